What follows belongs to an exercise in optimizing a design on an open flow for small area and a short achievable clock period; a production flow would make more cautious choices.
At most, simulation tests tie the RTL to the original design; equivalence was not proved.
The runs stand in the order in which they began. Some may have run side by side, so a run need not build on the results above it, and the first need not be the original design.
Some runs may be left out. An edit can pass the tests and still lose a function that they never use.
Function not checked in runs 2 to 8, 13 to 17, 19, 29, 34, 37 and 38: the RTL went through the layout flow alone.
No activity file was given, so power comes from the tool's default toggle rates.

==> design/flow/design.v <==
`timescale 1ns / 1ps
module testAdd(a_1,b_1,sum_1);
	input [63:0] a_1;
	input [63:0] b_1;
	output [63:0] sum_1;
	Add #(.WIDTH(64)) Add_1(a_1,b_1,sum_1);
endmodule
module Add #(parameter WIDTH = 64)(a,b,sum);
input [WIDTH-1:0] a;
input [WIDTH-1:0] b;
output [WIDTH-1:0] sum;
assign{sum} = b + a;
endmodule  
`timescale 1ns / 1ps
module testSub(a_1,b_1,diff_1);
	input [31:0] a_1;
	input [31:0] b_1;
	output [31:0] diff_1;
	Sub #(.WIDTH(32)) Sub_1(a_1,b_1,diff_1);
	endmodule
module Sub #(parameter WIDTH = 32) (a,b,diff);
input [WIDTH - 1: 0] a;
input [WIDTH - 1: 0] b;
output [WIDTH - 1: 0] diff;
	assign{diff} = a - b;
endmodule  
`timescale 1ns / 1ps
module testComp(a_1,b_1,eq_1,lt_1,gt_1);
	input [63:0] a_1;
	input [63:0] b_1;
	output    eq_1;
	output    lt_1;
	output    gt_1;
	Comp #(.WIDTH(64)) Comp_1(a_1,b_1,eq_1,lt_1,gt_1);
endmodule
module Comp #(parameter WIDTH = 64) (a, b, eq, lt, gt);
input [WIDTH - 1:0] a;
input [WIDTH - 1:0] b;
output reg   eq;
output reg   lt;
output reg   gt;
    always @* begin
      if (a<b) begin
        eq = 0;
        lt = 1;
        gt = 0;
      end
      else if (a==b) begin
        eq = 1;
        lt = 0;
        gt = 0;
      end
      else begin
        eq = 0;
        lt = 0;
        gt = 1;
      end
    end
endmodule  
`timescale 1ns / 1ps
module testMux2x1(a_1,b_1,sel_1,d_1);
	input [63:0] a_1;
	input [63:0] b_1;
	input [63:0] sel_1;
	output [63:0] d_1;
	Mux2x1 #(.WIDTH(64)) Mux2x1_1(a_1,b_1,sel_1,d_1);
endmodule
 module Mux2x1 #(parameter WIDTH = 64) (a, b, sel, d);
 input [WIDTH - 1: 0] a; 
 input [WIDTH - 1: 0] b;
 input [WIDTH - 1: 0] sel;
 output [WIDTH - 1: 0] d;
 reg [WIDTH - 1: 0] d;
 always @(a or b or sel)
 if (sel == 1'b0)
 d = a;
 else
 d = b;
 endmodule  
`timescale 1ns / 1ps
module testReg(d_1,Clk,Rst,q_1);
	input Clk;
	input Rst;
	input [31:0] d_1;
	output [31:0] q_1;
	Reg #(.WIDTH(32)) Reg_1(d_1,Clk,Rst,q_1);
endmodule
module Reg #(parameter WIDTH = 32)(d,Clk,Rst,q);
input Clk;
input Rst;
input [WIDTH-1:0] d;
output reg [WIDTH-1:0] q;
 always @(posedge Clk) begin
 if(Rst == 0)begin
 q <= d;
end
end
endmodule  
`timescale 1ns / 1ps
module testSHL(a_1,sh_amt_1,d_1);
	input [1:0] a_1;
	input [1:0] sh_amt_1;
	output [1:0] d_1;
	SHL #(.WIDTH(2)) SHL_1(a_1,sh_amt_1,d_1);
endmodule
module SHL #(parameter WIDTH = 2) (a,sh_amt,d);
input [WIDTH-1 : 0] a;
input [WIDTH-1 : 0] sh_amt;
output [WIDTH-1 : 0] d;
    assign d = {a<<sh_amt};
	endmodule  
`timescale 1ns / 1ps
module testSHR(a_1,sh_amt_1,d_1);
	input [1:0] a_1;
	input [1:0] sh_amt_1;
	output [1:0] d_1;
	SHR #(.WIDTH(2)) SHR_1(a_1,sh_amt_1,d_1);
endmodule
module SHR #(parameter WIDTH = 2) (a,sh_amt,d);
input [WIDTH-1 : 0] a;
input [WIDTH-1 : 0] sh_amt;
output [WIDTH-1 : 0] d;
    assign d = {a>>sh_amt};
	endmodule  
`timescale 1ns / 1ps
module CircuitTest (a,b,c,z,x,clk,rst);
input [63:0] a, b, c;
input clk,rst;
output [31:0] z, x;
wire [63:0] d, e, f, g, h;			
wire dLTe, dEQe, dGTe; 
wire [63:0] xrin, zrin;
wire [63:0] greg, hreg;
Add #(.WIDTH(64)) Add_1(a,b,d);
Add #(.WIDTH(64)) Add_2(a,c,e);
Sub #(.WIDTH(64)) Sub_1(a,b,f);
Comp #(.WIDTH(64)) Comp_1(d,e,dEQe,dLTe,dGTe);
Mux2x1 #(.WIDTH(64)) Mux2x1_1(d,e,dLTe,g);
Mux2x1 #(.WIDTH(64)) Mux2x1_2(g,f,dEQe,h);
Reg #(.WIDTH(64)) Reg_1(g,clk,rst,greg);
Reg #(.WIDTH(64)) Reg_2(h,clk,rst,hreg);
SHL #(.WIDTH(64)) SHL_1(hreg,dLTe,xrin);
SHR #(.WIDTH(64)) SHR_1(greg,dEQe,zrin);
Reg #(.WIDTH(64)) Reg_3(xrin[31:0],clk,rst,x);
Reg #(.WIDTH(64)) Reg_4(zrin[31:0],clk,rst,z);
endmodule
==> design/flow/run.sh <==
#!/bin/bash
# synth_recipe.tcl (not shown) runs the flow's synth.tcl, then flattens the netlist and writes it again
# the make line also repeats each setting of config.mk as NAME=value (left out here)
make -C /OpenROAD-flow-scripts/flow DESIGN_CONFIG=/design/flow/config.mk WORK_HOME=/design/flow/orfs CLKGATE_MAP_FILE= SYNTH_SCRIPT=/design/flow/synth_recipe.tcl finish
==> design/flow/config.mk <==
export PLATFORM = sky130hd
export DESIGN_NAME = CircuitTest
export DESIGN_NICKNAME = CircuitTest
export VERILOG_FILES = /design/flow/design.v
export SDC_FILE = /design/flow/constraint.sdc
export NUM_CORES = 4
export LEC_CHECK = 0
export CAP_MARGIN = 20
export CORE_MARGIN = 2
export CORE_UTILIZATION = 40
export SLEW_MARGIN = 20
==> design/flow/constraint.sdc <==
create_clock -name core_clock -period 7.5 [get_ports {clk}]
set_input_delay 1.5000 -clock core_clock [delete_from_list [all_inputs] [get_ports {clk}]]
set_output_delay 1.5000 -clock core_clock [all_outputs]
set_load 0.01 [all_outputs]
==> results of run 1 <==
[state kept, by name (all words and copies together), names as in the netlist]
| name | cells |
|---|---|
| Reg_3.q | 32 |
| Reg_2.q | 32 |
| Reg_1.q | 33 |
| Reg_4.q | 32 |
[per-stage QoR]
step                total power [mW]  hold WS, ns  cell area [um^2]  setup slack, ns
detailed placement              3.56        0.509             21200           -0.831
global placement                3.51        0.513             21200           -0.731
floorplan                       2.55        0.491             15700            0.443
global route                    4.82        0.542             22300         -0.00394
finish                          4.52        0.503             22300            0.159
CTS                             4.46        0.507             21900          0.00359
[power by group]
group	switching [mW]	internal, mW	leakage, nW
clock	0.285	0.587	0.318
sequential	0.0939	1.12	1.26
combinational	1.23	1.21	8.47
[routing by layer]
metal	vias up	GRT usage [%]
met1	7427	38.2
met5	-	0
met2	478	41.7
met4	8	5.88
met3	73	2.89
li1	7931	-
[cell usage in the layout, fill, tap and decap left out, types with 17 or more instances in the layout]
cell type,instances
buf_4,337
clkdlybuf4s50_1,248
ha_1,219
nand2_1,201
a21oi_1,192
edfxtp_1,129
nor2_1,111
o21ai_0,106
inv_1,99
xnor2_1,94
a21o_1,85
xor2_1,54
mux2_2,48
nand3_1,32
nor2b_1,29
nor3_1,29
clkbuf_16,28
nand4_1,24
nand2b_1,23
o21bai_1,22
o21a_1,20
a31oi_1,18
and3_1,17
[layout make-up]
| type | instances | share of cell area, % |
|---|---|---|
| multi-input combinational | 1556 | 51.3 |
| timing repair buffer | 605 | 23.8 |
| sequential | 129 | 17.3 |
| tap | 518 | 2.90 |
| clock buffer | 26 | 2.82 |
| inverter | 101 | 1.71 |
| clock inverter | 5 | 0.106 |
[repair_timing]
| item | CTS | global route |
|---|---|---|
| hold buffers | 0 | 0 |
| cloned | 0 | 4 |
| setup buffers | 2 | 8 |
| endpoints found under the setup margin | 129 | 129 |
| resized for setup | 17 | 70 |
| pin swaps | 4 | 42 |
[final timing paths]
| check | from | end | slack (ns) | depth (start not counted) |
|---|---|---|---|---|
| setup / recovery | c[0] | Reg_2.q[12] | 0.16 | 28 |
| hold / removal | Reg_1.q[32] | Reg_4.q[31] | 0.50 | 2 |
| setup reg to reg | Reg_2.q[24] | Reg_3.q[24] | 6.55 | 1 |
| hold reg to reg | Reg_1.q[32] | Reg_4.q[31] | 0.50 | 2 |
[logic make-up after synthesis]
logic type               count (synthesis)  synth area share [%]
flip-flops                             129                  24.7
multiplexers                            57                  4.04
buffers and inverters                  172                  4.46
adder cells (fa/ha/maj)                224                  18.0
XOR/XNOR                               148                  8.26
AO/OA/AOI/OAI                          590                  24.3
AND/OR/NAND/NOR                        537                  16.3
[critical path, delay by kind of cell]
kind	cells	cell delay [ns]
and+or+nand+nor	11	2.06
AOI/OAI and AO/OA	7	1.62
buffers and inverters	5	1.03
adders and majority gates	3	0.89
muxes	1	0.33
xor gates and xnor gates	1	0.08
==> qor.yml, run 1 <==
cts_tree: "built"
initial_core_util_pct: 40.6
synthesis.area_um2: 15700
grt_pass1_vias: 15516
skew_ns: 0.0170
synthCells: 1857
htreeDepth: 4
status: "timing/DRC/antenna clean"
ys_seq_elements: 129
crit_type: "in2reg"
dr_wl_met3_mm: 3.26
yosysMostFrequentCell: "ha_1"
yosys.area.top_type: "edfxtp_1"
critPathArrivalTime_ns: 7.53
cts_sinks: 129
num_vias: 15917
drc: 0
cpMaxStageDelayCell: "clkdlybuf4s50_1"
final.period_utilization_pct: 97.9
finalMaxSlewViolations: 0
slew_headroom_pct: 34.4
dieArea_um2: 40800
overflow: 0
wl_met2_mm: 24.3
multiInputGateArea_um2: 11400
dp.cells: 2895
rows: 72
setup_viol: 0
dieWidth_um: 202
wire_per_inst_um: 18.8
yosysWarnings: 11
crit_fanout: 5
hpwlAfterDp_mm: 47.8
clock_latency_ns: 0.45
wl_met1_mm: 26.6
drive_gt1_share_pct: 21.0
drtPass1Iterations: 6
slowest_delay_ns: 0.46
instances_no_fill: 2940
final_util_pct: 57.8
cp-end-kind: "register"
synth_top_area_share_pct: 24.7
synth-edff-count: 129
clkTransAtPathRegs_ns: 0.05
seq_area_frac_synth_pct: 24.7
antenna_left: 0
synthTopCellsByArea: "edfxtp_1 (25%), ha_1 (18%), a21oi_1 (6.2%), xnor2_1 (5.2%), nand2_1 (4.8%)"
io_pins: 258
final.setup.tns_ns: 0
ys_async_sr_fraction_pct: 0
netlist_top_cells_count: "ha_1 (221), nand2_1 (201), a21oi_1 (195), edfxtp_1 (129), nor2_1 (118)"
post-route-min-period_ns: 7.34
io_buffers: 257
gp_congestion: 0.992
cellPowerDensity_nw_per_um2: 202
synth_nets: 2275
core_um2: 38600
antenna_found_initial: 4
die_y_um: 202
nets: 2836
synthDistinctLibCells: 79
root_buffer: "clkbuf_16"
cts_buffers: 25
tightest_slew_ns: 0.984
grt_pass1_wl_mm: 84.5
fmax_mhz: 136
fillCellCount: 3455
cap_viol_max_count: 0
critPathLaunchType: "primary input"
drt_iter0_drc: 1064
syn_avg_cell_area_um2: 8.45
viasPerCell: 5.41
drt-total-wl_mm: 55.4
grt_max_degree: 86
hold_violations: 0
leakage_nw: 10.1
track_usage_pct: 26.3
top_layer: "met5"
ys.flop_type: "edfxtp_1"
required_ns: 7.69
area_growth_pct: 42.4
cts_buffer_depth: 3
final-seq-area_um2: 3870
ir_drop_v: 0.000153
num_antenna_cells: 0
hold_class: "reg2reg"
==> run 2, diff against run 1 <==
--- a/design/flow/design.v
+++ b/design/flow/design.v
@@ -128,19 +128,1162 @@
 input clk,rst;
-output [31:0] z, x;
-wire [63:0] d, e, f, g, h;			
-wire dLTe, dEQe, dGTe; 
-wire [63:0] xrin, zrin;
-wire [63:0] greg, hreg;
-Add #(.WIDTH(64)) Add_1(a,b,d);
-Add #(.WIDTH(64)) Add_2(a,c,e);
-Sub #(.WIDTH(64)) Sub_1(a,b,f);
-Comp #(.WIDTH(64)) Comp_1(d,e,dEQe,dLTe,dGTe);
-Mux2x1 #(.WIDTH(64)) Mux2x1_1(d,e,dLTe,g);
-Mux2x1 #(.WIDTH(64)) Mux2x1_2(g,f,dEQe,h);
-Reg #(.WIDTH(64)) Reg_1(g,clk,rst,greg);
-Reg #(.WIDTH(64)) Reg_2(h,clk,rst,hreg);
-SHL #(.WIDTH(64)) SHL_1(hreg,dLTe,xrin);
-SHR #(.WIDTH(64)) SHR_1(greg,dEQe,zrin);
-Reg #(.WIDTH(64)) Reg_3(xrin[31:0],clk,rst,x);
-Reg #(.WIDTH(64)) Reg_4(zrin[31:0],clk,rst,z);
+output reg [31:0] z, x;
+reg [32:0] greg;
+reg [31:0] hreg;
+wire n1 = a[0] ^ b[0];
+wire n2 = a[1] ^ b[1];
+wire n3 = a[2] ^ b[2];
+wire n4 = a[3] ^ b[3];
+wire n5 = a[4] ^ b[4];
+wire n6 = a[5] ^ b[5];
+wire n7 = a[6] ^ b[6];
+wire n8 = a[7] ^ b[7];
+wire n9 = a[8] ^ b[8];
+wire n10 = a[9] ^ b[9];
+wire n11 = a[10] ^ b[10];
+wire n12 = a[11] ^ b[11];
+wire n13 = a[12] ^ b[12];
+wire n14 = a[13] ^ b[13];
+wire n15 = a[14] ^ b[14];
+wire n16 = a[15] ^ b[15];
+wire n17 = a[16] ^ b[16];
+wire n18 = a[17] ^ b[17];
+wire n19 = a[18] ^ b[18];
+wire n20 = a[19] ^ b[19];
+wire n21 = a[20] ^ b[20];
+wire n22 = a[21] ^ b[21];
+wire n23 = a[22] ^ b[22];
+wire n24 = a[23] ^ b[23];
+wire n25 = a[24] ^ b[24];
+wire n26 = a[25] ^ b[25];
+wire n27 = a[26] ^ b[26];
+wire n28 = a[27] ^ b[27];
+wire n29 = a[28] ^ b[28];
+wire n30 = a[29] ^ b[29];
+wire n31 = a[30] ^ b[30];
+wire n32 = a[31] ^ b[31];
+wire n33 = a[32] ^ b[32];
+wire n34 = a[0] & b[0];
+wire n35 = a[1] & b[1];
+wire n36 = a[2] & b[2];
+wire n37 = a[3] & b[3];
+wire n38 = a[4] & b[4];
+wire n39 = a[5] & b[5];
+wire n40 = a[6] & b[6];
+wire n41 = a[7] & b[7];
+wire n42 = a[8] & b[8];
+wire n43 = a[9] & b[9];
+wire n44 = a[10] & b[10];
+wire n45 = a[11] & b[11];
+wire n46 = a[12] & b[12];
+wire n47 = a[13] & b[13];
+wire n48 = a[14] & b[14];
+wire n49 = a[15] & b[15];
+wire n50 = a[16] & b[16];
+wire n51 = a[17] & b[17];
+wire n52 = a[18] & b[18];
+wire n53 = a[19] & b[19];
+wire n54 = a[20] & b[20];
+wire n55 = a[21] & b[21];
+wire n56 = a[22] & b[22];
+wire n57 = a[23] & b[23];
+wire n58 = a[24] & b[24];
+wire n59 = a[25] & b[25];
+wire n60 = a[26] & b[26];
+wire n61 = a[27] & b[27];
+wire n62 = a[28] & b[28];
+wire n63 = a[29] & b[29];
+wire n64 = a[30] & b[30];
+wire n65 = a[31] & b[31];
+wire n66 = a[32] & b[32];
+wire n67 = n35 | (n2 & n34);
+wire n68 = n2 & n1;
+wire n69 = n37 | (n4 & n36);
+wire n70 = n4 & n3;
+wire n71 = n39 | (n6 & n38);
+wire n72 = n6 & n5;
+wire n73 = n41 | (n8 & n40);
+wire n74 = n8 & n7;
+wire n75 = n43 | (n10 & n42);
+wire n76 = n10 & n9;
+wire n77 = n45 | (n12 & n44);
+wire n78 = n12 & n11;
+wire n79 = n47 | (n14 & n46);
+wire n80 = n14 & n13;
+wire n81 = n49 | (n16 & n48);
+wire n82 = n16 & n15;
+wire n83 = n51 | (n18 & n50);
+wire n84 = n18 & n17;
+wire n85 = n53 | (n20 & n52);
+wire n86 = n20 & n19;
+wire n87 = n55 | (n22 & n54);
+wire n88 = n22 & n21;
+wire n89 = n57 | (n24 & n56);
+wire n90 = n24 & n23;
+wire n91 = n59 | (n26 & n58);
+wire n92 = n26 & n25;
+wire n93 = n61 | (n28 & n60);
+wire n94 = n28 & n27;
+wire n95 = n63 | (n30 & n62);
+wire n96 = n30 & n29;
+wire n97 = n65 | (n32 & n64);
+wire n98 = n32 & n31;
+wire n99 = n69 | (n70 & n67);
+wire n100 = n70 & n68;
+wire n101 = n73 | (n74 & n71);
+wire n102 = n74 & n72;
+wire n103 = n77 | (n78 & n75);
+wire n104 = n78 & n76;
+wire n105 = n81 | (n82 & n79);
+wire n106 = n82 & n80;
+wire n107 = n85 | (n86 & n83);
+wire n108 = n86 & n84;
+wire n109 = n89 | (n90 & n87);
+wire n110 = n90 & n88;
+wire n111 = n93 | (n94 & n91);
+wire n112 = n94 & n92;
+wire n113 = n97 | (n98 & n95);
+wire n114 = n98 & n96;
+wire n115 = n101 | (n102 & n99);
+wire n116 = n102 & n100;
+wire n117 = n105 | (n106 & n103);
+wire n118 = n106 & n104;
+wire n119 = n109 | (n110 & n107);
+wire n120 = n110 & n108;
+wire n121 = n113 | (n114 & n111);
+wire n122 = n114 & n112;
+wire n123 = n117 | (n118 & n115);
+wire n124 = n118 & n116;
+wire n125 = n121 | (n122 & n119);
+wire n126 = n122 & n120;
+wire n127 = n125 | (n126 & n123);
+wire n128 = n126 & n124;
+wire n129 = n119 | (n120 & n123);
+wire n130 = n120 & n124;
+wire n131 = n103 | (n104 & n115);
+wire n132 = n104 & n116;
+wire n133 = n107 | (n108 & n123);
+wire n134 = n108 & n124;
+wire n135 = n111 | (n112 & n129);
+wire n136 = n112 & n130;
+wire n137 = n71 | (n72 & n99);
+wire n138 = n72 & n100;
+wire n139 = n75 | (n76 & n115);
+wire n140 = n76 & n116;
+wire n141 = n79 | (n80 & n131);
+wire n142 = n80 & n132;
+wire n143 = n83 | (n84 & n123);
+wire n144 = n84 & n124;
+wire n145 = n87 | (n88 & n133);
+wire n146 = n88 & n134;
+wire n147 = n91 | (n92 & n129);
+wire n148 = n92 & n130;
+wire n149 = n95 | (n96 & n135);
+wire n150 = n96 & n136;
+wire n151 = n36 | (n3 & n67);
+wire n152 = n3 & n68;
+wire n153 = n38 | (n5 & n99);
+wire n154 = n5 & n100;
+wire n155 = n40 | (n7 & n137);
+wire n156 = n7 & n138;
+wire n157 = n42 | (n9 & n115);
+wire n158 = n9 & n116;
+wire n159 = n44 | (n11 & n139);
+wire n160 = n11 & n140;
+wire n161 = n46 | (n13 & n131);
+wire n162 = n13 & n132;
+wire n163 = n48 | (n15 & n141);
+wire n164 = n15 & n142;
+wire n165 = n50 | (n17 & n123);
+wire n166 = n17 & n124;
+wire n167 = n52 | (n19 & n143);
+wire n168 = n19 & n144;
+wire n169 = n54 | (n21 & n133);
+wire n170 = n21 & n134;
+wire n171 = n56 | (n23 & n145);
+wire n172 = n23 & n146;
+wire n173 = n58 | (n25 & n129);
+wire n174 = n25 & n130;
+wire n175 = n60 | (n27 & n147);
+wire n176 = n27 & n148;
+wire n177 = n62 | (n29 & n135);
+wire n178 = n29 & n136;
+wire n179 = n64 | (n31 & n149);
+wire n180 = n31 & n150;
+wire n181 = n66 | (n33 & n127);
+wire n182 = n33 & n128;
+wire n183 = n2 ^ n34;
+wire n184 = n3 ^ n67;
+wire n185 = n4 ^ n151;
+wire n186 = n5 ^ n99;
+wire n187 = n6 ^ n153;
+wire n188 = n7 ^ n137;
+wire n189 = n8 ^ n155;
+wire n190 = n9 ^ n115;
+wire n191 = n10 ^ n157;
+wire n192 = n11 ^ n139;
+wire n193 = n12 ^ n159;
+wire n194 = n13 ^ n131;
+wire n195 = n14 ^ n161;
+wire n196 = n15 ^ n141;
+wire n197 = n16 ^ n163;
+wire n198 = n17 ^ n123;
+wire n199 = n18 ^ n165;
+wire n200 = n19 ^ n143;
+wire n201 = n20 ^ n167;
+wire n202 = n21 ^ n133;
+wire n203 = n22 ^ n169;
+wire n204 = n23 ^ n145;
+wire n205 = n24 ^ n171;
+wire n206 = n25 ^ n129;
+wire n207 = n26 ^ n173;
+wire n208 = n27 ^ n147;
+wire n209 = n28 ^ n175;
+wire n210 = n29 ^ n135;
+wire n211 = n30 ^ n177;
+wire n212 = n31 ^ n149;
+wire n213 = n32 ^ n179;
+wire n214 = n33 ^ n127;
+wire n215 = a[33] & b[33];
+wire n216 = a[33] | b[33];
+wire n217 = a[34] & b[34];
+wire n218 = a[34] | b[34];
+wire n219 = a[35] & b[35];
+wire n220 = a[35] | b[35];
+wire n221 = a[36] & b[36];
+wire n222 = a[36] | b[36];
+wire n223 = a[37] & b[37];
+wire n224 = a[37] | b[37];
+wire n225 = a[38] & b[38];
+wire n226 = a[38] | b[38];
+wire n227 = a[39] & b[39];
+wire n228 = a[39] | b[39];
+wire n229 = a[40] & b[40];
+wire n230 = a[40] | b[40];
+wire n231 = a[41] & b[41];
+wire n232 = a[41] | b[41];
+wire n233 = a[42] & b[42];
+wire n234 = a[42] | b[42];
+wire n235 = a[43] & b[43];
+wire n236 = a[43] | b[43];
+wire n237 = a[44] & b[44];
+wire n238 = a[44] | b[44];
+wire n239 = a[45] & b[45];
+wire n240 = a[45] | b[45];
+wire n241 = a[46] & b[46];
+wire n242 = a[46] | b[46];
+wire n243 = a[47] & b[47];
+wire n244 = a[47] | b[47];
+wire n245 = a[48] & b[48];
+wire n246 = a[48] | b[48];
+wire n247 = a[49] & b[49];
+wire n248 = a[49] | b[49];
+wire n249 = a[50] & b[50];
+wire n250 = a[50] | b[50];
+wire n251 = a[51] & b[51];
+wire n252 = a[51] | b[51];
+wire n253 = a[52] & b[52];
+wire n254 = a[52] | b[52];
+wire n255 = a[53] & b[53];
+wire n256 = a[53] | b[53];
+wire n257 = a[54] & b[54];
+wire n258 = a[54] | b[54];
+wire n259 = a[55] & b[55];
+wire n260 = a[55] | b[55];
+wire n261 = a[56] & b[56];
+wire n262 = a[56] | b[56];
+wire n263 = a[57] & b[57];
+wire n264 = a[57] | b[57];
+wire n265 = a[58] & b[58];
+wire n266 = a[58] | b[58];
+wire n267 = a[59] & b[59];
+wire n268 = a[59] | b[59];
+wire n269 = a[60] & b[60];
+wire n270 = a[60] | b[60];
+wire n271 = a[61] & b[61];
+wire n272 = a[61] | b[61];
+wire n273 = a[62] & b[62];
+wire n274 = a[62] | b[62];
+wire n275 = a[63] & b[63];
+wire n276 = a[63] | b[63];
+wire n277 = n217 | (n218 & n215);
+wire n278 = n218 & n216;
+wire n279 = n221 | (n222 & n219);
+wire n280 = n222 & n220;
+wire n281 = n225 | (n226 & n223);
+wire n282 = n226 & n224;
+wire n283 = n229 | (n230 & n227);
+wire n284 = n230 & n228;
+wire n285 = n233 | (n234 & n231);
+wire n286 = n234 & n232;
+wire n287 = n237 | (n238 & n235);
+wire n288 = n238 & n236;
+wire n289 = n241 | (n242 & n239);
+wire n290 = n242 & n240;
+wire n291 = n245 | (n246 & n243);
+wire n292 = n246 & n244;
+wire n293 = n249 | (n250 & n247);
+wire n294 = n250 & n248;
+wire n295 = n253 | (n254 & n251);
+wire n296 = n254 & n252;
+wire n297 = n257 | (n258 & n255);
+wire n298 = n258 & n256;
+wire n299 = n261 | (n262 & n259);
+wire n300 = n262 & n260;
+wire n301 = n265 | (n266 & n263);
+wire n302 = n266 & n264;
+wire n303 = n269 | (n270 & n267);
+wire n304 = n270 & n268;
+wire n305 = n273 | (n274 & n271);
+wire n306 = n274 & n272;
+wire n307 = n279 | (n280 & n277);
+wire n308 = n280 & n278;
+wire n309 = n283 | (n284 & n281);
+wire n310 = n284 & n282;
+wire n311 = n287 | (n288 & n285);
+wire n312 = n288 & n286;
+wire n313 = n291 | (n292 & n289);
+wire n314 = n292 & n290;
+wire n315 = n295 | (n296 & n293);
+wire n316 = n296 & n294;
+wire n317 = n299 | (n300 & n297);
+wire n318 = n300 & n298;
+wire n319 = n303 | (n304 & n301);
+wire n320 = n304 & n302;
+wire n321 = n275 | (n276 & n305);
+wire n322 = n276 & n306;
+wire n323 = n309 | (n310 & n307);
+wire n324 = n310 & n308;
+wire n325 = n313 | (n314 & n311);
+wire n326 = n314 & n312;
+wire n327 = n317 | (n318 & n315);
+wire n328 = n318 & n316;
+wire n329 = n321 | (n322 & n319);
+wire n330 = n322 & n320;
+wire n331 = n325 | (n326 & n323);
+wire n332 = n326 & n324;
+wire n333 = n329 | (n330 & n327);
+wire n334 = n330 & n328;
+wire n335 = n333 | (n334 & n331);
+wire n336 = n334 & n332;
+wire n337 = n335 | (n336 & n181);
+wire n338 = a[0] ^ c[0];
+wire n339 = a[1] ^ c[1];
+wire n340 = a[2] ^ c[2];
+wire n341 = a[3] ^ c[3];
+wire n342 = a[4] ^ c[4];
+wire n343 = a[5] ^ c[5];
+wire n344 = a[6] ^ c[6];
+wire n345 = a[7] ^ c[7];
+wire n346 = a[8] ^ c[8];
+wire n347 = a[9] ^ c[9];
+wire n348 = a[10] ^ c[10];
+wire n349 = a[11] ^ c[11];
+wire n350 = a[12] ^ c[12];
+wire n351 = a[13] ^ c[13];
+wire n352 = a[14] ^ c[14];
+wire n353 = a[15] ^ c[15];
+wire n354 = a[16] ^ c[16];
+wire n355 = a[17] ^ c[17];
+wire n356 = a[18] ^ c[18];
+wire n357 = a[19] ^ c[19];
+wire n358 = a[20] ^ c[20];
+wire n359 = a[21] ^ c[21];
+wire n360 = a[22] ^ c[22];
+wire n361 = a[23] ^ c[23];
+wire n362 = a[24] ^ c[24];
+wire n363 = a[25] ^ c[25];
+wire n364 = a[26] ^ c[26];
+wire n365 = a[27] ^ c[27];
+wire n366 = a[28] ^ c[28];
+wire n367 = a[29] ^ c[29];
+wire n368 = a[30] ^ c[30];
+wire n369 = a[31] ^ c[31];
+wire n370 = a[32] ^ c[32];
+wire n371 = a[0] & c[0];
+wire n372 = a[1] & c[1];
+wire n373 = a[2] & c[2];
+wire n374 = a[3] & c[3];
+wire n375 = a[4] & c[4];
+wire n376 = a[5] & c[5];
+wire n377 = a[6] & c[6];
+wire n378 = a[7] & c[7];
+wire n379 = a[8] & c[8];
+wire n380 = a[9] & c[9];
+wire n381 = a[10] & c[10];
+wire n382 = a[11] & c[11];
+wire n383 = a[12] & c[12];
+wire n384 = a[13] & c[13];
+wire n385 = a[14] & c[14];
+wire n386 = a[15] & c[15];
+wire n387 = a[16] & c[16];
+wire n388 = a[17] & c[17];
+wire n389 = a[18] & c[18];
+wire n390 = a[19] & c[19];
+wire n391 = a[20] & c[20];
+wire n392 = a[21] & c[21];
+wire n393 = a[22] & c[22];
+wire n394 = a[23] & c[23];
+wire n395 = a[24] & c[24];
+wire n396 = a[25] & c[25];
+wire n397 = a[26] & c[26];
+wire n398 = a[27] & c[27];
+wire n399 = a[28] & c[28];
+wire n400 = a[29] & c[29];
+wire n401 = a[30] & c[30];
+wire n402 = a[31] & c[31];
+wire n403 = a[32] & c[32];
+wire n404 = n372 | (n339 & n371);
+wire n405 = n339 & n338;
+wire n406 = n374 | (n341 & n373);
+wire n407 = n341 & n340;
+wire n408 = n376 | (n343 & n375);
+wire n409 = n343 & n342;
+wire n410 = n378 | (n345 & n377);
+wire n411 = n345 & n344;
+wire n412 = n380 | (n347 & n379);
+wire n413 = n347 & n346;
+wire n414 = n382 | (n349 & n381);
+wire n415 = n349 & n348;
+wire n416 = n384 | (n351 & n383);
+wire n417 = n351 & n350;
+wire n418 = n386 | (n353 & n385);
+wire n419 = n353 & n352;
+wire n420 = n388 | (n355 & n387);
+wire n421 = n355 & n354;
+wire n422 = n390 | (n357 & n389);
+wire n423 = n357 & n356;
+wire n424 = n392 | (n359 & n391);
+wire n425 = n359 & n358;
+wire n426 = n394 | (n361 & n393);
+wire n427 = n361 & n360;
+wire n428 = n396 | (n363 & n395);
+wire n429 = n363 & n362;
+wire n430 = n398 | (n365 & n397);
+wire n431 = n365 & n364;
+wire n432 = n400 | (n367 & n399);
+wire n433 = n367 & n366;
+wire n434 = n402 | (n369 & n401);
+wire n435 = n369 & n368;
+wire n436 = n406 | (n407 & n404);
+wire n437 = n407 & n405;
+wire n438 = n410 | (n411 & n408);
+wire n439 = n411 & n409;
+wire n440 = n414 | (n415 & n412);
+wire n441 = n415 & n413;
+wire n442 = n418 | (n419 & n416);
+wire n443 = n419 & n417;
+wire n444 = n422 | (n423 & n420);
+wire n445 = n423 & n421;
+wire n446 = n426 | (n427 & n424);
+wire n447 = n427 & n425;
+wire n448 = n430 | (n431 & n428);
+wire n449 = n431 & n429;
+wire n450 = n434 | (n435 & n432);
+wire n451 = n435 & n433;
+wire n452 = n438 | (n439 & n436);
+wire n453 = n439 & n437;
+wire n454 = n442 | (n443 & n440);
+wire n455 = n443 & n441;
+wire n456 = n446 | (n447 & n444);
+wire n457 = n447 & n445;
+wire n458 = n450 | (n451 & n448);
+wire n459 = n451 & n449;
+wire n460 = n454 | (n455 & n452);
+wire n461 = n455 & n453;
+wire n462 = n458 | (n459 & n456);
+wire n463 = n459 & n457;
+wire n464 = n462 | (n463 & n460);
+wire n465 = n463 & n461;
+wire n466 = n456 | (n457 & n460);
+wire n467 = n457 & n461;
+wire n468 = n440 | (n441 & n452);
+wire n469 = n441 & n453;
+wire n470 = n444 | (n445 & n460);
+wire n471 = n445 & n461;
+wire n472 = n448 | (n449 & n466);
+wire n473 = n449 & n467;
+wire n474 = n408 | (n409 & n436);
+wire n475 = n409 & n437;
+wire n476 = n412 | (n413 & n452);
+wire n477 = n413 & n453;
+wire n478 = n416 | (n417 & n468);
+wire n479 = n417 & n469;
+wire n480 = n420 | (n421 & n460);
+wire n481 = n421 & n461;
+wire n482 = n424 | (n425 & n470);
+wire n483 = n425 & n471;
+wire n484 = n428 | (n429 & n466);
+wire n485 = n429 & n467;
+wire n486 = n432 | (n433 & n472);
+wire n487 = n433 & n473;
+wire n488 = n373 | (n340 & n404);
+wire n489 = n340 & n405;
+wire n490 = n375 | (n342 & n436);
+wire n491 = n342 & n437;
+wire n492 = n377 | (n344 & n474);
+wire n493 = n344 & n475;
+wire n494 = n379 | (n346 & n452);
+wire n495 = n346 & n453;
+wire n496 = n381 | (n348 & n476);
+wire n497 = n348 & n477;
+wire n498 = n383 | (n350 & n468);
+wire n499 = n350 & n469;
+wire n500 = n385 | (n352 & n478);
+wire n501 = n352 & n479;
+wire n502 = n387 | (n354 & n460);
+wire n503 = n354 & n461;
+wire n504 = n389 | (n356 & n480);
+wire n505 = n356 & n481;
+wire n506 = n391 | (n358 & n470);
+wire n507 = n358 & n471;
+wire n508 = n393 | (n360 & n482);
+wire n509 = n360 & n483;
+wire n510 = n395 | (n362 & n466);
+wire n511 = n362 & n467;
+wire n512 = n397 | (n364 & n484);
+wire n513 = n364 & n485;
+wire n514 = n399 | (n366 & n472);
+wire n515 = n366 & n473;
+wire n516 = n401 | (n368 & n486);
+wire n517 = n368 & n487;
+wire n518 = n403 | (n370 & n464);
+wire n519 = n370 & n465;
+wire n520 = n339 ^ n371;
+wire n521 = n340 ^ n404;
+wire n522 = n341 ^ n488;
+wire n523 = n342 ^ n436;
+wire n524 = n343 ^ n490;
+wire n525 = n344 ^ n474;
+wire n526 = n345 ^ n492;
+wire n527 = n346 ^ n452;
+wire n528 = n347 ^ n494;
+wire n529 = n348 ^ n476;
+wire n530 = n349 ^ n496;
+wire n531 = n350 ^ n468;
+wire n532 = n351 ^ n498;
+wire n533 = n352 ^ n478;
+wire n534 = n353 ^ n500;
+wire n535 = n354 ^ n460;
+wire n536 = n355 ^ n502;
+wire n537 = n356 ^ n480;
+wire n538 = n357 ^ n504;
+wire n539 = n358 ^ n470;
+wire n540 = n359 ^ n506;
+wire n541 = n360 ^ n482;
+wire n542 = n361 ^ n508;
+wire n543 = n362 ^ n466;
+wire n544 = n363 ^ n510;
+wire n545 = n364 ^ n484;
+wire n546 = n365 ^ n512;
+wire n547 = n366 ^ n472;
+wire n548 = n367 ^ n514;
+wire n549 = n368 ^ n486;
+wire n550 = n369 ^ n516;
+wire n551 = n370 ^ n464;
+wire n552 = a[33] & c[33];
+wire n553 = a[33] | c[33];
+wire n554 = a[34] & c[34];
+wire n555 = a[34] | c[34];
+wire n556 = a[35] & c[35];
+wire n557 = a[35] | c[35];
+wire n558 = a[36] & c[36];
+wire n559 = a[36] | c[36];
+wire n560 = a[37] & c[37];
+wire n561 = a[37] | c[37];
+wire n562 = a[38] & c[38];
+wire n563 = a[38] | c[38];
+wire n564 = a[39] & c[39];
+wire n565 = a[39] | c[39];
+wire n566 = a[40] & c[40];
+wire n567 = a[40] | c[40];
+wire n568 = a[41] & c[41];
+wire n569 = a[41] | c[41];
+wire n570 = a[42] & c[42];
+wire n571 = a[42] | c[42];
+wire n572 = a[43] & c[43];
+wire n573 = a[43] | c[43];
+wire n574 = a[44] & c[44];
+wire n575 = a[44] | c[44];
+wire n576 = a[45] & c[45];
+wire n577 = a[45] | c[45];
+wire n578 = a[46] & c[46];
+wire n579 = a[46] | c[46];
+wire n580 = a[47] & c[47];
+wire n581 = a[47] | c[47];
+wire n582 = a[48] & c[48];
+wire n583 = a[48] | c[48];
+wire n584 = a[49] & c[49];
+wire n585 = a[49] | c[49];
+wire n586 = a[50] & c[50];
+wire n587 = a[50] | c[50];
+wire n588 = a[51] & c[51];
+wire n589 = a[51] | c[51];
+wire n590 = a[52] & c[52];
+wire n591 = a[52] | c[52];
+wire n592 = a[53] & c[53];
+wire n593 = a[53] | c[53];
+wire n594 = a[54] & c[54];
+wire n595 = a[54] | c[54];
+wire n596 = a[55] & c[55];
+wire n597 = a[55] | c[55];
+wire n598 = a[56] & c[56];
+wire n599 = a[56] | c[56];
+wire n600 = a[57] & c[57];
+wire n601 = a[57] | c[57];
+wire n602 = a[58] & c[58];
+wire n603 = a[58] | c[58];
+wire n604 = a[59] & c[59];
+wire n605 = a[59] | c[59];
+wire n606 = a[60] & c[60];
+wire n607 = a[60] | c[60];
+wire n608 = a[61] & c[61];
+wire n609 = a[61] | c[61];
+wire n610 = a[62] & c[62];
+wire n611 = a[62] | c[62];
+wire n612 = a[63] & c[63];
+wire n613 = a[63] | c[63];
+wire n614 = n554 | (n555 & n552);
+wire n615 = n555 & n553;
+wire n616 = n558 | (n559 & n556);
+wire n617 = n559 & n557;
+wire n618 = n562 | (n563 & n560);
+wire n619 = n563 & n561;
+wire n620 = n566 | (n567 & n564);
+wire n621 = n567 & n565;
+wire n622 = n570 | (n571 & n568);
+wire n623 = n571 & n569;
+wire n624 = n574 | (n575 & n572);
+wire n625 = n575 & n573;
+wire n626 = n578 | (n579 & n576);
+wire n627 = n579 & n577;
+wire n628 = n582 | (n583 & n580);
+wire n629 = n583 & n581;
+wire n630 = n586 | (n587 & n584);
+wire n631 = n587 & n585;
+wire n632 = n590 | (n591 & n588);
+wire n633 = n591 & n589;
+wire n634 = n594 | (n595 & n592);
+wire n635 = n595 & n593;
+wire n636 = n598 | (n599 & n596);
+wire n637 = n599 & n597;
+wire n638 = n602 | (n603 & n600);
+wire n639 = n603 & n601;
+wire n640 = n606 | (n607 & n604);
+wire n641 = n607 & n605;
+wire n642 = n610 | (n611 & n608);
+wire n643 = n611 & n609;
+wire n644 = n616 | (n617 & n614);
+wire n645 = n617 & n615;
+wire n646 = n620 | (n621 & n618);
+wire n647 = n621 & n619;
+wire n648 = n624 | (n625 & n622);
+wire n649 = n625 & n623;
+wire n650 = n628 | (n629 & n626);
+wire n651 = n629 & n627;
+wire n652 = n632 | (n633 & n630);
+wire n653 = n633 & n631;
+wire n654 = n636 | (n637 & n634);
+wire n655 = n637 & n635;
+wire n656 = n640 | (n641 & n638);
+wire n657 = n641 & n639;
+wire n658 = n612 | (n613 & n642);
+wire n659 = n613 & n643;
+wire n660 = n646 | (n647 & n644);
+wire n661 = n647 & n645;
+wire n662 = n650 | (n651 & n648);
+wire n663 = n651 & n649;
+wire n664 = n654 | (n655 & n652);
+wire n665 = n655 & n653;
+wire n666 = n658 | (n659 & n656);
+wire n667 = n659 & n657;
+wire n668 = n662 | (n663 & n660);
+wire n669 = n663 & n661;
+wire n670 = n666 | (n667 & n664);
+wire n671 = n667 & n665;
+wire n672 = n670 | (n671 & n668);
+wire n673 = n671 & n669;
+wire n674 = n672 | (n673 & n518);
+wire n675 = ~b[0] & c[0];
+wire n676 = ~(b[0] ^ c[0]);
+wire n677 = ~b[1] & c[1];
+wire n678 = ~(b[1] ^ c[1]);
+wire n679 = ~b[2] & c[2];
+wire n680 = ~(b[2] ^ c[2]);
+wire n681 = ~b[3] & c[3];
+wire n682 = ~(b[3] ^ c[3]);
+wire n683 = ~b[4] & c[4];
+wire n684 = ~(b[4] ^ c[4]);
+wire n685 = ~b[5] & c[5];
+wire n686 = ~(b[5] ^ c[5]);
+wire n687 = ~b[6] & c[6];
+wire n688 = ~(b[6] ^ c[6]);
+wire n689 = ~b[7] & c[7];
+wire n690 = ~(b[7] ^ c[7]);
+wire n691 = ~b[8] & c[8];
+wire n692 = ~(b[8] ^ c[8]);
+wire n693 = ~b[9] & c[9];
+wire n694 = ~(b[9] ^ c[9]);
+wire n695 = ~b[10] & c[10];
+wire n696 = ~(b[10] ^ c[10]);
+wire n697 = ~b[11] & c[11];
+wire n698 = ~(b[11] ^ c[11]);
+wire n699 = ~b[12] & c[12];
+wire n700 = ~(b[12] ^ c[12]);
+wire n701 = ~b[13] & c[13];
+wire n702 = ~(b[13] ^ c[13]);
+wire n703 = ~b[14] & c[14];
+wire n704 = ~(b[14] ^ c[14]);
+wire n705 = ~b[15] & c[15];
+wire n706 = ~(b[15] ^ c[15]);
+wire n707 = ~b[16] & c[16];
+wire n708 = ~(b[16] ^ c[16]);
+wire n709 = ~b[17] & c[17];
+wire n710 = ~(b[17] ^ c[17]);
+wire n711 = ~b[18] & c[18];
+wire n712 = ~(b[18] ^ c[18]);
+wire n713 = ~b[19] & c[19];
+wire n714 = ~(b[19] ^ c[19]);
+wire n715 = ~b[20] & c[20];
+wire n716 = ~(b[20] ^ c[20]);
+wire n717 = ~b[21] & c[21];
+wire n718 = ~(b[21] ^ c[21]);
+wire n719 = ~b[22] & c[22];
+wire n720 = ~(b[22] ^ c[22]);
+wire n721 = ~b[23] & c[23];
+wire n722 = ~(b[23] ^ c[23]);
+wire n723 = ~b[24] & c[24];
+wire n724 = ~(b[24] ^ c[24]);
+wire n725 = ~b[25] & c[25];
+wire n726 = ~(b[25] ^ c[25]);
+wire n727 = ~b[26] & c[26];
+wire n728 = ~(b[26] ^ c[26]);
+wire n729 = ~b[27] & c[27];
+wire n730 = ~(b[27] ^ c[27]);
+wire n731 = ~b[28] & c[28];
+wire n732 = ~(b[28] ^ c[28]);
+wire n733 = ~b[29] & c[29];
+wire n734 = ~(b[29] ^ c[29]);
+wire n735 = ~b[30] & c[30];
+wire n736 = ~(b[30] ^ c[30]);
+wire n737 = ~b[31] & c[31];
+wire n738 = ~(b[31] ^ c[31]);
+wire n739 = ~b[32] & c[32];
+wire n740 = ~(b[32] ^ c[32]);
+wire n741 = ~b[33] & c[33];
+wire n742 = ~(b[33] ^ c[33]);
+wire n743 = ~b[34] & c[34];
+wire n744 = ~(b[34] ^ c[34]);
+wire n745 = ~b[35] & c[35];
+wire n746 = ~(b[35] ^ c[35]);
+wire n747 = ~b[36] & c[36];
+wire n748 = ~(b[36] ^ c[36]);
+wire n749 = ~b[37] & c[37];
+wire n750 = ~(b[37] ^ c[37]);
+wire n751 = ~b[38] & c[38];
+wire n752 = ~(b[38] ^ c[38]);
+wire n753 = ~b[39] & c[39];
+wire n754 = ~(b[39] ^ c[39]);
+wire n755 = ~b[40] & c[40];
+wire n756 = ~(b[40] ^ c[40]);
+wire n757 = ~b[41] & c[41];
+wire n758 = ~(b[41] ^ c[41]);
+wire n759 = ~b[42] & c[42];
+wire n760 = ~(b[42] ^ c[42]);
+wire n761 = ~b[43] & c[43];
+wire n762 = ~(b[43] ^ c[43]);
+wire n763 = ~b[44] & c[44];
+wire n764 = ~(b[44] ^ c[44]);
+wire n765 = ~b[45] & c[45];
+wire n766 = ~(b[45] ^ c[45]);
+wire n767 = ~b[46] & c[46];
+wire n768 = ~(b[46] ^ c[46]);
+wire n769 = ~b[47] & c[47];
+wire n770 = ~(b[47] ^ c[47]);
+wire n771 = ~b[48] & c[48];
+wire n772 = ~(b[48] ^ c[48]);
+wire n773 = ~b[49] & c[49];
+wire n774 = ~(b[49] ^ c[49]);
+wire n775 = ~b[50] & c[50];
+wire n776 = ~(b[50] ^ c[50]);
+wire n777 = ~b[51] & c[51];
+wire n778 = ~(b[51] ^ c[51]);
+wire n779 = ~b[52] & c[52];
+wire n780 = ~(b[52] ^ c[52]);
+wire n781 = ~b[53] & c[53];
+wire n782 = ~(b[53] ^ c[53]);
+wire n783 = ~b[54] & c[54];
+wire n784 = ~(b[54] ^ c[54]);
+wire n785 = ~b[55] & c[55];
+wire n786 = ~(b[55] ^ c[55]);
+wire n787 = ~b[56] & c[56];
+wire n788 = ~(b[56] ^ c[56]);
+wire n789 = ~b[57] & c[57];
+wire n790 = ~(b[57] ^ c[57]);
+wire n791 = ~b[58] & c[58];
+wire n792 = ~(b[58] ^ c[58]);
+wire n793 = ~b[59] & c[59];
+wire n794 = ~(b[59] ^ c[59]);
+wire n795 = ~b[60] & c[60];
+wire n796 = ~(b[60] ^ c[60]);
+wire n797 = ~b[61] & c[61];
+wire n798 = ~(b[61] ^ c[61]);
+wire n799 = ~b[62] & c[62];
+wire n800 = ~(b[62] ^ c[62]);
+wire n801 = ~b[63] & c[63];
+wire n802 = ~(b[63] ^ c[63]);
+wire n803 = n677 | (n678 & n675);
+wire n804 = n678 & n676;
+wire n805 = n681 | (n682 & n679);
+wire n806 = n682 & n680;
+wire n807 = n685 | (n686 & n683);
+wire n808 = n686 & n684;
+wire n809 = n689 | (n690 & n687);
+wire n810 = n690 & n688;
+wire n811 = n693 | (n694 & n691);
+wire n812 = n694 & n692;
+wire n813 = n697 | (n698 & n695);
+wire n814 = n698 & n696;
+wire n815 = n701 | (n702 & n699);
+wire n816 = n702 & n700;
+wire n817 = n705 | (n706 & n703);
+wire n818 = n706 & n704;
+wire n819 = n709 | (n710 & n707);
+wire n820 = n710 & n708;
+wire n821 = n713 | (n714 & n711);
+wire n822 = n714 & n712;
+wire n823 = n717 | (n718 & n715);
+wire n824 = n718 & n716;
+wire n825 = n721 | (n722 & n719);
+wire n826 = n722 & n720;
+wire n827 = n725 | (n726 & n723);
+wire n828 = n726 & n724;
+wire n829 = n729 | (n730 & n727);
+wire n830 = n730 & n728;
+wire n831 = n733 | (n734 & n731);
+wire n832 = n734 & n732;
+wire n833 = n737 | (n738 & n735);
+wire n834 = n738 & n736;
+wire n835 = n741 | (n742 & n739);
+wire n836 = n742 & n740;
+wire n837 = n745 | (n746 & n743);
+wire n838 = n746 & n744;
+wire n839 = n749 | (n750 & n747);
+wire n840 = n750 & n748;
+wire n841 = n753 | (n754 & n751);
+wire n842 = n754 & n752;
+wire n843 = n757 | (n758 & n755);
+wire n844 = n758 & n756;
+wire n845 = n761 | (n762 & n759);
+wire n846 = n762 & n760;
+wire n847 = n765 | (n766 & n763);
+wire n848 = n766 & n764;
+wire n849 = n769 | (n770 & n767);
+wire n850 = n770 & n768;
+wire n851 = n773 | (n774 & n771);
+wire n852 = n774 & n772;
+wire n853 = n777 | (n778 & n775);
+wire n854 = n778 & n776;
+wire n855 = n781 | (n782 & n779);
+wire n856 = n782 & n780;
+wire n857 = n785 | (n786 & n783);
+wire n858 = n786 & n784;
+wire n859 = n789 | (n790 & n787);
+wire n860 = n790 & n788;
+wire n861 = n793 | (n794 & n791);
+wire n862 = n794 & n792;
+wire n863 = n797 | (n798 & n795);
+wire n864 = n798 & n796;
+wire n865 = n801 | (n802 & n799);
+wire n866 = n802 & n800;
+wire n867 = n805 | (n806 & n803);
+wire n868 = n806 & n804;
+wire n869 = n809 | (n810 & n807);
+wire n870 = n810 & n808;
+wire n871 = n813 | (n814 & n811);
+wire n872 = n814 & n812;
+wire n873 = n817 | (n818 & n815);
+wire n874 = n818 & n816;
+wire n875 = n821 | (n822 & n819);
+wire n876 = n822 & n820;
+wire n877 = n825 | (n826 & n823);
+wire n878 = n826 & n824;
+wire n879 = n829 | (n830 & n827);
+wire n880 = n830 & n828;
+wire n881 = n833 | (n834 & n831);
+wire n882 = n834 & n832;
+wire n883 = n837 | (n838 & n835);
+wire n884 = n838 & n836;
+wire n885 = n841 | (n842 & n839);
+wire n886 = n842 & n840;
+wire n887 = n845 | (n846 & n843);
+wire n888 = n846 & n844;
+wire n889 = n849 | (n850 & n847);
+wire n890 = n850 & n848;
+wire n891 = n853 | (n854 & n851);
+wire n892 = n854 & n852;
+wire n893 = n857 | (n858 & n855);
+wire n894 = n858 & n856;
+wire n895 = n861 | (n862 & n859);
+wire n896 = n862 & n860;
+wire n897 = n865 | (n866 & n863);
+wire n898 = n866 & n864;
+wire n899 = n869 | (n870 & n867);
+wire n900 = n870 & n868;
+wire n901 = n873 | (n874 & n871);
+wire n902 = n874 & n872;
+wire n903 = n877 | (n878 & n875);
+wire n904 = n878 & n876;
+wire n905 = n881 | (n882 & n879);
+wire n906 = n882 & n880;
+wire n907 = n885 | (n886 & n883);
+wire n908 = n886 & n884;
+wire n909 = n889 | (n890 & n887);
+wire n910 = n890 & n888;
+wire n911 = n893 | (n894 & n891);
+wire n912 = n894 & n892;
+wire n913 = n897 | (n898 & n895);
+wire n914 = n898 & n896;
+wire n915 = n901 | (n902 & n899);
+wire n916 = n902 & n900;
+wire n917 = n905 | (n906 & n903);
+wire n918 = n906 & n904;
+wire n919 = n909 | (n910 & n907);
+wire n920 = n910 & n908;
+wire n921 = n913 | (n914 & n911);
+wire n922 = n914 & n912;
+wire n923 = n917 | (n918 & n915);
+wire n924 = n918 & n916;
+wire n925 = n921 | (n922 & n919);
+wire n926 = n922 & n920;
+wire n927 = n925 | (n926 & n923);
+wire n928 = n926 & n924;
+wire n929 = a[0] ^ ~b[0];
+wire n930 = a[1] ^ ~b[1];
+wire n931 = a[2] ^ ~b[2];
+wire n932 = a[3] ^ ~b[3];
+wire n933 = a[4] ^ ~b[4];
+wire n934 = a[5] ^ ~b[5];
+wire n935 = a[6] ^ ~b[6];
+wire n936 = a[7] ^ ~b[7];
+wire n937 = a[8] ^ ~b[8];
+wire n938 = a[9] ^ ~b[9];
+wire n939 = a[10] ^ ~b[10];
+wire n940 = a[11] ^ ~b[11];
+wire n941 = a[12] ^ ~b[12];
+wire n942 = a[13] ^ ~b[13];
+wire n943 = a[14] ^ ~b[14];
+wire n944 = a[15] ^ ~b[15];
+wire n945 = a[16] ^ ~b[16];
+wire n946 = a[17] ^ ~b[17];
+wire n947 = a[18] ^ ~b[18];
+wire n948 = a[19] ^ ~b[19];
+wire n949 = a[20] ^ ~b[20];
+wire n950 = a[21] ^ ~b[21];
+wire n951 = a[22] ^ ~b[22];
+wire n952 = a[23] ^ ~b[23];
+wire n953 = a[24] ^ ~b[24];
+wire n954 = a[25] ^ ~b[25];
+wire n955 = a[26] ^ ~b[26];
+wire n956 = a[27] ^ ~b[27];
+wire n957 = a[28] ^ ~b[28];
+wire n958 = a[29] ^ ~b[29];
+wire n959 = a[30] ^ ~b[30];
+wire n960 = a[31] ^ ~b[31];
+wire n961 = a[0] & ~b[0];
+wire n962 = a[1] & ~b[1];
+wire n963 = a[2] & ~b[2];
+wire n964 = a[3] & ~b[3];
+wire n965 = a[4] & ~b[4];
+wire n966 = a[5] & ~b[5];
+wire n967 = a[6] & ~b[6];
+wire n968 = a[7] & ~b[7];
+wire n969 = a[8] & ~b[8];
+wire n970 = a[9] & ~b[9];
+wire n971 = a[10] & ~b[10];
+wire n972 = a[11] & ~b[11];
+wire n973 = a[12] & ~b[12];
+wire n974 = a[13] & ~b[13];
+wire n975 = a[14] & ~b[14];
+wire n976 = a[15] & ~b[15];
+wire n977 = a[16] & ~b[16];
+wire n978 = a[17] & ~b[17];
+wire n979 = a[18] & ~b[18];
+wire n980 = a[19] & ~b[19];
+wire n981 = a[20] & ~b[20];
+wire n982 = a[21] & ~b[21];
+wire n983 = a[22] & ~b[22];
+wire n984 = a[23] & ~b[23];
+wire n985 = a[24] & ~b[24];
+wire n986 = a[25] & ~b[25];
+wire n987 = a[26] & ~b[26];
+wire n988 = a[27] & ~b[27];
+wire n989 = a[28] & ~b[28];
+wire n990 = a[29] & ~b[29];
+wire n991 = a[30] & ~b[30];
+wire n992 = a[31] & ~b[31];
+wire n993 = n961 | n929;
+wire n994 = n962 | (n930 & n993);
+wire n995 = n930 & n929;
+wire n996 = n964 | (n932 & n963);
+wire n997 = n932 & n931;
+wire n998 = n966 | (n934 & n965);
+wire n999 = n934 & n933;
+wire n1000 = n968 | (n936 & n967);
+wire n1001 = n936 & n935;
+wire n1002 = n970 | (n938 & n969);
+wire n1003 = n938 & n937;
+wire n1004 = n972 | (n940 & n971);
+wire n1005 = n940 & n939;
+wire n1006 = n974 | (n942 & n973);
+wire n1007 = n942 & n941;
+wire n1008 = n976 | (n944 & n975);
+wire n1009 = n944 & n943;
+wire n1010 = n978 | (n946 & n977);
+wire n1011 = n946 & n945;
+wire n1012 = n980 | (n948 & n979);
+wire n1013 = n948 & n947;
+wire n1014 = n982 | (n950 & n981);
+wire n1015 = n950 & n949;
+wire n1016 = n984 | (n952 & n983);
+wire n1017 = n952 & n951;
+wire n1018 = n986 | (n954 & n985);
+wire n1019 = n954 & n953;
+wire n1020 = n988 | (n956 & n987);
+wire n1021 = n956 & n955;
+wire n1022 = n990 | (n958 & n989);
+wire n1023 = n958 & n957;
+wire n1024 = n992 | (n960 & n991);
+wire n1025 = n960 & n959;
+wire n1026 = n996 | (n997 & n994);
+wire n1027 = n997 & n995;
+wire n1028 = n1000 | (n1001 & n998);
+wire n1029 = n1001 & n999;
+wire n1030 = n1004 | (n1005 & n1002);
+wire n1031 = n1005 & n1003;
+wire n1032 = n1008 | (n1009 & n1006);
+wire n1033 = n1009 & n1007;
+wire n1034 = n1012 | (n1013 & n1010);
+wire n1035 = n1013 & n1011;
+wire n1036 = n1016 | (n1017 & n1014);
+wire n1037 = n1017 & n1015;
+wire n1038 = n1020 | (n1021 & n1018);
+wire n1039 = n1021 & n1019;
+wire n1040 = n1024 | (n1025 & n1022);
+wire n1041 = n1025 & n1023;
+wire n1042 = n1028 | (n1029 & n1026);
+wire n1043 = n1029 & n1027;
+wire n1044 = n1032 | (n1033 & n1030);
+wire n1045 = n1033 & n1031;
+wire n1046 = n1036 | (n1037 & n1034);
+wire n1047 = n1037 & n1035;
+wire n1048 = n1040 | (n1041 & n1038);
+wire n1049 = n1041 & n1039;
+wire n1050 = n1044 | (n1045 & n1042);
+wire n1051 = n1045 & n1043;
+wire n1052 = n1048 | (n1049 & n1046);
+wire n1053 = n1049 & n1047;
+wire n1054 = n1052 | (n1053 & n1050);
+wire n1055 = n1053 & n1051;
+wire n1056 = n1046 | (n1047 & n1050);
+wire n1057 = n1047 & n1051;
+wire n1058 = n1030 | (n1031 & n1042);
+wire n1059 = n1031 & n1043;
+wire n1060 = n1034 | (n1035 & n1050);
+wire n1061 = n1035 & n1051;
+wire n1062 = n1038 | (n1039 & n1056);
+wire n1063 = n1039 & n1057;
+wire n1064 = n998 | (n999 & n1026);
+wire n1065 = n999 & n1027;
+wire n1066 = n1002 | (n1003 & n1042);
+wire n1067 = n1003 & n1043;
+wire n1068 = n1006 | (n1007 & n1058);
+wire n1069 = n1007 & n1059;
+wire n1070 = n1010 | (n1011 & n1050);
+wire n1071 = n1011 & n1051;
+wire n1072 = n1014 | (n1015 & n1060);
+wire n1073 = n1015 & n1061;
+wire n1074 = n1018 | (n1019 & n1056);
+wire n1075 = n1019 & n1057;
+wire n1076 = n1022 | (n1023 & n1062);
+wire n1077 = n1023 & n1063;
+wire n1078 = n963 | (n931 & n994);
+wire n1079 = n931 & n995;
+wire n1080 = n965 | (n933 & n1026);
+wire n1081 = n933 & n1027;
+wire n1082 = n967 | (n935 & n1064);
+wire n1083 = n935 & n1065;
+wire n1084 = n969 | (n937 & n1042);
+wire n1085 = n937 & n1043;
+wire n1086 = n971 | (n939 & n1066);
+wire n1087 = n939 & n1067;
+wire n1088 = n973 | (n941 & n1058);
+wire n1089 = n941 & n1059;
+wire n1090 = n975 | (n943 & n1068);
+wire n1091 = n943 & n1069;
+wire n1092 = n977 | (n945 & n1050);
+wire n1093 = n945 & n1051;
+wire n1094 = n979 | (n947 & n1070);
+wire n1095 = n947 & n1071;
+wire n1096 = n981 | (n949 & n1060);
+wire n1097 = n949 & n1061;
+wire n1098 = n983 | (n951 & n1072);
+wire n1099 = n951 & n1073;
+wire n1100 = n985 | (n953 & n1056);
+wire n1101 = n953 & n1057;
+wire n1102 = n987 | (n955 & n1074);
+wire n1103 = n955 & n1075;
+wire n1104 = n989 | (n957 & n1062);
+wire n1105 = n957 & n1063;
+wire n1106 = n991 | (n959 & n1076);
+wire n1107 = n959 & n1077;
+wire n1108 = ~n929;
+wire n1109 = n930 ^ n993;
+wire n1110 = n931 ^ n994;
+wire n1111 = n932 ^ n1078;
+wire n1112 = n933 ^ n1026;
+wire n1113 = n934 ^ n1080;
+wire n1114 = n935 ^ n1064;
+wire n1115 = n936 ^ n1082;
+wire n1116 = n937 ^ n1042;
+wire n1117 = n938 ^ n1084;
+wire n1118 = n939 ^ n1066;
+wire n1119 = n940 ^ n1086;
+wire n1120 = n941 ^ n1058;
+wire n1121 = n942 ^ n1088;
+wire n1122 = n943 ^ n1068;
+wire n1123 = n944 ^ n1090;
+wire n1124 = n945 ^ n1050;
+wire n1125 = n946 ^ n1092;
+wire n1126 = n947 ^ n1070;
+wire n1127 = n948 ^ n1094;
+wire n1128 = n949 ^ n1060;
+wire n1129 = n950 ^ n1096;
+wire n1130 = n951 ^ n1072;
+wire n1131 = n952 ^ n1098;
+wire n1132 = n953 ^ n1056;
+wire n1133 = n954 ^ n1100;
+wire n1134 = n955 ^ n1074;
+wire n1135 = n956 ^ n1102;
+wire n1136 = n957 ^ n1062;
+wire n1137 = n958 ^ n1104;
+wire n1138 = n959 ^ n1076;
+wire n1139 = n960 ^ n1106;
+wire [32:0] dlo = {n214,n213,n212,n211,n210,n209,n208,n207,n206,n205,n204,n203,n202,n201,n200,n199,n198,n197,n196,n195,n194,n193,n192,n191,n190,n189,n188,n187,n186,n185,n184,n183,n1};
+wire [32:0] elo = {n551,n550,n549,n548,n547,n546,n545,n544,n543,n542,n541,n540,n539,n538,n537,n536,n535,n534,n533,n532,n531,n530,n529,n528,n527,n526,n525,n524,n523,n522,n521,n520,n338};
+wire cd = n337;
+wire ce = n674;
+wire dEQe = n928;
+wire bLTc = n927;
+wire dLTe = (cd ^ ce) ? cd : bLTc;
+wire [32:0] g = dLTe ? elo : dlo;
+wire [31:0] f = {n1139,n1138,n1137,n1136,n1135,n1134,n1133,n1132,n1131,n1130,n1129,n1128,n1127,n1126,n1125,n1124,n1123,n1122,n1121,n1120,n1119,n1118,n1117,n1116,n1115,n1114,n1113,n1112,n1111,n1110,n1109,n1108};
+wire [31:0] h = dEQe ? f : g[31:0];
+always @(posedge clk) begin
+  if (!rst) begin
+    greg <= g;
+    hreg <= h;
+    x <= dLTe ? {hreg[30:0], 1'b0} : hreg;
+    z <= dEQe ? greg[32:1] : greg[31:0];
+  end
+end
 endmodule
--- a/design/flow/config.mk
+++ b/design/flow/config.mk
@@ -7,2 +7,3 @@
 export LEC_CHECK = 0
+export ABC_AREA = 1
 export CAP_MARGIN = 20
==> run 2 against run 1 <==
Still clean on timing, DRC and antenna. Count of clock-buffer cells in the layout shrank 8. Fmax rose by 21%. Die area is 22% lower. Total power fell by 36%. Non-clock buffer count is 343 lower. Via count fell by 35%. Critical path type unchanged. Largest cell class unchanged. Largest power group is now registers.
==> qor.yml, run 2 <==
yosys.area_share.simple_pct: 20.8  # +4.6 points
setup_viol: 0  # unchanged
overflow: 0  # unchanged
seq_area_frac_synth_pct: 31.9  # +7.2 points
crit_fanout: 28  # +23
synthDistinctLibCells: 44  # -44%
area_growth_pct: 28.9
ys_seq_elements: 129  # unchanged
rows: 63  # -13%
crit_end: "hreg[22]"
hold_class: "reg2reg"
nets: 2134  # -25%
cts_buffer_depth: 2  # -1
post-route-min-period_ns: 6.04  # -1.30 ns
status: "timing/DRC/antenna clean"
antenna_left: 0  # unchanged
r2r-end: "z[0]"
cpMaxStageDelayCell: "clkdlybuf4s50_1"
leakage_nw: 7.44  # -26%
cp-end-kind: "register"
clkTransAtPathRegs_ns: 0.06  # about the same
drtPass1Iterations: 5  # -1
track_usage_pct: 20.8  # -5.4 points
crit_cells: 32  # +14%
netlist_top_cells_count: "nand2_1 (464), inv_1 (206), ha_1 (155), edfxtp_1 (129), nor2_1 (89)"
largest_reg_flops: 33  # unchanged
crit_top_cell: "nand2_1"
yosysMostFrequentCell: "nand2_1"
final_common_cell: "nand2_1"
fin_ws_ns: 1.46  # +1.30 ns
synthTopCellsByArea: "edfxtp_1 (32%), ha_1 (16%), nand2_1 (14%), fa_1 (8.2%), inv_1 (6.4%)"
startpoint: "c[0]"
num_vias: 10367  # -35%
yosys.area.top_type: "edfxtp_1"
num_antenna_cells: 0  # unchanged
ys_async_sr_fraction_pct: 0  # unchanged
final.period_utilization_pct: 80.6  # -17 points
synth_top_family_by_area: "adder cells"
core_um2: 29800  # -23%
critPathArrivalTime_ns: 6.17  # -1.36 ns
root_buffer: "clkbuf_16"
cts_buffers: 17  # -32%
slew_headroom_pct: 34.8  # +0.38 points
gp_congestion: 0.885  # -11%
synth_xor_area_share_pct: 3.25  # -5.0 points
synth_compound_area_share_pct: 11.6  # -13 points
viasPerCell: 4.85  # -10%
initial_core_util_pct: 40.7  # +0.16 points
skew_ns: 0.0105  # -0.00651 ns
cts_tree: "built"
clock_latency_ns: 0.43  # -0.02 ns
final.setup.tns_ns: 0  # unchanged
cellPowerDensity_nw_per_um2: 185  # -8.6%
required_ns: 7.63  # -0.06 ns
cap_viol_max_count: 0  # unchanged
holdBufCountCts: 0  # unchanged
ys.flop_type: "edfxtp_1"
drive_gt1_share_pct: 4.92  # -16 points
grt_pass1_vias: 10589  # -32%
drt-total-wl_mm: 32.0  # -42%
yosysWarnings: 1  # -10
die_y_um: 178  # -12%
synthCells: 1489  # -20%
wire_per_inst_um: 15.0  # -20%
grt_pass1_wl_mm: 51.6  # -39%
reg2reg_slack_ns: 6.63  # +0.08 ns
cts_sinks: 129  # unchanged
dpl_worst_slack_ns: 0.950  # +1.78 ns
tightest_slew_ns: 0.979  # -0.00573 ns
rr_worst_depth: 2  # +1
fmax_mhz: 165  # +21%
final-seq-area_um2: 3870  # unchanged
synth-edff-count: 129  # unchanged
hold_violations: 0  # unchanged
dieWidth_um: 178  # -12%
crit_type: "in2reg"
synth_top_area_share_pct: 31.9  # +7.2 points
antenna_found_initial: 2  # -2
drc: 0  # unchanged
synthAdderAreaFrac_pct: 24.2  # +6.2 points
post_cts_resized: 0  # -17
htreeDepth: 4  # unchanged
final_cell_mix: "nand2_1 (464), clkdlybuf4s50_1 (257), inv_1 (204), ha_1 (155), edfxtp_1 (129)"
path_buf_inv: 3  # -2
r2r_start: "greg[0]"
grt_max_degree: 74  # -14%
synthesis.area_um2: 12100  # -23%
syn_avg_cell_area_um2: 8.15  # -3.5%
top_register: "greg"
hpwlAfterDp_mm: 26.6  # -44%
fillCellCount: 2842  # -18%
critPathLaunchType: "primary input"
muxShareOfSynthArea_pct: 0  # -4.0 points
io_buffers: 257  # unchanged
rsz0062_at_grt: "no"
cts_setup_buffers: 0  # -2
drt_iter0_drc: 526  # -51%
finalMaxSlewViolations: 0  # unchanged
slowest_delay_ns: 0.49  # +0.03 ns
dieArea_um2: 31800  # -22%
synth_nets: 1888  # -17%
io_pins: 258  # unchanged
multiInputGateArea_um2: 7290  # -36%
ir_drop_v: 0.000133  # -13%
cpLargestDelayFamily: "simple AND/OR/NAND/NOR gates"
-- run 2: cell count changes after synthesis, sizes merged, moves of 47 or more --
cell   previous run  this run
a21o             85        17
a21oi           198        78
fa                3        50
ha              221       155
inv             101       209
mux2             50         0
nand2           201       473
xnor2            94        10
-- run 2: final cells by class --
class | count | share of cell area (%)
clock inverters | 14 | 1.06
multi-input cells | 1116 | 46.5
flip-flops and latches | 129 | 24.7
clock buffers | 18 | 2.74
inverters | 209 | 5.04
well taps | 390 | 3.12
repair buffers | 262 | 16.8
-- run 2: logic make-up after synthesis --
group / after synthesis
xor+xnor: 45
buf+inv: 244
flops: 129
simple gates: 632
compound gates: 234
fa+ha+maj: 205
-- run 2: power by group --
group,switching (mW),internal (mW)
clock,0.319,0.521
sequential,0.0572,0.995
combinational,0.549,0.454
total,0.925,1.97
-- run 2: per-layer routing --
metal / GRT usage, % / part of all wire, % / vias to the layer above
met5: 0 / 0.084 / -
met4: 4.30 / 1.0 / 4
met3: 5.39 / 6.4 / 23
met2: 37.5 / 49 / 253
met1: 25.0 / 43 / 4749
li1: - / - / 5338
-- run 2: metrics by stage --
step                std cells  instance area, um^2  hold slack [ns]  total power [mW]  util (%)
finish                   2138                15700            0.538              2.89      52.5
global route             2138                15700            0.566              3.10      52.5
CTS                      2138                15700            0.536              2.93      52.5
detailed placement       2106                15100            0.516              2.08      50.5
global placement         2106                15100            0.511              2.06      50.5
floorplan                1489                12100            0.494              1.68         -
-- run 2: worst min path at each step --
stage / start / endpoint / slack [ns] / depth (start not counted)
3_3_place_gp: greg[32] / z[31] / 0.51 / 2
6_report: greg[32] / z[31] / 0.54 / 2
2_1_floorplan: greg[32] / z[31] / 0.49 / 2
4_1_cts: greg[32] / z[31] / 0.54 / 2
3_5_place_dp: greg[32] / z[31] / 0.52 / 2
5_1_grt: greg[32] / z[31] / 0.57 / 2
-- run 2: worst min-delay path, stage by stage (launching register included) --
cell      delay, ns
edfxtp_1       0.32
nand2_1        0.05
nand2_1        0.05
==> run 3, diff against run 2 <==
==> design/flow/flow/run.sh (new file) <==
#!/bin/bash
# Own layout flow: the standard ORFS flow (standard.sh) with two changes:
#  - no Yosys full/half-adder extraction (ADDER_MAP_FILE empty), so ABC maps the
#    hand-written prefix carry logic itself;
#  - the port buffers that buffer_ports inserts on every input and output are
#    sky130_fd_sc_hd__buf_2 instead of the default delay buffer.
# Make's full output goes to flow_make.log here; each ORFS step keeps its own log
# under orfs/logs/.
set -uo pipefail
bash standard.sh ADDER_MAP_FILE= \
  "BUFFER_PORTS_ARGS=-buffer_cell sky130_fd_sc_hd__buf_2" \
  finish > flow_make.log 2>&1
==> design/flow/standard.sh (new file) <==
#!/bin/bash
# synth_recipe.tcl (not shown) runs the flow's synth.tcl, then flattens the netlist and writes it again
# the make line also repeats each setting of config.mk as NAME=value (left out here)
make -C /OpenROAD-flow-scripts/flow DESIGN_CONFIG=/design/flow/config.mk WORK_HOME=/design/flow/orfs CLKGATE_MAP_FILE= SYNTH_SCRIPT=/design/flow/synth_recipe.tcl "${@:-finish}"
removed: design/flow/run.sh
==> run 3 against run 2 <==
Setup slack gained 1.6 ns. Fmax grew 36%. Sequential power is essentially flat. Via count grew 17%. Synthesized area shrank 3.2%. Clock power shrank 7.0%. Register-to-register slack lost 0.06 ns. Combinational power shrank 15%. Clock skew shrank 0.0034 ns. Largest cell class unchanged.
==> qor.yml, run 3 <==
fmax_mhz: 225  # +36%
ys_seq_elements: 129  # unchanged
die_y_um: 175  # -1.6%
r2r-end: "z[29]"
final_cell_mix: "nand2_1 (739), inv_1 (273), buf_2 (257), nor2_1 (199), edfxtp_1 (129)"
rows: 62  # -1.6%
total_power_mw: 2.65  # -8.3%
dpl_worst_slack_ns: 2.65  # +1.70 ns
slew_headroom_pct: 31.3  # -3.4 points
largest_reg_flops: 33  # unchanged
synthesis.area_um2: 11800  # -3.2%
fillCellCount: 3004  # +5.7%
yosys.area_share.simple_pct: 38.0  # +17 points
critPathArrivalTime_ns: 4.72  # -1.45 ns
synthCells: 1889  # +27%
critPathLaunchType: "primary input"
cap_viol_max_count: 0  # unchanged
cts_sinks: 129  # unchanged
required_ns: 7.77  # +0.14 ns
rsz0062_at_grt: "no"
startpoint: "b[12]"
grt_pass1_wl_mm: 53.2  # +3.1%
crit_type: "in2reg"
cpLargestDelayFamily: "simple AND/OR/NAND/NOR gates"
track_usage_pct: 21.4  # +0.52 points
cpMaxStageDelayCell: "buf_4"
grt_max_degree: 86  # +16%
clock_latency_ns: 0.41  # -0.02 ns
overflow: 0  # unchanged
top_register: "greg"
slowest_delay_ns: 0.55  # +0.06 ns
synth_xor_area_share_pct: 5.36  # +2.1 points
synth_nets: 2083  # +10%
cts_buffers: 17  # unchanged
antenna_found_initial: 15  # +13
antenna_left: 0  # unchanged
synth_compound_area_share_pct: 13.1  # +1.5 points
synth-edff-count: 129  # unchanged
root_buffer: "clkbuf_16"
final.setup.tns_ns: 0  # unchanged
htreeDepth: 4  # unchanged
viasPerCell: 4.75  # -2.1%
drt_iter0_drc: 898  # +71%
crit_top_cell: "nand2_1"
grt_pass1_vias: 10999  # +3.9%
cts_setup_buffers: 0  # unchanged
yosys.area.top_type: "edfxtp_1"
core_um2: 28800  # -3.4%
crit_cells: 23  # -28%
nets: 2337  # +9.5%
tightest_slew_ns: 1.03  # +0.0515 ns
yosysWarnings: 1  # unchanged
finalMaxSlewViolations: 0  # unchanged
gp_congestion: 0.914  # +3.3%
drc: 0  # unchanged
final_common_cell: "nand2_1"
dieWidth_um: 175  # -1.6%
num_vias: 12100  # +17%
status: "timing/DRC/antenna clean"
drive_gt1_share_pct: 16.0  # +11 points
drtPass1Iterations: 5  # unchanged
rr_worst_depth: 2  # unchanged
r2r_start: "greg[30]"
hold_violations: 0  # unchanged
hpwlAfterDp_mm: 27.6  # +3.7%
holdWs_ns: 0.532  # -0.00646 ns
final.period_utilization_pct: 59.2  # -21 points
synthDistinctLibCells: 49  # +11%
io_pins: 258  # unchanged
cts_buffer_depth: 2  # unchanged
seq_area_frac_synth_pct: 33.0  # +1.1 points
netlist_top_cells_count: "nand2_1 (740), inv_1 (274), nor2_1 (199), edfxtp_1 (129), o21ai_0 (120)"
synthAdderAreaFrac_pct: 0.170  # -24 points
yosysMostFrequentCell: "nand2_1"
cellPowerDensity_nw_per_um2: 190  # +2.6%
ys.flop_type: "edfxtp_1"
syn_avg_cell_area_um2: 6.22  # -24%
synth_top_area_share_pct: 33.0  # +1.1 points
setup_viol: 0  # unchanged
leakage_nw: 7.51  # +0.88%
hold_class: "reg2reg"
clkTransAtPathRegs_ns: 0.06  # about the same
cts_tree: "built"
ir_drop_v: 0.000161  # +21%
fin_ws_ns: 3.06  # +1.60 ns
post-route-min-period_ns: 4.44  # -1.60 ns
io_buffers: 257  # unchanged
cp-end-kind: "register"
wire_per_inst_um: 12.9  # -14%
ys_async_sr_fraction_pct: 0  # unchanged
crit_end: "hreg[28]"
reg2reg_slack_ns: 6.57  # -0.06 ns
synth_top_family_by_area: "simple AND/OR/NAND/NOR gates"
holdBufCountCts: 0  # unchanged
muxShareOfSynthArea_pct: 0  # unchanged
crit_chain: "buf_2 -> inv_1 -> nand2_1 -> nand2_1 -> inv_1 -> nor2_1 -> nand2_1 -> nor2_1 -> nand2_1 -> nand2_1 -> nand2_1 -> nand2_1 -> nand2_1 -> nand2_1 -> nand2_1 -> nand2_2 -> nand2_1 -> nand2_2 -> buf_4 -> nand3_1 -> nand2_1 -> nand2_1 -> nand2_1"
initial_core_util_pct: 40.8  # +0.078 points
skew_ns: 0.00713  # -0.00340 ns
post_cts_resized: 0  # unchanged
dieArea_um2: 30800  # -3.2%
synthTopCellsByArea: "edfxtp_1 (33%), nand2_1 (24%), inv_1 (8.8%), nor2_1 (6.4%), o21ai_0 (5.1%)"
crit_fanout: 47  # +68%
drt-total-wl_mm: 32.9  # +2.7%
area_growth_pct: 19.0
path_buf_inv: 4  # +1
-- run 3: worst min path at each step --
| stage | startpoint | to | slack, ns | depth (start not counted) |
|---|---|---|---|---|
| floorplan | hreg[31] | x[31] | 0.49 | 2 |
| global placement | greg[0] | z[0] | 0.52 | 2 |
| detailed placement | greg[0] | z[0] | 0.52 | 2 |
| CTS | greg[0] | z[0] | 0.54 | 2 |
| global route | greg[0] | z[0] | 0.55 | 2 |
| finish | greg[0] | z[0] | 0.53 | 2 |
-- run 3: kinds of logic (layout without fill, tap and decap cells) --
logic type	Yosys count	count (layout)
compound gates	272	272
xor+xnor	71	71
fa+ha+maj	2	2
buf+inv	308	575
flops	129	129
other cells	0	8
simple gates	1107	1107
-- run 3: layout make-up --
cell class	instances	area, um^2	share of cell area (%)
multi-input cells	1452	6660	47.6
clock buffers	17	425	3.04
diodes	8	20.0	0.143
flip-flops and latches	129	3870	27.7
repair buffers	261	1320	9.41
clock inverters	15	148	1.06
well taps	384	480	3.44
inverters	282	1060	7.59
-- run 3: power breakdown --
group	switching [mW]	internal [mW]	total (mW)
combinational	0.554	0.297	0.851
clock	0.316	0.464	0.780
sequential	0.0441	0.979	1.02
total	0.914	1.74	2.65
-- run 3: tightest hold or removal path, delay by kind of cell (launching register included) --
kind / cells / cell delay (ns)
flops: 1 / 0.32
compound gates: 1 / 0.06
simple gates: 1 / 0.04
-- run 3: metal layers --
layer / share of wire (%) / wire (um) / vias up / global-route usage, %
li1: - / - / 6525 / -
met1: 50 / 16500 / 5186 / 30.7
met2: 41 / 13600 / 334 / 32.4
met3: 6.9 / 2260 / 43 / 4.87
met4: 1.6 / 518 / 12 / 5.07
met5: 0.23 / 76 / - / 0
-- run 3: stage by stage --
stage | util [%] | instances | cell area [um^2]
2_1_floorplan | - | 1889 | 11800
4_1_cts | 48.5 | 2540 | 14000
3_5_place_dp | 46.5 | 2508 | 13400
5_1_grt | 48.6 | 2546 | 14000
3_3_place_gp | 46.5 | 2508 | 13400
6_report | 48.6 | 2548 | 14000
==> run 4, diff against run 3 <==
--- a/design/flow/config.mk
+++ b/design/flow/config.mk
@@ -11,2 +11,3 @@
 export CORE_UTILIZATION = 40
+export SETUP_SLACK_MARGIN = 4
 export SLEW_MARGIN = 20
==> run 4 against run 3 <==
Total power increased by 11%. Count of clock-buffer cells in the layout unchanged. Global-route usage increased by 1.0 points. Hold slack got worse by 0.019 ns. Utilization increased by 7.3 points. Non-clock buffer count increased by 71. Final cell count increased by 2.8%. Critical path depth decreased by 3. Critical path type unchanged.
==> qor.yml, run 4 <==
yosysWarnings: 1  # unchanged
synthCells: 1889  # unchanged
cts_buffers: 17  # unchanged
drive_gt1_share_pct: 31.5  # +16 points
skew_ns: 0.00532  # -0.00182 ns
drc: 0  # unchanged
crit_type: "in2reg"
track_usage_pct: 22.4  # +1.0 points
synthesis.area_um2: 11800  # unchanged
instances_no_fill: 2620  # +2.8%
p_sw_mw: 1.04  # +14%
hold_violations: 0  # unchanged
grt_max_degree: 79  # -8.1%
die_y_um: 175  # unchanged
fmax_mhz: 284  # +26%
synthDistinctLibCells: 49  # unchanged
area_growth_pct: 36.8
synth_top_area_share_pct: 33.0  # unchanged
wire_per_inst_um: 13.9  # +7.6%
pwr-share-clk_pct: 26.5  # -2.9 points
rsz0062_at_grt: "yes"
top_register: "greg"
synthTopCellsByArea: "edfxtp_1 (33%), nand2_1 (24%), inv_1 (8.8%), nor2_1 (6.4%), o21ai_0 (5.1%)"
critPathArrivalTime_ns: 3.75  # -0.97 ns
ys_seq_elements: 129  # unchanged
ys_async_sr_fraction_pct: 0  # unchanged
netlist_top_cells_count: "nand2_1 (740), inv_1 (274), nor2_1 (199), edfxtp_1 (129), o21ai_0 (120)"
hpwlAfterDp_mm: 27.5  # -0.31%
drt-total-wl_mm: 36.4  # +11%
slew_headroom_pct: 37.5  # +6.2 points
num_vias: 12722  # +5.1%
seq_area_frac_synth_pct: 33.0  # unchanged
cellPowerDensity_nw_per_um2: 183  # -3.8%
syn_avg_cell_area_um2: 6.22  # unchanged
nets: 2411  # +3.2%
dieWidth_um: 175  # unchanged
status: "timing/DRC/antenna clean"
core_um2: 28800  # unchanged
clkTransAtPathRegs_ns: 0.06  # about the same
rows: 62  # unchanged
cap_viol_max_count: 0  # unchanged
viasPerCell: 4.86  # +2.3%
holdBufCountCts: 0  # unchanged
cp-end-kind: "register"
cts_sinks: 129  # unchanged
htreeDepth: 4  # unchanged
holdWs_ns: 0.512  # -0.0193 ns
grt_pass1_wl_mm: 55.5  # +4.3%
total_power_mw: 2.93  # +11%
post-route-min-period_ns: 3.52  # -0.926 ns
combPwrFrac_pct: 38.6  # +6.5 points
p_int_mw: 1.90  # +9.0%
drt_iter0_drc: 616  # -31%
final_common_cell: "nand2_1"
drtPass1Iterations: 6  # +1
final.period_utilization_pct: 46.9  # -12 points
power_frac_seq_pct: 34.9  # -3.7 points
synth-edff-count: 129  # unchanged
fillCellCount: 2869  # -4.5%
final.setup.tns_ns: 0  # unchanged
antenna_left: 0  # unchanged
ys.flop_type: "edfxtp_1"
io_pins: 258  # unchanged
dieArea_um2: 30800  # unchanged
hold_class: "reg2reg"
tightest_slew_ns: 0.938  # -0.0923 ns
synth_nets: 2083  # unchanged
initial_core_util_pct: 40.8  # unchanged
largest_reg_flops: 33  # unchanged
yosys.area.top_type: "edfxtp_1"
setup_viol: 0  # unchanged
switching_share_pct: 35.4  # +0.93 points
grt_pass1_vias: 11424  # +3.9%
finalMaxSlewViolations: 0  # unchanged
dp.cells: 2508  # unchanged
critPathLaunchType: "primary input"
overflow: 0  # unchanged
final_cell_mix: "nand2_1 (589), inv_1 (244), buf_2 (224), nor2_1 (153), edfxtp_1 (129)"
leakage_nw: 8.22  # +9.4%
yosysMostFrequentCell: "nand2_1"
cts_tree: "built"
crit_fanout: 14  # -70%
ir_drop_v: 0.000147  # -8.5%
antenna_found_initial: 10  # -5
cts_buffer_depth: 2  # unchanged
gp_congestion: 0.914  # about the same
clock_latency_ns: 0.41  # about the same
io_buffers: 257  # unchanged
required_ns: 7.74  # -0.03 ns
root_buffer: "clkbuf_16"
==> run 4: cell counts after synthesis <==
No cell type changed its count.
==> run 4: power by group through the flow <==
stage,combinational [mW],clock [mW],sequential (mW)
floorplan,0.547,0,1.06
global placement,0.841,0,1.04
detailed placement,0.853,0,1.04
CTS,0.968,0.789,1.03
global route,1.26,0.822,1.04
finish,1.13,0.777,1.02
==> run 4: cells by family (layout without fill, tap and decap cells) <==
| family | count (synthesis) | in the layout | share of synthesized area, % |
|---|---|---|---|
| simple gates | 1107 | 1110 | 38.0 |
| fa+ha+maj | 2 | 2 | 0.170 |
| other cells | 0 | 6 | 0 |
| buf+inv | 308 | 646 | 10.4 |
| compound gates | 272 | 272 | 13.1 |
| xor+xnor | 71 | 71 | 5.36 |
| flops | 129 | 129 | 33.0 |
==> run 4: layer usage <==
metal	routed length (um)	vias up	global-route usage [%]
met3	2110	57	4.13
met1	16800	5644	30.5
met4	1010	4	7.53
met5	29	-	0
met2	16400	336	35.7
li1	-	6681	-
==> run 4: path summary, 6_finish.rpt <==
path / start / endpoint / slack (ns) / cells after the start
min reg2reg: hreg[31] / x[31] / 0.51 / 2
min: hreg[31] / x[31] / 0.51 / 2
max: a[17] / hreg[14] / 3.98 / 20
max reg2reg: greg[21] / z[20] / 6.65 / 2
==> run 4: cell type report <==
cell class	instances	area (um^2)	area share [%]
multi-input cells	1455	7820	48.7
flip-flops and latches	129	3870	24.1
repair buffers	332	2210	13.8
inverters	282	1090	6.80
well taps	384	480	2.99
clock buffers	17	425	2.65
clock inverters	15	149	0.927
diodes	6	15.0	0.0934
==> run 4: what timing repair did <==
action	4_1_cts	5_1_grt
resized for setup	80	373
pin swaps	16	80
setup endpoints to repair	114	125
setup buffers	18	46
gates cloned	6	3
==> run 4: worst max-delay path: stages <==
cell and delay, ns:
buf_2 0.14, nand2_1 0.11, inv_1 0.06, nor2_2 0.17, nand3_1 0.12, nor2_2 0.12
and2_4 0.15, nand2_2 0.05, nand2_2 0.06, nand2_2 0.06, nand2_1 0.07, nand2_1 0.05
nand2_2 0.12, nand2_4 0.10, a21oi_4 0.26, buf_12 0.20, nand2_1 0.06, nand2_1 0.13
nand2_1 0.08, o21ai_2 0.11
==> run 4: through the flow <==
step | util, % | setup WS, ns | cell area [um^2]
floorplan | - | 3.75 | 11800
global placement | 46.5 | 2.64 | 13400
detailed placement | 46.5 | 2.60 | 13400
CTS | 50.5 | 3.96 | 14500
global route | 55.8 | 3.86 | 16100
finish | 55.8 | 3.98 | 16100
==> run 5, diff against run 4 <==
--- a/design/flow/config.mk
+++ b/design/flow/config.mk
@@ -10,3 +10,3 @@
 export CORE_MARGIN = 2
-export CORE_UTILIZATION = 40
+export CORE_UTILIZATION = 60
 export SETUP_SLACK_MARGIN = 4
==> run 5 against run 4 <==
Still clean. First-iteration DRC count grew to 3.6 times the previous value. Final cell count shrank 2.6%. Fmax shrank 9.8%. Register-to-register slack lost 0.19 ns. Hold slack gained 0.064 ns. Die area shrank 33%. Clock power grew 7.3%. Clock skew grew 0.0041 ns. Count of clock-buffer cells in the layout is the same. Utilization grew 31 points. Setup slack lost 0.38 ns. Critical path depth grew 5.
==> qor.yml, run 5 <==
io_buffers: 257  # unchanged
rsz0062_at_grt: "yes"
grt_pass1_vias: 11711  # +2.5%
muxShareOfSynthArea_pct: 0  # unchanged
hpwlAfterDp_mm: 25.3  # -8.0%
crit_fanout: 6  # -8
synthesis.area_um2: 11800  # unchanged
finalMaxSlewViolations: 0  # unchanged
overflow: 0  # unchanged
critPathLaunchType: "primary input"
cts_sinks: 129  # unchanged
netlist_top_cells_count: "nand2_1 (740), inv_1 (274), nor2_1 (199), edfxtp_1 (129), o21ai_0 (120)"
ys_async_sr_fraction_pct: 0  # unchanged
viasPerCell: 5.90  # +21%
initial_core_util_pct: 60.8  # +20 points
final_common_cell: "nand2_1"
wire_per_inst_um: 18.5  # +33%
post-route-min-period_ns: 3.90  # +0.383 ns
yosys.area_share.simple_pct: 38.0  # unchanged
cap_viol_max_count: 0  # unchanged
cts_buffer_depth: 2  # unchanged
dieWidth_um: 144  # -18%
dpl_worst_slack_ns: 2.65  # +0.0566 ns
hold_violations: 0  # unchanged
antenna_found_initial: 4  # -6
dieArea_um2: 20700  # -33%
synthDistinctLibCells: 49  # unchanged
seq_area_frac_synth_pct: 33.0  # unchanged
final.period_utilization_pct: 52.0  # +5.1 points
skew_ns: 0.00937  # +0.00406 ns
holdBufCountCts: 0  # unchanged
drt_iter0_drc: 2226  # +260%
cts_tree: "built"
cp-end-kind: "register"
grt_pass1_wl_mm: 55.8  # +0.65%
fin_ws_ns: 3.60  # -0.383 ns
clock_latency_ns: 0.42  # about the same
drtPass1Iterations: 12  # +6
io_pins: 258  # unchanged
yosysMostFrequentCell: "nand2_1"
synth-edff-count: 129  # unchanged
final.setup.tns_ns: 0  # unchanged
synth_nets: 2083  # unchanged
drc: 0  # unchanged
fmax_mhz: 256  # -9.8%
top_register: "greg"
gp_congestion: 1.03  # +13%
yosysWarnings: 1  # unchanged
synth_compound_area_share_pct: 13.1  # unchanged
synthTopCellsByArea: "edfxtp_1 (33%), nand2_1 (24%), inv_1 (8.8%), nor2_1 (6.4%), o21ai_0 (5.1%)"
tightest_slew_ns: 1.10  # +0.160 ns
grt_max_degree: 87  # +10%
nets: 2463  # +2.2%
syn_avg_cell_area_um2: 6.22  # unchanged
clkTransAtPathRegs_ns: 0.06  # about the same
ir_drop_v: 0.000188  # +27%
final_cell_mix: "nand2_1 (567), inv_1 (227), buf_2 (207), nor2_1 (144), nand2_2 (141)"
synth_top_area_share_pct: 33.0  # unchanged
htreeDepth: 4  # unchanged
leakage_nw: 8.59  # +4.5%
track_usage_pct: 34.0  # +12 points
area_growth_pct: 43.2
drive_gt1_share_pct: 35.6  # +4.1 points
ys.flop_type: "edfxtp_1"
drt-total-wl_mm: 47.2  # +30%
root_buffer: "clkbuf_16"
yosys.area.top_type: "edfxtp_1"
core_um2: 19300  # -33%
num_vias: 15053  # +18%
rows: 51  # -18%
synthAdderAreaFrac_pct: 0.170  # unchanged
largest_reg_flops: 33  # unchanged
fillCellCount: 1049  # -63%
cellPowerDensity_nw_per_um2: 190  # +4.3%
crit_type: "in2reg"
required_ns: 7.79  # +0.05 ns
setup_viol: 0  # unchanged
reg2reg_slack_ns: 6.46  # -0.19 ns
critPathArrivalTime_ns: 4.19  # +0.44 ns
status: "timing/DRC/antenna clean"
antenna_left: 0  # unchanged
ys_seq_elements: 129  # unchanged
cts_buffers: 17  # unchanged
synth_top_family_by_area: "simple AND/OR/NAND/NOR gates"
synthCells: 1889  # unchanged
slew_headroom_pct: 26.8  # -11 points
hold_class: "reg2reg"
synth_xor_area_share_pct: 5.36  # unchanged
die_y_um: 144  # -18%
-- run 5: cell count changes in the layout (fill, tap and decap cells not counted), sizes merged --
cell | before | now
buf | 326 | 379
bufbuf | 0 | 1
bufinv | 1 | 2
clkbuf | 23 | 22
clkinv | 4 | 7
diode | 6 | 5
inv | 286 | 282
nand2 | 754 | 753
-- run 5: per-stage QoR --
stage | cell area, um^2 | instances | util [%] | power [mW] | hold WS [ns]
6_report | 16800 | 2552 | 87.0 | 3.20 | 0.576
5_1_grt | 16800 | 2548 | 87.0 | 3.31 | 0.596
4_1_cts | 14700 | 2472 | 76.1 | 2.82 | 0.535
3_5_place_dp | 13200 | 2389 | 68.5 | 1.88 | 0.517
3_3_place_gp | 13200 | 2389 | 68.5 | 1.85 | 0.514
2_1_floorplan | 11800 | 1889 | - | 1.60 | 0.487
-- run 5: kinds of logic (layout without fill, tap and decap cells) --
logic type,Yosys count,in the layout
buf+inv,308,699
flops,129,129
xor+xnor,71,71
other cells,0,5
compound gates,272,272
simple gates,1107,1109
fa+ha+maj,2,2
-- run 5: final timing paths --
path / start / to / cells after the start
worst max register to register: hreg[7] / x[7] / 2
worst max-delay path: c[3] / hreg[12] / 25
worst min-delay path: greg[31] / z[30] / 2
worst min register to register: greg[31] / z[30] / 2
-- run 5: routing by layer --
| metal | track usage [%] | vias up | wire, um |
|---|---|---|---|
| li1 | - | 6792 | - |
| met1 | 44.3 | 6626 | 16100 |
| met2 | 56.3 | 1284 | 21400 |
| met3 | 7.66 | 349 | 6220 |
| met4 | 11.0 | 2 | 3470 |
| met5 | 0 | - | 16 |
-- run 5: final cells by class --
type | count | area, um^2 | area share, %
inverters | 282 | 1120 | 6.65
multi-input cells | 1454 | 8120 | 48.2
clock buffers | 17 | 425 | 2.53
clock inverters | 15 | 160 | 0.952
diodes | 5 | 12.5 | 0.0743
well taps | 265 | 332 | 1.97
flip-flops and latches | 129 | 3870 | 23.0
repair buffers | 385 | 2790 | 16.6
-- run 5: critical path, cell delays in order --
cell,delay [ns]
buf_6,0.09
inv_2,0.05
nand2_2,0.06
nand2_2,0.17
nor2_4,0.19
nand2_2,0.09
nand2_2,0.09
nand2_2,0.06
nand2_4,0.08
nand2_4,0.05
nand2_4,0.09
nand2_2,0.07
nand2_2,0.08
nand2_2,0.06
nand2_2,0.09
nand2_2,0.08
nand2_4,0.10
nand2_4,0.07
nand2_4,0.10
nand2_8,0.11
buf_6,0.17
clkbuf_16,0.16
o21ai_2,0.32
nand2_1,0.11
nand2_1,0.10
-- run 5: power breakdown --
part / internal (mW) / leakage (nW) / total [mW] / switching (mW)
Sequential: 0.981 / 1.27 / 1.04 / 0.0632
Combinational: 0.509 / 7.05 / 1.32 / 0.815
Clock: 0.492 / 0.272 / 0.834 / 0.342
-- run 5: what timing repair did --
action	4_1_cts	5_1_grt
gates resized for setup	103	497
gates cloned	9	2
hold endpoints to repair	0	0
buffers inserted	42	73
pin swaps	27	159
endpoints found under the setup margin	114	129
--- run 6: outline of the changes from run 5 ---
design/flow/design.v: 1289 -> 1745 lines; modules unchanged: 14
  CircuitTest: edited, 1164 -> 1584 lines, not shown
  g_aoi21: new, 3 lines
  g_aoi222: new, 3 lines
  g_inv: new, 3 lines
  g_mux2: new, 3 lines
  g_mux2i: new, 3 lines
  g_nand2: new, 3 lines
  g_nand2b: new, 3 lines
  g_nor2: new, 3 lines
  g_nor2b: new, 3 lines
  g_oai21: new, 3 lines
  g_xnor2: new, 3 lines
  g_xor2: new, 3 lines
==> module g_aoi21 as of run 6 <==
module g_aoi21 (input a1, input a2, input b1, output y);
  assign y = ~((a1 & a2) | b1);
endmodule
==> module g_aoi222 as of run 6 <==
module g_aoi222 (input a, input b, input c, output y);
  assign y = ~((a & b) | (a & c) | (b & c));
endmodule
==> module g_inv as of run 6 <==
module g_inv (input a, output y);
  assign y = ~a;
endmodule
==> module g_mux2 as of run 6 <==
module g_mux2 (input a0, input a1, input s, output y);
  assign y = s ? a1 : a0;
endmodule
==> module g_mux2i as of run 6 <==
module g_mux2i (input a0, input a1, input s, output y);
  assign y = ~(s ? a1 : a0);
endmodule
==> module g_nand2 as of run 6 <==
module g_nand2 (input a, input b, output y);
  assign y = ~(a & b);
endmodule
==> module g_nand2b as of run 6 <==
module g_nand2b (input an, input b, output y);
  assign y = ~(~an & b);
endmodule
==> module g_nor2 as of run 6 <==
module g_nor2 (input a, input b, output y);
  assign y = ~(a | b);
endmodule
==> module g_nor2b as of run 6 <==
module g_nor2b (input a, input bn, output y);
  assign y = ~(a | ~bn);
endmodule
==> module g_oai21 as of run 6 <==
module g_oai21 (input a1, input a2, input b1, output y);
  assign y = ~((a1 | a2) & b1);
endmodule
==> module g_xnor2 as of run 6 <==
module g_xnor2 (input a, input b, output y);
  assign y = ~(a ^ b);
endmodule
==> module g_xor2 as of run 6 <==
module g_xor2 (input a, input b, output y);
  assign y = a ^ b;
endmodule
==> design/flow/flow/run.sh (replaced) <==
#!/bin/bash
# Own layout flow: the standard ORFS flow (standard.sh) with these changes:
#  - no Yosys full/half-adder extraction (ADDER_MAP_FILE empty);
#  - ABC sizes its cells for a 2 fF load (ABC_LOAD_IN_FF), so each small gate
#    module of the hand-built netlist maps to the smallest cell of its kind;
#  - the port buffers that buffer_ports puts on every input and output are
#    sky130_fd_sc_hd__buf_2 instead of the default delay buffer.
# Make's full output goes to flow_make.log here; each ORFS step keeps its own log
# under orfs/logs/.
set -uo pipefail
bash standard.sh ADDER_MAP_FILE= ABC_LOAD_IN_FF=2 \
  "BUFFER_PORTS_ARGS=-buffer_cell sky130_fd_sc_hd__buf_2" \
  finish > flow_make.log 2>&1
--- a/design/flow/config.mk
+++ b/design/flow/config.mk
@@ -7,7 +7,8 @@
 export LEC_CHECK = 0
-export ABC_AREA = 1
+export ABC_AREA = 0
 export CAP_MARGIN = 20
 export CORE_MARGIN = 2
-export CORE_UTILIZATION = 60
+export CORE_UTILIZATION = 40
 export SETUP_SLACK_MARGIN = 4
 export SLEW_MARGIN = 20
+export SYNTH_HIERARCHICAL = 1
==> run 6 against run 5 <==
Still clean. Synthesized area grew 11%. Critical endpoint is now x[12]. Global-route usage shrank 12 points. Routed wire length shrank 15%. Critical path type unchanged.
==> qor.yml, run 6 <==
setup_viol: 0  # unchanged
cap_viol_max_count: 0  # unchanged
io_buffers: 257  # unchanged
synthesis.area_um2: 13100  # +11%
overflow: 0  # unchanged
power_frac_seq_pct: 32.5  # about the same
multiInputGateArea_um2: 9700  # +19%
dieArea_um2: 34200  # +65%
cts_buffer_depth: 2  # unchanged
p_sw_mw: 1.10  # -10%
clock_latency_ns: 0.41  # about the same
synth_nets: 1840  # -12%
switching_share_pct: 33.3  # -4.8 points
die_y_um: 185  # +28%
rows: 66  # +29%
root_buffer: "clkbuf_16"
drt_iter0_drc: 829  # -63%
rsz0062_at_grt: "yes"
seq_area_frac_synth_pct: 29.6  # -3.4 points
combPwrFrac_pct: 41.3  # about the same
synthCells: 1646  # -13%
required_ns: 7.66  # -0.13 ns
drive_gt1_share_pct: 30.3  # -5.3 points
final_cell_mix: "nor2_1 (226), buf_2 (209), nand2_1 (204), o21ai_1 (193), xor2_1 (167)"
grt_max_degree: 60  # -31%
crit_type: "in2reg"
area_growth_pct: 31.4
cellPowerDensity_nw_per_um2: 192  # +0.65%
viasPerCell: 5.10  # -14%
crit_end: "x[12]"
fmax_mhz: 284  # +11%
rr_worst_depth: 1  # -1
antenna_found_initial: 13  # +9
ys_async_sr_fraction_pct: 0  # unchanged
clkTransAtPathRegs_ns: 0.06  # about the same
instances_no_fill: 2443  # -4.3%
netlist_top_cells_count: "nor2_1 (304), o21ai_1 (225), nand2_1 (218), xor2_1 (176), a21oi_1 (137)"
tightest_slew_ns: 0.766  # -0.332 ns
wire_per_inst_um: 16.4  # -11%
r2r-end: "x[28]"
final_util_pct: 53.1  # -34 points
r2r_start: "hreg[28]"
top_register: "greg"
slew_headroom_pct: 48.8  # +22 points
final-seq-area_um2: 3870  # unchanged
startpoint: "a[17]"
core_um2: 32400  # +67%
ys_seq_elements: 129  # unchanged
grt_pass1_wl_mm: 59.6  # +6.8%
final_common_cell: "nor2_1"
pwr-share-clk_pct: 26.3  # +0.3 points
synth-edff-count: 129  # unchanged
dieWidth_um: 185  # +28%
initial_core_util_pct: 40.4  # -20 points
final.period_utilization_pct: 46.9  # -5.1 points
ir_drop_v: 0.000156  # -17%
critPathArrivalTime_ns: 3.68  # -0.51 ns
cts_sinks: 129  # unchanged
final.setup.tns_ns: 0  # unchanged
yosysMostFrequentCell: "nor2_1"
drc: 0  # unchanged
cts_buffers: 17  # unchanged
dp.cells: 2341  # -2.0%
cts_tree: "built"
hpwlAfterDp_mm: 28.7  # +13%
crit_fanout: 9  # +3
grt_pass1_vias: 11594  # -1.0%
dpl_worst_slack_ns: 2.00  # -0.648 ns
nets: 2173  # -12%
htreeDepth: 4  # unchanged
fillCellCount: 3092  # +190%
syn_avg_cell_area_um2: 7.95  # +28%
synth_top_area_share_pct: 29.6  # -3.4 points
synthDistinctLibCells: 18  # -63%
skew_ns: 0.00427  # -0.00510 ns
leakage_nw: 7.34  # -15%
antenna_left: 0  # unchanged
critPathLaunchType: "primary input"
status: "timing/DRC/antenna clean"
hold_violations: 0  # unchanged
track_usage_pct: 22.2  # -12 points
p_int_mw: 2.20  # +11%
gp_congestion: 0.905  # -12%
reg2reg_slack_ns: 6.47  # about the same
drtPass1Iterations: 5  # -7
ys.flop_type: "edfxtp_1"
hold_class: "reg2reg"
post-route-min-period_ns: 3.52  # -0.380 ns
yosys.area.top_type: "edfxtp_1"
total_power_mw: 3.29  # +2.8%
io_pins: 258  # unchanged
drt-total-wl_mm: 40.1  # -15%
holdBufCountCts: 0  # unchanged
fin_ws_ns: 3.98  # +0.380 ns
num_vias: 12456  # -17%
yosysWarnings: 7  # +6
cp-end-kind: "register"
largest_reg_flops: 33  # unchanged
finalMaxSlewViolations: 0  # unchanged
synthTopCellsByArea: "edfxtp_1 (30%), xor2_1 (12%), nor2_1 (8.7%), o21ai_1 (8.6%), mux2_4 (6.8%)"
## run 6: cell count changes after synthesis, sizes merged, moves of 32 or more
cell and delta:
nor2b +32, nand2b +94, xnor2 +69, xor2 +117, nor2 +99, a21oi +68
inv -202, mux2 +95, o21ai +77, mux2i +65, nand2 -533, nand3 -83
## run 6: what timing repair did
item / 4_1_cts / 5_1_grt
cloned: 5 / 5
endpoints found under the setup margin: 129 / 123
setup buffers: 31 / 20
pin swaps: 29 / 50
resized for setup: 110 / 170
## run 6: routing by layer
metal / track usage [%] / share of wire, % / up-vias
met5: 0 / 0.14 / -
met3: 3.76 / 5.8 / 51
met4: 6.98 / 1.9 / 8
li1: - / - / 6257
met1: 28.3 / 44 / 5761
met2: 38.4 / 48 / 379
## run 6: cell type report
| cell class | instances | share of cell area [%] |
|---|---|---|
| diodes | 9 | 0.131 |
| clock buffers | 18 | 2.50 |
| clock inverters | 14 | 1.10 |
| inverters | 80 | 1.81 |
| multi-input cells | 1430 | 56.4 |
| flip-flops and latches | 129 | 22.5 |
| well taps | 442 | 3.22 |
| repair buffers | 321 | 12.3 |
## run 6: per-stage QoR
step | cell area (um^2) | hold slack (ns)
6_report | 17200 | 0.547
5_1_grt | 17200 | 0.568
4_1_cts | 16300 | 0.549
3_5_place_dp | 14900 | 0.536
3_3_place_gp | 14900 | 0.531
2_1_floorplan | 13200 | 0.525
## run 6: worst min-delay path by stage
| stage | from | endpoint | slack (ns) | cells after the start |
|---|---|---|---|---|
| after floorplan | hreg[31] | x[31] | 0.52 | 1 |
| after global placement | hreg[31] | x[31] | 0.53 | 1 |
| after detailed placement | greg[0] | z[0] | 0.54 | 1 |
| after CTS | greg[0] | z[0] | 0.55 | 1 |
| after global routing | greg[0] | z[0] | 0.57 | 1 |
| final | greg[0] | z[0] | 0.55 | 1 |
## run 6: power groups by stage
stage               sequential (mW)  combinational, mW  clock (mW)
floorplan                      1.09              0.768           0
global placement               1.08               1.10           0
detailed placement             1.08               1.12           0
CTS                            1.07               1.25       0.880
global route                   1.08               1.47       0.907
finish                         1.07               1.36       0.866
## run 6: critical path: stages
cell and delay, ns:
clkbuf_4 0.19, nor2_4 0.15, o21ai_2 0.11, a21oi_4 0.19, o21ai_4 0.10, a21oi_2 0.19
o21ai_4 0.10, a21oi_4 0.17, a21o_1 0.17, o21ai_4 0.07, buf_12 0.14, buf_12 0.13
clkbuf_16 0.16, mux2_4 0.29
## run 6: cells by family (layout without fill, tap and decap cells)
family / Yosys count / in the layout / synth area share, %
DFF: 129 / 129 / 29.6
buffers and inverters: 88 / 433 / 3.39
muxes: 160 / 160 / 14.8
xor gates and xnor gates: 257 / 257 / 17.2
AOI/OAI and AO/OA: 364 / 364 / 13.9
other: 0 / 9 / 0
and+or+nand+nor: 648 / 649 / 21.0
## run 6: per-module statistics from Yosys (local to each module, per instance), excerpt
| module | area [um^2] | cells | copies in the design |
|---|---|---|---|
| g_inv | 3.75 | 1 | 79 |
| g_nand2b | 6.26 | 1 | 94 |
| g_xor2 | 8.76 | 1 | 176 |
| g_oai21 | 5.00 | 1 | 225 |
| g_xnor2 | 8.76 | 1 | 81 |
| g_nor2 | 3.75 | 1 | 304 |
==> run 7, diff against run 6 <==
==> design/flow/design.v: back to that of run 2 <==
==> design/flow/flow/run.sh (replaced) <==
#!/bin/bash
# Own layout flow: the standard ORFS flow (standard.sh) with two changes:
#  - no Yosys full/half-adder extraction (ADDER_MAP_FILE empty), so ABC maps the
#    hand-written prefix carry logic itself;
#  - the port buffers that buffer_ports inserts on every input and output are
#    sky130_fd_sc_hd__buf_1 instead of the default delay buffer.
# Make's full output goes to flow_make.log here; each ORFS step keeps its own log
# under orfs/logs/.
set -uo pipefail
bash standard.sh ADDER_MAP_FILE= \
  "BUFFER_PORTS_ARGS=-buffer_cell sky130_fd_sc_hd__buf_1" \
  finish > flow_make.log 2>&1
--- a/design/flow/config.mk
+++ b/design/flow/config.mk
@@ -7,3 +7,3 @@
 export LEC_CHECK = 0
-export ABC_AREA = 0
+export ABC_AREA = 1
 export CAP_MARGIN = 20
@@ -11,4 +11,3 @@
 export CORE_UTILIZATION = 40
-export SETUP_SLACK_MARGIN = 4
+export SETUP_SLACK_MARGIN = 4.5
 export SLEW_MARGIN = 20
-export SYNTH_HIERARCHICAL = 1
==> run 7 against run 6 <==
Global-route usage is 5.0 points higher. Critical path depth is 5 higher. Register-to-register slack better by 0.09 ns. Synthesized area is 10% lower. Non-clock buffer count is 114 higher. Final cell count is 12% higher. Largest power group unchanged. Highest routed layer unchanged.
==> qor.yml, run 7 <==
die_y_um: 175  # -5.1%
synth_nets: 2083  # +13%
synthesis.area_um2: 11800  # -10%
slew_headroom_pct: 46.1  # -2.7 points
rr_worst_depth: 2  # +1
synthDistinctLibCells: 49  # +31
fmax_mhz: 280  # -1.4%
drt-total-wl_mm: 45.8  # +14%
yosysWarnings: 1  # -6
setup_viol: 0  # unchanged
clkTransAtPathRegs_ns: 0.06  # about the same
synthTopCellsByArea: "edfxtp_1 (33%), nand2_1 (24%), inv_1 (8.8%), nor2_1 (6.4%), o21ai_0 (5.1%)"
io_buffers: 257  # unchanged
hold_violations: 0  # unchanged
final_common_cell: "nand2_1"
nets: 2529  # +16%
ys_seq_elements: 129  # unchanged
syn_avg_cell_area_um2: 6.22  # -22%
cap_viol_max_count: 0  # unchanged
synthCells: 1889  # +15%
yosys.area_share.simple_pct: 38.0  # +17 points
final_util_pct: 64.3  # +11 points
io_pins: 258  # unchanged
ys.flop_type: "edfxtp_1"
post-route-min-period_ns: 3.57  # +0.0502 ns
cts_tree: "built"
dpl_worst_slack_ns: 2.71  # +0.708 ns
htreeDepth: 4  # unchanged
seq_area_frac_synth_pct: 33.0  # +3.4 points
hold_depth: 2  # +1
cellPowerDensity_nw_per_um2: 178  # -7.3%
grt_pass1_vias: 12811  # +10%
viasPerCell: 5.19  # +1.8%
core_um2: 28800  # -11%
cts_buffer_depth: 2  # unchanged
leakage_nw: 8.94  # +22%
status: "timing/DRC/antenna clean"
grt_max_degree: 72  # +20%
hpwlAfterDp_mm: 27.6  # -3.6%
largest_reg_flops: 33  # unchanged
top_register: "greg"
synth_xor_area_share_pct: 5.36  # -12 points
critPathLaunchType: "primary input"
required_ns: 7.76  # +0.10 ns
antenna_found_initial: 2  # -11
yosys.area.top_type: "edfxtp_1"
overflow: 0  # unchanged
root_buffer: "clkbuf_16"
wire_per_inst_um: 16.7  # +2.0%
final.period_utilization_pct: 47.6  # +0.67 points
cts_sinks: 129  # unchanged
finalMaxSlewViolations: 0  # unchanged
cp-end-kind: "register"
synth_top_family_by_area: "simple AND/OR/NAND/NOR gates"
final-seq-area_um2: 3870  # unchanged
yosysMostFrequentCell: "nand2_1"
skew_ns: 0.00603  # +0.00176 ns
synth-edff-count: 129  # unchanged
drt_iter0_drc: 1093  # +32%
ir_drop_v: 0.000178  # +14%
rows: 62  # -6.1%
synth_compound_area_share_pct: 13.1  # -0.87 points
drive_gt1_share_pct: 36.9  # +6.6 points
synthAdderAreaFrac_pct: 0.170  # +0.17 points
dieWidth_um: 175  # -5.1%
area_growth_pct: 57.4
muxShareOfSynthArea_pct: 0  # -15 points
initial_core_util_pct: 40.8  # +0.42 points
fillCellCount: 2447  # -21%
dieArea_um2: 30800  # -10%
synth_top_area_share_pct: 33.0  # +3.4 points
drc: 0  # unchanged
critPathArrivalTime_ns: 3.83  # +0.15 ns
gp_congestion: 0.908  # +0.34%
crit_fanout: 19  # +10
final.setup.tns_ns: 0  # unchanged
fin_ws_ns: 3.93  # -0.0502 ns
cts_buffers: 17  # unchanged
tightest_slew_ns: 0.808  # +0.0421 ns
num_vias: 14185  # +14%
hold_class: "reg2reg"
clock_latency_ns: 0.42  # about the same
track_usage_pct: 27.2  # +5.0 points
rsz0062_at_grt: "yes"
multiInputGateArea_um2: 8840  # -8.8%
antenna_left: 0  # unchanged
drtPass1Iterations: 5  # unchanged
crit_type: "in2reg"
ys_async_sr_fraction_pct: 0  # unchanged
grt_pass1_wl_mm: 66.4  # +11%
final_cell_mix: "nand2_1 (510), inv_1 (216), nand2_2 (174), buf_4 (155), buf_1 (139)"
netlist_top_cells_count: "nand2_1 (740), inv_1 (274), nor2_1 (199), edfxtp_1 (129), o21ai_0 (120)"
run 7: worst max-delay path: stages:
cell	delay, ns
clkbuf_4	0.16
nand2_4	0.07
inv_2	0.05
nor2_4	0.17
inv_4	0.06
nor3_4	0.25
nand2_2	0.12
nor2_2	0.13
nand2_2	0.08
nand2_2	0.10
nand2_2	0.09
nand2_2	0.09
nand2_2	0.06
nand2_4	0.10
nand2_8	0.19
buf_12	0.22
nand2_8	0.14
nand2_1	0.10
o21ai_1	0.11
run 7: worst paths after layout:
path / end / slack [ns] / startpoint
worst min-delay path: x[26] / 0.56 / hreg[26]
worst max-delay path: x[21] / 3.93 / b[24]
worst max register to register: z[13] / 6.56 / greg[14]
worst min register to register: x[26] / 0.56 / hreg[26]
run 7: metal layers:
| metal | global-route usage (%) | vias to the layer above | part of all wire (%) |
|---|---|---|---|
| met5 | 0 | - | 0.035 |
| met4 | 6.74 | 2 | 3.6 |
| met2 | 46.2 | 603 | 47 |
| met1 | 35.8 | 6533 | 41 |
| met3 | 4.91 | 110 | 7.7 |
| li1 | - | 6937 | - |
run 7: logic make-up after synthesis:
kind of cell	after synthesis
xor gates and xnor gates	71
and+or+nand+nor	1107
AOI/OAI and AO/OA	272
DFF	129
buffers and inverters	308
adders and majority gates	2
run 7: layout make-up:
| cell class | instances | area share [%] |
|---|---|---|
| clock inverter | 14 | 1.10 |
| clock buffer | 18 | 2.32 |
| timing repair inverter | 7 | 0.805 |
| inverter | 282 | 6.30 |
| tap | 384 | 2.60 |
| sequential | 129 | 20.9 |
| antenna | 2 | 0.0271 |
| timing repair buffer | 435 | 18.1 |
| multi-input combinational | 1463 | 47.8 |
run 7: metrics by stage:
step                      area [um^2]  instances  hold WS [ns]  power, mW
after floorplan                 12100       1889         0.487       1.65
after global placement          13400       2508         0.527       1.88
after detailed placement        13400       2508         0.540       1.90
after CTS                       16600       2667         0.567       3.00
after global routing            18500       2733         0.595       3.45
final                           18500       2734         0.560       3.28
run 7: power breakdown:
group | switching (mW) | total (mW) | internal (mW)
clock network | 0.327 | 0.889 | 0.562
logic | 0.800 | 1.34 | 0.540
registers | 0.0725 | 1.05 | 0.981
total | 1.20 | 3.28 | 2.08
run 7: what timing repair did:
action	CTS	global route
endpoints found under the setup margin	200	129
gates resized for setup	493	385
pin swaps	122	124
cloned	27	8
hold buffers	0	0
setup buffers	100	57
==> run 8: too many edits to list; what changed since run 7 <==
design/flow/design.v: 1289 -> 1549 lines; modules unchanged: 14
  CircuitTest: edited, 1164 -> 1424 lines, shown in part
==> module CircuitTest as of run 8, first 71 of 1424 lines <==
module CircuitTest (a,b,c,z,x,clk,rst);
input [63:0] a, b, c;
input clk,rst;
output reg [31:0] z, x;
reg [32:0] greg;
reg [31:0] hreg;
wire n1 = a[0] ^ b[0];
wire n2 = a[1] ^ b[1];
wire n3 = a[2] ^ b[2];
wire n4 = a[3] ^ b[3];
wire n5 = a[4] ^ b[4];
wire n6 = a[5] ^ b[5];
wire n7 = a[6] ^ b[6];
wire n8 = a[7] ^ b[7];
wire n9 = a[8] ^ b[8];
wire n10 = a[9] ^ b[9];
wire n11 = a[10] ^ b[10];
wire n12 = a[11] ^ b[11];
wire n13 = a[12] ^ b[12];
wire n14 = a[13] ^ b[13];
wire n15 = a[14] ^ b[14];
wire n16 = a[15] ^ b[15];
wire n17 = a[16] ^ b[16];
wire n18 = a[17] ^ b[17];
wire n19 = a[18] ^ b[18];
wire n20 = a[19] ^ b[19];
wire n21 = a[20] ^ b[20];
wire n22 = a[21] ^ b[21];
wire n23 = a[22] ^ b[22];
wire n24 = a[23] ^ b[23];
wire n25 = a[24] ^ b[24];
wire n26 = a[25] ^ b[25];
wire n27 = a[26] ^ b[26];
wire n28 = a[27] ^ b[27];
wire n29 = a[28] ^ b[28];
wire n30 = a[29] ^ b[29];
wire n31 = a[30] ^ b[30];
wire n32 = a[31] ^ b[31];
wire n33 = a[32] ^ b[32];
wire n34 = a[0] & b[0];
wire n35 = a[1] & b[1];
wire n36 = a[2] & b[2];
wire n37 = a[3] & b[3];
wire n38 = a[4] & b[4];
wire n39 = a[5] & b[5];
wire n40 = a[6] & b[6];
wire n41 = a[7] & b[7];
wire n42 = a[8] & b[8];
wire n43 = a[9] & b[9];
wire n44 = a[10] & b[10];
wire n45 = a[11] & b[11];
wire n46 = a[12] & b[12];
wire n47 = a[13] & b[13];
wire n48 = a[14] & b[14];
wire n49 = a[15] & b[15];
wire n50 = a[16] & b[16];
wire n51 = a[17] & b[17];
wire n52 = a[18] & b[18];
wire n53 = a[19] & b[19];
wire n54 = a[20] & b[20];
wire n55 = a[21] & b[21];
wire n56 = a[22] & b[22];
wire n57 = a[23] & b[23];
wire n58 = a[24] & b[24];
wire n59 = a[25] & b[25];
wire n60 = a[26] & b[26];
wire n61 = a[27] & b[27];
wire n62 = a[28] & b[28];
wire n63 = a[29] & b[29];
wire n64 = a[30] & b[30];
wire n65 = a[31] & b[31];
--- a/design/flow/config.mk
+++ b/design/flow/config.mk
@@ -11,3 +11,3 @@
 export CORE_UTILIZATION = 40
-export SETUP_SLACK_MARGIN = 4.5
+export SETUP_SLACK_MARGIN = 4
 export SLEW_MARGIN = 20
==> run 8 against run 7 <==
Still clean. Hold slack worse by 0.023 ns. Largest cell class unchanged. Final cell count down 3.5%. Critical endpoint is now greg[16]. Count of clock-buffer cells in the layout down 1. Critical path depth unchanged. First-iteration DRC count down 21%. Die area up 1.6%.
==> qor.yml, run 8 <==
finalMaxSlewViolations: 0  # unchanged
final.period_utilization_pct: 45.5  # -2.1 points
required_ns: 7.67  # -0.09 ns
synth_nets: 2146  # +3.0%
fmax_mhz: 293  # +4.6%
reg_top3: "greg (33), x (32), z (32)"
yosysMostFrequentCell: "nand2_1"
hold_class: "reg2reg"
hpwlAfterDp_mm: 28.4  # +2.8%
die_y_um: 177  # +0.79%
r2r_start: "greg[0]"
holdBufCountCts: 0  # unchanged
synthDistinctLibCells: 44  # -10%
dieArea_um2: 31200  # +1.6%
combPwrFrac_pct: 35.4  # -5.4 points
antenna_found_initial: 8  # +6
antenna_left: 0  # unchanged
leakage_nw: 7.43  # -17%
drt-total-wl_mm: 38.2  # -16%
core_um2: 29500  # +2.4%
track_usage_pct: 23.1  # -4.1 points
r2r-end: "x[1]"
dieWidth_um: 177  # +0.79%
largest_reg_flops: 33  # unchanged
ys_async_sr_fraction_pct: 0  # unchanged
area_growth_pct: 24.9
p_sw_mw: 1.03  # -14%
power_frac_seq_pct: 36.6  # +4.5 points
syn_avg_cell_area_um2: 6.12  # -1.7%
cts_sinks: 128  # -0.78%
drc: 0  # unchanged
final.setup.tns_ns: 0  # unchanged
seq_area_frac_synth_pct: 32.2  # -0.78 points
path_buf_inv: 4  # unchanged
nets: 2423  # -4.2%
cp-end-kind: "register"
hold_violations: 0  # unchanged
drt_iter0_drc: 865  # -21%
top_register: "greg"
yosys.area.top_type: "edfxtp_1"
ys_seq_elements: 128  # -0.78%
p_int_mw: 1.79  # -14%
skew_ns: 0.00990  # +0.00387 ns
io_pins: 258  # unchanged
synthesis.area_um2: 11900  # +1.6%
critPathLaunchType: "primary input"
clkTransAtPathRegs_ns: 0.06  # about the same
ir_drop_v: 0.000138  # -23%
rsz0062_at_grt: "yes"
cts_tree: "built"
drtPass1Iterations: 7  # +2
synthCells: 1952  # +3.3%
ys.flop_type: "edfxtp_1"
post-route-min-period_ns: 3.41  # -0.158 ns
slowest_delay_ns: 0.20  # -0.05 ns
root_buffer: "clkbuf_16"
htreeDepth: 4  # unchanged
overflow: 0  # unchanged
critPathArrivalTime_ns: 3.58  # -0.25 ns
switching_share_pct: 36.6  # +0.075 points
reg2reg_slack_ns: 6.57  # about the same
crit_fanout: 31  # +12
crit_chain: "clkbuf_4 -> inv_1 -> nand2_2 -> nand2_4 -> o21ai_4 -> nand2_2 -> nand2_4 -> nand2_2 -> nand2_4 -> nand4_2 -> nand2_1 -> nand2_1 -> nand2_1 -> nand2_1 -> nand2_2 -> nand2_8 -> buf_16 -> inv_16 -> o21ai_0"
grt_max_degree: 83  # +15%
rows: 63  # +1.6%
rr_worst_depth: 2  # unchanged
synth_top_area_share_pct: 32.2  # -0.78 points
viasPerCell: 4.98  # -3.9%
netlist_top_cells_count: "nand2_1 (737), inv_1 (266), nor2_1 (230), edfxtp_1 (128), o21ai_0 (125)"
cap_viol_max_count: 0  # unchanged
crit_type: "in2reg"
clock_latency_ns: 0.43  # about the same
io_buffers: 257  # unchanged
crit_end: "greg[16]"
grt_pass1_wl_mm: 57.1  # -14%
yosysWarnings: 1  # unchanged
cts_buffer_depth: 2  # unchanged
setup_viol: 0  # unchanged
synthTopCellsByArea: "edfxtp_1 (32%), nand2_1 (23%), inv_1 (8.4%), nor2_1 (7.2%), o21ai_0 (5.2%)"
cts_buffers: 17  # unchanged
slew_headroom_pct: 27.0  # -19 points
holdWs_ns: 0.537  # -0.0228 ns
crit_cells: 19  # unchanged
final_common_cell: "nand2_1"
status: "timing/DRC/antenna clean"
drive_gt1_share_pct: 13.2  # -24 points
wire_per_inst_um: 14.5  # -13%
cellPowerDensity_nw_per_um2: 189  # +6.7%
grt_pass1_vias: 11615  # -9.3%
synth-edff-count: 128  # -0.78%
cpMaxStageDelayCell: "buf_16"
gp_congestion: 0.921  # +1.5%
num_vias: 13154  # -7.3%
startpoint: "a[1]"
initial_core_util_pct: 40.5  # -0.33 points
tightest_slew_ns: 1.10  # +0.288 ns
final_cell_mix: "nand2_1 (695), inv_1 (261), nor2_1 (202), buf_1 (198), edfxtp_1 (128)"
pwr-share-clk_pct: 28.0  # +0.9 points
cpLargestDelayFamily: "simple AND/OR/NAND/NOR gates"
run 8: cell count changes after synthesis, sizes merged, moves of 4 or more:
cell / change
nor2: +28
a21oi: +20
nor3: +15
xor2: -10
nand3: +9
xnor2: +8
a211oi: -5
inv: -5
buf: +4
nand2: +4
run 8: layout make-up:
class	instances	area, um^2
Sequential cell	128	3840
Timing Repair Buffer	283	1420
Timing Repair inverter	4	56.3
Antenna cell	8	20.0
Tap cell	390	488
Clock buffer	17	425
Clock inverter	14	133
Multi-Input combinational cell	1517	7430
Fill cell	3109	14600
Inverter	278	1090
run 8: through the flow:
step	power, mW	util [%]	instance area (um^2)	instances	worst slack, ns
after global routing	3.01	50.6	14900	2639	3.94
after CTS	2.72	47.6	14000	2608	3.93
final	2.82	50.6	14900	2639	4.09
after global placement	1.88	45.0	13300	2575	2.92
after floorplan	1.63	-	11900	1952	3.77
after detailed placement	1.90	45.0	13300	2575	2.89
run 8: how the worst min path moves through the flow:
stage	startpoint	endpoint	slack, ns	cells after the start
after global placement	hreg[18]	x[19]	0.53	2
final	hreg[6]	x[7]	0.54	2
after floorplan	greg[32]	z[31]	0.49	2
after global routing	hreg[6]	x[7]	0.56	2
after CTS	hreg[31]	x[31]	0.54	2
after detailed placement	hreg[31]	x[31]	0.52	2
run 8: timing repair:
item | 4_1_cts | 5_1_grt
pin swaps | 0 | 32
buffers inserted | 0 | 16
setup endpoints to repair | 104 | 118
cloned | 2 | 7
resized for setup | 42 | 211
run 8: cells by family after synthesis:
group,Yosys count,synth area share (%)
and+or+nand+nor,1164,39.6
buffers and inverters,307,10.1
AOI/OAI and AO/OA,284,13.0
DFF,128,32.2
xor gates and xnor gates,69,5.06
run 8: power by group through the flow:
| stage | logic, mW | registers, mW | clock network (mW) |
|---|---|---|---|
| after detailed placement | 0.847 | 1.05 | 0 |
| final | 1.00 | 1.03 | 0.790 |
| after floorplan | 0.574 | 1.06 | 0 |
| after CTS | 0.887 | 1.03 | 0.801 |
| after global routing | 1.13 | 1.05 | 0.834 |
| after global placement | 0.831 | 1.05 | 0 |
run 8: worst reg2reg max path: stages, from the launching register on:
cell and delay (ns):
edfxtp_1 0.38, inv_1 0.17, o21ai_0 0.12
run 8: layer usage:
| metal | GRT usage, % | share of wire [%] |
|---|---|---|
| met1 | 29.9 | 44 |
| met2 | 38.4 | 48 |
| met3 | 4.19 | 5.5 |
| met4 | 8.61 | 2.7 |
| met5 | 0 | 0 |
## Run 9: large edit since run 8, in outline
design/flow/design.v: 1549 -> 1368 lines; modules unchanged: 14
  CircuitTest: edited, 1424 -> 1243 lines, shown in part
==> module CircuitTest as of run 9, first 72 of 1243 lines <==
module CircuitTest (a,b,c,z,x,clk,rst);
input [63:0] a, b, c;
input clk,rst;
output reg [31:0] z, x;
reg [32:0] ar, yr;
reg er;
wire n1 = a[0] & b[0];
wire n2 = a[0] | b[0];
wire n3 = a[1] & b[1];
wire n4 = a[1] | b[1];
wire n5 = a[2] & b[2];
wire n6 = a[2] | b[2];
wire n7 = a[3] & b[3];
wire n8 = a[3] | b[3];
wire n9 = a[4] & b[4];
wire n10 = a[4] | b[4];
wire n11 = a[5] & b[5];
wire n12 = a[5] | b[5];
wire n13 = a[6] & b[6];
wire n14 = a[6] | b[6];
wire n15 = a[7] & b[7];
wire n16 = a[7] | b[7];
wire n17 = a[8] & b[8];
wire n18 = a[8] | b[8];
wire n19 = a[9] & b[9];
wire n20 = a[9] | b[9];
wire n21 = a[10] & b[10];
wire n22 = a[10] | b[10];
wire n23 = a[11] & b[11];
wire n24 = a[11] | b[11];
wire n25 = a[12] & b[12];
wire n26 = a[12] | b[12];
wire n27 = a[13] & b[13];
wire n28 = a[13] | b[13];
wire n29 = a[14] & b[14];
wire n30 = a[14] | b[14];
wire n31 = a[15] & b[15];
wire n32 = a[15] | b[15];
wire n33 = a[16] & b[16];
wire n34 = a[16] | b[16];
wire n35 = a[17] & b[17];
wire n36 = a[17] | b[17];
wire n37 = a[18] & b[18];
wire n38 = a[18] | b[18];
wire n39 = a[19] & b[19];
wire n40 = a[19] | b[19];
wire n41 = a[20] & b[20];
wire n42 = a[20] | b[20];
wire n43 = a[21] & b[21];
wire n44 = a[21] | b[21];
wire n45 = a[22] & b[22];
wire n46 = a[22] | b[22];
wire n47 = a[23] & b[23];
wire n48 = a[23] | b[23];
wire n49 = a[24] & b[24];
wire n50 = a[24] | b[24];
wire n51 = a[25] & b[25];
wire n52 = a[25] | b[25];
wire n53 = a[26] & b[26];
wire n54 = a[26] | b[26];
wire n55 = a[27] & b[27];
wire n56 = a[27] | b[27];
wire n57 = a[28] & b[28];
wire n58 = a[28] | b[28];
wire n59 = a[29] & b[29];
wire n60 = a[29] | b[29];
wire n61 = a[30] & b[30];
wire n62 = a[30] | b[30];
wire n63 = a[31] & b[31];
wire n64 = a[31] | b[31];
wire n65 = a[32] & b[32];
wire n66 = a[32] | b[32];
--- a/design/flow/config.mk
+++ b/design/flow/config.mk
@@ -13 +13,2 @@
 export SLEW_MARGIN = 20
+export TNS_END_PERCENT = 0
==> run 9 against run 8 <==
Die area down 1.5%. Setup slack worse by 0.042 ns. Non-clock buffer count down 6. Hold slack better by 0.25 ns. Largest cell class unchanged. Highest routed layer unchanged.
==> qor.yml, run 9 <==
root_buffer: "clkbuf_16"
synth_top_area_share_pct: 33.4  # +1.3 points
post-route-min-period_ns: 3.45  # +0.0420 ns
yosysWarnings: 1  # unchanged
hold_violations: 0  # unchanged
area_growth_pct: 20.2
setup_viol: 0  # unchanged
status: "timing/DRC/antenna clean"
die_y_um: 175  # -0.73%
final_cell_mix: "nand2_1 (578), inv_1 (263), buf_1 (247), nor2_1 (181), o21ai_0 (139)"
cpMaxStageDelayCell: "buf_12"
drc: 0  # unchanged
drive_gt1_share_pct: 7.17  # -6.0 points
initial_core_util_pct: 40.8  # +0.26 points
ys.flop_type: "edfxtp_1"
io_pins: 258  # unchanged
num_vias: 12308  # -6.4%
cellPowerDensity_nw_per_um2: 228  # +20%
total_power_mw: 3.22  # +14%
synthCells: 1789  # -8.4%
gp_congestion: 0.947  # +2.8%
seq_area_frac_synth_pct: 33.4  # +1.3 points
crit_fanout: 49  # +58%
reg_top3: "ar (33), yr (33)"
dp.cells: 2411  # -6.4%
fmax_mhz: 290  # -1.2%
clock_latency_ns: 0.43  # about the same
dieWidth_um: 175  # -0.73%
synth_nets: 1983  # -7.6%
htreeDepth: 4  # unchanged
crit_type: "in2reg"
cp-end-kind: "register"
slew_headroom_pct: 39.9  # +13 points
whs_endpoint: "x[0]"
hold_depth: 2  # unchanged
drt-total-wl_mm: 36.8  # -3.8%
overflow: 0  # unchanged
viasPerCell: 5.00  # +0.21%
grt_max_degree: 70  # -16%
required_ns: 7.65  # -0.02 ns
reg2reg_slack_ns: 4.34  # -2.23 ns
netlist_top_cells_count: "nand2_1 (582), inv_1 (266), nor2_1 (182), o21ai_0 (148), edfxtp_1 (131)"
cts_buffer_depth: 2  # unchanged
cts_buffers: 17  # unchanged
critPathLaunchType: "primary input"
cts_tree: "built"
yosysMostFrequentCell: "nand2_1"
hold_class: "reg2reg"
startpoint: "a[27]"
hold_start: "ar[0]"
finalMaxSlewViolations: 0  # unchanged
synthesis.area_um2: 11800  # -1.5%
crit_chain: "clkbuf_2 -> nor2_1 -> inv_1 -> o21ai_1 -> nor2_1 -> nand2_1 -> nand3_1 -> nand2_1 -> nand3_1 -> a21oi_2 -> nand2_1 -> a21oi_2 -> buf_4 -> nor2_2 -> a21oi_4 -> buf_12 -> o21ai_0"
track_usage_pct: 22.7  # -0.45 points
r2r_start: "er"
skew_ns: 0.00620  # -0.00370 ns
core_um2: 28900  # -2.1%
hpwlAfterDp_mm: 28.3  # -0.48%
cap_viol_max_count: 0  # unchanged
synth-edff-count: 131  # +2.3%
drtPass1Iterations: 6  # -1
grt_pass1_wl_mm: 55.6  # -2.6%
dieArea_um2: 30800  # -1.5%
grt_pass1_vias: 11329  # -2.5%
antenna_left: 0  # unchanged
ir_drop_v: 0.000138  # about the same
critPathArrivalTime_ns: 3.60  # +0.02 ns
rows: 62  # -1.6%
final_util_pct: 49.0  # -1.6 points
syn_avg_cell_area_um2: 6.57  # +7.5%
crit_top_cell: "nand2_1"
final_common_cell: "nand2_1"
slowest_delay_ns: 0.25  # +0.05 ns
drt_iter0_drc: 756  # -13%
wire_per_inst_um: 14.9  # +3.1%
synthTopCellsByArea: "edfxtp_1 (33%), nand2_1 (19%), inv_1 (8.5%), o21ai_0 (6.3%), nor2_1 (5.8%)"
io_buffers: 257  # unchanged
clkTransAtPathRegs_ns: 0.06  # about the same
tightest_slew_ns: 0.901  # -0.194 ns
final.period_utilization_pct: 46.0  # +0.56 points
rr_worst_depth: 21  # +19
rsz0062_at_grt: "yes"
holdWs_ns: 0.784  # +0.247 ns
instances_no_fill: 2464  # -6.6%
leakage_nw: 6.65  # -10%
r2r-end: "x[23]"
synthDistinctLibCells: 56  # +27%
ys_seq_elements: 131  # +2.3%
final.setup.tns_ns: 0  # unchanged
nets: 2259  # -6.8%
antenna_found_initial: 2  # -6
yosys.area.top_type: "edfxtp_1"
cts_sinks: 131  # +2.3%
ys_async_sr_fraction_pct: 0  # unchanged
==> run 9: cell count changes in the layout (fill, tap and decap cells not counted), moves of 9 or more <==
cell	before	now
o21ai_0	116	139
nor3_2	11	2
nand2_1	695	578
nor2_4	14	0
xnor2_1	20	32
nor2_2	17	7
nor2_1	202	181
or2_1	0	9
nand2_2	52	26
buf_1	198	247
a211oi_1	1	10
clkbuf_2	48	4
o21ai_1	27	14
inv_2	13	0
==> run 9: what timing repair did <==
item	4_1_cts	5_1_grt
pin swaps	2	7
buffers inserted	1	7
hold endpoints to repair	0	0
setup endpoints to repair	98	94
hold buffers	0	0
cloned	2	9
resized for setup	29	36
==> run 9: final cells by class <==
type / instances / area, um^2
Fill cell: 3028 / 14700
Inverter: 266 / 1010
Tap cell: 384 / 480
Clock inverter: 15 / 190
Antenna cell: 2 / 5.00
Timing Repair Buffer: 277 / 1240
Sequential cell: 131 / 3930
Multi-Input combinational cell: 1369 / 6820
Timing Repair inverter: 3 / 20.0
Clock buffer: 17 / 425
==> run 9: power breakdown <==
group	switching, mW	internal (mW)	total [mW]
Combinational	0.829	0.448	1.28
Sequential	0.0709	1.01	1.08
Clock	0.311	0.551	0.862
==> run 9: critical path: cells and delay by family <==
kind | cells | cell delay [ns]
AO/OA/AOI/OAI | 5 | 0.80
AND/OR/NAND/NOR | 8 | 0.68
buffers and inverters | 4 | 0.60
==> run 9: worst max-delay path by stage <==
stage / end / slack (ns) / cells after the start
after CTS: z[17] / 3.99 / 12
after global placement: z[27] / 2.56 / 10
after global routing: yr[17] / 3.90 / 20
after detailed placement: z[17] / 2.38 / 10
final: yr[29] / 4.05 / 17
after floorplan: ar[0] / 3.72 / 1
==> run 9: through the flow <==
stage | area [um^2] | setup slack [ns]
3_3_place_gp | 13100 | 2.56
5_1_grt | 14100 | 3.90
6_report | 14100 | 4.05
3_5_place_dp | 13100 | 2.38
2_1_floorplan | 11800 | 3.72
4_1_cts | 13900 | 3.99
==> run 9: cell families after synthesis <==
group | count (synthesis) | share of synthesized area (%)
and+or+nand+nor | 967 | 34.3
AOI/OAI and AO/OA | 313 | 15.3
buffers and inverters | 290 | 9.95
DFF | 131 | 33.4
xor gates and xnor gates | 87 | 6.96
adders and majority gates | 1 | 0.0851
==> run 9: routing by layer <==
layer	part of all wire, %	vias up	track usage [%]
met4	2.3	0	8.09
met5	0	-	0
met1	45	5432	29.3
met3	7.7	52	5.04
li1	-	6370	-
met2	45	454	37.4
==> run 10, diff against run 9 <==
--- a/design/flow/config.mk
+++ b/design/flow/config.mk
@@ -11,2 +11,3 @@
 export CORE_UTILIZATION = 40
+export CTS_BUF_LIST = sky130_fd_sc_hd__clkbuf_8
 export SETUP_SLACK_MARGIN = 4
==> run 10 against run 9 <==
Still clean. Fmax is 0.13% higher. Synthesized cell count stayed put. Combinational power hardly changed. Via count is 0.50% lower. Total power is 6.9% lower. Register-to-register slack better by 0.06 ns. Largest cell class unchanged.
==> qor.yml, run 10 <==
clock_latency_ns: 0.45  # +0.02 ns
track_usage_pct: 22.6  # -0.097 points
netlist_top_cells_count: "nand2_1 (582), inv_1 (266), nor2_1 (182), o21ai_0 (148), edfxtp_1 (131)"
skew_ns: 0.0101  # +0.00386 ns
fmax_mhz: 290  # +0.13%
drc: 0  # unchanged
final_common_cell: "nand2_1"
cp-end-kind: "register"
cpLargestDelayFamily: "simple AND/OR/NAND/NOR gates"
finalMaxSlewViolations: 0  # unchanged
cts_buffers: 17  # unchanged
hold_violations: 0  # unchanged
drtPass1Iterations: 5  # -1
synth_top_area_share_pct: 33.4  # unchanged
final.period_utilization_pct: 46.0  # -0.058 points
crit_fanout: 10  # -80%
drive_gt1_share_pct: 7.60  # +0.43 points
drt-total-wl_mm: 36.7  # -0.15%
critPathLaunchType: "primary input"
nets: 2261  # +0.089%
rr_worst_depth: 21  # unchanged
drt_iter0_drc: 757  # +0.13%
crit_type: "in2reg"
io_pins: 258  # unchanged
num_vias: 12246  # -0.50%
ys_async_sr_fraction_pct: 0  # unchanged
critPathArrivalTime_ns: 3.64  # +0.04 ns
grt_pass1_wl_mm: 55.4  # -0.51%
dieArea_um2: 30800  # unchanged
initial_core_util_pct: 40.8  # unchanged
synth_nets: 1983  # unchanged
cts_buffer_depth: 2  # unchanged
io_buffers: 257  # unchanged
viasPerCell: 4.97  # -0.58%
crit_top_cell: "nand2_1"
r2r_start: "er"
gp_congestion: 0.947  # unchanged
synthesis.area_um2: 11800  # unchanged
required_ns: 7.69  # +0.04 ns
seq_area_frac_synth_pct: 33.4  # unchanged
reg2reg_slack_ns: 4.40  # +0.06 ns
hpwlAfterDp_mm: 28.3  # unchanged
final-seq-area_um2: 3930  # unchanged
die_y_um: 175  # unchanged
synthCells: 1789  # unchanged
syn_avg_cell_area_um2: 6.57  # unchanged
r2r-end: "x[24]"
multiInputGateArea_um2: 6840  # +0.26%
cpMaxStageDelayCell: "a21oi_2"
rows: 62  # unchanged
whs_endpoint: "x[0]"
root_buffer: "clkbuf_8"
synthTopCellsByArea: "edfxtp_1 (33%), nand2_1 (19%), inv_1 (8.5%), o21ai_0 (6.3%), nor2_1 (5.8%)"
cellPowerDensity_nw_per_um2: 214  # -6.0%
slew_headroom_pct: 40.0  # +0.13 points
path_buf_inv: 4  # unchanged
fillCellCount: 3056  # +0.92%
final.setup.tns_ns: 0  # unchanged
antenna_left: 0  # unchanged
status: "timing/DRC/antenna clean"
dieWidth_um: 175  # unchanged
total_power_mw: 3.00  # -6.9%
grt_pass1_vias: 11283  # -0.41%
yosys.area.top_type: "edfxtp_1"
grt_max_degree: 70  # unchanged
hold_depth: 2  # unchanged
cap_viol_max_count: 0  # unchanged
slowest_delay_ns: 0.29  # +0.04 ns
synth-edff-count: 131  # unchanged
dpl_worst_slack_ns: 2.38  # unchanged
leakage_nw: 6.59  # -0.82%
ys_seq_elements: 131  # unchanged
ys.flop_type: "edfxtp_1"
fin_ws_ns: 4.05  # +0.00434 ns
cts_sinks: 131  # unchanged
reg_top3: "ar (33), yr (33)"
tightest_slew_ns: 0.899  # -0.00194 ns
antenna_found_initial: 2  # unchanged
core_um2: 28900  # unchanged
synthDistinctLibCells: 56  # unchanged
holdBufCountCts: 0  # unchanged
post-route-min-period_ns: 3.45  # -0.00434 ns
yosysWarnings: 1  # unchanged
crit_chain: "clkbuf_2 -> nor2_1 -> inv_1 -> o21ai_0 -> nor2_1 -> nand2_1 -> nand3_1 -> nand2_1 -> nand3_1 -> a21oi_2 -> nand2_1 -> a21oi_2 -> nand2_4 -> nand2_2 -> o21ai_4 -> buf_12 -> buf_6 -> nand2_1 -> o21ai_0"
hold_class: "reg2reg"
overflow: 0  # unchanged
cts_tree: "built"
hold_start: "ar[0]"
area_growth_pct: 19.1
clkTransAtPathRegs_ns: 0.07  # about the same
yosysMostFrequentCell: "nand2_1"
rsz0062_at_grt: "yes"
ir_drop_v: 0.000102  # -26%
final_cell_mix: "nand2_1 (577), inv_1 (263), buf_1 (243), nor2_1 (182), o21ai_0 (140)"
setup_viol: 0  # unchanged
htreeDepth: 4  # unchanged
wire_per_inst_um: 14.9  # -0.23%
[run 10: cell counts after synthesis]
Identical to the previous run, type by type.
[run 10: logic make-up (layout without fill, tap and decap cells)]
logic type      Yosys count  count (layout)  share of synthesized area [%]
xor+xnor                 87              87                           6.96
compound gates          313             313                           15.3
flops                   131             131                           33.4
fa+ha+maj                 1               1                         0.0851
simple gates            967             968                           34.3
other cells               0               2                              0
buf+inv                 290             580                           9.95
[run 10: per-stage QoR]
stage               hold slack (ns)  area (um^2)  cells  utilization, %
floorplan                     0.619        11800   1789               -
global placement              0.756        13100   2411            45.4
detailed placement            0.746        13100   2411            45.4
CTS                           0.760        13700   2445            47.3
global route                  0.804        14000   2466            48.5
finish                        0.780        14000   2466            48.5
[run 10: how the worst max path moves through the flow]
stage,slack [ns],to,cells after the start,startpoint
3_5_place_dp,2.38,z[17],10,c[47]
4_1_cts,4.00,yr[22],18,a[27]
3_3_place_gp,2.56,z[27],10,c[47]
5_1_grt,3.95,yr[22],15,b[57]
6_report,4.05,yr[25],19,a[27]
2_1_floorplan,3.72,ar[0],1,rst
[run 10: repair_timing]
| item | CTS | global route |
|---|---|---|
| setup endpoints to repair | 98 | 87 |
| gates cloned | 2 | 10 |
| buffers inserted | 0 | 9 |
| gates resized for setup | 27 | 48 |
| pin swaps | 1 | 9 |
[run 10: layout make-up]
| class | instances | share of cell area [%] |
|---|---|---|
| Timing Repair Buffer | 279 | 9.20 |
| Sequential cell | 131 | 28.1 |
| Inverter | 266 | 7.21 |
| Multi-Input combinational cell | 1369 | 48.9 |
| Timing Repair inverter | 3 | 0.143 |
| Clock inverter | 15 | 1.36 |
| Clock buffer | 17 | 1.67 |
| Tap cell | 384 | 3.43 |
| Antenna cell | 2 | 0.0357 |
[run 10: worst reg2reg max path: stages, from the launching register on]
cell	delay, ns
edfxtp_1	0.36
buf_8	0.34
clkinvlp_4	0.19
buf_4	0.21
buf_4	0.16
nand2_1	0.08
nand3_1	0.12
nand2_2	0.13
nor2_1	0.05
nor2_1	0.13
nand2_1	0.11
a21oi_2	0.18
nand2_2	0.08
nand2_1	0.06
nand2_1	0.10
nand2_1	0.08
nand2_1	0.07
nand2_1	0.09
nand2_1	0.06
nand3_1	0.06
nand2_1	0.09
o21ai_1	0.20
[run 10: power by group]
group	switching [mW]	internal, mW	total [mW]
Combinational	0.832	0.452	1.28
Sequential	0.0706	1.01	1.08
Clock	0.278	0.358	0.636
Total	1.18	1.82	3.00
[run 10: routing by layer]
| layer | GRT usage (%) | wire (um) | vias to the layer above |
|---|---|---|---|
| li1 | - | - | 6375 |
| met1 | 29.3 | 16600 | 5392 |
| met2 | 37.1 | 16500 | 424 |
| met3 | 4.89 | 2730 | 55 |
| met4 | 8.23 | 986 | 0 |
| met5 | 0 | 0 | - |
==> run 11, diff against run 10 <==
--- a/design/flow/config.mk
+++ b/design/flow/config.mk
@@ -12,3 +12,3 @@
 export CTS_BUF_LIST = sky130_fd_sc_hd__clkbuf_8
-export SETUP_SLACK_MARGIN = 4
+export SETUP_SLACK_MARGIN = 4.2
 export SLEW_MARGIN = 20
==> run 11 against run 10 <==
Still clean. Combinational power hardly changed. First-iteration DRC count is 2.6% lower. Setup slack better by 0.022 ns. Non-clock buffer count increased by 2. Synthesized area did not move. Synthesized cell count did not move. Register-to-register slack improved by 0.09 ns. Design area is 0.61% higher. Critical endpoint is now yr[27].
==> qor.yml, run 11 <==
viasPerCell: 4.96  # about the same
rsz0062_at_grt: "yes"
tightest_slew_ns: 0.892  # -0.00728 ns
hpwlAfterDp_mm: 28.3  # unchanged
wire_per_inst_um: 14.9  # -0.11%
critPathLaunchType: "primary input"
drt_iter0_drc: 737  # -2.6%
cts_buffers: 17  # unchanged
cts_buffer_depth: 2  # unchanged
clock_latency_ns: 0.46  # about the same
synthesis.area_um2: 11800  # unchanged
hold_class: "reg2reg"
track_usage_pct: 23.1  # +0.55 points
yosysMostFrequentCell: "nand2_1"
io_buffers: 257  # unchanged
cts_tree: "built"
root_buffer: "clkbuf_8"
total_power_mw: 3.01  # +0.43%
nets: 2262  # +0.044%
grt_max_degree: 70  # unchanged
ys_seq_elements: 131  # unchanged
drive_gt1_share_pct: 8.36  # +0.77 points
yosysWarnings: 1  # unchanged
crit_fanout: 10  # unchanged
die_y_um: 175  # unchanged
antenna_left: 0  # unchanged
synthDistinctLibCells: 56  # unchanged
leakage_nw: 6.64  # +0.62%
initial_core_util_pct: 40.8  # unchanged
ys.flop_type: "edfxtp_1"
post-route-min-period_ns: 3.43  # -0.0221 ns
crit_end: "yr[27]"
reg_top3: "ar (33), yr (33)"
setup_viol: 0  # unchanged
rows: 62  # unchanged
area_growth_pct: 19.8
required_ns: 7.68  # about the same
yosys.area.top_type: "edfxtp_1"
startpoint: "b[57]"
synth_nets: 1983  # unchanged
drtPass1Iterations: 5  # unchanged
syn_avg_cell_area_um2: 6.57  # unchanged
hold_violations: 0  # unchanged
finalMaxSlewViolations: 0  # unchanged
holdBufCountCts: 0  # unchanged
synth-edff-count: 131  # unchanged
critPathArrivalTime_ns: 3.60  # -0.04 ns
ys_async_sr_fraction_pct: 0  # unchanged
drc: 0  # unchanged
cap_viol_max_count: 0  # unchanged
synth_top_area_share_pct: 33.4  # unchanged
netlist_top_cells_count: "nand2_1 (582), inv_1 (266), nor2_1 (182), o21ai_0 (148), edfxtp_1 (131)"
status: "timing/DRC/antenna clean"
dieWidth_um: 175  # unchanged
core_um2: 28900  # unchanged
synthTopCellsByArea: "edfxtp_1 (33%), nand2_1 (19%), inv_1 (8.5%), o21ai_0 (6.3%), nor2_1 (5.8%)"
skew_ns: 0.00932  # -0.000736 ns
crit_type: "in2reg"
final_common_cell: "nand2_1"
reg2reg_slack_ns: 4.49  # +0.09 ns
gp_congestion: 0.947  # unchanged
cellPowerDensity_nw_per_um2: 214  # -0.18%
clkTransAtPathRegs_ns: 0.07  # about the same
cp-end-kind: "register"
rr_worst_depth: 21  # unchanged
final_cell_mix: "nand2_1 (576), inv_1 (263), buf_1 (239), nor2_1 (179), o21ai_0 (140)"
num_vias: 12244  # -0.016%
synthCells: 1789  # unchanged
htreeDepth: 4  # unchanged
dieArea_um2: 30800  # unchanged
final.period_utilization_pct: 45.7  # -0.30 points
grt_pass1_wl_mm: 56.6  # +2.2%
final.setup.tns_ns: 0  # unchanged
drt-total-wl_mm: 36.7  # about the same
r2r_start: "er"
grt_pass1_vias: 11479  # +1.7%
antenna_found_initial: 2  # unchanged
ir_drop_v: 0.000101  # -1.0%
cts_sinks: 131  # unchanged
r2r-end: "x[28]"
overflow: 0  # unchanged
seq_area_frac_synth_pct: 33.4  # unchanged
io_pins: 258  # unchanged
fmax_mhz: 292  # +0.65%
slew_headroom_pct: 40.5  # +0.49 points
==> run 11: cell counts after synthesis <==
No cell type changed its count.
==> run 11: logic make-up after synthesis <==
kind of cell | Yosys count | share of synthesized area [%]
compound gates | 313 | 15.3
buf+inv | 290 | 9.95
fa+ha+maj | 1 | 0.0851
simple gates | 967 | 34.3
flops | 131 | 33.4
xor+xnor | 87 | 6.96
==> run 11: repair_timing <==
action / 4_1_cts / 5_1_grt
setup buffers: 8 / 4
setup endpoints to repair: 98 / 98
pin swaps: 5 / 8
cloned: 5 / 5
gates resized for setup: 36 / 55
==> run 11: stage by stage <==
step,hold WS (ns),std cells,area (um^2),util (%),setup WS [ns]
floorplan,0.619,1789,11800,-,3.72
detailed placement,0.746,2411,13100,45.4,2.38
finish,0.777,2467,14100,48.8,4.07
global route,0.804,2467,14100,48.8,3.98
CTS,0.760,2456,13800,47.8,4.11
global placement,0.756,2411,13100,45.4,2.56
==> run 11: report_power, final <==
group / switching, mW / leakage, nW / internal [mW]
logic: 0.835 / 5.14 / 0.460
clock network: 0.278 / 0.213 / 0.358
registers: 0.0710 / 1.28 / 1.01
total: 1.18 / 6.64 / 1.82
==> run 11: layer usage <==
metal  global-route usage, %  part of all wire, %  vias to the layer above
li1                        -                    -                     6377
met1                    30.0                   45                     5417
met2                    38.0                   45                      402
met3                    4.87                  7.3                       48
met4                    8.57                  2.2                        0
met5                       0                    0                        -
==> run 11: cell type report <==
class	instances	area, um^2
Tap cell	384	480
Fill cell	3052	14800
Timing Repair Buffer	281	1330
Clock buffer	17	234
Timing Repair inverter	2	15.0
Multi-Input combinational cell	1369	6890
Sequential cell	131	3930
Inverter	266	1010
Antenna cell	2	5.00
Clock inverter	15	190
==> run 11: worst max-delay path, cell delays in order <==
cell and delay (ns):
buf_1 0.14, nor2_2 0.21, nor2_1 0.06, a21oi_1 0.12, o21ai_0 0.09, a211oi_1 0.29
nand2_1 0.14, a21oi_1 0.24, nand2_4 0.11, nand2_4 0.09, nand2_2 0.06, o21ai_4 0.07
buf_12 0.17, buf_12 0.16, o21ai_0 0.14
==> run 11: how the worst min path moves through the flow <==
stage,from,end,cells after the start
2_1_floorplan,ar[0],x[0],2
3_3_place_gp,ar[0],x[0],2
3_5_place_dp,ar[0],x[0],2
4_1_cts,ar[0],x[0],2
5_1_grt,ar[0],x[0],2
6_report,ar[0],x[0],2
==> run 12, diff against run 11 <==
--- a/design/flow/config.mk
+++ b/design/flow/config.mk
@@ -10,5 +10,5 @@
 export CORE_MARGIN = 2
-export CORE_UTILIZATION = 40
+export CORE_UTILIZATION = 50
 export CTS_BUF_LIST = sky130_fd_sc_hd__clkbuf_8
-export SETUP_SLACK_MARGIN = 4.2
+export SETUP_SLACK_MARGIN = 4
 export SLEW_MARGIN = 20
==> run 12 against run 11 <==
Still clean. Register-to-register slack got worse by 0.19 ns. Utilization increased by 11 points. Global-route usage is 1.9 points higher. Combinational power barely moved. Sequential power about the same. Via count shrank 0.82%. Design area decreased by 1.8%. Synthesized cell count unchanged. Setup slack improved by 0.0023 ns. Critical endpoint is now yr[31]. Largest power group unchanged.
==> qor.yml, run 12 <==
fillCellCount: 2289  # -25%
final.setup.tns_ns: 0  # unchanged
synth-edff-count: 131  # unchanged
dieArea_um2: 24800  # -20%
gp_congestion: 0.878  # -7.3%
drtPass1Iterations: 5  # unchanged
synth_nets: 1983  # unchanged
status: "timing/DRC/antenna clean"
cts_sinks: 131  # unchanged
syn_avg_cell_area_um2: 6.57  # unchanged
holdBufCountCts: 0  # unchanged
final_cell_mix: "nand2_1 (577), inv_1 (266), buf_1 (250), nor2_1 (182), o21ai_0 (137)"
drive_gt1_share_pct: 6.60  # -1.8 points
antenna_found_initial: 1  # -1
ys.flop_type: "edfxtp_1"
hpwlAfterDp_mm: 25.4  # -10%
synthesis.area_um2: 11800  # unchanged
netlist_top_cells_count: "nand2_1 (582), inv_1 (266), nor2_1 (182), o21ai_0 (148), edfxtp_1 (131)"
skew_ns: 0.0128  # +0.00343 ns
ys_async_sr_fraction_pct: 0  # unchanged
yosysMostFrequentCell: "nand2_1"
overflow: 0  # unchanged
cellPowerDensity_nw_per_um2: 214  # about the same
yosys.area.top_type: "edfxtp_1"
reg_top3: "ar (33), yr (33)"
grt_pass1_vias: 10352  # -9.8%
cts_tree: "built"
num_vias: 12144  # -0.82%
root_buffer: "clkbuf_8"
holdWs_ns: 0.794  # +0.0168 ns
combPwrFrac_pct: 43.0  # about the same
critPathLaunchType: "primary input"
tightest_slew_ns: 0.820  # -0.0723 ns
pwr-share-clk_pct: 20.7  # -0.5 points
crit_chain: "buf_1 -> xor2_1 -> nor3_1 -> nand2_1 -> nor4_4 -> nand3_1 -> nor3_4 -> a21oi_4 -> nand2_2 -> o21ai_4 -> buf_12 -> clkbuf_16 -> nand2_1 -> o21ai_0"
crit_type: "in2reg"
track_usage_pct: 25.0  # +1.9 points
io_pins: 258  # unchanged
grt_pass1_wl_mm: 49.2  # -13%
antenna_left: 0  # unchanged
io_buffers: 257  # unchanged
switching_share_pct: 38.8  # -0.52 points
dieWidth_um: 157  # -10%
synthCells: 1789  # unchanged
power_frac_seq_pct: 36.3  # +0.5 points
cpLargestDelayFamily: "simple AND/OR/NAND/NOR gates"
slew_headroom_pct: 45.3  # +4.8 points
final_common_cell: "nand2_1"
path_buf_inv: 3  # unchanged
rsz0062_at_grt: "yes"
synthDistinctLibCells: 56  # unchanged
hold_violations: 0  # unchanged
clkTransAtPathRegs_ns: 0.07  # about the same
crit_top_cell: "nand2_1"
viasPerCell: 5.07  # +2.1%
cp-end-kind: "register"
die_y_um: 157  # -10%
htreeDepth: 4  # unchanged
multiInputGateArea_um2: 6820  # -1.0%
crit_fanout: 10  # unchanged
initial_core_util_pct: 50.6  # +9.8 points
synthTopCellsByArea: "edfxtp_1 (33%), nand2_1 (19%), inv_1 (8.5%), o21ai_0 (6.3%), nor2_1 (5.8%)"
final-seq-area_um2: 3930  # unchanged
final.period_utilization_pct: 45.6  # about the same
nets: 2258  # -0.18%
leakage_nw: 6.55  # -1.2%
fmax_mhz: 292  # about the same
hold_class: "reg2reg"
finalMaxSlewViolations: 0  # unchanged
ys_seq_elements: 131  # unchanged
slowest_delay_ns: 0.26  # -0.03 ns
rows: 56  # -9.7%
synth_top_area_share_pct: 33.4  # unchanged
cpMaxStageDelayCell: "nor3_4"
core_um2: 23300  # -19%
cap_viol_max_count: 0  # unchanged
grt_max_degree: 81  # +16%
drc: 0  # unchanged
seq_area_frac_synth_pct: 33.4  # unchanged
wire_per_inst_um: 13.8  # -7.2%
yosysWarnings: 1  # unchanged
area_growth_pct: 17.7
ir_drop_v: 0.000134  # +33%
critPathArrivalTime_ns: 3.60  # about the same
setup_viol: 0  # unchanged
post-route-min-period_ns: 3.42  # -0.00229 ns
clock_latency_ns: 0.44  # -0.02 ns
required_ns: 7.67  # about the same
drt-total-wl_mm: 33.1  # -9.8%
p_sw_mw: 1.15  # -3.0%
drt_iter0_drc: 842  # +14%
cts_buffers: 17  # unchanged
cts_buffer_depth: 2  # unchanged
p_int_mw: 1.81  # -0.84%
run 12: through the flow:
step | util [%] | power (mW) | setup WS [ns] | cells | area, um^2
finish | 59.5 | 2.96 | 4.08 | 2396 | 13800
global route | 59.5 | 3.18 | 3.94 | 2396 | 13800
CTS | 58.0 | 2.89 | 3.95 | 2379 | 13500
detailed placement | 55.9 | 2.26 | 2.36 | 2346 | 13000
global placement | 55.9 | 2.25 | 2.46 | 2346 | 13000
floorplan | - | 1.93 | 3.72 | 1789 | 11800
run 12: worst paths after layout:
path         cells after the start     end  slack (ns)   from
max                             14  yr[31]        4.08  c[47]
min                              2    x[0]        0.79  ar[0]
max reg2reg                     21   x[28]        4.30     er
min reg2reg                      2    x[0]        0.79  ar[0]
run 12: kinds of logic after synthesis:
kind of cell	synth area share, %
AOI/OAI and AO/OA	15.3
xor gates and xnor gates	6.96
adders and majority gates	0.0851
buffers and inverters	9.95
DFF	33.4
and+or+nand+nor	34.3
run 12: repair_timing:
action                     in CTS  in global routing
buffers inserted                0                  7
resized for setup              13                 47
setup endpoints to repair      98                 98
cloned                          2                  9
pin swaps                       0                  7
run 12: final cells by class:
type,count,area share (%)
Multi-Input combinational cell,1369,49.3
Sequential cell,131,28.4
Timing Repair Buffer,277,9.08
Inverter,266,7.30
Tap cell,319,2.88
Clock buffer,17,1.69
Clock inverter,14,1.25
Timing Repair inverter,2,0.108
Antenna cell,1,0.0181
run 12: worst register-to-register path: cells and delay by family (launching register included):
| family | cells | cell delay (ns) |
|---|---|---|
| compound gates | 2 | 0.39 |
| buf+inv | 3 | 0.80 |
| flops | 1 | 0.34 |
| simple gates | 16 | 1.45 |
run 12: power groups by stage:
stage / Clock, mW / Combinational (mW) / Sequential (mW)
floorplan: 0 / 0.798 / 1.13
global placement: 0 / 1.16 / 1.09
detailed placement: 0 / 1.17 / 1.09
CTS: 0.628 / 1.19 / 1.08
global route: 0.655 / 1.44 / 1.09
finish: 0.614 / 1.27 / 1.07
run 12: routing by layer:
metal | routed length (um) | GRT usage (%) | up-vias
li1 | - | - | 6362
met1 | 15300 | 34.9 | 5307
met5 | 0 | 0 | -
met2 | 14400 | 39.1 | 430
met3 | 2660 | 4.85 | 45
met4 | 719 | 7.58 | 0
## Run 13: large edit since run 12, in outline
design/flow/design.v: 1368 -> 1379 lines; modules unchanged: 14
  CircuitTest: edited, 1243 -> 1230 lines, not shown
  g_aoi21: new, 3 lines
  g_inv: new, 3 lines
  g_ltsel: new, 3 lines
  g_nand2: new, 3 lines
  g_nand2b: new, 3 lines
  g_nor2: new, 3 lines
  g_oai21: new, 3 lines
  g_xor2: new, 3 lines
==> module g_aoi21 as of run 13 <==
module g_aoi21 (input a1, input a2, input b1, output y);
  assign y = ~((a1 & a2) | b1);
endmodule
==> module g_inv as of run 13 <==
module g_inv (input a, output y);
  assign y = ~a;
endmodule
==> module g_ltsel as of run 13 <==
module g_ltsel (input cdn, input cen, input bltn, output y);
  assign y = ~cdn ? (cen | ~bltn) : (cen & ~bltn);
endmodule
==> module g_nand2 as of run 13 <==
module g_nand2 (input a, input b, output y);
  assign y = ~(a & b);
endmodule
==> module g_nand2b as of run 13 <==
module g_nand2b (input an, input b, output y);
  assign y = ~(~an & b);
endmodule
==> module g_nor2 as of run 13 <==
module g_nor2 (input a, input b, output y);
  assign y = ~(a | b);
endmodule
==> module g_oai21 as of run 13 <==
module g_oai21 (input a1, input a2, input b1, output y);
  assign y = ~((a1 | a2) & b1);
endmodule
==> module g_xor2 as of run 13 <==
module g_xor2 (input a, input b, output y);
  assign y = a ^ b;
endmodule
==> design/flow/flow/run.sh (replaced) <==
#!/bin/bash
# Own layout flow: the standard ORFS flow (standard.sh) with these changes:
#  - synthesis script flow/mixsynth.tcl: synth_recipe.tcl with ABC run per module,
#    the small gate modules (g_*) with ORFS's speed script and the top module with
#    ORFS's area script (ABC_AREA 1); hierarchy is flattened at the end as before;
#  - no Yosys full/half-adder extraction (ADDER_MAP_FILE empty);
#  - ABC sizes for a 2 fF load (ABC_LOAD_IN_FF), so gate modules get small cells;
#  - the port buffers that buffer_ports puts on every input and output are
#    sky130_fd_sc_hd__buf_1 instead of the default delay buffer.
# Make's full output goes to flow_make.log here; each ORFS step keeps its own log
# under orfs/logs/.
set -uo pipefail
here=$(pwd)
bash standard.sh ADDER_MAP_FILE= ABC_LOAD_IN_FF=2 \
  "SYNTH_SCRIPT=$here/flow/mixsynth.tcl" \
  "BUFFER_PORTS_ARGS=-buffer_cell sky130_fd_sc_hd__buf_1" \
  finish > flow_make.log 2>&1
==> design/flow/flow/mixsynth.tcl (new file) <==
# The standard flow's synthesis script (synth_recipe.tcl) with one change: ABC maps the small
# gate modules (g_*) with ORFS's speed script, which keeps XOR and MUX cells,
# and the rest of the design with ORFS's area script.
proc synth {args} { yosys synth -nofsm -noshare {*}$args }
proc abc {args} {
  set i [lsearch -exact $args -script]
  set speed [lreplace $args $i [expr {$i + 1}] -script $::env(SCRIPTS_DIR)/abc_speed.script]
  set area [lreplace $args $i [expr {$i + 1}] -script $::env(SCRIPTS_DIR)/abc_area.script]
  foreach m [split [string trim [yosys tee -q -s result.string select -list-mod =g_*]] "\n"] {
    if {$m ne ""} { yosys abc {*}$speed =$m }
  }
  yosys abc {*}$area =$::env(DESIGN_NAME)
}
source $::env(SCRIPTS_DIR)/synth.tcl
# left out here: clear keep_hierarchy, flatten, clean up, hide names made inside functions, write 1_2_yosys.v
--- a/design/flow/config.mk
+++ b/design/flow/config.mk
@@ -10,3 +10,3 @@
 export CORE_MARGIN = 2
-export CORE_UTILIZATION = 50
+export CORE_UTILIZATION = 40
 export CTS_BUF_LIST = sky130_fd_sc_hd__clkbuf_8
@@ -14,2 +14,3 @@
 export SLEW_MARGIN = 20
+export SYNTH_HIERARCHICAL = 1
 export TNS_END_PERCENT = 0
==> run 13 against run 12 <==
Design area is 1.2% lower. Synthesized area is 0.73% lower. Combinational power is 3% lower. Largest power group unchanged.
==> qor.yml, run 13 <==
whs_endpoint: "x[0]"
hold_class: "reg2reg"
cts_buffer_depth: 2  # unchanged
synthDistinctLibCells: 39  # -30%
finalMaxSlewViolations: 0  # unchanged
crit_type: "in2reg"
drive_gt1_share_pct: 5.67  # -0.93 points
slew_headroom_pct: 43.4  # -2.0 points
tightest_slew_ns: 0.849  # +0.0296 ns
track_usage_pct: 22.1  # -2.9 points
reg2reg_slack_ns: 4.42  # +0.12 ns
crit_fanout: 24  # +14
drtPass1Iterations: 5  # unchanged
dieWidth_um: 175  # +11%
io_buffers: 257  # unchanged
dpl_worst_slack_ns: 2.64  # +0.278 ns
grt_max_degree: 67  # -17%
ys.flop_type: "edfxtp_1"
rr_worst_depth: 19  # -9.5%
grt_pass1_vias: 10775  # +4.1%
yosys.area.top_type: "edfxtp_1"
yosysWarnings: 7  # +6
skew_ns: 0.0126  # -0.000185 ns
post-route-min-period_ns: 3.43  # +0.00229 ns
drc: 0  # unchanged
reg_top3: "ar (33), yr (33)"
rows: 62  # +11%
leakage_nw: 5.98  # -8.7%
clock_latency_ns: 0.46  # +0.02 ns
fillCellCount: 3009  # +31%
synth_nets: 1960  # -1.2%
die_y_um: 175  # +11%
synth-edff-count: 131  # unchanged
seq_area_frac_synth_pct: 33.7  # +0.25 points
synthCells: 1766  # -1.3%
nets: 2226  # -1.4%
holdWs_ns: 0.748  # -0.0459 ns
netlist_top_cells_count: "nand2_1 (577), nor2_1 (323), edfxtp_1 (131), o21ai_1 (130), xor2_1 (113)"
antenna_found_initial: 2  # +1
cp-end-kind: "register"
final.setup.tns_ns: 0  # unchanged
antenna_left: 0  # unchanged
cts_tree: "built"
final_cell_mix: "nand2_1 (577), nor2_1 (320), buf_1 (243), edfxtp_1 (131), o21ai_1 (129)"
holdBufCountCts: 0  # unchanged
hold_depth: 2  # unchanged
hold_violations: 0  # unchanged
multiInputGateArea_um2: 7200  # +5.6%
ys_async_sr_fraction_pct: 0  # unchanged
hold_start: "ar[0]"
syn_avg_cell_area_um2: 6.61  # +0.56%
area_growth_pct: 17.1
root_buffer: "clkbuf_8"
io_pins: 258  # unchanged
ir_drop_v: 0.000117  # -13%
overflow: 0  # unchanged
cts_buffers: 17  # unchanged
clkTransAtPathRegs_ns: 0.08  # about the same
wire_per_inst_um: 14.2  # +2.8%
ys_seq_elements: 131  # unchanged
fin_ws_ns: 4.07  # -0.00229 ns
cts_sinks: 131  # unchanged
hpwlAfterDp_mm: 27.3  # +7.7%
fmax_mhz: 292  # about the same
critPathArrivalTime_ns: 3.76  # +0.16 ns
required_ns: 7.83  # +0.16 ns
core_um2: 28700  # +23%
setup_viol: 0  # unchanged
cap_viol_max_count: 0  # unchanged
drt_iter0_drc: 669  # -21%
num_vias: 11844  # -2.5%
synthTopCellsByArea: "edfxtp_1 (34%), nand2_1 (19%), nor2_1 (10%), xor2_1 (8.5%), o21ai_1 (5.6%)"
synthesis.area_um2: 11700  # -0.73%
r2r-end: "x[29]"
rsz0062_at_grt: "yes"
drt-total-wl_mm: 34.5  # +4.3%
status: "timing/DRC/antenna clean"
dieArea_um2: 30600  # +23%
initial_core_util_pct: 40.7  # -9.9 points
synth_top_area_share_pct: 33.7  # +0.25 points
final-seq-area_um2: 3930  # unchanged
viasPerCell: 4.87  # -3.9%
gp_congestion: 0.900  # +2.5%
grt_pass1_wl_mm: 53.4  # +8.6%
final_common_cell: "nand2_1"
htreeDepth: 4  # unchanged
r2r_start: "er"
yosysMostFrequentCell: "nand2_1"
cellPowerDensity_nw_per_um2: 216  # +1.0%
critPathLaunchType: "primary input"
final.period_utilization_pct: 45.7  # about the same
-- run 13: cell types whose count changed after synthesis, moves of 29 or more --
| cell | delta |
|---|---|
| o21ai_1 | +125 |
| o21ai_0 | -88 |
| nand3_1 | -53 |
| nand2b_1 | +65 |
| nor3_1 | -29 |
| nor2_1 | +141 |
| inv_1 | -159 |
| xor2_1 | +64 |
-- run 13: power by group --
group | switching (mW) | internal, mW | leakage (nW)
Combinational | 0.793 | 0.439 | 4.50
Sequential | 0.0703 | 1.01 | 1.28
Clock | 0.285 | 0.358 | 0.204
-- run 13: timing repair --
| item | 4_1_cts | 5_1_grt |
|---|---|---|
| pin swaps | 0 | 3 |
| setup buffers | 0 | 5 |
| resized for setup | 16 | 21 |
| setup endpoints to repair | 82 | 79 |
| cloned | 2 | 2 |
-- run 13: through the flow --
step | power (mW) | instances | utilization [%] | instance area, um^2
finish | 2.95 | 2431 | 47.7 | 13700
global route | 3.18 | 2431 | 47.7 | 13700
CTS | 2.95 | 2422 | 47.2 | 13500
detailed placement | 2.28 | 2388 | 45.4 | 13000
global placement | 2.25 | 2388 | 45.4 | 13000
floorplan | 1.91 | 1766 | - | 11700
-- run 13: area by class of cell --
class                           count  area share (%)
Antenna cell                        2          0.0366
Clock buffer                       17            1.71
Clock inverter                     15            1.39
Inverter                          112            3.22
Multi-Input combinational cell   1498            52.7
Sequential cell                   131            28.8
Tap cell                          384            3.51
Timing Repair Buffer              271            8.65
Timing Repair inverter              1          0.0549
-- run 13: modules after synthesis (local to each module, per instance) --
module / area (um^2) / cells
g_aoi21: 5.00 / 1
g_nor2: 3.75 / 1
g_nand2b: 6.26 / 1
g_xor2: 8.76 / 1
g_nand2: 3.75 / 1
g_ltsel: 15.0 / 3
CircuitTest: 8130 / 1014
g_inv: 3.75 / 1
g_oai21: 5.00 / 1
-- run 13: cells by family after synthesis --
group	after synthesis	synth area share (%)
AOI/OAI and AO/OA	304	13.5
and+or+nand+nor	1045	36.4
DFF	131	33.7
xor gates and xnor gates	148	11.4
muxes	1	0.0857
buffers and inverters	137	4.90
-- run 13: layer usage --
layer  part of all wire, %  vias to the layer above  track usage, %  routed length [um]
li1                      -                     6239               -                   -
met4                   2.0                        0            7.53                 677
met5                     0                        -               0                   0
met2                    46                      379            37.0               16000
met1                    46                     5184            28.9               15800
met3                   6.2                       42            3.81                2130
-- run 13: worst max path at each step --
| stage | endpoint | depth (start not counted) | from | slack, ns |
|---|---|---|---|---|
| final | x[15] | 15 | a[29] | 4.07 |
| after global placement | x[15] | 15 | c[29] | 2.62 |
| after floorplan | ar[0] | 1 | rst | 3.72 |
| after CTS | x[15] | 15 | c[28] | 3.89 |
| after detailed placement | x[15] | 15 | c[29] | 2.64 |
| after global routing | z[10] | 14 | b[61] | 3.89 |
-- run 13: worst max-delay path, cell delays in order --
cell and delay, ns:
buf_1 0.29, nor2_1 0.10, nor2_1 0.11, nand2_1 0.08, nor2_1 0.18, nand2_1 0.12
o21ai_1 0.19, a21oi_2 0.08, nor2_1 0.09, o21a_2 0.15, buf_12 0.18, clkinv_8 0.13
buf_16 0.19, or2_2 0.29, nand2_1 0.06
==> run 14, diff against run 13 <==
--- a/design/flow/config.mk
+++ b/design/flow/config.mk
@@ -12,3 +12,3 @@
 export CTS_BUF_LIST = sky130_fd_sc_hd__clkbuf_8
-export SETUP_SLACK_MARGIN = 4
+export SETUP_SLACK_MARGIN = 4.2
 export SLEW_MARGIN = 20
==> run 14 against run 13 <==
Synthesized cell count did not move. Routed wire length rose by 1.5%. Setup slack improved by 0.20 ns. Critical path depth did not move. Sequential power barely moved. Critical path type unchanged. Total power rose by 1.9%. Combinational power rose by 5%. Hold slack improved by 0.0049 ns. First-iteration DRC count rose by 5.4%. Synthesized area did not move. Final cell count rose by 0.25%. Largest cell class unchanged.
==> qor.yml, run 14 <==
wl_met1_mm: 15.8  # +0.35%
instances_no_fill: 2437  # +0.25%
synth_xor_area_share_pct: 11.4  # unchanged
rsz0062_at_grt: "yes"
wl_met2_mm: 16.5  # +3.1%
track_usage_pct: 22.4  # +0.34 points
drt_iter0_drc: 705  # +5.4%
yosys.area.top_type: "edfxtp_1"
netlist_top_cells_count: "nand2_1 (577), nor2_1 (323), edfxtp_1 (131), o21ai_1 (130), xor2_1 (113)"
reg_top3: "ar (33), yr (33)"
cpMaxStageDelayCell: "buf_1"
hpwlAfterDp_mm: 27.3  # unchanged
antenna_left: 0  # unchanged
ys_async_sr_fraction_pct: 0  # unchanged
viasPerCell: 4.88  # +0.20%
core_um2: 28700  # unchanged
critPathArrivalTime_ns: 3.42  # -0.34 ns
dieWidth_um: 175  # unchanged
whs_endpoint: "x[0]"
overflow: 0  # unchanged
grt_pass1_vias: 10843  # +0.63%
drtPass1Iterations: 5  # unchanged
htreeDepth: 4  # unchanged
r2r_start: "er"
cp-end-kind: "register"
final-seq-area_um2: 3930  # unchanged
fillCellCount: 2999  # -0.33%
drive_gt1_share_pct: 11.8  # +6.2 points
syn_avg_cell_area_um2: 6.61  # unchanged
dpl_cell_area_um2: 13000  # unchanged
cellPowerDensity_nw_per_um2: 213  # -1.3%
grt_max_degree: 67  # unchanged
synthAdderAreaFrac_pct: 0  # unchanged
clock_latency_ns: 0.46  # about the same
skew_ns: 0.0125  # -0.0000727 ns
ir_drop_v: 0.000117  # -0.50%
crit_top_cell: "nor2_1"
final_cell_mix: "nand2_1 (573), nor2_1 (307), buf_1 (165), edfxtp_1 (131), o21ai_1 (126)"
drc: 0  # unchanged
crit_fanout: 12  # -50%
synthTopCellsByArea: "edfxtp_1 (34%), nand2_1 (19%), nor2_1 (10%), xor2_1 (8.5%), o21ai_1 (5.6%)"
leakage_nw: 6.29  # +5.2%
antenna_found_initial: 2  # unchanged
final.setup.tns_ns: 0  # unchanged
nets: 2232  # +0.27%
critPathLaunchType: "primary input"
r2r-end: "x[29]"
dp.cells: 2388  # unchanged
dieArea_um2: 30600  # unchanged
holdBufCountCts: 0  # unchanged
die_y_um: 175  # unchanged
rows: 62  # unchanged
setup_viol: 0  # unchanged
gp_congestion: 0.900  # unchanged
total_power_mw: 3.01  # +1.9%
yosysWarnings: 7  # unchanged
synth_nets: 1960  # unchanged
crit_chain: "buf_1 -> nor2_1 -> nor2_1 -> a21oi_1 -> o21ai_1 -> a21oi_1 -> o21ai_1 -> a21oi_2 -> nor2_1 -> o21a_2 -> buf_12 -> clkinv_16 -> clkbuf_16 -> nand3_1 -> o21ai_0"
final_cell_area_um2: 14100  # +3.2%
multiInputGateArea_um2: 7400  # +2.8%
hold_depth: 2  # unchanged
synthCells: 1766  # unchanged
synthesis.area_um2: 11700  # unchanged
area_growth_pct: 20.9
synth_compound_area_share_pct: 13.5  # unchanged
initial_core_util_pct: 40.7  # unchanged
cts_buffers: 17  # unchanged
final.period_utilization_pct: 43.0  # -2.7 points
clkTransAtPathRegs_ns: 0.08  # about the same
cts_buffer_depth: 2  # unchanged
wire_per_inst_um: 14.4  # +1.2%
crit_type: "in2reg"
top_layer: "met4"
seq_area_frac_synth_pct: 33.7  # unchanged
ys_seq_elements: 131  # unchanged
finalMaxSlewViolations: 0  # unchanged
cpLargestDelayFamily: "compound AO/OA/AOI/OAI gates"
synthDistinctLibCells: 39  # unchanged
status: "timing/DRC/antenna clean"
drt-total-wl_mm: 35.1  # +1.5%
synth_top_family_by_area: "simple AND/OR/NAND/NOR gates"
synth-edff-count: 131  # unchanged
hold_class: "reg2reg"
slowest_delay_ns: 0.22  # -0.07 ns
tightest_slew_ns: 0.843  # -0.00663 ns
post-route-min-period_ns: 3.22  # -0.202 ns
grt_pass1_wl_mm: 54.1  # +1.3%
slew_headroom_pct: 43.8  # +0.44 points
path_buf_inv: 4  # unchanged
hold_violations: 0  # unchanged
reg2reg_slack_ns: 4.55  # +0.13 ns
ys.flop_type: "edfxtp_1"
io_pins: 258  # unchanged
cts_tree: "built"
cts_sinks: 131  # unchanged
muxShareOfSynthArea_pct: 0.0857  # unchanged
dr_wl_met3_mm: 2.08  # -2.4%
hold_start: "ar[0]"
num_vias: 11897  # +0.45%
required_ns: 7.70  # -0.13 ns
cap_viol_max_count: 0  # unchanged
yosys.area_share.simple_pct: 36.4  # unchanged
rr_worst_depth: 19  # unchanged
io_buffers: 257  # unchanged
fmax_mhz: 310  # +6.2%
synth_top_area_share_pct: 33.7  # unchanged
final_common_cell: "nand2_1"
yosysMostFrequentCell: "nand2_1"
root_buffer: "clkbuf_8"
==> run 14: cell types whose count changed in the layout (fill, tap and decap cells not counted), moves of 11 or more <==
cell      change
buf_1        -78
clkbuf_2     +43
buf_2        +33
nor2_1       -13
xor2_1       -13
xor2_2       +13
nor2_2       +11
==> run 14: report_power, final <==
group | switching (mW) | leakage, nW | internal [mW] | total (mW)
combinational | 0.815 | 4.81 | 0.472 | 1.29
sequential | 0.0709 | 1.28 | 1.01 | 1.08
clock | 0.284 | 0.204 | 0.358 | 0.642
==> run 14: metrics by stage <==
step           hold WS (ns)  util, %  setup slack [ns]
4_1_cts               0.749     47.7              4.16
3_5_place_dp          0.730     45.4              2.64
2_1_floorplan         0.603        -              3.72
3_3_place_gp          0.734     45.4              2.62
6_report              0.753     49.2              4.28
5_1_grt               0.802     49.2              4.18
==> run 14: kinds of logic (layout without fill, tap and decap cells) <==
kind of cell              after synthesis  in the layout
and+or+nand+nor                      1045           1045
AOI/OAI and AO/OA                     304            304
xor gates and xnor gates              148            148
buffers and inverters                 137            422
DFF                                   131            131
muxes                                   1              1
other                                   0              2
==> run 14: how the worst max path moves through the flow <==
stage          cells past startpoint  endpoint  start
6_report                          15     x[22]   a[3]
4_1_cts                           15     x[15]  c[26]
5_1_grt                           14     x[19]  c[59]
2_1_floorplan                      1     ar[0]    rst
3_3_place_gp                      15     x[15]  c[29]
3_5_place_dp                      15     x[15]  c[29]
==> run 14: worst min-delay path: stages, from the launching register on <==
cell and delay, ns:
edfxtp_1 0.37, xnor2_1 0.16, nor2_1 0.11
==> run 14: Yosys stat by module (local to each module, per instance) <==
| module | copies in the design | area (um^2) |
|---|---|---|
| CircuitTest | 1 | 8130 |
| g_nand2b | 64 | 6.26 |
| g_aoi21 | 63 | 5.00 |
| g_nor2 | 246 | 3.75 |
| g_ltsel | 1 | 15.0 |
| g_xor2 | 64 | 8.76 |
| g_nand2 | 185 | 3.75 |
| g_inv | 1 | 3.75 |
| g_oai21 | 126 | 5.00 |
==> run 14: metal layers <==
layer  vias up  track usage [%]
li1       6245                -
met1      5250             29.1
met2       361             38.1
met3        41             3.79
met4         0             7.33
met5         -                0
==> run 14: area by class of cell <==
| cell class | count | area share [%] |
|---|---|---|
| multi-input combinational | 1498 | 52.5 |
| sequential | 131 | 27.9 |
| timing repair buffer | 276 | 9.87 |
| tap | 384 | 3.40 |
| inverter | 112 | 3.22 |
| clock buffer | 17 | 1.66 |
| clock inverter | 15 | 1.35 |
| timing repair inverter | 2 | 0.133 |
| antenna | 2 | 0.0355 |
==> run 14: what timing repair did <==
| action | in CTS | in global routing |
|---|---|---|
| pin swaps | 8 | 31 |
| setup buffers | 4 | 4 |
| resized for setup | 57 | 121 |
| gates cloned | 4 | 3 |
| setup endpoints to repair | 83 | 83 |
| hold endpoints to repair | 0 | 0 |
--- run 15: outline of the changes from run 14 ---
design/flow/design.v: 1379 -> 1380 lines; modules unchanged: 22
  CircuitTest: edited, 1230 -> 1231 lines, shown in part
==> module CircuitTest as of run 15, first 6 of 1231 lines <==
module CircuitTest (a,b,c,z,x,clk,rst);
input [63:0] a, b, c;
input clk,rst;
output reg [31:0] z, x;
reg [32:0] ar, yr;
reg er;
--- a/design/flow/config.mk
+++ b/design/flow/config.mk
@@ -12,3 +12,3 @@
 export CTS_BUF_LIST = sky130_fd_sc_hd__clkbuf_8
-export SETUP_SLACK_MARGIN = 4.2
+export SETUP_SLACK_MARGIN = 4
 export SLEW_MARGIN = 20
==> run 15 against run 14 <==
Design area fell by 3.6%. Total power rose by 3.3%. Routed wire length is 12% lower. Die area decreased by 2.5%. Sequential cell count stayed put. First-iteration DRC count shrank 24%. Synthesized cell count down 14%. Sequential share of layout area rose by 1.0 points. Combinational power about the same. Final cell count is 11% lower.
==> qor.yml, run 15 <==
status: "timing/DRC/antenna clean"
hold_violations: 0  # unchanged
final.period_utilization_pct: 46.4  # +3.4 points
io_buffers: 257  # unchanged
cpLargestDelayFamily: "compound AO/OA/AOI/OAI gates"
drive_gt1_share_pct: 11.3  # -0.58 points
ys_seq_elements: 131  # unchanged
synth_top_area_share_pct: 34.6  # +0.88 points
hpwlAfterDp_mm: 24.8  # -9.4%
num_vias: 10859  # -8.7%
slew_headroom_pct: 46.8  # +3.0 points
skew_ns: 0.0125  # -0.0000225 ns
yosysMostFrequentCell: "nand2_1"
muxShareOfSynthArea_pct: 3.56  # +3.5 points
crit_type: "in2reg"
cellPowerDensity_nw_per_um2: 228  # +7.2%
antenna_left: 0  # unchanged
finalMaxSlewViolations: 0  # unchanged
io_pins: 258  # unchanged
synth_nets: 1714  # -13%
die_y_um: 173  # -1.3%
whs_endpoint: "z[0]"
synthCells: 1520  # -14%
final_cell_area_um2: 13600  # -3.6%
drt-total-wl_mm: 31.0  # -12%
final-seq-area_um2: 3930  # unchanged
synth_compound_area_share_pct: 14.0  # +0.45 points
grt_max_degree: 64  # -4.5%
wire_per_inst_um: 14.2  # -1.1%
dieWidth_um: 173  # -1.3%
cts_tree: "built"
cp-end-kind: "register"
synth_xor_area_share_pct: 17.3  # +5.9 points
reg_top3: "ar (33), yr (33)"
dieArea_um2: 29800  # -2.5%
htreeDepth: 4  # unchanged
grt_pass1_wl_mm: 49.2  # -9.0%
setup_viol: 0  # unchanged
hold_depth: 2  # unchanged
yosys.area_share.simple_pct: 27.9  # -8.6 points
drtPass1Iterations: 5  # unchanged
antenna_found_initial: 1  # -1
viasPerCell: 4.98  # +2.0%
slowest_delay_ns: 0.37  # +0.15 ns
num_antenna_cells: 0  # -2
grt_pass1_vias: 9997  # -7.8%
synthDistinctLibCells: 29  # -26%
crit_fanout: 15  # +3
overflow: 0  # unchanged
r2r_start: "er"
synth_top_family_by_area: "simple AND/OR/NAND/NOR gates"
dpl_cell_area_um2: 12800  # -1.7%
clkTransAtPathRegs_ns: 0.08  # about the same
initial_core_util_pct: 40.7  # +0.053 points
hold_start: "yr[0]"
area_growth_pct: 19.6
cpMaxStageDelayCell: "mux2_2"
rr_worst_depth: 23  # +4
rsz0062_at_grt: "yes"
final_common_cell: "nand2_1"
ir_drop_v: 0.000110  # -5.5%
crit_chain: "buf_2 -> nor2_1 -> nor2_1 -> a21oi_1 -> o21ai_1 -> a21oi_2 -> o21ai_1 -> a21oi_2 -> o21a_4 -> buf_12 -> mux2_2"
cts_buffers: 17  # unchanged
ys_async_sr_fraction_pct: 0  # unchanged
yosysWarnings: 7  # unchanged
fmax_mhz: 287  # -7.3%
clock_latency_ns: 0.45  # about the same
synthTopCellsByArea: "edfxtp_1 (35%), xor2_1 (17%), nand2_1 (11%), nor2_1 (9.5%), o21ai_1 (5.5%)"
synthesis.area_um2: 11400  # -2.6%
netlist_top_cells_count: "nand2_1 (325), nor2_1 (288), xor2_1 (225), edfxtp_1 (131), o21ai_1 (126)"
post-route-min-period_ns: 3.48  # +0.255 ns
track_usage_pct: 20.3  # -2.2 points
hold_class: "reg2reg"
final_util_pct: 48.7  # -0.47 points
seq_area_frac_synth_pct: 34.6  # +0.88 points
reg2reg_slack_ns: 4.32  # -0.23 ns
gp_congestion: 0.885  # -1.7%
critPathLaunchType: "primary input"
cap_viol_max_count: 0  # unchanged
critPathArrivalTime_ns: 3.67  # +0.25 ns
multiInputGateArea_um2: 7340  # -0.90%
synthAdderAreaFrac_pct: 0  # unchanged
rows: 61  # -1.6%
cts_sinks: 131  # unchanged
drc: 0  # unchanged
fillCellCount: 2836  # -5.4%
root_buffer: "clkbuf_8"
path_buf_inv: 2  # -2
syn_avg_cell_area_um2: 7.49  # +13%
drt_iter0_drc: 538  # -24%
core_um2: 27900  # -2.7%
required_ns: 7.69  # about the same
cts_buffer_depth: 2  # unchanged
final_cell_mix: "nand2_1 (323), nor2_1 (275), xor2_1 (220), buf_1 (211), edfxtp_1 (131)"
ys.flop_type: "edfxtp_1"
tightest_slew_ns: 0.798  # -0.0449 ns
nets: 1983  # -11%
synth-edff-count: 131  # unchanged
leakage_nw: 5.58  # -11%
r2r-end: "x[31]"
yosys.area.top_type: "edfxtp_1"
startpoint: "c[31]"
final.setup.tns_ns: 0  # unchanged
[run 15: layout make-up]
type / count / area share, %
Multi-Input combinational cell: 1308 / 53.9
Timing Repair Buffer: 267 / 8.43
Inverter: 64 / 1.79
Clock buffer: 17 / 1.72
Tap cell: 378 / 3.48
Clock inverter: 15 / 1.73
Sequential cell: 131 / 28.9
[run 15: worst max path at each step]
| stage | to | slack (ns) | depth (start not counted) |
|---|---|---|---|
| 3_3_place_gp | x[31] | 2.82 | 12 |
| 2_1_floorplan | ar[0] | 3.72 | 1 |
| 6_report | yr[6] | 4.02 | 11 |
| 5_1_grt | yr[6] | 3.94 | 11 |
| 3_5_place_dp | yr[31] | 2.77 | 12 |
| 4_1_cts | yr[6] | 3.99 | 11 |
[run 15: timing repair]
| item | CTS | global route |
|---|---|---|
| setup buffers | 2 | 2 |
| gates resized for setup | 15 | 81 |
| gates cloned | 2 | 0 |
| hold endpoints to repair | 0 | 0 |
| setup endpoints to repair | 65 | 67 |
| pin swaps | 1 | 22 |
| hold buffers | 0 | 0 |
[run 15: worst min-delay path: stages (launching register included)]
cell	delay (ns)
edfxtp_1	0.42
xor2_1	0.15
mux2_2	0.16
[run 15: modules after synthesis (local to each module, per instance)]
| module | cells | flops+latches |
|---|---|---|
| CircuitTest | 607 | 131 |
| g_ltsel | 3 | 0 |
| g_xor2 | 1 | 0 |
| g_nand2b | 1 | 0 |
| g_aoi21 | 1 | 0 |
| g_oai21 | 1 | 0 |
| g_inv | 1 | 0 |
| g_nand2 | 1 | 0 |
| g_nor2 | 1 | 0 |
[run 15: metrics by stage]
step / setup WS, ns / power (mW) / hold WS [ns] / std cells
2_1_floorplan: 3.72 / 1.97 / 0.735 / 1520
3_3_place_gp: 2.82 / 2.33 / 0.818 / 2142
3_5_place_dp: 2.77 / 2.35 / 0.826 / 2142
4_1_cts: 3.99 / 3.11 / 0.846 / 2178
5_1_grt: 3.94 / 3.32 / 0.895 / 2180
6_report: 4.02 / 3.11 / 0.839 / 2180
[run 15: layer usage]
metal | wire length [um] | vias to the layer above | global-route usage [%]
li1 | - | 5622 | -
met1 | 14000 | 4892 | 26.8
met2 | 14500 | 318 | 34.1
met3 | 2150 | 27 | 4.51
met4 | 337 | 0 | 4.27
met5 | 0 | - | 0
[run 15: report_power, final]
| group | switching [mW] | total, mW | internal (mW) |
|---|---|---|---|
| logic | 0.796 | 1.28 | 0.479 |
| clock network | 0.295 | 0.722 | 0.427 |
| registers | 0.0938 | 1.11 | 1.02 |
[run 15: cells by family after synthesis]
group,after synthesis
DFF,131
muxes,36
buffers and inverters,82
and+or+nand+nor,755
AOI/OAI and AO/OA,291
xor gates and xnor gates,225
==> run 16, diff against run 15 <==
==> design/flow/design.v: back to that of run 13 <==
--- a/design/flow/config.mk
+++ b/design/flow/config.mk
@@ -12,3 +12,3 @@
 export CTS_BUF_LIST = sky130_fd_sc_hd__clkbuf_8
-export SETUP_SLACK_MARGIN = 4
+export SETUP_SLACK_MARGIN = 4.5
 export SLEW_MARGIN = 20
==> run 16 against run 15 <==
Setup slack improved by 0.30 ns. Combinational power is 5% higher. Synthesized area grew 2.6%. Sequential power hardly changed. Critical path type unchanged. Critical endpoint is now yr[2].
==> qor.yml, run 16 <==
final_common_cell: "nand2_1"
cts_sinks: 131  # unchanged
crit_chain: "buf_2 -> xor2_2 -> nor2_2 -> a21oi_1 -> o21ai_2 -> a21oi_2 -> o21ai_2 -> a21oi_2 -> nor2_1 -> o21a_2 -> buf_8 -> clkbuf_16 -> nand2_1 -> nand2_1"
synthTopCellsByArea: "edfxtp_1 (34%), nand2_1 (19%), nor2_1 (10%), xor2_1 (8.5%), o21ai_1 (5.6%)"
clkTransAtPathRegs_ns: 0.08  # about the same
post-route-min-period_ns: 3.18  # -0.295 ns
final_cell_mix: "nand2_1 (569), nor2_1 (293), buf_1 (133), edfxtp_1 (131), o21ai_1 (126)"
final_util_pct: 50.2  # +1.5 points
tightest_slew_ns: 0.860  # +0.0616 ns
synthDistinctLibCells: 39  # +34%
antenna_found_initial: 1  # unchanged
holdBufCountCts: 0  # unchanged
cts_tree: "built"
drtPass1Iterations: 5  # unchanged
cellPowerDensity_nw_per_um2: 212  # -7.1%
rr_worst_depth: 20  # -13%
netlist_top_cells_count: "nand2_1 (577), nor2_1 (323), edfxtp_1 (131), o21ai_1 (130), xor2_1 (113)"
finalMaxSlewViolations: 0  # unchanged
yosysMostFrequentCell: "nand2_1"
crit_fanout: 8  # -7
cap_viol_max_count: 0  # unchanged
setup_viol: 0  # unchanged
synth_top_area_share_pct: 33.7  # -0.88 points
yosys.area.top_type: "edfxtp_1"
cp-end-kind: "register"
startpoint: "c[7]"
hold_violations: 0  # unchanged
core_um2: 28700  # +2.8%
initial_core_util_pct: 40.7  # -0.053 points
crit_end: "yr[2]"
r2r_start: "er"
status: "timing/DRC/antenna clean"
cts_buffers: 17  # unchanged
dieWidth_um: 175  # +1.3%
cpMaxStageDelayCell: "o21a_2"
rows: 62  # +1.6%
drc: 0  # unchanged
synth_nets: 1960  # +14%
dieArea_um2: 30600  # +2.6%
drt_iter0_drc: 678  # +26%
synthCells: 1766  # +16%
dpl_worst_slack_ns: 2.64  # -0.128 ns
cts_buffer_depth: 2  # unchanged
num_vias: 12049  # +11%
crit_type: "in2reg"
io_buffers: 257  # unchanged
final.setup.tns_ns: 0  # unchanged
nets: 2236  # +13%
synth-edff-count: 131  # unchanged
fmax_mhz: 314  # +9.3%
io_pins: 258  # unchanged
yosysWarnings: 7  # unchanged
drt-total-wl_mm: 36.5  # +18%
crit_cells: 14  # +3
ir_drop_v: 0.000121  # +10%
clock_latency_ns: 0.46  # about the same
ys_seq_elements: 131  # unchanged
synthesis.area_um2: 11700  # +2.6%
grt_pass1_vias: 10867  # +8.7%
overflow: 0  # unchanged
required_ns: 7.71  # +0.02 ns
track_usage_pct: 22.6  # +2.4 points
ys_async_sr_fraction_pct: 0  # unchanged
r2r-end: "x[29]"
critPathArrivalTime_ns: 3.40  # -0.27 ns
rsz0062_at_grt: "yes"
antenna_left: 0  # unchanged
reg_top3: "ar (33), yr (33)"
slowest_delay_ns: 0.23  # -0.14 ns
fin_ws_ns: 4.32  # +0.295 ns
die_y_um: 175  # +1.3%
gp_congestion: 0.900  # +1.7%
path_buf_inv: 3  # +1
htreeDepth: 4  # unchanged
seq_area_frac_synth_pct: 33.7  # -0.88 points
grt_max_degree: 67  # +4.7%
wire_per_inst_um: 14.9  # +5.0%
area_growth_pct: 23.5
slew_headroom_pct: 42.7  # -4.1 points
viasPerCell: 4.94  # -0.86%
leakage_nw: 6.47  # +16%
grt_pass1_wl_mm: 54.5  # +11%
critPathLaunchType: "primary input"
cpLargestDelayFamily: "compound AO/OA/AOI/OAI gates"
ys.flop_type: "edfxtp_1"
root_buffer: "clkbuf_8"
reg2reg_slack_ns: 4.69  # +0.37 ns
syn_avg_cell_area_um2: 6.61  # -12%
final.period_utilization_pct: 42.5  # -3.9 points
hpwlAfterDp_mm: 27.3  # +10%
skew_ns: 0.0138  # +0.00136 ns
hold_class: "reg2reg"
drive_gt1_share_pct: 15.0  # +3.8 points
run 16: cell count changes after synthesis, moves of 28 or more:
cell / delta
xor2_1: -112
mux2_2: -36
nand2_1: +252
o21ai_0: +28
nor2_1: +35
xnor2_1: +32
inv_1: +43
run 16: logic make-up after synthesis:
| logic type | count (synthesis) | share of synthesized area [%] |
|---|---|---|
| xor gates and xnor gates | 148 | 11.4 |
| buffers and inverters | 137 | 4.90 |
| AOI/OAI and AO/OA | 304 | 13.5 |
| DFF | 131 | 33.7 |
| muxes | 1 | 0.0857 |
| and+or+nand+nor | 1045 | 36.4 |
run 16: how the worst min path moves through the flow:
| stage | to | depth (start not counted) | start |
|---|---|---|---|
| 2_1_floorplan | x[0] | 2 | ar[0] |
| 3_3_place_gp | x[0] | 2 | ar[0] |
| 3_5_place_dp | x[0] | 2 | ar[0] |
| 4_1_cts | x[0] | 2 | ar[0] |
| 5_1_grt | x[0] | 2 | ar[0] |
| 6_report | x[0] | 2 | ar[0] |
run 16: power breakdown:
| group | switching, mW | internal [mW] |
|---|---|---|
| Clock | 0.285 | 0.358 |
| Sequential | 0.0709 | 1.01 |
| Combinational | 0.840 | 0.499 |
run 16: cell type report:
cell class / count / area [um^2]
clock buffers: 17 / 234
fillers: 2979 / 14300
well taps: 384 / 480
multi-input cells: 1498 / 7520
diodes: 1 / 2.50
clock inverters: 15 / 190
repair inverters: 2 / 16.3
repair buffers: 280 / 1580
flip-flops and latches: 131 / 3930
inverters: 112 / 459
run 16: repair_timing:
item | 4_1_cts | 5_1_grt
gates cloned | 6 | 5
setup buffers | 6 | 2
endpoints found under the setup margin | 86 | 97
resized for setup | 83 | 192
pin swaps | 17 | 52
run 16: stage by stage:
stage,cells,hold slack (ns),area (um^2),power (mW)
CTS,2432,0.749,13800,3.00
detailed placement,2388,0.730,13000,2.28
global route,2440,0.808,14400,3.28
floorplan,1766,0.603,11700,1.91
finish,2440,0.760,14400,3.06
global placement,2388,0.734,13000,2.25
run 16: modules after synthesis, one instance, submodules excluded:
module | cell area [um^2] | cells
g_inv | 3.75 | 1
g_oai21 | 5.00 | 1
g_nand2 | 3.75 | 1
g_aoi21 | 5.00 | 1
g_xor2 | 8.76 | 1
g_ltsel | 15.0 | 3
g_nor2 | 3.75 | 1
CircuitTest | 8130 | 1014
g_nand2b | 6.26 | 1
run 16: tightest hold or removal path, stage by stage (launching register included):
cell,delay (ns)
edfxtp_1,0.37
xnor2_1,0.16
nor2_1,0.12
run 16: layer usage:
| metal | wire length [um] | track usage, % |
|---|---|---|
| met4 | 898 | 7.15 |
| met5 | 0 | 0 |
| met3 | 2380 | 3.76 |
| met2 | 17200 | 38.6 |
| met1 | 16000 | 29.3 |
==> run 17, diff against run 16 <==
--- a/design/flow/config.mk
+++ b/design/flow/config.mk
@@ -12,3 +12,3 @@
 export CTS_BUF_LIST = sky130_fd_sc_hd__clkbuf_8
-export SETUP_SLACK_MARGIN = 4.5
+export SETUP_SLACK_MARGIN = 4.35
 export SLEW_MARGIN = 20
==> run 17 against run 16 <==
Synthesized area stayed put. Clock skew stayed put. Utilization stayed put. Sequential cell count stayed put. Clock power hardly changed. Final cell count stayed put. Fmax stayed put. Sequential share of layout area stayed put. Via count stayed put. First-iteration DRC count stayed put. Synthesized cell count stayed put. Critical path depth stayed put. Critical path type unchanged.
==> qor.yml, run 17 <==
leakage_nw: 6.47  # unchanged
critPathLaunchType: "primary input"
seq_area_frac_synth_pct: 33.7  # unchanged
ys_async_sr_fraction_pct: 0  # unchanged
synthDistinctLibCells: 39  # unchanged
cpMaxStageDelayCell: "o21a_2"
antenna_left: 0  # unchanged
cap_viol_max_count: 0  # unchanged
power_frac_seq_pct: 35.2  # about the same
cts_buffers: 17  # unchanged
synth_top_area_share_pct: 33.7  # unchanged
total_power_mw: 3.06  # unchanged
drtPass1Iterations: 5  # unchanged
finalMaxSlewViolations: 0  # unchanged
hpwlAfterDp_mm: 27.3  # unchanged
tightest_slew_ns: 0.860  # unchanged
io_buffers: 257  # unchanged
clkTransAtPathRegs_ns: 0.08  # about the same
setup_viol: 0  # unchanged
drt_iter0_drc: 678  # unchanged
cellPowerDensity_nw_per_um2: 212  # unchanged
p_sw_mw: 1.20  # unchanged
area_growth_pct: 23.5  # unchanged
cts_sinks: 131  # unchanged
ys_seq_elements: 131  # unchanged
die_y_um: 175  # unchanged
nets: 2236  # unchanged
critPathArrivalTime_ns: 3.40  # about the same
root_buffer: "clkbuf_8"
status: "timing/DRC/antenna clean"
reg_top3: "ar (33), yr (33)"
cts_tree: "built"
num_vias: 12049  # unchanged
antenna_found_initial: 1  # unchanged
yosysMostFrequentCell: "nand2_1"
gp_congestion: 0.900  # unchanged
pwr-share-clk_pct: 21.0  # about the same
io_pins: 258  # unchanged
dieWidth_um: 175  # unchanged
synthCells: 1766  # unchanged
drc: 0  # unchanged
crit_chain: "buf_2 -> xor2_2 -> nor2_2 -> a21oi_1 -> o21ai_2 -> a21oi_2 -> o21ai_2 -> a21oi_2 -> nor2_1 -> o21a_2 -> buf_8 -> clkbuf_16 -> nand2_1 -> nand2_1"
final.period_utilization_pct: 42.5  # unchanged
dp.cells: 2388  # unchanged
crit_fanout: 8  # unchanged
slowest_delay_ns: 0.23  # about the same
dpl_cell_area_um2: 13000  # unchanged
synthesis.area_um2: 11700  # unchanged
viasPerCell: 4.94  # unchanged
htreeDepth: 4  # unchanged
synth_nets: 1960  # unchanged
grt_max_degree: 67  # unchanged
ir_drop_v: 0.000121  # unchanged
synthTopCellsByArea: "edfxtp_1 (34%), nand2_1 (19%), nor2_1 (10%), xor2_1 (8.5%), o21ai_1 (5.6%)"
dpl_worst_slack_ns: 2.64  # unchanged
grt_pass1_wl_mm: 54.5  # unchanged
p_int_mw: 1.86  # unchanged
initial_core_util_pct: 40.7  # unchanged
track_usage_pct: 22.6  # unchanged
hold_class: "reg2reg"
skew_ns: 0.0138  # unchanged
fin_ws_ns: 4.32  # unchanged
holdWs_ns: 0.760  # unchanged
final.setup.tns_ns: 0  # unchanged
final_common_cell: "nand2_1"
grt_pass1_vias: 10867  # unchanged
hold_violations: 0  # unchanged
final_cell_area_um2: 14400  # unchanged
slew_headroom_pct: 42.7  # unchanged
crit_type: "in2reg"
netlist_top_cells_count: "nand2_1 (577), nor2_1 (323), edfxtp_1 (131), o21ai_1 (130), xor2_1 (113)"
drive_gt1_share_pct: 15.0  # unchanged
overflow: 0  # unchanged
final_cell_mix: "nand2_1 (569), nor2_1 (293), buf_1 (133), edfxtp_1 (131), o21ai_1 (126)"
dieArea_um2: 30600  # unchanged
cts_buffer_depth: 2  # unchanged
final_util_pct: 50.2  # unchanged
required_ns: 7.71  # about the same
fmax_mhz: 314  # unchanged
yosysWarnings: 7  # unchanged
drt-total-wl_mm: 36.5  # unchanged
clock_latency_ns: 0.46  # about the same
wire_per_inst_um: 14.9  # unchanged
combPwrFrac_pct: 43.8  # about the same
ys.flop_type: "edfxtp_1"
synth-edff-count: 131  # unchanged
switching_share_pct: 39.1  # unchanged
cp-end-kind: "register"
yosys.area.top_type: "edfxtp_1"
fillCellCount: 2979  # unchanged
rows: 62  # unchanged
syn_avg_cell_area_um2: 6.61  # unchanged
instances_no_fill: 2440  # unchanged
rsz0062_at_grt: "yes"
core_um2: 28700  # unchanged
post-route-min-period_ns: 3.18  # unchanged
run 17: cell counts in the layout (fill, tap and decap cells not counted):
Identical to the previous run, type by type.
run 17: final cells by class:
class	count	area [um^2]	share of cell area (%)
antenna	1	2.50	0.0174
timing repair inverter	2	16.3	0.113
clock buffer	17	234	1.62
clock inverter	15	190	1.32
tap	384	480	3.33
inverter	112	459	3.19
sequential	131	3930	27.3
multi-input combinational	1498	7520	52.2
timing repair buffer	280	1580	11.0
run 17: power groups by stage:
stage	combinational, mW	sequential (mW)	clock [mW]
after floorplan	0.780	1.13	0
after global routing	1.51	1.10	0.680
after CTS	1.26	1.08	0.656
after global placement	1.16	1.10	0
after detailed placement	1.18	1.10	0
final	1.34	1.08	0.643
run 17: modules after synthesis, one instance, submodules excluded, a selection:
module | copies in the design | area, um^2 | flops+latches | cells inside
g_xor2 | 64 | 8.76 | 0 | 1
g_inv | 1 | 3.75 | 0 | 1
g_nor2 | 246 | 3.75 | 0 | 1
g_nand2b | 64 | 6.26 | 0 | 1
g_ltsel | 1 | 15.0 | 0 | 3
CircuitTest | 1 | 8130 | 131 | 1014
g_nand2 | 185 | 3.75 | 0 | 1
run 17: routing by layer:
layer	global-route usage (%)	wire (um)
met1	29.3	16000
met2	38.6	17200
met3	3.76	2380
met4	7.15	898
met5	0	0
run 17: what timing repair did:
item,CTS,global route
endpoints found under the hold margin,0,0
pin swaps,17,52
hold buffers,0,0
cloned,6,5
setup buffers,6,2
gates resized for setup,83,192
endpoints found under the setup margin,83,84
run 17: cells by family after synthesis:
kind of cell / after synthesis / synth area share, %
and+or+nand+nor: 1045 / 36.4
xor gates and xnor gates: 148 / 11.4
DFF: 131 / 33.7
AOI/OAI and AO/OA: 304 / 13.5
muxes: 1 / 0.0857
buffers and inverters: 137 / 4.90
run 17: critical path, delay by kind of cell:
kind            cells  cell delay [ns]
buf+inv             3             0.51
xor+xnor            1             0.22
simple gates        4             0.27
compound gates      6             0.88
run 17: worst paths after layout:
check | startpoint | end | slack (ns) | cells past startpoint
min reg2reg | ar[0] | x[0] | 0.76 | 2
min | ar[0] | x[0] | 0.76 | 2
max reg2reg | er | x[29] | 4.69 | 20
max | c[7] | yr[2] | 4.32 | 14
--- run 18: outline of the changes from run 17 ---
design/flow/design.v: 1379 -> 1380 lines; modules unchanged: 22
  CircuitTest: edited, 1230 -> 1231 lines, shown in part
==> module CircuitTest as of run 18, first 6 of 1231 lines <==
module CircuitTest (a,b,c,z,x,clk,rst);
input [63:0] a, b, c;
input clk,rst;
output reg [31:0] z, x;
reg [32:0] ar, yr;
reg er;
--- a/design/flow/config.mk
+++ b/design/flow/config.mk
@@ -12,3 +12,3 @@
 export CTS_BUF_LIST = sky130_fd_sc_hd__clkbuf_8
-export SETUP_SLACK_MARGIN = 4.35
+export SETUP_SLACK_MARGIN = 4.2
 export SLEW_MARGIN = 20
==> run 18 against run 17 <==
Hold slack worse by 0.0067 ns. Sequential power about the same. Clock skew down 0.0013 ns. Total power down 1.7%. Sequential cell count unchanged. Non-clock buffer count down 4. Fmax down 1.2%. Final cell count down 0.12%. Design area down 2.1%. Synthesized cell count unchanged. Clock power about the same.
==> qor.yml, run 18 <==
status: "timing/DRC/antenna clean"
dieWidth_um: 175  # unchanged
synthDistinctLibCells: 39  # unchanged
drc: 0  # unchanged
required_ns: 7.70  # about the same
crit_chain: "buf_1 -> nor2_1 -> nor2_1 -> a21oi_1 -> o21ai_1 -> a21oi_1 -> o21ai_1 -> a21oi_2 -> nor2_1 -> o21a_2 -> buf_12 -> clkinv_16 -> clkbuf_16 -> nand3_1 -> o21ai_0"
io_buffers: 257  # unchanged
crit_top_cell: "nor2_1"
cellPowerDensity_nw_per_um2: 213  # +0.39%
seq_area_frac_synth_pct: 33.7  # unchanged
setup_viol: 0  # unchanged
wire_per_inst_um: 14.4  # -3.7%
crit_type: "in2reg"
yosys.area.top_type: "edfxtp_1"
hold_class: "reg2reg"
reg_top3: "ar (33), yr (33)"
cts_buffer_depth: 2  # unchanged
synth_compound_area_share_pct: 13.5  # unchanged
fmax_mhz: 310  # -1.2%
cts_tree: "built"
holdWs_ns: 0.753  # -0.00667 ns
cts_buffers: 17  # unchanged
syn_avg_cell_area_um2: 6.61  # unchanged
num_vias: 11897  # -1.3%
overflow: 0  # unchanged
yosysWarnings: 7  # unchanged
final_cell_mix: "nand2_1 (573), nor2_1 (307), buf_1 (165), edfxtp_1 (131), o21ai_1 (126)"
leakage_nw: 6.29  # -2.8%
nets: 2232  # -0.18%
drt_iter0_drc: 705  # +4.0%
synthAdderAreaFrac_pct: 0  # unchanged
hold_violations: 0  # unchanged
ys_async_sr_fraction_pct: 0  # unchanged
synth_nets: 1960  # unchanged
rows: 62  # unchanged
initial_core_util_pct: 40.7  # unchanged
synth-edff-count: 131  # unchanged
synthesis.area_um2: 11700  # unchanged
total_power_mw: 3.01  # -1.7%
final_common_cell: "nand2_1"
gp_congestion: 0.900  # unchanged
yosys.area_share.simple_pct: 36.4  # unchanged
post-route-min-period_ns: 3.22  # +0.0401 ns
synth_xor_area_share_pct: 11.4  # unchanged
slowest_delay_ns: 0.22  # about the same
hpwlAfterDp_mm: 27.3  # unchanged
final.period_utilization_pct: 43.0  # +0.53 points
htreeDepth: 4  # unchanged
drt-total-wl_mm: 35.1  # -3.8%
clkTransAtPathRegs_ns: 0.08  # about the same
finalMaxSlewViolations: 0  # unchanged
ys_seq_elements: 131  # unchanged
ir_drop_v: 0.000117  # -3.8%
final.setup.tns_ns: 0  # unchanged
area_growth_pct: 20.9
startpoint: "a[3]"
synth_top_family_by_area: "simple AND/OR/NAND/NOR gates"
reg2reg_slack_ns: 4.55  # -0.14 ns
drtPass1Iterations: 5  # unchanged
synthTopCellsByArea: "edfxtp_1 (34%), nand2_1 (19%), nor2_1 (10%), xor2_1 (8.5%), o21ai_1 (5.6%)"
viasPerCell: 4.88  # -1.1%
critPathArrivalTime_ns: 3.42  # +0.02 ns
hold_start: "ar[0]"
path_buf_inv: 4  # +1
clock_latency_ns: 0.46  # about the same
r2r_start: "er"
muxShareOfSynthArea_pct: 0.0857  # unchanged
fin_ws_ns: 4.28  # -0.0401 ns
skew_ns: 0.0125  # -0.00133 ns
ys.flop_type: "edfxtp_1"
cpLargestDelayFamily: "compound AO/OA/AOI/OAI gates"
drive_gt1_share_pct: 11.8  # -3.2 points
cp-end-kind: "register"
cap_viol_max_count: 0  # unchanged
grt_max_degree: 67  # unchanged
cts_sinks: 131  # unchanged
root_buffer: "clkbuf_8"
netlist_top_cells_count: "nand2_1 (577), nor2_1 (323), edfxtp_1 (131), o21ai_1 (130), xor2_1 (113)"
synth_top_area_share_pct: 33.7  # unchanged
crit_fanout: 12  # +4
core_um2: 28700  # unchanged
antenna_found_initial: 2  # +1
grt_pass1_wl_mm: 54.1  # -0.83%
slew_headroom_pct: 43.8  # +1.1 points
dieArea_um2: 30600  # unchanged
die_y_um: 175  # unchanged
tightest_slew_ns: 0.843  # -0.0168 ns
critPathLaunchType: "primary input"
rsz0062_at_grt: "yes"
holdBufCountCts: 0  # unchanged
track_usage_pct: 22.4  # -0.20 points
io_pins: 258  # unchanged
dpl_worst_slack_ns: 2.64  # unchanged
yosysMostFrequentCell: "nand2_1"
synthCells: 1766  # unchanged
cpMaxStageDelayCell: "buf_1"
antenna_left: 0  # unchanged
grt_pass1_vias: 10843  # -0.22%
-- run 18: path summary, 6_finish.rpt --
check | end | cells past startpoint
setup / recovery | x[22] | 15
hold / removal | x[0] | 2
setup reg to reg | x[29] | 19
hold reg to reg | x[0] | 2
-- run 18: metal layers --
metal | up-vias | global-route usage, % | share of wire (%)
li1 | 6245 | - | -
met1 | 5250 | 29.1 | 45
met2 | 361 | 38.1 | 47
met3 | 41 | 3.79 | 5.9
met4 | 0 | 7.33 | 2.0
met5 | - | 0 | 0
-- run 18: where the power goes --
part	switching (mW)	leakage (nW)	internal (mW)
Clock	0.284	0.204	0.358
Combinational	0.815	4.81	0.472
Sequential	0.0709	1.28	1.01
-- run 18: cells by family after synthesis --
kind of cell	Yosys count
buffers and inverters	137
xor gates and xnor gates	148
AOI/OAI and AO/OA	304
and+or+nand+nor	1045
DFF	131
muxes	1
-- run 18: layout make-up --
| class | count | area, um^2 |
|---|---|---|
| repair buffers | 276 | 1390 |
| repair inverters | 2 | 18.8 |
| flip-flops and latches | 131 | 3930 |
| well taps | 384 | 480 |
| inverters | 112 | 454 |
| clock buffers | 17 | 234 |
| multi-input cells | 1498 | 7400 |
| clock inverters | 15 | 190 |
| fillers | 2999 | 14600 |
| diodes | 2 | 5.00 |
-- run 18: per-module statistics from Yosys, one instance, submodules excluded --
module | flip-flops and latches | cell area [um^2] | cells
g_nand2b | 0 | 6.26 | 1
g_inv | 0 | 3.75 | 1
CircuitTest | 131 | 8130 | 1014
g_aoi21 | 0 | 5.00 | 1
g_oai21 | 0 | 5.00 | 1
g_ltsel | 0 | 15.0 | 3
g_xor2 | 0 | 8.76 | 1
g_nand2 | 0 | 3.75 | 1
g_nor2 | 0 | 3.75 | 1
-- run 18: worst reg2reg max path, cell delays in order (launching register included) --
cell and delay (ns):
edfxtp_1 0.38, buf_12 0.26, inv_2 0.20, o21ai_0 0.26
nand3_1 0.13, nand2_1 0.14, nand2_1 0.08, nand2_2 0.11
nand2_1 0.08, nand2_2 0.12, nand2_1 0.08, nand2_2 0.10
nand2_1 0.07, nand2_2 0.12, nand2_2 0.06, nand2_2 0.11
nand2_1 0.06, nand2_1 0.07, xor2_1 0.18, o21ai_0 0.11
-- run 18: what timing repair did --
action,4_1_cts,5_1_grt
resized for setup,57,121
endpoints found under the setup margin,83,83
setup buffers,4,4
pin swaps,8,31
endpoints found under the hold margin,0,0
cloned,4,3
-- run 18: per-stage QoR --
stage          area, um^2  std cells  utilization (%)
6_report            14100       2437             49.2
5_1_grt             14100       2437             49.2
4_1_cts             13700       2428             47.7
3_5_place_dp        13000       2388             45.4
3_3_place_gp        13000       2388             45.4
2_1_floorplan       11700       1766                -
==> run 19, diff against run 18 <==
--- a/design/flow/design.v
+++ b/design/flow/design.v
@@ -131,3 +131,3 @@
 reg er;
-wire w1, w2, w3, w4, w5, w6, w7, w8, w9, w10, w11, w12, w13, w14, w15, w16, w17, w18, w19, w20, w21, w22, w23, w24, w25, w26, w27, w28, w29, w30, w31, w32, w33, w34, w35, w36, w37, w38, w39, w40, w41, w42, w43, w44, w45, w46, w47, w48, w49, w50, w51, w52, w53, w54, w55, w56, w57, w58, w59, w60, w61, w62, w63, w64, w65, w66, w67, w68, w69, w70, w71, w72, w73, w74, w75, w76, w77, w78, w79, w80, w81, w82, w83, w84, w85, w86, w87, w88, w89, w90, w91, w92, w93, w94, w95, w96, w97, w98, w99, w100, w101, w102, w103, w104, w105, w106, w107, w108, w109, w110, w111, w112, w113, w114, w115, w116, w117, w118, w119, w120, w121, w122, w123, w124, w125, w126, w127, w128, w129, w130, w131, w132, w133, w134, w135, w136, w137, w138, w139, w140, w141, w142, w143, w144, w145, w146, w147, w148, w149, w150, w151, w152, w153, w154, w155, w156, w157, w158, w159, w160, w161, w162, w163, w164, w165, w166, w167, w168, w169, w170, w171, w172, w173, w174, w175, w176, w177, w178, w179, w180, w181, w182, w183, w184, w185, w186, w187, w188, w189, w190, w191, w192, w193, w194, w195, w196, w197, w198, w199, w200, w201, w202, w203, w204, w205, w206, w207, w208, w209, w210, w211, w212, w213, w214, w215, w216, w217, w218, w219, w220, w221, w222, w223, w224, w225, w226, w227, w228, w229, w230, w231, w232, w233, w234, w235, w236, w237, w238, w239, w240, w241, w242, w243, w244, w245, w246, w247, w248, w249, w250, w251, w252, w253, w254, w255, w256, w257, w258, w259, w260, w261, w262, w263, w264, w265, w266, w267, w268, w269, w270, w271, w272, w273, w274, w275, w276, w277, w278, w279, w280, w281, w282, w283, w284, w285, w286, w287, w288, w289, w290, w291, w292, w293, w294, w295, w296, w297, w298, w299, w300, w301, w302, w303, w304, w305, w306, w307, w308, w309, w310, w311, w312, w313, w314, w315, w316, w317, w318, w319, w320, w321, w322, w323, w324, w325, w326, w327, w328, w329, w330, w331, w332, w333, w334, w335, w336, w337, w338, w339, w340, w341, w342, w343, w344, w345, w346, w347, w348, w349, w350, w351, w352, w353, w354, w355, w356, w357, w358, w359, w360, w361, w362, w363, w364, w365, w366, w367, w368, w369, w370, w371, w372, w373, w374, w375, w376, w377, w378, w379, w380, w381, w382, w383, w384, w385, w386, w387, w388, w389, w390, w391, w392, w393, w394, w395, w396, w397, w398, w399, w400, w401, w402, w403, w404, w405, w406, w407, w408, w409, w410, w411, w412, w413, w414, w415, w416, w417, w418, w419, w420, w421, w422, w423, w424, w425, w426, w427, w428, w429, w430, w431, w432, w433, w434, w435, w436, w437, w438, w439, w440, w441, w442, w443, w444, w445, w446, w447, w448, w449, w450, w451, w452, w453, w454, w455, w456, w457, w458, w459, w460, w461, w462, w463, w464, w465, w466, w467, w468, w469, w470, w471, w472, w473, w474, w475, w476, w477, w478, w479, w480, w481, w482, w483, w484, w485, w486, w487, w488, w489, w490, w491, w492, w493, w494, w495, w496, w497, w498, w499, w500, w501, w502, w503, w504, w505, w506, w507, w508, w509, w510, w511, w512, w513, w514, w515, w516, w517, w518, w519, w520, w521, w522, w523, w524, w525, w526, w527, w528, w529, w530, w531, w532, w533, w534, w535, w536, w537, w538, w539, w540, w541, w542, w543, w544, w545, w546, w547, w548, w549, w550, w551, w552, w553, w554, w555, w556, w557, w558, w559, w560, w561, w562, w563, w564, w565, w566, w567, w568, w569, w570, w571, w572, w573, w574, w575, w576, w577, w578, w579, w580, w581, w582, w583, w584, w585, w586, w587, w588, w589, w590, w591, w592, w593, w594, w595, w596, w597, w598, w599, w600, w601, w602, w603, w604, w605, w606, w607, w608, w609, w610, w611, w612, w613, w614, w615, w616, w617, w618, w619, w620, w621, w622, w623, w624, w625, w626, w627, w628, w629, w630, w631, w632, w633, w634, w635, w636, w637, w638, w639, w640, w641, w642, w643, w644, w645, w646, w647, w648, w649, w650, w651, w652, w653, w654, w655, w656, w657, w658, w659, w660, w661, w662, w663, w664, w665, w666, w667, w668, w669, w670, w671, w672, w673, w674, w675, w676, w677, w678, w679, w680, w681, w682, w683, w684, w685, w686, w687, w688, w689, w690, w691, w692, w693, w694, w695, w696, w697, w698, w699, w700, w701, w702, w703, w704, w705, w706, w707, w708, w709, w710, w711, w712, w713, w714, w715, w716, w717, w718, w719, w720, w721, w722, w723, w724, w725, w726, w727, w728, w729, w730, w731, w732, w733, w734, w735, w736, w737, w738, w739, w740, w741, w742, w743, w744, w745, w746, w747, w748, w749, w750, w751, w752;
+wire w1, w2, w3, w4, w5, w6, w7, w8, w9, w10, w11, w12, w13, w14, w15, w16, w17, w18, w19, w20, w21, w22, w23, w24, w25, w26, w27, w28, w29, w30, w31, w32, w33, w34, w35, w36, w37, w38, w39, w40, w41, w42, w43, w44, w45, w46, w47, w48, w49, w50, w51, w52, w53, w54, w55, w56, w57, w58, w59, w60, w61, w62, w63, w64, w65, w66, w67, w68, w69, w70, w71, w72, w73, w74, w75, w76, w77, w78, w79, w80, w81, w82, w83, w84, w85, w86, w87, w88, w89, w90, w91, w92, w93, w94, w95, w96, w97, w98, w99, w100, w101, w102, w103, w104, w105, w106, w107, w108, w109, w110, w111, w112, w113, w114, w115, w116, w117, w118, w119, w120, w121, w122, w123, w124, w125, w126, w127, w128, w129, w130, w131, w132, w133, w134, w135, w136, w137, w138, w139, w140, w141, w142, w143, w144, w145, w146, w147, w148, w149, w150, w151, w152, w153, w154, w155, w156, w157, w158, w159, w160, w161, w162, w163, w164, w165, w166, w167, w168, w169, w170, w171, w172, w173, w174, w175, w176, w177, w178, w179, w180, w181, w182, w183, w184, w185, w186, w187, w188, w189, w190, w191, w192, w193, w194, w195, w196, w197, w198, w199, w200, w201, w202, w203, w204, w205, w206, w207, w208, w209, w210, w211, w212, w213, w214, w215, w216, w217, w218, w219, w220, w221, w222, w223, w224, w225, w226, w227, w228, w229, w230, w231, w232, w233, w234, w235, w236, w237, w238, w239, w240, w241, w242, w243, w244, w245, w246, w247, w248, w249, w250, w251, w252, w253, w254, w255, w256, w257, w258, w259, w260, w261, w262, w263, w264, w265, w266, w267, w268, w269, w270, w271, w272, w273, w274, w275, w276, w277, w278, w279, w280, w281, w282, w283, w284, w285, w286, w287, w288, w289, w290, w291, w292, w293, w294, w295, w296, w297, w298, w299, w300, w301, w302, w303, w304, w305, w306, w307, w308, w309, w310, w311, w312, w313, w314, w315, w316, w317, w318, w319, w320, w321, w322, w323, w324, w325, w326, w327, w328, w329, w330, w331, w332, w333, w334, w335, w336, w337, w338, w339, w340, w341, w342, w343, w344, w345, w346, w347, w348, w349, w350, w351, w352, w353, w354, w355, w356, w357, w358, w359, w360, w361, w362, w363, w364, w365, w366, w367, w368, w369, w370, w371, w372, w373, w374, w375, w376, w377, w378, w379, w380, w381, w382, w383, w384, w385, w386, w387, w388, w389, w390, w391, w392, w393, w394, w395, w396, w397, w398, w399, w400, w401, w402, w403, w404, w405, w406, w407, w408, w409, w410, w411, w412, w413, w414, w415, w416, w417, w418, w419, w420, w421, w422, w423, w424, w425, w426, w427, w428, w429, w430, w431, w432, w433, w434, w435, w436, w437, w438, w439, w440, w441, w442, w443, w444, w445, w446, w447, w448, w449, w450, w451, w452, w453, w454, w455, w456, w457, w458, w459, w460, w461, w462, w463, w464, w465, w466, w467, w468, w469, w470, w471, w472, w473, w474, w475, w476, w477, w478, w479, w480, w481, w482, w483, w484, w485, w486, w487, w488, w489, w490, w491, w492, w493, w494, w495, w496, w497, w498, w499, w500, w501, w502, w503, w504, w505, w506, w507, w508, w509, w510, w511, w512, w513, w514, w515, w516, w517, w518, w519, w520, w521, w522, w523, w524, w525, w526, w527, w528, w529, w530, w531, w532, w533, w534, w535, w536, w537, w538, w539, w540, w541, w542, w543, w544, w545, w546, w547, w548, w549, w550, w551, w552, w553, w554, w555, w556, w557, w558, w559, w560, w561, w562, w563, w564, w565, w566, w567, w568, w569, w570, w571, w572, w573, w574, w575, w576, w577, w578, w579, w580, w581, w582, w583, w584, w585, w586, w587, w588, w589, w590, w591, w592, w593, w594, w595, w596, w597, w598, w599, w600, w601, w602, w603, w604, w605, w606, w607, w608, w609, w610, w611, w612, w613, w614, w615, w616, w617, w618, w619, w620, w621, w622, w623, w624, w625, w626, w627, w628, w629, w630, w631, w632, w633, w634, w635, w636, w637, w638, w639, w640, w641, w642, w643, w644, w645, w646, w647, w648, w649, w650, w651, w652, w653, w654, w655, w656, w657, w658, w659, w660, w661, w662, w663, w664, w665, w666, w667, w668, w669, w670, w671, w672, w673, w674, w675, w676, w677, w678, w679, w680, w681, w682, w683, w684, w685, w686, w687, w688, w689, w690, w691, w692, w693, w694, w695, w696, w697, w698, w699, w700, w701, w702, w703, w704, w705, w706, w707, w708, w709, w710, w711, w712, w713, w714, w715, w716, w717, w718, w719, w720, w721, w722, w723, w724, w725, w726, w727, w728, w729, w730, w731, w732, w733, w734, w735, w736, w737, w738, w739, w740, w741, w742, w743, w744, w745, w746, w747, w748, w749, w750, w751, w752, w753, w754;
 g_nand2 u1 (.a(a[0]), .b(b[0]), .y(w1));
@@ -883,74 +883,107 @@
 g_ltsel u751 (.cdn(w248), .cen(w496), .bltn(w749), .y(w751));
-g_inv u752 (.a(w750), .y(w752));
+g_ltsel u752 (.cdn(w248), .cen(w496), .bltn(w749), .y(w752));
+g_ltsel u753 (.cdn(w248), .cen(w496), .bltn(w749), .y(w753));
+g_inv u754 (.a(w750), .y(w754));
 wire dLTe = w751;
-wire dEQe = w752;
-wire [32:0] y = dLTe ? c[32:0] : b[32:0];
-wire n753 = ar[0] ^ yr[0];
-wire n754 = ar[1] ^ yr[1];
-wire n755 = ar[2] ^ yr[2];
-wire n756 = ar[3] ^ yr[3];
-wire n757 = ar[4] ^ yr[4];
-wire n758 = ar[5] ^ yr[5];
-wire n759 = ar[6] ^ yr[6];
-wire n760 = ar[7] ^ yr[7];
-wire n761 = ar[8] ^ yr[8];
-wire n762 = ar[9] ^ yr[9];
-wire n763 = ar[10] ^ yr[10];
-wire n764 = ar[11] ^ yr[11];
-wire n765 = ar[12] ^ yr[12];
-wire n766 = ar[13] ^ yr[13];
-wire n767 = ar[14] ^ yr[14];
-wire n768 = ar[15] ^ yr[15];
-wire n769 = ar[16] ^ yr[16];
-wire n770 = ar[17] ^ yr[17];
-wire n771 = ar[18] ^ yr[18];
-wire n772 = ar[19] ^ yr[19];
-wire n773 = ar[20] ^ yr[20];
-wire n774 = ar[21] ^ yr[21];
-wire n775 = ar[22] ^ yr[22];
-wire n776 = ar[23] ^ yr[23];
-wire n777 = ar[24] ^ yr[24];
-wire n778 = ar[25] ^ yr[25];
-wire n779 = ar[26] ^ yr[26];
-wire n780 = ar[27] ^ yr[27];
-wire n781 = ar[28] ^ yr[28];
-wire n782 = ar[29] ^ yr[29];
-wire n783 = ar[30] ^ yr[30];
-wire n784 = ar[31] ^ yr[31];
-wire n785 = ar[32] ^ yr[32];
-wire n786 = ar[0] & yr[0];
-wire n787 = ar[1] & yr[1];
-wire n788 = ar[2] & yr[2];
-wire n789 = ar[3] & yr[3];
-wire n790 = ar[4] & yr[4];
-wire n791 = ar[5] & yr[5];
-wire n792 = ar[6] & yr[6];
-wire n793 = ar[7] & yr[7];
-wire n794 = ar[8] & yr[8];
-wire n795 = ar[9] & yr[9];
-wire n796 = ar[10] & yr[10];
-wire n797 = ar[11] & yr[11];
-wire n798 = ar[12] & yr[12];
-wire n799 = ar[13] & yr[13];
-wire n800 = ar[14] & yr[14];
-wire n801 = ar[15] & yr[15];
-wire n802 = ar[16] & yr[16];
-wire n803 = ar[17] & yr[17];
-wire n804 = ar[18] & yr[18];
-wire n805 = ar[19] & yr[19];
-wire n806 = ar[20] & yr[20];
-wire n807 = ar[21] & yr[21];
-wire n808 = ar[22] & yr[22];
-wire n809 = ar[23] & yr[23];
-wire n810 = ar[24] & yr[24];
-wire n811 = ar[25] & yr[25];
-wire n812 = ar[26] & yr[26];
-wire n813 = ar[27] & yr[27];
-wire n814 = ar[28] & yr[28];
-wire n815 = ar[29] & yr[29];
-wire n816 = ar[30] & yr[30];
-wire n817 = ar[31] & yr[31];
-wire n818 = ar[32] & yr[32];
-wire n819 = n787 | (n754 & n786);
-wire n820 = n754 & n753;
+wire dEQe = w754;
+wire y0 = w751 ? c[0] : b[0];
+wire y1 = w751 ? c[1] : b[1];
+wire y2 = w751 ? c[2] : b[2];
+wire y3 = w751 ? c[3] : b[3];
+wire y4 = w751 ? c[4] : b[4];
+wire y5 = w751 ? c[5] : b[5];
+wire y6 = w751 ? c[6] : b[6];
+wire y7 = w751 ? c[7] : b[7];
+wire y8 = w751 ? c[8] : b[8];
+wire y9 = w751 ? c[9] : b[9];
+wire y10 = w751 ? c[10] : b[10];
+wire y11 = w751 ? c[11] : b[11];
+wire y12 = w751 ? c[12] : b[12];
+wire y13 = w751 ? c[13] : b[13];
+wire y14 = w751 ? c[14] : b[14];
+wire y15 = w751 ? c[15] : b[15];
+wire y16 = w751 ? c[16] : b[16];
+wire y17 = w751 ? c[17] : b[17];
+wire y18 = w751 ? c[18] : b[18];
+wire y19 = w751 ? c[19] : b[19];
+wire y20 = w751 ? c[20] : b[20];
+wire y21 = w751 ? c[21] : b[21];
+wire y22 = w752 ? c[22] : b[22];
+wire y23 = w752 ? c[23] : b[23];
+wire y24 = w752 ? c[24] : b[24];
+wire y25 = w752 ? c[25] : b[25];
+wire y26 = w752 ? c[26] : b[26];
+wire y27 = w752 ? c[27] : b[27];
+wire y28 = w752 ? c[28] : b[28];
+wire y29 = w752 ? c[29] : b[29];
+wire y30 = w752 ? c[30] : b[30];
+wire y31 = w752 ? c[31] : b[31];
+wire y32 = w752 ? c[32] : b[32];
+wire [32:0] y = {y32, y31, y30, y29, y28, y27, y26, y25, y24, y23, y22, y21, y20, y19, y18, y17, y16, y15, y14, y13, y12, y11, y10, y9, y8, y7, y6, y5, y4, y3, y2, y1, y0};
+wire n755 = ar[0] ^ yr[0];
+wire n756 = ar[1] ^ yr[1];
+wire n757 = ar[2] ^ yr[2];
+wire n758 = ar[3] ^ yr[3];
+wire n759 = ar[4] ^ yr[4];
+wire n760 = ar[5] ^ yr[5];
+wire n761 = ar[6] ^ yr[6];
+wire n762 = ar[7] ^ yr[7];
+wire n763 = ar[8] ^ yr[8];
+wire n764 = ar[9] ^ yr[9];
+wire n765 = ar[10] ^ yr[10];
+wire n766 = ar[11] ^ yr[11];
+wire n767 = ar[12] ^ yr[12];
+wire n768 = ar[13] ^ yr[13];
+wire n769 = ar[14] ^ yr[14];
+wire n770 = ar[15] ^ yr[15];
+wire n771 = ar[16] ^ yr[16];
+wire n772 = ar[17] ^ yr[17];
+wire n773 = ar[18] ^ yr[18];
+wire n774 = ar[19] ^ yr[19];
+wire n775 = ar[20] ^ yr[20];
+wire n776 = ar[21] ^ yr[21];
+wire n777 = ar[22] ^ yr[22];
+wire n778 = ar[23] ^ yr[23];
+wire n779 = ar[24] ^ yr[24];
+wire n780 = ar[25] ^ yr[25];
+wire n781 = ar[26] ^ yr[26];
+wire n782 = ar[27] ^ yr[27];
+wire n783 = ar[28] ^ yr[28];
+wire n784 = ar[29] ^ yr[29];
+wire n785 = ar[30] ^ yr[30];
+wire n786 = ar[31] ^ yr[31];
+wire n787 = ar[32] ^ yr[32];
+wire n788 = ar[0] & yr[0];
+wire n789 = ar[1] & yr[1];
+wire n790 = ar[2] & yr[2];
+wire n791 = ar[3] & yr[3];
+wire n792 = ar[4] & yr[4];
+wire n793 = ar[5] & yr[5];
+wire n794 = ar[6] & yr[6];
+wire n795 = ar[7] & yr[7];
+wire n796 = ar[8] & yr[8];
+wire n797 = ar[9] & yr[9];
+wire n798 = ar[10] & yr[10];
+wire n799 = ar[11] & yr[11];
+wire n800 = ar[12] & yr[12];
+wire n801 = ar[13] & yr[13];
+wire n802 = ar[14] & yr[14];
+wire n803 = ar[15] & yr[15];
+wire n804 = ar[16] & yr[16];
+wire n805 = ar[17] & yr[17];
+wire n806 = ar[18] & yr[18];
+wire n807 = ar[19] & yr[19];
+wire n808 = ar[20] & yr[20];
+wire n809 = ar[21] & yr[21];
+wire n810 = ar[22] & yr[22];
+wire n811 = ar[23] & yr[23];
+wire n812 = ar[24] & yr[24];
+wire n813 = ar[25] & yr[25];
+wire n814 = ar[26] & yr[26];
+wire n815 = ar[27] & yr[27];
+wire n816 = ar[28] & yr[28];
+wire n817 = ar[29] & yr[29];
+wire n818 = ar[30] & yr[30];
+wire n819 = ar[31] & yr[31];
+wire n820 = ar[32] & yr[32];
 wire n821 = n789 | (n756 & n788);
@@ -985,218 +1018,218 @@
 wire n850 = n784 & n783;
-wire n851 = n821 | (n822 & n819);
-wire n852 = n822 & n820;
-wire n853 = n825 | (n826 & n823);
-wire n854 = n826 & n824;
-wire n855 = n829 | (n830 & n827);
-wire n856 = n830 & n828;
-wire n857 = n833 | (n834 & n831);
-wire n858 = n834 & n832;
-wire n859 = n837 | (n838 & n835);
-wire n860 = n838 & n836;
-wire n861 = n841 | (n842 & n839);
-wire n862 = n842 & n840;
-wire n863 = n845 | (n846 & n843);
-wire n864 = n846 & n844;
-wire n865 = n849 | (n850 & n847);
-wire n866 = n850 & n848;
-wire n867 = n853 | (n854 & n851);
-wire n868 = n854 & n852;
-wire n869 = n857 | (n858 & n855);
-wire n870 = n858 & n856;
-wire n871 = n861 | (n862 & n859);
-wire n872 = n862 & n860;
-wire n873 = n865 | (n866 & n863);
-wire n874 = n866 & n864;
-wire n875 = n869 | (n870 & n867);
-wire n876 = n870 & n868;
-wire n877 = n873 | (n874 & n871);
-wire n878 = n874 & n872;
-wire n879 = n877 | (n878 & n875);
-wire n880 = n878 & n876;
-wire n881 = n871 | (n872 & n875);
-wire n882 = n872 & n876;
-wire n883 = n855 | (n856 & n867);
-wire n884 = n856 & n868;
-wire n885 = n859 | (n860 & n875);
-wire n886 = n860 & n876;
-wire n887 = n863 | (n864 & n881);
-wire n888 = n864 & n882;
-wire n889 = n823 | (n824 & n851);
-wire n890 = n824 & n852;
-wire n891 = n827 | (n828 & n867);
-wire n892 = n828 & n868;
-wire n893 = n831 | (n832 & n883);
-wire n894 = n832 & n884;
-wire n895 = n835 | (n836 & n875);
-wire n896 = n836 & n876;
-wire n897 = n839 | (n840 & n885);
-wire n898 = n840 & n886;
-wire n899 = n843 | (n844 & n881);
-wire n900 = n844 & n882;
-wire n901 = n847 | (n848 & n887);
-wire n902 = n848 & n888;
-wire n903 = n788 | (n755 & n819);
-wire n904 = n755 & n820;
-wire n905 = n790 | (n757 & n851);
-wire n906 = n757 & n852;
-wire n907 = n792 | (n759 & n889);
-wire n908 = n759 & n890;
-wire n909 = n794 | (n761 & n867);
-wire n910 = n761 & n868;
-wire n911 = n796 | (n763 & n891);
-wire n912 = n763 & n892;
-wire n913 = n798 | (n765 & n883);
-wire n914 = n765 & n884;
-wire n915 = n800 | (n767 & n893);
-wire n916 = n767 & n894;
-wire n917 = n802 | (n769 & n875);
-wire n918 = n769 & n876;
-wire n919 = n804 | (n771 & n895);
-wire n920 = n771 & n896;
-wire n921 = n806 | (n773 & n885);
-wire n922 = n773 & n886;
-wire n923 = n808 | (n775 & n897);
-wire n924 = n775 & n898;
-wire n925 = n810 | (n777 & n881);
-wire n926 = n777 & n882;
-wire n927 = n812 | (n779 & n899);
-wire n928 = n779 & n900;
-wire n929 = n814 | (n781 & n887);
-wire n930 = n781 & n888;
-wire n931 = n816 | (n783 & n901);
-wire n932 = n783 & n902;
-wire n933 = n818 | (n785 & n879);
-wire n934 = n785 & n880;
-wire n935 = n754 ^ n786;
-wire n936 = n755 ^ n819;
-wire n937 = n756 ^ n903;
-wire n938 = n757 ^ n851;
+wire n851 = n819 | (n786 & n818);
+wire n852 = n786 & n785;
+wire n853 = n823 | (n824 & n821);
+wire n854 = n824 & n822;
+wire n855 = n827 | (n828 & n825);
+wire n856 = n828 & n826;
+wire n857 = n831 | (n832 & n829);
+wire n858 = n832 & n830;
+wire n859 = n835 | (n836 & n833);
+wire n860 = n836 & n834;
+wire n861 = n839 | (n840 & n837);
+wire n862 = n840 & n838;
+wire n863 = n843 | (n844 & n841);
+wire n864 = n844 & n842;
+wire n865 = n847 | (n848 & n845);
+wire n866 = n848 & n846;
+wire n867 = n851 | (n852 & n849);
+wire n868 = n852 & n850;
+wire n869 = n855 | (n856 & n853);
+wire n870 = n856 & n854;
+wire n871 = n859 | (n860 & n857);
+wire n872 = n860 & n858;
+wire n873 = n863 | (n864 & n861);
+wire n874 = n864 & n862;
+wire n875 = n867 | (n868 & n865);
+wire n876 = n868 & n866;
+wire n877 = n871 | (n872 & n869);
+wire n878 = n872 & n870;
+wire n879 = n875 | (n876 & n873);
+wire n880 = n876 & n874;
+wire n881 = n879 | (n880 & n877);
+wire n882 = n880 & n878;
+wire n883 = n873 | (n874 & n877);
+wire n884 = n874 & n878;
+wire n885 = n857 | (n858 & n869);
+wire n886 = n858 & n870;
+wire n887 = n861 | (n862 & n877);
+wire n888 = n862 & n878;
+wire n889 = n865 | (n866 & n883);
+wire n890 = n866 & n884;
+wire n891 = n825 | (n826 & n853);
+wire n892 = n826 & n854;
+wire n893 = n829 | (n830 & n869);
+wire n894 = n830 & n870;
+wire n895 = n833 | (n834 & n885);
+wire n896 = n834 & n886;
+wire n897 = n837 | (n838 & n877);
+wire n898 = n838 & n878;
+wire n899 = n841 | (n842 & n887);
+wire n900 = n842 & n888;
+wire n901 = n845 | (n846 & n883);
+wire n902 = n846 & n884;
+wire n903 = n849 | (n850 & n889);
+wire n904 = n850 & n890;
+wire n905 = n790 | (n757 & n821);
+wire n906 = n757 & n822;
+wire n907 = n792 | (n759 & n853);
+wire n908 = n759 & n854;
+wire n909 = n794 | (n761 & n891);
+wire n910 = n761 & n892;
+wire n911 = n796 | (n763 & n869);
+wire n912 = n763 & n870;
+wire n913 = n798 | (n765 & n893);
+wire n914 = n765 & n894;
+wire n915 = n800 | (n767 & n885);
+wire n916 = n767 & n886;
+wire n917 = n802 | (n769 & n895);
+wire n918 = n769 & n896;
+wire n919 = n804 | (n771 & n877);
+wire n920 = n771 & n878;
+wire n921 = n806 | (n773 & n897);
+wire n922 = n773 & n898;
+wire n923 = n808 | (n775 & n887);
+wire n924 = n775 & n888;
+wire n925 = n810 | (n777 & n899);
+wire n926 = n777 & n900;
+wire n927 = n812 | (n779 & n883);
+wire n928 = n779 & n884;
+wire n929 = n814 | (n781 & n901);
+wire n930 = n781 & n902;
+wire n931 = n816 | (n783 & n889);
+wire n932 = n783 & n890;
+wire n933 = n818 | (n785 & n903);
+wire n934 = n785 & n904;
+wire n935 = n820 | (n787 & n881);
+wire n936 = n787 & n882;
+wire n937 = n756 ^ n788;
+wire n938 = n757 ^ n821;
 wire n939 = n758 ^ n905;
-wire n940 = n759 ^ n889;
+wire n940 = n759 ^ n853;
 wire n941 = n760 ^ n907;
-wire n942 = n761 ^ n867;
+wire n942 = n761 ^ n891;
 wire n943 = n762 ^ n909;
-wire n944 = n763 ^ n891;
+wire n944 = n763 ^ n869;
 wire n945 = n764 ^ n911;
-wire n946 = n765 ^ n883;
+wire n946 = n765 ^ n893;
 wire n947 = n766 ^ n913;
-wire n948 = n767 ^ n893;
+wire n948 = n767 ^ n885;
 wire n949 = n768 ^ n915;
-wire n950 = n769 ^ n875;
+wire n950 = n769 ^ n895;
 wire n951 = n770 ^ n917;
-wire n952 = n771 ^ n895;
+wire n952 = n771 ^ n877;
 wire n953 = n772 ^ n919;
-wire n954 = n773 ^ n885;
+wire n954 = n773 ^ n897;
 wire n955 = n774 ^ n921;
-wire n956 = n775 ^ n897;
+wire n956 = n775 ^ n887;
 wire n957 = n776 ^ n923;
-wire n958 = n777 ^ n881;
+wire n958 = n777 ^ n899;
 wire n959 = n778 ^ n925;
-wire n960 = n779 ^ n899;
+wire n960 = n779 ^ n883;
 wire n961 = n780 ^ n927;
-wire n962 = n781 ^ n887;
+wire n962 = n781 ^ n901;
 wire n963 = n782 ^ n929;
-wire n964 = n783 ^ n901;
+wire n964 = n783 ^ n889;
 wire n965 = n784 ^ n931;
-wire n966 = n785 ^ n879;
-wire n967 = yr[0] ^ er;
-wire n968 = yr[1] ^ er;
-wire n969 = yr[2] ^ er;
-wire n970 = yr[3] ^ er;
-wire n971 = yr[4] ^ er;
-wire n972 = yr[5] ^ er;
-wire n973 = yr[6] ^ er;
-wire n974 = yr[7] ^ er;
-wire n975 = yr[8] ^ er;
-wire n976 = yr[9] ^ er;
-wire n977 = yr[10] ^ er;
-wire n978 = yr[11] ^ er;
-wire n979 = yr[12] ^ er;
-wire n980 = yr[13] ^ er;
-wire n981 = yr[14] ^ er;
-wire n982 = yr[15] ^ er;
-wire n983 = yr[16] ^ er;
-wire n984 = yr[17] ^ er;
-wire n985 = yr[18] ^ er;
-wire n986 = yr[19] ^ er;
-wire n987 = yr[20] ^ er;
-wire n988 = yr[21] ^ er;
-wire n989 = yr[22] ^ er;
-wire n990 = yr[23] ^ er;
-wire n991 = yr[24] ^ er;
-wire n992 = yr[25] ^ er;
-wire n993 = yr[26] ^ er;
-wire n994 = yr[27] ^ er;
-wire n995 = yr[28] ^ er;
-wire n996 = yr[29] ^ er;
-wire n997 = yr[30] ^ er;
-wire n998 = yr[31] ^ er;
-wire n999 = ar[0] ^ n967;
-wire n1000 = ar[1] ^ n968;
-wire n1001 = ar[2] ^ n969;
-wire n1002 = ar[3] ^ n970;
-wire n1003 = ar[4] ^ n971;
-wire n1004 = ar[5] ^ n972;
-wire n1005 = ar[6] ^ n973;
-wire n1006 = ar[7] ^ n974;
-wire n1007 = ar[8] ^ n975;
-wire n1008 = ar[9] ^ n976;
-wire n1009 = ar[10] ^ n977;
-wire n1010 = ar[11] ^ n978;
-wire n1011 = ar[12] ^ n979;
-wire n1012 = ar[13] ^ n980;
-wire n1013 = ar[14] ^ n981;
-wire n1014 = ar[15] ^ n982;
-wire n1015 = ar[16] ^ n983;
-wire n1016 = ar[17] ^ n984;
-wire n1017 = ar[18] ^ n985;
-wire n1018 = ar[19] ^ n986;
-wire n1019 = ar[20] ^ n987;
-wire n1020 = ar[21] ^ n988;
-wire n1021 = ar[22] ^ n989;
-wire n1022 = ar[23] ^ n990;
-wire n1023 = ar[24] ^ n991;
-wire n1024 = ar[25] ^ n992;
-wire n1025 = ar[26] ^ n993;
-wire n1026 = ar[27] ^ n994;
-wire n1027 = ar[28] ^ n995;
-wire n1028 = ar[29] ^ n996;
-wire n1029 = ar[30] ^ n997;
-wire n1030 = ar[31] ^ n998;
-wire n1031 = ar[0] & n967;
-wire n1032 = ar[1] & n968;
-wire n1033 = ar[2] & n969;
-wire n1034 = ar[3] & n970;
-wire n1035 = ar[4] & n971;
-wire n1036 = ar[5] & n972;
-wire n1037 = ar[6] & n973;
-wire n1038 = ar[7] & n974;
-wire n1039 = ar[8] & n975;
-wire n1040 = ar[9] & n976;
-wire n1041 = ar[10] & n977;
-wire n1042 = ar[11] & n978;
-wire n1043 = ar[12] & n979;
-wire n1044 = ar[13] & n980;
-wire n1045 = ar[14] & n981;
-wire n1046 = ar[15] & n982;
-wire n1047 = ar[16] & n983;
-wire n1048 = ar[17] & n984;
-wire n1049 = ar[18] & n985;
-wire n1050 = ar[19] & n986;
-wire n1051 = ar[20] & n987;
-wire n1052 = ar[21] & n988;
-wire n1053 = ar[22] & n989;
-wire n1054 = ar[23] & n990;
-wire n1055 = ar[24] & n991;
-wire n1056 = ar[25] & n992;
-wire n1057 = ar[26] & n993;
-wire n1058 = ar[27] & n994;
-wire n1059 = ar[28] & n995;
-wire n1060 = ar[29] & n996;
-wire n1061 = ar[30] & n997;
-wire n1062 = ar[31] & n998;
-wire n1063 = n1031 | (n999 & er);
-wire n1064 = n1032 | (n1000 & n1063);
-wire n1065 = n1000 & n999;
-wire n1066 = n1034 | (n1002 & n1033);
+wire n966 = n785 ^ n903;
+wire n967 = n786 ^ n933;
+wire n968 = n787 ^ n881;
+wire n969 = yr[0] ^ er;
+wire n970 = yr[1] ^ er;
+wire n971 = yr[2] ^ er;
+wire n972 = yr[3] ^ er;
+wire n973 = yr[4] ^ er;
+wire n974 = yr[5] ^ er;
+wire n975 = yr[6] ^ er;
+wire n976 = yr[7] ^ er;
+wire n977 = yr[8] ^ er;
+wire n978 = yr[9] ^ er;
+wire n979 = yr[10] ^ er;
+wire n980 = yr[11] ^ er;
+wire n981 = yr[12] ^ er;
+wire n982 = yr[13] ^ er;
+wire n983 = yr[14] ^ er;
+wire n984 = yr[15] ^ er;
+wire n985 = yr[16] ^ er;
+wire n986 = yr[17] ^ er;
+wire n987 = yr[18] ^ er;
+wire n988 = yr[19] ^ er;
+wire n989 = yr[20] ^ er;
+wire n990 = yr[21] ^ er;
+wire n991 = yr[22] ^ er;
+wire n992 = yr[23] ^ er;
+wire n993 = yr[24] ^ er;
+wire n994 = yr[25] ^ er;
+wire n995 = yr[26] ^ er;
+wire n996 = yr[27] ^ er;
+wire n997 = yr[28] ^ er;
+wire n998 = yr[29] ^ er;
+wire n999 = yr[30] ^ er;
+wire n1000 = yr[31] ^ er;
+wire n1001 = ar[0] ^ n969;
+wire n1002 = ar[1] ^ n970;
+wire n1003 = ar[2] ^ n971;
+wire n1004 = ar[3] ^ n972;
+wire n1005 = ar[4] ^ n973;
+wire n1006 = ar[5] ^ n974;
+wire n1007 = ar[6] ^ n975;
+wire n1008 = ar[7] ^ n976;
+wire n1009 = ar[8] ^ n977;
+wire n1010 = ar[9] ^ n978;
+wire n1011 = ar[10] ^ n979;
+wire n1012 = ar[11] ^ n980;
+wire n1013 = ar[12] ^ n981;
+wire n1014 = ar[13] ^ n982;
+wire n1015 = ar[14] ^ n983;
+wire n1016 = ar[15] ^ n984;
+wire n1017 = ar[16] ^ n985;
+wire n1018 = ar[17] ^ n986;
+wire n1019 = ar[18] ^ n987;
+wire n1020 = ar[19] ^ n988;
+wire n1021 = ar[20] ^ n989;
+wire n1022 = ar[21] ^ n990;
+wire n1023 = ar[22] ^ n991;
+wire n1024 = ar[23] ^ n992;
+wire n1025 = ar[24] ^ n993;
+wire n1026 = ar[25] ^ n994;
+wire n1027 = ar[26] ^ n995;
+wire n1028 = ar[27] ^ n996;
+wire n1029 = ar[28] ^ n997;
+wire n1030 = ar[29] ^ n998;
+wire n1031 = ar[30] ^ n999;
+wire n1032 = ar[31] ^ n1000;
+wire n1033 = ar[0] & n969;
+wire n1034 = ar[1] & n970;
+wire n1035 = ar[2] & n971;
+wire n1036 = ar[3] & n972;
+wire n1037 = ar[4] & n973;
+wire n1038 = ar[5] & n974;
+wire n1039 = ar[6] & n975;
+wire n1040 = ar[7] & n976;
+wire n1041 = ar[8] & n977;
+wire n1042 = ar[9] & n978;
+wire n1043 = ar[10] & n979;
+wire n1044 = ar[11] & n980;
+wire n1045 = ar[12] & n981;
+wire n1046 = ar[13] & n982;
+wire n1047 = ar[14] & n983;
+wire n1048 = ar[15] & n984;
+wire n1049 = ar[16] & n985;
+wire n1050 = ar[17] & n986;
+wire n1051 = ar[18] & n987;
+wire n1052 = ar[19] & n988;
+wire n1053 = ar[20] & n989;
+wire n1054 = ar[21] & n990;
+wire n1055 = ar[22] & n991;
+wire n1056 = ar[23] & n992;
+wire n1057 = ar[24] & n993;
+wire n1058 = ar[25] & n994;
+wire n1059 = ar[26] & n995;
+wire n1060 = ar[27] & n996;
+wire n1061 = ar[28] & n997;
+wire n1062 = ar[29] & n998;
+wire n1063 = ar[30] & n999;
+wire n1064 = ar[31] & n1000;
+wire n1065 = n1033 | (n1001 & er);
+wire n1066 = n1034 | (n1002 & n1065);
 wire n1067 = n1002 & n1001;
@@ -1230,118 +1263,120 @@
 wire n1095 = n1030 & n1029;
-wire n1096 = n1066 | (n1067 & n1064);
-wire n1097 = n1067 & n1065;
-wire n1098 = n1070 | (n1071 & n1068);
-wire n1099 = n1071 & n1069;
-wire n1100 = n1074 | (n1075 & n1072);
-wire n1101 = n1075 & n1073;
-wire n1102 = n1078 | (n1079 & n1076);
-wire n1103 = n1079 & n1077;
-wire n1104 = n1082 | (n1083 & n1080);
-wire n1105 = n1083 & n1081;
-wire n1106 = n1086 | (n1087 & n1084);
-wire n1107 = n1087 & n1085;
-wire n1108 = n1090 | (n1091 & n1088);
-wire n1109 = n1091 & n1089;
-wire n1110 = n1094 | (n1095 & n1092);
-wire n1111 = n1095 & n1093;
-wire n1112 = n1098 | (n1099 & n1096);
-wire n1113 = n1099 & n1097;
-wire n1114 = n1102 | (n1103 & n1100);
-wire n1115 = n1103 & n1101;
-wire n1116 = n1106 | (n1107 & n1104);
-wire n1117 = n1107 & n1105;
-wire n1118 = n1110 | (n1111 & n1108);
-wire n1119 = n1111 & n1109;
-wire n1120 = n1114 | (n1115 & n1112);
-wire n1121 = n1115 & n1113;
-wire n1122 = n1118 | (n1119 & n1116);
-wire n1123 = n1119 & n1117;
-wire n1124 = n1122 | (n1123 & n1120);
-wire n1125 = n1123 & n1121;
-wire n1126 = n1116 | (n1117 & n1120);
-wire n1127 = n1117 & n1121;
-wire n1128 = n1100 | (n1101 & n1112);
-wire n1129 = n1101 & n1113;
-wire n1130 = n1104 | (n1105 & n1120);
-wire n1131 = n1105 & n1121;
-wire n1132 = n1108 | (n1109 & n1126);
-wire n1133 = n1109 & n1127;
-wire n1134 = n1068 | (n1069 & n1096);
-wire n1135 = n1069 & n1097;
-wire n1136 = n1072 | (n1073 & n1112);
-wire n1137 = n1073 & n1113;
-wire n1138 = n1076 | (n1077 & n1128);
-wire n1139 = n1077 & n1129;
-wire n1140 = n1080 | (n1081 & n1120);
-wire n1141 = n1081 & n1121;
-wire n1142 = n1084 | (n1085 & n1130);
-wire n1143 = n1085 & n1131;
-wire n1144 = n1088 | (n1089 & n1126);
-wire n1145 = n1089 & n1127;
-wire n1146 = n1092 | (n1093 & n1132);
-wire n1147 = n1093 & n1133;
-wire n1148 = n1033 | (n1001 & n1064);
-wire n1149 = n1001 & n1065;
-wire n1150 = n1035 | (n1003 & n1096);
-wire n1151 = n1003 & n1097;
-wire n1152 = n1037 | (n1005 & n1134);
-wire n1153 = n1005 & n1135;
-wire n1154 = n1039 | (n1007 & n1112);
-wire n1155 = n1007 & n1113;
-wire n1156 = n1041 | (n1009 & n1136);
-wire n1157 = n1009 & n1137;
-wire n1158 = n1043 | (n1011 & n1128);
-wire n1159 = n1011 & n1129;
-wire n1160 = n1045 | (n1013 & n1138);
-wire n1161 = n1013 & n1139;
-wire n1162 = n1047 | (n1015 & n1120);
-wire n1163 = n1015 & n1121;
-wire n1164 = n1049 | (n1017 & n1140);
-wire n1165 = n1017 & n1141;
-wire n1166 = n1051 | (n1019 & n1130);
-wire n1167 = n1019 & n1131;
-wire n1168 = n1053 | (n1021 & n1142);
-wire n1169 = n1021 & n1143;
-wire n1170 = n1055 | (n1023 & n1126);
-wire n1171 = n1023 & n1127;
-wire n1172 = n1057 | (n1025 & n1144);
-wire n1173 = n1025 & n1145;
-wire n1174 = n1059 | (n1027 & n1132);
-wire n1175 = n1027 & n1133;
-wire n1176 = n1061 | (n1029 & n1146);
-wire n1177 = n1029 & n1147;
-wire n1178 = n999 ^ er;
-wire n1179 = n1000 ^ n1063;
-wire n1180 = n1001 ^ n1064;
-wire n1181 = n1002 ^ n1148;
-wire n1182 = n1003 ^ n1096;
+wire n1096 = n1064 | (n1032 & n1063);
+wire n1097 = n1032 & n1031;
+wire n1098 = n1068 | (n1069 & n1066);
+wire n1099 = n1069 & n1067;
+wire n1100 = n1072 | (n1073 & n1070);
+wire n1101 = n1073 & n1071;
+wire n1102 = n1076 | (n1077 & n1074);
+wire n1103 = n1077 & n1075;
+wire n1104 = n1080 | (n1081 & n1078);
+wire n1105 = n1081 & n1079;
+wire n1106 = n1084 | (n1085 & n1082);
+wire n1107 = n1085 & n1083;
+wire n1108 = n1088 | (n1089 & n1086);
+wire n1109 = n1089 & n1087;
+wire n1110 = n1092 | (n1093 & n1090);
+wire n1111 = n1093 & n1091;
+wire n1112 = n1096 | (n1097 & n1094);
+wire n1113 = n1097 & n1095;
+wire n1114 = n1100 | (n1101 & n1098);
+wire n1115 = n1101 & n1099;
+wire n1116 = n1104 | (n1105 & n1102);
+wire n1117 = n1105 & n1103;
+wire n1118 = n1108 | (n1109 & n1106);
+wire n1119 = n1109 & n1107;
+wire n1120 = n1112 | (n1113 & n1110);
+wire n1121 = n1113 & n1111;
+wire n1122 = n1116 | (n1117 & n1114);
+wire n1123 = n1117 & n1115;
+wire n1124 = n1120 | (n1121 & n1118);
+wire n1125 = n1121 & n1119;
+wire n1126 = n1124 | (n1125 & n1122);
+wire n1127 = n1125 & n1123;
+wire n1128 = n1118 | (n1119 & n1122);
+wire n1129 = n1119 & n1123;
+wire n1130 = n1102 | (n1103 & n1114);
+wire n1131 = n1103 & n1115;
+wire n1132 = n1106 | (n1107 & n1122);
+wire n1133 = n1107 & n1123;
+wire n1134 = n1110 | (n1111 & n1128);
+wire n1135 = n1111 & n1129;
+wire n1136 = n1070 | (n1071 & n1098);
+wire n1137 = n1071 & n1099;
+wire n1138 = n1074 | (n1075 & n1114);
+wire n1139 = n1075 & n1115;
+wire n1140 = n1078 | (n1079 & n1130);
+wire n1141 = n1079 & n1131;
+wire n1142 = n1082 | (n1083 & n1122);
+wire n1143 = n1083 & n1123;
+wire n1144 = n1086 | (n1087 & n1132);
+wire n1145 = n1087 & n1133;
+wire n1146 = n1090 | (n1091 & n1128);
+wire n1147 = n1091 & n1129;
+wire n1148 = n1094 | (n1095 & n1134);
+wire n1149 = n1095 & n1135;
+wire n1150 = n1035 | (n1003 & n1066);
+wire n1151 = n1003 & n1067;
+wire n1152 = n1037 | (n1005 & n1098);
+wire n1153 = n1005 & n1099;
+wire n1154 = n1039 | (n1007 & n1136);
+wire n1155 = n1007 & n1137;
+wire n1156 = n1041 | (n1009 & n1114);
+wire n1157 = n1009 & n1115;
+wire n1158 = n1043 | (n1011 & n1138);
+wire n1159 = n1011 & n1139;
+wire n1160 = n1045 | (n1013 & n1130);
+wire n1161 = n1013 & n1131;
+wire n1162 = n1047 | (n1015 & n1140);
+wire n1163 = n1015 & n1141;
+wire n1164 = n1049 | (n1017 & n1122);
+wire n1165 = n1017 & n1123;
+wire n1166 = n1051 | (n1019 & n1142);
+wire n1167 = n1019 & n1143;
+wire n1168 = n1053 | (n1021 & n1132);
+wire n1169 = n1021 & n1133;
+wire n1170 = n1055 | (n1023 & n1144);
+wire n1171 = n1023 & n1145;
+wire n1172 = n1057 | (n1025 & n1128);
+wire n1173 = n1025 & n1129;
+wire n1174 = n1059 | (n1027 & n1146);
+wire n1175 = n1027 & n1147;
+wire n1176 = n1061 | (n1029 & n1134);
+wire n1177 = n1029 & n1135;
+wire n1178 = n1063 | (n1031 & n1148);
+wire n1179 = n1031 & n1149;
+wire n1180 = n1001 ^ er;
+wire n1181 = n1002 ^ n1065;
+wire n1182 = n1003 ^ n1066;
 wire n1183 = n1004 ^ n1150;
-wire n1184 = n1005 ^ n1134;
+wire n1184 = n1005 ^ n1098;
 wire n1185 = n1006 ^ n1152;
-wire n1186 = n1007 ^ n1112;
+wire n1186 = n1007 ^ n1136;
 wire n1187 = n1008 ^ n1154;
-wire n1188 = n1009 ^ n1136;
+wire n1188 = n1009 ^ n1114;
 wire n1189 = n1010 ^ n1156;
-wire n1190 = n1011 ^ n1128;
+wire n1190 = n1011 ^ n1138;
 wire n1191 = n1012 ^ n1158;
-wire n1192 = n1013 ^ n1138;
+wire n1192 = n1013 ^ n1130;
 wire n1193 = n1014 ^ n1160;
-wire n1194 = n1015 ^ n1120;
+wire n1194 = n1015 ^ n1140;
 wire n1195 = n1016 ^ n1162;
-wire n1196 = n1017 ^ n1140;
+wire n1196 = n1017 ^ n1122;
 wire n1197 = n1018 ^ n1164;
-wire n1198 = n1019 ^ n1130;
+wire n1198 = n1019 ^ n1142;
 wire n1199 = n1020 ^ n1166;
-wire n1200 = n1021 ^ n1142;
+wire n1200 = n1021 ^ n1132;
 wire n1201 = n1022 ^ n1168;
-wire n1202 = n1023 ^ n1126;
+wire n1202 = n1023 ^ n1144;
 wire n1203 = n1024 ^ n1170;
-wire n1204 = n1025 ^ n1144;
+wire n1204 = n1025 ^ n1128;
 wire n1205 = n1026 ^ n1172;
-wire n1206 = n1027 ^ n1132;
+wire n1206 = n1027 ^ n1146;
 wire n1207 = n1028 ^ n1174;
-wire n1208 = n1029 ^ n1146;
+wire n1208 = n1029 ^ n1134;
 wire n1209 = n1030 ^ n1176;
-wire [32:0] greg = {n966, n965, n964, n963, n962, n961, n960, n959, n958, n957, n956, n955, n954, n953, n952, n951, n950, n949, n948, n947, n946, n945, n944, n943, n942, n941, n940, n939, n938, n937, n936, n935, n753};
-wire [31:0] hreg = {n1209, n1208, n1207, n1206, n1205, n1204, n1203, n1202, n1201, n1200, n1199, n1198, n1197, n1196, n1195, n1194, n1193, n1192, n1191, n1190, n1189, n1188, n1187, n1186, n1185, n1184, n1183, n1182, n1181, n1180, n1179, n1178};
+wire n1210 = n1031 ^ n1148;
+wire n1211 = n1032 ^ n1178;
+wire [32:0] greg = {n968, n967, n966, n965, n964, n963, n962, n961, n960, n959, n958, n957, n956, n955, n954, n953, n952, n951, n950, n949, n948, n947, n946, n945, n944, n943, n942, n941, n940, n939, n938, n937, n755};
+wire [31:0] hreg = {n1211, n1210, n1209, n1208, n1207, n1206, n1205, n1204, n1203, n1202, n1201, n1200, n1199, n1198, n1197, n1196, n1195, n1194, n1193, n1192, n1191, n1190, n1189, n1188, n1187, n1186, n1185, n1184, n1183, n1182, n1181, n1180};
 always @(posedge clk) begin
@@ -1351,3 +1386,3 @@
     er <= dEQe;
-    x <= dLTe ? {hreg[30:0], 1'b0} : hreg;
+    x <= {(w753 ? hreg[30] : hreg[31]), (w753 ? hreg[29] : hreg[30]), (w753 ? hreg[28] : hreg[29]), (w753 ? hreg[27] : hreg[28]), (w753 ? hreg[26] : hreg[27]), (w753 ? hreg[25] : hreg[26]), (w753 ? hreg[24] : hreg[25]), (w753 ? hreg[23] : hreg[24]), (w753 ? hreg[22] : hreg[23]), (w753 ? hreg[21] : hreg[22]), (w753 ? hreg[20] : hreg[21]), (w753 ? hreg[19] : hreg[20]), (w753 ? hreg[18] : hreg[19]), (w753 ? hreg[17] : hreg[18]), (w753 ? hreg[16] : hreg[17]), (w753 ? hreg[15] : hreg[16]), (w753 ? hreg[14] : hreg[15]), (w753 ? hreg[13] : hreg[14]), (w753 ? hreg[12] : hreg[13]), (w753 ? hreg[11] : hreg[12]), (w753 ? hreg[10] : hreg[11]), (w752 ? hreg[9] : hreg[10]), (w752 ? hreg[8] : hreg[9]), (w752 ? hreg[7] : hreg[8]), (w752 ? hreg[6] : hreg[7]), (w752 ? hreg[5] : hreg[6]), (w752 ? hreg[4] : hreg[5]), (w752 ? hreg[3] : hreg[4]), (w752 ? hreg[2] : hreg[3]), (w752 ? hreg[1] : hreg[2]), (w752 ? hreg[0] : hreg[1]), (~w752 & hreg[0])};
     z <= dEQe ? greg[32:1] : greg[31:0];
==> run 19 against run 18 <==
Still clean on timing, DRC and antenna. Via count down 1.2%. First-iteration DRC count up 37%. Combinational power down 3%. Highest routed layer unchanged. Hold slack better by 0.019 ns. Die area up 0.20%. Routed wire length up 1.7%. Largest cell class unchanged. Clock power down 13%. Design area up 0.36%. Synthesized cell count down 2.2%. Critical path type unchanged. Synthesized area up 0.20%. Non-clock buffer count up 6.
==> qor.yml, run 19 <==
grt_max_degree: 95  # +42%
cts_sinks: 131  # unchanged
drtPass1Iterations: 5  # unchanged
io_pins: 258  # unchanged
drt-total-wl_mm: 35.7  # +1.7%
grt_pass1_vias: 10650  # -1.8%
root_buffer: "clkbuf_8"
total_power_mw: 2.88  # -4.4%
drive_gt1_share_pct: 14.4  # +2.6 points
htreeDepth: 4  # unchanged
status: "timing/DRC/antenna clean"
antenna_found_initial: 4  # +2
reg_top3: "ar (33), yr (33)"
clkTransAtPathRegs_ns: 0.08  # about the same
final_cell_mix: "nand2_1 (519), nor2_1 (297), buf_1 (172), edfxtp_1 (131), o21ai_1 (119)"
ys_seq_elements: 131  # unchanged
cp-end-kind: "register"
cts_tree: "built"
post-route-min-period_ns: 3.41  # +0.185 ns
hpwlAfterDp_mm: 27.5  # +0.74%
required_ns: 7.72  # +0.02 ns
antenna_left: 0  # unchanged
clock_latency_ns: 0.47  # about the same
initial_core_util_pct: 40.7  # about the same
synthesis.area_um2: 11700  # +0.20%
area_growth_pct: 21.1
final_util_pct: 49.2  # about the same
final.setup.tns_ns: 0  # unchanged
grt_pass1_wl_mm: 54.2  # +0.22%
overflow: 0  # unchanged
synthCells: 1728  # -2.2%
hold_class: "reg2reg"
skew_ns: 0.0157  # +0.00317 ns
dieWidth_um: 175  # +0.10%
finalMaxSlewViolations: 0  # unchanged
cts_buffers: 17  # unchanged
drc: 0  # unchanged
synth_nets: 1922  # -1.9%
num_vias: 11755  # -1.2%
slew_headroom_pct: 42.8  # -1.0 points
cts_buffer_depth: 2  # unchanged
synthDistinctLibCells: 44  # +13%
synth-edff-count: 131  # unchanged
cellPowerDensity_nw_per_um2: 203  # -4.7%
die_y_um: 175  # +0.10%
track_usage_pct: 22.4  # -0.047 points
yosysWarnings: 7  # unchanged
final_common_cell: "nand2_1"
rsz0062_at_grt: "yes"
viasPerCell: 4.86  # -0.38%
final_cell_area_um2: 14200  # +0.36%
ir_drop_v: 0.000117  # +0.29%
seq_area_frac_synth_pct: 33.6  # -0.068 points
fmax_mhz: 293  # -5.4%
gp_congestion: 0.916  # +1.7%
yosysMostFrequentCell: "nand2_1"
critPathArrivalTime_ns: 3.63  # +0.21 ns
syn_avg_cell_area_um2: 6.77  # +2.4%
yosys.area.top_type: "edfxtp_1"
wire_per_inst_um: 14.8  # +2.6%
crit_fanout: 8  # -4
setup_viol: 0  # unchanged
dieArea_um2: 30600  # +0.20%
cap_viol_max_count: 0  # unchanged
netlist_top_cells_count: "nand2_1 (521), nor2_1 (320), edfxtp_1 (131), o21ai_1 (128), inv_1 (116)"
crit_type: "in2reg"
critPathLaunchType: "primary input"
nets: 2209  # -1.0%
io_buffers: 257  # unchanged
leakage_nw: 6.19  # -1.6%
ys.flop_type: "edfxtp_1"
drt_iter0_drc: 963  # +37%
synthTopCellsByArea: "edfxtp_1 (34%), nand2_1 (17%), nor2_1 (10%), xor2_1 (8.6%), o21ai_1 (5.5%)"
rows: 62  # unchanged
ys_async_sr_fraction_pct: 0  # unchanged
holdBufCountCts: 0  # unchanged
final.period_utilization_pct: 45.5  # +2.5 points
core_um2: 28800  # +0.27%
synth_top_area_share_pct: 33.6  # -0.068 points
dpl_cell_area_um2: 13000  # +0.11%
hold_violations: 0  # unchanged
tightest_slew_ns: 0.858  # +0.0153 ns
==> run 19: cell count changes after synthesis, moves of 3 or more <==
cell	delta
clkbuf_1	-6
nand2_1	-56
nor2_1	-3
nand3_1	+4
or2_1	-3
mux2_2	+22
inv_1	+9
o21ai_0	-3
a21boi_0	+5
a21oi_1	-9
==> run 19: layout make-up <==
type	instances	area [um^2]
clock buffers	17	234
well taps	384	480
multi-input cells	1458	7580
repair inverters	6	45.0
diodes	5	12.5
fillers	2998	14600
inverters	119	465
flip-flops and latches	131	3930
clock inverters	15	118
repair buffers	282	1300
==> run 19: layer usage <==
layer  share of wire, %  wire [um]  vias up  track usage, %
met5                  0          0        -               0
met4                2.2        792        0            8.40
met3                6.2       2220       48            3.63
met2                 46      16500      375            36.5
met1                 45      16200     5155            29.9
li1                   -          -     6177               -
==> run 19: cells by family (layout without fill, tap and decap cells) <==
logic type	after synthesis	count (layout)	share of synthesized area, %
compound gates	300	302	13.5
xor+xnor	148	148	11.2
buf+inv	141	439	5.03
flops	131	131	33.6
mux	22	22	2.12
other cells	0	5	0
simple gates	986	986	34.5
==> run 19: repair_timing <==
action | CTS | global route
setup buffers | 10 | 11
pin swaps | 8 | 40
endpoints found under the setup margin | 97 | 95
resized for setup | 33 | 157
gates cloned | 6 | 3
==> run 19: Yosys stat by module (local to each module, per instance), a selection <==
module	cells inside	area (um^2)	flip-flops and latches	copies in the design
g_xor2	1	8.76	0	64
g_nand2b	1	6.26	0	64
g_oai21	1	5.00	0	126
g_ltsel	3	15.0	0	3
g_aoi21	1	5.00	0	63
g_nor2	1	3.75	0	246
g_inv	1	3.75	0	1
==> run 19: stage by stage <==
stage / hold WS [ns] / setup slack, ns / instances
2_1_floorplan: 0.603 / 3.72 / 1728
3_3_place_gp: 0.752 / 2.70 / 2350
3_5_place_dp: 0.742 / 2.63 / 2350
4_1_cts: 0.762 / 4.02 / 2398
5_1_grt: 0.789 / 4.02 / 2416
6_report: 0.772 / 4.09 / 2417
==> run 19: power by group <==
group,internal [mW],switching (mW),total [mW]
logic,0.458,0.790,1.25
registers,0.998,0.0718,1.07
clock network,0.256,0.303,0.559
total,1.71,1.16,2.88
==> run 19: worst max-delay path, cell delays in order <==
cell     delay, ns
buf_1         0.14
xor2_1        0.20
nor2_1        0.09
a21oi_1       0.22
o21ai_1       0.13
a21oi_2       0.21
o21ai_4       0.08
a21oi_4       0.26
nor2_2        0.06
o21a_4        0.25
buf_12        0.16
mux2_4        0.31
==> run 19: final timing paths <==
| path | start | end | slack, ns | cells after the start |
|---|---|---|---|---|
| hold reg to reg | ar[0] | x[0] | 0.77 | 2 |
| setup reg to reg | er | x[19] | 4.60 | 14 |
| setup / recovery | b[39] | yr[7] | 4.09 | 12 |
| hold / removal | ar[0] | x[0] | 0.77 | 2 |
## Run 20: large edit since run 19, in outline
design/flow/design.v: 1415 -> 1420 lines; modules unchanged: 22
  CircuitTest: edited, 1266 -> 1268 lines, shown in part
  g_xnor2: new, 3 lines
==> module CircuitTest as of run 20, first 6 of 1268 lines <==
module CircuitTest (a,b,c,z,x,clk,rst);
input [63:0] a, b, c;
input clk,rst;
output reg [31:0] z, x;
reg [32:0] ar, yr;
reg er;
==> module g_xnor2 as of run 20 <==
module g_xnor2 (input a, input b, output y);
  assign y = ~(a ^ b);
endmodule
==> run 20 against run 19 <==
Fmax rose by 5.4%. Final cell count fell by 6.2%. Clock power rose by 19%. Largest cell class unchanged. First-iteration DRC count fell by 32%. Sequential cell count did not move. Synthesized cell count fell by 7.6%. Setup slack improved by 0.17 ns. Clock skew fell by 0.00058 ns. Critical path type unchanged.
==> qor.yml, run 20 <==
root_buffer: "clkbuf_8"
fin_ws_ns: 4.27  # +0.175 ns
nets: 2067  # -6.4%
final-seq-area_um2: 3930  # unchanged
htreeDepth: 4  # unchanged
seq_area_frac_synth_pct: 35.2  # +1.6 points
drt-total-wl_mm: 33.7  # -5.4%
skew_ns: 0.0151  # -0.000579 ns
instances_no_fill: 2266  # -6.2%
critPathLaunchType: "primary input"
synthCells: 1597  # -7.6%
fmax_mhz: 309  # +5.4%
final_common_cell: "nand2_1"
grt_max_degree: 67  # -29%
ys_async_sr_fraction_pct: 0  # unchanged
synthTopCellsByArea: "edfxtp_1 (35%), nand2_1 (19%), nor2_1 (9.5%), xor2_1 (9.3%), o21ai_1 (9.0%)"
cts_buffers: 17  # unchanged
initial_core_util_pct: 40.4  # -0.24 points
clkTransAtPathRegs_ns: 0.07  # about the same
track_usage_pct: 21.8  # -0.59 points
path_buf_inv: 2  # unchanged
syn_avg_cell_area_um2: 6.99  # +3.3%
setup_viol: 0  # unchanged
die_y_um: 171  # -2.3%
multiInputGateArea_um2: 7190  # -5.1%
synthDistinctLibCells: 14  # -68%
synthesis.area_um2: 11200  # -4.6%
area_growth_pct: 20.0
drive_gt1_share_pct: 6.63  # -7.8 points
ir_drop_v: 0.000128  # +9.3%
io_buffers: 257  # unchanged
startpoint: "b[25]"
dieArea_um2: 29300  # -4.5%
required_ns: 7.71  # about the same
grt_pass1_vias: 10052  # -5.6%
drtPass1Iterations: 5  # unchanged
r2r_start: "er"
tightest_slew_ns: 0.861  # +0.00240 ns
cts_buffer_depth: 2  # unchanged
cpMaxStageDelayCell: "o21a_4"
hold_violations: 0  # unchanged
ys.flop_type: "edfxtp_1"
antenna_found_initial: 6  # +2
netlist_top_cells_count: "nand2_1 (551), nor2_1 (282), o21ai_1 (201), edfxtp_1 (131), xor2_1 (118)"
io_pins: 258  # unchanged
dieWidth_um: 171  # -2.3%
holdBufCountCts: 0  # unchanged
hold_class: "reg2reg"
finalMaxSlewViolations: 0  # unchanged
viasPerCell: 4.91  # +0.98%
reg2reg_slack_ns: 4.40  # -0.20 ns
drc: 0  # unchanged
core_um2: 27600  # -4.0%
final.setup.tns_ns: 0  # unchanged
hpwlAfterDp_mm: 25.9  # -5.9%
yosysMostFrequentCell: "nand2_1"
antenna_left: 0  # unchanged
cp-end-kind: "register"
grt_pass1_wl_mm: 50.0  # -7.7%
fillCellCount: 2908  # -3.0%
synth-edff-count: 131  # unchanged
num_vias: 11129  # -5.3%
drt_iter0_drc: 657  # -32%
dpl_worst_slack_ns: 3.44  # +0.812 ns
yosys.area.top_type: "edfxtp_1"
crit_fanout: 32  # +24
hold_start: "yr[0]"
crit_type: "in2reg"
leakage_nw: 5.36  # -13%
crit_chain: "clkbuf_2 -> nor2_1 -> o21ai_1 -> a21oi_1 -> o21ai_1 -> a21oi_1 -> o21ai_1 -> a21oi_1 -> nor2_1 -> o21a_4 -> clkbuf_16 -> nand2_1 -> nand2_1"
hold_depth: 4  # +2
slowest_delay_ns: 0.26  # -0.05 ns
clock_latency_ns: 0.46  # about the same
critPathArrivalTime_ns: 3.44  # -0.19 ns
cts_tree: "built"
overflow: 0  # unchanged
gp_congestion: 0.877  # -4.2%
rsz0062_at_grt: "yes"
dp.cells: 2217  # -5.7%
reg_top3: "ar (33), yr (33)"
cellPowerDensity_nw_per_um2: 238  # +17%
ys_seq_elements: 131  # unchanged
slew_headroom_pct: 42.6  # -0.16 points
crit_end: "x[5]"
rows: 61  # -1.6%
synth_top_area_share_pct: 35.2  # +1.6 points
final.period_utilization_pct: 43.1  # -2.3 points
cpLargestDelayFamily: "compound AO/OA/AOI/OAI gates"
status: "timing/DRC/antenna clean"
cts_sinks: 131  # unchanged
post-route-min-period_ns: 3.23  # -0.175 ns
r2r-end: "x[31]"
crit_cells: 13  # +1
final_cell_mix: "nand2_1 (550), nor2_1 (276), buf_1 (219), o21ai_1 (195), edfxtp_1 (131)"
synth_nets: 1791  # -6.8%
yosysWarnings: 7  # unchanged
rr_worst_depth: 17  # +3
wire_per_inst_um: 14.9  # +0.88%
final_util_pct: 48.5  # -0.71 points
cap_viol_max_count: 0  # unchanged
run 20: worst min path at each step:
stage	to	slack, ns
global route	z[0]	0.85
detailed placement	z[0]	0.74
CTS	z[0]	0.77
finish	z[0]	0.81
global placement	z[0]	0.73
floorplan	z[0]	0.67
run 20: area by class of cell:
| class | count | share of cell area [%] |
|---|---|---|
| diodes | 4 | 0.0747 |
| clock buffers | 17 | 1.75 |
| clock inverters | 13 | 1.46 |
| inverters | 24 | 0.812 |
| multi-input cells | 1422 | 53.7 |
| flip-flops and latches | 131 | 29.4 |
| well taps | 378 | 3.53 |
| repair buffers | 273 | 9.01 |
| repair inverters | 4 | 0.336 |
run 20: modules after synthesis (local to each module, per instance):
module,flops+latches,cells
CircuitTest,131,444
g_ltsel,0,3
g_aoi21,0,1
g_inv,0,1
g_nand2,0,1
g_xnor2,0,1
g_xor2,0,1
g_oai21,0,1
g_nor2,0,1
g_nand2b,0,1
run 20: metal layers:
metal	GRT usage [%]	wire length, um	up-vias
met5	0	13	-
met4	7.30	990	2
met3	3.96	1950	57
met2	36.5	15700	329
met1	28.4	15100	4952
li1	-	-	5789
run 20: per-stage QoR:
| stage | total power, mW | area, um^2 | hold WS, ns |
|---|---|---|---|
| after floorplan | 2.08 | 11200 | 0.672 |
| after global placement | 2.42 | 12500 | 0.731 |
| after detailed placement | 2.45 | 12500 | 0.744 |
| after CTS | 3.12 | 13100 | 0.766 |
| after global routing | 3.42 | 13400 | 0.851 |
| final | 3.18 | 13400 | 0.807 |
run 20: timing repair:
item	4_1_cts	5_1_grt
pin swaps	1	17
resized for setup	15	71
endpoints found under the setup margin	77	97
gates cloned	1	5
setup buffers	1	8
run 20: worst min-delay path: cells and delay by family (launching register included):
| family | cells | cell delay [ns] |
|---|---|---|
| simple gates | 2 | 0.10 |
| flops | 1 | 0.45 |
| xor+xnor | 1 | 0.10 |
| buf+inv | 1 | 0.05 |
run 20: logic make-up (layout without fill, tap and decap cells):
logic type	count (synthesis)	after routing	synth area share (%)
DFF	131	131	35.2
and+or+nand+nor	897	897	31.6
other	0	4	0
buffers and inverters	44	331	2.07
xor gates and xnor gates	225	225	17.6
AOI/OAI and AO/OA	300	300	13.5
run 20: where the power goes:
| part | internal (mW) | switching (mW) |
|---|---|---|
| Sequential | 1.03 | 0.0889 |
| Clock | 0.387 | 0.276 |
| Combinational | 0.519 | 0.878 |
| Total | 1.94 | 1.24 |
==> run 21, diff against run 20 <==
--- a/design/flow/config.mk
+++ b/design/flow/config.mk
@@ -11,3 +11,3 @@
 export CORE_UTILIZATION = 40
-export CTS_BUF_LIST = sky130_fd_sc_hd__clkbuf_8
+export CTS_BUF_LIST = sky130_fd_sc_hd__clkbuf_4
 export SETUP_SLACK_MARGIN = 4.2
==> run 21 against run 20 <==
Non-clock buffer count decreased by 4. Final cell count shrank 0.26%. Fmax increased by 0.18%. Design area shrank 2.3%. Sequential cell count unchanged. Synthesized area did not move. Register-to-register slack worse by 0.03 ns. Utilization shrank 1.1 points. Clock skew grew 0.0026 ns. Routed wire length decreased by 3.5%. Total power is 4.6% lower. Combinational power fell by 4%.
==> qor.yml, run 21 <==
yosys.area.top_type: "edfxtp_1"
netlist_top_cells_count: "nand2_1 (551), nor2_1 (282), o21ai_1 (201), edfxtp_1 (131), xor2_1 (118)"
grt_pass1_wl_mm: 49.8  # -0.54%
seq_area_frac_synth_pct: 35.2  # unchanged
instances_no_fill: 2260  # -0.26%
final.period_utilization_pct: 43.0  # -0.079 points
track_usage_pct: 21.7  # -0.11 points
drt_iter0_drc: 575  # -12%
htreeDepth: 4  # unchanged
syn_avg_cell_area_um2: 6.99  # unchanged
final_common_cell: "nand2_1"
dp.cells: 2217  # unchanged
gp_congestion: 0.877  # unchanged
critPathLaunchType: "primary input"
hold_violations: 0  # unchanged
r2r-end: "x[31]"
total_power_mw: 3.04  # -4.6%
io_pins: 258  # unchanged
dieWidth_um: 171  # unchanged
drt-total-wl_mm: 32.5  # -3.5%
drtPass1Iterations: 7  # +2
skew_ns: 0.0177  # +0.00261 ns
clock_latency_ns: 0.53  # +0.07 ns
ys_seq_elements: 131  # unchanged
num_vias: 11041  # -0.79%
die_y_um: 171  # unchanged
dieArea_um2: 29300  # unchanged
rows: 61  # unchanged
cts_sinks: 131  # unchanged
slew_headroom_pct: 42.5  # -0.095 points
final.setup.tns_ns: 0  # unchanged
ys.flop_type: "edfxtp_1"
final_cell_mix: "nand2_1 (551), nor2_1 (282), buf_1 (254), o21ai_1 (198), edfxtp_1 (131)"
cp-end-kind: "register"
antenna_left: 0  # unchanged
synth_compound_area_share_pct: 13.5  # unchanged
nets: 2060  # -0.34%
core_um2: 27600  # unchanged
wire_per_inst_um: 14.4  # -3.3%
hold_start: "yr[0]"
synthCells: 1597  # unchanged
reg_top3: "ar (33), yr (33)"
hold_class: "reg2reg"
reg2reg_slack_ns: 4.37  # -0.03 ns
cts_buffer_depth: 2  # unchanged
hpwlAfterDp_mm: 25.9  # unchanged
power_frac_seq_pct: 36.9  # +1.6 points
hold_depth: 4  # unchanged
synth_top_area_share_pct: 35.2  # unchanged
root_buffer: "clkbuf_4"
io_buffers: 257  # unchanged
r2r_start: "er"
synth_xor_area_share_pct: 17.6  # unchanged
switching_share_pct: 39.4  # +0.37 points
critPathArrivalTime_ns: 3.54  # +0.10 ns
rsz0062_at_grt: "yes"
dpl_cell_area_um2: 12500  # unchanged
synth_top_family_by_area: "simple AND/OR/NAND/NOR gates"
ys_async_sr_fraction_pct: 0  # unchanged
crit_type: "in2reg"
post-route-min-period_ns: 3.23  # -0.00594 ns
tightest_slew_ns: 0.862  # +0.00142 ns
synthTopCellsByArea: "edfxtp_1 (35%), nand2_1 (19%), nor2_1 (9.5%), xor2_1 (9.3%), o21ai_1 (9.0%)"
cellPowerDensity_nw_per_um2: 232  # -2.4%
yosysWarnings: 7  # unchanged
viasPerCell: 4.89  # -0.53%
setup_viol: 0  # unchanged
grt_max_degree: 67  # unchanged
fmax_mhz: 310  # +0.18%
synthDistinctLibCells: 14  # unchanged
leakage_nw: 5.15  # -3.9%
holdBufCountCts: 0  # unchanged
synthesis.area_um2: 11200  # unchanged
initial_core_util_pct: 40.4  # unchanged
p_sw_mw: 1.20  # -3.7%
cts_tree: "built"
cts_buffers: 17  # unchanged
drc: 0  # unchanged
combPwrFrac_pct: 44.6  # +0.7 points
rr_worst_depth: 17  # unchanged
cap_viol_max_count: 0  # unchanged
synthAdderAreaFrac_pct: 0  # unchanged
yosys.area_share.simple_pct: 31.6  # unchanged
muxShareOfSynthArea_pct: 0  # unchanged
clkTransAtPathRegs_ns: 0.12  # +0.05 ns
p_int_mw: 1.84  # -5.2%
finalMaxSlewViolations: 0  # unchanged
antenna_found_initial: 7  # +1
grt_pass1_vias: 10039  # -0.13%
final_cell_area_um2: 13100  # -2.3%
drive_gt1_share_pct: 3.52  # -3.1 points
ir_drop_v: 0.0000930  # -27%
pwr-share-clk_pct: 18.5  # -2.3 points
fillCellCount: 2904  # -0.14%
status: "timing/DRC/antenna clean"
final_util_pct: 47.4  # -1.1 points
synth_nets: 1791  # unchanged
crit_fanout: 32  # unchanged
whs_endpoint: "z[0]"
required_ns: 7.81  # +0.10 ns
yosysMostFrequentCell: "nand2_1"
overflow: 0  # unchanged
area_growth_pct: 17.3
synth-edff-count: 131  # unchanged
-- run 21: critical path: stages --
cell	delay [ns]
buf_1	0.20
xor2_1	0.23
nor2_1	0.08
a21oi_1	0.16
o21ai_1	0.11
a21oi_1	0.20
o21ai_1	0.10
a21oi_1	0.19
nor2_1	0.08
o21a_4	0.27
clkbuf_16	0.24
nand2_1	0.10
nand2_1	0.05
-- run 21: metal layers --
metal	global-route usage [%]	share of wire, %	vias to the layer above
met3	4.16	6.0	41
li1	-	-	5787
met2	36.2	47	336
met4	7.15	2.2	2
met5	0	0.040	-
met1	28.2	45	4875
-- run 21: area by class of cell --
cell class	count	area [um^2]	share of cell area, %
Timing Repair Buffer	269	1120	8.57
Antenna cell	5	12.5	0.0955
Tap cell	378	473	3.61
Inverter	24	109	0.831
Clock inverter	10	184	1.40
Timing Repair inverter	1	8.76	0.0669
Clock buffer	20	150	1.15
Multi-Input combinational cell	1422	7100	54.2
Sequential cell	131	3930	30.0
-- run 21: worst max path at each step --
stage               startpoint     end  slack [ns]  cells after the start
floorplan                  rst   ar[0]        3.72                      1
global placement          c[5]  yr[15]        3.17                     13
detailed placement        c[6]    x[5]        3.44                     13
CTS                         er   x[31]        4.07                     17
global route                er   x[28]        4.15                     17
finish                    c[3]   x[30]        4.27                     13
-- run 21: repair_timing --
| item | 4_1_cts | 5_1_grt |
|---|---|---|
| gates cloned | 0 | 3 |
| setup endpoints to repair | 71 | 97 |
| setup buffers | 0 | 5 |
| resized for setup | 8 | 19 |
| pin swaps | 0 | 3 |
-- run 21: power groups by stage --
stage	sequential, mW	clock (mW)	combinational [mW]
finish	1.12	0.563	1.35
global route	1.14	0.605	1.53
CTS	1.12	0.576	1.31
detailed placement	1.14	0	1.30
global placement	1.14	0	1.28
floorplan	1.18	0	0.893
-- run 21: cells by family (layout without fill, tap and decap cells) --
family,Yosys count,after routing
xor gates and xnor gates,225,225
DFF,131,131
AOI/OAI and AO/OA,300,300
other,0,5
buffers and inverters,44,324
and+or+nand+nor,897,897
-- run 21: modules after synthesis, one instance, submodules excluded, a selection --
module       cells  cell area [um^2]  times used
g_xnor2          1              8.76         107
g_aoi21          1              5.00          98
CircuitTest    444              5170           1
g_inv            1              3.75          20
g_nor2           1              3.75         280
g_ltsel          3              15.0           1
g_nand2          1              3.75         262
g_xor2           1              8.76         118
g_nand2b         1              6.26          64
-- run 21: through the flow --
| stage | setup WS [ns] | hold slack, ns |
|---|---|---|
| floorplan | 3.72 | 0.672 |
| global placement | 3.17 | 0.731 |
| detailed placement | 3.44 | 0.744 |
| CTS | 4.07 | 0.779 |
| global route | 4.15 | 0.864 |
| finish | 4.27 | 0.823 |
==> run 22, diff against run 21 <==
--- a/design/flow/config.mk
+++ b/design/flow/config.mk
@@ -11,4 +11,4 @@
 export CORE_UTILIZATION = 40
-export CTS_BUF_LIST = sky130_fd_sc_hd__clkbuf_4
-export SETUP_SLACK_MARGIN = 4.2
+export CTS_BUF_LIST = sky130_fd_sc_hd__clkbuf_8
+export SETUP_SLACK_MARGIN = 4.6
 export SLEW_MARGIN = 20
==> run 22 against run 21 <==
Still clean. Register-to-register slack got worse by 0.02 ns. First-iteration DRC count rose by 6.8%. Design area rose by 2.2%. Clock skew fell by 0.0021 ns. Sequential share of layout area fell by 0.65 points. Utilization rose by 1.0 points. Largest power group unchanged. Highest routed layer unchanged.
==> qor.yml, run 22 <==
critPathLaunchType: "primary input"
antenna_left: 0  # unchanged
grt_pass1_wl_mm: 50.9  # +2.4%
hold_violations: 0  # unchanged
grt_max_degree: 67  # unchanged
dieArea_um2: 29300  # unchanged
synthCells: 1597  # unchanged
total_power_mw: 3.17  # +4.2%
netlist_top_cells_count: "nand2_1 (551), nor2_1 (282), o21ai_1 (201), edfxtp_1 (131), xor2_1 (118)"
crit_top_cell: "nand2_1"
pwr-share-clk_pct: 20.9  # +2.4 points
slew_headroom_pct: 42.7  # +0.13 points
slowest_delay_ns: 0.25  # -0.02 ns
seq_area_frac_synth_pct: 35.2  # unchanged
p_sw_mw: 1.22  # +2.0%
synthDistinctLibCells: 14  # unchanged
grt_pass1_vias: 10199  # +1.6%
overflow: 0  # unchanged
cts_buffers: 17  # unchanged
final.period_utilization_pct: 42.5  # -0.52 points
core_um2: 27600  # unchanged
root_buffer: "clkbuf_8"
muxShareOfSynthArea_pct: 0  # unchanged
synth_top_area_share_pct: 35.2  # unchanged
critPathArrivalTime_ns: 3.40  # -0.14 ns
setup_viol: 0  # unchanged
yosysMostFrequentCell: "nand2_1"
skew_ns: 0.0156  # -0.00210 ns
hpwlAfterDp_mm: 25.9  # unchanged
cellPowerDensity_nw_per_um2: 236  # +2.0%
synth_compound_area_share_pct: 13.5  # unchanged
syn_avg_cell_area_um2: 6.99  # unchanged
synth-edff-count: 131  # unchanged
yosys.area.top_type: "edfxtp_1"
cts_sinks: 131  # unchanged
drive_gt1_share_pct: 6.69  # +3.2 points
drtPass1Iterations: 6  # -1
drc: 0  # unchanged
final-seq-area_um2: 3930  # unchanged
dpl_cell_area_um2: 12500  # unchanged
cp-end-kind: "register"
antenna_found_initial: 6  # -1
finalMaxSlewViolations: 0  # unchanged
holdBufCountCts: 0  # unchanged
rsz0062_at_grt: "yes"
synthesis.area_um2: 11200  # unchanged
cts_buffer_depth: 2  # unchanged
leakage_nw: 5.35  # +3.9%
crit_type: "in2reg"
crit_fanout: 64  # +100%
tightest_slew_ns: 0.860  # -0.00196 ns
path_buf_inv: 2  # unchanged
wire_per_inst_um: 14.4  # -0.13%
fillCellCount: 2907  # +0.10%
post-route-min-period_ns: 3.19  # -0.0388 ns
p_int_mw: 1.94  # +5.7%
drt_iter0_drc: 614  # +6.8%
combPwrFrac_pct: 43.6  # -1.0 points
yosysWarnings: 7  # unchanged
crit_chain: "buf_2 -> xor2_1 -> nor2_1 -> nand2_1 -> o21ai_2 -> a21oi_2 -> o21ai_1 -> a21oi_2 -> nor2_1 -> o21a_4 -> inv_12 -> nand2_1 -> nand2_1"
ys_async_sr_fraction_pct: 0  # unchanged
final_cell_area_um2: 13400  # +2.2%
ys.flop_type: "edfxtp_1"
reg_top3: "ar (33), yr (33)"
nets: 2066  # +0.29%
multiInputGateArea_um2: 7190  # +1.2%
die_y_um: 171  # unchanged
track_usage_pct: 22.3  # +0.56 points
yosys.area_share.simple_pct: 31.6  # unchanged
final.setup.tns_ns: 0  # unchanged
io_buffers: 257  # unchanged
switching_share_pct: 38.6  # -0.85 points
clkTransAtPathRegs_ns: 0.07  # -0.05 ns
hold_class: "reg2reg"
viasPerCell: 4.89  # about the same
ys_seq_elements: 131  # unchanged
ir_drop_v: 0.000115  # +24%
synthAdderAreaFrac_pct: 0  # unchanged
synth_top_family_by_area: "simple AND/OR/NAND/NOR gates"
final_cell_mix: "nand2_1 (551), nor2_1 (277), buf_1 (217), o21ai_1 (195), edfxtp_1 (131)"
dieWidth_um: 171  # unchanged
cts_tree: "built"
final_common_cell: "nand2_1"
initial_core_util_pct: 40.4  # unchanged
cpMaxStageDelayCell: "o21a_4"
num_vias: 11065  # +0.22%
io_pins: 258  # unchanged
cpLargestDelayFamily: "compound AO/OA/AOI/OAI gates"
status: "timing/DRC/antenna clean"
cap_viol_max_count: 0  # unchanged
synth_nets: 1791  # unchanged
clock_latency_ns: 0.45  # -0.08 ns
htreeDepth: 4  # unchanged
rows: 61  # unchanged
required_ns: 7.71  # -0.10 ns
drt-total-wl_mm: 32.6  # about the same
synthTopCellsByArea: "edfxtp_1 (35%), nand2_1 (19%), nor2_1 (9.5%), xor2_1 (9.3%), o21ai_1 (9.0%)"
power_frac_seq_pct: 35.4  # -1.5 points
synth_xor_area_share_pct: 17.6  # unchanged
fmax_mhz: 314  # +1.2%
gp_congestion: 0.877  # unchanged
area_growth_pct: 19.9
==> run 22: metal layers <==
metal	part of all wire (%)	track usage, %	up-vias
met2	47	37.5	318
met1	46	28.8	4907
li1	-	-	5792
met3	5.5	3.82	46
met5	0.040	0	-
met4	2.2	7.55	2
==> run 22: cell families (layout without fill, tap and decap cells) <==
| group | Yosys count | after routing |
|---|---|---|
| buffers and inverters | 44 | 330 |
| xor gates and xnor gates | 225 | 225 |
| and+or+nand+nor | 897 | 897 |
| other | 0 | 4 |
| AOI/OAI and AO/OA | 300 | 300 |
| DFF | 131 | 131 |
==> run 22: stage by stage <==
stage / hold slack, ns / cells / setup slack (ns) / util, %
final: 0.809 / 2265 / 4.31 / 48.4
after global routing: 0.851 / 2264 / 4.17 / 48.4
after CTS: 0.766 / 2255 / 4.36 / 47.9
after detailed placement: 0.744 / 2217 / 3.44 / 45.4
after global placement: 0.731 / 2217 / 3.17 / 45.4
after floorplan: 0.672 / 1597 / 3.72 / -
==> run 22: worst reg2reg max path, stage by stage (launching register included) <==
cell and delay (ns):
edfxtp_1 0.43, buf_12 0.19, xor2_2 0.22, xnor2_2 0.16
inv_1 0.09, a21oi_2 0.19, o21ai_2 0.12, a21oi_4 0.22
o21ai_4 0.12, a21oi_4 0.22, inv_1 0.12, a21oi_4 0.22
o21ai_2 0.12, a21oi_2 0.17, o21ai_1 0.11, xnor2_1 0.13
nand2_1 0.07, nand2_1 0.05
==> run 22: final cells by class <==
type | count | share of cell area (%)
multi-input combinational | 1422 | 53.7
sequential | 131 | 29.4
timing repair buffer | 276 | 9.26
tap | 378 | 3.53
clock buffer | 17 | 1.75
clock inverter | 13 | 1.46
inverter | 24 | 0.813
antenna | 4 | 0.0748
==> run 22: what timing repair did <==
action                                  CTS  global route
cloned                                    2             0
resized for setup                        59            27
endpoints found under the setup margin  163           164
setup buffers                             6             6
pin swaps                                18            15
==> run 22: modules after synthesis (local to each module, per instance) <==
module | flops+latches | cells | copies in the design
g_ltsel | 0 | 3 | 1
CircuitTest | 131 | 444 | 1
g_inv | 0 | 1 | 20
g_nor2 | 0 | 1 | 280
g_nand2 | 0 | 1 | 262
g_oai21 | 0 | 1 | 201
g_aoi21 | 0 | 1 | 98
g_nand2b | 0 | 1 | 64
g_xnor2 | 0 | 1 | 107
g_xor2 | 0 | 1 | 118
==> run 22: path summary, 6_finish.rpt <==
check	from	endpoint	slack [ns]	depth (start not counted)
min reg2reg	yr[0]	z[0]	0.81	4
max	c[7]	x[5]	4.31	13
min	yr[0]	z[0]	0.81	4
max reg2reg	er	x[31]	4.35	17
==> run 22: power by group through the flow <==
stage / Sequential [mW] / Clock (mW) / Combinational (mW)
6_report: 1.12 / 0.663 / 1.38
3_5_place_dp: 1.14 / 0 / 1.30
2_1_floorplan: 1.18 / 0 / 0.893
5_1_grt: 1.14 / 0.703 / 1.56
3_3_place_gp: 1.14 / 0 / 1.28
4_1_cts: 1.12 / 0.673 / 1.36
==> run 23, diff against run 22 <==
--- a/design/flow/config.mk
+++ b/design/flow/config.mk
@@ -11,4 +11,4 @@
 export CORE_UTILIZATION = 40
-export CTS_BUF_LIST = sky130_fd_sc_hd__clkbuf_8
-export SETUP_SLACK_MARGIN = 4.6
+export CTS_BUF_LIST = sky130_fd_sc_hd__clkbuf_4 sky130_fd_sc_hd__clkbuf_8
+export SETUP_SLACK_MARGIN = 4.4
 export SLEW_MARGIN = 20
==> run 23 against run 22 <==
Setup slack got worse by 0.0046 ns. Critical path depth unchanged. Synthesized area stayed put. Sequential cell count is the same. Sequential power barely moved. Global-route usage stayed put. Still clean. Fmax is 0.14% lower. Largest power group unchanged. Non-clock buffer count unchanged. Design area about the same. Register-to-register slack about the same. Sequential share of layout area hardly changed.
==> qor.yml, run 23 <==
required_ns: 7.71  # about the same
grt_use_met2_pct: 37.5  # unchanged
crit_top_cell: "nand2_1"
drt_iter0_drc: 614  # unchanged
cpLargestDelayFamily: "compound AO/OA/AOI/OAI gates"
skew_ns: 0.0138  # -0.00179 ns
synth_top_area_share_pct: 35.2  # unchanged
finalMaxSlewViolations: 0  # unchanged
slowest_delay_ns: 0.25  # about the same
num_vias: 11067  # +0.018%
area_growth_pct: 20.0  # about the same
post-route-min-period_ns: 3.19  # +0.00455 ns
drive_gt1_share_pct: 6.85  # +0.16 points
syn_avg_cell_area_um2: 6.99  # unchanged
dieArea_um2: 29300  # unchanged
yosysWarnings: 7  # unchanged
synthesis.area_um2: 11200  # unchanged
slew_headroom_pct: 43.0  # +0.37 points
cap_viol_max_count: 0  # unchanged
final_common_cell: "nand2_1"
track_usage_pct: 22.3  # unchanged
critPathArrivalTime_ns: 3.40  # about the same
reg_top3: "ar (33), yr (33)"
core_um2: 27600  # unchanged
antenna_left: 0  # unchanged
final.setup.tns_ns: 0  # unchanged
crit_fanout: 64  # unchanged
gp_congestion: 0.877  # unchanged
clkTransAtPathRegs_ns: 0.07  # about the same
yosysMostFrequentCell: "nand2_1"
cts_sinks: 131  # unchanged
synthTopCellsByArea: "edfxtp_1 (35%), nand2_1 (19%), nor2_1 (9.5%), xor2_1 (9.3%), o21ai_1 (9.0%)"
yosys.area.top_type: "edfxtp_1"
nets: 2066  # unchanged
ys_seq_elements: 131  # unchanged
grt_busiest_layer: "met2"
synth-edff-count: 131  # unchanged
final_cell_mix: "nand2_1 (551), nor2_1 (277), buf_1 (217), o21ai_1 (195), edfxtp_1 (131)"
leakage_nw: 5.35  # about the same
clock_latency_ns: 0.45  # about the same
final.period_utilization_pct: 42.6  # +0.061 points
ir_drop_v: 0.000115  # about the same
antenna_found_initial: 6  # unchanged
hold_violations: 0  # unchanged
holdWs_ns: 0.808  # -0.000178 ns
crit_type: "in2reg"
synthDistinctLibCells: 14  # unchanged
use_met3_pct: 3.82  # unchanged
path_buf_inv: 2  # unchanged
io_buffers: 257  # unchanged
grt_max_degree: 67  # unchanged
netlist_top_cells_count: "nand2_1 (551), nor2_1 (282), o21ai_1 (201), edfxtp_1 (131), xor2_1 (118)"
synthCells: 1597  # unchanged
synth_nets: 1791  # unchanged
hpwlAfterDp_mm: 25.9  # unchanged
io_pins: 258  # unchanged
critPathLaunchType: "primary input"
die_y_um: 171  # unchanged
cts_tree: "built"
cellPowerDensity_nw_per_um2: 237  # +0.35%
grt_pass1_wl_mm: 50.9  # unchanged
crit_chain: "buf_2 -> xor2_1 -> nor2_1 -> nand2_1 -> o21ai_2 -> a21oi_2 -> o21ai_1 -> a21oi_2 -> nor2_1 -> o21a_4 -> inv_12 -> nand2_1 -> nand2_1"
viasPerCell: 4.89  # about the same
grt_pass1_vias: 10199  # unchanged
hold_class: "reg2reg"
drc: 0  # unchanged
cpMaxStageDelayCell: "o21a_4"
status: "timing/DRC/antenna clean"
initial_core_util_pct: 40.4  # unchanged
cts_buffer_depth: 2  # unchanged
overflow: 0  # unchanged
ys_async_sr_fraction_pct: 0  # unchanged
dieWidth_um: 171  # unchanged
ys.flop_type: "edfxtp_1"
met1_usage_pct: 28.8  # unchanged
root_buffer: "clkbuf_8"
drtPass1Iterations: 5  # -1
fmax_mhz: 313  # -0.14%
rsz0062_at_grt: "yes"
drt-total-wl_mm: 32.6  # +0.17%
tightest_slew_ns: 0.854  # -0.00562 ns
fillCellCount: 2906  # -0.034%
cp-end-kind: "register"
htreeDepth: 4  # unchanged
seq_area_frac_synth_pct: 35.2  # unchanged
cts_buffers: 17  # unchanged
setup_viol: 0  # unchanged
rows: 61  # unchanged
wire_per_inst_um: 14.4  # +0.17%
run 23: through the flow:
step	setup slack [ns]	utilization (%)	cell area [um^2]	total power, mW	std cells
final	4.31	48.5	13400	3.18	2265
after global routing	4.17	48.5	13400	3.42	2264
after CTS	4.36	47.9	13200	3.17	2255
after detailed placement	3.44	45.4	12500	2.45	2217
after global placement	3.17	45.4	12500	2.42	2217
after floorplan	3.72	-	11200	2.08	1597
run 23: final timing paths:
path / from / to / slack, ns / cells past startpoint
worst max-delay path: c[7] / x[5] / 4.31 / 13
worst max register to register: er / x[31] / 4.34 / 17
worst min-delay path: yr[0] / z[0] / 0.81 / 4
worst min register to register: yr[0] / z[0] / 0.81 / 4
run 23: routing by layer:
| layer | part of all wire, % | routed length (um) |
|---|---|---|
| met5 | 0.040 | 13 |
| met2 | 46 | 15200 |
| met1 | 46 | 15000 |
| met3 | 5.4 | 1770 |
| met4 | 2.2 | 718 |
run 23: final cells by class:
type	count	area [um^2]	share of cell area (%)
Clock inverter	10	184	1.37
Clock buffer	20	256	1.91
Sequential cell	131	3930	29.4
Inverter	24	109	0.813
Tap cell	378	473	3.53
Timing Repair Buffer	276	1240	9.26
Multi-Input combinational cell	1422	7190	53.7
Antenna cell	4	10.0	0.0747
run 23: what timing repair did:
item	4_1_cts	5_1_grt
cloned	2	0
resized for setup	59	27
hold buffers	0	0
buffers inserted	6	6
pin swaps	18	15
endpoints found under the setup margin	97	163
run 23: tightest hold or removal path: stages (launching register included):
cell and delay [ns]:
edfxtp_1 0.45, xnor2_1 0.10, inv_1 0.05, nand2_1 0.05
nand2_1 0.05
run 23: kinds of logic after synthesis:
family / Yosys count / synth area share [%]
XOR/XNOR: 225 / 17.6
AND/OR/NAND/NOR: 897 / 31.6
buffers and inverters: 44 / 2.07
flip-flops: 131 / 35.2
AO/OA/AOI/OAI: 300 / 13.5
run 23: Yosys stat by module, one instance, submodules excluded:
module       times used  cells inside
g_oai21             201             1
g_xnor2             107             1
g_nand2             262             1
g_inv                20             1
g_ltsel               1             3
g_nand2b             64             1
g_xor2              118             1
g_nor2              280             1
CircuitTest           1           444
g_aoi21              98             1
run 23: where the power goes:
part           leakage (nW)  internal, mW  switching, mW
sequential             1.29          1.03         0.0881
combinational          3.84         0.523          0.857
clock                 0.219         0.402          0.275
==> run 24, diff against run 23 <==
--- a/design/flow/config.mk
+++ b/design/flow/config.mk
@@ -11,3 +11,4 @@
 export CORE_UTILIZATION = 40
-export CTS_BUF_LIST = sky130_fd_sc_hd__clkbuf_4 sky130_fd_sc_hd__clkbuf_8
+export CTS_BUF_LIST = sky130_fd_sc_hd__clkbuf_4
+export CTS_CLUSTER_SIZE = 8
 export SETUP_SLACK_MARGIN = 4.4
==> run 24 against run 23 <==
Largest power group unchanged. Sequential share of layout area is the same. Via count grew 0.74%. Largest cell class unchanged. Setup slack worse by 0.014 ns. Still clean on timing, DRC and antenna.
==> qor.yml, run 24 <==
status: "timing/DRC/antenna clean"
yosysMostFrequentCell: "nand2_1"
synthDistinctLibCells: 14  # unchanged
grt_max_degree: 67  # unchanged
p_sw_mw: 1.23  # +1.1%
final_cell_area_um2: 13400  # unchanged
grt_pass1_wl_mm: 50.0  # -1.8%
syn_avg_cell_area_um2: 6.99  # unchanged
fmax_mhz: 312  # -0.43%
dieArea_um2: 29300  # unchanged
setup_viol: 0  # unchanged
hold_depth: 4  # unchanged
ys_seq_elements: 131  # unchanged
critPathLaunchType: "primary input"
synth_top_area_share_pct: 35.2  # unchanged
power_frac_seq_pct: 36.1  # +0.8 points
switching_share_pct: 39.7  # +1.3 points
drc: 0  # unchanged
final_cell_mix: "nand2_1 (551), nor2_1 (281), buf_1 (216), o21ai_1 (196), edfxtp_1 (131)"
initial_core_util_pct: 40.4  # unchanged
cts_tree: "built"
clock_latency_ns: 0.55  # +0.10 ns
netlist_top_cells_count: "nand2_1 (551), nor2_1 (282), o21ai_1 (201), edfxtp_1 (131), xor2_1 (118)"
drt_iter0_drc: 636  # +3.6%
io_pins: 258  # unchanged
cts_sinks: 131  # unchanged
grt_pass1_vias: 10100  # -0.97%
hold_violations: 0  # unchanged
hold_start: "ar[0]"
crit_type: "in2reg"
synth_nets: 1791  # unchanged
final.period_utilization_pct: 42.8  # +0.18 points
r2r_start: "er"
combPwrFrac_pct: 45.8  # +2.4 points
overflow: 0  # unchanged
ir_drop_v: 0.0000976  # -15%
cts_buffer_depth: 2  # unchanged
seq_area_frac_synth_pct: 35.2  # unchanged
drtPass1Iterations: 5  # unchanged
clkTransAtPathRegs_ns: 0.11  # +0.04 ns
area_growth_pct: 20.0  # unchanged
leakage_nw: 5.37  # +0.49%
num_vias: 11149  # +0.74%
yosysWarnings: 7  # unchanged
pwr-share-clk_pct: 18.2  # -3.1 points
post-route-min-period_ns: 3.21  # +0.0137 ns
yosys.area.top_type: "edfxtp_1"
critPathArrivalTime_ns: 3.52  # +0.12 ns
cts_buffers: 17  # unchanged
tightest_slew_ns: 0.858  # +0.00397 ns
final_common_cell: "nand2_1"
drt-total-wl_mm: 33.9  # +3.8%
nets: 2077  # +0.53%
dieWidth_um: 171  # unchanged
finalMaxSlewViolations: 0  # unchanged
total_power_mw: 3.11  # -2.3%
rr_worst_depth: 17  # unchanged
slew_headroom_pct: 42.8  # -0.26 points
drive_gt1_share_pct: 7.13  # +0.28 points
startpoint: "b[11]"
p_int_mw: 1.87  # -4.4%
io_buffers: 257  # unchanged
required_ns: 7.81  # +0.10 ns
instances_no_fill: 2277  # +0.53%
reg2reg_slack_ns: 4.37  # +0.03 ns
synthTopCellsByArea: "edfxtp_1 (35%), nand2_1 (19%), nor2_1 (9.5%), xor2_1 (9.3%), o21ai_1 (9.0%)"
dp.cells: 2217  # unchanged
dpl_cell_area_um2: 12500  # unchanged
synthesis.area_um2: 11200  # unchanged
ys_async_sr_fraction_pct: 0  # unchanged
skew_ns: 0.0203  # +0.00652 ns
synth-edff-count: 131  # unchanged
root_buffer: "clkbuf_4"
holdBufCountCts: 0  # unchanged
crit_fanout: 32  # -50%
wire_per_inst_um: 14.9  # +3.2%
cellPowerDensity_nw_per_um2: 232  # -2.3%
antenna_found_initial: 7  # +1
track_usage_pct: 21.8  # -0.44 points
die_y_um: 171  # unchanged
rsz0062_at_grt: "yes"
synthCells: 1597  # unchanged
gp_congestion: 0.877  # unchanged
viasPerCell: 4.90  # +0.21%
cp-end-kind: "register"
cap_viol_max_count: 0  # unchanged
rows: 61  # unchanged
hpwlAfterDp_mm: 25.9  # unchanged
antenna_left: 0  # unchanged
htreeDepth: 4  # unchanged
reg_top3: "ar (33), yr (33)"
ys.flop_type: "edfxtp_1"
core_um2: 27600  # unchanged
hold_class: "reg2reg"
final.setup.tns_ns: 0  # unchanged
[run 24: changes by cell type in the layout (fill, tap and decap cells not counted), moves of 4 or more]
cell and delta:
nor2_1 +4, clkbuf_2 +31, clkbuf_8 -17, nor2_2 -4, buf_2 -30, buf_4 +6, clkbuf_4 +17
[run 24: per-stage QoR]
stage	hold WS [ns]	setup slack (ns)	utilization, %
floorplan	0.672	3.72	-
global placement	0.731	3.17	45.4
detailed placement	0.744	3.44	45.4
CTS	0.779	4.32	47.1
global route	0.901	4.23	48.5
finish	0.845	4.29	48.5
[run 24: modules after synthesis, one instance, submodules excluded]
module	times used	flip-flops and latches
CircuitTest	1	131
g_ltsel	1	0
g_xnor2	107	0
g_xor2	118	0
g_nand2b	64	0
g_aoi21	98	0
g_oai21	201	0
g_inv	20	0
g_nand2	262	0
g_nor2	280	0
[run 24: logic make-up (layout without fill, tap and decap cells)]
family                 Yosys count  in the layout  synth area share, %
other                            0              5                    0
AND/OR/NAND/NOR                897            897                 31.6
AO/OA/AOI/OAI                  300            300                 13.5
buffers and inverters           44            341                 2.07
flip-flops                     131            131                 35.2
XOR/XNOR                       225            225                 17.6
[run 24: worst max-delay path, cell delays in order]
cell	delay, ns
buf_1	0.21
xor2_1	0.24
nor2_1	0.09
a21oi_1	0.16
o21ai_1	0.10
a21oi_2	0.14
o21ai_1	0.10
a21oi_2	0.16
nor2_1	0.07
o21a_4	0.24
buf_12	0.14
clkbuf_16	0.21
nand2_1	0.10
nand2_1	0.05
[run 24: final cells by class]
cell class | instances | area, um^2
tap | 378 | 473
sequential | 131 | 3930
timing repair buffer | 284 | 1320
antenna | 5 | 12.5
multi-input combinational | 1422 | 7180
fill | 2888 | 14200
clock buffer | 20 | 150
timing repair inverter | 3 | 26.3
clock inverter | 10 | 184
inverter | 24 | 109
[run 24: repair_timing]
action                     4_1_cts  5_1_grt
gates resized for setup         18       62
cloned                           1        5
pin swaps                        5       17
setup buffers                    4       15
setup endpoints to repair       97       97
[run 24: power groups by stage]
stage	sequential (mW)	combinational (mW)	clock [mW]
after CTS	1.12	1.33	0.576
after detailed placement	1.14	1.30	0
final	1.12	1.42	0.564
after floorplan	1.18	0.893	0
after global placement	1.14	1.28	0
after global routing	1.14	1.59	0.605
[run 24: path summary, 6_finish.rpt]
check | endpoint
hold reg to reg | z[0]
hold / removal | z[0]
setup / recovery | x[30]
setup reg to reg | x[31]
[run 24: layer usage]
metal / global-route usage, % / part of all wire (%) / vias up
li1: - / - / 5815
met5: 0 / 0.038 / -
met1: 28.2 / 45 / 4978
met2: 36.7 / 47 / 311
met3: 4.12 / 5.3 / 43
met4: 7.15 / 2.3 / 2
==> run 25, diff against run 24 <==
--- a/design/flow/config.mk
+++ b/design/flow/config.mk
@@ -12,3 +12,2 @@
 export CTS_BUF_LIST = sky130_fd_sc_hd__clkbuf_4
-export CTS_CLUSTER_SIZE = 8
 export SETUP_SLACK_MARGIN = 4.4
==> run 25 against run 24 <==
Clock skew did not move. Synthesized area did not move. Combinational power barely moved. Total power did not move. Via count did not move. Sequential share of layout area did not move. Critical path depth did not move. Hold slack did not move. Design area did not move. Setup slack did not move. Count of clock-buffer cells in the layout did not move. Non-clock buffer count did not move.
==> qor.yml, run 25 <==
wire_per_inst_um: 14.9  # unchanged
tightest_slew_ns: 0.858  # unchanged
cts_tree: "built"
yosysMostFrequentCell: "nand2_1"
synth_nets: 1791  # unchanged
instances_no_fill: 2277  # unchanged
final-seq-area_um2: 3930  # unchanged
synth-edff-count: 131  # unchanged
post-route-min-period_ns: 3.21  # unchanged
required_ns: 7.81  # about the same
hold_violations: 0  # unchanged
num_vias: 11149  # unchanged
synthTopCellsByArea: "edfxtp_1 (35%), nand2_1 (19%), nor2_1 (9.5%), xor2_1 (9.3%), o21ai_1 (9.0%)"
finalMaxSlewViolations: 0  # unchanged
die_y_um: 171  # unchanged
reg_top3: "ar (33), yr (33)"
track_usage_pct: 21.8  # unchanged
viasPerCell: 4.90  # unchanged
yosysWarnings: 7  # unchanged
final_cell_mix: "nand2_1 (551), nor2_1 (281), buf_1 (216), o21ai_1 (196), edfxtp_1 (131)"
dp.cells: 2217  # unchanged
setup_viol: 0  # unchanged
rsz0062_at_grt: "yes"
ir_drop_v: 0.0000976  # unchanged
antenna_left: 0  # unchanged
status: "timing/DRC/antenna clean"
ys_async_sr_fraction_pct: 0  # unchanged
final.period_utilization_pct: 42.8  # unchanged
hold_class: "reg2reg"
antenna_found_initial: 7  # unchanged
area_growth_pct: 20.0  # unchanged
htreeDepth: 4  # unchanged
final.setup.tns_ns: 0  # unchanged
cellPowerDensity_nw_per_um2: 232  # unchanged
netlist_top_cells_count: "nand2_1 (551), nor2_1 (282), o21ai_1 (201), edfxtp_1 (131), xor2_1 (118)"
leakage_nw: 5.37  # unchanged
fillCellCount: 2888  # unchanged
r2r_start: "er"
cts_sinks: 131  # unchanged
critPathLaunchType: "primary input"
dieArea_um2: 29300  # unchanged
drtPass1Iterations: 5  # unchanged
root_buffer: "clkbuf_4"
clock_latency_ns: 0.55  # about the same
grt_pass1_wl_mm: 50.0  # unchanged
cts_buffer_depth: 2  # unchanged
syn_avg_cell_area_um2: 6.99  # unchanged
io_buffers: 257  # unchanged
dieWidth_um: 171  # unchanged
crit_type: "in2reg"
crit_fanout: 32  # unchanged
yosys.area.top_type: "edfxtp_1"
drive_gt1_share_pct: 7.13  # unchanged
grt_max_degree: 67  # unchanged
cap_viol_max_count: 0  # unchanged
grt_pass1_vias: 10100  # unchanged
synthDistinctLibCells: 14  # unchanged
reg2reg_slack_ns: 4.37  # about the same
synthesis.area_um2: 11200  # unchanged
ys.flop_type: "edfxtp_1"
drt-total-wl_mm: 33.9  # unchanged
nets: 2077  # unchanged
multiInputGateArea_um2: 7180  # unchanged
hold_depth: 4  # unchanged
ys_seq_elements: 131  # unchanged
drc: 0  # unchanged
critPathArrivalTime_ns: 3.52  # about the same
initial_core_util_pct: 40.4  # unchanged
io_pins: 258  # unchanged
rr_worst_depth: 17  # unchanged
synthCells: 1597  # unchanged
clkTransAtPathRegs_ns: 0.11  # about the same
overflow: 0  # unchanged
whs_endpoint: "z[0]"
seq_area_frac_synth_pct: 35.2  # unchanged
fmax_mhz: 312  # unchanged
gp_congestion: 0.877  # unchanged
final_common_cell: "nand2_1"
hold_start: "ar[0]"
r2r-end: "x[31]"
skew_ns: 0.0203  # unchanged
drt_iter0_drc: 636  # unchanged
core_um2: 27600  # unchanged
rows: 61  # unchanged
synth_top_area_share_pct: 35.2  # unchanged
slew_headroom_pct: 42.8  # unchanged
cp-end-kind: "register"
cts_buffers: 17  # unchanged
hpwlAfterDp_mm: 25.9  # unchanged
run 25: cell counts after synthesis:
Identical to the previous run, type by type.
run 25: critical path, cell delays in order:
cell	delay (ns)
buf_1	0.21
xor2_1	0.24
nor2_1	0.09
a21oi_1	0.16
o21ai_1	0.10
a21oi_2	0.14
o21ai_1	0.10
a21oi_2	0.16
nor2_1	0.07
o21a_4	0.24
buf_12	0.14
clkbuf_16	0.21
nand2_1	0.10
nand2_1	0.05
run 25: cells by family (layout without fill, tap and decap cells):
kind of cell | Yosys count | after routing | synth area share, %
other | 0 | 5 | 0
buffers and inverters | 44 | 341 | 2.07
AO/OA/AOI/OAI | 300 | 300 | 13.5
XOR/XNOR | 225 | 225 | 17.6
AND/OR/NAND/NOR | 897 | 897 | 31.6
flip-flops | 131 | 131 | 35.2
run 25: layout make-up:
class | count | area share, %
flip-flops and latches | 131 | 29.4
inverters | 24 | 0.813
well taps | 378 | 3.53
diodes | 5 | 0.0934
clock inverters | 10 | 1.37
multi-input cells | 1422 | 53.6
repair buffers | 284 | 9.88
repair inverters | 3 | 0.196
clock buffers | 20 | 1.12
run 25: how the worst max path moves through the flow:
stage                     slack, ns  startpoint      to
after detailed placement       3.44        c[6]    x[5]
after global placement         3.17        c[5]  yr[15]
final                          4.29       b[11]   x[30]
after CTS                      4.32        c[1]    x[5]
after floorplan                3.72         rst   ar[0]
after global routing           4.23          er   x[28]
run 25: per-layer routing:
| metal | vias up | global-route usage, % | part of all wire (%) |
|---|---|---|---|
| met1 | 4978 | 28.2 | 45 |
| met5 | - | 0 | 0.038 |
| met2 | 311 | 36.7 | 47 |
| met4 | 2 | 7.15 | 2.3 |
| met3 | 43 | 4.12 | 5.3 |
| li1 | 5815 | - | - |
run 25: metrics by stage:
stage / hold WS, ns / cell area (um^2) / power, mW / worst slack, ns / util, %
after global routing: 0.901 / 13400 / 3.34 / 4.23 / 48.5
after detailed placement: 0.744 / 12500 / 2.45 / 3.44 / 45.4
after floorplan: 0.672 / 11200 / 2.08 / 3.72 / -
final: 0.845 / 13400 / 3.11 / 4.29 / 48.5
after CTS: 0.779 / 13000 / 3.03 / 4.32 / 47.1
after global placement: 0.731 / 12500 / 2.42 / 3.17 / 45.4
run 25: report_power, final:
group	internal (mW)	switching, mW	total, mW	leakage [nW]
clock network	0.305	0.259	0.564	0.175
registers	1.03	0.0888	1.12	1.29
logic	0.536	0.885	1.42	3.91
total	1.87	1.23	3.11	5.37
run 25: modules after synthesis (local to each module, per instance):
module	cell area (um^2)	flops+latches	cells inside
g_nor2	3.75	0	1
g_ltsel	15.0	0	3
g_inv	3.75	0	1
g_xor2	8.76	0	1
g_aoi21	5.00	0	1
g_xnor2	8.76	0	1
g_oai21	5.00	0	1
g_nand2b	6.26	0	1
g_nand2	3.75	0	1
CircuitTest	5170	131	444
run 25: timing repair:
action | CTS | global route
endpoints found under the setup margin | 97 | 97
pin swaps | 5 | 17
gates cloned | 1 | 5
resized for setup | 18 | 62
hold buffers | 0 | 0
setup buffers | 4 | 15
==> run 26, diff against run 25 <==
--- a/design/flow/config.mk
+++ b/design/flow/config.mk
@@ -11,3 +11,3 @@
 export CORE_UTILIZATION = 40
-export CTS_BUF_LIST = sky130_fd_sc_hd__clkbuf_4
+export CTS_BUF_LIST = sky130_fd_sc_hd__clkbuf_8
 export SETUP_SLACK_MARGIN = 4.4
==> run 26 against run 25 <==
Still clean. Sequential power barely moved. First-iteration DRC count fell by 3.5%. Non-clock buffer count fell by 8. Sequential share of layout area barely moved. Via count fell by 0.75%.
==> qor.yml, run 26 <==
skew_ns: 0.0156  # -0.00473 ns
cp-end-kind: "register"
cts_buffers: 17  # unchanged
cts_buffer_depth: 2  # unchanged
synth-edff-count: 131  # unchanged
fmax_mhz: 314  # +0.57%
grt_pass1_vias: 10199  # +0.98%
overflow: 0  # unchanged
finalMaxSlewViolations: 0  # unchanged
drt_iter0_drc: 614  # -3.5%
crit_fanout: 64  # +100%
io_buffers: 257  # unchanged
crit_end: "x[5]"
clkTransAtPathRegs_ns: 0.07  # -0.04 ns
hpwlAfterDp_mm: 25.9  # unchanged
slew_headroom_pct: 42.7  # -0.11 points
synth_nets: 1791  # unchanged
crit_top_cell: "nand2_1"
gp_congestion: 0.877  # unchanged
initial_core_util_pct: 40.4  # unchanged
dieArea_um2: 29300  # unchanged
status: "timing/DRC/antenna clean"
wire_per_inst_um: 14.4  # -3.3%
core_um2: 27600  # unchanged
ir_drop_v: 0.000115  # +18%
tightest_slew_ns: 0.860  # +0.00165 ns
synth_xor_area_share_pct: 17.6  # unchanged
drtPass1Iterations: 6  # +1
cts_sinks: 131  # unchanged
holdWs_ns: 0.809  # -0.0362 ns
slowest_delay_ns: 0.25  # about the same
post-route-min-period_ns: 3.19  # -0.0182 ns
multiInputGateArea_um2: 7190  # about the same
io_pins: 258  # unchanged
rr_worst_depth: 17  # unchanged
seq_area_frac_synth_pct: 35.2  # unchanged
synthesis.area_um2: 11200  # unchanged
leakage_nw: 5.35  # -0.45%
antenna_found_initial: 6  # -1
cap_viol_max_count: 0  # unchanged
instances_no_fill: 2265  # -0.53%
final.setup.tns_ns: 0  # unchanged
crit_cells: 13  # -1
yosysMostFrequentCell: "nand2_1"
rsz0062_at_grt: "yes"
reg2reg_slack_ns: 4.35  # -0.02 ns
viasPerCell: 4.89  # -0.23%
drc: 0  # unchanged
area_growth_pct: 19.9  # about the same
final.period_utilization_pct: 42.5  # -0.24 points
synthDistinctLibCells: 14  # unchanged
cellPowerDensity_nw_per_um2: 236  # +2.0%
synth_compound_area_share_pct: 13.5  # unchanged
crit_type: "in2reg"
final-seq-area_um2: 3930  # unchanged
final_common_cell: "nand2_1"
fillCellCount: 2907  # +0.66%
reg_top3: "ar (33), yr (33)"
antenna_left: 0  # unchanged
synth_top_area_share_pct: 35.2  # unchanged
critPathLaunchType: "primary input"
track_usage_pct: 22.3  # +0.44 points
r2r-end: "x[31]"
die_y_um: 171  # unchanged
hold_start: "yr[0]"
ys_seq_elements: 131  # unchanged
cpLargestDelayFamily: "compound AO/OA/AOI/OAI gates"
syn_avg_cell_area_um2: 6.99  # unchanged
r2r_start: "er"
critPathArrivalTime_ns: 3.40  # -0.12 ns
required_ns: 7.71  # -0.10 ns
ys_async_sr_fraction_pct: 0  # unchanged
ys.flop_type: "edfxtp_1"
nets: 2066  # -0.53%
clock_latency_ns: 0.45  # -0.10 ns
grt_max_degree: 67  # unchanged
path_buf_inv: 2  # -1
rows: 61  # unchanged
cpMaxStageDelayCell: "o21a_4"
crit_chain: "buf_2 -> xor2_1 -> nor2_1 -> nand2_1 -> o21ai_2 -> a21oi_2 -> o21ai_1 -> a21oi_2 -> nor2_1 -> o21a_4 -> inv_12 -> nand2_1 -> nand2_1"
setup_viol: 0  # unchanged
muxShareOfSynthArea_pct: 0  # unchanged
dieWidth_um: 171  # unchanged
synthTopCellsByArea: "edfxtp_1 (35%), nand2_1 (19%), nor2_1 (9.5%), xor2_1 (9.3%), o21ai_1 (9.0%)"
grt_pass1_wl_mm: 50.9  # +1.9%
startpoint: "c[7]"
htreeDepth: 4  # unchanged
hold_class: "reg2reg"
yosys.area.top_type: "edfxtp_1"
dp.cells: 2217  # unchanged
drive_gt1_share_pct: 6.69  # -0.44 points
yosys.area_share.simple_pct: 31.6  # unchanged
final_cell_mix: "nand2_1 (551), nor2_1 (277), buf_1 (217), o21ai_1 (195), edfxtp_1 (131)"
netlist_top_cells_count: "nand2_1 (551), nor2_1 (282), o21ai_1 (201), edfxtp_1 (131), xor2_1 (118)"
root_buffer: "clkbuf_8"
cts_tree: "built"
synthCells: 1597  # unchanged
num_vias: 11065  # -0.75%
yosysWarnings: 7  # unchanged
total_power_mw: 3.17  # +1.9%
synthAdderAreaFrac_pct: 0  # unchanged
hold_violations: 0  # unchanged
synth_top_family_by_area: "simple AND/OR/NAND/NOR gates"
drt-total-wl_mm: 32.6  # -3.8%
==> run 26: per-layer routing <==
| layer | track usage, % | routed length (um) |
|---|---|---|
| met3 | 3.82 | 1800 |
| met5 | 0 | 13 |
| met4 | 7.55 | 715 |
| met1 | 28.8 | 14900 |
| met2 | 37.5 | 15200 |
==> run 26: cells by family after synthesis <==
logic type             after synthesis
XOR/XNOR                           225
flip-flops                         131
AND/OR/NAND/NOR                    897
AO/OA/AOI/OAI                      300
buffers and inverters               44
==> run 26: repair_timing <==
| item | 4_1_cts | 5_1_grt |
|---|---|---|
| hold buffers | 0 | 0 |
| setup endpoints to repair | 97 | 163 |
| gates resized for setup | 59 | 27 |
| gates cloned | 2 | 0 |
| setup buffers | 6 | 6 |
| pin swaps | 18 | 15 |
==> run 26: cell type report <==
cell class | count | share of cell area, %
well taps | 378 | 3.53
flip-flops and latches | 131 | 29.4
clock inverters | 13 | 1.46
inverters | 24 | 0.813
clock buffers | 17 | 1.75
diodes | 4 | 0.0748
repair buffers | 276 | 9.26
multi-input cells | 1422 | 53.7
==> run 26: worst min-delay path by stage <==
| stage | endpoint | slack [ns] | cells past startpoint |
|---|---|---|---|
| 6_report | z[0] | 0.81 | 4 |
| 3_3_place_gp | z[0] | 0.73 | 4 |
| 4_1_cts | z[0] | 0.77 | 4 |
| 2_1_floorplan | z[0] | 0.67 | 4 |
| 3_5_place_dp | z[0] | 0.74 | 4 |
| 5_1_grt | z[0] | 0.85 | 4 |
==> run 26: where the power goes <==
part	leakage, nW	internal [mW]	switching (mW)
clock	0.221	0.387	0.276
sequential	1.29	1.03	0.0881
combinational	3.84	0.523	0.857
total	5.35	1.94	1.22
==> run 26: worst register-to-register path, delay by kind of cell, from the launching register on <==
kind / cells / cell delay (ns)
AO/OA/AOI/OAI: 9 / 1.49
XOR/XNOR: 3 / 0.51
flip-flops: 1 / 0.43
buffers and inverters: 3 / 0.40
AND/OR/NAND/NOR: 2 / 0.12
==> run 26: metrics by stage <==
step / instance area (um^2) / setup WS [ns] / util [%]
2_1_floorplan: 11200 / 3.72 / -
3_3_place_gp: 12500 / 3.17 / 45.4
3_5_place_dp: 12500 / 3.44 / 45.4
4_1_cts: 13200 / 4.36 / 47.9
5_1_grt: 13400 / 4.17 / 48.4
6_report: 13400 / 4.31 / 48.4
==> run 26: modules after synthesis, one instance, submodules excluded, a selection <==
module	flops+latches	cells inside
g_nand2b	0	1
g_aoi21	0	1
g_xnor2	0	1
CircuitTest	131	444
g_xor2	0	1
g_nand2	0	1
g_nor2	0	1
==> run 27, diff against run 26 <==
--- a/design/flow/config.mk
+++ b/design/flow/config.mk
@@ -12,2 +12,3 @@
 export CTS_BUF_LIST = sky130_fd_sc_hd__clkbuf_8
+export PLACE_DENSITY = 0.8
 export SETUP_SLACK_MARGIN = 4.4
==> run 27 against run 26 <==
Via count grew 1.5%. Hold slack got worse by 0.018 ns. First-iteration DRC count is 0.81% higher. Sequential cell count unchanged. Largest power group unchanged. Final cell count is 0.13% lower. Design area down 1.4%. Total power fell by 4.3%. Clock skew is 0.0036 ns higher. Highest routed layer unchanged. Utilization down 0.66 points. Critical endpoint is now x[0]. Clock power fell by 16%. Die area unchanged.
==> qor.yml, run 27 <==
dpl_cell_area_um2: 12500  # about the same
drtPass1Iterations: 7  # +1
num_vias: 11233  # +1.5%
synthCells: 1597  # unchanged
htreeDepth: 4  # unchanged
cellPowerDensity_nw_per_um2: 229  # -3.0%
gp_congestion: 0.960  # +9.4%
netlist_top_cells_count: "nand2_1 (551), nor2_1 (282), o21ai_1 (201), edfxtp_1 (131), xor2_1 (118)"
io_buffers: 257  # unchanged
synthTopCellsByArea: "edfxtp_1 (35%), nand2_1 (19%), nor2_1 (9.5%), xor2_1 (9.3%), o21ai_1 (9.0%)"
cts_sinks: 131  # unchanged
core_um2: 27600  # unchanged
slew_headroom_pct: 41.9  # -0.75 points
grt_use_met2_pct: 36.9  # -0.61 points
drt-total-wl_mm: 31.7  # -2.7%
clkTransAtPathRegs_ns: 0.09  # +0.02 ns
synth_top_area_share_pct: 35.2  # unchanged
dpl_worst_slack_ns: 3.21  # -0.237 ns
ys.flop_type: "edfxtp_1"
synthesis.area_um2: 11200  # unchanged
yosysWarnings: 7  # unchanged
drc: 0  # unchanged
area_growth_pct: 18.2
grt_pass1_wl_mm: 49.3  # -3.3%
dieWidth_um: 171  # unchanged
r2r_start: "yr[2]"
final_common_cell: "nand2_1"
final_cell_area_um2: 13200  # -1.4%
rsz0062_at_grt: "yes"
cts_buffers: 17  # unchanged
synthDistinctLibCells: 14  # unchanged
drt_iter0_drc: 619  # +0.81%
hold_class: "reg2reg"
hpwlAfterDp_mm: 25.1  # -3.0%
yosysMostFrequentCell: "nand2_1"
reg_top3: "ar (33), yr (33)"
fin_ws_ns: 4.26  # -0.0461 ns
critPathLaunchType: "primary input"
holdWs_ns: 0.791  # -0.0177 ns
setup_viol: 0  # unchanged
startpoint: "b[5]"
post-route-min-period_ns: 3.24  # +0.0461 ns
critPathArrivalTime_ns: 3.42  # +0.02 ns
tightest_slew_ns: 0.869  # +0.00937 ns
finalMaxSlewViolations: 0  # unchanged
cp-end-kind: "register"
crit_fanout: 33  # -48%
final.period_utilization_pct: 43.1  # +0.61 points
holdBufCountCts: 0  # unchanged
antenna_left: 0  # unchanged
track_usage_pct: 21.1  # -1.1 points
hold_start: "yr[0]"
ys_async_sr_fraction_pct: 0  # unchanged
nets: 2060  # -0.29%
cts_tree: "built"
crit_type: "in2reg"
viasPerCell: 4.97  # +1.7%
initial_core_util_pct: 40.4  # unchanged
grt_busiest_layer: "met2"
ir_drop_v: 0.0000994  # -14%
die_y_um: 171  # unchanged
seq_area_frac_synth_pct: 35.2  # unchanged
leakage_nw: 5.23  # -2.1%
clock_latency_ns: 0.44  # about the same
wire_per_inst_um: 14.0  # -2.6%
grt_pass1_vias: 10282  # +0.81%
rows: 61  # unchanged
ys_seq_elements: 131  # unchanged
status: "timing/DRC/antenna clean"
synth_nets: 1791  # unchanged
met1_usage_pct: 25.9  # -2.9 points
root_buffer: "clkbuf_8"
grt_max_degree: 91  # +36%
cap_viol_max_count: 0  # unchanged
fmax_mhz: 309  # -1.4%
overflow: 0  # unchanged
dieArea_um2: 29300  # unchanged
antenna_found_initial: 7  # +1
final_cell_mix: "nand2_1 (551), nor2_1 (280), buf_1 (231), o21ai_1 (197), edfxtp_1 (131)"
synth-edff-count: 131  # unchanged
final.setup.tns_ns: 0  # unchanged
cts_buffer_depth: 2  # unchanged
use_met3_pct: 3.26  # -0.56 points
syn_avg_cell_area_um2: 6.99  # unchanged
required_ns: 7.68  # -0.03 ns
skew_ns: 0.0192  # +0.00363 ns
hold_violations: 0  # unchanged
io_pins: 258  # unchanged
drive_gt1_share_pct: 5.16  # -1.5 points
yosys.area.top_type: "edfxtp_1"
==> run 27: cell counts after synthesis <==
No cell type changed its count.
==> run 27: through the flow <==
stage	power, mW	util, %	instances
global route	3.26	47.8	2259
CTS	3.03	47.6	2256
finish	3.03	47.8	2262
global placement	2.39	45.4	2216
floorplan	2.08	-	1597
detailed placement	2.43	45.4	2216
==> run 27: layout make-up <==
type | instances | area [um^2]
fill | 2756 | 14400
multi-input combinational | 1422 | 7130
sequential | 131 | 3930
timing repair buffer | 270 | 1180
tap | 378 | 473
clock buffer | 17 | 234
clock inverter | 15 | 135
inverter | 24 | 111
antenna | 5 | 12.5
==> run 27: worst max-delay path, stage by stage <==
cell,delay (ns)
buf_1,0.13
xor2_1,0.20
buf_4,0.15
nor2_1,0.11
nand2_1,0.08
o21ai_1,0.18
a21oi_1,0.11
o21ai_1,0.14
a21oi_1,0.09
nor2_1,0.14
o21a_4,0.25
buf_12,0.23
nor2_1,0.07
==> run 27: final timing paths <==
check | to | slack [ns] | depth (start not counted)
max | x[0] | 4.26 | 13
max reg2reg | z[30] | 4.37 | 13
min reg2reg | z[0] | 0.79 | 4
min | z[0] | 0.79 | 4
==> run 27: modules after synthesis (local to each module, per instance), a selection <==
module	copies in the design	area (um^2)	cells	flip-flops and latches
g_xor2	118	8.76	1	0
g_inv	20	3.75	1	0
g_nor2	280	3.75	1	0
g_nand2	262	3.75	1	0
g_ltsel	1	15.0	3	0
g_nand2b	64	6.26	1	0
g_oai21	201	5.00	1	0
CircuitTest	1	5170	444	131
==> run 27: cell families after synthesis <==
kind of cell	synth area share, %
AO/OA/AOI/OAI	13.5
AND/OR/NAND/NOR	31.6
buffers and inverters	2.07
flip-flops	35.2
XOR/XNOR	17.6
==> run 27: what timing repair did <==
| item | in CTS | in global routing |
|---|---|---|
| resized for setup | 47 | 12 |
| endpoints found under the setup margin | 187 | 97 |
| pin swaps | 10 | 2 |
| gates cloned | 2 | 0 |
| setup buffers | 6 | 1 |
==> run 27: layer usage <==
metal / share of wire, % / wire, um / vias to the layer above
met5: 0.085 / 27 / -
met4: 3.2 / 1020 / 4
met3: 7.7 / 2450 / 62
met2: 48 / 15100 / 432
met1: 41 / 13000 / 4958
li1: - / - / 5777
==> run 27: power by group <==
group	internal, mW	switching (mW)
sequential	1.03	0.0852
combinational	0.506	0.845
clock	0.264	0.295
total	1.80	1.22
==> run 28, diff against run 27 <==
--- a/design/flow/config.mk
+++ b/design/flow/config.mk
@@ -10,5 +10,4 @@
 export CORE_MARGIN = 2
-export CORE_UTILIZATION = 40
+export CORE_UTILIZATION = 50
 export CTS_BUF_LIST = sky130_fd_sc_hd__clkbuf_8
-export PLACE_DENSITY = 0.8
 export SETUP_SLACK_MARGIN = 4.4
==> run 28 against run 27 <==
Final cell count is 3.7% lower. Still clean on timing, DRC and antenna. Critical endpoint is now yr[30]. Largest power group unchanged. Synthesized cell count unchanged. Count of clock-buffer cells in the layout stayed put.
==> qor.yml, run 28 <==
p_sw_mw: 1.28  # +4.2%
hold_violations: 0  # unchanged
leakage_nw: 5.58  # +6.6%
drc: 0  # unchanged
ys_seq_elements: 131  # unchanged
crit_cells: 14  # +1
ys.flop_type: "edfxtp_1"
drt_iter0_drc: 746  # +21%
fin_ws_ns: 4.32  # +0.0516 ns
cts_buffer_depth: 2  # unchanged
r2r_start: "er"
area_growth_pct: 22.0
rows: 54  # -11%
required_ns: 7.69  # about the same
yosys.area.top_type: "edfxtp_1"
cellPowerDensity_nw_per_um2: 234  # +2.1%
instances_no_fill: 2178  # -3.7%
final.setup.tns_ns: 0  # unchanged
cts_buffers: 17  # unchanged
crit_top_cell: "a21oi_2"
drive_gt1_share_pct: 11.4  # +6.3 points
clock_latency_ns: 0.45  # about the same
crit_chain: "buf_2 -> xor2_2 -> o21ai_1 -> a21oi_2 -> o21ai_2 -> a21oi_2 -> o21ai_2 -> a21oi_2 -> nor2_1 -> o21a_2 -> buf_12 -> buf_4 -> nand2_1 -> nand2_1"
nets: 2078  # +0.87%
dp.cells: 2118  # -4.4%
status: "timing/DRC/antenna clean"
synth_nets: 1791  # unchanged
slew_headroom_pct: 42.1  # +0.19 points
overflow: 0  # unchanged
ir_drop_v: 0.000107  # +7.7%
track_usage_pct: 25.5  # +4.3 points
ys_async_sr_fraction_pct: 0  # unchanged
htreeDepth: 4  # unchanged
synthesis.area_um2: 11200  # unchanged
startpoint: "b[1]"
rr_worst_depth: 17  # +4
seq_area_frac_synth_pct: 35.2  # unchanged
cts_sinks: 131  # unchanged
fillCellCount: 2080  # -25%
crit_type: "in2reg"
final_common_cell: "nand2_1"
drtPass1Iterations: 5  # -2
post-route-min-period_ns: 3.18  # -0.0516 ns
clkTransAtPathRegs_ns: 0.08  # about the same
p_int_mw: 1.92  # +6.3%
finalMaxSlewViolations: 0  # unchanged
cap_viol_max_count: 0  # unchanged
reg_top3: "ar (33), yr (33)"
die_y_um: 153  # -10%
total_power_mw: 3.19  # +5.4%
grt_pass1_wl_mm: 48.4  # -1.8%
reg2reg_slack_ns: 4.39  # +0.02 ns
synth_top_area_share_pct: 35.2  # unchanged
r2r-end: "x[30]"
final.period_utilization_pct: 42.5  # -0.69 points
io_pins: 258  # unchanged
slowest_delay_ns: 0.25  # about the same
root_buffer: "clkbuf_8"
dpl_worst_slack_ns: 2.79  # -0.418 ns
final_cell_mix: "nand2_1 (549), nor2_1 (272), o21ai_1 (193), buf_1 (168), edfxtp_1 (131)"
holdWs_ns: 0.810  # +0.0190 ns
switching_share_pct: 40.0  # -0.48 points
power_frac_seq_pct: 35.0  # -1.9 points
yosysWarnings: 7  # unchanged
crit_fanout: 8  # -76%
hpwlAfterDp_mm: 23.8  # -5.2%
skew_ns: 0.0143  # -0.00491 ns
core_um2: 21900  # -21%
antenna_found_initial: 1  # -6
setup_viol: 0  # unchanged
critPathLaunchType: "primary input"
grt_pass1_vias: 9683  # -5.8%
viasPerCell: 5.12  # +3.2%
synth-edff-count: 131  # unchanged
io_buffers: 257  # unchanged
cpMaxStageDelayCell: "o21a_2"
cts_tree: "built"
synthDistinctLibCells: 14  # unchanged
drt-total-wl_mm: 31.8  # +0.32%
combPwrFrac_pct: 45.8  # +1.2 points
antenna_left: 0  # unchanged
grt_max_degree: 68  # -25%
cpLargestDelayFamily: "compound AO/OA/AOI/OAI gates"
fmax_mhz: 314  # +1.6%
path_buf_inv: 3  # unchanged
pwr-share-clk_pct: 19.2  # +0.7 points
dieArea_um2: 23500  # -20%
syn_avg_cell_area_um2: 6.99  # unchanged
num_vias: 11162  # -0.63%
synthTopCellsByArea: "edfxtp_1 (35%), nand2_1 (19%), nor2_1 (9.5%), xor2_1 (9.3%), o21ai_1 (9.0%)"
netlist_top_cells_count: "nand2_1 (551), nor2_1 (282), o21ai_1 (201), edfxtp_1 (131), xor2_1 (118)"
hold_class: "reg2reg"
rsz0062_at_grt: "yes"
wire_per_inst_um: 14.6  # +4.2%
dieWidth_um: 153  # -10%
gp_congestion: 0.903  # -5.9%
yosysMostFrequentCell: "nand2_1"
synthCells: 1597  # unchanged
crit_end: "yr[30]"
initial_core_util_pct: 51.0  # +11 points
critPathArrivalTime_ns: 3.37  # -0.05 ns
cp-end-kind: "register"
tightest_slew_ns: 0.868  # -0.00104 ns
[run 28: cell count changes in the layout (fill, tap and decap cells not counted), sizes merged]
cell,change
bufinv,+2
buf,-60
clkinv,+2
clkinvlp,+3
clkbuf,+76
inv,-5
diode,-4
[run 28: layout make-up]
type	count	area, um^2	area share (%)
multi-input combinational	1422	7360	54.0
clock buffer	17	234	1.72
tap	280	350	2.57
inverter	24	116	0.854
clock inverter	15	168	1.23
timing repair buffer	286	1440	10.5
timing repair inverter	2	27.5	0.202
antenna	1	2.50	0.0184
sequential	131	3930	28.9
[run 28: metal layers]
| metal | vias to the layer above | GRT usage [%] | routed length [um] |
|---|---|---|---|
| met3 | 31 | 5.13 | 2170 |
| li1 | 5795 | - | - |
| met2 | 368 | 41.8 | 14500 |
| met1 | 4968 | 34.9 | 14700 |
| met5 | - | 0 | 0 |
| met4 | 0 | 6.12 | 486 |
[run 28: timing repair]
item                       in CTS  in global routing
cloned                          4                  4
gates resized for setup        19                163
hold buffers                    0                  0
setup endpoints to repair      98                165
pin swaps                       2                 42
setup buffers                   3                 16
[run 28: through the flow]
| step | util, % | area, um^2 |
|---|---|---|
| floorplan | - | 11200 |
| global placement | 56.7 | 12400 |
| detailed placement | 56.7 | 12400 |
| CTS | 59.3 | 13000 |
| global route | 62.2 | 13600 |
| finish | 62.2 | 13600 |
[run 28: worst min-delay path by stage]
stage | startpoint | endpoint | slack [ns] | cells after the start
4_1_cts | yr[0] | z[0] | 0.76 | 4
3_5_place_dp | yr[0] | z[0] | 0.74 | 4
2_1_floorplan | yr[0] | z[0] | 0.67 | 4
3_3_place_gp | yr[0] | z[0] | 0.73 | 4
6_report | ar[0] | z[0] | 0.81 | 4
5_1_grt | ar[0] | z[0] | 0.88 | 4
[run 28: tightest hold or removal path, stage by stage (launching register included)]
cell and delay (ns):
edfxtp_1 0.47, xnor2_1 0.09, inv_1 0.05, nand2_1 0.04
nand2_1 0.05
[run 28: power groups by stage]
stage	Combinational, mW	Sequential, mW	Clock, mW
2_1_floorplan	0.893	1.18	0
3_3_place_gp	1.28	1.13	0
3_5_place_dp	1.31	1.13	0
4_1_cts	1.35	1.12	0.618
5_1_grt	1.63	1.14	0.650
6_report	1.46	1.12	0.612
[run 28: kinds of logic after synthesis]
logic type      synth area share, %
xor+xnor                       17.6
buf+inv                        2.07
compound gates                 13.5
flops                          35.2
simple gates                   31.6
[run 28: Yosys stat by module, one instance, submodules excluded]
module,cells inside,times used
g_nor2,1,280
g_xnor2,1,107
g_inv,1,20
g_ltsel,3,1
g_xor2,1,118
g_nand2,1,262
CircuitTest,444,1
g_oai21,1,201
g_nand2b,1,64
g_aoi21,1,98
==> run 29: too many edits to list; what changed since run 28 <==
design/flow/design.v: 1420 -> 1425 lines; modules unchanged: 22
  CircuitTest: edited, 1268 -> 1270 lines, shown in part
  g_mux2i: new, 3 lines
  g_nor2b: new, 3 lines
  removed: g_ltsel
==> module CircuitTest as of run 29, first 6 of 1270 lines <==
module CircuitTest (a,b,c,z,x,clk,rst);
input [63:0] a, b, c;
input clk,rst;
output reg [31:0] z, x;
reg [32:0] ar, yr;
reg er;
==> module g_mux2i as of run 29 <==
module g_mux2i (input a0, input a1, input s, output y);
  assign y = ~(s ? a1 : a0);
endmodule
==> module g_nor2b as of run 29 <==
module g_nor2b (input a, input bn, output y);
  assign y = ~(a | ~bn);
endmodule
--- a/design/flow/config.mk
+++ b/design/flow/config.mk
@@ -10,3 +10,3 @@
 export CORE_MARGIN = 2
-export CORE_UTILIZATION = 50
+export CORE_UTILIZATION = 40
 export CTS_BUF_LIST = sky130_fd_sc_hd__clkbuf_8
==> run 29 against run 28 <==
Sequential power hardly changed. Fmax is 3.2% lower. Final cell count up 4.5%. Via count is 0.70% higher. Synthesized cell count did not move. Clock skew increased by 0.0062 ns. Die area is 24% higher. Sequential share of layout area down 0.75 points. Largest cell class unchanged. Highest routed layer is now met5.
==> qor.yml, run 29 <==
status: "timing/DRC/antenna clean"
final.period_utilization_pct: 43.9  # +1.4 points
tightest_slew_ns: 0.852  # -0.0161 ns
drive_gt1_share_pct: 14.9  # +3.4 points
cts_tree: "built"
io_buffers: 257  # unchanged
use_met3_pct: 3.91  # -1.2 points
final.setup.tns_ns: 0  # unchanged
dieWidth_um: 171  # +12%
synthesis.area_um2: 11200  # about the same
cts_buffers: 17  # unchanged
p_sw_mw: 1.26  # -1.1%
yosysWarnings: 7  # unchanged
synthDistinctLibCells: 15  # +1
ys_seq_elements: 131  # unchanged
final_common_cell: "nand2_1"
cap_viol_max_count: 0  # unchanged
initial_core_util_pct: 40.4  # -11 points
leakage_nw: 5.77  # +3.3%
switching_share_pct: 38.4  # -1.6 points
met1_usage_pct: 29.7  # -5.2 points
dpl_worst_slack_ns: 3.31  # +0.525 ns
clkTransAtPathRegs_ns: 0.08  # about the same
htreeDepth: 4  # unchanged
area_growth_pct: 25.2
syn_avg_cell_area_um2: 7.00  # about the same
final_cell_mix: "nand2_1 (541), nor2_1 (260), o21ai_1 (191), edfxtp_1 (131), buf_1 (126)"
dieArea_um2: 29300  # +24%
io_pins: 258  # unchanged
viasPerCell: 4.94  # -3.7%
drtPass1Iterations: 5  # unchanged
fmax_mhz: 304  # -3.2%
ir_drop_v: 0.000110  # +2.9%
core_um2: 27600  # +26%
antenna_left: 0  # unchanged
hold_violations: 0  # unchanged
root_buffer: "clkbuf_8"
synth-edff-count: 131  # unchanged
rows: 61  # +13%
fin_ws_ns: 4.21  # -0.105 ns
antenna_found_initial: 5  # +4
num_vias: 11240  # +0.70%
power_frac_seq_pct: 34.0  # -1.0 points
finalMaxSlewViolations: 0  # unchanged
cts_buffer_depth: 2  # unchanged
die_y_um: 171  # +12%
ys_async_sr_fraction_pct: 0  # unchanged
gp_congestion: 0.970  # +7.5%
synth_nets: 1791  # unchanged
pwr-share-clk_pct: 21.3  # +2.1 points
crit_fanout: 6  # -2
skew_ns: 0.0205  # +0.00619 ns
required_ns: 7.70  # about the same
grt_busiest_layer: "met2"
yosysMostFrequentCell: "nand2_1"
netlist_top_cells_count: "nand2_1 (550), nor2_1 (281), o21ai_1 (201), edfxtp_1 (131), xor2_1 (118)"
cp-end-kind: "register"
ys.flop_type: "edfxtp_1"
reg_top3: "ar (33), yr (33)"
clock_latency_ns: 0.45  # about the same
critPathArrivalTime_ns: 3.49  # +0.12 ns
hold_class: "reg2reg"
hpwlAfterDp_mm: 25.5  # +7.2%
drc: 0  # unchanged
crit_type: "in2reg"
track_usage_pct: 22.4  # -3.1 points
nets: 2077  # -0.048%
critPathLaunchType: "primary input"
p_int_mw: 2.03  # +5.7%
seq_area_frac_synth_pct: 35.2  # about the same
synthCells: 1597  # unchanged
cellPowerDensity_nw_per_um2: 235  # +0.31%
grt_pass1_wl_mm: 51.3  # +6.0%
setup_viol: 0  # unchanged
synth_top_area_share_pct: 35.2  # about the same
holdBufCountCts: 0  # unchanged
overflow: 0  # unchanged
grt_pass1_vias: 10187  # +5.2%
wire_per_inst_um: 14.6  # +0.18%
cts_sinks: 131  # unchanged
yosys.area.top_type: "edfxtp_1"
post-route-min-period_ns: 3.29  # +0.105 ns
drt_iter0_drc: 685  # -8.2%
rsz0062_at_grt: "yes"
combPwrFrac_pct: 44.7  # -1.1 points
grt_use_met2_pct: 37.1  # -4.7 points
synthTopCellsByArea: "edfxtp_1 (35%), nand2_1 (18%), nor2_1 (9.4%), xor2_1 (9.2%), o21ai_1 (9.0%)"
drt-total-wl_mm: 33.3  # +4.7%
slew_headroom_pct: 43.2  # +1.1 points
grt_max_degree: 67  # -1.5%
[run 29: cell types whose count changed after synthesis]
cell / delta
mux2i_1: +1
nand2_1: -1
nand2b_1: +1
nor2_1: -1
nor2b_1: +1
o21a_1: -1
[run 29: critical path, cell delays in order]
cell and delay, ns:
buf_8 0.11, xor2_2 0.17, o21ai_1 0.12, a21oi_1 0.20, o21ai_1 0.11, a21oi_2 0.18, o21ai_2 0.07, a21oi_2 0.19
mux2i_4 0.32, buf_6 0.20, buf_8 0.14, inv_8 0.05, nand2_2 0.05, nand2_2 0.05
[run 29: area by class of cell]
cell class / instances / area [um^2]
flip-flops and latches: 131 / 3930
well taps: 378 / 473
multi-input cells: 1422 / 7450
clock inverters: 15 / 223
inverters: 24 / 101
fillers: 2792 / 13600
diodes: 3 / 7.51
clock buffers: 17 / 234
repair inverters: 2 / 20.0
repair buffers: 285 / 1550
[run 29: cell families after synthesis]
kind of cell / count (synthesis) / synth area share [%]
buffers and inverters: 44 / 2.07
DFF: 131 / 35.2
muxes: 1 / 0.0896
and+or+nand+nor: 897 / 31.6
AOI/OAI and AO/OA: 299 / 13.4
xor gates and xnor gates: 225 / 17.6
[run 29: repair_timing]
action,4_1_cts,5_1_grt
setup buffers,10,8
pin swaps,37,32
gates cloned,4,2
resized for setup,125,137
endpoints found under the setup margin,97,163
[run 29: power groups by stage]
stage	Combinational, mW	Sequential [mW]	Clock [mW]
2_1_floorplan	0.898	1.18	0
5_1_grt	1.66	1.13	0.742
4_1_cts	1.42	1.12	0.710
3_3_place_gp	1.29	1.14	0
6_report	1.47	1.12	0.701
3_5_place_dp	1.32	1.13	0
[run 29: final timing paths]
kind,from,end,slack (ns),cells after the start
min,ar[0],z[0],0.77,4
min reg2reg,ar[0],z[0],0.77,4
max,b[1],yr[17],4.21,14
max reg2reg,er,x[31],4.38,17
[run 29: routing by layer]
layer	vias to the layer above	part of all wire, %
met5	-	0.081
met4	4	2.1
met3	49	6.2
met2	354	47
met1	5037	45
li1	5796	-
[run 29: through the flow]
stage	total power, mW	hold slack, ns	cells	instance area [um^2]	util (%)
6_report	3.29	0.774	2277	14000	50.6
5_1_grt	3.54	0.869	2277	14000	50.6
3_3_place_gp	2.43	0.717	2218	12600	45.5
3_5_place_dp	2.45	0.724	2218	12600	45.5
4_1_cts	3.25	0.787	2264	13500	48.9
2_1_floorplan	2.08	0.672	1597	11200	-
[run 29: modules after synthesis, one instance, submodules excluded, excerpt]
module,flops+latches,cells
CircuitTest,131,444
g_inv,0,1
g_mux2i,0,1
g_nand2,0,1
g_nor2b,0,1
g_oai21,0,1
g_xnor2,0,1
==> run 30, diff against run 29 <==
==> design/flow/design.v: back to that of run 20 <==
--- a/design/flow/config.mk
+++ b/design/flow/config.mk
@@ -15,2 +15,2 @@
 export SYNTH_HIERARCHICAL = 1
-export TNS_END_PERCENT = 0
+export TNS_END_PERCENT = 100
==> run 30 against run 29 <==
Design area grew 7.7%. Final cell count up 0.40%. Setup slack gained 0.051 ns. Global-route usage is 1.6 points higher. Die area about the same. Total power increased by 3.3%. Synthesized cell count is the same. Critical path depth rose by 1. Via count increased by 1.6%. Count of clock-buffer cells in the layout is the same. Routed wire length increased by 10%. Critical endpoint is now yr[9].
==> qor.yml, run 30 <==
status: "timing/DRC/antenna clean"
crit_fanout: 8  # +2
hold_depth: 4  # unchanged
yosys.area.top_type: "edfxtp_1"
antenna_left: 0  # unchanged
cts_buffer_depth: 2  # unchanged
dp.cells: 2218  # unchanged
initial_core_util_pct: 40.4  # about the same
synthCells: 1597  # unchanged
synth-edff-count: 131  # unchanged
holdWs_ns: 0.819  # +0.0454 ns
grt_pass1_wl_mm: 53.8  # +4.9%
drive_gt1_share_pct: 23.8  # +9.0 points
wire_per_inst_um: 16.0  # +9.7%
hold_class: "reg2reg"
ir_drop_v: 0.000102  # -7.2%
cts_sinks: 131  # unchanged
reg2reg_slack_ns: 4.39  # about the same
synthTopCellsByArea: "edfxtp_1 (35%), nand2_1 (19%), nor2_1 (9.5%), xor2_1 (9.3%), o21ai_1 (9.0%)"
viasPerCell: 4.99  # +1.2%
instances_no_fill: 2286  # +0.40%
core_um2: 27600  # unchanged
r2r-end: "x[31]"
crit_chain: "buf_4 -> xor2_1 -> nor2_2 -> a21oi_1 -> o21ai_2 -> a21oi_2 -> o21ai_2 -> a21oi_2 -> nor2_1 -> o21a_2 -> buf_12 -> buf_12 -> buf_16 -> nand2_2 -> nand2_1"
ys.flop_type: "edfxtp_1"
slew_headroom_pct: 63.9  # +21 points
dpl_cell_area_um2: 12600  # +0.63%
htreeDepth: 4  # unchanged
reg_top3: "ar (33), yr (33)"
cts_tree: "built"
required_ns: 7.72  # +0.02 ns
final.period_utilization_pct: 43.2  # -0.68 points
ys_seq_elements: 131  # unchanged
r2r_start: "er"
ys_async_sr_fraction_pct: 0  # unchanged
clock_latency_ns: 0.46  # about the same
antenna_found_initial: 8  # +3
slowest_delay_ns: 0.25  # -0.07 ns
clkTransAtPathRegs_ns: 0.07  # about the same
overflow: 0  # unchanged
gp_congestion: 0.883  # -9.0%
dieWidth_um: 171  # about the same
fmax_mhz: 309  # +1.6%
critPathArrivalTime_ns: 3.45  # -0.04 ns
drt-total-wl_mm: 36.7  # +10%
final_cell_mix: "nand2_1 (477), nor2_1 (226), o21ai_1 (173), edfxtp_1 (131), buf_1 (107)"
setup_viol: 0  # unchanged
tightest_slew_ns: 0.542  # -0.310 ns
final_common_cell: "nand2_1"
synth_nets: 1791  # unchanged
drtPass1Iterations: 5  # unchanged
fin_ws_ns: 4.26  # +0.0509 ns
num_vias: 11415  # +1.6%
yosysMostFrequentCell: "nand2_1"
io_buffers: 257  # unchanged
final_cell_area_um2: 15100  # +7.7%
grt_max_degree: 57  # -15%
final.setup.tns_ns: 0  # unchanged
netlist_top_cells_count: "nand2_1 (551), nor2_1 (282), o21ai_1 (201), edfxtp_1 (131), xor2_1 (118)"
cpMaxStageDelayCell: "o21a_2"
dpl_worst_slack_ns: 3.01  # -0.305 ns
cap_viol_max_count: 0  # unchanged
cts_buffers: 17  # unchanged
io_pins: 258  # unchanged
track_usage_pct: 24.0  # +1.6 points
nets: 2086  # +0.43%
path_buf_inv: 4  # unchanged
leakage_nw: 6.12  # +6.2%
area_growth_pct: 34.9
post-route-min-period_ns: 3.24  # -0.0509 ns
syn_avg_cell_area_um2: 6.99  # about the same
root_buffer: "clkbuf_8"
synthDistinctLibCells: 14  # -1
yosysWarnings: 7  # unchanged
cellPowerDensity_nw_per_um2: 225  # -4.1%
holdBufCountCts: 0  # unchanged
hold_violations: 0  # unchanged
synth_top_area_share_pct: 35.2  # about the same
hpwlAfterDp_mm: 25.8  # +0.96%
dieArea_um2: 29300  # about the same
hold_start: "ar[0]"
cp-end-kind: "register"
finalMaxSlewViolations: 0  # unchanged
synthesis.area_um2: 11200  # about the same
rows: 61  # unchanged
grt_pass1_vias: 10296  # +1.1%
drc: 0  # unchanged
seq_area_frac_synth_pct: 35.2  # about the same
crit_type: "in2reg"
rsz0062_at_grt: "yes"
die_y_um: 171  # about the same
cpLargestDelayFamily: "compound AO/OA/AOI/OAI gates"
critPathLaunchType: "primary input"
whs_endpoint: "z[0]"
rr_worst_depth: 17  # unchanged
drt_iter0_drc: 652  # -4.8%
skew_ns: 0.0117  # -0.00880 ns
==> run 30: cell count changes after synthesis <==
| cell | delta |
|---|---|
| mux2i_1 | -1 |
| nor2_1 | +1 |
| nand2_1 | +1 |
| nor2b_1 | -1 |
| o21a_1 | +1 |
| nand2b_1 | -1 |
==> run 30: repair_timing <==
item,4_1_cts,5_1_grt
gates cloned,13,2
gates resized for setup,234,301
endpoints found under the setup margin,151,151
pin swaps,49,113
setup buffers,12,6
==> run 30: kinds of logic after synthesis <==
| group | after synthesis | synth area share [%] |
|---|---|---|
| compound gates | 300 | 13.5 |
| flops | 131 | 35.2 |
| buf+inv | 44 | 2.07 |
| simple gates | 897 | 31.6 |
| xor+xnor | 225 | 17.6 |
==> run 30: per-stage QoR <==
| stage | util (%) | power [mW] |
|---|---|---|
| floorplan | - | 2.09 |
| global placement | 45.8 | 2.43 |
| detailed placement | 45.8 | 2.45 |
| CTS | 50.9 | 3.25 |
| global route | 54.5 | 3.62 |
| finish | 54.5 | 3.40 |
==> run 30: final cells by class <==
type	instances	area [um^2]
antenna	7	17.5
fill	2732	12600
timing repair buffer	296	2110
inverter	24	115
sequential	131	3930
clock buffer	17	234
tap	378	473
clock inverter	11	97.6
multi-input combinational	1422	8090
==> run 30: worst max-delay path by stage <==
stage / startpoint / endpoint / slack [ns] / depth (start not counted)
2_1_floorplan: rst / ar[0] / 3.72 / 1
3_3_place_gp: b[27] / yr[26] / 3.00 / 15
3_5_place_dp: b[27] / x[24] / 3.01 / 15
4_1_cts: b[21] / x[19] / 4.31 / 15
5_1_grt: er / x[27] / 4.20 / 17
6_report: b[30] / yr[9] / 4.26 / 15
==> run 30: Yosys stat by module, one instance, submodules excluded <==
module,cells inside,flops+latches,cell area [um^2],copies in the design
g_nor2,1,0,3.75,280
g_nand2,1,0,3.75,262
g_xor2,1,0,8.76,118
g_xnor2,1,0,8.76,107
g_aoi21,1,0,5.00,98
CircuitTest,444,131,5170,1
g_oai21,1,0,5.00,201
g_nand2b,1,0,6.26,64
g_inv,1,0,3.75,20
g_ltsel,3,0,15.0,1
==> run 30: worst min-delay path, cell delays in order, from the launching register on <==
cell and delay, ns:
edfxtp_1 0.46, xnor2_1 0.10, inv_1 0.05, nand2_1 0.04, nand2_1 0.06
==> run 30: routing by layer <==
metal / GRT usage [%] / routed length, um
met1: 30.1 / 15700
met2: 41.5 / 18000
met3: 4.14 / 2150
met4: 8.77 / 839
met5: 0 / 13
==> run 30: power by group <==
group	switching [mW]	internal [mW]	total (mW)	leakage [nW]
Sequential	0.0871	1.03	1.12	1.29
Combinational	1.03	0.703	1.73	4.67
Clock	0.269	0.278	0.547	0.172
Total	1.38	2.01	3.40	6.12
==> run 31, diff against run 30 <==
--- a/design/flow/config.mk
+++ b/design/flow/config.mk
@@ -15,2 +15,2 @@
 export SYNTH_HIERARCHICAL = 1
-export TNS_END_PERCENT = 100
+export TNS_END_PERCENT = 20
==> run 31 against run 30 <==
Still clean on timing, DRC and antenna. Setup slack improved by 0.058 ns. Total power fell by 6.6%. Sequential power barely moved. Synthesized cell count did not move. Hold slack improved by 0.011 ns. Combinational power fell by about 20%. Critical endpoint is now x[5].
==> qor.yml, run 31 <==
status: "timing/DRC/antenna clean"
fmax_mhz: 314  # +1.8%
cts_sinks: 131  # unchanged
fillCellCount: 2896  # +6.0%
yosysWarnings: 7  # unchanged
synth-edff-count: 131  # unchanged
root_buffer: "clkbuf_8"
synthTopCellsByArea: "edfxtp_1 (35%), nand2_1 (19%), nor2_1 (9.5%), xor2_1 (9.3%), o21ai_1 (9.0%)"
drive_gt1_share_pct: 7.63  # -16 points
r2r_start: "er"
htreeDepth: 4  # unchanged
cp-end-kind: "register"
ys.flop_type: "edfxtp_1"
hold_violations: 0  # unchanged
wire_per_inst_um: 14.4  # -10%
yosysMostFrequentCell: "nand2_1"
io_pins: 258  # unchanged
tightest_slew_ns: 0.857  # +0.314 ns
path_buf_inv: 2  # -2
final.period_utilization_pct: 42.4  # -0.77 points
ir_drop_v: 0.000115  # +13%
reg2reg_slack_ns: 4.39  # about the same
hold_class: "reg2reg"
drtPass1Iterations: 5  # unchanged
synthCells: 1597  # unchanged
drc: 0  # unchanged
ys_seq_elements: 131  # unchanged
required_ns: 7.71  # about the same
clock_latency_ns: 0.45  # about the same
antenna_found_initial: 6  # -2
drt_iter0_drc: 601  # -7.8%
reg_top3: "ar (33), yr (33)"
gp_congestion: 0.877  # -0.76%
antenna_left: 0  # unchanged
final-seq-area_um2: 3930  # unchanged
ys_async_sr_fraction_pct: 0  # unchanged
cts_buffers: 17  # unchanged
grt_pass1_wl_mm: 50.9  # -5.3%
whs_endpoint: "z[0]"
cap_viol_max_count: 0  # unchanged
num_vias: 11123  # -2.6%
multiInputGateArea_um2: 7220  # -11%
holdBufCountCts: 0  # unchanged
io_buffers: 257  # unchanged
r2r-end: "x[31]"
grt_max_degree: 67  # +18%
area_growth_pct: 20.5
slowest_delay_ns: 0.25  # about the same
leakage_nw: 5.41  # -12%
setup_viol: 0  # unchanged
cellPowerDensity_nw_per_um2: 236  # +4.6%
crit_fanout: 64  # +56
critPathArrivalTime_ns: 3.39  # -0.06 ns
netlist_top_cells_count: "nand2_1 (551), nor2_1 (282), o21ai_1 (201), edfxtp_1 (131), xor2_1 (118)"
drt-total-wl_mm: 32.6  # -11%
crit_top_cell: "nand2_1"
synthesis.area_um2: 11200  # unchanged
cpMaxStageDelayCell: "o21a_4"
crit_chain: "buf_2 -> xor2_1 -> nor2_1 -> nand2_1 -> o21ai_2 -> a21oi_2 -> o21ai_1 -> a21oi_2 -> nor2_1 -> o21a_4 -> inv_12 -> nand2_1 -> nand2_1"
hpwlAfterDp_mm: 25.9  # +0.53%
synth_top_area_share_pct: 35.2  # unchanged
rr_worst_depth: 17  # unchanged
nets: 2070  # -0.77%
synthDistinctLibCells: 14  # unchanged
track_usage_pct: 22.3  # -1.7 points
core_um2: 27600  # unchanged
finalMaxSlewViolations: 0  # unchanged
dieWidth_um: 171  # unchanged
clkTransAtPathRegs_ns: 0.07  # about the same
die_y_um: 171  # unchanged
skew_ns: 0.0131  # +0.00134 ns
dieArea_um2: 29300  # unchanged
fin_ws_ns: 4.32  # +0.0578 ns
cpLargestDelayFamily: "compound AO/OA/AOI/OAI gates"
hold_start: "ar[0]"
final_cell_mix: "nand2_1 (551), nor2_1 (277), buf_1 (207), o21ai_1 (195), edfxtp_1 (131)"
slew_headroom_pct: 42.9  # -21 points
hold_depth: 4  # unchanged
synth_nets: 1791  # unchanged
yosys.area.top_type: "edfxtp_1"
syn_avg_cell_area_um2: 6.99  # unchanged
dpl_worst_slack_ns: 3.44  # +0.435 ns
cts_buffer_depth: 2  # unchanged
crit_type: "in2reg"
final.setup.tns_ns: 0  # unchanged
grt_pass1_vias: 10189  # -1.0%
final_common_cell: "nand2_1"
rows: 61  # unchanged
rsz0062_at_grt: "yes"
critPathLaunchType: "primary input"
post-route-min-period_ns: 3.18  # -0.0578 ns
seq_area_frac_synth_pct: 35.2  # unchanged
cts_tree: "built"
viasPerCell: 4.90  # -1.8%
overflow: 0  # unchanged
initial_core_util_pct: 40.4  # unchanged
run 31: area by class of cell:
type,count,share of cell area [%]
diodes,4,0.0744
multi-input cells,1422,53.7
clock inverters,13,1.45
flip-flops and latches,131,29.2
well taps,378,3.51
inverters,24,0.809
repair buffers,280,9.53
clock buffers,17,1.74
run 31: how the worst max path moves through the flow:
stage / start / end / slack (ns) / depth (start not counted)
CTS: c[7] / x[5] / 4.36 / 13
floorplan: rst / ar[0] / 3.72 / 1
global placement: c[5] / yr[15] / 3.17 / 13
finish: c[7] / x[5] / 4.32 / 13
global route: c[7] / x[16] / 4.24 / 13
detailed placement: c[6] / x[5] / 3.44 / 13
run 31: cells by family after synthesis:
group,after synthesis,share of synthesized area (%)
AOI/OAI and AO/OA,300,13.5
xor gates and xnor gates,225,17.6
buffers and inverters,44,2.07
DFF,131,35.2
and+or+nand+nor,897,31.6
run 31: metal layers:
| metal | up-vias | wire length [um] | share of wire, % | track usage, % |
|---|---|---|---|---|
| li1 | 5797 | - | - | - |
| met1 | 4925 | 14800 | 46 | 28.8 |
| met2 | 349 | 15200 | 47 | 37.6 |
| met3 | 50 | 1830 | 5.6 | 3.82 |
| met4 | 2 | 733 | 2.2 | 7.55 |
| met5 | - | 13 | 0.040 | 0 |
run 31: metrics by stage:
stage / power (mW) / util, % / cells / cell area, um^2 / hold WS (ns)
CTS: 3.16 / 47.9 / 2255 / 13200 / 0.766
detailed placement: 2.45 / 45.4 / 2217 / 12500 / 0.744
finish: 3.17 / 48.7 / 2269 / 13500 / 0.830
global route: 3.41 / 48.7 / 2268 / 13500 / 0.888
floorplan: 2.08 / - / 1597 / 11200 / 0.672
global placement: 2.42 / 45.4 / 2217 / 12500 / 0.731
run 31: repair_timing:
item	in CTS	in global routing
buffers inserted	6	10
setup endpoints to repair	97	163
gates resized for setup	60	41
gates cloned	2	0
pin swaps	18	15
run 31: power by group:
| group | internal [mW] | switching, mW | total (mW) |
|---|---|---|---|
| Combinational | 0.528 | 0.860 | 1.39 |
| Clock | 0.387 | 0.275 | 0.662 |
| Sequential | 1.03 | 0.0889 | 1.12 |
run 31: worst min-delay path: stages, from the launching register on:
cell and delay, ns:
edfxtp_1 0.48, xnor2_1 0.09, inv_1 0.05, nand2_1 0.05, nand2_1 0.05
run 31: modules after synthesis (local to each module, per instance):
module | cells | area, um^2
g_nand2b | 1 | 6.26
g_oai21 | 1 | 5.00
g_nand2 | 1 | 3.75
g_nor2 | 1 | 3.75
CircuitTest | 444 | 5170
g_xor2 | 1 | 8.76
g_inv | 1 | 3.75
g_ltsel | 3 | 15.0
g_xnor2 | 1 | 8.76
g_aoi21 | 1 | 5.00
==> run 32, diff against run 31 <==
--- a/design/flow/config.mk
+++ b/design/flow/config.mk
@@ -12,2 +12,3 @@
 export CTS_BUF_LIST = sky130_fd_sc_hd__clkbuf_8
+export GPL_TIMING_DRIVEN = 0
 export SETUP_SLACK_MARGIN = 4.4
@@ -15,2 +16,2 @@
 export SYNTH_HIERARCHICAL = 1
-export TNS_END_PERCENT = 20
+export TNS_END_PERCENT = 0
==> run 32 against run 31 <==
Clock skew is 0.0057 ns higher. Synthesized area is the same. Sequential power about the same. Count of clock-buffer cells in the layout unchanged.
==> qor.yml, run 32 <==
status: "timing/DRC/antenna clean"
wire_per_inst_um: 13.9  # -3.2%
rsz0062_at_grt: "yes"
grt_pass1_wl_mm: 48.9  # -4.0%
area_growth_pct: 23.0
cts_buffer_depth: 2  # unchanged
yosysWarnings: 7  # unchanged
holdBufCountCts: 0  # unchanged
final-seq-area_um2: 3930  # unchanged
cpLargestDelayFamily: "compound AO/OA/AOI/OAI gates"
die_y_um: 171  # unchanged
netlist_top_cells_count: "nand2_1 (551), nor2_1 (282), o21ai_1 (201), edfxtp_1 (131), xor2_1 (118)"
drc: 0  # unchanged
antenna_found_initial: 6  # unchanged
viasPerCell: 4.81  # -2.0%
drt_iter0_drc: 495  # -18%
cts_sinks: 131  # unchanged
slew_headroom_pct: 51.7  # +8.8 points
tightest_slew_ns: 0.723  # -0.134 ns
nets: 2085  # +0.72%
io_pins: 258  # unchanged
ys_seq_elements: 131  # unchanged
fmax_mhz: 314  # -0.27%
initial_core_util_pct: 40.4  # unchanged
instances_no_fill: 2285  # +0.71%
dpl_cell_area_um2: 12700  # +1.5%
dp.cells: 2237  # +0.90%
synthCells: 1597  # unchanged
reg_top3: "ar (33), yr (33)"
hpwlAfterDp_mm: 26.2  # +1.3%
synthDistinctLibCells: 14  # unchanged
post-route-min-period_ns: 3.19  # +0.00853 ns
yosysMostFrequentCell: "nand2_1"
track_usage_pct: 21.4  # -0.85 points
clkTransAtPathRegs_ns: 0.08  # about the same
antenna_left: 0  # unchanged
final.setup.tns_ns: 0  # unchanged
final_cell_mix: "nand2_1 (549), nor2_1 (276), o21ai_1 (192), buf_1 (163), edfxtp_1 (131)"
ir_drop_v: 0.0000976  # -15%
htreeDepth: 4  # unchanged
yosys.area.top_type: "edfxtp_1"
power_frac_seq_pct: 34.4  # -1.0 points
p_int_mw: 2.01  # +3.2%
required_ns: 7.69  # -0.02 ns
rows: 61  # unchanged
core_um2: 27600  # unchanged
leakage_nw: 5.63  # +4.2%
path_buf_inv: 3  # +1
overflow: 0  # unchanged
critPathArrivalTime_ns: 3.37  # -0.02 ns
cts_tree: "built"
ys.flop_type: "edfxtp_1"
switching_share_pct: 38.0  # -0.60 points
cellPowerDensity_nw_per_um2: 236  # about the same
final_cell_area_um2: 13700  # +2.1%
io_buffers: 257  # unchanged
cp-end-kind: "register"
ys_async_sr_fraction_pct: 0  # unchanged
pwr-share-clk_pct: 21.9  # +1.0 points
dieArea_um2: 29300  # unchanged
crit_chain: "buf_1 -> nand2_1 -> o21ai_1 -> a21oi_1 -> o21ai_1 -> a21oi_2 -> o21ai_2 -> a21oi_2 -> nor2_1 -> o21a_2 -> inv_6 -> buf_4 -> nand2_1 -> nand2_1"
combPwrFrac_pct: 43.7  # about the same
seq_area_frac_synth_pct: 35.2  # unchanged
gp_congestion: 0.893  # +1.8%
skew_ns: 0.0188  # +0.00575 ns
critPathLaunchType: "primary input"
final_common_cell: "nand2_1"
fillCellCount: 2807  # -3.1%
dieWidth_um: 171  # unchanged
grt_pass1_vias: 9870  # -3.1%
finalMaxSlewViolations: 0  # unchanged
drt-total-wl_mm: 31.8  # -2.5%
cap_viol_max_count: 0  # unchanged
final_util_pct: 49.7  # +1.0 points
synth_nets: 1791  # unchanged
hold_violations: 0  # unchanged
final.period_utilization_pct: 42.5  # +0.11 points
cts_buffers: 17  # unchanged
multiInputGateArea_um2: 7290  # +1.0%
crit_fanout: 10  # -84%
p_sw_mw: 1.23  # +0.59%
root_buffer: "clkbuf_8"
synthTopCellsByArea: "edfxtp_1 (35%), nand2_1 (19%), nor2_1 (9.5%), xor2_1 (9.3%), o21ai_1 (9.0%)"
synthesis.area_um2: 11200  # unchanged
crit_top_cell: "nand2_1"
hold_class: "reg2reg"
syn_avg_cell_area_um2: 6.99  # unchanged
setup_viol: 0  # unchanged
synth-edff-count: 131  # unchanged
synth_top_area_share_pct: 35.2  # unchanged
clock_latency_ns: 0.44  # about the same
drtPass1Iterations: 5  # unchanged
crit_type: "in2reg"
slowest_delay_ns: 0.24  # about the same
grt_max_degree: 38  # -43%
drive_gt1_share_pct: 11.4  # +3.8 points
cpMaxStageDelayCell: "buf_1"
num_vias: 10980  # -1.3%
[run 32: cell types whose count changed in the layout (fill, tap and decap cells not counted), sizes merged]
cell	change
clkbuf	+30
buf	-14
bufinv	+1
inv	-1
diode	-1
bufbuf	-1
clkinv	+2
[run 32: kinds of logic (layout without fill, tap and decap cells)]
kind of cell / Yosys count / after routing / share of synthesized area, %
compound gates: 300 / 300 / 13.5
xor+xnor: 225 / 225 / 17.6
buf+inv: 44 / 351 / 2.07
flops: 131 / 131 / 35.2
other cells: 0 / 3 / 0
simple gates: 897 / 897 / 31.6
[run 32: per-module statistics from Yosys (local to each module, per instance)]
module,cells,area (um^2),flops+latches,times used
g_nor2,1,3.75,0,280
g_nand2,1,3.75,0,262
CircuitTest,444,5170,131,1
g_inv,1,3.75,0,20
g_ltsel,3,15.0,0,1
g_nand2b,1,6.26,0,64
g_xnor2,1,8.76,0,107
g_oai21,1,5.00,0,201
g_aoi21,1,5.00,0,98
g_xor2,1,8.76,0,118
[run 32: final timing paths]
path | from | slack, ns | cells after the start | end
min reg2reg | ar[0] | 0.76 | 4 | z[0]
min | ar[0] | 0.76 | 4 | z[0]
max | a[8] | 4.31 | 14 | yr[15]
max reg2reg | er | 4.36 | 17 | x[24]
[run 32: worst min-delay path, cell delays in order, from the launching register on]
cell      delay, ns
edfxtp_1       0.45
xnor2_1        0.08
inv_1          0.04
nand2_1        0.04
nand2_1        0.04
[run 32: power by group through the flow]
stage | Combinational, mW | Clock, mW | Sequential (mW)
CTS | 1.38 | 0.723 | 1.12
global placement | 1.30 | 0 | 1.14
global route | 1.60 | 0.750 | 1.13
finish | 1.42 | 0.710 | 1.12
floorplan | 0.893 | 0 | 1.18
detailed placement | 1.33 | 0 | 1.13
[run 32: routing by layer]
layer	GRT usage [%]	part of all wire, %	up-vias	wire length (um)
li1	-	-	5822	-
met1	27.6	45	4786	14300
met2	36.1	47	308	14800
met3	3.70	5.4	58	1710
met4	7.66	2.9	6	926
met5	0	0.12	-	38
[run 32: metrics by stage]
stage	power (mW)	worst slack [ns]	hold slack, ns
2_1_floorplan	2.08	3.72	0.672
3_3_place_gp	2.43	2.81	0.715
3_5_place_dp	2.46	3.45	0.727
4_1_cts	3.22	4.30	0.745
5_1_grt	3.48	4.16	0.856
6_report	3.24	4.31	0.765
[run 32: cell type report]
class / count / area share, %
buffer: 20 / 1.28
sequential: 131 / 28.6
timing repair buffer: 275 / 9.34
antenna: 3 / 0.0546
tap: 378 / 3.44
clock inverter: 15 / 1.73
inverter: 24 / 0.719
multi-input combinational: 1422 / 53.1
clock buffer: 17 / 1.70
[run 32: timing repair]
action,CTS,global route
gates cloned,0,0
resized for setup,80,86
pin swaps,25,41
endpoints found under the setup margin,74,97
buffers inserted,9,4
==> run 33, diff against run 32 <==
--- a/design/flow/config.mk
+++ b/design/flow/config.mk
@@ -10,5 +10,4 @@
 export CORE_MARGIN = 2
-export CORE_UTILIZATION = 40
+export CORE_UTILIZATION = 35
 export CTS_BUF_LIST = sky130_fd_sc_hd__clkbuf_8
-export GPL_TIMING_DRIVEN = 0
 export SETUP_SLACK_MARGIN = 4.4
==> run 33 against run 32 <==
Clock power decreased by 8.0%. Critical endpoint is now yr[2]. Still clean. Die area rose by 14%. Utilization is 5.2 points lower. Highest routed layer unchanged. Final cell count rose by 1.3%. Count of clock-buffer cells in the layout unchanged.
==> qor.yml, run 33 <==
status: "timing/DRC/antenna clean"
synth-edff-count: 131  # unchanged
io_pins: 258  # unchanged
drt-total-wl_mm: 34.7  # +9.2%
root_buffer: "clkbuf_8"
required_ns: 7.70  # about the same
viasPerCell: 4.83  # +0.61%
hold_violations: 0  # unchanged
core_um2: 31500  # +14%
synth_nets: 1791  # unchanged
overflow: 0  # unchanged
yosysMostFrequentCell: "nand2_1"
dieArea_um2: 33400  # +14%
tightest_slew_ns: 0.865  # +0.142 ns
final_util_pct: 44.5  # -5.2 points
crit_fanout: 32  # +22
critPathArrivalTime_ns: 3.46  # +0.09 ns
crit_type: "in2reg"
cts_sinks: 131  # unchanged
clock_latency_ns: 0.45  # about the same
skew_ns: 0.0151  # -0.00372 ns
nets: 2091  # +0.29%
drive_gt1_share_pct: 13.0  # +1.6 points
grt_max_degree: 68  # +79%
finalMaxSlewViolations: 0  # unchanged
num_vias: 11187  # +1.9%
wire_per_inst_um: 15.0  # +7.8%
reg_top3: "ar (33), yr (33)"
area_growth_pct: 25.5
synthesis.area_um2: 11200  # unchanged
fmax_mhz: 307  # -2.1%
netlist_top_cells_count: "nand2_1 (551), nor2_1 (282), o21ai_1 (201), edfxtp_1 (131), xor2_1 (118)"
synthCells: 1597  # unchanged
post-route-min-period_ns: 3.26  # +0.0682 ns
rows: 65  # +6.6%
synthDistinctLibCells: 14  # unchanged
io_buffers: 257  # unchanged
final.period_utilization_pct: 43.4  # +0.91 points
clkTransAtPathRegs_ns: 0.07  # about the same
ys_seq_elements: 131  # unchanged
ys_async_sr_fraction_pct: 0  # unchanged
ys.flop_type: "edfxtp_1"
rsz0062_at_grt: "yes"
ir_drop_v: 0.000129  # +33%
cts_buffers: 17  # unchanged
cts_tree: "built"
setup_viol: 0  # unchanged
dieWidth_um: 183  # +6.7%
yosysWarnings: 7  # unchanged
critPathLaunchType: "primary input"
track_usage_pct: 19.4  # -2.1 points
gp_congestion: 0.908  # +1.7%
final_cell_mix: "nand2_1 (541), nor2_1 (256), o21ai_1 (187), buf_1 (174), edfxtp_1 (131)"
grt_pass1_wl_mm: 51.2  # +4.8%
yosys.area.top_type: "edfxtp_1"
cap_viol_max_count: 0  # unchanged
cp-end-kind: "register"
initial_core_util_pct: 35.5  # -4.9 points
seq_area_frac_synth_pct: 35.2  # unchanged
leakage_nw: 5.70  # +1.2%
cts_buffer_depth: 2  # unchanged
cellPowerDensity_nw_per_um2: 234  # -0.70%
antenna_found_initial: 3  # -3
die_y_um: 183  # +6.7%
syn_avg_cell_area_um2: 6.99  # unchanged
final_common_cell: "nand2_1"
grt_pass1_vias: 10182  # +3.2%
drc: 0  # unchanged
drtPass1Iterations: 4  # -1
final.setup.tns_ns: 0  # unchanged
drt_iter0_drc: 569  # +15%
synthTopCellsByArea: "edfxtp_1 (35%), nand2_1 (19%), nor2_1 (9.5%), xor2_1 (9.3%), o21ai_1 (9.0%)"
htreeDepth: 4  # unchanged
hold_class: "reg2reg"
slew_headroom_pct: 42.3  # -9.4 points
antenna_left: 0  # unchanged
holdBufCountCts: 0  # unchanged
synth_top_area_share_pct: 35.2  # unchanged
hpwlAfterDp_mm: 26.5  # +0.87%
## run 33: changes by cell type in the layout (fill, tap and decap cells not counted), sizes merged
cell	change
buf	-24
bufinv	-1
clkbuf	+27
clkinv	+4
clkinvlp	-1
diode	-1
inv	+1
## run 33: cell families (layout without fill, tap and decap cells)
group / Yosys count / count (layout) / share of synthesized area (%)
AO/OA/AOI/OAI: 300 / 300 / 13.5
XOR/XNOR: 225 / 225 / 17.6
buffers and inverters: 44 / 357 / 2.07
flip-flops: 131 / 131 / 35.2
other: 0 / 2 / 0
AND/OR/NAND/NOR: 897 / 897 / 31.6
## run 33: report_power, final
part           total (mW)  leakage [nW]  internal (mW)  switching, mW
registers            1.12          1.29           1.03         0.0870
clock network       0.653         0.218          0.386          0.267
logic                1.51          4.20          0.590          0.920
## run 33: per-stage QoR
stage / hold slack, ns / worst slack, ns / cell area (um^2) / power [mW] / std cells
6_report: 0.809 / 4.24 / 14000 / 3.28 / 2314
5_1_grt: 0.841 / 4.18 / 14000 / 3.52 / 2313
4_1_cts: 0.801 / 4.26 / 13200 / 3.15 / 2277
3_5_place_dp: 0.752 / 3.25 / 12600 / 2.45 / 2242
3_3_place_gp: 0.751 / 3.27 / 12600 / 2.42 / 2242
2_1_floorplan: 0.672 / 3.72 / 11200 / 2.08 / 1597
## run 33: layer usage
| layer | part of all wire (%) | up-vias | GRT usage, % |
|---|---|---|---|
| li1 | - | 5820 | - |
| met1 | 44 | 5011 | 24.0 |
| met2 | 48 | 312 | 33.5 |
| met3 | 6.0 | 42 | 4.01 |
| met4 | 2.3 | 2 | 6.45 |
| met5 | 0.037 | - | 0 |
## run 33: repair_timing
action | 4_1_cts | 5_1_grt
endpoints found under the setup margin | 97 | 162
gates cloned | 1 | 10
pin swaps | 4 | 62
gates resized for setup | 42 | 157
buffers inserted | 2 | 25
## run 33: critical path: stages
cell and delay [ns]:
clkbuf_2 0.16, xor2_2 0.20, nor2_2 0.07, a21oi_1 0.21, o21ai_1 0.12, a21oi_2 0.17
o21ai_2 0.08, a21oi_2 0.20, nor2_2 0.06, o21a_4 0.29, clkbuf_16 0.24, nand2_1 0.09
nand2_1 0.06
## run 33: path summary, 6_finish.rpt
| kind | from | to | slack, ns | cells after the start |
|---|---|---|---|---|
| setup reg to reg | er | x[30] | 4.33 | 17 |
| hold reg to reg | ar[0] | z[0] | 0.81 | 4 |
| hold / removal | ar[0] | z[0] | 0.81 | 4 |
| setup / recovery | c[11] | yr[2] | 4.24 | 13 |
## run 33: area by class of cell
| cell class | count | area (um^2) |
|---|---|---|
| repair buffers | 298 | 1580 |
| clock inverters | 15 | 195 |
| repair inverters | 3 | 26.3 |
| clock buffers | 17 | 234 |
| flip-flops and latches | 131 | 3930 |
| inverters | 24 | 109 |
| fillers | 3258 | 17500 |
| diodes | 2 | 5.00 |
| well taps | 402 | 503 |
| multi-input cells | 1422 | 7430 |
## run 33: modules after synthesis, one instance, submodules excluded
module / area [um^2] / cells / copies in the design / flops+latches
g_xnor2: 8.76 / 1 / 107 / 0
CircuitTest: 5170 / 444 / 1 / 131
g_nor2: 3.75 / 1 / 280 / 0
g_nand2: 3.75 / 1 / 262 / 0
g_oai21: 5.00 / 1 / 201 / 0
g_inv: 3.75 / 1 / 20 / 0
g_xor2: 8.76 / 1 / 118 / 0
g_nand2b: 6.26 / 1 / 64 / 0
g_aoi21: 5.00 / 1 / 98 / 0
g_ltsel: 15.0 / 3 / 1 / 0
## Run 34: large edit since run 33, in outline
design/flow/design.v: 1420 -> 1388 lines; modules unchanged: 23
  CircuitTest: edited, 1268 -> 1233 lines, not shown
  g_nor2b: new, 3 lines
==> module g_nor2b as of run 34 <==
module g_nor2b (input a, input bn, output y);
  assign y = ~(a | ~bn);
endmodule
--- a/design/flow/config.mk
+++ b/design/flow/config.mk
@@ -10,3 +10,3 @@
 export CORE_MARGIN = 2
-export CORE_UTILIZATION = 35
+export CORE_UTILIZATION = 40
 export CTS_BUF_LIST = sky130_fd_sc_hd__clkbuf_8
==> run 34 against run 33 <==
Critical path depth is the same. Combinational power shrank 9%. Routed wire length fell by 4.9%. Critical endpoint is now yr[4].
==> qor.yml, run 34 <==
status: "timing/DRC/antenna clean"
netlist_top_cells_count: "nand2_1 (457), nor2_1 (282), o21ai_1 (201), edfxtp_1 (131), a21oi_1 (97)"
synth-edff-count: 131  # unchanged
hpwlAfterDp_mm: 25.9  # -2.2%
slew_headroom_pct: 35.3  # -7.0 points
hold_violations: 0  # unchanged
fmax_mhz: 311  # +1.3%
hold_start: "ar[0]"
area_growth_pct: 22.4
cpMaxStageDelayCell: "o21a_4"
ys_async_sr_fraction_pct: 0  # unchanged
core_um2: 27800  # -12%
final_common_cell: "nand2_1"
final_cell_mix: "nand2_1 (453), nor2_1 (272), o21ai_1 (194), buf_1 (159), edfxtp_1 (131)"
yosysWarnings: 7  # unchanged
cpLargestDelayFamily: "compound AO/OA/AOI/OAI gates"
required_ns: 7.71  # about the same
critPathLaunchType: "primary input"
synth_nets: 1851  # +3.4%
final.setup.tns_ns: 0  # unchanged
finalMaxSlewViolations: 0  # unchanged
grt_max_degree: 77  # +13%
tightest_slew_ns: 0.970  # +0.105 ns
final_util_pct: 49.8  # +5.2 points
synthTopCellsByArea: "edfxtp_1 (35%), nand2_1 (15%), nor2_1 (9.4%), o21ai_1 (8.9%), xor2_1 (7.4%)"
crit_fanout: 33  # +3.1%
cp-end-kind: "register"
antenna_left: 0  # unchanged
fin_ws_ns: 4.28  # +0.0421 ns
slowest_delay_ns: 0.28  # about the same
grt_pass1_vias: 10337  # +1.5%
drc: 0  # unchanged
synthDistinctLibCells: 17  # +3
antenna_found_initial: 3  # unchanged
yosysMostFrequentCell: "nand2_1"
track_usage_pct: 22.5  # +3.1 points
yosys.area.top_type: "edfxtp_1"
drt_iter0_drc: 767  # +35%
dieArea_um2: 29600  # -11%
startpoint: "c[0]"
num_vias: 11407  # +2.0%
cap_viol_max_count: 0  # unchanged
initial_core_util_pct: 40.7  # +5.2 points
dieWidth_um: 172  # -5.8%
r2r_start: "yr[1]"
cts_buffers: 17  # unchanged
leakage_nw: 5.72  # +0.31%
post-route-min-period_ns: 3.22  # -0.0421 ns
die_y_um: 172  # -5.8%
clock_latency_ns: 0.46  # about the same
htreeDepth: 4  # unchanged
holdWs_ns: 0.779  # -0.0298 ns
drtPass1Iterations: 7  # +3
grt_pass1_wl_mm: 52.2  # +1.8%
root_buffer: "clkbuf_8"
seq_area_frac_synth_pct: 34.8  # -0.41 points
reg_top3: "ar (33), yr (33)"
synthCells: 1657  # +3.8%
ys.flop_type: "edfxtp_1"
rsz0062_at_grt: "yes"
cts_tree: "built"
skew_ns: 0.0145  # -0.000611 ns
hold_class: "reg2reg"
io_buffers: 257  # unchanged
io_pins: 258  # unchanged
syn_avg_cell_area_um2: 6.82  # -2.5%
dpl_worst_slack_ns: 2.74  # -0.508 ns
cts_sinks: 131  # unchanged
gp_congestion: 0.938  # +3.4%
crit_chain: "buf_1 -> nand2_1 -> o21ai_1 -> a21oi_1 -> o21ai_1 -> a21oi_1 -> o21ai_1 -> a21oi_1 -> o21a_4 -> buf_12 -> buf_16 -> nand2_1 -> nand2_1"
holdBufCountCts: 0  # unchanged
final.period_utilization_pct: 42.9  # -0.56 points
crit_type: "in2reg"
cellPowerDensity_nw_per_um2: 223  # -5.0%
synth_top_area_share_pct: 34.8  # -0.41 points
viasPerCell: 4.91  # +1.6%
setup_viol: 0  # unchanged
wire_per_inst_um: 14.2  # -5.3%
synthesis.area_um2: 11300  # +1.2%
ir_drop_v: 0.0000992  # -23%
clkTransAtPathRegs_ns: 0.08  # about the same
drive_gt1_share_pct: 11.3  # -1.7 points
cts_buffer_depth: 2  # unchanged
ys_seq_elements: 131  # unchanged
rows: 61  # -6.2%
drt-total-wl_mm: 33.0  # -4.9%
overflow: 0  # unchanged
path_buf_inv: 3  # +1
nets: 2124  # +1.6%
critPathArrivalTime_ns: 3.42  # -0.04 ns
run 34: changes by cell type in the layout (fill, tap and decap cells not counted), sizes merged, moves of 3 or more:
cell / change
buf: +15
clkbuf: -34
clkinvlp: +3
inv: +58
nand2: -94
nand2b: +30
nand3: +61
nor2b: +31
o21ai: +32
xnor2: -42
xor2: -23
run 34: layout make-up:
class	count	area, um^2
Fill cell	2860	14000
Multi-Input combinational cell	1416	7250
Sequential cell	131	3930
Timing Repair Buffer	279	1420
Tap cell	378	473
Inverter	84	335
Clock buffer	17	234
Clock inverter	14	165
Timing Repair inverter	1	11.3
Antenna cell	3	7.51
run 34: layer usage:
| layer | wire [um] | track usage [%] | share of wire (%) |
|---|---|---|---|
| met5 | 0 | 0 | 0 |
| met4 | 662 | 7.56 | 2.0 |
| met3 | 2060 | 3.85 | 6.2 |
| met2 | 15300 | 36.8 | 46 |
| met1 | 15000 | 30.1 | 46 |
run 34: power by group:
group / switching (mW) / total [mW] / internal [mW]
registers: 0.0763 / 1.09 / 1.01
clock network: 0.287 / 0.610 / 0.324
logic: 0.849 / 1.38 / 0.530
run 34: cells by family (layout without fill, tap and decap cells):
kind of cell / after synthesis / in the layout / synth area share, %
buffers and inverters: 110 / 395 / 3.91
flip-flops: 131 / 131 / 34.8
XOR/XNOR: 160 / 160 / 12.4
other: 0 / 3 / 0
AND/OR/NAND/NOR: 925 / 925 / 34.2
AO/OA/AOI/OAI: 331 / 331 / 14.7
run 34: final timing paths:
| check | endpoint | slack (ns) | cells past startpoint |
|---|---|---|---|
| worst max-delay path | yr[4] | 4.28 | 13 |
| worst min-delay path | x[1] | 0.78 | 4 |
| worst max register to register | z[31] | 4.38 | 13 |
| worst min register to register | x[1] | 0.78 | 4 |
run 34: Yosys stat by module, one instance, submodules excluded:
module | flops+latches | cell area, um^2
g_nor2b | 0 | 6.26
CircuitTest | 131 | 5620
g_xnor2 | 0 | 8.76
g_oai21 | 0 | 5.00
g_nor2 | 0 | 3.75
g_xor2 | 0 | 8.76
g_ltsel | 0 | 15.0
g_inv | 0 | 3.75
g_nand2 | 0 | 3.75
g_nand2b | 0 | 6.26
g_aoi21 | 0 | 5.00
run 34: worst reg2reg max path: stages (launching register included):
cell and delay [ns]:
edfxtp_1 0.49, xnor2_2 0.28, o21ai_1 0.16, a21oi_2 0.21, o21ai_2 0.13, a21oi_2 0.24
inv_1 0.11, a21oi_2 0.24, o21ai_1 0.19, a21oi_2 0.19, o21ai_1 0.10, xnor2_1 0.25
inv_1 0.09, o21ai_0 0.24
run 34: what timing repair did:
| item | in CTS | in global routing |
|---|---|---|
| setup endpoints to repair | 93 | 97 |
| cloned | 4 | 0 |
| resized for setup | 115 | 73 |
| setup buffers | 9 | 5 |
| pin swaps | 30 | 30 |
run 34: per-stage QoR:
stage	std cells	cell area, um^2	power (mW)
final	2323	13800	3.08
after detailed placement	2271	12700	2.34
after global routing	2322	13800	3.32
after global placement	2271	12700	2.32
after CTS	2315	13500	3.06
after floorplan	1657	11300	1.98
==> run 35, diff against run 34 <==
==> design/flow/design.v: back to that of run 20 <==
--- a/design/flow/config.mk
+++ b/design/flow/config.mk
@@ -12,3 +12,3 @@
 export CTS_BUF_LIST = sky130_fd_sc_hd__clkbuf_8
-export SETUP_SLACK_MARGIN = 4.4
+export SETUP_SLACK_MARGIN = 4.3
 export SLEW_MARGIN = 20
==> run 35 against run 34 <==
Critical path depth stayed put. Hold slack better by 0.052 ns. Critical endpoint is now x[5]. Clock power up 8.7%. Largest power group unchanged. Via count fell by 3.1%. Highest routed layer is now met5. Register-to-register slack worse by 0.02 ns. Synthesized area down 1.2%. First-iteration DRC count decreased by 20%.
==> qor.yml, run 35 <==
status: "timing/DRC/antenna clean"
skew_ns: 0.0144  # -0.0000339 ns
die_y_um: 171  # -0.56%
grt_pass1_vias: 10140  # -1.9%
grt_pass1_wl_mm: 50.7  # -2.8%
critPathLaunchType: "primary input"
hold_depth: 4  # unchanged
clkTransAtPathRegs_ns: 0.07  # about the same
crit_fanout: 64  # +94%
cts_buffers: 17  # unchanged
drc: 0  # unchanged
drt-total-wl_mm: 32.5  # -1.7%
num_vias: 11051  # -3.1%
synth-edff-count: 131  # unchanged
nets: 2062  # -2.9%
cellPowerDensity_nw_per_um2: 236  # +6.2%
drive_gt1_share_pct: 6.17  # -5.2 points
synthDistinctLibCells: 14  # -3
finalMaxSlewViolations: 0  # unchanged
multiInputGateArea_um2: 7210  # -0.62%
gp_congestion: 0.877  # -6.6%
slowest_delay_ns: 0.25  # -0.03 ns
hold_violations: 0  # unchanged
final_cell_mix: "nand2_1 (551), nor2_1 (277), buf_1 (223), o21ai_1 (195), edfxtp_1 (131)"
drtPass1Iterations: 5  # -2
holdWs_ns: 0.832  # +0.0521 ns
synth_top_area_share_pct: 35.2  # +0.41 points
ys.flop_type: "edfxtp_1"
final.setup.tns_ns: 0  # unchanged
fillCellCount: 2901  # +1.4%
fmax_mhz: 313  # +0.53%
io_pins: 258  # unchanged
post-route-min-period_ns: 3.20  # -0.0169 ns
tightest_slew_ns: 0.872  # -0.0988 ns
htreeDepth: 4  # unchanged
instances_no_fill: 2261  # -2.7%
dieWidth_um: 171  # -0.56%
crit_top_cell: "nand2_1"
hpwlAfterDp_mm: 25.9  # about the same
critPathArrivalTime_ns: 3.41  # about the same
drt_iter0_drc: 613  # -20%
hold_class: "reg2reg"
final-seq-area_um2: 3930  # unchanged
dieArea_um2: 29300  # -1.1%
rr_worst_depth: 17  # +4
track_usage_pct: 22.2  # -0.32 points
final_util_pct: 48.4  # -1.4 points
core_um2: 27600  # -0.55%
slew_headroom_pct: 41.9  # +6.6 points
yosysWarnings: 7  # unchanged
seq_area_frac_synth_pct: 35.2  # +0.41 points
rows: 61  # unchanged
cts_buffer_depth: 2  # unchanged
leakage_nw: 5.32  # -7.0%
clock_latency_ns: 0.45  # about the same
final.period_utilization_pct: 42.6  # -0.23 points
area_growth_pct: 19.7
cts_tree: "built"
cpMaxStageDelayCell: "o21a_4"
antenna_left: 0  # unchanged
yosys.area.top_type: "edfxtp_1"
cp-end-kind: "register"
initial_core_util_pct: 40.4  # -0.25 points
final_cell_area_um2: 13400  # -3.4%
dp.cells: 2217  # -2.4%
crit_chain: "buf_2 -> xor2_1 -> nor2_1 -> nand2_1 -> o21ai_2 -> a21oi_2 -> o21ai_1 -> a21oi_2 -> nor2_1 -> o21a_4 -> inv_12 -> nand2_1 -> nand2_1"
holdBufCountCts: 0  # unchanged
ys_seq_elements: 131  # unchanged
synthesis.area_um2: 11200  # -1.2%
netlist_top_cells_count: "nand2_1 (551), nor2_1 (282), o21ai_1 (201), edfxtp_1 (131), xor2_1 (118)"
ys_async_sr_fraction_pct: 0  # unchanged
synth_nets: 1791  # -3.2%
antenna_found_initial: 6  # +3
rsz0062_at_grt: "yes"
reg_top3: "ar (33), yr (33)"
viasPerCell: 4.89  # -0.46%
synthCells: 1597  # -3.6%
syn_avg_cell_area_um2: 6.99  # +2.6%
crit_type: "in2reg"
cts_sinks: 131  # unchanged
overflow: 0  # unchanged
grt_max_degree: 67  # -13%
root_buffer: "clkbuf_8"
io_buffers: 257  # unchanged
setup_viol: 0  # unchanged
ir_drop_v: 0.000116  # +17%
dpl_cell_area_um2: 12500  # -0.86%
final_common_cell: "nand2_1"
required_ns: 7.71  # about the same
cap_viol_max_count: 0  # unchanged
yosysMostFrequentCell: "nand2_1"
wire_per_inst_um: 14.4  # +1.0%
synthTopCellsByArea: "edfxtp_1 (35%), nand2_1 (19%), nor2_1 (9.5%), xor2_1 (9.3%), o21ai_1 (9.0%)"
run 35: cell types whose count changed after synthesis, moves of 23 or more:
cell	before	now
nand2b_1	94	64
nand3_1	61	0
nor2b_1	31	0
xor2_1	95	118
xnor2_1	65	107
nand2_1	457	551
o21ai_0	32	0
inv_1	82	22
run 35: modules after synthesis (local to each module, per instance):
module	flops+latches	cells	area [um^2]	times used
CircuitTest	131	444	5170	1
g_inv	0	1	3.75	20
g_oai21	0	1	5.00	201
g_aoi21	0	1	5.00	98
g_ltsel	0	3	15.0	1
g_nand2b	0	1	6.26	64
g_nand2	0	1	3.75	262
g_nor2	0	1	3.75	280
g_xor2	0	1	8.76	118
g_xnor2	0	1	8.76	107
run 35: final cells by class:
cell class	instances	share of cell area, %
multi-input combinational	1422	53.9
sequential	131	29.4
timing repair buffer	272	9.00
tap	378	3.54
clock buffer	17	1.75
clock inverter	13	1.46
inverter	24	0.815
antenna	4	0.0749
run 35: cell families (layout without fill, tap and decap cells):
logic type / count (synthesis) / count (layout) / synth area share (%)
compound gates: 300 / 300 / 13.5
xor+xnor: 225 / 225 / 17.6
buf+inv: 44 / 326 / 2.07
flops: 131 / 131 / 35.2
other cells: 0 / 4 / 0
simple gates: 897 / 897 / 31.6
run 35: stage by stage:
stage,power (mW),setup slack [ns]
after floorplan,2.08,3.72
after global placement,2.42,3.17
after detailed placement,2.45,3.44
after CTS,3.15,4.25
after global routing,3.39,4.20
final,3.16,4.30
run 35: what timing repair did:
action	in CTS	in global routing
endpoints found under the setup margin	97	102
buffers inserted	4	4
gates cloned	2	0
resized for setup	28	53
pin swaps	9	18
run 35: layer usage:
metal	wire [um]	part of all wire [%]	global-route usage, %
met5	13	0.040	0
met4	768	2.4	7.55
met3	1820	5.6	3.89
met2	15000	46	37.3
met1	14900	46	28.7
run 35: path summary, 6_finish.rpt:
kind,startpoint,endpoint,slack (ns)
worst min register to register,ar[0],z[0],0.83
worst max-delay path,c[7],x[5],4.30
worst max register to register,er,x[31],4.36
worst min-delay path,ar[0],z[0],0.83
run 35: report_power, final:
part	internal, mW	switching, mW
sequential	1.03	0.0886
combinational	0.516	0.855
clock	0.387	0.276
total	1.94	1.22
run 35: critical path: cells and delay by family:
family                    cells  cell delay [ns]
AOI/OAI and AO/OA             5             0.78
and+or+nand+nor               5             0.62
buffers and inverters         2             0.26
xor gates and xnor gates      1             0.18
==> run 36, diff against run 35 <==
--- a/design/flow/config.mk
+++ b/design/flow/config.mk
@@ -10,5 +10,5 @@
 export CORE_MARGIN = 2
-export CORE_UTILIZATION = 40
+export CORE_UTILIZATION = 45
 export CTS_BUF_LIST = sky130_fd_sc_hd__clkbuf_8
-export SETUP_SLACK_MARGIN = 4.3
+export SETUP_SLACK_MARGIN = 4.4
 export SLEW_MARGIN = 20
==> run 36 against run 35 <==
Still clean on timing, DRC and antenna. Combinational power increased by 12%. Clock skew fell by 0.0020 ns. First-iteration DRC count rose by 8.5%. Final cell count fell by 1.5%. Utilization up 9.5 points. Sequential cell count is the same. Synthesized cell count stayed put. Non-clock buffer count rose by 17. Routed wire length increased by 5.0%. Synthesized area stayed put. Die area is 11% lower. Register-to-register slack hardly changed. Largest power group unchanged.
==> qor.yml, run 36 <==
status: "timing/DRC/antenna clean"
reg_top3: "ar (33), yr (33)"
dieArea_um2: 26100  # -11%
initial_core_util_pct: 45.9  # +5.5 points
slew_headroom_pct: 39.6  # -2.2 points
grt_pass1_vias: 10024  # -1.1%
final_cell_mix: "nand2_1 (528), nor2_1 (248), o21ai_1 (190), buf_1 (145), edfxtp_1 (131)"
ys_async_sr_fraction_pct: 0  # unchanged
hpwlAfterDp_mm: 25.0  # -3.7%
critPathArrivalTime_ns: 3.50  # +0.09 ns
drt_iter0_drc: 665  # +8.5%
grt_pass1_wl_mm: 51.3  # +1.3%
holdWs_ns: 0.833  # +0.00132 ns
num_vias: 11184  # +1.2%
grt_max_degree: 73  # +9.0%
ir_drop_v: 0.000115  # -0.39%
dieWidth_um: 162  # -5.6%
post-route-min-period_ns: 3.31  # +0.114 ns
skew_ns: 0.0124  # -0.00199 ns
cts_tree: "built"
final_util_pct: 57.8  # +9.5 points
wire_per_inst_um: 15.3  # +6.6%
netlist_top_cells_count: "nand2_1 (551), nor2_1 (282), o21ai_1 (201), edfxtp_1 (131), xor2_1 (118)"
synthTopCellsByArea: "edfxtp_1 (35%), nand2_1 (19%), nor2_1 (9.5%), xor2_1 (9.3%), o21ai_1 (9.0%)"
combPwrFrac_pct: 47.2  # +3.8 points
power_frac_seq_pct: 34.4  # -1.2 points
cts_buffers: 17  # unchanged
p_sw_mw: 1.31  # +7.6%
gp_congestion: 0.918  # +4.7%
drt-total-wl_mm: 34.1  # +5.0%
clock_latency_ns: 0.45  # about the same
drive_gt1_share_pct: 15.7  # +9.6 points
overflow: 0  # unchanged
drtPass1Iterations: 5  # unchanged
syn_avg_cell_area_um2: 6.99  # unchanged
root_buffer: "clkbuf_8"
leakage_nw: 5.76  # +8.2%
synthDistinctLibCells: 14  # unchanged
ys.flop_type: "edfxtp_1"
synthCells: 1597  # unchanged
finalMaxSlewViolations: 0  # unchanged
area_growth_pct: 26.0
viasPerCell: 5.02  # +2.7%
final.period_utilization_pct: 44.2  # +1.5 points
nets: 2081  # +0.92%
hold_class: "reg2reg"
core_um2: 24300  # -12%
pwr-share-clk_pct: 18.4  # -2.6 points
total_power_mw: 3.25  # +2.8%
p_int_mw: 1.93  # -0.19%
synthesis.area_um2: 11200  # unchanged
critPathLaunchType: "primary input"
antenna_left: 0  # unchanged
htreeDepth: 4  # unchanged
cap_viol_max_count: 0  # unchanged
setup_viol: 0  # unchanged
drc: 0  # unchanged
final.setup.tns_ns: 0  # unchanged
required_ns: 7.69  # -0.02 ns
switching_share_pct: 40.4  # +1.8 points
antenna_found_initial: 4  # -2
synth_nets: 1791  # unchanged
crit_fanout: 7  # -89%
cts_buffer_depth: 2  # unchanged
seq_area_frac_synth_pct: 35.2  # unchanged
fmax_mhz: 302  # -3.4%
cp-end-kind: "register"
yosysWarnings: 7  # unchanged
cellPowerDensity_nw_per_um2: 231  # -2.3%
final_common_cell: "nand2_1"
rsz0062_at_grt: "yes"
tightest_slew_ns: 0.905  # +0.0337 ns
rows: 57  # -6.6%
yosysMostFrequentCell: "nand2_1"
fillCellCount: 2406  # -17%
io_pins: 258  # unchanged
ys_seq_elements: 131  # unchanged
hold_violations: 0  # unchanged
synth_top_area_share_pct: 35.2  # unchanged
io_buffers: 257  # unchanged
holdBufCountCts: 0  # unchanged
yosys.area.top_type: "edfxtp_1"
die_y_um: 162  # -5.6%
clkTransAtPathRegs_ns: 0.09  # +0.02 ns
synth-edff-count: 131  # unchanged
cts_sinks: 131  # unchanged
crit_type: "in2reg"
track_usage_pct: 25.1  # +2.9 points
## run 36: final timing paths
kind         start     to  slack, ns  cells after the start
max          c[31]  yr[9]       4.19                     15
min reg2reg  ar[0]   z[0]       0.83                      4
max reg2reg     er  x[31]       4.36                     17
min          ar[0]   z[0]       0.83                      4
## run 36: cell type report
cell class | count | area [um^2] | share of cell area [%]
clock inverters | 15 | 158 | 1.12
repair buffers | 289 | 1610 | 11.4
flip-flops and latches | 131 | 3930 | 28.0
inverters | 24 | 123 | 0.872
multi-input cells | 1423 | 7580 | 53.9
repair inverters | 1 | 11.3 | 0.0801
clock buffers | 17 | 234 | 1.66
well taps | 324 | 405 | 2.88
diodes | 4 | 10.0 | 0.0712
## run 36: routing by layer
| layer | up-vias | share of wire [%] | track usage, % | wire (um) |
|---|---|---|---|---|
| met1 | 5008 | 45 | 33.6 | 15400 |
| met2 | 334 | 47 | 41.4 | 16000 |
| li1 | 5801 | - | - | - |
| met5 | - | 0 | 0 | 0 |
| met3 | 41 | 5.8 | 3.93 | 1980 |
| met4 | 0 | 2.1 | 8.44 | 715 |
## run 36: per-module statistics from Yosys (local to each module, per instance)
module       cells inside  flops+latches  cell area, um^2  times used
CircuitTest           444            131             5170           1
g_ltsel                 3              0             15.0           1
g_xnor2                 1              0             8.76         107
g_xor2                  1              0             8.76         118
g_nand2b                1              0             6.26          64
g_aoi21                 1              0             5.00          98
g_oai21                 1              0             5.00         201
g_inv                   1              0             3.75          20
g_nand2                 1              0             3.75         262
g_nor2                  1              0             3.75         280
## run 36: power groups by stage
| stage | clock [mW] | sequential, mW | combinational, mW |
|---|---|---|---|
| after floorplan | 0 | 1.18 | 0.893 |
| after global placement | 0 | 1.13 | 1.28 |
| after detailed placement | 0 | 1.13 | 1.30 |
| after CTS | 0.611 | 1.12 | 1.43 |
| after global routing | 0.637 | 1.14 | 1.71 |
| final | 0.597 | 1.12 | 1.53 |
## run 36: worst max-delay path: stages
cell       delay [ns]
clkbuf_4         0.15
xor2_2           0.16
nor2_2           0.15
nand2_2          0.11
nor2_4           0.16
nand2_2          0.09
o21ai_2          0.20
a21oi_4          0.09
nor2_4           0.14
o21a_4           0.21
buf_12           0.17
clkinv_16        0.09
clkbuf_16        0.18
nand2_2          0.05
nand2_1          0.05
## run 36: timing repair
item	in CTS	in global routing
cloned	6	6
resized for setup	97	173
setup endpoints to repair	97	169
setup buffers	11	5
pin swaps	26	63
## run 36: logic make-up (layout without fill, tap and decap cells)
kind of cell,Yosys count,count (layout),share of synthesized area [%]
XOR/XNOR,225,225,17.6
AO/OA/AOI/OAI,300,301,13.5
buffers and inverters,44,346,2.07
other,0,4,0
flip-flops,131,131,35.2
AND/OR/NAND/NOR,897,897,31.6
## run 36: through the flow
stage | cell area, um^2 | cells | setup slack (ns)
2_1_floorplan | 11200 | 1597 | 3.72
3_3_place_gp | 12500 | 2164 | 2.72
3_5_place_dp | 12500 | 2164 | 2.67
4_1_cts | 13400 | 2213 | 4.27
5_1_grt | 14100 | 2228 | 4.18
6_report | 14100 | 2228 | 4.19
--- run 37: outline of the changes from run 36 ---
design/flow/design.v: 1420 -> 1664 lines; modules unchanged: 23
  CircuitTest: edited, 1268 -> 1509 lines, shown in part
  g_nor2b: new, 3 lines
==> module CircuitTest as of run 37, first 6 of 1509 lines <==
module CircuitTest (a,b,c,z,x,clk,rst);
input [63:0] a, b, c;
input clk,rst;
output reg [31:0] z, x;
reg [32:0] ar, yr;
reg er;
==> module g_nor2b as of run 37 <==
module g_nor2b (input a, input bn, output y);
  assign y = ~(a | ~bn);
endmodule
--- a/design/flow/config.mk
+++ b/design/flow/config.mk
@@ -10,3 +10,3 @@
 export CORE_MARGIN = 2
-export CORE_UTILIZATION = 45
+export CORE_UTILIZATION = 40
 export CTS_BUF_LIST = sky130_fd_sc_hd__clkbuf_8
==> run 37 against run 36 <==
Synthesized cell count is 16% higher. Clock power is 4.5% higher. Sequential power hardly changed. Global-route usage is 3.2 points lower. Clock skew is 0.0010 ns higher. Combinational power is 8% higher. Total power is 5.2% higher. Die area is 23% higher. Synthesized area is 10% higher. First-iteration DRC count is 30% higher. Hold slack worse by 0.056 ns. Setup slack better by 0.16 ns. Critical path type unchanged. Critical endpoint is now yr[8]. Largest power group unchanged.
==> qor.yml, run 37 <==
fillCellCount: 3188  # +33%
setup_viol: 0  # unchanged
cts_buffer_depth: 2  # unchanged
synthDistinctLibCells: 15  # +1
skew_ns: 0.0135  # +0.00104 ns
drive_gt1_share_pct: 10.8  # -4.9 points
cts_sinks: 131  # unchanged
startpoint: "b[1]"
ys_async_sr_fraction_pct: 0  # unchanged
r2r_start: "er"
instances_no_fill: 2543  # +14%
crit_type: "in2reg"
gp_congestion: 0.871  # -5.2%
final.period_utilization_pct: 42.0  # -2.2 points
final_util_pct: 49.2  # -8.7 points
slew_headroom_pct: 48.7  # +9.0 points
io_buffers: 257  # unchanged
p_sw_mw: 1.39  # +6.2%
switching_share_pct: 40.8  # +0.36 points
hold_depth: 4  # unchanged
dieArea_um2: 32200  # +23%
synth_top_area_share_pct: 31.9  # -3.3 points
grt_pass1_vias: 11445  # +14%
reg_top3: "ar (33), yr (33)"
whs_endpoint: "z[0]"
critPathLaunchType: "primary input"
grt_max_degree: 71  # -2.7%
final-seq-area_um2: 3930  # unchanged
final_cell_mix: "nand2_1 (586), nor2_1 (329), o21ai_1 (208), buf_1 (162), edfxtp_1 (131)"
drt-total-wl_mm: 38.0  # +11%
num_vias: 12636  # +13%
required_ns: 7.71  # +0.02 ns
yosys.area.top_type: "edfxtp_1"
finalMaxSlewViolations: 0  # unchanged
clock_latency_ns: 0.46  # about the same
die_y_um: 179  # +11%
root_buffer: "clkbuf_8"
power_frac_seq_pct: 33.0  # -1.4 points
nets: 2322  # +12%
cellPowerDensity_nw_per_um2: 228  # -1.1%
cap_viol_max_count: 0  # unchanged
drt_iter0_drc: 864  # +30%
tightest_slew_ns: 0.770  # -0.136 ns
final_cell_area_um2: 15000  # +6.4%
drtPass1Iterations: 6  # +1
holdBufCountCts: 0  # unchanged
combPwrFrac_pct: 48.7  # +1.5 points
hold_start: "yr[0]"
holdWs_ns: 0.777  # -0.0556 ns
initial_core_util_pct: 40.5  # -5.5 points
yosysWarnings: 7  # unchanged
cts_buffers: 17  # unchanged
dpl_worst_slack_ns: 2.85  # +0.177 ns
reg2reg_slack_ns: 4.51  # +0.15 ns
htreeDepth: 4  # unchanged
rsz0062_at_grt: "yes"
leakage_nw: 6.19  # +7.5%
io_pins: 258  # unchanged
yosysMostFrequentCell: "nand2_1"
critPathArrivalTime_ns: 3.36  # -0.14 ns
drc: 0  # unchanged
synth_nets: 2039  # +14%
synthTopCellsByArea: "edfxtp_1 (32%), nand2_1 (18%), nor2_1 (11%), xor2_1 (9.1%), o21ai_1 (8.9%)"
hpwlAfterDp_mm: 28.4  # +14%
area_growth_pct: 21.6
netlist_top_cells_count: "nand2_1 (587), nor2_1 (349), o21ai_1 (219), edfxtp_1 (131), xor2_1 (128)"
dp.cells: 2484  # +15%
hold_class: "reg2reg"
clkTransAtPathRegs_ns: 0.07  # -0.02 ns
seq_area_frac_synth_pct: 31.9  # -3.3 points
rr_worst_depth: 14  # -3
final.setup.tns_ns: 0  # unchanged
cts_tree: "built"
final_common_cell: "nand2_1"
synthCells: 1845  # +16%
core_um2: 30400  # +25%
status: "timing/DRC/antenna clean"
fmax_mhz: 317  # +5.2%
ys.flop_type: "edfxtp_1"
syn_avg_cell_area_um2: 6.67  # -4.6%
fin_ws_ns: 4.35  # +0.162 ns
wire_per_inst_um: 15.0  # -2.3%
p_int_mw: 2.02  # +4.6%
synthesis.area_um2: 12300  # +10%
pwr-share-clk_pct: 18.3  # about the same
ys_seq_elements: 131  # unchanged
cp-end-kind: "register"
overflow: 0  # unchanged
multiInputGateArea_um2: 8330  # +9.8%
total_power_mw: 3.42  # +5.2%
synth-edff-count: 131  # unchanged
r2r-end: "x[24]"
crit_fanout: 8  # +1
grt_pass1_wl_mm: 57.2  # +11%
antenna_found_initial: 6  # +2
rows: 64  # +12%
hold_violations: 0  # unchanged
antenna_left: 0  # unchanged
viasPerCell: 4.97  # -1.0%
dieWidth_um: 179  # +11%
dpl_cell_area_um2: 13700  # +9.7%
track_usage_pct: 21.9  # -3.2 points
ir_drop_v: 0.000101  # -12%
post-route-min-period_ns: 3.15  # -0.162 ns
-- run 37: critical path, stage by stage --
cell and delay [ns]:
buf_4 0.13, nor2b_4 0.12, o21ai_2 0.17, a21oi_2 0.09, o21ai_2 0.21, a21oi_2 0.11, o21ai_2 0.17, a21oi_2 0.08
nor2_1 0.09, o21a_2 0.17, buf_12 0.13, inv_12 0.05, clkbuf_16 0.18, nand2_1 0.06, nand2_1 0.07
-- run 37: how the worst max path moves through the flow --
stage	end	slack, ns	cells after the start
global placement	x[26]	2.88	15
detailed placement	yr[20]	2.85	15
CTS	yr[20]	4.31	15
global route	yr[28]	4.28	14
finish	yr[8]	4.35	15
floorplan	ar[0]	3.72	1
-- run 37: final cells by class --
cell class                      instances  area share (%)
Clock buffer                           17            1.56
Multi-Input combinational cell       1634            55.6
Timing Repair Buffer                  284            10.3
Tap cell                              396            3.31
Clock inverter                         15            1.16
Inverter                               60            1.63
Antenna cell                            6           0.100
Sequential cell                       131            26.3
-- run 37: kinds of logic (layout without fill, tap and decap cells) --
family,count (synthesis),after routing,share of synthesized area (%)
buffers and inverters,80,376,2.98
AO/OA/AOI/OAI,346,346,14.1
other,0,6,0
AND/OR/NAND/NOR,1063,1063,35.0
flip-flops,131,131,31.9
XOR/XNOR,225,225,16.0
-- run 37: modules after synthesis, one instance, submodules excluded --
| module | flip-flops and latches | times used | area (um^2) |
|---|---|---|---|
| CircuitTest | 131 | 1 | 5170 |
| g_ltsel | 0 | 1 | 15.0 |
| g_xnor2 | 0 | 97 | 8.76 |
| g_xor2 | 0 | 128 | 8.76 |
| g_nand2b | 0 | 64 | 6.26 |
| g_nor2b | 0 | 63 | 6.26 |
| g_aoi21 | 0 | 126 | 5.00 |
| g_oai21 | 0 | 219 | 5.00 |
| g_inv | 0 | 56 | 3.75 |
| g_nand2 | 0 | 298 | 3.75 |
| g_nor2 | 0 | 347 | 3.75 |
-- run 37: power by group through the flow --
stage                     sequential, mW  combinational, mW  clock [mW]
after CTS                           1.13               1.55       0.636
after global placement              1.15               1.44           0
final                               1.13               1.66       0.624
after global routing                1.15               1.86       0.665
after detailed placement            1.15               1.46           0
after floorplan                     1.19               1.00           0
-- run 37: timing repair --
action	CTS	global route
setup endpoints to repair	97	167
setup buffers	5	4
cloned	3	9
pin swaps	12	24
resized for setup	108	110
-- run 37: layer usage --
layer	up-vias	track usage (%)	share of wire [%]
li1	6568	-	-
met1	5618	28.5	45
met2	391	36.7	47
met3	55	4.23	6.0
met4	4	6.60	2.2
met5	-	0	0.071
## Run 38: large edit since run 37, in outline
design/flow/design.v: 1664 -> 1544 lines; modules unchanged: 24
  CircuitTest: edited, 1509 -> 1389 lines, shown in part
==> module CircuitTest as of run 38, first 6 of 1389 lines <==
module CircuitTest (a,b,c,z,x,clk,rst);
input [63:0] a, b, c;
input clk,rst;
output reg [31:0] z, x;
reg [32:0] ar, yr;
reg er;
==> run 38 against run 37 <==
Still clean on timing, DRC and antenna. First-iteration DRC count down 35%. Count of clock-buffer cells in the layout is the same. Sequential share of layout area up 0.92 points. Die area decreased by 4.3%. Routed wire length is 7.8% lower. Synthesized area fell by 4.4%. Fmax down 0.35%. Clock skew rose by 0.0041 ns. Synthesized cell count fell by 6.9%. Final cell count decreased by 5.6%. Register-to-register slack worse by 0.04 ns. Combinational power decreased by 8%. Critical path type unchanged. Largest power group unchanged. Highest routed layer unchanged.
==> qor.yml, run 38 <==
status: "timing/DRC/antenna clean"
ys_seq_elements: 131  # unchanged
reg_top3: "ar (33), yr (33)"
post-route-min-period_ns: 3.16  # +0.0110 ns
cp-end-kind: "register"
root_buffer: "clkbuf_8"
cpMaxStageDelayCell: "o21a_2"
cts_buffers: 17  # unchanged
ir_drop_v: 0.000100  # -0.71%
antenna_left: 0  # unchanged
yosysMostFrequentCell: "nand2_1"
grt_use_met2_pct: 37.8  # +1.1 points
hpwlAfterDp_mm: 26.9  # -5.3%
drc: 0  # unchanged
reg2reg_slack_ns: 4.47  # -0.04 ns
dieWidth_um: 176  # -2.2%
grt_max_degree: 69  # -2.8%
track_usage_pct: 22.4  # +0.56 points
dieArea_um2: 30800  # -4.3%
fmax_mhz: 316  # -0.35%
num_vias: 11785  # -6.7%
synth_nets: 1911  # -6.3%
htreeDepth: 4  # unchanged
synthesis.area_um2: 11800  # -4.4%
wire_per_inst_um: 14.6  # -2.3%
nets: 2195  # -5.5%
clock_latency_ns: 0.45  # about the same
drive_gt1_share_pct: 14.6  # +3.8 points
grt_pass1_vias: 10828  # -5.4%
cap_viol_max_count: 0  # unchanged
area_growth_pct: 22.8
grt_pass1_wl_mm: 54.6  # -4.5%
crit_fanout: 7  # -1
crit_chain: "buf_2 -> nor2_2 -> nor2_2 -> a21oi_1 -> o21ai_2 -> a21oi_2 -> o21ai_1 -> a21oi_2 -> nor2_1 -> o21a_2 -> buf_12 -> buf_12 -> nand2_1 -> nand2_1"
synthDistinctLibCells: 15  # unchanged
ys.flop_type: "edfxtp_1"
netlist_top_cells_count: "nand2_1 (569), nor2_1 (321), o21ai_1 (201), edfxtp_1 (131), xor2_1 (118)"
finalMaxSlewViolations: 0  # unchanged
cellPowerDensity_nw_per_um2: 220  # -3.7%
use_met3_pct: 5.22  # +0.98 points
die_y_um: 176  # -2.2%
overflow: 0  # unchanged
ys_async_sr_fraction_pct: 0  # unchanged
critPathLaunchType: "primary input"
cts_sinks: 131  # unchanged
rsz0062_at_grt: "yes"
slew_headroom_pct: 44.3  # -4.3 points
synthTopCellsByArea: "edfxtp_1 (33%), nand2_1 (18%), nor2_1 (10%), xor2_1 (8.8%), o21ai_1 (8.5%)"
syn_avg_cell_area_um2: 6.86  # +2.8%
io_buffers: 257  # unchanged
skew_ns: 0.0176  # +0.00411 ns
final.setup.tns_ns: 0  # unchanged
synth-edff-count: 131  # unchanged
core_um2: 28900  # -5.2%
clkTransAtPathRegs_ns: 0.07  # about the same
drt-total-wl_mm: 35.1  # -7.8%
startpoint: "b[31]"
leakage_nw: 6.03  # -2.6%
drt_iter0_drc: 564  # -35%
grt_busiest_layer: "met2"
synth_top_area_share_pct: 33.4  # +1.5 points
initial_core_util_pct: 40.8  # +0.34 points
rr_worst_depth: 16  # +2
final_cell_mix: "nand2_1 (568), nor2_1 (292), o21ai_1 (190), edfxtp_1 (131), buf_1 (125)"
io_pins: 258  # unchanged
gp_congestion: 0.919  # +5.6%
cts_buffer_depth: 2  # unchanged
met1_usage_pct: 28.4  # -0.15 points
hold_class: "reg2reg"
rows: 62  # -3.1%
final.period_utilization_pct: 42.1  # +0.15 points
required_ns: 7.69  # -0.02 ns
hold_violations: 0  # unchanged
total_power_mw: 3.18  # -7.0%
crit_end: "yr[2]"
seq_area_frac_synth_pct: 33.4  # +1.5 points
final_common_cell: "nand2_1"
tightest_slew_ns: 0.835  # +0.0652 ns
synthCells: 1717  # -6.9%
antenna_found_initial: 7  # +1
yosysWarnings: 7  # unchanged
cts_tree: "built"
hold_start: "yr[0]"
critPathArrivalTime_ns: 3.35  # about the same
r2r-end: "x[28]"
drtPass1Iterations: 7  # +1
yosys.area.top_type: "edfxtp_1"
r2r_start: "er"
crit_type: "in2reg"
slowest_delay_ns: 0.26  # +0.05 ns
viasPerCell: 4.91  # -1.2%
setup_viol: 0  # unchanged
## run 38: cell count changes in the layout (fill, tap and decap cells not counted), moves of 25 or more
| cell | before | now |
|---|---|---|
| a21oi_1 | 104 | 72 |
| buf_1 | 162 | 125 |
| buf_2 | 41 | 66 |
| inv_1 | 60 | 23 |
| nor2_1 | 329 | 292 |
## run 38: worst min path at each step
stage	to	slack, ns	depth (start not counted)
after floorplan	z[0]	0.67	4
after global placement	z[0]	0.73	4
after detailed placement	z[0]	0.72	4
after CTS	z[0]	0.74	4
after global routing	z[0]	0.85	4
final	z[0]	0.75	4
## run 38: kinds of logic (layout without fill, tap and decap cells)
logic type | Yosys count | count (layout) | share of synthesized area (%)
AOI/OAI and AO/OA | 300 | 300 | 12.8
other | 0 | 5 | 0
buffers and inverters | 44 | 339 | 1.97
and+or+nand+nor | 1017 | 1017 | 35.1
xor gates and xnor gates | 225 | 225 | 16.7
DFF | 131 | 131 | 33.4
## run 38: layout make-up
class | count | area [um^2]
fill | 2946 | 14400
multi-input combinational | 1542 | 8070
sequential | 131 | 3930
timing repair buffer | 284 | 1500
tap | 384 | 480
clock buffer | 17 | 234
inverter | 24 | 113
clock inverter | 13 | 105
timing repair inverter | 1 | 20.0
antenna | 5 | 12.5
## run 38: metrics by stage
stage	hold slack (ns)	setup WS [ns]	utilization (%)	area [um^2]	std cells
floorplan	0.672	3.72	-	11800	1717
global placement	0.731	2.82	45.6	13200	2343
detailed placement	0.719	2.75	45.6	13200	2343
CTS	0.740	4.36	48.7	14100	2390
global route	0.850	4.27	50.1	14500	2399
finish	0.745	4.34	50.1	14500	2401
## run 38: worst max-delay path, delay by kind of cell
family                 cells  cell delay (ns)
AOI/OAI and AO/OA          6             0.95
buffers and inverters      3             0.48
and+or+nand+nor            5             0.40
## run 38: repair_timing
| action | CTS | global route |
|---|---|---|
| hold endpoints to repair | 0 | 0 |
| gates resized for setup | 159 | 125 |
| gates cloned | 4 | 0 |
| pin swaps | 20 | 32 |
| setup buffers | 13 | 6 |
| setup endpoints to repair | 97 | 97 |
| hold buffers | 0 | 0 |
## run 38: routing by layer
| layer | wire [um] | up-vias |
|---|---|---|
| met5 | 13 | - |
| met4 | 754 | 2 |
| met3 | 2310 | 47 |
| met2 | 16500 | 334 |
| met1 | 15500 | 5237 |
| li1 | - | 6165 |
## run 38: per-module statistics from Yosys (local to each module, per instance), a selection
| module | cells | flip-flops and latches | area [um^2] |
|---|---|---|---|
| g_xnor2 | 1 | 0 | 8.76 |
| g_aoi21 | 1 | 0 | 5.00 |
| g_ltsel | 3 | 0 | 15.0 |
| g_xor2 | 1 | 0 | 8.76 |
| g_nand2b | 1 | 0 | 6.26 |
| g_nor2 | 1 | 0 | 3.75 |
| g_oai21 | 1 | 0 | 5.00 |
| g_nand2 | 1 | 0 | 3.75 |
## run 38: power breakdown
part	internal [mW]	switching [mW]	leakage (nW)
sequential	1.04	0.0854	1.29
clock	0.279	0.249	0.190
combinational	0.598	0.927	4.55
==> run 39, diff against run 38 <==
==> design/flow/design.v: back to that of run 20 <==
--- a/design/flow/flow/run.sh
+++ b/design/flow/flow/run.sh
@@ -16,2 +16,3 @@
   "BUFFER_PORTS_ARGS=-buffer_cell sky130_fd_sc_hd__buf_1" \
+  SETUP_MOVE_SEQUENCE=sizeup,swap,buffer,clone,split \
   finish > flow_make.log 2>&1
==> run 39 against run 38 <==
Still clean on timing, DRC and antenna. Total power is 0.39% lower. Synthesized area decreased by 5.2%. Clock skew down 0.0020 ns. Fmax shrank 0.90%. Clock power rose by 25%. Utilization is 1.7 points lower. Synthesized cell count down 7.0%. Sequential power about the same. Critical path type unchanged. Critical endpoint is now x[5]. Largest cell class unchanged. Highest routed layer unchanged.
==> qor.yml, run 39 <==
wire_per_inst_um: 14.4  # -1.6%
fmax_mhz: 314  # -0.90%
antenna_left: 0  # unchanged
total_power_mw: 3.17  # -0.39%
yosys.area.top_type: "edfxtp_1"
rows: 61  # -1.6%
final_common_cell: "nand2_1"
initial_core_util_pct: 40.4  # -0.39 points
hpwlAfterDp_mm: 25.9  # -3.6%
core_um2: 27600  # -4.3%
critPathLaunchType: "primary input"
ir_drop_v: 0.000115  # +15%
leakage_nw: 5.35  # -11%
dieWidth_um: 171  # -2.6%
synthCells: 1597  # -7.0%
die_y_um: 171  # -2.6%
cap_viol_max_count: 0  # unchanged
yosysMostFrequentCell: "nand2_1"
syn_avg_cell_area_um2: 6.99  # +2.0%
cts_buffers: 17  # unchanged
slew_headroom_pct: 42.7  # -1.7 points
clock_latency_ns: 0.45  # about the same
cts_buffer_depth: 2  # unchanged
track_usage_pct: 22.3  # -0.16 points
drtPass1Iterations: 6  # -1
ys.flop_type: "edfxtp_1"
required_ns: 7.71  # +0.02 ns
tightest_slew_ns: 0.860  # +0.0249 ns
dpl_worst_slack_ns: 3.44  # +0.689 ns
synthDistinctLibCells: 14  # -1
final.setup.tns_ns: 0  # unchanged
reg2reg_slack_ns: 4.35  # -0.12 ns
post-route-min-period_ns: 3.19  # +0.0286 ns
htreeDepth: 4  # unchanged
ys_seq_elements: 131  # unchanged
skew_ns: 0.0156  # -0.00198 ns
synth-edff-count: 131  # unchanged
crit_fanout: 64  # +57
final_cell_mix: "nand2_1 (551), nor2_1 (277), buf_1 (217), o21ai_1 (195), edfxtp_1 (131)"
area_growth_pct: 19.9
finalMaxSlewViolations: 0  # unchanged
synthTopCellsByArea: "edfxtp_1 (35%), nand2_1 (19%), nor2_1 (9.5%), xor2_1 (9.3%), o21ai_1 (9.0%)"
setup_viol: 0  # unchanged
cp-end-kind: "register"
drt-total-wl_mm: 32.6  # -7.1%
drc: 0  # unchanged
grt_pass1_wl_mm: 50.9  # -6.7%
seq_area_frac_synth_pct: 35.2  # +1.8 points
crit_chain: "buf_2 -> xor2_1 -> nor2_1 -> nand2_1 -> o21ai_2 -> a21oi_2 -> o21ai_1 -> a21oi_2 -> nor2_1 -> o21a_4 -> inv_12 -> nand2_1 -> nand2_1"
cts_sinks: 131  # unchanged
reg_top3: "ar (33), yr (33)"
synth_top_area_share_pct: 35.2  # +1.8 points
grt_pass1_vias: 10199  # -5.8%
holdBufCountCts: 0  # unchanged
crit_top_cell: "nand2_1"
io_pins: 258  # unchanged
rsz0062_at_grt: "yes"
nets: 2066  # -5.9%
fin_ws_ns: 4.31  # -0.0286 ns
io_buffers: 257  # unchanged
critPathArrivalTime_ns: 3.40  # +0.05 ns
fillCellCount: 2907  # -1.3%
synthesis.area_um2: 11200  # -5.2%
root_buffer: "clkbuf_8"
num_vias: 11065  # -6.1%
crit_type: "in2reg"
cpMaxStageDelayCell: "o21a_4"
overflow: 0  # unchanged
cts_tree: "built"
netlist_top_cells_count: "nand2_1 (551), nor2_1 (282), o21ai_1 (201), edfxtp_1 (131), xor2_1 (118)"
antenna_found_initial: 6  # -1
cpLargestDelayFamily: "compound AO/OA/AOI/OAI gates"
cellPowerDensity_nw_per_um2: 236  # +7.6%
ys_async_sr_fraction_pct: 0  # unchanged
final_util_pct: 48.4  # -1.7 points
final.period_utilization_pct: 42.5  # +0.38 points
path_buf_inv: 2  # -1
grt_max_degree: 67  # -2.9%
viasPerCell: 4.89  # -0.47%
holdWs_ns: 0.809  # +0.0634 ns
hold_violations: 0  # unchanged
status: "timing/DRC/antenna clean"
gp_congestion: 0.877  # -4.6%
hold_class: "reg2reg"
clkTransAtPathRegs_ns: 0.07  # about the same
dieArea_um2: 29300  # -5.0%
drive_gt1_share_pct: 6.69  # -7.9 points
yosysWarnings: 7  # unchanged
slowest_delay_ns: 0.25  # about the same
synth_nets: 1791  # -6.3%
drt_iter0_drc: 614  # +8.9%
[run 39: cell count changes in the layout (fill, tap and decap cells not counted), sizes merged]
| cell | previous run | this run |
|---|---|---|
| buf | 229 | 268 |
| nand2 | 569 | 551 |
| clkbuf | 71 | 24 |
| nor2 | 321 | 282 |
| nor2b | 63 | 0 |
| diode | 5 | 4 |
| bufinv | 2 | 5 |
| clkinvlp | 1 | 3 |
| clkinv | 7 | 3 |
| inv | 28 | 26 |
[run 39: power by group]
part	switching, mW	internal, mW
clock network	0.276	0.387
logic	0.857	0.523
registers	0.0881	1.03
total	1.22	1.94
[run 39: modules after synthesis, one instance, submodules excluded]
module       flops+latches  times used
g_xor2                   0         118
g_oai21                  0         201
g_inv                    0          20
g_nand2b                 0          64
g_ltsel                  0           1
CircuitTest            131           1
g_aoi21                  0          98
g_nand2                  0         262
g_xnor2                  0         107
g_nor2                   0         280
[run 39: repair_timing]
item,CTS,global route
resized for setup,59,27
setup endpoints to repair,97,163
buffers inserted,6,6
gates cloned,2,0
pin swaps,18,15
endpoints found under the hold margin,0,0
[run 39: final timing paths]
kind         start     to  cells past startpoint
min reg2reg  yr[0]   z[0]                      4
max reg2reg     er  x[31]                     17
min          yr[0]   z[0]                      4
max           c[7]   x[5]                     13
[run 39: worst register-to-register path: cells and delay by family, from the launching register on]
kind,cells,cell delay [ns]
and+or+nand+nor,2,0.12
DFF,1,0.43
buffers and inverters,3,0.40
xor gates and xnor gates,3,0.51
AOI/OAI and AO/OA,9,1.49
[run 39: cells by family after synthesis]
family          after synthesis  synth area share, %
flops                       131                 35.2
compound gates              300                 13.5
buf+inv                      44                 2.07
simple gates                897                 31.6
xor+xnor                    225                 17.6
[run 39: layout make-up]
cell class | instances | area (um^2) | share of cell area, %
multi-input cells | 1422 | 7190 | 53.7
flip-flops and latches | 131 | 3930 | 29.4
repair buffers | 276 | 1240 | 9.26
well taps | 378 | 473 | 3.53
clock buffers | 17 | 234 | 1.75
clock inverters | 13 | 195 | 1.46
inverters | 24 | 109 | 0.813
diodes | 4 | 10.0 | 0.0748
[run 39: per-stage QoR]
step           cells  cell area (um^2)
6_report        2265             13400
3_3_place_gp    2217             12500
5_1_grt         2264             13400
3_5_place_dp    2217             12500
4_1_cts         2255             13200
2_1_floorplan   1597             11200
[run 39: metal layers]
metal	vias up	GRT usage (%)	wire, um
met5	-	0	13
met4	2	7.55	715
met3	46	3.82	1800
met2	318	37.5	15200
met1	4907	28.8	14900
li1	5792	-	-
==> run 40, diff against run 39 <==
--- a/design/flow/flow/run.sh
+++ b/design/flow/flow/run.sh
@@ -16,3 +16,3 @@
   "BUFFER_PORTS_ARGS=-buffer_cell sky130_fd_sc_hd__buf_1" \
-  SETUP_MOVE_SEQUENCE=sizeup,swap,buffer,clone,split \
+  SKIP_GATE_CLONING=1 \
   finish > flow_make.log 2>&1
==> run 40 against run 39 <==
Final cell count fell by 0.31%. Largest power group unchanged. Sequential share of layout area is 0.30 points higher. Hold slack better by 0.00093 ns. Still clean on timing, DRC and antenna. Clock power about the same. Synthesized area did not move. Setup slack got worse by 0.083 ns.
==> qor.yml, run 40 <==
status: "timing/DRC/antenna clean"
drive_gt1_share_pct: 5.86  # -0.83 points
drtPass1Iterations: 5  # -1
netlist_top_cells_count: "nand2_1 (551), nor2_1 (282), o21ai_1 (201), edfxtp_1 (131), xor2_1 (118)"
track_usage_pct: 22.1  # -0.13 points
slowest_delay_ns: 0.23  # -0.02 ns
yosysMostFrequentCell: "nand2_1"
io_buffers: 257  # unchanged
post-route-min-period_ns: 3.27  # +0.0833 ns
clkTransAtPathRegs_ns: 0.07  # about the same
yosys.area_share.simple_pct: 31.6  # unchanged
synth_top_family_by_area: "simple AND/OR/NAND/NOR gates"
dieArea_um2: 29300  # unchanged
hold_class: "reg2reg"
critPathArrivalTime_ns: 3.48  # +0.08 ns
ys_seq_elements: 131  # unchanged
tightest_slew_ns: 0.872  # +0.0120 ns
synth_xor_area_share_pct: 17.6  # unchanged
r2r_start: "er"
finalMaxSlewViolations: 0  # unchanged
crit_chain: "buf_1 -> nand2b_1 -> o21ai_1 -> a21oi_1 -> o21ai_1 -> a21oi_2 -> o21ai_1 -> a21oi_2 -> nor2_1 -> o21a_2 -> buf_12 -> buf_16 -> nand2_1 -> nand2_1"
hold_depth: 4  # unchanged
r2r-end: "x[31]"
holdBufCountCts: 0  # unchanged
final_cell_mix: "nand2_1 (551), nor2_1 (281), buf_1 (213), o21ai_1 (197), edfxtp_1 (131)"
synth_nets: 1791  # unchanged
yosys.area.top_type: "edfxtp_1"
leakage_nw: 5.30  # -0.92%
crit_top_cell: "o21ai_1"
io_pins: 258  # unchanged
synthesis.area_um2: 11200  # unchanged
area_growth_pct: 18.7
setup_viol: 0  # unchanged
whs_endpoint: "z[0]"
nets: 2059  # -0.34%
seq_area_frac_synth_pct: 35.2  # unchanged
rows: 61  # unchanged
die_y_um: 171  # unchanged
cts_sinks: 131  # unchanged
final.setup.tns_ns: 0  # unchanged
drt_iter0_drc: 580  # -5.5%
ys_async_sr_fraction_pct: 0  # unchanged
cpLargestDelayFamily: "compound AO/OA/AOI/OAI gates"
crit_type: "in2reg"
synthCells: 1597  # unchanged
fillCellCount: 2905  # -0.069%
ys.flop_type: "edfxtp_1"
cts_buffer_depth: 2  # unchanged
gp_congestion: 0.877  # unchanged
hpwlAfterDp_mm: 25.9  # unchanged
num_vias: 10985  # -0.72%
final.period_utilization_pct: 43.6  # +1.1 points
synth-edff-count: 131  # unchanged
instances_no_fill: 2258  # -0.31%
clock_latency_ns: 0.45  # about the same
wire_per_inst_um: 14.3  # -0.44%
skew_ns: 0.0143  # -0.00131 ns
yosysWarnings: 7  # unchanged
total_power_mw: 3.14  # -0.95%
grt_max_degree: 67  # unchanged
grt_pass1_wl_mm: 50.7  # -0.50%
drt-total-wl_mm: 32.3  # -0.75%
antenna_found_initial: 6  # unchanged
crit_fanout: 34  # -47%
ir_drop_v: 0.000102  # -11%
muxShareOfSynthArea_pct: 0  # unchanged
core_um2: 27600  # unchanged
hold_violations: 0  # unchanged
cp-end-kind: "register"
synth_compound_area_share_pct: 13.5  # unchanged
rr_worst_depth: 17  # unchanged
cpMaxStageDelayCell: "buf_1"
synthAdderAreaFrac_pct: 0  # unchanged
final_common_cell: "nand2_1"
cellPowerDensity_nw_per_um2: 237  # about the same
antenna_left: 0  # unchanged
dieWidth_um: 171  # unchanged
dp.cells: 2217  # unchanged
hold_start: "ar[0]"
rsz0062_at_grt: "yes"
slew_headroom_pct: 41.9  # -0.80 points
htreeDepth: 4  # unchanged
cts_tree: "built"
syn_avg_cell_area_um2: 6.99  # unchanged
root_buffer: "clkbuf_8"
overflow: 0  # unchanged
synth_top_area_share_pct: 35.2  # unchanged
viasPerCell: 4.86  # -0.42%
grt_pass1_vias: 10166  # -0.32%
reg2reg_slack_ns: 4.33  # -0.02 ns
fmax_mhz: 306  # -2.5%
path_buf_inv: 3  # +1
drc: 0  # unchanged
critPathLaunchType: "primary input"
cap_viol_max_count: 0  # unchanged
cts_buffers: 17  # unchanged
synthDistinctLibCells: 14  # unchanged
synthTopCellsByArea: "edfxtp_1 (35%), nand2_1 (19%), nor2_1 (9.5%), xor2_1 (9.3%), o21ai_1 (9.0%)"
initial_core_util_pct: 40.4  # unchanged
required_ns: 7.70  # about the same
reg_top3: "ar (33), yr (33)"
==> run 40: cell counts after synthesis <==
Identical to the previous run, type by type.
==> run 40: worst reg2reg max path: stages, from the launching register on <==
cell and delay [ns]:
edfxtp_1 0.41, buf_12 0.19, xor2_2 0.17, xnor2_1 0.21, inv_1 0.08, a21oi_2 0.20, o21ai_2 0.13, a21oi_4 0.20
o21ai_2 0.15, a21oi_4 0.21, inv_1 0.12, a21oi_4 0.24, o21ai_2 0.13, a21oi_2 0.17, o21ai_1 0.11, xnor2_1 0.13
nand2_1 0.07, nand2_1 0.04
==> run 40: cell type report <==
class	instances	area (um^2)	share of cell area [%]
inverter	24	109	0.821
clock inverter	13	195	1.47
clock buffer	17	234	1.77
sequential	131	3930	29.7
multi-input combinational	1422	7120	53.7
timing repair buffer	269	1180	8.89
tap	378	473	3.57
antenna	4	10.0	0.0755
==> run 40: per-stage QoR <==
stage          setup slack [ns]  instance area [um^2]  utilization [%]  hold WS [ns]
2_1_floorplan              3.72                 11200                -         0.672
3_3_place_gp               3.17                 12500             45.4         0.731
3_5_place_dp               3.44                 12500             45.4         0.744
4_1_cts                    4.25                 13200             47.7         0.766
5_1_grt                    4.10                 13200             48.0         0.855
6_report                   4.23                 13300             48.0         0.810
==> run 40: timing repair <==
| action | CTS | global route |
|---|---|---|
| pin swaps | 13 | 6 |
| endpoints found under the setup margin | 97 | 163 |
| setup buffers | 6 | 1 |
| gates resized for setup | 51 | 22 |
==> run 40: Yosys stat by module, one instance, submodules excluded <==
module	flops+latches	copies in the design	cells inside	cell area (um^2)
CircuitTest	131	1	444	5170
g_ltsel	0	1	3	15.0
g_xnor2	0	107	1	8.76
g_xor2	0	118	1	8.76
g_nand2b	0	64	1	6.26
g_aoi21	0	98	1	5.00
g_oai21	0	201	1	5.00
g_inv	0	20	1	3.75
g_nand2	0	262	1	3.75
g_nor2	0	280	1	3.75
==> run 40: worst max-delay path by stage <==
stage | from | endpoint | slack, ns | cells past startpoint
2_1_floorplan | rst | ar[0] | 3.72 | 1
3_3_place_gp | c[5] | yr[15] | 3.17 | 13
3_5_place_dp | c[6] | x[5] | 3.44 | 13
4_1_cts | b[55] | x[31] | 4.25 | 14
5_1_grt | b[37] | yr[13] | 4.10 | 14
6_report | b[4] | yr[18] | 4.23 | 14
==> run 40: cell families (layout without fill, tap and decap cells) <==
group / Yosys count / after routing
AO/OA/AOI/OAI: 300 / 300
XOR/XNOR: 225 / 225
AND/OR/NAND/NOR: 897 / 897
buffers and inverters: 44 / 323
flip-flops: 131 / 131
other: 0 / 4
==> run 40: report_power, final <==
part | switching (mW) | internal [mW]
Clock | 0.274 | 0.387
Sequential | 0.0873 | 1.03
Combinational | 0.847 | 0.505
Total | 1.21 | 1.93
==> run 40: per-layer routing <==
metal	vias to the layer above	track usage [%]	routed length, um
met4	2	7.52	703
met5	-	0	13
met2	301	37.4	15000
li1	5775	-	-
met3	43	3.86	1730
met1	4864	28.6	14800

what the ideal ports hide:
Ports are ideal in the flow. The routed layouts listed here were re-timed in OpenROAD.
Step 1 (the two cells are an assumption about what drives the block):
set clk [get_ports {clk}]
set_driving_cell -lib_cell sky130_fd_sc_hd__clkbuf_16 $clk
set_driving_cell -lib_cell sky130_fd_sc_hd__buf_2 [delete_from_list [all_inputs] $clk]
Step 2 times the ports against the registers' clock, not the clock port: input delays grow and output delays shrink by t, the midpoint of the rising clock arrivals with the driver on.
a / b / c = no drivers / after step 1 / after step 2; a / b = the first two.
| run | shift t [ns] | setup WS [ns] | worst hold slack (ns) | worst setup path at the end | worst register clock-pin slew, ns |
|---|---|---|---|---|---|
| run 1 | 0.483 | 0.159 / 0.165 / -0.319 | 0.503 / 0.503 / 0.503 | input to register | 0.05 / 0.05 |
| run 2 | 0.474 | 1.455 / 1.448 / 0.974 | 0.538 / 0.538 / 0.538 | input to register | 0.06 / 0.06 |
| run 3 | 0.449 | 3.057 / 3.039 / 2.590 | 0.532 / 0.532 / 0.532 | input to register | 0.06 / 0.06 |
| run 4 | 0.446 | 3.984 / 3.976 / 3.530 | 0.512 / 0.512 / 0.512 | input to register | 0.06 / 0.06 |
| run 5 | 0.465 | 3.601 / 3.577 / 3.112 | 0.576 / 0.576 / 0.576 | input to register | 0.07 / 0.07 |
| run 6 | 0.455 | 3.982 / 3.984 / 3.529 | 0.547 / 0.547 / 0.547 | input to register | 0.06 / 0.06 |
| run 7 | 0.464 | 3.931 / 3.954 / 3.491 | 0.560 / 0.560 / 0.560 | input to register | 0.06 / 0.06 |
| run 8 | 0.475 | 4.090 / 4.112 / 3.637 | 0.537 / 0.537 / 0.537 | input to register | 0.07 / 0.07 |
| run 9 | 0.475 | 4.048 / 4.075 / 3.600 | 0.784 / 0.784 / 0.784 | input to register | 0.06 / 0.06 |
| run 10 | 0.493 | 4.052 / 4.075 / 3.582 | 0.780 / 0.780 / 0.780 | input to register | 0.08 / 0.08 |
| run 11 | 0.502 | 4.074 / 4.096 / 3.593 | 0.777 / 0.777 / 0.777 | input to register | 0.08 / 0.08 |
| run 12 | 0.472 | 4.077 / 4.064 / 3.593 | 0.794 / 0.794 / 0.794 | input to register | 0.08 / 0.08 |
| run 13 | 0.495 | 4.074 / 4.055 / 3.560 | 0.748 / 0.748 / 0.748 | input to register | 0.08 / 0.08 |
| run 14 | 0.493 | 4.276 / 4.294 / 3.801 | 0.753 / 0.753 / 0.753 | input to register | 0.08 / 0.08 |
| run 15 | 0.486 | 4.021 / 4.035 / 3.548 | 0.839 / 0.839 / 0.839 | input to register | 0.08 / 0.08 |
| run 16 | 0.496 | 4.316 / 4.321 / 3.825 | 0.760 / 0.760 / 0.760 | input to register | 0.08 / 0.08 |
| run 17 | 0.496 | 4.316 / 4.321 / 3.825 | 0.760 / 0.760 / 0.760 | input to register | 0.08 / 0.08 |
| run 18 | 0.493 | 4.276 / 4.294 / 3.801 | 0.753 / 0.753 / 0.753 | input to register | 0.08 / 0.08 |
| run 19 | 0.506 | 4.091 / 4.108 / 3.602 | 0.772 / 0.772 / 0.772 | input to register | 0.08 / 0.08 |
| run 20 | 0.488 | 4.266 / 4.285 / 3.796 | 0.807 / 0.807 / 0.807 | input to register | 0.08 / 0.08 |
| run 21 | 0.569 | 4.272 / 4.284 / 3.715 | 0.823 / 0.823 / 0.823 | input to register | 0.12 / 0.12 |
| run 22 | 0.484 | 4.310 / 4.325 / 3.841 | 0.809 / 0.809 / 0.809 | input to register | 0.08 / 0.08 |
| run 23 | 0.484 | 4.306 / 4.321 / 3.837 | 0.808 / 0.808 / 0.808 | input to register | 0.08 / 0.08 |
| run 24 | 0.574 | 4.292 / 4.284 / 3.710 | 0.845 / 0.845 / 0.845 | input to register | 0.12 / 0.12 |
| run 25 | 0.574 | 4.292 / 4.284 / 3.710 | 0.845 / 0.845 / 0.845 | input to register | 0.12 / 0.12 |
| run 26 | 0.484 | 4.310 / 4.325 / 3.841 | 0.809 / 0.809 / 0.809 | input to register | 0.08 / 0.08 |
| run 27 | 0.465 | 4.264 / 4.277 / 3.812 | 0.791 / 0.791 / 0.791 | input to register | 0.09 / 0.09 |
| run 28 | 0.480 | 4.316 / 4.324 / 3.844 | 0.810 / 0.810 / 0.810 | input to register | 0.08 / 0.08 |
| run 29 | 0.482 | 4.210 / 4.210 / 3.728 | 0.774 / 0.774 / 0.774 | input to register | 0.09 / 0.09 |
| run 30 | 0.497 | 4.261 / 4.266 / 3.768 | 0.819 / 0.819 / 0.819 | input to register | 0.08 / 0.08 |
| run 31 | 0.484 | 4.319 / 4.336 / 3.852 | 0.830 / 0.830 / 0.830 | input to register | 0.08 / 0.08 |
| run 32 | 0.473 | 4.311 / 4.298 / 3.825 | 0.765 / 0.765 / 0.765 | input to register | 0.09 / 0.09 |
| run 33 | 0.479 | 4.242 / 4.224 / 3.745 | 0.809 / 0.809 / 0.809 | input to register | 0.08 / 0.08 |
| run 34 | 0.493 | 4.285 / 4.295 / 3.802 | 0.779 / 0.779 / 0.779 | input to register | 0.08 / 0.08 |
| run 35 | 0.486 | 4.301 / 4.319 / 3.832 | 0.832 / 0.832 / 0.832 | input to register | 0.08 / 0.08 |
| run 36 | 0.477 | 4.188 / 4.192 / 3.714 | 0.833 / 0.833 / 0.833 | input to register | 0.09 / 0.09 |
| run 37 | 0.492 | 4.350 / 4.356 / 3.864 | 0.777 / 0.777 / 0.777 | input to register | 0.08 / 0.08 |
| run 38 | 0.480 | 4.339 / 4.349 / 3.868 | 0.745 / 0.745 / 0.745 | input to register | 0.08 / 0.08 |
| run 39 | 0.484 | 4.310 / 4.325 / 3.841 | 0.809 / 0.809 / 0.809 | input to register | 0.08 / 0.08 |
| run 40 | 0.484 | 4.227 / 4.230 / 3.745 | 0.810 / 0.810 / 0.810 | input to register | 0.08 / 0.08 |
With both steps, setup timing fails in run 1, where it was met with ideal ports.
